This is an optimization exercise on Yosys and OpenROAD, whose aim is small area, a short achievable clock period and few clock cycles per item, not a production implementation. At most, simulation tests tie the RTL to the original design; equivalence was not proved. Runs are listed by start time; runs that overlapped did not see each other's results, and the first one shown may already differ from the original design. The series may have gaps, and a smaller design here may also do less where the tests do not look. No functional check of the RTL was part of runs 3 to 5, 7, 8, 10, 12, 13, 17, 18 and 20.

<file path="flow/design.v">
`timescale 1ns / 1ps
module Shift_Reg #(parameter MSB = 8) (
  input       clk,
  input  wire din,
  output wire dout
);
reg [MSB-1:0] state;
always @(posedge clk) begin
  state <= {state[MSB-2 : 0], din};
end
assign dout = state[MSB-1];
endmodule
module Zeta (
  input             clka,
  input      [6:0]  addra,
  output reg [15:0] douta
);
always @(posedge clka)
  case (addra)
    7'd0: douta <= 16'd2285;
    7'd1: douta <= 16'd2571;
    7'd2: douta <= 16'd2970;
    7'd3: douta <= 16'd1812;
    7'd4: douta <= 16'd1493;
    7'd5: douta <= 16'd1422;
    7'd6: douta <= 16'd287;
    7'd7: douta <= 16'd202;
    7'd8: douta <= 16'd3158;
    7'd9: douta <= 16'd622;
    7'd10: douta <= 16'd1577;
    7'd11: douta <= 16'd182;
    7'd12: douta <= 16'd962;
    7'd13: douta <= 16'd2127;
    7'd14: douta <= 16'd1855;
    7'd15: douta <= 16'd1468;
    7'd16: douta <= 16'd573;
    7'd17: douta <= 16'd2004;
    7'd18: douta <= 16'd264;
    7'd19: douta <= 16'd383;
    7'd20: douta <= 16'd2500;
    7'd21: douta <= 16'd1458;
    7'd22: douta <= 16'd1727;
    7'd23: douta <= 16'd3199;
    7'd24: douta <= 16'd2648;
    7'd25: douta <= 16'd1017;
    7'd26: douta <= 16'd732;
    7'd27: douta <= 16'd608;
    7'd28: douta <= 16'd1787;
    7'd29: douta <= 16'd411;
    7'd30: douta <= 16'd3124;
    7'd31: douta <= 16'd1758;
    7'd32: douta <= 16'd1223;
    7'd33: douta <= 16'd652;
    7'd34: douta <= 16'd2777;
    7'd35: douta <= 16'd1015;
    7'd36: douta <= 16'd2036;
    7'd37: douta <= 16'd1491;
    7'd38: douta <= 16'd3047;
    7'd39: douta <= 16'd1785;
    7'd40: douta <= 16'd516;
    7'd41: douta <= 16'd3321;
    7'd42: douta <= 16'd3009;
    7'd43: douta <= 16'd2663;
    7'd44: douta <= 16'd1711;
    7'd45: douta <= 16'd2167;
    7'd46: douta <= 16'd126;
    7'd47: douta <= 16'd1469;
    7'd48: douta <= 16'd2476;
    7'd49: douta <= 16'd3239;
    7'd50: douta <= 16'd3058;
    7'd51: douta <= 16'd830;
    7'd52: douta <= 16'd107;
    7'd53: douta <= 16'd1908;
    7'd54: douta <= 16'd3082;
    7'd55: douta <= 16'd2378;
    7'd56: douta <= 16'd2931;
    7'd57: douta <= 16'd961;
    7'd58: douta <= 16'd1821;
    7'd59: douta <= 16'd2604;
    7'd60: douta <= 16'd448;
    7'd61: douta <= 16'd2264;
    7'd62: douta <= 16'd677;
    7'd63: douta <= 16'd2054;
    7'd64: douta <= 16'd2226;
    7'd65: douta <= 16'd430;
    7'd66: douta <= 16'd555;
    7'd67: douta <= 16'd843;
    7'd68: douta <= 16'd2078;
    7'd69: douta <= 16'd871;
    7'd70: douta <= 16'd1550;
    7'd71: douta <= 16'd105;
    7'd72: douta <= 16'd422;
    7'd73: douta <= 16'd587;
    7'd74: douta <= 16'd177;
    7'd75: douta <= 16'd3094;
    7'd76: douta <= 16'd3038;
    7'd77: douta <= 16'd2869;
    7'd78: douta <= 16'd1574;
    7'd79: douta <= 16'd1653;
    7'd80: douta <= 16'd3083;
    7'd81: douta <= 16'd778;
    7'd82: douta <= 16'd1159;
    7'd83: douta <= 16'd3182;
    7'd84: douta <= 16'd2552;
    7'd85: douta <= 16'd1483;
    7'd86: douta <= 16'd2727;
    7'd87: douta <= 16'd1119;
    7'd88: douta <= 16'd1739;
    7'd89: douta <= 16'd644;
    7'd90: douta <= 16'd2457;
    7'd91: douta <= 16'd349;
    7'd92: douta <= 16'd418;
    7'd93: douta <= 16'd329;
    7'd94: douta <= 16'd3173;
    7'd95: douta <= 16'd3254;
    7'd96: douta <= 16'd817;
    7'd97: douta <= 16'd1097;
    7'd98: douta <= 16'd603;
    7'd99: douta <= 16'd610;
    7'd100: douta <= 16'd1322;
    7'd101: douta <= 16'd2044;
    7'd102: douta <= 16'd1864;
    7'd103: douta <= 16'd384;
    7'd104: douta <= 16'd2114;
    7'd105: douta <= 16'd3193;
    7'd106: douta <= 16'd1218;
    7'd107: douta <= 16'd1994;
    7'd108: douta <= 16'd2455;
    7'd109: douta <= 16'd220;
    7'd110: douta <= 16'd2142;
    7'd111: douta <= 16'd1670;
    7'd112: douta <= 16'd2144;
    7'd113: douta <= 16'd1799;
    7'd114: douta <= 16'd2051;
    7'd115: douta <= 16'd794;
    7'd116: douta <= 16'd1819;
    7'd117: douta <= 16'd2475;
    7'd118: douta <= 16'd2459;
    7'd119: douta <= 16'd478;
    7'd120: douta <= 16'd3221;
    7'd121: douta <= 16'd3021;
    7'd122: douta <= 16'd996;
    7'd123: douta <= 16'd991;
    7'd124: douta <= 16'd958;
    7'd125: douta <= 16'd1869;
    7'd126: douta <= 16'd1522;
    7'd127: douta <= 16'd1628;
    default: douta <= 16'd0;
  endcase
endmodule
`timescale 1ns / 1ps
module Montgomery_Reduce #(
  parameter MontgomeryR_QINV = 62209,
  parameter KYBER_Q = 3329)
(
  input                 clk,
  input                 ce,
  input   signed [31:0] iCoeffs_a,
  output  reg    [15:0] oCoeffs,
  output  wire          reduce_done
);
localparam K = 4;
reg signed [31:0] a;
reg signed [31:0] t;
reg signed [15:0] u;
wire signed [31:0] fifo_out;
reg [K-1:0] state;
assign reduce_done = state[K-1];
always @(posedge clk)
  state <= {state[K-2:0], ce};
always @(posedge clk) begin
  a <= iCoeffs_a;
  u <= a * $signed(MontgomeryR_QINV);
  t <= u * $signed(KYBER_Q);
  oCoeffs <= $signed(fifo_out - t) >>> 16;
end
Shift_Reg #(.MSB(K-1)) FIFO[31:0] (
  .clk(clk),
  .din(iCoeffs_a),
  .dout(fifo_out)
);
endmodule
`timescale 1ns / 1ps
module NTT #(
  parameter KYBER_K = 2,
  parameter KYBER_N = 256,
  parameter KYBER_Q = 3329,
  parameter COEFF_SZ = 16
)(
	input clk,		
	input reset_n,
	input enable,
  input [COEFF_SZ-1 : 0] Coef_RData,
  output reg  [7 : 0] Coef_RAd,
  output reg  [0 : 0] Coef_WEN,
  output reg  [7 : 0] Coef_WAd,
  output reg  [COEFF_SZ-1 : 0] Coef_WData,
  output reg Poly_NTT_done
);
localparam LOG2_N = $clog2(KYBER_N);
reg [9:0] index;
reg   [7:0] stage;
reg   [8:0] start;
reg   [7:0] j, k;
reg         update, pass, P0_reduce_enable;
wire        P0_reduce_done;
wire  [7:0] len, j_plus_len;
wire [COEFF_SZ-1:0] zeta_k;
wire [COEFF_SZ-1:0] Montgomery_oCoeffs;
reg        [COEFF_SZ-1:0] A_j;  
reg signed [      32-1:0] a;
reg [2:0] cstate, nstate;
localparam [2:0] IDLE      = 3'd0;
localparam [2:0] COMPUTE_R = 3'd1;
localparam [2:0] REDUCE    = 3'd2;
localparam [2:0] COMPUTE_W = 3'd3;
localparam [2:0] WAIT      = 3'd4;
assign len = 128 >> stage;
assign j_plus_len = len + j;
always @(posedge clk)
  if (!reset_n) cstate <= IDLE;
  else          cstate <= nstate;
always @(cstate, enable, stage, update, P0_reduce_done, pass) begin
  case (cstate)
    IDLE:       if (enable)             nstate = COMPUTE_R;
                else                    nstate = IDLE;
    COMPUTE_R:  if (stage == LOG2_N-1)  nstate = IDLE;
                else if (update)        nstate = WAIT;
                else                    nstate = COMPUTE_R;
    WAIT:                               nstate = REDUCE;
    REDUCE:     if (P0_reduce_done)     nstate = COMPUTE_W;
                else                    nstate = REDUCE;
    COMPUTE_W:                          nstate = COMPUTE_R;
    default:                            nstate = IDLE;
  endcase
end
always @(posedge clk, negedge reset_n) begin
  if (!reset_n) begin
    Coef_WEN  <= 0;
    stage     <= 0;
    start     <= 0;
    j         <= 0;
    k         <= 1;
    index     <= 0;
    update    <= 0;
    pass      <= 0;
    P0_reduce_enable <= 0;
    Poly_NTT_done <= 0;
    Coef_RAd  <= 0;
  end else begin
    case ({cstate,nstate})
      {IDLE,IDLE}: Poly_NTT_done <= 0;
      {IDLE,COMPUTE_R}: begin
        Poly_NTT_done <= 0;
        stage <= 0;
        start <= 0;
        j     <= 0;
        k     <= 1;
        index <= 0;
      end
      {COMPUTE_R,COMPUTE_R}: begin
        Coef_WEN    <= 0;
        if (start < KYBER_N) begin
          if (j < start + len) begin
            update   <= 1;
            Coef_RAd <= j_plus_len;
          end else begin
            k     <= k + 1;
            start <= j + len;
            j     <= j + len;
          end
        end else begin
          stage <= stage + 1;
          start <= 0;
          j     <= 0;
        end
      end
      {COMPUTE_R,WAIT}: begin
        update  <= 0; 
      end
      {WAIT,REDUCE}: begin
        update            <= 0;
        P0_reduce_enable  <= 1;
        a                 <= $signed(Coef_RData) * $signed(zeta_k);
      end
      {REDUCE,REDUCE}: begin
        P0_reduce_enable  <= 0;
        Coef_RAd          <= j;
        A_j               <= Coef_RData;
      end
      {REDUCE,COMPUTE_W}: begin
        Coef_RAd    <= Coef_RAd;  
        Coef_WEN    <= 1;
        Coef_WAd    <= j_plus_len;
        Coef_WData  <= A_j - Montgomery_oCoeffs;
      end
      {COMPUTE_W,COMPUTE_R}: begin
        Coef_WAd    <= j;
        Coef_WData  <= A_j + Montgomery_oCoeffs;
        index       <= index + 1;
        j           <= j + 1;        
      end
      {COMPUTE_R,IDLE}: begin
        Coef_WEN      <= 0;        
        Poly_NTT_done <= 1;
      end
      default: ;
    endcase
  end
end
Zeta M0(
.clka(clk),
.addra(k[6:0]),
.douta(zeta_k)
);    
Montgomery_Reduce P0 (
.clk(clk),
.ce(P0_reduce_enable),
.iCoeffs_a(a),
.oCoeffs(Montgomery_oCoeffs),
.reduce_done(P0_reduce_done)
);
endmodule
</file>
<file path="flow/config.mk">
export PLATFORM = sky130hd
export DESIGN_NAME = NTT
export DESIGN_NICKNAME = NTT
export VERILOG_FILES = /design/flow/design.v
export SDC_FILE = /design/flow/constraint.sdc
export NUM_CORES = 8
export LEC_CHECK = 0
export CAP_MARGIN = 20
export CORE_MARGIN = 2
export CORE_UTILIZATION = 40
export PLACE_DENSITY = 0.6
export SLEW_MARGIN = 20
</file>
<file path="flow/constraint.sdc">
create_clock -name core_clock -period 8.0 [get_ports {clk}]
set_input_delay 1.6000 -clock core_clock [delete_from_list [all_inputs] [get_ports {clk}]]
set_output_delay 1.6000 -clock core_clock [all_outputs]
set_load 0.01 [all_outputs]
</file>
<file path="flow/run.sh">
#!/bin/bash
# synth_recipe.tcl (not shown) runs the flow's synth.tcl, then flattens the netlist and writes it again
# the make line also repeats each setting of config.mk as NAME=value (left out here)
make -C /OpenROAD-flow-scripts/flow DESIGN_CONFIG=/design/flow/config.mk WORK_HOME=/design/flow/orfs CLKGATE_MAP_FILE= SYNTH_SCRIPT=/design/flow/synth_recipe.tcl finish
</file>
==> results of run 1 <==
state kept, by name, indices dropped and copies added, names as in the netlist, 3 cells and up:
name and count:
k 7, M0.douta 12, start 9, a 32, Coef_WAd 8, P0.oCoeffs 16
P0.FIFO.state 88, Coef_RAd 8, cstate 3, P0.state 4, A_j 16, stage 8
j 8, P0.u 8, P0.t 21, Coef_WData 16
metrics by stage:
step	utilization (%)	setup WS (ns)	instance area (µm²)	setup TNS, ns	cells
detailed placement	43.0	-0.119	25400	-0.285	3367
global placement	43.0	-0.00957	25400	-0.0143	3367
finish	44.7	0.459	26400	0	3425
floorplan	-	0.787	24000	0	2596
CTS	44.7	0.518	26400	0	3425
global route	44.7	0.181	26400	0	3425
worst paths after layout:
kind,endpoint,slack [ns],cells past startpoint
max,a[28],0.46,21
min,P0.FIFO[8].state[2],0.32,0
max reg2reg,a[28],1.54,19
min reg2reg,P0.FIFO[8].state[2],0.32,0
max in group asynchronous,k[2],6.42,2
min in group asynchronous,k[3],1.12,2
logic make-up after synthesis:
| logic type | Yosys count | share of synthesized area (%) |
|---|---|---|
| adders and majority gates | 510 | 33.8 |
| buffers and inverters | 551 | 8.75 |
| AOI/OAI and AO/OA | 504 | 13.2 |
| xor gates and xnor gates | 113 | 4.13 |
| DFF | 268 | 26.3 |
| and+or+nand+nor | 630 | 12.5 |
| muxes | 20 | 1.27 |
placed cells by master, fill, tap and decap left out, drive strengths merged, types with 6 or more instances in the layout:
master,Yosys,final
o211ai,12,12
nor2,123,123
mux4,8,8
and3,9,9
xnor2,72,72
nand3,36,36
a21o,41,41
clkdlybuf4s50,0,51
dfrtp,43,43
o21bai,13,13
dfxtp,152,152
mux2i,9,9
nand2,244,244
clkbuf,79,43
fa,231,231
inv,450,455
a21boi,6,6
o31ai,13,13
and2,113,113
clkinv,3,12
a21oi,155,155
o21ai,132,132
nor3,31,31
xor2,41,41
edfxtp,72,72
a211oi,22,22
a31oi,21,21
nand2b,20,20
ha,279,279
or2,8,8
o21a,18,18
or3,7,7
a311oi,11,11
nor2b,15,15
buf,19,45
area by class of cell:
| class | instances | share of cell area, % |
|---|---|---|
| Inverter | 453 | 6.43 |
| Sequential cell | 268 | 23.9 |
| Clock buffer | 43 | 3.37 |
| Timing Repair Buffer | 96 | 3.20 |
| Multi-Input combinational cell | 1777 | 58.9 |
| Clock inverter | 15 | 0.544 |
| Tap cell | 773 | 3.66 |
layer usage:
metal | global-route usage [%] | vias to the layer above
met4 | 5.16 | 0
met2 | 31.9 | 471
met5 | 0 | -
met1 | 26.7 | 8823
li1 | - | 8570
met3 | 1.96 | 95
==> flow_summary_export.csv, run 1 <==
group,metric,value,unit
synthesis,postSynthAreaPerCell,9.24,µm²
sta,finalSetupViolCount,0,
sta,fin_hold_ws,0.316,ns
synthesis,synth.ff_latch_count,268,
synthesis,synthesis.area,24000,µm²
placement,dp.final_hpwl,45.9,mm
detailed_routing,routed-via-count,17959,
clock_tree,cts_buffer_depth,3,
worst_setup_path,r2r-start,"M0.douta[7]",
worst_setup_path,timing.critical_path.slowest_stage_cell,"sky130_fd_sc_hd__clkdlybuf4s50_1",
clock_tree,cts_hold_repair.buffers,0,
synthesis,synth_async_sr_flop_share,16.4,%
detailed_routing,detail_route.wl_per_cell,17.2,µm
sta,grt_setup_unrepaired,"no",
synthesis,warning_count_from_the_yosys_run,4,
global_routing,grt_start_max_net_pins,77,
clock_tree,worstSkewPairLatency,0.60,ns
synthesis,netlist.area_leader.share,19.3,%
cells_and_area,area_of_the_multi_input_gates,15600,µm²
cells_and_area,fillCellCount,5671,
cells_and_area,fin_nets,3156,
die,design.portCount,53,
clock_tree,h-tree-depth,1,
run_status,outcome,"no timing/DRC/antenna violations",
clock_tree,root_buffer,"sky130_fd_sc_hd__clkbuf_16",
worst_setup_path,crit_path_most_repeated_cell,"sky130_fd_sc_hd__fa_1",
clock_tree,ctsResizeCount,0,
detailed_routing,detail_route.wirelength.met1,27.5,mm
die,initial_core_util,40.6,%
worst_setup_path,criticalPathCategory,"in -> reg",
synthesis,synth_edf_count,72,
hold_path,hold_start,"P0.FIFO[8].state[1]",
synthesis,netlist_instances,2596,
placement,buffer_ports.inserted,52,
die,die-area,61900,µm²
global_routing,grt_first_pass_wirelength,97.5,mm
worst_setup_path,critical_path.top_delay_family,"adder cells",
die,floorplan.die.height,249,µm
die,die-width,249,µm
synthesis,synth_cell_types,85,
clock_tree,clkTransAtPathRegs,0.06,ns
worst_setup_path,cp_data_arrival_time,7.88,ns
detailed_routing,met2RoutedLength,27.2,mm
clock_tree,cts.sinks,268,
cells_and_area,antenna_cells_inserted,0,
sta,timing_hold_violations_final,0,
synthesis,ys_top_cells_by_area,"sky130_fd_sc_hd__fa_1, sky130_fd_sc_hd__ha_1, sky130_fd_sc_hd__dfxtp_1, sky130_fd_sc_hd__edfxtp_1, sky130_fd_sc_hd__inv_1",
worst_setup_path,timing.critical_path.from,"Coef_RData[8]",
worst_setup_path,kind_of_launch_point_of_the_worst_setup_path,"input pin",
cells_and_area,drive_gt1_share,5.39,%
detailed_routing,route.antenna.remaining_nets,0,
global_routing,grt_overflow_total,0,
sta,finalWorstPathRequiredPeriod,7.54,ns
global_routing,antenna_violations_before_repair,0,
sta,final.period_utilization,94.3,%
worst_setup_path,critPathRequiredTime,8.34,ns
clock_tree,number_of_clock_buffers_inserted_by_tritoncts,31,
synthesis,yosys.cell_count.top_type,"sky130_fd_sc_hd__inv_1",
worst_setup_path,path_buf_inv,5,
global_routing,first_global_vias,18770,
synthesis,synth_top_area_cell,"sky130_fd_sc_hd__fa_1",
detailed_routing,dr.first_iter.drc_count,1385,
detailed_routing,detailroute.wirelength.met3,2.91,mm
clock_tree,post-cts-setup-buffers,0,
synthesis,synth_top_cells_by_count,"sky130_fd_sc_hd__inv_1, sky130_fd_sc_hd__ha_1, sky130_fd_sc_hd__nand2_1, sky130_fd_sc_hd__fa_1, sky130_fd_sc_hd__a21oi_1",
detailed_routing,remaining_drc_errors,0,
cells_and_area,area_growth_syn_to_layout,10.3,%
worst_setup_path,worst-path-max-fanout,11,
clock_tree,tritoncts,"built",
hold_path,worst_hold_path_type,"reg -> reg",
run,max_cap_viol_count,0,
sta,fin_worst_skew,0.0278,ns
detailed_routing,post_drt_via_cell_ratio,5.24,
die,core_area,59100,µm²
sta,timing_worst_slew_pin_value,1.04,ns
global_routing,globalRouteTotalUtil,19.2,%
cells_and_area,ff_latch_area,6310,µm²
worst_setup_path,cp_cell_sequence,"clkdlybuf4s50_1 > and2_1 > fa_1 > inv_1 > fa_1 > inv_1 > fa_1 > fa_1 > fa_1 > inv_1 > fa_1 > inv_1 > ha_1 > a21o_1 > a211oi_1 > nor2_1 > a2111oi_4 > o2111ai_1 > a31o_2 > a21oi_2 > xnor2_1",
worst_setup_path,end_kind,"flop",
synthesis,synth_ff_type,"sky130_fd_sc_hd__dfxtp_1",
die,rows,89,
detailed_routing,wirelength,59.0,mm
detailed_routing,drt-pass1-iter-count,5,
sta,max_clock_freq,133,MHz
placement,gp_congestion,0.947,
sta,max-slew-margin-rel,29.6,%
synthesis,synth_sequential_area_ratio,26.3,%
worst_setup_path,cpPeakStageDelay,0.75,ns
sta,timing_max_transition_violations_final,0,
detailed_routing,highest_layer,"met4",
Testbench counts, summed over its fixed seeds: cycles 262,400, ntts 32.
Power of run 1 is not shown: default switching activity piles up to over one toggle a cycle in this logic, so the estimate is an artifact.
==> run 2: changes to the inputs <==
==> flow/design.v (replaced) <==
module Zeta (
  input             clka,
  input      [6:0]  addra,
  output reg [11:0] douta
);
always @(posedge clka)
  case (addra)
    7'd0: douta <= 12'd2285;
    7'd1: douta <= 12'd2571;
    7'd2: douta <= 12'd2970;
    7'd3: douta <= 12'd1812;
    7'd4: douta <= 12'd1493;
    7'd5: douta <= 12'd1422;
    7'd6: douta <= 12'd287;
    7'd7: douta <= 12'd202;
    7'd8: douta <= 12'd3158;
    7'd9: douta <= 12'd622;
    7'd10: douta <= 12'd1577;
    7'd11: douta <= 12'd182;
    7'd12: douta <= 12'd962;
    7'd13: douta <= 12'd2127;
    7'd14: douta <= 12'd1855;
    7'd15: douta <= 12'd1468;
    7'd16: douta <= 12'd573;
    7'd17: douta <= 12'd2004;
    7'd18: douta <= 12'd264;
    7'd19: douta <= 12'd383;
    7'd20: douta <= 12'd2500;
    7'd21: douta <= 12'd1458;
    7'd22: douta <= 12'd1727;
    7'd23: douta <= 12'd3199;
    7'd24: douta <= 12'd2648;
    7'd25: douta <= 12'd1017;
    7'd26: douta <= 12'd732;
    7'd27: douta <= 12'd608;
    7'd28: douta <= 12'd1787;
    7'd29: douta <= 12'd411;
    7'd30: douta <= 12'd3124;
    7'd31: douta <= 12'd1758;
    7'd32: douta <= 12'd1223;
    7'd33: douta <= 12'd652;
    7'd34: douta <= 12'd2777;
    7'd35: douta <= 12'd1015;
    7'd36: douta <= 12'd2036;
    7'd37: douta <= 12'd1491;
    7'd38: douta <= 12'd3047;
    7'd39: douta <= 12'd1785;
    7'd40: douta <= 12'd516;
    7'd41: douta <= 12'd3321;
    7'd42: douta <= 12'd3009;
    7'd43: douta <= 12'd2663;
    7'd44: douta <= 12'd1711;
    7'd45: douta <= 12'd2167;
    7'd46: douta <= 12'd126;
    7'd47: douta <= 12'd1469;
    7'd48: douta <= 12'd2476;
    7'd49: douta <= 12'd3239;
    7'd50: douta <= 12'd3058;
    7'd51: douta <= 12'd830;
    7'd52: douta <= 12'd107;
    7'd53: douta <= 12'd1908;
    7'd54: douta <= 12'd3082;
    7'd55: douta <= 12'd2378;
    7'd56: douta <= 12'd2931;
    7'd57: douta <= 12'd961;
    7'd58: douta <= 12'd1821;
    7'd59: douta <= 12'd2604;
    7'd60: douta <= 12'd448;
    7'd61: douta <= 12'd2264;
    7'd62: douta <= 12'd677;
    7'd63: douta <= 12'd2054;
    7'd64: douta <= 12'd2226;
    7'd65: douta <= 12'd430;
    7'd66: douta <= 12'd555;
    7'd67: douta <= 12'd843;
    7'd68: douta <= 12'd2078;
    7'd69: douta <= 12'd871;
    7'd70: douta <= 12'd1550;
    7'd71: douta <= 12'd105;
    7'd72: douta <= 12'd422;
    7'd73: douta <= 12'd587;
    7'd74: douta <= 12'd177;
    7'd75: douta <= 12'd3094;
    7'd76: douta <= 12'd3038;
    7'd77: douta <= 12'd2869;
    7'd78: douta <= 12'd1574;
    7'd79: douta <= 12'd1653;
    7'd80: douta <= 12'd3083;
    7'd81: douta <= 12'd778;
    7'd82: douta <= 12'd1159;
    7'd83: douta <= 12'd3182;
    7'd84: douta <= 12'd2552;
    7'd85: douta <= 12'd1483;
    7'd86: douta <= 12'd2727;
    7'd87: douta <= 12'd1119;
    7'd88: douta <= 12'd1739;
    7'd89: douta <= 12'd644;
    7'd90: douta <= 12'd2457;
    7'd91: douta <= 12'd349;
    7'd92: douta <= 12'd418;
    7'd93: douta <= 12'd329;
    7'd94: douta <= 12'd3173;
    7'd95: douta <= 12'd3254;
    7'd96: douta <= 12'd817;
    7'd97: douta <= 12'd1097;
    7'd98: douta <= 12'd603;
    7'd99: douta <= 12'd610;
    7'd100: douta <= 12'd1322;
    7'd101: douta <= 12'd2044;
    7'd102: douta <= 12'd1864;
    7'd103: douta <= 12'd384;
    7'd104: douta <= 12'd2114;
    7'd105: douta <= 12'd3193;
    7'd106: douta <= 12'd1218;
    7'd107: douta <= 12'd1994;
    7'd108: douta <= 12'd2455;
    7'd109: douta <= 12'd220;
    7'd110: douta <= 12'd2142;
    7'd111: douta <= 12'd1670;
    7'd112: douta <= 12'd2144;
    7'd113: douta <= 12'd1799;
    7'd114: douta <= 12'd2051;
    7'd115: douta <= 12'd794;
    7'd116: douta <= 12'd1819;
    7'd117: douta <= 12'd2475;
    7'd118: douta <= 12'd2459;
    7'd119: douta <= 12'd478;
    7'd120: douta <= 12'd3221;
    7'd121: douta <= 12'd3021;
    7'd122: douta <= 12'd996;
    7'd123: douta <= 12'd991;
    7'd124: douta <= 12'd958;
    7'd125: douta <= 12'd1869;
    7'd126: douta <= 12'd1522;
    7'd127: douta <= 12'd1628;
    default: douta <= 12'd0;
  endcase
endmodule
module Montgomery_Reduce (
  input                    clk,
  input      signed [15:0] v,
  input             [11:0] zeta,
  output reg signed [12:0] r
);
reg signed [27:0] a;
reg signed [15:0] t;
reg signed [11:0] ah1, ah2, tqh;
wire signed [27:0] tq = t * $signed(16'sd3329);
always @(posedge clk) begin
  a   <= v * $signed({1'b0, zeta});
  t   <= a[15:0] * 16'd62209;
  ah1 <= a[27:16];
  tqh <= tq[27:16];
  ah2 <= ah1;
  r   <= ah2 - tqh;
end
endmodule
module NTT #(
  parameter KYBER_K = 2,
  parameter KYBER_N = 256,
  parameter KYBER_Q = 3329,
  parameter COEFF_SZ = 16
)(
  input clk,
  input reset_n,
  input enable,
  input [COEFF_SZ-1 : 0] Coef_RData,
  output reg  [7 : 0] Coef_RAd,
  output reg  [0 : 0] Coef_WEN,
  output reg  [7 : 0] Coef_WAd,
  output reg  [COEFF_SZ-1 : 0] Coef_WData,
  output reg Poly_NTT_done
);
localparam [10:0] LAST_WRITE = 11'd1037;
reg        running;
reg [10:0] c;
wire [10:0] cn = c + 11'd1;      
function [7:0] addr;
  input [7:0] G;
  input [1:0] xsel;
  case (G[7:6])
    2'd0:    addr = {xsel, G[5:0]};
    2'd1:    addr = {G[5], xsel, G[4:0]};
    2'd2:    addr = {G[5:3], xsel, G[2:0]};
    default: addr = {G[5:1], xsel, G[0]};
  endcase
endfunction
function [6:0] zidx1;
  input [7:0] G;
  case (G[7:6])
    2'd0:    zidx1 = 7'd1;
    2'd1:    zidx1 = {6'd1, G[5]};
    2'd2:    zidx1 = {4'd1, G[5:3]};
    default: zidx1 = {2'd1, G[5:1]};
  endcase
endfunction
function [6:0] zidx2;
  input [7:0] G;
  input       d;
  case (G[7:6])
    2'd1:    zidx2 = {5'd1, G[5], d};
    2'd2:    zidx2 = {3'd1, G[5:3], d};
    default: zidx2 = {1'd1, G[5:1], d};
  endcase
endfunction
wire [7:0] gn  = cn[9:2];
wire [7:0] gn1 = gn - 8'd1;
reg  [7:0] raddr_n;
always @(*)
  case (cn[1:0])
    2'd0: raddr_n = addr(gn,  2'd3);
    2'd1: raddr_n = addr(gn1, 2'd2);
    2'd2: raddr_n = addr(gn1, 2'd0);
    default: raddr_n = addr(gn, 2'd1);
  endcase
wire [10:0] cz  = c + 11'd2;
wire [7:0]  gz  = cz[9:2];
wire [7:0]  gz1 = gz - 8'd1;
wire [7:0]  gz2 = gz - 8'd2;
reg  [6:0]  zidx_n, zidx;
always @(*)
  case (cz[1:0])
    2'd2: zidx_n = zidx1(gz);
    2'd3: zidx_n = zidx1(gz1);
    2'd0: zidx_n = zidx2(gz2, 1'b0);
    default: zidx_n = zidx2(gz2, 1'b1);
  endcase
wire [11:0] zeta;
Zeta M0 (.clka(clk), .addra(zidx), .douta(zeta));
wire        dbl   = (cn >= 11'd270);
wire [10:0] w14   = cn - 11'd14;
wire [10:0] w8    = cn - 11'd8;
wire [10:0] w13   = cn - 11'd13;
reg  [7:0]  waddr_n;
reg         wen_n;
always @(*) begin
  if (dbl) begin
    wen_n = (cn <= LAST_WRITE);
    case (w14[1:0])
      2'd0: waddr_n = addr(w14[9:2], 2'd0);
      2'd1: waddr_n = addr(w14[9:2], 2'd2);
      2'd2: waddr_n = addr(w14[9:2], 2'd3);
      default: waddr_n = addr(w14[9:2], 2'd1);
    endcase
  end else begin
    case (cn[1:0])
      2'd0: begin wen_n = (cn >= 11'd8)  && w8[9:8] == 2'd0;  waddr_n = addr(w8[9:2],  2'd1); end
      2'd3: begin wen_n = (cn >= 11'd11) && w8[9:8] == 2'd0;  waddr_n = addr(w8[9:2],  2'd3); end
      2'd1: begin wen_n = (cn >= 11'd13) && w13[9:8] == 2'd0; waddr_n = addr(w13[9:2], 2'd0); end
      default: begin wen_n = (cn >= 11'd14) && w13[9:8] == 2'd0; waddr_n = addr(w13[9:2], 2'd2); end
    endcase
  end
end
wire [1:0] wsel = cn[1:0] + {dbl, 1'b0};
reg  signed [15:0] V, U0, U1, O0, O1, X, Y;
wire signed [12:0] R;
reg  signed [15:0] u;
Montgomery_Reduce P0 (.clk(clk), .v(V), .zeta(zeta), .r(R));
always @(*)
  case (c[1:0])
    2'd2: u = U1;
    2'd3: u = U0;
    2'd0: u = O0;
    default: u = X;
  endcase
always @(posedge clk) begin
  case (c[1:0])
    2'd1, 2'd2: V <= Coef_RData;
    2'd3:       V <= O0;
    default:    V <= X;
  endcase
  if (c[1:0] == 2'd0) U1 <= Coef_RData;
  if (c[1:0] == 2'd3) U0 <= Coef_RData;
  O0 <= u + R;
  O1 <= u - R;
  X  <= O1;
  if (!c[0]) Y <= X;
  zidx <= zidx_n;
  case (wsel)
    2'd0, 2'd1: Coef_WData <= O0;
    2'd2:       Coef_WData <= X;
    default:    Coef_WData <= Y;
  endcase
  Coef_WAd <= waddr_n;
end
always @(posedge clk, negedge reset_n) begin
  if (!reset_n) begin
    running       <= 1'b0;
    c             <= 11'd0;
    Coef_RAd      <= 8'd0;
    Coef_WEN      <= 1'b0;
    Poly_NTT_done <= 1'b0;
  end else begin
    Poly_NTT_done <= running && (c == LAST_WRITE);
    if (running) begin
      c        <= cn;
      Coef_RAd <= raddr_n;
      Coef_WEN <= wen_n;
      if (c == LAST_WRITE) begin
        running  <= 1'b0;
        Coef_WEN <= 1'b0;
      end
    end else if (enable) begin
      running  <= 1'b1;
      c        <= 11'd0;
      Coef_RAd <= addr(8'd0, 2'd3);
      Coef_WEN <= 1'b0;
    end
  end
end
endmodule
==> run 2 against run 1 <==
Still clean on timing, DRC and antenna. Critical path depth is 3 lower. Register-to-register slack better by 0.65 ns. Synthesized cell count is 8.3% higher. Wire length is 7.4% higher. First-iteration DRC count is 12% higher. Worst hold slack better by 0.0033 ns. Clock-buffer cell count is 5 higher. Global-route usage is 0.66 points higher. Core utilization is 0.40 points lower. Sequential share of layout area is 1.6 points lower. Critical path type is now reg -> reg. Largest cell class unchanged.
==> flow_summary_export.csv, run 2 <==
group,metric,value,unit
sta,timing.final.ws_setup,2.19,ns
worst_setup_path,worst-path-max-fanout,16,
sta,finalWorstPathRequiredPeriod,5.81,ns
detailed_routing,routed-via-count,19222,
worst_setup_path,crit_path_most_repeated_cell,"sky130_fd_sc_hd__fa_1",
clock_tree,number_of_clock_buffers_inserted_by_tritoncts,34,
sta,grt_setup_unrepaired,"no",
synthesis,yosys.cell_count.top_type,"sky130_fd_sc_hd__inv_1",
synthesis,synthesis.area,24500,µm²
worst_setup_path,criticalPathCategory,"reg -> reg",
cells_and_area,antenna_cells_inserted,0,
cells_and_area,drive_gt1_share,4.38,%
synthesis,warning_count_from_the_yosys_run,3,
detailed_routing,post_drt_via_cell_ratio,5.35,
cells_and_area,area_growth_syn_to_layout,9.36,%
synthesis,netlist.area_leader.share,17.5,%
worst_setup_path,timing.reg2reg.worst_path_depth,18,
worst_setup_path,cpPeakStageDelay,0.68,ns
sta,finalSetupViolCount,0,
synthesis,synth_edf_count,48,
global_routing,grt_start_max_net_pins,107,
clock_tree,tritoncts,"built",
clock_tree,worstSkewPairLatency,0.55,ns
detailed_routing,remaining_drc_errors,0,
worst_setup_path,critPathRequiredTime,8.47,ns
die,initial_core_util,40.5,%
sta,max-slew-margin-rel,32.3,%
clock_tree,cts_hold_repair.buffers,0,
worst_setup_path,timing.critical_path.slowest_stage_cell,"sky130_fd_sc_hd__dfxtp_1",
detailed_routing,wirelength,63.4,mm
clock_tree,root_buffer,"sky130_fd_sc_hd__clkbuf_16",
worst_setup_path,timing.reg2reg.setup_slack,2.19,ns
worst_setup_path,r2r-start,"M0.douta[6]",
cells_and_area,fillCellCount,5895,
cells_and_area,layout_commonest_cell,"sky130_fd_sc_hd__inv_1",
synthesis,synth.ff_latch_count,269,
worst_setup_path,cp_data_arrival_time,6.28,ns
detailed_routing,route.antenna.remaining_nets,0,
synthesis,synth_top_area_cell,"sky130_fd_sc_hd__fa_1",
worst_setup_path,timing.critical_path.from,"M0.douta[6]",
die,rows,90,
sta,timing_max_transition_violations_final,0,
worst_setup_path,path_buf_inv,3,
placement,gp_congestion,0.909,
run,max_cap_viol_count,0,
cells_and_area,largest_register_ffs,28,
run_status,outcome,"no timing/DRC/antenna violations",
synthesis,ys_top_cells_by_area,"sky130_fd_sc_hd__fa_1, sky130_fd_sc_hd__dfxtp_1, sky130_fd_sc_hd__ha_1, sky130_fd_sc_hd__inv_1, sky130_fd_sc_hd__edfxtp_1",
detailed_routing,dr.first_iter.drc_count,1558,
sta,timing.setup.tns,0,ns
clock_tree,ctsResizeCount,0,
sta,timing_hold_violations_final,0,
worst_setup_path,worstReg2RegEnd,"P0.a[26]",
clock_tree,cts.sinks,269,
cells_and_area,layout.cells.most_common_list,"sky130_fd_sc_hd__inv_1, sky130_fd_sc_hd__ha_1, sky130_fd_sc_hd__nand2_1",
global_routing,globalRouteTotalUtil,19.9,%
detailed_routing,drt-pass1-iter-count,5,
sta,max_clock_freq,172,MHz
global_routing,grt_first_pass_wirelength,102,mm
die,design.portCount,53,
synthesis,synth_cell_types,93,
clock_tree,h-tree-depth,2,
placement,post-place-ws,2.25,ns
synthesis,postSynthAreaPerCell,8.72,µm²
cells_and_area,finalCoreUtilization,44.3,%
worst_setup_path,crit_cells,18,
die,die-width,252,µm
worst_setup_path,cp_cell_sequence,"nand2_1 > fa_1 > fa_1 > inv_1 > fa_1 > fa_1 > inv_1 > fa_1 > inv_1 > ha_1 > a21o_1 > a211oi_1 > nand2_1 > o221ai_1 > o2111ai_1 > a31o_2 > a21oi_1 > xnor2_1",
cells_and_area,fin_nets,3254,
sta,final.period_utilization,72.6,%
worst_setup_path,end_kind,"flop",
synthesis,synth_top_cells_by_count,"sky130_fd_sc_hd__inv_1, sky130_fd_sc_hd__ha_1, sky130_fd_sc_hd__nand2_1, sky130_fd_sc_hd__fa_1, sky130_fd_sc_hd__dfxtp_1",
synthesis,synth_async_sr_flop_share,8.18,%
placement,buffer_ports.inserted,52,
die,floorplan.die.height,252,µm
worst_setup_path,critical_path.top_delay_family,"adder cells",
detailed_routing,detail_route.wl_per_cell,17.7,µm
die,core_area,60500,µm²
cells_and_area,max_flop_register,"P0.a",
die,die-area,63300,µm²
hold_path,worst_hold_path_type,"reg -> reg",
sta,fin_worst_skew,0.0178,ns
clock_tree,post-cts-setup-buffers,0,
synthesis,netlist_instances,2811,
synthesis,synth_ff_type,"sky130_fd_sc_hd__dfxtp_1",
global_routing,grt_overflow_total,0,
cells_and_area,ff_latch_area,5980,µm²
clock_tree,clkTransAtPathRegs,0.06,ns
placement,dp.final_hpwl,48.1,mm
cells_and_area,area_of_the_multi_input_gates,16200,µm²
synthesis,synth_sequential_area_ratio,24.4,%
worst_setup_path,kind_of_launch_point_of_the_worst_setup_path,"flop",
clock_tree,cts_buffer_depth,3,
global_routing,first_global_vias,19313,
global_routing,antenna_violations_before_repair,0,
sta,timing_worst_slew_pin_value,1.02,ns
worst_setup_path,setup.worst_path.end,"P0.a[26]",
[run 2: changes by cell type after synthesis, sizes merged, moves of 21 or more]
cell and delta:
nor2 +54, dfxtp +47, xnor2 +41, ha -40, clkbuf +25, edfxtp -24
mux2i +24, a21o -22, dfrtp -21, inv +21, nand2 -21
[run 2: worst min-delay path by stage]
stage / startpoint / end / slack [ns] / cells past startpoint
finish: P0.ah1[5] / P0.ah2[5] / 0.32 / 0
global route: P0.a[21] / P0.ah1[5] / 0.33 / 0
CTS: P0.ah1[9] / P0.ah2[9] / 0.32 / 0
detailed placement: P0.a[22] / P0.ah1[6] / 0.31 / 0
global placement: O1[3] / X[3] / 0.31 / 0
floorplan: P0.a[16] / P0.ah1[0] / 0.31 / 0
[run 2: through the flow]
stage	area, µm²	instances	hold WS [ns]
after floorplan	24500	2811	0.310
after global placement	25600	3528	0.311
after detailed placement	25600	3528	0.312
after CTS	26800	3590	0.322
after global routing	26800	3590	0.331
final	26800	3590	0.319
[run 2: cells by family after synthesis]
logic type	count (synthesis)	synth area share [%]
AOI/OAI and AO/OA	561	14.7
xor gates and xnor gates	145	5.38
adders and majority gates	453	29.7
buffers and inverters	616	9.58
DFF	269	24.4
muxes	41	1.94
and+or+nand+nor	726	14.4
[run 2: worst reg2reg max path, cell delays in order (launching register included)]
cell,delay [ns]
sky130_fd_sc_hd__dfxtp_1,0.68
sky130_fd_sc_hd__nand2_1,0.18
sky130_fd_sc_hd__fa_1,0.53
sky130_fd_sc_hd__fa_1,0.53
sky130_fd_sc_hd__inv_1,0.06
sky130_fd_sc_hd__fa_1,0.46
sky130_fd_sc_hd__fa_1,0.54
sky130_fd_sc_hd__inv_1,0.05
sky130_fd_sc_hd__fa_1,0.54
sky130_fd_sc_hd__inv_1,0.05
sky130_fd_sc_hd__ha_1,0.39
sky130_fd_sc_hd__a21o_1,0.21
sky130_fd_sc_hd__a211oi_1,0.31
sky130_fd_sc_hd__nand2_1,0.09
sky130_fd_sc_hd__o221ai_1,0.33
sky130_fd_sc_hd__o2111ai_1,0.21
sky130_fd_sc_hd__a31o_2,0.26
sky130_fd_sc_hd__a21oi_1,0.17
sky130_fd_sc_hd__xnor2_1,0.13
[run 2: per-layer routing]
layer / up-vias / wire length [µm] / global-route usage (%)
li1: 9240 / - / -
met1: 9306 / 29100 / 27.2
met2: 577 / 29400 / 32.2
met3: 99 / 3380 / 2.96
met4: 0 / 1570 / 6.45
met5: - / 0 / 0
[run 2: final cells by class]
| type | instances | share of cell area (%) |
|---|---|---|
| repair buffers | 75 | 2.59 |
| flip-flops and latches | 269 | 22.3 |
| inverters | 476 | 6.67 |
| clock buffers | 48 | 3.63 |
| well taps | 782 | 3.65 |
| clock inverters | 14 | 0.728 |
| multi-input cells | 1926 | 60.4 |
Testbench counts for the RTL of run 2, summed over its fixed seeds: cycles 33,248, ntts 32.
Power of run 2 is left out for the same reason.
==> run 3: changes to the inputs <==
--- a/flow/design.v
+++ b/flow/design.v
@@ -142,17 +142,1289 @@
   input             [11:0] zeta,
-  output reg signed [12:0] r
+  output reg        [15:0] rS,
+  output reg        [15:0] rC,
+  output reg               rk
 );
-reg signed [27:0] a;
-reg signed [15:0] t;
-reg signed [11:0] ah1, ah2, tqh;
-wire signed [27:0] tq = t * $signed(16'sd3329);
+wire s1_1;
+wire s1_2;
+wire s1_3;
+wire s1_4;
+wire s1_5;
+wire s1_6;
+wire s1_7;
+wire s1_8;
+wire s1_9;
+wire s1_10;
+wire s1_11;
+wire s1_12;
+wire s1_13;
+wire s1_14;
+wire s1_15;
+wire s1_16;
+wire s1_17;
+wire s1_18;
+wire s1_19;
+wire s1_20;
+wire s1_21;
+wire s1_22;
+wire s1_23;
+wire s1_24;
+wire s1_25;
+wire s1_26;
+wire s1_27;
+wire s1_28;
+wire s1_29;
+wire s1_30;
+wire s1_31;
+wire s1_32;
+wire s1_33;
+wire s1_34;
+wire s1_35;
+wire s1_36;
+wire s1_37;
+wire s1_38;
+wire s1_39;
+wire s1_40;
+wire s1_41;
+wire s1_42;
+wire s1_43;
+wire s1_44;
+wire s1_45;
+wire s1_46;
+wire s1_47;
+wire s1_48;
+wire s1_49;
+wire s1_50;
+wire s1_51;
+wire s1_52;
+wire s1_53;
+wire s1_54;
+wire s1_55;
+wire s1_56;
+wire s1_57;
+wire s1_58;
+wire s1_59;
+wire s1_60;
+wire s1_61;
+wire s1_62;
+wire s1_63;
+wire s1_64;
+wire s1_65;
+wire s1_66;
+wire s1_67;
+wire s1_68;
+wire s1_69;
+wire s1_70;
+wire s1_71;
+wire s1_72;
+wire s1_73;
+wire s1_74;
+wire s1_75;
+wire s1_76;
+wire s1_77;
+wire s1_78;
+wire s1_79;
+wire s1_80;
+wire s1_81;
+wire s1_82;
+wire s1_83;
+wire s1_84;
+wire s1_85;
+wire s1_86;
+wire s1_87;
+wire s1_88;
+wire s1_89;
+wire s1_90;
+wire s1_91;
+wire s1_92;
+wire s1_93;
+wire s1_94;
+wire s1_95;
+wire s1_96;
+wire s1_97;
+wire s1_98;
+wire s1_99;
+wire s1_100;
+wire s1_101;
+wire s1_102;
+wire s1_103;
+wire s1_104;
+wire s1_105;
+wire s1_106;
+wire s1_107;
+wire s1_108;
+wire s1_109;
+wire s1_110;
+wire s1_111;
+wire s1_112;
+wire s1_113;
+wire s1_114;
+wire s1_115;
+wire s1_116;
+wire s1_117;
+wire s1_118;
+wire s1_119;
+wire s1_120;
+wire s1_121;
+wire s1_122;
+wire s1_123;
+wire s1_124;
+wire s1_125;
+wire s1_126;
+wire s1_127;
+wire s1_128;
+wire s1_129;
+wire s1_130;
+wire s1_131;
+wire s1_132;
+wire s1_133;
+wire s1_134;
+wire s1_135;
+wire s1_136;
+wire s1_137;
+wire s1_138;
+wire s1_139;
+wire s1_140;
+wire s1_141;
+wire s1_142;
+wire s1_143;
+wire s1_144;
+wire s1_145;
+wire s1_146;
+wire s1_147;
+wire s1_148;
+wire s1_149;
+wire s1_150;
+wire s1_151;
+wire s1_152;
+wire s1_153;
+wire s1_154;
+wire s1_155;
+wire s1_156;
+wire s1_157;
+wire s1_158;
+wire s1_159;
+wire s1_160;
+wire s1_161;
+wire s1_162;
+wire s1_163;
+wire s1_164;
+wire s1_165;
+wire s1_166;
+wire s1_167;
+wire s1_168;
+wire s1_169;
+wire s1_170;
+wire s1_171;
+wire s1_172;
+wire s1_173;
+wire s1_174;
+wire s1_175;
+wire s1_176;
+wire s1_177;
+wire s1_178;
+wire s1_179;
+wire s1_180;
+wire s1_181;
+wire s1_182;
+wire s1_183;
+wire s1_184;
+wire s1_185;
+wire s1_186;
+wire s1_187;
+wire s1_188;
+wire s1_189;
+wire s1_190;
+wire s1_191;
+wire s1_192;
+wire s1_193;
+wire s1_194;
+wire s1_195;
+wire s1_196;
+wire s1_197;
+wire s1_198;
+wire s1_199;
+wire s1_200;
+wire s1_201;
+wire s1_202;
+wire s1_203;
+wire s1_204;
+wire s1_205;
+wire s1_206;
+wire s1_207;
+wire s1_208;
+wire s1_209;
+wire s1_210;
+wire s1_211;
+wire s1_212;
+wire s1_213;
+wire s1_214;
+wire s1_215;
+wire s1_216;
+wire s1_217;
+wire s1_218;
+wire s1_219;
+wire s1_220;
+wire s1_221;
+wire s1_222;
+wire s1_223;
+wire s1_224;
+wire s1_225;
+wire s1_226;
+wire s1_227;
+wire s1_228;
+wire s1_229;
+wire s1_230;
+wire s1_231;
+wire s1_232;
+wire s1_233;
+wire s1_234;
+wire s1_235;
+wire s1_236;
+wire s1_237;
+wire s1_238;
+wire s1_239;
+wire s1_240;
+wire s1_241;
+wire s1_242;
+wire s1_243;
+wire s1_244;
+wire s1_245;
+wire s1_246;
+wire s1_247;
+wire s1_248;
+wire s1_249;
+wire s1_250;
+wire s1_251;
+wire s1_252;
+wire s1_253;
+wire s1_254;
+wire s1_255;
+wire s1_256;
+wire s1_257;
+wire s1_258;
+wire s1_259;
+wire s1_260;
+wire s1_261;
+wire s1_262;
+wire s1_263;
+wire s1_264;
+wire s1_265;
+wire s1_266;
+wire s1_267;
+wire s1_268;
+wire s1_269;
+wire s1_270;
+wire s1_271;
+wire s1_272;
+wire s1_273;
+wire s1_274;
+wire s1_275;
+wire s1_276;
+wire s1_277;
+wire s1_278;
+wire s1_279;
+wire s1_280;
+wire s1_281;
+wire s1_282;
+wire s1_283;
+wire s1_284;
+wire s1_285;
+wire s1_286;
+wire s1_287;
+wire s1_288;
+wire s1_289;
+wire s1_290;
+wire s1_291;
+wire s1_292;
+wire s1_293;
+wire s1_294;
+wire s1_295;
+wire s1_296;
+wire s1_297;
+wire s1_298;
+wire s1_299;
+wire s1_300;
+wire s1_301;
+wire s1_302;
+wire s1_303;
+wire s1_304;
+wire s1_305;
+wire s1_306;
+wire s1_307;
+wire s1_308;
+wire s1_309;
+wire s1_310;
+wire s1_311;
+wire s1_312;
+wire s1_313;
+wire s1_314;
+wire s1_315;
+wire s1_316;
+wire s1_317;
+wire s1_318;
+wire s1_319;
+wire s1_320;
+wire s1_321;
+wire s1_322;
+wire s1_323;
+wire s1_324;
+wire s1_325;
+wire s1_326;
+wire s1_327;
+wire s1_328;
+wire s1_329;
+wire s1_330;
+wire s1_331;
+wire s1_332;
+wire s1_333;
+wire s1_334;
+wire s1_335;
+wire s1_336;
+wire s1_337;
+wire s1_338;
+wire s1_339;
+wire s1_340;
+wire s1_341;
+wire s1_342;
+wire s1_343;
+wire s1_344;
+wire s1_345;
+wire s1_346;
+wire s1_347;
+wire s1_348;
+wire s1_349;
+wire s1_350;
+wire s1_351;
+wire s1_352;
+wire s1_353;
+wire s1_354;
+wire s1_355;
+wire s1_356;
+wire s1_357;
+wire s1_358;
+wire s1_359;
+wire s1_360;
+wire s1_361;
+wire s1_362;
+wire s1_363;
+wire s1_364;
+wire s1_365;
+wire s1_366;
+wire s1_367;
+wire s1_368;
+wire s1_369;
+wire s1_370;
+wire s1_371;
+wire s1_372;
+wire s1_373;
+wire s1_374;
+wire s1_375;
+wire s1_376;
+wire s1_377;
+wire s1_378;
+wire s1_379;
+wire s1_380;
+wire s1_381;
+wire s1_382;
+wire s1_383;
+wire s1_384;
+wire s1_385;
+wire s1_386;
+wire s1_387;
+wire s1_388;
+wire s1_389;
+wire s1_390;
+wire s1_391;
+wire s1_392;
+wire s1_393;
+wire s1_394;
+wire s1_395;
+wire s1_396;
+wire s1_397;
+wire s1_398;
+wire s1_399;
+wire s1_400;
+wire s1_401;
+wire s1_402;
+wire s1_403;
+wire s1_404;
+wire s1_405;
+wire s1_406;
+wire s1_407;
+wire s1_408;
+wire s1_409;
+wire s1_410;
+wire s1_411;
+wire s1_412;
+wire s1_413;
+wire s1_414;
+wire s1_415;
+wire s1_416;
+wire s1_417;
+wire s1_418;
+wire s1_419;
+wire s1_420;
+wire s1_421;
+wire s1_422;
+wire s1_423;
+wire s1_424;
+wire s1_425;
+wire s1_426;
+wire s1_427;
+wire s1_428;
+wire s1_429;
+wire s1_430;
+wire s1_431;
+wire s1_432;
+wire s1_433;
+wire s1_434;
+wire s1_435;
+wire s1_436;
+wire s1_437;
+wire s1_438;
+wire s1_439;
+wire s1_440;
+wire s1_441;
+wire s1_442;
+wire s1_443;
+wire s1_444;
+wire s1_445;
+wire s1_446;
+assign s1_1 = v[0] & zeta[0];
+assign s1_2 = v[0] & zeta[1];
+assign s1_3 = v[0] & zeta[2];
+assign s1_4 = v[0] & zeta[3];
+assign s1_5 = v[0] & zeta[4];
+assign s1_6 = v[0] & zeta[5];
+assign s1_7 = v[0] & zeta[6];
+assign s1_8 = v[0] & zeta[7];
+assign s1_9 = v[0] & zeta[8];
+assign s1_10 = v[0] & zeta[9];
+assign s1_11 = v[0] & zeta[10];
+assign s1_12 = v[0] & zeta[11];
+assign s1_13 = v[1] & zeta[0];
+assign s1_14 = v[1] & zeta[1];
+assign s1_15 = v[1] & zeta[2];
+assign s1_16 = v[1] & zeta[3];
+assign s1_17 = v[1] & zeta[4];
+assign s1_18 = v[1] & zeta[5];
+assign s1_19 = v[1] & zeta[6];
+assign s1_20 = v[1] & zeta[7];
+assign s1_21 = v[1] & zeta[8];
+assign s1_22 = v[1] & zeta[9];
+assign s1_23 = v[1] & zeta[10];
+assign s1_24 = v[1] & zeta[11];
+assign s1_25 = v[2] & zeta[0];
+assign s1_26 = v[2] & zeta[1];
+assign s1_27 = v[2] & zeta[2];
+assign s1_28 = v[2] & zeta[3];
+assign s1_29 = v[2] & zeta[4];
+assign s1_30 = v[2] & zeta[5];
+assign s1_31 = v[2] & zeta[6];
+assign s1_32 = v[2] & zeta[7];
+assign s1_33 = v[2] & zeta[8];
+assign s1_34 = v[2] & zeta[9];
+assign s1_35 = v[2] & zeta[10];
+assign s1_36 = v[2] & zeta[11];
+assign s1_37 = v[3] & zeta[0];
+assign s1_38 = v[3] & zeta[1];
+assign s1_39 = v[3] & zeta[2];
+assign s1_40 = v[3] & zeta[3];
+assign s1_41 = v[3] & zeta[4];
+assign s1_42 = v[3] & zeta[5];
+assign s1_43 = v[3] & zeta[6];
+assign s1_44 = v[3] & zeta[7];
+assign s1_45 = v[3] & zeta[8];
+assign s1_46 = v[3] & zeta[9];
+assign s1_47 = v[3] & zeta[10];
+assign s1_48 = v[3] & zeta[11];
+assign s1_49 = v[4] & zeta[0];
+assign s1_50 = v[4] & zeta[1];
+assign s1_51 = v[4] & zeta[2];
+assign s1_52 = v[4] & zeta[3];
+assign s1_53 = v[4] & zeta[4];
+assign s1_54 = v[4] & zeta[5];
+assign s1_55 = v[4] & zeta[6];
+assign s1_56 = v[4] & zeta[7];
+assign s1_57 = v[4] & zeta[8];
+assign s1_58 = v[4] & zeta[9];
+assign s1_59 = v[4] & zeta[10];
+assign s1_60 = v[4] & zeta[11];
+assign s1_61 = v[5] & zeta[0];
+assign s1_62 = v[5] & zeta[1];
+assign s1_63 = v[5] & zeta[2];
+assign s1_64 = v[5] & zeta[3];
+assign s1_65 = v[5] & zeta[4];
+assign s1_66 = v[5] & zeta[5];
+assign s1_67 = v[5] & zeta[6];
+assign s1_68 = v[5] & zeta[7];
+assign s1_69 = v[5] & zeta[8];
+assign s1_70 = v[5] & zeta[9];
+assign s1_71 = v[5] & zeta[10];
+assign s1_72 = v[5] & zeta[11];
+assign s1_73 = v[6] & zeta[0];
+assign s1_74 = v[6] & zeta[1];
+assign s1_75 = v[6] & zeta[2];
+assign s1_76 = v[6] & zeta[3];
+assign s1_77 = v[6] & zeta[4];
+assign s1_78 = v[6] & zeta[5];
+assign s1_79 = v[6] & zeta[6];
+assign s1_80 = v[6] & zeta[7];
+assign s1_81 = v[6] & zeta[8];
+assign s1_82 = v[6] & zeta[9];
+assign s1_83 = v[6] & zeta[10];
+assign s1_84 = v[6] & zeta[11];
+assign s1_85 = v[7] & zeta[0];
+assign s1_86 = v[7] & zeta[1];
+assign s1_87 = v[7] & zeta[2];
+assign s1_88 = v[7] & zeta[3];
+assign s1_89 = v[7] & zeta[4];
+assign s1_90 = v[7] & zeta[5];
+assign s1_91 = v[7] & zeta[6];
+assign s1_92 = v[7] & zeta[7];
+assign s1_93 = v[7] & zeta[8];
+assign s1_94 = v[7] & zeta[9];
+assign s1_95 = v[7] & zeta[10];
+assign s1_96 = v[7] & zeta[11];
+assign s1_97 = v[8] & zeta[0];
+assign s1_98 = v[8] & zeta[1];
+assign s1_99 = v[8] & zeta[2];
+assign s1_100 = v[8] & zeta[3];
+assign s1_101 = v[8] & zeta[4];
+assign s1_102 = v[8] & zeta[5];
+assign s1_103 = v[8] & zeta[6];
+assign s1_104 = v[8] & zeta[7];
+assign s1_105 = v[8] & zeta[8];
+assign s1_106 = v[8] & zeta[9];
+assign s1_107 = v[8] & zeta[10];
+assign s1_108 = v[8] & zeta[11];
+assign s1_109 = v[9] & zeta[0];
+assign s1_110 = v[9] & zeta[1];
+assign s1_111 = v[9] & zeta[2];
+assign s1_112 = v[9] & zeta[3];
+assign s1_113 = v[9] & zeta[4];
+assign s1_114 = v[9] & zeta[5];
+assign s1_115 = v[9] & zeta[6];
+assign s1_116 = v[9] & zeta[7];
+assign s1_117 = v[9] & zeta[8];
+assign s1_118 = v[9] & zeta[9];
+assign s1_119 = v[9] & zeta[10];
+assign s1_120 = v[9] & zeta[11];
+assign s1_121 = v[10] & zeta[0];
+assign s1_122 = v[10] & zeta[1];
+assign s1_123 = v[10] & zeta[2];
+assign s1_124 = v[10] & zeta[3];
+assign s1_125 = v[10] & zeta[4];
+assign s1_126 = v[10] & zeta[5];
+assign s1_127 = v[10] & zeta[6];
+assign s1_128 = v[10] & zeta[7];
+assign s1_129 = v[10] & zeta[8];
+assign s1_130 = v[10] & zeta[9];
+assign s1_131 = v[10] & zeta[10];
+assign s1_132 = v[10] & zeta[11];
+assign s1_133 = v[11] & zeta[0];
+assign s1_134 = v[11] & zeta[1];
+assign s1_135 = v[11] & zeta[2];
+assign s1_136 = v[11] & zeta[3];
+assign s1_137 = v[11] & zeta[4];
+assign s1_138 = v[11] & zeta[5];
+assign s1_139 = v[11] & zeta[6];
+assign s1_140 = v[11] & zeta[7];
+assign s1_141 = v[11] & zeta[8];
+assign s1_142 = v[11] & zeta[9];
+assign s1_143 = v[11] & zeta[10];
+assign s1_144 = v[11] & zeta[11];
+assign s1_145 = v[12] & zeta[0];
+assign s1_146 = v[12] & zeta[1];
+assign s1_147 = v[12] & zeta[2];
+assign s1_148 = v[12] & zeta[3];
+assign s1_149 = v[12] & zeta[4];
+assign s1_150 = v[12] & zeta[5];
+assign s1_151 = v[12] & zeta[6];
+assign s1_152 = v[12] & zeta[7];
+assign s1_153 = v[12] & zeta[8];
+assign s1_154 = v[12] & zeta[9];
+assign s1_155 = v[12] & zeta[10];
+assign s1_156 = v[12] & zeta[11];
+assign s1_157 = v[13] & zeta[0];
+assign s1_158 = v[13] & zeta[1];
+assign s1_159 = v[13] & zeta[2];
+assign s1_160 = v[13] & zeta[3];
+assign s1_161 = v[13] & zeta[4];
+assign s1_162 = v[13] & zeta[5];
+assign s1_163 = v[13] & zeta[6];
+assign s1_164 = v[13] & zeta[7];
+assign s1_165 = v[13] & zeta[8];
+assign s1_166 = v[13] & zeta[9];
+assign s1_167 = v[13] & zeta[10];
+assign s1_168 = v[13] & zeta[11];
+assign s1_169 = v[14] & zeta[0];
+assign s1_170 = v[14] & zeta[1];
+assign s1_171 = v[14] & zeta[2];
+assign s1_172 = v[14] & zeta[3];
+assign s1_173 = v[14] & zeta[4];
+assign s1_174 = v[14] & zeta[5];
+assign s1_175 = v[14] & zeta[6];
+assign s1_176 = v[14] & zeta[7];
+assign s1_177 = v[14] & zeta[8];
+assign s1_178 = v[14] & zeta[9];
+assign s1_179 = v[14] & zeta[10];
+assign s1_180 = v[14] & zeta[11];
+assign s1_181 = ~(v[15] & zeta[0]);
+assign s1_182 = ~(v[15] & zeta[1]);
+assign s1_183 = ~(v[15] & zeta[2]);
+assign s1_184 = ~(v[15] & zeta[3]);
+assign s1_185 = ~(v[15] & zeta[4]);
+assign s1_186 = ~(v[15] & zeta[5]);
+assign s1_187 = ~(v[15] & zeta[6]);
+assign s1_188 = ~(v[15] & zeta[7]);
+assign s1_189 = ~(v[15] & zeta[8]);
+assign s1_190 = ~(v[15] & zeta[9]);
+assign s1_191 = ~(v[15] & zeta[10]);
+assign s1_192 = ~(v[15] & zeta[11]);
+HA s1_ha1 (.a(s1_10), .b(s1_21), .s(s1_193), .co(s1_194));
+FA s1_fa1 (.a(s1_11), .b(s1_22), .c(s1_33), .s(s1_195), .co(s1_196));
+HA s1_ha2 (.a(s1_44), .b(s1_55), .s(s1_197), .co(s1_198));
+FA s1_fa2 (.a(s1_12), .b(s1_23), .c(s1_34), .s(s1_199), .co(s1_200));
+FA s1_fa3 (.a(s1_45), .b(s1_56), .c(s1_67), .s(s1_201), .co(s1_202));
+HA s1_ha3 (.a(s1_78), .b(s1_89), .s(s1_203), .co(s1_204));
+FA s1_fa4 (.a(s1_24), .b(s1_35), .c(s1_46), .s(s1_205), .co(s1_206));
+FA s1_fa5 (.a(s1_57), .b(s1_68), .c(s1_79), .s(s1_207), .co(s1_208));
+FA s1_fa6 (.a(s1_90), .b(s1_101), .c(s1_112), .s(s1_209), .co(s1_210));
+FA s1_fa7 (.a(s1_36), .b(s1_47), .c(s1_58), .s(s1_211), .co(s1_212));
+FA s1_fa8 (.a(s1_69), .b(s1_80), .c(s1_91), .s(s1_213), .co(s1_214));
+FA s1_fa9 (.a(s1_102), .b(s1_113), .c(s1_124), .s(s1_215), .co(s1_216));
+FA s1_fa10 (.a(s1_48), .b(s1_59), .c(s1_70), .s(s1_217), .co(s1_218));
+FA s1_fa11 (.a(s1_81), .b(s1_92), .c(s1_103), .s(s1_219), .co(s1_220));
+FA s1_fa12 (.a(s1_114), .b(s1_125), .c(s1_136), .s(s1_221), .co(s1_222));
+assign s1_223 = ~(s1_60 ^ s1_71);
+assign s1_224 = s1_60 | s1_71;
+FA s1_fa13 (.a(s1_82), .b(s1_93), .c(s1_104), .s(s1_225), .co(s1_226));
+FA s1_fa14 (.a(s1_115), .b(s1_126), .c(s1_137), .s(s1_227), .co(s1_228));
+HA s1_ha4 (.a(s1_148), .b(s1_159), .s(s1_229), .co(s1_230));
+FA s1_fa15 (.a(s1_72), .b(s1_83), .c(s1_94), .s(s1_231), .co(s1_232));
+FA s1_fa16 (.a(s1_105), .b(s1_116), .c(s1_127), .s(s1_233), .co(s1_234));
+FA s1_fa17 (.a(s1_138), .b(s1_149), .c(s1_160), .s(s1_235), .co(s1_236));
+FA s1_fa18 (.a(s1_84), .b(s1_95), .c(s1_106), .s(s1_237), .co(s1_238));
+FA s1_fa19 (.a(s1_117), .b(s1_128), .c(s1_139), .s(s1_239), .co(s1_240));
+FA s1_fa20 (.a(s1_96), .b(s1_107), .c(s1_118), .s(s1_241), .co(s1_242));
+HA s1_ha5 (.a(s1_7), .b(s1_18), .s(s1_243), .co(s1_244));
+FA s1_fa21 (.a(s1_8), .b(s1_19), .c(s1_30), .s(s1_245), .co(s1_246));
+HA s1_ha6 (.a(s1_41), .b(s1_52), .s(s1_247), .co(s1_248));
+FA s1_fa22 (.a(s1_9), .b(s1_20), .c(s1_31), .s(s1_249), .co(s1_250));
+FA s1_fa23 (.a(s1_42), .b(s1_53), .c(s1_64), .s(s1_251), .co(s1_252));
+HA s1_ha7 (.a(s1_75), .b(s1_86), .s(s1_253), .co(s1_254));
+FA s1_fa24 (.a(s1_32), .b(s1_43), .c(s1_54), .s(s1_255), .co(s1_256));
+FA s1_fa25 (.a(s1_65), .b(s1_76), .c(s1_87), .s(s1_257), .co(s1_258));
+FA s1_fa26 (.a(s1_98), .b(s1_109), .c(s1_193), .s(s1_259), .co(s1_260));
+FA s1_fa27 (.a(s1_66), .b(s1_77), .c(s1_88), .s(s1_261), .co(s1_262));
+FA s1_fa28 (.a(s1_99), .b(s1_110), .c(s1_121), .s(s1_263), .co(s1_264));
+FA s1_fa29 (.a(s1_197), .b(s1_194), .c(s1_195), .s(s1_265), .co(s1_266));
+FA s1_fa30 (.a(s1_100), .b(s1_111), .c(s1_122), .s(s1_267), .co(s1_268));
+FA s1_fa31 (.a(s1_133), .b(s1_203), .c(s1_198), .s(s1_269), .co(s1_270));
+FA s1_fa32 (.a(s1_199), .b(s1_201), .c(s1_196), .s(s1_271), .co(s1_272));
+FA s1_fa33 (.a(s1_123), .b(s1_134), .c(s1_145), .s(s1_273), .co(s1_274));
+FA s1_fa34 (.a(s1_204), .b(s1_205), .c(s1_207), .s(s1_275), .co(s1_276));
+FA s1_fa35 (.a(s1_209), .b(s1_200), .c(s1_202), .s(s1_277), .co(s1_278));
+FA s1_fa36 (.a(s1_135), .b(s1_146), .c(s1_157), .s(s1_279), .co(s1_280));
+FA s1_fa37 (.a(s1_211), .b(s1_213), .c(s1_215), .s(s1_281), .co(s1_282));
+FA s1_fa38 (.a(s1_206), .b(s1_208), .c(s1_210), .s(s1_283), .co(s1_284));
+FA s1_fa39 (.a(s1_147), .b(s1_158), .c(s1_169), .s(s1_285), .co(s1_286));
+FA s1_fa40 (.a(s1_217), .b(s1_219), .c(s1_221), .s(s1_287), .co(s1_288));
+FA s1_fa41 (.a(s1_212), .b(s1_214), .c(s1_216), .s(s1_289), .co(s1_290));
+FA s1_fa42 (.a(s1_170), .b(s1_181), .c(s1_229), .s(s1_291), .co(s1_292));
+FA s1_fa43 (.a(s1_223), .b(s1_225), .c(s1_227), .s(s1_293), .co(s1_294));
+FA s1_fa44 (.a(s1_218), .b(s1_220), .c(s1_222), .s(s1_295), .co(s1_296));
+FA s1_fa45 (.a(s1_171), .b(s1_182), .c(s1_230), .s(s1_297), .co(s1_298));
+FA s1_fa46 (.a(s1_231), .b(s1_233), .c(s1_235), .s(s1_299), .co(s1_300));
+FA s1_fa47 (.a(s1_224), .b(s1_226), .c(s1_228), .s(s1_301), .co(s1_302));
+FA s1_fa48 (.a(s1_150), .b(s1_161), .c(s1_172), .s(s1_303), .co(s1_304));
+FA s1_fa49 (.a(s1_183), .b(s1_237), .c(s1_239), .s(s1_305), .co(s1_306));
+FA s1_fa50 (.a(s1_232), .b(s1_234), .c(s1_236), .s(s1_307), .co(s1_308));
+FA s1_fa51 (.a(s1_129), .b(s1_140), .c(s1_151), .s(s1_309), .co(s1_310));
+FA s1_fa52 (.a(s1_162), .b(s1_173), .c(s1_184), .s(s1_311), .co(s1_312));
+FA s1_fa53 (.a(s1_241), .b(s1_238), .c(s1_240), .s(s1_313), .co(s1_314));
+FA s1_fa54 (.a(s1_108), .b(s1_119), .c(s1_130), .s(s1_315), .co(s1_316));
+FA s1_fa55 (.a(s1_141), .b(s1_152), .c(s1_163), .s(s1_317), .co(s1_318));
+FA s1_fa56 (.a(s1_174), .b(s1_185), .c(s1_242), .s(s1_319), .co(s1_320));
+FA s1_fa57 (.a(s1_120), .b(s1_131), .c(s1_142), .s(s1_321), .co(s1_322));
+FA s1_fa58 (.a(s1_153), .b(s1_164), .c(s1_175), .s(s1_323), .co(s1_324));
+FA s1_fa59 (.a(s1_132), .b(s1_143), .c(s1_154), .s(s1_325), .co(s1_326));
+HA s1_ha8 (.a(s1_5), .b(s1_16), .s(s1_327), .co(s1_328));
+FA s1_fa60 (.a(s1_6), .b(s1_17), .c(s1_28), .s(s1_329), .co(s1_330));
+HA s1_ha9 (.a(s1_39), .b(s1_50), .s(s1_331), .co(s1_332));
+FA s1_fa61 (.a(s1_29), .b(s1_40), .c(s1_51), .s(s1_333), .co(s1_334));
+FA s1_fa62 (.a(s1_62), .b(s1_73), .c(s1_243), .s(s1_335), .co(s1_336));
+FA s1_fa63 (.a(s1_63), .b(s1_74), .c(s1_85), .s(s1_337), .co(s1_338));
+FA s1_fa64 (.a(s1_247), .b(s1_244), .c(s1_245), .s(s1_339), .co(s1_340));
+FA s1_fa65 (.a(s1_97), .b(s1_253), .c(s1_248), .s(s1_341), .co(s1_342));
+FA s1_fa66 (.a(s1_249), .b(s1_251), .c(s1_246), .s(s1_343), .co(s1_344));
+FA s1_fa67 (.a(s1_254), .b(s1_255), .c(s1_257), .s(s1_345), .co(s1_346));
+FA s1_fa68 (.a(s1_250), .b(s1_252), .c(s1_259), .s(s1_347), .co(s1_348));
+FA s1_fa69 (.a(s1_261), .b(s1_263), .c(s1_256), .s(s1_349), .co(s1_350));
+FA s1_fa70 (.a(s1_258), .b(s1_260), .c(s1_265), .s(s1_351), .co(s1_352));
+FA s1_fa71 (.a(s1_267), .b(s1_262), .c(s1_264), .s(s1_353), .co(s1_354));
+FA s1_fa72 (.a(s1_269), .b(s1_271), .c(s1_266), .s(s1_355), .co(s1_356));
+FA s1_fa73 (.a(s1_273), .b(s1_268), .c(s1_270), .s(s1_357), .co(s1_358));
+FA s1_fa74 (.a(s1_275), .b(s1_277), .c(s1_272), .s(s1_359), .co(s1_360));
+FA s1_fa75 (.a(s1_279), .b(s1_274), .c(s1_281), .s(s1_361), .co(s1_362));
+FA s1_fa76 (.a(s1_283), .b(s1_276), .c(s1_278), .s(s1_363), .co(s1_364));
+FA s1_fa77 (.a(s1_285), .b(s1_280), .c(s1_287), .s(s1_365), .co(s1_366));
+FA s1_fa78 (.a(s1_289), .b(s1_282), .c(s1_284), .s(s1_367), .co(s1_368));
+FA s1_fa79 (.a(s1_286), .b(s1_291), .c(s1_293), .s(s1_369), .co(s1_370));
+FA s1_fa80 (.a(s1_295), .b(s1_288), .c(s1_290), .s(s1_371), .co(s1_372));
+FA s1_fa81 (.a(s1_297), .b(s1_292), .c(s1_299), .s(s1_373), .co(s1_374));
+FA s1_fa82 (.a(s1_301), .b(s1_294), .c(s1_296), .s(s1_375), .co(s1_376));
+FA s1_fa83 (.a(s1_303), .b(s1_298), .c(s1_305), .s(s1_377), .co(s1_378));
+FA s1_fa84 (.a(s1_307), .b(s1_300), .c(s1_302), .s(s1_379), .co(s1_380));
+FA s1_fa85 (.a(s1_309), .b(s1_311), .c(s1_304), .s(s1_381), .co(s1_382));
+FA s1_fa86 (.a(s1_313), .b(s1_306), .c(s1_308), .s(s1_383), .co(s1_384));
+FA s1_fa87 (.a(s1_315), .b(s1_317), .c(s1_310), .s(s1_385), .co(s1_386));
+FA s1_fa88 (.a(s1_312), .b(s1_319), .c(s1_314), .s(s1_387), .co(s1_388));
+FA s1_fa89 (.a(s1_186), .b(s1_321), .c(s1_323), .s(s1_389), .co(s1_390));
+FA s1_fa90 (.a(s1_316), .b(s1_318), .c(s1_320), .s(s1_391), .co(s1_392));
+FA s1_fa91 (.a(s1_165), .b(s1_176), .c(s1_187), .s(s1_393), .co(s1_394));
+FA s1_fa92 (.a(s1_325), .b(s1_322), .c(s1_324), .s(s1_395), .co(s1_396));
+FA s1_fa93 (.a(s1_144), .b(s1_155), .c(s1_166), .s(s1_397), .co(s1_398));
+FA s1_fa94 (.a(s1_177), .b(s1_188), .c(s1_326), .s(s1_399), .co(s1_400));
+FA s1_fa95 (.a(s1_156), .b(s1_167), .c(s1_178), .s(s1_401), .co(s1_402));
+HA s1_ha10 (.a(s1_4), .b(s1_15), .s(s1_403), .co(s1_404));
+FA s1_fa96 (.a(s1_27), .b(s1_38), .c(s1_49), .s(s1_405), .co(s1_406));
+FA s1_fa97 (.a(s1_61), .b(s1_331), .c(s1_328), .s(s1_407), .co(s1_408));
+FA s1_fa98 (.a(s1_332), .b(s1_333), .c(s1_330), .s(s1_409), .co(s1_410));
+FA s1_fa99 (.a(s1_337), .b(s1_334), .c(s1_336), .s(s1_411), .co(s1_412));
+FA s1_fa100 (.a(s1_338), .b(s1_341), .c(s1_343), .s(s1_413), .co(s1_414));
+FA s1_fa101 (.a(s1_342), .b(s1_345), .c(s1_344), .s(s1_415), .co(s1_416));
+FA s1_fa102 (.a(s1_349), .b(s1_346), .c(s1_348), .s(s1_417), .co(s1_418));
+FA s1_fa103 (.a(s1_353), .b(s1_350), .c(s1_355), .s(s1_419), .co(s1_420));
+FA s1_fa104 (.a(s1_354), .b(s1_357), .c(s1_359), .s(s1_421), .co(s1_422));
+FA s1_fa105 (.a(s1_358), .b(s1_361), .c(s1_363), .s(s1_423), .co(s1_424));
+FA s1_fa106 (.a(s1_365), .b(s1_367), .c(s1_362), .s(s1_425), .co(s1_426));
+FA s1_fa107 (.a(s1_369), .b(s1_371), .c(s1_366), .s(s1_427), .co(s1_428));
+FA s1_fa108 (.a(s1_373), .b(s1_375), .c(s1_370), .s(s1_429), .co(s1_430));
+FA s1_fa109 (.a(s1_377), .b(s1_379), .c(s1_374), .s(s1_431), .co(s1_432));
+FA s1_fa110 (.a(s1_381), .b(s1_383), .c(s1_378), .s(s1_433), .co(s1_434));
+FA s1_fa111 (.a(s1_385), .b(s1_382), .c(s1_387), .s(s1_435), .co(s1_436));
+FA s1_fa112 (.a(s1_389), .b(s1_386), .c(s1_391), .s(s1_437), .co(s1_438));
+FA s1_fa113 (.a(s1_393), .b(s1_395), .c(s1_390), .s(s1_439), .co(s1_440));
+FA s1_fa114 (.a(s1_397), .b(s1_394), .c(s1_399), .s(s1_441), .co(s1_442));
+FA s1_fa115 (.a(s1_189), .b(s1_401), .c(s1_398), .s(s1_443), .co(s1_444));
+FA s1_fa116 (.a(s1_168), .b(s1_179), .c(s1_190), .s(s1_445), .co(s1_446));
+reg  [28:0] m0, m1, m2;
+wire s2_1;
+wire s2_2;
+wire s2_3;
+wire s2_4;
+wire s2_5;
+wire s2_6;
+wire s2_7;
+wire s2_8;
+wire s2_9;
+wire s2_10;
+wire s2_11;
+wire s2_12;
+wire s2_13;
+wire s2_14;
+wire s2_15;
+wire s2_16;
+wire s2_17;
+wire s2_18;
+wire s2_19;
+wire s2_20;
+wire s2_21;
+wire s2_22;
+wire s2_23;
+wire s2_24;
+wire s2_25;
+wire s2_26;
+wire s2_27;
+wire s2_28;
+wire s2_29;
+wire s2_30;
+wire s2_31;
+wire s2_32;
+wire s2_33;
+wire s2_34;
+wire s2_35;
+wire s2_36;
+wire s2_37;
+wire s2_38;
+wire s2_39;
+wire s2_40;
+wire s2_41;
+wire s2_42;
+wire s2_43;
+wire s2_44;
+wire s2_45;
+wire s2_46;
+wire s2_47;
+wire s2_48;
+wire s2_49;
+wire s2_50;
+wire s2_51;
+wire s2_52;
+wire s2_53;
+wire s2_54;
+wire s2_55;
+wire s2_56;
+wire s2_57;
+wire s2_58;
+HA s2_ha1 (.a(m0[0]), .b(m1[0]), .s(s2_1), .co(s2_2));
+FA s2_fa1 (.a(m0[1]), .b(m1[1]), .c(m2[1]), .s(s2_3), .co(s2_4));
+FA s2_fa2 (.a(m0[2]), .b(m1[2]), .c(m2[2]), .s(s2_5), .co(s2_6));
+FA s2_fa3 (.a(m0[3]), .b(m1[3]), .c(m2[3]), .s(s2_7), .co(s2_8));
+FA s2_fa4 (.a(m0[4]), .b(m1[4]), .c(m2[4]), .s(s2_9), .co(s2_10));
+FA s2_fa5 (.a(m0[5]), .b(m1[5]), .c(m2[5]), .s(s2_11), .co(s2_12));
+FA s2_fa6 (.a(m0[6]), .b(m1[6]), .c(m2[6]), .s(s2_13), .co(s2_14));
+FA s2_fa7 (.a(m0[7]), .b(m1[7]), .c(m2[7]), .s(s2_15), .co(s2_16));
+FA s2_fa8 (.a(m0[8]), .b(m1[8]), .c(m2[8]), .s(s2_17), .co(s2_18));
+FA s2_fa9 (.a(m0[9]), .b(m1[9]), .c(m2[9]), .s(s2_19), .co(s2_20));
+FA s2_fa10 (.a(m0[10]), .b(m1[10]), .c(m2[10]), .s(s2_21), .co(s2_22));
+FA s2_fa11 (.a(m0[11]), .b(m1[11]), .c(m2[11]), .s(s2_23), .co(s2_24));
+FA s2_fa12 (.a(m0[12]), .b(m1[12]), .c(m2[12]), .s(s2_25), .co(s2_26));
+FA s2_fa13 (.a(m0[13]), .b(m1[13]), .c(m2[13]), .s(s2_27), .co(s2_28));
+FA s2_fa14 (.a(m0[14]), .b(m1[14]), .c(m2[14]), .s(s2_29), .co(s2_30));
+FA s2_fa15 (.a(m0[15]), .b(m1[15]), .c(m2[15]), .s(s2_31), .co(s2_32));
+FA s2_fa16 (.a(m0[16]), .b(m1[16]), .c(m2[16]), .s(s2_33), .co(s2_34));
+FA s2_fa17 (.a(m0[17]), .b(m1[17]), .c(m2[17]), .s(s2_35), .co(s2_36));
+FA s2_fa18 (.a(m0[18]), .b(m1[18]), .c(m2[18]), .s(s2_37), .co(s2_38));
+FA s2_fa19 (.a(m0[19]), .b(m1[19]), .c(m2[19]), .s(s2_39), .co(s2_40));
+FA s2_fa20 (.a(m0[20]), .b(m1[20]), .c(m2[20]), .s(s2_41), .co(s2_42));
+FA s2_fa21 (.a(m0[21]), .b(m1[21]), .c(m2[21]), .s(s2_43), .co(s2_44));
+FA s2_fa22 (.a(m0[22]), .b(m1[22]), .c(m2[22]), .s(s2_45), .co(s2_46));
+FA s2_fa23 (.a(m0[23]), .b(m1[23]), .c(m2[23]), .s(s2_47), .co(s2_48));
+FA s2_fa24 (.a(m0[24]), .b(m1[24]), .c(m2[24]), .s(s2_49), .co(s2_50));
+FA s2_fa25 (.a(m0[25]), .b(m1[25]), .c(m2[25]), .s(s2_51), .co(s2_52));
+FA s2_fa26 (.a(m0[26]), .b(m1[26]), .c(m2[26]), .s(s2_53), .co(s2_54));
+FA s2_fa27 (.a(m0[27]), .b(m1[27]), .c(m2[27]), .s(s2_55), .co(s2_56));
+FA s2_fa28 (.a(m0[28]), .b(m1[28]), .c(m2[28]), .s(s2_57), .co(s2_58));
+wire [28:0] a = {s2_57, s2_55, s2_53, s2_51, s2_49, s2_47, s2_45, s2_43, s2_41, s2_39, s2_37, s2_35, s2_33, s2_31, s2_29, s2_27, s2_25, s2_23, s2_21, s2_19, s2_17, s2_15, s2_13, s2_11, s2_9, s2_7, s2_5, s2_3, m2[0]} + {s2_56, s2_54, s2_52, s2_50, s2_48, s2_46, s2_44, s2_42, s2_40, s2_38, s2_36, s2_34, s2_32, s2_30, s2_28, s2_26, s2_24, s2_22, s2_20, s2_18, s2_16, s2_14, s2_12, s2_10, s2_8, s2_6, s2_4, s2_2, s2_1};
+reg  [28:0] ar;
+wire s3_1;
+wire s3_2;
+wire s3_3;
+wire s3_4;
+wire s3_5;
+wire s3_6;
+wire s3_7;
+wire s3_8;
+wire s3_9;
+wire s3_10;
+wire s3_11;
+wire s3_12;
+wire s3_13;
+wire s3_14;
+wire s3_15;
+wire s3_16;
+wire s3_17;
+wire s3_18;
+wire s3_19;
+wire s3_20;
+wire s3_21;
+wire s3_22;
+wire s3_23;
+wire s3_24;
+wire s3_25;
+wire s3_26;
+wire s3_27;
+wire s3_28;
+wire s3_29;
+wire s3_30;
+assign s3_1 = ~(ar[12]);
+assign s3_2 = ar[12];
+HA s3_ha1 (.a(ar[13]), .b(ar[5]), .s(s3_3), .co(s3_4));
+HA s3_ha2 (.a(ar[14]), .b(ar[6]), .s(s3_5), .co(s3_6));
+HA s3_ha3 (.a(ar[15]), .b(ar[7]), .s(s3_7), .co(s3_8));
+HA s3_ha4 (.a(ar[4]), .b(ar[3]), .s(s3_9), .co(s3_10));
+FA s3_fa1 (.a(ar[4]), .b(~ar[1]), .c(s3_3), .s(s3_11), .co(s3_12));
+FA s3_fa2 (.a(ar[5]), .b(~ar[2]), .c(s3_5), .s(s3_13), .co(s3_14));
+FA s3_fa3 (.a(ar[6]), .b(~ar[3]), .c(s3_7), .s(s3_15), .co(s3_16));
+HA s3_ha5 (.a(ar[9]), .b(ar[1]), .s(s3_17), .co(s3_18));
+FA s3_fa4 (.a(ar[10]), .b(ar[2]), .c(ar[1]), .s(s3_19), .co(s3_20));
+FA s3_fa5 (.a(ar[11]), .b(ar[3]), .c(ar[2]), .s(s3_21), .co(s3_22));
+FA s3_fa6 (.a(~ar[0]), .b(s3_1), .c(s3_9), .s(s3_23), .co(s3_24));
+FA s3_fa7 (.a(s3_2), .b(s3_10), .c(s3_11), .s(s3_25), .co(s3_26));
+FA s3_fa8 (.a(s3_4), .b(s3_13), .c(s3_12), .s(s3_27), .co(s3_28));
+FA s3_fa9 (.a(s3_6), .b(s3_15), .c(s3_14), .s(s3_29), .co(s3_30));
+wire [7:0] th = {s3_29, s3_27, s3_25, s3_23, s3_21, s3_19, ar[0], ar[8]} + {s3_28, s3_26, s3_24, s3_22, s3_20, s3_18, s3_17, ar[0]};
+reg  [15:0] t;
+reg  [28:0] a2;
+wire s4_1;
+wire s4_2;
+wire s4_3;
+wire s4_4;
+wire s4_5;
+wire s4_6;
+wire s4_7;
+wire s4_8;
+wire s4_9;
+wire s4_10;
+wire s4_11;
+wire s4_12;
+wire s4_13;
+wire s4_14;
+wire s4_15;
+wire s4_16;
+wire s4_17;
+wire s4_18;
+wire s4_19;
+wire s4_20;
+wire s4_21;
+wire s4_22;
+wire s4_23;
+wire s4_24;
+wire s4_25;
+wire s4_26;
+wire s4_27;
+wire s4_28;
+wire s4_29;
+wire s4_30;
+wire s4_31;
+wire s4_32;
+wire s4_33;
+wire s4_34;
+wire s4_35;
+wire s4_36;
+wire s4_37;
+wire s4_38;
+wire s4_39;
+wire s4_40;
+wire s4_41;
+wire s4_42;
+wire s4_43;
+wire s4_44;
+wire s4_45;
+wire s4_46;
+wire s4_47;
+wire s4_48;
+wire s4_49;
+wire s4_50;
+wire s4_51;
+wire s4_52;
+wire s4_53;
+wire s4_54;
+wire s4_55;
+wire s4_56;
+wire s4_57;
+wire s4_58;
+wire s4_59;
+wire s4_60;
+wire s4_61;
+wire s4_62;
+wire s4_63;
+wire s4_64;
+wire s4_65;
+wire s4_66;
+wire s4_67;
+wire s4_68;
+wire s4_69;
+wire s4_70;
+wire s4_71;
+wire s4_72;
+wire s4_73;
+wire s4_74;
+wire s4_75;
+wire s4_76;
+wire s4_77;
+wire s4_78;
+wire s4_79;
+wire s4_80;
+wire s4_81;
+wire s4_82;
+wire s4_83;
+wire s4_84;
+wire s4_85;
+wire s4_86;
+wire s4_87;
+wire s4_88;
+wire s4_89;
+wire s4_90;
+wire s4_91;
+wire s4_92;
+wire s4_93;
+wire s4_94;
+wire s4_95;
+wire s4_96;
+wire s4_97;
+wire s4_98;
+wire s4_99;
+wire s4_100;
+wire s4_101;
+wire s4_102;
+wire s4_103;
+wire s4_104;
+wire s4_105;
+wire s4_106;
+wire s4_107;
+wire s4_108;
+wire s4_109;
+wire s4_110;
+wire s4_111;
+wire s4_112;
+wire s4_113;
+wire s4_114;
+wire s4_115;
+wire s4_116;
+wire s4_117;
+wire s4_118;
+wire s4_119;
+wire s4_120;
+wire s4_121;
+wire s4_122;
+wire s4_123;
+wire s4_124;
+wire s4_125;
+wire s4_126;
+wire s4_127;
+wire s4_128;
+wire s4_129;
+wire s4_130;
+wire s4_131;
+wire s4_132;
+wire s4_133;
+wire s4_134;
+wire s4_135;
+wire s4_136;
+wire s4_137;
+wire s4_138;
+wire s4_139;
+wire s4_140;
+wire s4_141;
+wire s4_142;
+wire s4_143;
+wire s4_144;
+wire s4_145;
+wire s4_146;
+wire s4_147;
+wire s4_148;
+wire s4_149;
+wire s4_150;
+wire s4_151;
+wire s4_152;
+wire s4_153;
+wire s4_154;
+assign s4_1 = ~(~t[10]);
+assign s4_2 = ~t[10];
+assign s4_3 = ~(~t[11] ^ ~t[3]);
+assign s4_4 = ~t[11] | ~t[3];
+HA s4_ha1 (.a(~t[1]), .b(~t[0]), .s(s4_5), .co(s4_6));
+FA s4_fa1 (.a(~t[12]), .b(~t[4]), .c(~t[2]), .s(s4_7), .co(s4_8));
+HA s4_ha2 (.a(~t[1]), .b(a2[12]), .s(s4_9), .co(s4_10));
+FA s4_fa2 (.a(~t[13]), .b(~t[5]), .c(~t[3]), .s(s4_11), .co(s4_12));
+HA s4_ha3 (.a(~t[2]), .b(a2[13]), .s(s4_13), .co(s4_14));
+FA s4_fa3 (.a(~t[14]), .b(~t[6]), .c(~t[4]), .s(s4_15), .co(s4_16));
+HA s4_ha4 (.a(~t[3]), .b(a2[14]), .s(s4_17), .co(s4_18));
+assign s4_19 = ~(t[15] ^ ~t[7]);
+assign s4_20 = t[15] | ~t[7];
+FA s4_fa4 (.a(~t[5]), .b(~t[4]), .c(a2[15]), .s(s4_21), .co(s4_22));
+assign s4_23 = ~(~t[8] ^ ~t[6]);
+assign s4_24 = ~t[8] | ~t[6];
+HA s4_ha5 (.a(~t[5]), .b(a2[16]), .s(s4_25), .co(s4_26));
+assign s4_27 = ~(~t[9] ^ ~t[7]);
+assign s4_28 = ~t[9] | ~t[7];
+HA s4_ha6 (.a(~t[6]), .b(a2[17]), .s(s4_29), .co(s4_30));
+assign s4_31 = ~(~t[10] ^ ~t[8]);
+assign s4_32 = ~t[10] | ~t[8];
+HA s4_ha7 (.a(~t[7]), .b(a2[18]), .s(s4_33), .co(s4_34));
+assign s4_35 = ~(~t[11] ^ ~t[9]);
+assign s4_36 = ~t[11] | ~t[9];
+HA s4_ha8 (.a(~t[8]), .b(a2[19]), .s(s4_37), .co(s4_38));
+assign s4_39 = ~(~t[12] ^ ~t[10]);
+assign s4_40 = ~t[12] | ~t[10];
+HA s4_ha9 (.a(~t[9]), .b(a2[20]), .s(s4_41), .co(s4_42));
+assign s4_43 = ~(~t[13] ^ ~t[11]);
+assign s4_44 = ~t[13] | ~t[11];
+HA s4_ha10 (.a(~t[10]), .b(a2[21]), .s(s4_45), .co(s4_46));
+assign s4_47 = ~(~t[14] ^ ~t[12]);
+assign s4_48 = ~t[14] | ~t[12];
+HA s4_ha11 (.a(~t[11]), .b(a2[22]), .s(s4_49), .co(s4_50));
+FA s4_fa5 (.a(t[15]), .b(~t[13]), .c(~t[12]), .s(s4_51), .co(s4_52));
+assign s4_53 = ~(~t[14]);
+assign s4_54 = ~t[14];
+assign s4_55 = ~(~t[8]);
+assign s4_56 = ~t[8];
+HA s4_ha12 (.a(~t[9]), .b(~t[1]), .s(s4_57), .co(s4_58));
+FA s4_fa6 (.a(~t[2]), .b(~t[0]), .c(a2[10]), .s(s4_59), .co(s4_60));
+FA s4_fa7 (.a(a2[11]), .b(s4_5), .c(s4_2), .s(s4_61), .co(s4_62));
+FA s4_fa8 (.a(s4_9), .b(s4_6), .c(s4_7), .s(s4_63), .co(s4_64));
+FA s4_fa9 (.a(s4_13), .b(s4_10), .c(s4_11), .s(s4_65), .co(s4_66));
+FA s4_fa10 (.a(s4_17), .b(s4_14), .c(s4_15), .s(s4_67), .co(s4_68));
+FA s4_fa11 (.a(s4_18), .b(s4_19), .c(s4_21), .s(s4_69), .co(s4_70));
+FA s4_fa12 (.a(s4_25), .b(s4_23), .c(s4_20), .s(s4_71), .co(s4_72));
+FA s4_fa13 (.a(s4_29), .b(s4_26), .c(s4_27), .s(s4_73), .co(s4_74));
+FA s4_fa14 (.a(s4_33), .b(s4_30), .c(s4_31), .s(s4_75), .co(s4_76));
+FA s4_fa15 (.a(s4_37), .b(s4_34), .c(s4_35), .s(s4_77), .co(s4_78));
+FA s4_fa16 (.a(s4_41), .b(s4_38), .c(s4_39), .s(s4_79), .co(s4_80));
+FA s4_fa17 (.a(s4_45), .b(s4_42), .c(s4_43), .s(s4_81), .co(s4_82));
+FA s4_fa18 (.a(s4_49), .b(s4_46), .c(s4_47), .s(s4_83), .co(s4_84));
+FA s4_fa19 (.a(a2[23]), .b(s4_50), .c(s4_51), .s(s4_85), .co(s4_86));
+FA s4_fa20 (.a(~t[13]), .b(a2[24]), .c(s4_53), .s(s4_87), .co(s4_88));
+FA s4_fa21 (.a(t[15]), .b(~t[14]), .c(a2[25]), .s(s4_89), .co(s4_90));
+assign s4_91 = ~(~t[0]);
+assign s4_92 = ~t[0];
+HA s4_ha13 (.a(~t[1]), .b(a2[1]), .s(s4_93), .co(s4_94));
+HA s4_ha14 (.a(~t[2]), .b(a2[2]), .s(s4_95), .co(s4_96));
+HA s4_ha15 (.a(~t[3]), .b(a2[3]), .s(s4_97), .co(s4_98));
+HA s4_ha16 (.a(~t[4]), .b(a2[4]), .s(s4_99), .co(s4_100));
+HA s4_ha17 (.a(~t[5]), .b(a2[5]), .s(s4_101), .co(s4_102));
+HA s4_ha18 (.a(~t[6]), .b(a2[6]), .s(s4_103), .co(s4_104));
+HA s4_ha19 (.a(~t[7]), .b(a2[7]), .s(s4_105), .co(s4_106));
+FA s4_fa22 (.a(~t[0]), .b(a2[8]), .c(s4_55), .s(s4_107), .co(s4_108));
+FA s4_fa23 (.a(a2[9]), .b(s4_57), .c(s4_56), .s(s4_109), .co(s4_110));
+FA s4_fa24 (.a(s4_1), .b(s4_58), .c(s4_59), .s(s4_111), .co(s4_112));
+FA s4_fa25 (.a(s4_3), .b(s4_60), .c(s4_61), .s(s4_113), .co(s4_114));
+FA s4_fa26 (.a(s4_4), .b(s4_62), .c(s4_63), .s(s4_115), .co(s4_116));
+FA s4_fa27 (.a(s4_8), .b(s4_65), .c(s4_64), .s(s4_117), .co(s4_118));
+FA s4_fa28 (.a(s4_12), .b(s4_67), .c(s4_66), .s(s4_119), .co(s4_120));
+FA s4_fa29 (.a(s4_16), .b(s4_69), .c(s4_68), .s(s4_121), .co(s4_122));
+FA s4_fa30 (.a(s4_22), .b(s4_71), .c(s4_70), .s(s4_123), .co(s4_124));
+FA s4_fa31 (.a(s4_24), .b(s4_73), .c(s4_72), .s(s4_125), .co(s4_126));
+FA s4_fa32 (.a(s4_28), .b(s4_75), .c(s4_74), .s(s4_127), .co(s4_128));
+FA s4_fa33 (.a(s4_32), .b(s4_77), .c(s4_76), .s(s4_129), .co(s4_130));
+FA s4_fa34 (.a(s4_36), .b(s4_79), .c(s4_78), .s(s4_131), .co(s4_132));
+FA s4_fa35 (.a(s4_40), .b(s4_81), .c(s4_80), .s(s4_133), .co(s4_134));
+FA s4_fa36 (.a(s4_44), .b(s4_83), .c(s4_82), .s(s4_135), .co(s4_136));
+FA s4_fa37 (.a(s4_48), .b(s4_85), .c(s4_84), .s(s4_137), .co(s4_138));
+FA s4_fa38 (.a(s4_52), .b(s4_87), .c(s4_86), .s(s4_139), .co(s4_140));
+FA s4_fa39 (.a(s4_54), .b(s4_89), .c(s4_88), .s(s4_141), .co(s4_142));
+FA s4_fa40 (.a(t[15]), .b(a2[26]), .c(s4_90), .s(s4_143), .co(s4_144));
+assign s4_145 = ~(a2[27]);
+assign s4_146 = a2[27];
+assign s4_147 = ~(a2[28]);
+assign s4_148 = a2[28];
+assign s4_149 = ~(a2[28]);
+assign s4_150 = a2[28];
+assign s4_151 = ~(a2[28]);
+assign s4_152 = a2[28];
+assign s4_153 = ~(a2[28]);
+assign s4_154 = a2[28];
+wire [31:0] s4_r0 = {s4_153, s4_151, s4_149, s4_147, s4_145, s4_143, s4_141, s4_139, s4_137, s4_135, s4_133, s4_131, s4_129, s4_127, s4_125, s4_123, s4_121, s4_119, s4_117, s4_115, s4_113, s4_111, s4_109, s4_107, s4_105, s4_103, s4_101, s4_99, s4_97, s4_95, s4_93, a2[0]};
+wire [31:0] s4_r1 = {s4_152, s4_150, s4_148, s4_146, s4_144, s4_142, s4_140, s4_138, s4_136, s4_134, s4_132, s4_130, s4_128, s4_126, s4_124, s4_122, s4_120, s4_118, s4_116, s4_114, s4_112, s4_110, s4_108, s4_106, s4_104, s4_102, s4_100, s4_98, s4_96, s4_94, s4_92, s4_91};
 always @(posedge clk) begin
-  a   <= v * $signed({1'b0, zeta});
-  t   <= a[15:0] * 16'd62209;
-  ah1 <= a[27:16];
-  tqh <= tq[27:16];
-  ah2 <= ah1;
-  r   <= ah2 - tqh;
+  m0 <= {1'b1, 1'b1, s1_192, s1_180, s1_402, s1_400, s1_396, s1_392, s1_388, s1_384, s1_380, s1_376, s1_372, s1_368, s1_364, s1_360, s1_356, s1_352, s1_351, s1_347, s1_340, s1_339, s1_335, s1_329, s1_327, s1_26, s1_3, s1_2, s1_1};
+  m1 <= {1'b0, 1'b0, 1'b0, s1_191, s1_445, s1_443, s1_441, s1_439, s1_437, s1_435, s1_433, s1_431, s1_429, s1_427, s1_425, s1_423, s1_421, s1_419, s1_417, s1_415, s1_413, s1_411, s1_409, s1_407, s1_405, s1_37, s1_14, s1_13, 1'b0};
+  m2 <= {1'b0, 1'b0, 1'b0, s1_446, s1_444, s1_442, s1_440, s1_438, s1_436, s1_434, s1_432, s1_430, s1_428, s1_426, s1_424, s1_422, s1_420, s1_418, s1_416, s1_414, s1_412, s1_410, s1_408, s1_406, s1_404, s1_403, s1_25, 1'b0, 1'b0};
+  ar <= a;
+  t  <= {th, ar[7:0]};
+  a2 <= ar;
+  rS <= s4_r0[31:16];
+  rC <= s4_r1[31:16];
+  rk <= |(s4_r0[15:0] | s4_r1[15:0]);
 end
 endmodule
+module Butterfly (
+  input  [15:0] u,
+  input  [15:0] rS,
+  input  [15:0] rC,
+  input         rk,
+  output [15:0] o0,
+  output [15:0] o1
+);
+wire b_1;
+wire b_2;
+wire b_3;
+wire b_4;
+wire b_5;
+wire b_6;
+wire b_7;
+wire b_8;
+wire b_9;
+wire b_10;
+wire b_11;
+wire b_12;
+wire b_13;
+wire b_14;
+wire b_15;
+wire b_16;
+wire b_17;
+wire b_18;
+wire b_19;
+wire b_20;
+wire b_21;
+wire b_22;
+wire b_23;
+wire b_24;
+wire b_25;
+wire b_26;
+wire b_27;
+wire b_28;
+wire b_29;
+wire b_30;
+wire b_31;
+wire b_32;
+wire b_33;
+wire b_34;
+wire b_35;
+wire b_36;
+wire b_37;
+wire b_38;
+wire b_39;
+wire b_40;
+wire b_41;
+wire b_42;
+wire b_43;
+wire b_44;
+wire b_45;
+wire b_46;
+wire b_47;
+wire b_48;
+wire b_49;
+wire b_50;
+wire b_51;
+wire b_52;
+wire b_53;
+wire b_54;
+wire b_55;
+wire b_56;
+wire b_57;
+wire b_58;
+wire b_59;
+wire b_60;
+wire b_61;
+wire b_62;
+wire b_63;
+wire b_64;
+FA b_fa1 (.a(u[0]), .b(rS[0]), .c(rC[0]), .s(b_1), .co(b_2));
+FA b_fa2 (.a(~u[0]), .b(rS[0]), .c(rC[0]), .s(b_3), .co(b_4));
+FA b_fa3 (.a(u[1]), .b(rS[1]), .c(rC[1]), .s(b_5), .co(b_6));
+FA b_fa4 (.a(~u[1]), .b(rS[1]), .c(rC[1]), .s(b_7), .co(b_8));
+FA b_fa5 (.a(u[2]), .b(rS[2]), .c(rC[2]), .s(b_9), .co(b_10));
+FA b_fa6 (.a(~u[2]), .b(rS[2]), .c(rC[2]), .s(b_11), .co(b_12));
+FA b_fa7 (.a(u[3]), .b(rS[3]), .c(rC[3]), .s(b_13), .co(b_14));
+FA b_fa8 (.a(~u[3]), .b(rS[3]), .c(rC[3]), .s(b_15), .co(b_16));
+FA b_fa9 (.a(u[4]), .b(rS[4]), .c(rC[4]), .s(b_17), .co(b_18));
+FA b_fa10 (.a(~u[4]), .b(rS[4]), .c(rC[4]), .s(b_19), .co(b_20));
+FA b_fa11 (.a(u[5]), .b(rS[5]), .c(rC[5]), .s(b_21), .co(b_22));
+FA b_fa12 (.a(~u[5]), .b(rS[5]), .c(rC[5]), .s(b_23), .co(b_24));
+FA b_fa13 (.a(u[6]), .b(rS[6]), .c(rC[6]), .s(b_25), .co(b_26));
+FA b_fa14 (.a(~u[6]), .b(rS[6]), .c(rC[6]), .s(b_27), .co(b_28));
+FA b_fa15 (.a(u[7]), .b(rS[7]), .c(rC[7]), .s(b_29), .co(b_30));
+FA b_fa16 (.a(~u[7]), .b(rS[7]), .c(rC[7]), .s(b_31), .co(b_32));
+FA b_fa17 (.a(u[8]), .b(rS[8]), .c(rC[8]), .s(b_33), .co(b_34));
+FA b_fa18 (.a(~u[8]), .b(rS[8]), .c(rC[8]), .s(b_35), .co(b_36));
+FA b_fa19 (.a(u[9]), .b(rS[9]), .c(rC[9]), .s(b_37), .co(b_38));
+FA b_fa20 (.a(~u[9]), .b(rS[9]), .c(rC[9]), .s(b_39), .co(b_40));
+FA b_fa21 (.a(u[10]), .b(rS[10]), .c(rC[10]), .s(b_41), .co(b_42));
+FA b_fa22 (.a(~u[10]), .b(rS[10]), .c(rC[10]), .s(b_43), .co(b_44));
+FA b_fa23 (.a(u[11]), .b(rS[11]), .c(rC[11]), .s(b_45), .co(b_46));
+FA b_fa24 (.a(~u[11]), .b(rS[11]), .c(rC[11]), .s(b_47), .co(b_48));
+FA b_fa25 (.a(u[12]), .b(rS[12]), .c(rC[12]), .s(b_49), .co(b_50));
+FA b_fa26 (.a(~u[12]), .b(rS[12]), .c(rC[12]), .s(b_51), .co(b_52));
+FA b_fa27 (.a(u[13]), .b(rS[13]), .c(rC[13]), .s(b_53), .co(b_54));
+FA b_fa28 (.a(~u[13]), .b(rS[13]), .c(rC[13]), .s(b_55), .co(b_56));
+FA b_fa29 (.a(u[14]), .b(rS[14]), .c(rC[14]), .s(b_57), .co(b_58));
+FA b_fa30 (.a(~u[14]), .b(rS[14]), .c(rC[14]), .s(b_59), .co(b_60));
+FA b_fa31 (.a(u[15]), .b(rS[15]), .c(rC[15]), .s(b_61), .co(b_62));
+FA b_fa32 (.a(~u[15]), .b(rS[15]), .c(rC[15]), .s(b_63), .co(b_64));
+assign o0 = {b_61, b_57, b_53, b_49, b_45, b_41, b_37, b_33, b_29, b_25, b_21, b_17, b_13, b_9, b_5, b_1} + {{b_58, b_54, b_50, b_46, b_42, b_38, b_34, b_30, b_26, b_22, b_18, b_14, b_10, b_6, b_2}, rk};
+assign o1 = ~({b_63, b_59, b_55, b_51, b_47, b_43, b_39, b_35, b_31, b_27, b_23, b_19, b_15, b_11, b_7, b_3} + {{b_60, b_56, b_52, b_48, b_44, b_40, b_36, b_32, b_28, b_24, b_20, b_16, b_12, b_8, b_4}, rk});
+endmodule
+module FA (input a, input b, input c, output s, output co);
+assign s = a ^ b ^ c;
+assign co = (a & b) | (a & c) | (b & c);
+endmodule
+module HA (input a, input b, output s, output co);
+assign s = a ^ b;
+assign co = a & b;
+endmodule
 module NTT #(
@@ -173,6 +1445,2 @@
 );
-localparam [10:0] LAST_WRITE = 11'd1037;
-reg        running;
-reg [10:0] c;
-wire [10:0] cn = c + 11'd1;      
 function [7:0] addr;
@@ -198,30 +1466,24 @@
   input [7:0] G;
-  input       d;
   case (G[7:6])
-    2'd1:    zidx2 = {5'd1, G[5], d};
-    2'd2:    zidx2 = {3'd1, G[5:3], d};
-    default: zidx2 = {1'd1, G[5:1], d};
+    2'd1:    zidx2 = {5'd1, G[5], 1'b0};
+    2'd2:    zidx2 = {3'd1, G[5:3], 1'b0};
+    default: zidx2 = {1'd1, G[5:1], 1'b0};
   endcase
 endfunction
-wire [7:0] gn  = cn[9:2];
-wire [7:0] gn1 = gn - 8'd1;
-reg  [7:0] raddr_n;
-always @(*)
-  case (cn[1:0])
-    2'd0: raddr_n = addr(gn,  2'd3);
-    2'd1: raddr_n = addr(gn1, 2'd2);
-    2'd2: raddr_n = addr(gn1, 2'd0);
-    default: raddr_n = addr(gn, 2'd1);
-  endcase
-wire [10:0] cz  = c + 11'd2;
-wire [7:0]  gz  = cz[9:2];
-wire [7:0]  gz1 = gz - 8'd1;
-wire [7:0]  gz2 = gz - 8'd2;
-reg  [6:0]  zidx_n, zidx;
+reg       running;
+reg [3:0] sl;             
+reg [8:0] nF, nFm1;       
+reg       wdbl;           
+wire [3:0] ns = {sl[2:0], sl[3]};    
+wire [7:0] rG   = (ns[0] | ns[3]) ? nF[7:0] : nFm1[7:0];
+wire [1:0] rsel = {ns[0] | ns[1], ns[0] | ns[3]};
+wire [7:0] raddr_n = addr(rG, rsel);
+reg  [6:0] zidx;
+reg  [6:0] zidx_n;
 always @(*)
-  case (cz[1:0])
-    2'd2: zidx_n = zidx1(gz);
-    2'd3: zidx_n = zidx1(gz1);
-    2'd0: zidx_n = zidx2(gz2, 1'b0);
-    default: zidx_n = zidx2(gz2, 1'b1);
+  case (1'b1)
+    ns[1]:   zidx_n = zidx1(nF[7:0]);
+    ns[2]:   zidx_n = zidx1(nFm1[7:0]);
+    ns[3]:   zidx_n = zidx2(nFm1[7:0]);
+    default: zidx_n = {zidx[6:1], 1'b1};
   endcase
@@ -229,36 +1491,28 @@
 Zeta M0 (.clka(clk), .addra(zidx), .douta(zeta));
-wire        dbl   = (cn >= 11'd270);
-wire [10:0] w14   = cn - 11'd14;
-wire [10:0] w8    = cn - 11'd8;
-wire [10:0] w13   = cn - 11'd13;
-reg  [7:0]  waddr_n;
-reg         wen_n;
-always @(*) begin
-  if (dbl) begin
-    wen_n = (cn <= LAST_WRITE);
-    case (w14[1:0])
-      2'd0: waddr_n = addr(w14[9:2], 2'd0);
-      2'd1: waddr_n = addr(w14[9:2], 2'd2);
-      2'd2: waddr_n = addr(w14[9:2], 2'd3);
-      default: waddr_n = addr(w14[9:2], 2'd1);
-    endcase
-  end else begin
-    case (cn[1:0])
-      2'd0: begin wen_n = (cn >= 11'd8)  && w8[9:8] == 2'd0;  waddr_n = addr(w8[9:2],  2'd1); end
-      2'd3: begin wen_n = (cn >= 11'd11) && w8[9:8] == 2'd0;  waddr_n = addr(w8[9:2],  2'd3); end
-      2'd1: begin wen_n = (cn >= 11'd13) && w13[9:8] == 2'd0; waddr_n = addr(w13[9:2], 2'd0); end
-      default: begin wen_n = (cn >= 11'd14) && w13[9:8] == 2'd0; waddr_n = addr(w13[9:2], 2'd2); end
-    endcase
-  end
-end
-wire [1:0] wsel = cn[1:0] + {dbl, 1'b0};
-reg  signed [15:0] V, U0, U1, O0, O1, X, Y;
-wire signed [12:0] R;
-reg  signed [15:0] u;
-Montgomery_Reduce P0 (.clk(clk), .v(V), .zeta(zeta), .r(R));
+reg  [8:0] wP, wQ;
+wire       wuseP = wdbl ? (ns[2] | ns[3]) : (ns[0] | ns[3]);
+wire [8:0] wG = wuseP ? wP : wQ;
+reg  [1:0] wsel;
+always @(*)
+  case (1'b1)
+    ns[0]:   wsel = wdbl ? 2'd3 : 2'd1;
+    ns[1]:   wsel = wdbl ? 2'd1 : 2'd0;
+    ns[2]:   wsel = wdbl ? 2'd0 : 2'd2;
+    default: wsel = wdbl ? 2'd2 : 2'd3;
+  endcase
+wire       wvalid = wdbl ? (~wG[8] & (wG[7:6] != 2'd0)) : (wG[8:6] == 3'd0);
+wire [7:0] waddr_n = addr(wG[7:0], wsel);
+wire       wd_o0 = wdbl ? (ns[2] | ns[3]) : (ns[0] | ns[1]);
+wire       wd_x  = wdbl ? ns[0] : ns[2];
+reg  [15:0] V, U0, U1, O0, O1, X, Y;
+wire [15:0] rS, rC, o0, o1;
+wire        rk;
+reg  [15:0] u;
+Montgomery_Reduce P0 (.clk(clk), .v(V), .zeta(zeta), .rS(rS), .rC(rC), .rk(rk));
+Butterfly BF (.u(u), .rS(rS), .rC(rC), .rk(rk), .o0(o0), .o1(o1));
 always @(*)
-  case (c[1:0])
-    2'd2: u = U1;
-    2'd3: u = U0;
-    2'd0: u = O0;
+  case (1'b1)
+    sl[2]:   u = U1;
+    sl[3]:   u = U0;
+    sl[0]:   u = O0;
     default: u = X;
@@ -266,19 +1520,15 @@
 always @(posedge clk) begin
-  case (c[1:0])
-    2'd1, 2'd2: V <= Coef_RData;
-    2'd3:       V <= O0;
-    default:    V <= X;
-  endcase
-  if (c[1:0] == 2'd0) U1 <= Coef_RData;
-  if (c[1:0] == 2'd3) U0 <= Coef_RData;
-  O0 <= u + R;
-  O1 <= u - R;
+  if (sl[1] | sl[2])  V <= Coef_RData;
+  else if (sl[3])     V <= O0;
+  else                V <= X;
+  if (sl[0]) U1 <= Coef_RData;
+  if (sl[3]) U0 <= Coef_RData;
+  O0 <= o0;
+  O1 <= o1;
   X  <= O1;
-  if (!c[0]) Y <= X;
+  if (sl[0] | sl[2]) Y <= X;
   zidx <= zidx_n;
-  case (wsel)
-    2'd0, 2'd1: Coef_WData <= O0;
-    2'd2:       Coef_WData <= X;
-    default:    Coef_WData <= Y;
-  endcase
+  if (wd_o0)     Coef_WData <= O0;
+  else if (wd_x) Coef_WData <= X;
+  else           Coef_WData <= Y;
   Coef_WAd <= waddr_n;
@@ -288,3 +1538,8 @@
     running       <= 1'b0;
-    c             <= 11'd0;
+    sl            <= 4'd1;
+    nF            <= 9'd0;
+    nFm1          <= 9'd0;
+    wP            <= 9'd0;
+    wQ            <= 9'd0;
+    wdbl          <= 1'b0;
     Coef_RAd      <= 8'd0;
@@ -293,8 +1548,17 @@
   end else begin
-    Poly_NTT_done <= running && (c == LAST_WRITE);
+    Poly_NTT_done <= running && ns[2] && nF == 9'd259;
     if (running) begin
-      c        <= cn;
+      sl       <= ns;
       Coef_RAd <= raddr_n;
-      Coef_WEN <= wen_n;
-      if (c == LAST_WRITE) begin
+      Coef_WEN <= wvalid;
+      if (sl[2]) begin
+        nF   <= nF + 9'd1;
+        nFm1 <= nF;
+        if (nF == 9'd66) wdbl <= 1'b1;
+        else begin
+          wP <= wP + 9'd1;
+          wQ <= wP;
+        end
+      end
+      if (ns[2] && nF == 9'd259) begin
         running  <= 1'b0;
@@ -304,3 +1568,8 @@
       running  <= 1'b1;
-      c        <= 11'd0;
+      sl       <= 4'd1;
+      nF       <= 9'd0;
+      nFm1     <= 9'h1ff;
+      wP       <= 9'h1fe;
+      wQ       <= 9'h1fd;
+      wdbl     <= 1'b0;
       Coef_RAd <= addr(8'd0, 2'd3);
--- a/flow/config.mk
+++ b/flow/config.mk
@@ -12 +12,3 @@
 export SLEW_MARGIN = 20
+export SYNTH_HIERARCHICAL = 1
+export SYNTH_MINIMUM_KEEP_SIZE = 0
==> run 3 against run 2 <==
Non-clock buffer count shrank 11. Critical path depth shrank 4. Global-route usage rose by 0.24 points. First-iteration DRC count up 1.2%. Fmax rose by 43%. Worst hold slack better by 0.0055 ns. Via count shrank 13%. Sequential share of layout area up 9.6 points. Final cell count down 16%. Design area is 4.3% lower. Largest cell class unchanged.
==> flow_summary_export.csv, run 3 <==
group,metric,value,unit
run_status,outcome,"no timing/DRC/antenna violations",
global_routing,globalRouteTotalUtil,20.1,%
detailed_routing,post_drt_via_cell_ratio,5.52,
die,design.portCount,53,
synthesis,postSynthAreaPerCell,10.4,µm²
sta,timing_max_transition_violations_final,0,
sta,timing_hold_violations_final,0,
sta,timing_worst_slew_pin_value,0.941,ns
die,initial_core_util,40.3,%
placement,gp_congestion,0.940,
synthesis,synth_edf_count,54,
placement,dp.final_hpwl,44.3,mm
clock_tree,cts_buffer_depth,3,
global_routing,grt_start_max_net_pins,88,
clock_tree,h-tree-depth,2,
worst_setup_path,critPathRequiredTime,8.49,ns
worst_setup_path,cpPeakStageDelay,0.85,ns
cells_and_area,layout_commonest_cell,"sky130_fd_sc_hd__dfxtp_1",
detailed_routing,route.antenna.remaining_nets,0,
clock_tree,number_of_clock_buffers_inserted_by_tritoncts,42,
die,die-area,60000,µm²
detailed_routing,routed-via-count,16662,
sta,finalWorstPathRequiredPeriod,4.07,ns
synthesis,ys_top_cells_by_area,"sky130_fd_sc_hd__dfxtp_1, sky130_fd_sc_hd__fa_1, sky130_fd_sc_hd__edfxtp_1, sky130_fd_sc_hd__ha_1, sky130_fd_sc_hd__dfrtp_1",
synthesis,netlist.area_leader.share,22.8,%
clock_tree,clkTransAtPathRegs,0.06,ns
clock_tree,root_buffer,"sky130_fd_sc_hd__clkbuf_16",
clock_tree,cts.sinks,369,
sta,final.period_utilization,50.8,%
synthesis,warning_count_from_the_yosys_run,9,
cells_and_area,fillCellCount,5457,
die,rows,88,
synthesis,synth_top_area_cell,"sky130_fd_sc_hd__dfxtp_1",
cells_and_area,fin_nets,2573,
cells_and_area,max_flop_register,"P0.ar",
die,floorplan.die.height,245,µm
synthesis,synth_sequential_area_ratio,35.2,%
cells_and_area,layout.cells.most_common_list,"sky130_fd_sc_hd__dfxtp_1, sky130_fd_sc_hd__fa_1, sky130_fd_sc_hd__and2_1",
clock_tree,tritoncts,"built",
worst_setup_path,worst-path-max-fanout,37,
cells_and_area,drive_gt1_share,6.78,%
worst_setup_path,cp_cell_sequence,"buf_4 > mux2i_1 > nor2_1 > a21oi_1 > o21ai_0 > inv_1 > fa_1 > ha_1 > a21oi_1 > a21oi_1 > nor2_1 > o21ai_0 > a31oi_1 > xor2_1",
global_routing,grt_overflow_total,0,
clock_tree,ctsResizeCount,0,
detailed_routing,drt-pass1-iter-count,5,
worst_setup_path,timing.reg2reg.setup_slack,3.93,ns
sta,fin_worst_skew,0.0408,ns
synthesis,yosys.cell_count.top_type,"sky130_fd_sc_hd__dfxtp_1",
synthesis,netlist_instances,2244,
global_routing,first_global_vias,16839,
cells_and_area,reg_top3,"P0.ar: 29 flops, P0.m0: 27 flops, P0.m1: 25 flops",
synthesis,synth_ff_type,"sky130_fd_sc_hd__dfxtp_1",
worst_setup_path,crit_path_most_repeated_cell,"sky130_fd_sc_hd__a21oi_1",
sta,max_clock_freq,246,MHz
die,core_area,57600,µm²
sta,grt_setup_unrepaired,"no",
global_routing,antenna_violations_before_repair,0,
hold_path,worst_hold_path_type,"reg -> reg",
cells_and_area,ff_latch_area,8190,µm²
cells_and_area,antenna_cells_inserted,0,
placement,buffer_ports.inserted,52,
detailed_routing,remaining_drc_errors,0,
global_routing,grt_first_pass_wirelength,95.3,mm
synthesis,synth.ff_latch_count,369,
synthesis,synth_async_sr_flop_share,13.8,%
sta,max-slew-margin-rel,35.9,%
clock_tree,cts_hold_repair.buffers,0,
detailed_routing,dr.first_iter.drc_count,1577,
worst_setup_path,cp_data_arrival_time,4.56,ns
worst_setup_path,kind_of_launch_point_of_the_worst_setup_path,"flop",
cells_and_area,largest_register_ffs,29,
die,die-width,245,µm
synthesis,synthesis.area,23200,µm²
clock_tree,worstSkewPairLatency,0.57,ns
run,max_cap_viol_count,0,
cells_and_area,area_growth_syn_to_layout,10.4,%
sta,finalSetupViolCount,0,
sta,timing.setup.tns,0,ns
detailed_routing,detail_route.wl_per_cell,19.8,µm
detailed_routing,wirelength,59.9,mm
cells_and_area,area_of_the_multi_input_gates,14000,µm²
clock_tree,post-cts-setup-buffers,0,
synthesis,synth_cell_types,117,
worst_setup_path,criticalPathCategory,"reg -> reg",
synthesis,synth_top_cells_by_count,"sky130_fd_sc_hd__dfxtp_1, sky130_fd_sc_hd__fa_1, sky130_fd_sc_hd__and2_1, sky130_fd_sc_hd__nand2_1, sky130_fd_sc_hd__o21ai_0",
worst_setup_path,end_kind,"flop",
worst_setup_path,timing.critical_path.slowest_stage_cell,"sky130_fd_sc_hd__dfstp_2",
[run 3: changes by cell type after synthesis, sizes merged, moves of 26 or more]
cell	delta
ha	-123
and2	+73
xnor2	-71
nor2	-95
inv	-380
dfxtp	+65
clkbuf	-26
mux2i	+35
nand2	-39
a21oi	-39
dfrtp	+28
[run 3: critical path: cells and delay by family (launching register included)]
kind	cells	cell delay [ns]
AND/OR/NAND/NOR	2	0.22
multiplexers	1	0.14
flip-flops	1	0.85
XOR/XNOR	1	0.16
buffers and inverters	2	0.62
adder cells (fa/ha/maj)	2	0.87
AO/OA/AOI/OAI	6	1.12
[run 3: cells by family (layout without fill, tap and decap cells)]
kind of cell / Yosys count / in the layout / share of synthesized area (%)
AO/OA/AOI/OAI: 499 / 499 / 14.3
buffers and inverters: 231 / 233 / 4.44
XOR/XNOR: 71 / 71 / 2.68
adder cells (fa/ha/maj): 332 / 332 / 24.9
flip-flops: 369 / 369 / 35.2
other: 2 / 11 / 0.0323
AND/OR/NAND/NOR: 664 / 664 / 15.0
multiplexers: 76 / 76 / 3.39
[run 3: area by class of cell]
| class | instances | share of cell area, % |
|---|---|---|
| Multi-Input combinational cell | 1653 | 54.8 |
| Sequential cell | 369 | 31.9 |
| Clock buffer | 55 | 4.69 |
| Tap cell | 765 | 3.73 |
| Timing Repair Buffer | 64 | 2.36 |
| Inverter | 92 | 1.35 |
| Clock inverter | 22 | 1.19 |
[run 3: path summary, 6_finish.rpt]
path	from	endpoint	cells after the start
setup / recovery	sl[0]	O1[13]	14
hold / removal	P0.ar[26]	P0.a2[26]	0
setup reg to reg	sl[0]	O1[13]	14
hold reg to reg	P0.ar[26]	P0.a2[26]	0
max in group asynchronous	reset_n	sl[3]	2
min in group asynchronous	reset_n	wQ[1]	2
[run 3: modules after synthesis, one instance, submodules excluded]
module	copies in the design	cells inside	cell area, µm²	flip-flops and latches
HA	25	1	12.5	0
Montgomery_Reduce	1	657	6540	163
Butterfly	1	191	1430	0
NTT	1	732	7920	194
Zeta	1	427	2790	12
FA	212	1	20.0	0
[run 3: stage by stage]
step	cell area, µm²	hold WS [ns]	setup slack (ns)	utilization (%)	std cells
after floorplan	23300	0.310	4.04	-	2253
after global placement	24100	0.310	4.03	41.9	2943
after detailed placement	24100	0.312	3.96	41.9	2943
after CTS	25700	0.326	3.93	44.5	3020
after global routing	25700	0.328	3.59	44.5	3020
final	25700	0.325	3.93	44.5	3020
[run 3: metal layers]
layer,share of wire [%],up-vias,global-route usage [%]
met1,46,8294,27.7
met4,3.3,0,7.35
li1,-,7714,-
met5,0,-,0
met2,46,531,32.6
met3,4.7,123,2.39
Power of run 3 is left out for the same reason.
==> run 4: changes to the inputs <==
--- a/flow/config.mk
+++ b/flow/config.mk
@@ -11,2 +11,3 @@
 export PLACE_DENSITY = 0.6
+export SETUP_SLACK_MARGIN = 5
 export SLEW_MARGIN = 20
==> run 4 against run 3 <==
Fmax up 16%. Wire length up 4.0%. Worst hold slack worse by 0.0093 ns. Flip-flop and latch count unchanged. Critical path depth up 3. Clock-buffer cell count down 1. Design area up 3.3%. Core utilization up 1.5 points. Worst setup slack better by 0.56 ns.
==> flow_summary_export.csv, run 4 <==
group,metric,value,unit
clock_tree,cts.sinks,369,
detailed_routing,post_drt_via_cell_ratio,5.60,
clock_tree,tritoncts,"built",
worst_setup_path,critPathRequiredTime,8.46,ns
detailed_routing,detail_route.wl_per_cell,20.3,µm
synthesis,synth_sequential_area_ratio,35.2,%
die,core_area,57600,µm²
synthesis,postSynthAreaPerCell,10.4,µm²
synthesis,netlist.area_leader.share,22.8,%
die,initial_core_util,40.3,%
worst_setup_path,cp_cell_sequence,"buf_16 > mux2i_1 > nor2_1 > a21oi_2 > o21ai_2 > inv_1 > fa_1 > ha_4 > inv_2 > fa_2 > nor2b_4 > o31ai_4 > a2bb2oi_2 > buf_4 > a41o_1 > a21oi_2 > xor2_1",
die,floorplan.die.height,245,µm
synthesis,synth.ff_latch_count,369,
detailed_routing,route.antenna.remaining_nets,0,
synthesis,ys_top_cells_by_area,"sky130_fd_sc_hd__dfxtp_1, sky130_fd_sc_hd__fa_1, sky130_fd_sc_hd__edfxtp_1, sky130_fd_sc_hd__ha_1, sky130_fd_sc_hd__dfrtp_1",
clock_tree,root_buffer,"sky130_fd_sc_hd__clkbuf_16",
worst_setup_path,kind_of_launch_point_of_the_worst_setup_path,"flop",
detailed_routing,routed-via-count,17123,
cells_and_area,post-route-cell-area,26500,µm²
sta,grt_setup_unrepaired,"yes",
global_routing,global_route.usage.met1,27.5,%
worst_setup_path,criticalPathCategory,"reg -> reg",
detailed_routing,remaining_drc_errors,0,
sta,max-slew-margin-rel,33.9,%
cells_and_area,largest_register_ffs,29,
global_routing,use_met3,2.91,%
synthesis,synth_edf_count,54,
cells_and_area,layout.cells.most_common_list,"sky130_fd_sc_hd__dfxtp_1, sky130_fd_sc_hd__fa_1, sky130_fd_sc_hd__and2_1",
run_status,outcome,"no timing/DRC/antenna violations",
synthesis,synth_async_sr_flop_share,13.8,%
placement,post_dp_cell_area,24300,µm²
clock_tree,h-tree-depth,2,
detailed_routing,wirelength,62.2,mm
cells_and_area,layout_commonest_cell,"sky130_fd_sc_hd__dfxtp_1",
placement,gp_congestion,0.952,
sta,timing_hold_violations_final,0,
sta,final.period_utilization,43.8,%
placement,buffer_ports.inserted,52,
synthesis,synth_top_area_cell,"sky130_fd_sc_hd__dfxtp_1",
worst_setup_path,worst-path-max-fanout,5,
cells_and_area,area_growth_syn_to_layout,14.1,%
cells_and_area,finish.cell_count_without_fillers,3059,
global_routing,grt_most_used_layer,"met2",
sta,timing_max_transition_violations_final,0,
cells_and_area,drive_gt1_share,11.9,%
sta,timing.setup.tns,0,ns
detailed_routing,dr.first_iter.drc_count,1666,
sta,finalWorstPathRequiredPeriod,3.50,ns
detailed_routing,drt-pass1-iter-count,6,
sta,max_clock_freq,286,MHz
synthesis,netlist_instances,2244,
worst_setup_path,cpPeakStageDelay,0.67,ns
clock_tree,cts_hold_repair.buffers,0,
worst_setup_path,cp_data_arrival_time,3.96,ns
clock_tree,cts_buffer_depth,3,
sta,timing_worst_slew_pin_value,0.971,ns
die,design.portCount,53,
placement,post-place-cells,2943,
sta,fin_worst_skew,0.0464,ns
synthesis,synth_cell_types,117,
global_routing,grt_overflow_total,0,
placement,dp.final_hpwl,44.4,mm
clock_tree,number_of_clock_buffers_inserted_by_tritoncts,41,
hold_path,worst_hold_path_type,"reg -> reg",
global_routing,grt_first_pass_wirelength,98.1,mm
synthesis,synthesis.area,23200,µm²
cells_and_area,reg_top3,"P0.ar: 29 flops, P0.m0: 27 flops, P0.m1: 25 flops",
synthesis,synth_top_cells_by_count,"sky130_fd_sc_hd__dfxtp_1, sky130_fd_sc_hd__fa_1, sky130_fd_sc_hd__and2_1, sky130_fd_sc_hd__nand2_1, sky130_fd_sc_hd__o21ai_0",
worst_setup_path,crit_path_most_repeated_cell,"sky130_fd_sc_hd__a21oi_2",
die,rows,88,
worst_setup_path,end_kind,"flop",
global_routing,grt_start_max_net_pins,86,
die,die-area,60000,µm²
cells_and_area,max_flop_register,"P0.ar",
global_routing,first_global_vias,17186,
global_routing,globalRouteTotalUtil,20.7,%
global_routing,use_met2,34.5,%
sta,finalSetupViolCount,0,
global_routing,antenna_violations_before_repair,0,
synthesis,synth_ff_type,"sky130_fd_sc_hd__dfxtp_1",
die,die-width,245,µm
synthesis,warning_count_from_the_yosys_run,9,
worst_setup_path,timing.critical_path.slowest_stage_cell,"sky130_fd_sc_hd__dfstp_4",
synthesis,yosys.cell_count.top_type,"sky130_fd_sc_hd__dfxtp_1",
cells_and_area,antenna_cells_inserted,0,
run,max_cap_viol_count,0,
clock_tree,worstSkewPairLatency,0.57,ns
cells_and_area,fin_nets,2612,
clock_tree,clkTransAtPathRegs,0.06,ns
[run 4: cell counts after synthesis]
No cell type changed its count.
[run 4: cell families after synthesis]
kind of cell,count (synthesis),share of synthesized area [%]
buffers and inverters,231,4.44
adders and majority gates,332,24.9
muxes,76,3.39
DFF,369,35.2
and+or+nand+nor,664,15.0
AOI/OAI and AO/OA,499,14.3
other,2,0.0323
xor gates and xnor gates,71,2.68
[run 4: what timing repair did]
item                                    4_1_cts  5_1_grt
hold endpoints to repair                      0        0
endpoints found under the setup margin       88       47
gates cloned                                  1        0
gates resized for setup                      97       36
buffers inserted                             26       13
pin swaps                                    18       20
[run 4: worst max-delay path: cells and delay by family, from the launching register on]
| kind | cells | cell delay (ns) |
|---|---|---|
| flip-flops | 1 | 0.67 |
| buffers and inverters | 4 | 0.41 |
| multiplexers | 1 | 0.07 |
| AND/OR/NAND/NOR | 2 | 0.28 |
| AO/OA/AOI/OAI | 6 | 0.74 |
| adder cells (fa/ha/maj) | 3 | 1.07 |
| XOR/XNOR | 1 | 0.14 |
[run 4: final timing paths]
kind	from	to	slack (ns)	cells past startpoint
worst max-delay path	sl[0]	O1[12]	4.50	17
worst min-delay path	P0.a2[28]	P0.rC[13]	0.32	0
worst max register to register	sl[0]	O1[12]	4.50	17
worst min register to register	P0.a2[28]	P0.rC[13]	0.32	0
max in group asynchronous	reset_n	sl[3]	6.30	2
min in group asynchronous	reset_n	wQ[6]	1.14	2
[run 4: Yosys stat by module (local to each module, per instance)]
module,cells,times used,flip-flops and latches
Butterfly,191,1,0
FA,1,212,0
HA,1,25,0
Montgomery_Reduce,657,1,163
NTT,732,1,194
Zeta,427,1,12
[run 4: cell type report]
cell class	count	area, µm²
repair buffers	104	1000
fillers	5253	31100
clock inverters	22	327
inverters	92	349
well taps	765	957
multi-input cells	1653	14400
flip-flops and latches	369	8220
clock buffers	54	1210
[run 4: routing by layer]
metal,wire [µm],vias to the layer above
met4,2010,0
li1,-,7812
met1,27100,8651
met2,30100,525
met5,0,-
met3,3070,135
[run 4: stage by stage]
| step | utilization [%] | hold WS, ns | setup WS (ns) |
|---|---|---|---|
| floorplan | - | 0.310 | 4.57 |
| global placement | 42.2 | 0.312 | 3.81 |
| detailed placement | 42.2 | 0.312 | 3.72 |
| CTS | 45.6 | 0.314 | 4.51 |
| global route | 46.0 | 0.310 | 4.35 |
| finish | 46.0 | 0.315 | 4.50 |
Power of run 4 is left out for the same reason.
==> run 5: changes to the inputs <==
--- a/flow/design.v
+++ b/flow/design.v
@@ -1509,12 +1509,5 @@
 wire        rk;
-reg  [15:0] u;
+reg  [15:0] u;            
 Montgomery_Reduce P0 (.clk(clk), .v(V), .zeta(zeta), .rS(rS), .rC(rC), .rk(rk));
 Butterfly BF (.u(u), .rS(rS), .rC(rC), .rk(rk), .o0(o0), .o1(o1));
-always @(*)
-  case (1'b1)
-    sl[2]:   u = U1;
-    sl[3]:   u = U0;
-    sl[0]:   u = O0;
-    default: u = X;
-  endcase
 always @(posedge clk) begin
@@ -1525,2 +1518,6 @@
   if (sl[3]) U0 <= Coef_RData;
+  if (sl[1])      u <= U1;
+  else if (sl[2]) u <= U0;
+  else if (sl[3]) u <= o0;
+  else            u <= O1;
   O0 <= o0;
@@ -1535,2 +1532,26 @@
 end
+always @(posedge clk) begin
+  if (running) begin
+    sl       <= ns;
+    Coef_RAd <= raddr_n;
+    if (sl[2]) begin
+      nF   <= nF + 9'd1;
+      nFm1 <= nF;
+      if (nF == 9'd66) wdbl <= 1'b1;
+      else begin
+        wP <= wP + 9'd1;
+        wQ <= wP;
+      end
+    end
+  end else begin
+    sl       <= 4'd1;
+    nF       <= 9'd0;
+    nFm1     <= 9'h1ff;
+    wP       <= 9'h1fe;
+    wQ       <= 9'h1fd;
+    wdbl     <= 1'b0;
+    Coef_RAd <= addr(8'd0, 2'd3);
+  end
+end
+wire last = ns[2] && nF == 9'd259;    
 always @(posedge clk, negedge reset_n) begin
@@ -1538,9 +1559,2 @@
     running       <= 1'b0;
-    sl            <= 4'd1;
-    nF            <= 9'd0;
-    nFm1          <= 9'd0;
-    wP            <= 9'd0;
-    wQ            <= 9'd0;
-    wdbl          <= 1'b0;
-    Coef_RAd      <= 8'd0;
     Coef_WEN      <= 1'b0;
@@ -1548,31 +1562,8 @@
   end else begin
-    Poly_NTT_done <= running && ns[2] && nF == 9'd259;
+    Poly_NTT_done <= running && last;
+    Coef_WEN      <= running && !last && wvalid;
     if (running) begin
-      sl       <= ns;
-      Coef_RAd <= raddr_n;
-      Coef_WEN <= wvalid;
-      if (sl[2]) begin
-        nF   <= nF + 9'd1;
-        nFm1 <= nF;
-        if (nF == 9'd66) wdbl <= 1'b1;
-        else begin
-          wP <= wP + 9'd1;
-          wQ <= wP;
-        end
-      end
-      if (ns[2] && nF == 9'd259) begin
-        running  <= 1'b0;
-        Coef_WEN <= 1'b0;
-      end
-    end else if (enable) begin
-      running  <= 1'b1;
-      sl       <= 4'd1;
-      nF       <= 9'd0;
-      nFm1     <= 9'h1ff;
-      wP       <= 9'h1fe;
-      wQ       <= 9'h1fd;
-      wdbl     <= 1'b0;
-      Coef_RAd <= addr(8'd0, 2'd3);
-      Coef_WEN <= 1'b0;
-    end
+      if (last) running <= 1'b0;
+    end else if (enable)
+      running <= 1'b1;
   end
==> run 5 against run 4 <==
Core utilization shrank 0.87 points. Worst setup slack gained 0.55 ns. Worst hold slack gained 0.0077 ns. Final cell count shrank 0.82%. Area after synthesis grew 0.11%. Via count shrank 4.1%. Design area shrank 1.9%. Sequential share of layout area grew 0.95 points. Clock-buffer cell count grew 9. Flip-flop and latch count grew 16.
==> flow_summary_export.csv, run 5 <==
group,metric,value,unit
placement,post-place-cells,2944,
detailed_routing,dr.first_iter.drc_count,1307,
global_routing,grt_first_pass_wirelength,92.8,mm
worst_setup_path,worst-path-max-fanout,4,
die,rows,88,
synthesis,synthXorXnorAreaFrac,2.79,%
sta,timing_max_transition_violations_final,0,
hold_path,worst_hold_path_type,"reg -> reg",
sta,grt_setup_unrepaired,"yes",
clock_tree,root_buffer,"sky130_fd_sc_hd__clkbuf_16",
worst_setup_path,end_kind,"flop",
cells_and_area,fin_nets,2588,
synthesis,muxShareOfSynthArea,4.03,%
detailed_routing,remaining_drc_errors,0,
cells_and_area,ff_latch_area,8310,µm²
run,max_cap_viol_count,0,
worst_setup_path,worstReg2RegEnd,"u[13]",
synthesis,synth-adder-area-share,24.8,%
clock_tree,number_of_clock_buffers_inserted_by_tritoncts,43,
sta,timing_hold_violations_final,0,
cells_and_area,reg_top3,"P0.ar: 29 flops, P0.m0: 27 flops, P0.m1: 25 flops",
sta,max-slew-margin-rel,35.6,%
detailed_routing,detail_route.wl_per_cell,19.0,µm
synthesis,synth_sequential_area_ratio,35.5,%
detailed_routing,post_drt_via_cell_ratio,5.41,
detailed_routing,drt-pass1-iter-count,5,
cells_and_area,drive_gt1_share,9.48,%
synthesis,synthSimpleGateAreaFrac,15.1,%
synthesis,synth_ff_type,"sky130_fd_sc_hd__dfxtp_1",
synthesis,synth_compound_area_share,13.5,%
die,floorplan.die.height,245,µm
synthesis,synthesis.area,23300,µm²
hold_path,timing.hold.worst_path_depth,0,
worst_setup_path,r2r-start,"u[2]",
cells_and_area,post-route-cell-area,26000,µm²
worst_setup_path,cpPeakStageDelay,0.52,ns
cells_and_area,layout_commonest_cell,"sky130_fd_sc_hd__dfxtp_1",
clock_tree,clkTransAtPathRegs,0.06,ns
clock_tree,tritoncts,"built",
cells_and_area,finish.cell_count_without_fillers,3034,
synthesis,yosys.cell_count.top_type,"sky130_fd_sc_hd__dfxtp_1",
worst_setup_path,cp_cell_sequence,"fa_1 > ha_4 > nor2_2 > or3_4 > a21boi_4 > a31oi_1 > o21ai_1 > xor2_1 > mux2i_1 > nor2_1 > a21oi_1 > o21ai_1",
synthesis,synth.ff_latch_count,385,
sta,max_clock_freq,339,MHz
synthesis,synth_top_area_cell,"sky130_fd_sc_hd__dfxtp_1",
sta,final.period_utilization,36.8,%
sta,finalSetupViolCount,0,
cells_and_area,area_growth_syn_to_layout,11.8,%
worst_setup_path,criticalPathCategory,"reg -> reg",
synthesis,synth_top_family_by_area,"adder cells",
die,die-width,245,µm
clock_tree,cts.sinks,385,
cells_and_area,largest_register_ffs,29,
placement,post-place-ws,4.64,ns
clock_tree,cts_buffer_depth,3,
synthesis,synth_async_sr_flop_share,0.779,%
placement,buffer_ports.inserted,52,
global_routing,grt_start_max_net_pins,89,
synthesis,netlist_instances,2243,
cells_and_area,fillCellCount,5357,
worst_setup_path,timing.reg2reg.setup_slack,5.05,ns
die,design.portCount,53,
synthesis,synth_top_cells_by_count,"sky130_fd_sc_hd__dfxtp_1, sky130_fd_sc_hd__fa_1, sky130_fd_sc_hd__and2_1, sky130_fd_sc_hd__nand2_1, sky130_fd_sc_hd__ha_1",
synthesis,netlist.area_leader.share,28.2,%
placement,gp_congestion,0.953,
global_routing,first_global_vias,16732,
sta,timing.final.ws_setup,5.05,ns
worst_setup_path,crit_path_most_repeated_cell,"sky130_fd_sc_hd__o21ai_1",
global_routing,globalRouteTotalUtil,19.5,%
synthesis,synth_edf_count,54,
cells_and_area,antenna_cells_inserted,0,
clock_tree,h-tree-depth,2,
global_routing,antenna_violations_before_repair,0,
synthesis,synth_cell_types,95,
synthesis,warning_count_from_the_yosys_run,9,
placement,post_dp_cell_area,24200,µm²
worst_setup_path,kind_of_launch_point_of_the_worst_setup_path,"flop",
hold_path,min_to,"P0.a2[28]",
die,die-area,60100,µm²
sta,fin_worst_skew,0.0353,ns
detailed_routing,routed-via-count,16426,
synthesis,ys_top_cells_by_area,"sky130_fd_sc_hd__dfxtp_1, sky130_fd_sc_hd__fa_1, sky130_fd_sc_hd__edfxtp_1, sky130_fd_sc_hd__ha_1, sky130_fd_sc_hd__and2_1",
detailed_routing,wirelength,57.7,mm
worst_setup_path,timing.reg2reg.worst_path_depth,12,
die,core_area,57600,µm²
placement,dp.final_hpwl,41.9,mm
sta,timing_worst_slew_pin_value,0.965,ns
sta,finalWorstPathRequiredPeriod,2.95,ns
run_status,outcome,"no timing/DRC/antenna violations",
die,initial_core_util,40.4,%
cells_and_area,layout.cells.most_common_list,"sky130_fd_sc_hd__dfxtp_1, sky130_fd_sc_hd__fa_1, sky130_fd_sc_hd__and2_1",
worst_setup_path,timing.critical_path.slowest_stage_cell,"sky130_fd_sc_hd__fa_1",
worst_setup_path,critPathRequiredTime,8.52,ns
detailed_routing,route.antenna.remaining_nets,0,
cells_and_area,area_of_the_multi_input_gates,14200,µm²
cells_and_area,max_flop_register,"P0.ar",
global_routing,grt_overflow_total,0,
hold_path,hold_start,"P0.ar[28]",
worst_setup_path,cp_data_arrival_time,3.46,ns
clock_tree,worstSkewPairLatency,0.58,ns
synthesis,postSynthAreaPerCell,10.4,µm²
sta,timing.setup.tns,0,ns
-- run 5: changes by cell type in the layout (fill, tap and decap cells not counted), moves of 12 or more --
cell                      previous run  this run
sky130_fd_sc_hd__dfrtp_1            48         3
sky130_fd_sc_hd__dfxtp_1           245       293
sky130_fd_sc_hd__nand4_1            22        10
sky130_fd_sc_hd__nor2b_1            16        28
sky130_fd_sc_hd__dfxtp_2            19        34
sky130_fd_sc_hd__nand3_1            59        46
-- run 5: worst max path at each step --
stage / start / endpoint / slack, ns / depth (start not counted)
after CTS: P0.rS[4] / u[14] / 4.97 / 12
after floorplan: P0.rS[0] / u[12] / 5.21 / 13
after global placement: P0.rS[0] / u[14] / 4.75 / 13
final: u[2] / u[13] / 5.05 / 12
after global routing: P0.rC[0] / u[6] / 4.88 / 12
after detailed placement: P0.rS[0] / u[14] / 4.64 / 13
-- run 5: per-layer routing --
metal	track usage, %	up-vias	share of wire (%)
met5	0	-	0
met4	7.50	0	3.4
met3	2.98	125	5.1
met2	31.7	463	47
met1	26.1	8123	45
li1	-	7715	-
-- run 5: final cells by class --
cell class / instances / area share, %
clock buffer: 63 / 4.98
clock inverter: 14 / 0.683
inverter: 86 / 1.26
multi-input combinational: 1640 / 54.8
sequential: 385 / 32.0
tap: 765 / 3.68
timing repair buffer: 81 / 2.69
-- run 5: metrics by stage --
| step | util (%) | hold slack, ns |
|---|---|---|
| after CTS | 44.7 | 0.326 |
| after detailed placement | 42.1 | 0.312 |
| after global placement | 42.1 | 0.313 |
| after floorplan | - | 0.310 |
| after global routing | 45.2 | 0.323 |
| final | 45.2 | 0.323 |
-- run 5: kinds of logic after synthesis --
logic type,count (synthesis)
compound gates,469
other cells,2
fa+ha+maj,332
flops,385
simple gates,670
buf+inv,227
mux,84
xor+xnor,74
-- run 5: timing repair --
| item | in CTS | in global routing |
|---|---|---|
| hold buffers | 0 | 0 |
| buffers inserted | 4 | 9 |
| gates resized for setup | 51 | 58 |
| pin swaps | 8 | 29 |
| setup endpoints to repair | 48 | 36 |
-- run 5: per-module statistics from Yosys, one instance, submodules excluded --
module / flip-flops and latches / area, µm²
Montgomery_Reduce: 163 / 6620
HA: 0 / 12.5
FA: 0 / 20.0
NTT: 210 / 7840
Butterfly: 0 / 1430
Zeta: 12 / 2810
-- run 5: critical path, delay by kind of cell, from the launching register on --
kind                     cells  cell delay, ns
adder cells (fa/ha/maj)      2            0.82
multiplexers                 1            0.12
AND/OR/NAND/NOR              3            0.57
XOR/XNOR                     1            0.27
flip-flops                   1            0.33
AO/OA/AOI/OAI                5            0.78
Power of run 5 is left out for the same reason.
==> run 6: changes to the inputs <==
--- a/flow/design.v
+++ b/flow/design.v
@@ -1492,3 +1492,3 @@
 reg  [8:0] wP, wQ;
-wire       wuseP = wdbl ? (ns[2] | ns[3]) : (ns[0] | ns[3]);
+wire       wuseP = wdbl ? (ns[2] | ns[3]) : (ns[0] | ns[2]);
 wire [8:0] wG = wuseP ? wP : wQ;
@@ -1497,6 +1497,6 @@
   case (1'b1)
-    ns[0]:   wsel = wdbl ? 2'd3 : 2'd1;
-    ns[1]:   wsel = wdbl ? 2'd1 : 2'd0;
-    ns[2]:   wsel = wdbl ? 2'd0 : 2'd2;
-    default: wsel = wdbl ? 2'd2 : 2'd3;
+    ns[0]:   wsel = 2'd1;
+    ns[1]:   wsel = wdbl ? 2'd3 : 2'd0;
+    ns[2]:   wsel = wdbl ? 2'd0 : 2'd3;
+    default: wsel = 2'd2;
   endcase
@@ -1505,4 +1505,3 @@
 wire       wd_o0 = wdbl ? (ns[2] | ns[3]) : (ns[0] | ns[1]);
-wire       wd_x  = wdbl ? ns[0] : ns[2];
-reg  [15:0] V, U0, U1, O0, O1, X, Y;
+reg  [15:0] V, RD, U0, O0, O1, X, Y;
 wire [15:0] rS, rC, o0, o1;
@@ -1516,5 +1515,5 @@
   else                V <= X;
-  if (sl[0]) U1 <= Coef_RData;
+  RD <= Coef_RData;
   if (sl[3]) U0 <= Coef_RData;
-  if (sl[1])      u <= U1;
+  if (sl[1])      u <= RD;
   else if (sl[2]) u <= U0;
@@ -1525,7 +1524,5 @@
   X  <= O1;
-  if (sl[0] | sl[2]) Y <= X;
+  Y  <= X;
   zidx <= zidx_n;
-  if (wd_o0)     Coef_WData <= O0;
-  else if (wd_x) Coef_WData <= X;
-  else           Coef_WData <= Y;
+  Coef_WData <= wd_o0 ? O0 : Y;
   Coef_WAd <= waddr_n;
==> run 6 against run 5 <==
Fmax is 0.18% lower. Core utilization hardly changed. Worst hold slack better by 0.0035 ns. Via count is 2.1% lower. Global-route usage is 0.074 points higher.
==> flow_summary_export.csv, run 6 <==
group,metric,value,unit
run_status,outcome,"no timing/DRC/antenna violations",
clock_tree,number_of_clock_buffers_inserted_by_tritoncts,42,
hold_path,hold_start,"P0.ar[25]",
synthesis,synth_cell_types,103,
sta,max-slew-margin-rel,42.6,%
hold_path,worst_hold_path_type,"reg -> reg",
synthesis,warning_count_from_the_yosys_run,9,
detailed_routing,post_drt_via_cell_ratio,5.35,
clock_tree,tritoncts,"built",
cells_and_area,drive_gt1_share,9.11,%
worst_setup_path,timing.critical_path.slowest_stage_cell,"sky130_fd_sc_hd__fa_1",
cells_and_area,largest_register_ffs,29,
die,initial_core_util,40.6,%
detailed_routing,routed-via-count,16081,
synthesis,yosys.cell_count.top_type,"sky130_fd_sc_hd__dfxtp_1",
die,rows,87,
synthesis,synth_top_cells_by_count,"sky130_fd_sc_hd__dfxtp_1, sky130_fd_sc_hd__fa_1, sky130_fd_sc_hd__and2_1, sky130_fd_sc_hd__nand2_1, sky130_fd_sc_hd__ha_1",
cells_and_area,reg_top3,"P0.ar: 29 flops, P0.m0: 27 flops, P0.m1: 25 flops",
worst_setup_path,end_kind,"flop",
cells_and_area,antenna_cells_inserted,0,
die,core_area,56500,µm²
synthesis,postSynthAreaPerCell,10.3,µm²
die,die-width,243,µm
worst_setup_path,timing.reg2reg.worst_path_depth,12,
detailed_routing,remaining_drc_errors,0,
placement,gp_congestion,0.924,
detailed_routing,route.antenna.remaining_nets,0,
synthesis,synth_edf_count,22,
detailed_routing,dr.first_iter.drc_count,1229,
synthesis,synth_top_area_cell,"sky130_fd_sc_hd__dfxtp_1",
worst_setup_path,worstReg2RegEnd,"u[13]",
worst_setup_path,cpPeakStageDelay,0.52,ns
cells_and_area,fillCellCount,5300,
clock_tree,h-tree-depth,2,
cells_and_area,post-route-cell-area,25500,µm²
sta,finalWorstPathRequiredPeriod,2.95,ns
cells_and_area,area_growth_syn_to_layout,11.2,%
synthesis,synth_async_sr_flop_share,0.779,%
global_routing,globalRouteTotalUtil,19.6,%
sta,timing_worst_slew_pin_value,0.861,ns
sta,fin_worst_skew,0.0315,ns
worst_setup_path,worst-path-max-fanout,4,
worst_setup_path,critPathRequiredTime,8.50,ns
clock_tree,cts.sinks,385,
cells_and_area,max_flop_register,"P0.ar",
sta,timing_max_transition_violations_final,0,
placement,buffer_ports.inserted,52,
worst_setup_path,path_buf_inv,0,
cells_and_area,finalCoreUtilization,45.1,%
synthesis,netlist_instances,2228,
worst_setup_path,timing.reg2reg.setup_slack,5.05,ns
synthesis,synth_ff_type,"sky130_fd_sc_hd__dfxtp_1",
sta,timing.setup.tns,0,ns
worst_setup_path,cp_cell_sequence,"fa_1 > ha_4 > nor2_2 > or3_4 > a21boi_4 > a31oi_1 > o21ai_1 > xor2_1 > mux2i_1 > nor2_1 > a21oi_1 > o21ai_1",
sta,max_clock_freq,339,MHz
clock_tree,root_buffer,"sky130_fd_sc_hd__clkbuf_16",
worst_setup_path,r2r-start,"P0.rS[2]",
die,floorplan.die.height,243,µm
hold_path,timing.hold.worst_path_depth,0,
worst_setup_path,kind_of_launch_point_of_the_worst_setup_path,"flop",
cells_and_area,layout_commonest_cell,"sky130_fd_sc_hd__dfxtp_1",
detailed_routing,drt-pass1-iter-count,8,
cells_and_area,fin_nets,2573,
global_routing,grt_first_pass_wirelength,92.8,mm
worst_setup_path,critical_path.top_delay_family,"adder cells",
worst_setup_path,cp_data_arrival_time,3.45,ns
synthesis,synthXorXnorAreaFrac,2.75,%
sta,finalSetupViolCount,0,
synthesis,synth_compound_area_share,13.4,%
sta,final.period_utilization,36.9,%
synthesis,synthSimpleGateAreaFrac,15.3,%
synthesis,netlist.area_leader.share,31.4,%
synthesis,synth.ff_latch_count,385,
die,design.portCount,53,
placement,post-place-ws,4.67,ns
synthesis,ys_top_cells_by_area,"sky130_fd_sc_hd__dfxtp_1, sky130_fd_sc_hd__fa_1, sky130_fd_sc_hd__ha_1, sky130_fd_sc_hd__and2_1, sky130_fd_sc_hd__edfxtp_1",
detailed_routing,wirelength,57.6,mm
synthesis,synth_sequential_area_ratio,34.6,%
clock_tree,cts_hold_repair.buffers,0,
global_routing,antenna_violations_before_repair,2,
clock_tree,worstSkewPairLatency,0.57,ns
sta,timing.final.ws_setup,5.05,ns
run,max_cap_viol_count,0,
placement,post_dp_cell_area,23900,µm²
clock_tree,cts_buffer_depth,3,
worst_setup_path,crit_path_most_repeated_cell,"sky130_fd_sc_hd__o21ai_1",
clock_tree,clkTransAtPathRegs,0.06,ns
synthesis,muxShareOfSynthArea,4.00,%
synthesis,synth-adder-area-share,25.5,%
global_routing,grt_start_max_net_pins,95,
placement,dp.final_hpwl,42.1,mm
cells_and_area,layout.cells.most_common_list,"sky130_fd_sc_hd__dfxtp_1, sky130_fd_sc_hd__fa_1, sky130_fd_sc_hd__and2_1",
die,die-area,59300,µm²
global_routing,first_global_vias,16484,
sta,timing_hold_violations_final,0,
global_routing,grt_overflow_total,0,
worst_setup_path,criticalPathCategory,"reg -> reg",
detailed_routing,detail_route.wl_per_cell,19.1,µm
sta,grt_setup_unrepaired,"yes",
synthesis,synth_top_family_by_area,"adder cells",
hold_path,min_to,"P0.a2[25]",
synthesis,synthesis.area,22900,µm²
==> run 6: cell count changes after synthesis, moves of 8 or more <==
cell,delta
sky130_fd_sc_hd__dfxtp_1,+32
sky130_fd_sc_hd__edfxtp_1,-32
sky130_fd_sc_hd__nand2_1,-15
sky130_fd_sc_hd__a211oi_1,+14
sky130_fd_sc_hd__clkbuf_1,-14
sky130_fd_sc_hd__mux2_2,+14
sky130_fd_sc_hd__mux2i_1,-11
sky130_fd_sc_hd__nor3_1,+11
sky130_fd_sc_hd__nand3_1,-10
sky130_fd_sc_hd__o21ai_0,-10
sky130_fd_sc_hd__or2_2,-8
==> run 6: logic make-up after synthesis <==
group | Yosys count
and+or+nand+nor | 666
xor gates and xnor gates | 72
muxes | 84
AOI/OAI and AO/OA | 455
DFF | 385
buffers and inverters | 227
adders and majority gates | 337
other | 2
==> run 6: through the flow <==
step | hold WS (ns) | instances
2_1_floorplan | 0.310 | 2237
3_3_place_gp | 0.311 | 2921
3_5_place_dp | 0.312 | 2921
4_1_cts | 0.324 | 3002
5_1_grt | 0.329 | 3007
6_report | 0.327 | 3007
==> run 6: area by class of cell <==
| type | count | area (µm²) | area share [%] |
|---|---|---|---|
| Multi-Input combinational cell | 1625 | 14200 | 55.5 |
| Tap cell | 756 | 946 | 3.71 |
| Clock inverter | 16 | 174 | 0.682 |
| Clock buffer | 62 | 1270 | 4.99 |
| Timing Repair Buffer | 73 | 639 | 2.51 |
| Inverter | 90 | 338 | 1.32 |
| Sequential cell | 385 | 7990 | 31.3 |
==> run 6: metal layers <==
| metal | vias up | share of wire, % | track usage (%) |
|---|---|---|---|
| li1 | 7620 | - | - |
| met1 | 7930 | 46 | 27.0 |
| met2 | 430 | 47 | 32.0 |
| met3 | 101 | 4.4 | 2.37 |
| met4 | 0 | 2.6 | 6.32 |
| met5 | - | 0 | 0 |
==> run 6: worst reg2reg max path: stages, from the launching register on <==
cell and delay [ns]:
sky130_fd_sc_hd__dfxtp_2 0.33, sky130_fd_sc_hd__fa_1 0.52, sky130_fd_sc_hd__ha_4 0.31, sky130_fd_sc_hd__nor2_2 0.05
sky130_fd_sc_hd__or3_4 0.40, sky130_fd_sc_hd__a21boi_4 0.26, sky130_fd_sc_hd__a31oi_1 0.12, sky130_fd_sc_hd__o21ai_1 0.21
sky130_fd_sc_hd__xor2_1 0.24, sky130_fd_sc_hd__mux2i_1 0.11, sky130_fd_sc_hd__nor2_1 0.13, sky130_fd_sc_hd__a21oi_1 0.05
sky130_fd_sc_hd__o21ai_1 0.17
==> run 6: worst max-delay path by stage <==
stage | depth (start not counted) | start | to
6_report | 12 | P0.rS[2] | u[13]
5_1_grt | 12 | P0.rS[12] | u[14]
4_1_cts | 12 | P0.rS[4] | u[13]
3_5_place_dp | 13 | P0.rS[0] | u[14]
3_3_place_gp | 13 | P0.rS[0] | u[14]
2_1_floorplan | 13 | P0.rS[0] | u[12]
==> run 6: modules after synthesis, one instance, submodules excluded <==
| module | cells inside | cell area (µm²) | flops+latches | copies in the design |
|---|---|---|---|---|
| Butterfly | 191 | 1430 | 0 | 1 |
| Zeta | 433 | 2920 | 12 | 1 |
| Montgomery_Reduce | 678 | 6620 | 163 | 1 |
| HA | 1 | 12.5 | 0 | 25 |
| FA | 1 | 20.0 | 0 | 212 |
| NTT | 689 | 7410 | 210 | 1 |
==> run 6: what timing repair did <==
action | CTS | global route
gates resized for setup | 52 | 41
pin swaps | 7 | 16
gates cloned | 0 | 0
setup endpoints to repair | 54 | 33
setup buffers | 3 | 5
Testbench counts for the RTL of run 6, summed over its fixed seeds: cycles 33,248, ntts 32.
Power of run 6 is left out for the same reason.
==> run 7: changes to the inputs <==
--- a/flow/design.v
+++ b/flow/design.v
@@ -592,322 +592,371 @@
 wire s1_446;
-assign s1_1 = v[0] & zeta[0];
-assign s1_2 = v[0] & zeta[1];
-assign s1_3 = v[0] & zeta[2];
-assign s1_4 = v[0] & zeta[3];
-assign s1_5 = v[0] & zeta[4];
-assign s1_6 = v[0] & zeta[5];
-assign s1_7 = v[0] & zeta[6];
-assign s1_8 = v[0] & zeta[7];
-assign s1_9 = v[0] & zeta[8];
-assign s1_10 = v[0] & zeta[9];
-assign s1_11 = v[0] & zeta[10];
-assign s1_12 = v[0] & zeta[11];
-assign s1_13 = v[1] & zeta[0];
-assign s1_14 = v[1] & zeta[1];
-assign s1_15 = v[1] & zeta[2];
-assign s1_16 = v[1] & zeta[3];
-assign s1_17 = v[1] & zeta[4];
-assign s1_18 = v[1] & zeta[5];
-assign s1_19 = v[1] & zeta[6];
-assign s1_20 = v[1] & zeta[7];
-assign s1_21 = v[1] & zeta[8];
-assign s1_22 = v[1] & zeta[9];
-assign s1_23 = v[1] & zeta[10];
-assign s1_24 = v[1] & zeta[11];
-assign s1_25 = v[2] & zeta[0];
-assign s1_26 = v[2] & zeta[1];
-assign s1_27 = v[2] & zeta[2];
-assign s1_28 = v[2] & zeta[3];
-assign s1_29 = v[2] & zeta[4];
-assign s1_30 = v[2] & zeta[5];
-assign s1_31 = v[2] & zeta[6];
-assign s1_32 = v[2] & zeta[7];
-assign s1_33 = v[2] & zeta[8];
-assign s1_34 = v[2] & zeta[9];
-assign s1_35 = v[2] & zeta[10];
-assign s1_36 = v[2] & zeta[11];
-assign s1_37 = v[3] & zeta[0];
-assign s1_38 = v[3] & zeta[1];
-assign s1_39 = v[3] & zeta[2];
-assign s1_40 = v[3] & zeta[3];
-assign s1_41 = v[3] & zeta[4];
-assign s1_42 = v[3] & zeta[5];
-assign s1_43 = v[3] & zeta[6];
-assign s1_44 = v[3] & zeta[7];
-assign s1_45 = v[3] & zeta[8];
-assign s1_46 = v[3] & zeta[9];
-assign s1_47 = v[3] & zeta[10];
-assign s1_48 = v[3] & zeta[11];
-assign s1_49 = v[4] & zeta[0];
-assign s1_50 = v[4] & zeta[1];
-assign s1_51 = v[4] & zeta[2];
-assign s1_52 = v[4] & zeta[3];
-assign s1_53 = v[4] & zeta[4];
-assign s1_54 = v[4] & zeta[5];
-assign s1_55 = v[4] & zeta[6];
-assign s1_56 = v[4] & zeta[7];
-assign s1_57 = v[4] & zeta[8];
-assign s1_58 = v[4] & zeta[9];
-assign s1_59 = v[4] & zeta[10];
-assign s1_60 = v[4] & zeta[11];
-assign s1_61 = v[5] & zeta[0];
-assign s1_62 = v[5] & zeta[1];
-assign s1_63 = v[5] & zeta[2];
-assign s1_64 = v[5] & zeta[3];
-assign s1_65 = v[5] & zeta[4];
-assign s1_66 = v[5] & zeta[5];
-assign s1_67 = v[5] & zeta[6];
-assign s1_68 = v[5] & zeta[7];
-assign s1_69 = v[5] & zeta[8];
-assign s1_70 = v[5] & zeta[9];
-assign s1_71 = v[5] & zeta[10];
-assign s1_72 = v[5] & zeta[11];
-assign s1_73 = v[6] & zeta[0];
-assign s1_74 = v[6] & zeta[1];
-assign s1_75 = v[6] & zeta[2];
-assign s1_76 = v[6] & zeta[3];
-assign s1_77 = v[6] & zeta[4];
-assign s1_78 = v[6] & zeta[5];
-assign s1_79 = v[6] & zeta[6];
-assign s1_80 = v[6] & zeta[7];
-assign s1_81 = v[6] & zeta[8];
-assign s1_82 = v[6] & zeta[9];
-assign s1_83 = v[6] & zeta[10];
-assign s1_84 = v[6] & zeta[11];
-assign s1_85 = v[7] & zeta[0];
-assign s1_86 = v[7] & zeta[1];
-assign s1_87 = v[7] & zeta[2];
-assign s1_88 = v[7] & zeta[3];
-assign s1_89 = v[7] & zeta[4];
-assign s1_90 = v[7] & zeta[5];
-assign s1_91 = v[7] & zeta[6];
-assign s1_92 = v[7] & zeta[7];
-assign s1_93 = v[7] & zeta[8];
-assign s1_94 = v[7] & zeta[9];
-assign s1_95 = v[7] & zeta[10];
-assign s1_96 = v[7] & zeta[11];
-assign s1_97 = v[8] & zeta[0];
-assign s1_98 = v[8] & zeta[1];
-assign s1_99 = v[8] & zeta[2];
-assign s1_100 = v[8] & zeta[3];
-assign s1_101 = v[8] & zeta[4];
-assign s1_102 = v[8] & zeta[5];
-assign s1_103 = v[8] & zeta[6];
-assign s1_104 = v[8] & zeta[7];
-assign s1_105 = v[8] & zeta[8];
-assign s1_106 = v[8] & zeta[9];
-assign s1_107 = v[8] & zeta[10];
-assign s1_108 = v[8] & zeta[11];
-assign s1_109 = v[9] & zeta[0];
-assign s1_110 = v[9] & zeta[1];
-assign s1_111 = v[9] & zeta[2];
-assign s1_112 = v[9] & zeta[3];
-assign s1_113 = v[9] & zeta[4];
-assign s1_114 = v[9] & zeta[5];
-assign s1_115 = v[9] & zeta[6];
-assign s1_116 = v[9] & zeta[7];
-assign s1_117 = v[9] & zeta[8];
-assign s1_118 = v[9] & zeta[9];
-assign s1_119 = v[9] & zeta[10];
-assign s1_120 = v[9] & zeta[11];
-assign s1_121 = v[10] & zeta[0];
-assign s1_122 = v[10] & zeta[1];
-assign s1_123 = v[10] & zeta[2];
-assign s1_124 = v[10] & zeta[3];
-assign s1_125 = v[10] & zeta[4];
-assign s1_126 = v[10] & zeta[5];
-assign s1_127 = v[10] & zeta[6];
-assign s1_128 = v[10] & zeta[7];
-assign s1_129 = v[10] & zeta[8];
-assign s1_130 = v[10] & zeta[9];
-assign s1_131 = v[10] & zeta[10];
-assign s1_132 = v[10] & zeta[11];
-assign s1_133 = v[11] & zeta[0];
-assign s1_134 = v[11] & zeta[1];
-assign s1_135 = v[11] & zeta[2];
-assign s1_136 = v[11] & zeta[3];
-assign s1_137 = v[11] & zeta[4];
-assign s1_138 = v[11] & zeta[5];
-assign s1_139 = v[11] & zeta[6];
-assign s1_140 = v[11] & zeta[7];
-assign s1_141 = v[11] & zeta[8];
-assign s1_142 = v[11] & zeta[9];
-assign s1_143 = v[11] & zeta[10];
-assign s1_144 = v[11] & zeta[11];
-assign s1_145 = v[12] & zeta[0];
-assign s1_146 = v[12] & zeta[1];
-assign s1_147 = v[12] & zeta[2];
-assign s1_148 = v[12] & zeta[3];
-assign s1_149 = v[12] & zeta[4];
-assign s1_150 = v[12] & zeta[5];
-assign s1_151 = v[12] & zeta[6];
-assign s1_152 = v[12] & zeta[7];
-assign s1_153 = v[12] & zeta[8];
-assign s1_154 = v[12] & zeta[9];
-assign s1_155 = v[12] & zeta[10];
-assign s1_156 = v[12] & zeta[11];
-assign s1_157 = v[13] & zeta[0];
-assign s1_158 = v[13] & zeta[1];
-assign s1_159 = v[13] & zeta[2];
-assign s1_160 = v[13] & zeta[3];
-assign s1_161 = v[13] & zeta[4];
-assign s1_162 = v[13] & zeta[5];
-assign s1_163 = v[13] & zeta[6];
-assign s1_164 = v[13] & zeta[7];
-assign s1_165 = v[13] & zeta[8];
-assign s1_166 = v[13] & zeta[9];
-assign s1_167 = v[13] & zeta[10];
-assign s1_168 = v[13] & zeta[11];
-assign s1_169 = v[14] & zeta[0];
-assign s1_170 = v[14] & zeta[1];
-assign s1_171 = v[14] & zeta[2];
-assign s1_172 = v[14] & zeta[3];
-assign s1_173 = v[14] & zeta[4];
-assign s1_174 = v[14] & zeta[5];
-assign s1_175 = v[14] & zeta[6];
-assign s1_176 = v[14] & zeta[7];
-assign s1_177 = v[14] & zeta[8];
-assign s1_178 = v[14] & zeta[9];
-assign s1_179 = v[14] & zeta[10];
-assign s1_180 = v[14] & zeta[11];
-assign s1_181 = ~(v[15] & zeta[0]);
-assign s1_182 = ~(v[15] & zeta[1]);
-assign s1_183 = ~(v[15] & zeta[2]);
-assign s1_184 = ~(v[15] & zeta[3]);
-assign s1_185 = ~(v[15] & zeta[4]);
-assign s1_186 = ~(v[15] & zeta[5]);
-assign s1_187 = ~(v[15] & zeta[6]);
-assign s1_188 = ~(v[15] & zeta[7]);
-assign s1_189 = ~(v[15] & zeta[8]);
-assign s1_190 = ~(v[15] & zeta[9]);
-assign s1_191 = ~(v[15] & zeta[10]);
-assign s1_192 = ~(v[15] & zeta[11]);
-HA s1_ha1 (.a(s1_10), .b(s1_21), .s(s1_193), .co(s1_194));
-FA s1_fa1 (.a(s1_11), .b(s1_22), .c(s1_33), .s(s1_195), .co(s1_196));
-HA s1_ha2 (.a(s1_44), .b(s1_55), .s(s1_197), .co(s1_198));
-FA s1_fa2 (.a(s1_12), .b(s1_23), .c(s1_34), .s(s1_199), .co(s1_200));
-FA s1_fa3 (.a(s1_45), .b(s1_56), .c(s1_67), .s(s1_201), .co(s1_202));
-HA s1_ha3 (.a(s1_78), .b(s1_89), .s(s1_203), .co(s1_204));
-FA s1_fa4 (.a(s1_24), .b(s1_35), .c(s1_46), .s(s1_205), .co(s1_206));
-FA s1_fa5 (.a(s1_57), .b(s1_68), .c(s1_79), .s(s1_207), .co(s1_208));
-FA s1_fa6 (.a(s1_90), .b(s1_101), .c(s1_112), .s(s1_209), .co(s1_210));
-FA s1_fa7 (.a(s1_36), .b(s1_47), .c(s1_58), .s(s1_211), .co(s1_212));
-FA s1_fa8 (.a(s1_69), .b(s1_80), .c(s1_91), .s(s1_213), .co(s1_214));
-FA s1_fa9 (.a(s1_102), .b(s1_113), .c(s1_124), .s(s1_215), .co(s1_216));
-FA s1_fa10 (.a(s1_48), .b(s1_59), .c(s1_70), .s(s1_217), .co(s1_218));
-FA s1_fa11 (.a(s1_81), .b(s1_92), .c(s1_103), .s(s1_219), .co(s1_220));
-FA s1_fa12 (.a(s1_114), .b(s1_125), .c(s1_136), .s(s1_221), .co(s1_222));
-assign s1_223 = ~(s1_60 ^ s1_71);
-assign s1_224 = s1_60 | s1_71;
-FA s1_fa13 (.a(s1_82), .b(s1_93), .c(s1_104), .s(s1_225), .co(s1_226));
-FA s1_fa14 (.a(s1_115), .b(s1_126), .c(s1_137), .s(s1_227), .co(s1_228));
-HA s1_ha4 (.a(s1_148), .b(s1_159), .s(s1_229), .co(s1_230));
-FA s1_fa15 (.a(s1_72), .b(s1_83), .c(s1_94), .s(s1_231), .co(s1_232));
-FA s1_fa16 (.a(s1_105), .b(s1_116), .c(s1_127), .s(s1_233), .co(s1_234));
-FA s1_fa17 (.a(s1_138), .b(s1_149), .c(s1_160), .s(s1_235), .co(s1_236));
-FA s1_fa18 (.a(s1_84), .b(s1_95), .c(s1_106), .s(s1_237), .co(s1_238));
-FA s1_fa19 (.a(s1_117), .b(s1_128), .c(s1_139), .s(s1_239), .co(s1_240));
-FA s1_fa20 (.a(s1_96), .b(s1_107), .c(s1_118), .s(s1_241), .co(s1_242));
-HA s1_ha5 (.a(s1_7), .b(s1_18), .s(s1_243), .co(s1_244));
-FA s1_fa21 (.a(s1_8), .b(s1_19), .c(s1_30), .s(s1_245), .co(s1_246));
-HA s1_ha6 (.a(s1_41), .b(s1_52), .s(s1_247), .co(s1_248));
-FA s1_fa22 (.a(s1_9), .b(s1_20), .c(s1_31), .s(s1_249), .co(s1_250));
-FA s1_fa23 (.a(s1_42), .b(s1_53), .c(s1_64), .s(s1_251), .co(s1_252));
-HA s1_ha7 (.a(s1_75), .b(s1_86), .s(s1_253), .co(s1_254));
-FA s1_fa24 (.a(s1_32), .b(s1_43), .c(s1_54), .s(s1_255), .co(s1_256));
-FA s1_fa25 (.a(s1_65), .b(s1_76), .c(s1_87), .s(s1_257), .co(s1_258));
-FA s1_fa26 (.a(s1_98), .b(s1_109), .c(s1_193), .s(s1_259), .co(s1_260));
-FA s1_fa27 (.a(s1_66), .b(s1_77), .c(s1_88), .s(s1_261), .co(s1_262));
-FA s1_fa28 (.a(s1_99), .b(s1_110), .c(s1_121), .s(s1_263), .co(s1_264));
-FA s1_fa29 (.a(s1_197), .b(s1_194), .c(s1_195), .s(s1_265), .co(s1_266));
-FA s1_fa30 (.a(s1_100), .b(s1_111), .c(s1_122), .s(s1_267), .co(s1_268));
-FA s1_fa31 (.a(s1_133), .b(s1_203), .c(s1_198), .s(s1_269), .co(s1_270));
-FA s1_fa32 (.a(s1_199), .b(s1_201), .c(s1_196), .s(s1_271), .co(s1_272));
-FA s1_fa33 (.a(s1_123), .b(s1_134), .c(s1_145), .s(s1_273), .co(s1_274));
-FA s1_fa34 (.a(s1_204), .b(s1_205), .c(s1_207), .s(s1_275), .co(s1_276));
-FA s1_fa35 (.a(s1_209), .b(s1_200), .c(s1_202), .s(s1_277), .co(s1_278));
-FA s1_fa36 (.a(s1_135), .b(s1_146), .c(s1_157), .s(s1_279), .co(s1_280));
-FA s1_fa37 (.a(s1_211), .b(s1_213), .c(s1_215), .s(s1_281), .co(s1_282));
-FA s1_fa38 (.a(s1_206), .b(s1_208), .c(s1_210), .s(s1_283), .co(s1_284));
-FA s1_fa39 (.a(s1_147), .b(s1_158), .c(s1_169), .s(s1_285), .co(s1_286));
-FA s1_fa40 (.a(s1_217), .b(s1_219), .c(s1_221), .s(s1_287), .co(s1_288));
-FA s1_fa41 (.a(s1_212), .b(s1_214), .c(s1_216), .s(s1_289), .co(s1_290));
-FA s1_fa42 (.a(s1_170), .b(s1_181), .c(s1_229), .s(s1_291), .co(s1_292));
-FA s1_fa43 (.a(s1_223), .b(s1_225), .c(s1_227), .s(s1_293), .co(s1_294));
-FA s1_fa44 (.a(s1_218), .b(s1_220), .c(s1_222), .s(s1_295), .co(s1_296));
-FA s1_fa45 (.a(s1_171), .b(s1_182), .c(s1_230), .s(s1_297), .co(s1_298));
-FA s1_fa46 (.a(s1_231), .b(s1_233), .c(s1_235), .s(s1_299), .co(s1_300));
-FA s1_fa47 (.a(s1_224), .b(s1_226), .c(s1_228), .s(s1_301), .co(s1_302));
-FA s1_fa48 (.a(s1_150), .b(s1_161), .c(s1_172), .s(s1_303), .co(s1_304));
-FA s1_fa49 (.a(s1_183), .b(s1_237), .c(s1_239), .s(s1_305), .co(s1_306));
-FA s1_fa50 (.a(s1_232), .b(s1_234), .c(s1_236), .s(s1_307), .co(s1_308));
-FA s1_fa51 (.a(s1_129), .b(s1_140), .c(s1_151), .s(s1_309), .co(s1_310));
-FA s1_fa52 (.a(s1_162), .b(s1_173), .c(s1_184), .s(s1_311), .co(s1_312));
-FA s1_fa53 (.a(s1_241), .b(s1_238), .c(s1_240), .s(s1_313), .co(s1_314));
-FA s1_fa54 (.a(s1_108), .b(s1_119), .c(s1_130), .s(s1_315), .co(s1_316));
-FA s1_fa55 (.a(s1_141), .b(s1_152), .c(s1_163), .s(s1_317), .co(s1_318));
-FA s1_fa56 (.a(s1_174), .b(s1_185), .c(s1_242), .s(s1_319), .co(s1_320));
-FA s1_fa57 (.a(s1_120), .b(s1_131), .c(s1_142), .s(s1_321), .co(s1_322));
-FA s1_fa58 (.a(s1_153), .b(s1_164), .c(s1_175), .s(s1_323), .co(s1_324));
-FA s1_fa59 (.a(s1_132), .b(s1_143), .c(s1_154), .s(s1_325), .co(s1_326));
-HA s1_ha8 (.a(s1_5), .b(s1_16), .s(s1_327), .co(s1_328));
-FA s1_fa60 (.a(s1_6), .b(s1_17), .c(s1_28), .s(s1_329), .co(s1_330));
-HA s1_ha9 (.a(s1_39), .b(s1_50), .s(s1_331), .co(s1_332));
-FA s1_fa61 (.a(s1_29), .b(s1_40), .c(s1_51), .s(s1_333), .co(s1_334));
-FA s1_fa62 (.a(s1_62), .b(s1_73), .c(s1_243), .s(s1_335), .co(s1_336));
-FA s1_fa63 (.a(s1_63), .b(s1_74), .c(s1_85), .s(s1_337), .co(s1_338));
-FA s1_fa64 (.a(s1_247), .b(s1_244), .c(s1_245), .s(s1_339), .co(s1_340));
-FA s1_fa65 (.a(s1_97), .b(s1_253), .c(s1_248), .s(s1_341), .co(s1_342));
-FA s1_fa66 (.a(s1_249), .b(s1_251), .c(s1_246), .s(s1_343), .co(s1_344));
-FA s1_fa67 (.a(s1_254), .b(s1_255), .c(s1_257), .s(s1_345), .co(s1_346));
-FA s1_fa68 (.a(s1_250), .b(s1_252), .c(s1_259), .s(s1_347), .co(s1_348));
-FA s1_fa69 (.a(s1_261), .b(s1_263), .c(s1_256), .s(s1_349), .co(s1_350));
-FA s1_fa70 (.a(s1_258), .b(s1_260), .c(s1_265), .s(s1_351), .co(s1_352));
-FA s1_fa71 (.a(s1_267), .b(s1_262), .c(s1_264), .s(s1_353), .co(s1_354));
-FA s1_fa72 (.a(s1_269), .b(s1_271), .c(s1_266), .s(s1_355), .co(s1_356));
-FA s1_fa73 (.a(s1_273), .b(s1_268), .c(s1_270), .s(s1_357), .co(s1_358));
-FA s1_fa74 (.a(s1_275), .b(s1_277), .c(s1_272), .s(s1_359), .co(s1_360));
-FA s1_fa75 (.a(s1_279), .b(s1_274), .c(s1_281), .s(s1_361), .co(s1_362));
-FA s1_fa76 (.a(s1_283), .b(s1_276), .c(s1_278), .s(s1_363), .co(s1_364));
-FA s1_fa77 (.a(s1_285), .b(s1_280), .c(s1_287), .s(s1_365), .co(s1_366));
-FA s1_fa78 (.a(s1_289), .b(s1_282), .c(s1_284), .s(s1_367), .co(s1_368));
-FA s1_fa79 (.a(s1_286), .b(s1_291), .c(s1_293), .s(s1_369), .co(s1_370));
-FA s1_fa80 (.a(s1_295), .b(s1_288), .c(s1_290), .s(s1_371), .co(s1_372));
-FA s1_fa81 (.a(s1_297), .b(s1_292), .c(s1_299), .s(s1_373), .co(s1_374));
-FA s1_fa82 (.a(s1_301), .b(s1_294), .c(s1_296), .s(s1_375), .co(s1_376));
-FA s1_fa83 (.a(s1_303), .b(s1_298), .c(s1_305), .s(s1_377), .co(s1_378));
-FA s1_fa84 (.a(s1_307), .b(s1_300), .c(s1_302), .s(s1_379), .co(s1_380));
-FA s1_fa85 (.a(s1_309), .b(s1_311), .c(s1_304), .s(s1_381), .co(s1_382));
-FA s1_fa86 (.a(s1_313), .b(s1_306), .c(s1_308), .s(s1_383), .co(s1_384));
-FA s1_fa87 (.a(s1_315), .b(s1_317), .c(s1_310), .s(s1_385), .co(s1_386));
-FA s1_fa88 (.a(s1_312), .b(s1_319), .c(s1_314), .s(s1_387), .co(s1_388));
-FA s1_fa89 (.a(s1_186), .b(s1_321), .c(s1_323), .s(s1_389), .co(s1_390));
-FA s1_fa90 (.a(s1_316), .b(s1_318), .c(s1_320), .s(s1_391), .co(s1_392));
-FA s1_fa91 (.a(s1_165), .b(s1_176), .c(s1_187), .s(s1_393), .co(s1_394));
-FA s1_fa92 (.a(s1_325), .b(s1_322), .c(s1_324), .s(s1_395), .co(s1_396));
-FA s1_fa93 (.a(s1_144), .b(s1_155), .c(s1_166), .s(s1_397), .co(s1_398));
-FA s1_fa94 (.a(s1_177), .b(s1_188), .c(s1_326), .s(s1_399), .co(s1_400));
-FA s1_fa95 (.a(s1_156), .b(s1_167), .c(s1_178), .s(s1_401), .co(s1_402));
-HA s1_ha10 (.a(s1_4), .b(s1_15), .s(s1_403), .co(s1_404));
-FA s1_fa96 (.a(s1_27), .b(s1_38), .c(s1_49), .s(s1_405), .co(s1_406));
-FA s1_fa97 (.a(s1_61), .b(s1_331), .c(s1_328), .s(s1_407), .co(s1_408));
-FA s1_fa98 (.a(s1_332), .b(s1_333), .c(s1_330), .s(s1_409), .co(s1_410));
-FA s1_fa99 (.a(s1_337), .b(s1_334), .c(s1_336), .s(s1_411), .co(s1_412));
-FA s1_fa100 (.a(s1_338), .b(s1_341), .c(s1_343), .s(s1_413), .co(s1_414));
-FA s1_fa101 (.a(s1_342), .b(s1_345), .c(s1_344), .s(s1_415), .co(s1_416));
-FA s1_fa102 (.a(s1_349), .b(s1_346), .c(s1_348), .s(s1_417), .co(s1_418));
-FA s1_fa103 (.a(s1_353), .b(s1_350), .c(s1_355), .s(s1_419), .co(s1_420));
-FA s1_fa104 (.a(s1_354), .b(s1_357), .c(s1_359), .s(s1_421), .co(s1_422));
-FA s1_fa105 (.a(s1_358), .b(s1_361), .c(s1_363), .s(s1_423), .co(s1_424));
-FA s1_fa106 (.a(s1_365), .b(s1_367), .c(s1_362), .s(s1_425), .co(s1_426));
-FA s1_fa107 (.a(s1_369), .b(s1_371), .c(s1_366), .s(s1_427), .co(s1_428));
-FA s1_fa108 (.a(s1_373), .b(s1_375), .c(s1_370), .s(s1_429), .co(s1_430));
-FA s1_fa109 (.a(s1_377), .b(s1_379), .c(s1_374), .s(s1_431), .co(s1_432));
-FA s1_fa110 (.a(s1_381), .b(s1_383), .c(s1_378), .s(s1_433), .co(s1_434));
-FA s1_fa111 (.a(s1_385), .b(s1_382), .c(s1_387), .s(s1_435), .co(s1_436));
-FA s1_fa112 (.a(s1_389), .b(s1_386), .c(s1_391), .s(s1_437), .co(s1_438));
-FA s1_fa113 (.a(s1_393), .b(s1_395), .c(s1_390), .s(s1_439), .co(s1_440));
-FA s1_fa114 (.a(s1_397), .b(s1_394), .c(s1_399), .s(s1_441), .co(s1_442));
-FA s1_fa115 (.a(s1_189), .b(s1_401), .c(s1_398), .s(s1_443), .co(s1_444));
-FA s1_fa116 (.a(s1_168), .b(s1_179), .c(s1_190), .s(s1_445), .co(s1_446));
+wire s1_447;
+wire s1_448;
+wire s1_449;
+wire s1_450;
+wire s1_451;
+wire s1_452;
+wire s1_453;
+wire s1_454;
+wire s1_455;
+wire s1_456;
+wire s1_457;
+wire s1_458;
+wire s1_459;
+wire s1_460;
+wire s1_461;
+wire s1_462;
+wire s1_463;
+wire s1_464;
+wire s1_465;
+wire s1_466;
+wire s1_467;
+wire s1_468;
+wire s1_469;
+wire s1_470;
+wire s1_471;
+wire s1_472;
+assign s1_1 = ~(v[0] & zeta[0]);
+assign s1_2 = ~(v[0] & zeta[1]);
+assign s1_3 = ~(v[0] & zeta[2]);
+assign s1_4 = ~(v[0] & zeta[3]);
+assign s1_5 = ~(v[0] & zeta[4]);
+assign s1_6 = ~(v[0] & zeta[5]);
+assign s1_7 = ~(v[0] & zeta[6]);
+assign s1_8 = ~(v[0] & zeta[7]);
+assign s1_9 = ~(v[0] & zeta[8]);
+assign s1_10 = ~(v[0] & zeta[9]);
+assign s1_11 = ~(v[0] & zeta[10]);
+assign s1_12 = ~(v[0] & zeta[11]);
+assign s1_13 = ~(v[1] & zeta[0]);
+assign s1_14 = ~(v[1] & zeta[1]);
+assign s1_15 = ~(v[1] & zeta[2]);
+assign s1_16 = ~(v[1] & zeta[3]);
+assign s1_17 = ~(v[1] & zeta[4]);
+assign s1_18 = ~(v[1] & zeta[5]);
+assign s1_19 = ~(v[1] & zeta[6]);
+assign s1_20 = ~(v[1] & zeta[7]);
+assign s1_21 = ~(v[1] & zeta[8]);
+assign s1_22 = ~(v[1] & zeta[9]);
+assign s1_23 = ~(v[1] & zeta[10]);
+assign s1_24 = ~(v[1] & zeta[11]);
+assign s1_25 = ~(v[2] & zeta[0]);
+assign s1_26 = ~(v[2] & zeta[1]);
+assign s1_27 = ~(v[2] & zeta[2]);
+assign s1_28 = ~(v[2] & zeta[3]);
+assign s1_29 = ~(v[2] & zeta[4]);
+assign s1_30 = ~(v[2] & zeta[5]);
+assign s1_31 = ~(v[2] & zeta[6]);
+assign s1_32 = ~(v[2] & zeta[7]);
+assign s1_33 = ~(v[2] & zeta[8]);
+assign s1_34 = ~(v[2] & zeta[9]);
+assign s1_35 = ~(v[2] & zeta[10]);
+assign s1_36 = ~(v[2] & zeta[11]);
+assign s1_37 = ~(v[3] & zeta[0]);
+assign s1_38 = ~(v[3] & zeta[1]);
+assign s1_39 = ~(v[3] & zeta[2]);
+assign s1_40 = ~(v[3] & zeta[3]);
+assign s1_41 = ~(v[3] & zeta[4]);
+assign s1_42 = ~(v[3] & zeta[5]);
+assign s1_43 = ~(v[3] & zeta[6]);
+assign s1_44 = ~(v[3] & zeta[7]);
+assign s1_45 = ~(v[3] & zeta[8]);
+assign s1_46 = ~(v[3] & zeta[9]);
+assign s1_47 = ~(v[3] & zeta[10]);
+assign s1_48 = ~(v[3] & zeta[11]);
+assign s1_49 = ~(v[4] & zeta[0]);
+assign s1_50 = ~(v[4] & zeta[1]);
+assign s1_51 = ~(v[4] & zeta[2]);
+assign s1_52 = ~(v[4] & zeta[3]);
+assign s1_53 = ~(v[4] & zeta[4]);
+assign s1_54 = ~(v[4] & zeta[5]);
+assign s1_55 = ~(v[4] & zeta[6]);
+assign s1_56 = ~(v[4] & zeta[7]);
+assign s1_57 = ~(v[4] & zeta[8]);
+assign s1_58 = ~(v[4] & zeta[9]);
+assign s1_59 = ~(v[4] & zeta[10]);
+assign s1_60 = ~(v[4] & zeta[11]);
+assign s1_61 = ~(v[5] & zeta[0]);
+assign s1_62 = ~(v[5] & zeta[1]);
+assign s1_63 = ~(v[5] & zeta[2]);
+assign s1_64 = ~(v[5] & zeta[3]);
+assign s1_65 = ~(v[5] & zeta[4]);
+assign s1_66 = ~(v[5] & zeta[5]);
+assign s1_67 = ~(v[5] & zeta[6]);
+assign s1_68 = ~(v[5] & zeta[7]);
+assign s1_69 = ~(v[5] & zeta[8]);
+assign s1_70 = ~(v[5] & zeta[9]);
+assign s1_71 = ~(v[5] & zeta[10]);
+assign s1_72 = ~(v[5] & zeta[11]);
+assign s1_73 = ~(v[6] & zeta[0]);
+assign s1_74 = ~(v[6] & zeta[1]);
+assign s1_75 = ~(v[6] & zeta[2]);
+assign s1_76 = ~(v[6] & zeta[3]);
+assign s1_77 = ~(v[6] & zeta[4]);
+assign s1_78 = ~(v[6] & zeta[5]);
+assign s1_79 = ~(v[6] & zeta[6]);
+assign s1_80 = ~(v[6] & zeta[7]);
+assign s1_81 = ~(v[6] & zeta[8]);
+assign s1_82 = ~(v[6] & zeta[9]);
+assign s1_83 = ~(v[6] & zeta[10]);
+assign s1_84 = ~(v[6] & zeta[11]);
+assign s1_85 = ~(v[7] & zeta[0]);
+assign s1_86 = ~(v[7] & zeta[1]);
+assign s1_87 = ~(v[7] & zeta[2]);
+assign s1_88 = ~(v[7] & zeta[3]);
+assign s1_89 = ~(v[7] & zeta[4]);
+assign s1_90 = ~(v[7] & zeta[5]);
+assign s1_91 = ~(v[7] & zeta[6]);
+assign s1_92 = ~(v[7] & zeta[7]);
+assign s1_93 = ~(v[7] & zeta[8]);
+assign s1_94 = ~(v[7] & zeta[9]);
+assign s1_95 = ~(v[7] & zeta[10]);
+assign s1_96 = ~(v[7] & zeta[11]);
+assign s1_97 = ~(v[8] & zeta[0]);
+assign s1_98 = ~(v[8] & zeta[1]);
+assign s1_99 = ~(v[8] & zeta[2]);
+assign s1_100 = ~(v[8] & zeta[3]);
+assign s1_101 = ~(v[8] & zeta[4]);
+assign s1_102 = ~(v[8] & zeta[5]);
+assign s1_103 = ~(v[8] & zeta[6]);
+assign s1_104 = ~(v[8] & zeta[7]);
+assign s1_105 = ~(v[8] & zeta[8]);
+assign s1_106 = ~(v[8] & zeta[9]);
+assign s1_107 = ~(v[8] & zeta[10]);
+assign s1_108 = ~(v[8] & zeta[11]);
+assign s1_109 = ~(v[9] & zeta[0]);
+assign s1_110 = ~(v[9] & zeta[1]);
+assign s1_111 = ~(v[9] & zeta[2]);
+assign s1_112 = ~(v[9] & zeta[3]);
+assign s1_113 = ~(v[9] & zeta[4]);
+assign s1_114 = ~(v[9] & zeta[5]);
+assign s1_115 = ~(v[9] & zeta[6]);
+assign s1_116 = ~(v[9] & zeta[7]);
+assign s1_117 = ~(v[9] & zeta[8]);
+assign s1_118 = ~(v[9] & zeta[9]);
+assign s1_119 = ~(v[9] & zeta[10]);
+assign s1_120 = ~(v[9] & zeta[11]);
+assign s1_121 = ~(v[10] & zeta[0]);
+assign s1_122 = ~(v[10] & zeta[1]);
+assign s1_123 = ~(v[10] & zeta[2]);
+assign s1_124 = ~(v[10] & zeta[3]);
+assign s1_125 = ~(v[10] & zeta[4]);
+assign s1_126 = ~(v[10] & zeta[5]);
+assign s1_127 = ~(v[10] & zeta[6]);
+assign s1_128 = ~(v[10] & zeta[7]);
+assign s1_129 = ~(v[10] & zeta[8]);
+assign s1_130 = ~(v[10] & zeta[9]);
+assign s1_131 = ~(v[10] & zeta[10]);
+assign s1_132 = ~(v[10] & zeta[11]);
+assign s1_133 = ~(v[11] & zeta[0]);
+assign s1_134 = ~(v[11] & zeta[1]);
+assign s1_135 = ~(v[11] & zeta[2]);
+assign s1_136 = ~(v[11] & zeta[3]);
+assign s1_137 = ~(v[11] & zeta[4]);
+assign s1_138 = ~(v[11] & zeta[5]);
+assign s1_139 = ~(v[11] & zeta[6]);
+assign s1_140 = ~(v[11] & zeta[7]);
+assign s1_141 = ~(v[11] & zeta[8]);
+assign s1_142 = ~(v[11] & zeta[9]);
+assign s1_143 = ~(v[11] & zeta[10]);
+assign s1_144 = ~(v[11] & zeta[11]);
+assign s1_145 = ~(v[12] & zeta[0]);
+assign s1_146 = ~(v[12] & zeta[1]);
+assign s1_147 = ~(v[12] & zeta[2]);
+assign s1_148 = ~(v[12] & zeta[3]);
+assign s1_149 = ~(v[12] & zeta[4]);
+assign s1_150 = ~(v[12] & zeta[5]);
+assign s1_151 = ~(v[12] & zeta[6]);
+assign s1_152 = ~(v[12] & zeta[7]);
+assign s1_153 = ~(v[12] & zeta[8]);
+assign s1_154 = ~(v[12] & zeta[9]);
+assign s1_155 = ~(v[12] & zeta[10]);
+assign s1_156 = ~(v[12] & zeta[11]);
+assign s1_157 = ~(v[13] & zeta[0]);
+assign s1_158 = ~(v[13] & zeta[1]);
+assign s1_159 = ~(v[13] & zeta[2]);
+assign s1_160 = ~(v[13] & zeta[3]);
+assign s1_161 = ~(v[13] & zeta[4]);
+assign s1_162 = ~(v[13] & zeta[5]);
+assign s1_163 = ~(v[13] & zeta[6]);
+assign s1_164 = ~(v[13] & zeta[7]);
+assign s1_165 = ~(v[13] & zeta[8]);
+assign s1_166 = ~(v[13] & zeta[9]);
+assign s1_167 = ~(v[13] & zeta[10]);
+assign s1_168 = ~(v[13] & zeta[11]);
+assign s1_169 = ~(v[14] & zeta[0]);
+assign s1_170 = ~(v[14] & zeta[1]);
+assign s1_171 = ~(v[14] & zeta[2]);
+assign s1_172 = ~(v[14] & zeta[3]);
+assign s1_173 = ~(v[14] & zeta[4]);
+assign s1_174 = ~(v[14] & zeta[5]);
+assign s1_175 = ~(v[14] & zeta[6]);
+assign s1_176 = ~(v[14] & zeta[7]);
+assign s1_177 = ~(v[14] & zeta[8]);
+assign s1_178 = ~(v[14] & zeta[9]);
+assign s1_179 = ~(v[14] & zeta[10]);
+assign s1_180 = ~(v[14] & zeta[11]);
+assign s1_181 = v[15] & zeta[0];
+assign s1_182 = v[15] & zeta[1];
+assign s1_183 = v[15] & zeta[2];
+assign s1_184 = v[15] & zeta[3];
+assign s1_185 = v[15] & zeta[4];
+assign s1_186 = v[15] & zeta[5];
+assign s1_187 = v[15] & zeta[6];
+assign s1_188 = v[15] & zeta[7];
+assign s1_189 = v[15] & zeta[8];
+assign s1_190 = v[15] & zeta[9];
+assign s1_191 = v[15] & zeta[10];
+assign s1_192 = v[15] & zeta[11];
+assign s1_193 = ~(s1_9);
+assign s1_194 = s1_9;
+assign s1_195 = ~(s1_10 ^ s1_21);
+assign s1_196 = s1_10 | s1_21;
+HA s1_ha1 (.a(s1_32), .b(s1_43), .s(s1_197), .co(s1_198));
+assign s1_199 = ~(s1_11 ^ s1_22);
+assign s1_200 = s1_11 | s1_22;
+FA s1_fa1 (.a(s1_33), .b(s1_44), .c(s1_55), .s(s1_201), .co(s1_202));
+HA s1_ha2 (.a(s1_66), .b(s1_77), .s(s1_203), .co(s1_204));
+assign s1_205 = ~(s1_12 ^ s1_23);
+assign s1_206 = s1_12 | s1_23;
+FA s1_fa2 (.a(s1_34), .b(s1_45), .c(s1_56), .s(s1_207), .co(s1_208));
+FA s1_fa3 (.a(s1_67), .b(s1_78), .c(s1_89), .s(s1_209), .co(s1_210));
+HA s1_ha3 (.a(s1_100), .b(s1_111), .s(s1_211), .co(s1_212));
+FA s1_fa4 (.a(s1_24), .b(s1_35), .c(s1_46), .s(s1_213), .co(s1_214));
+FA s1_fa5 (.a(s1_57), .b(s1_68), .c(s1_79), .s(s1_215), .co(s1_216));
+FA s1_fa6 (.a(s1_90), .b(s1_101), .c(s1_112), .s(s1_217), .co(s1_218));
+HA s1_ha4 (.a(s1_123), .b(s1_134), .s(s1_219), .co(s1_220));
+FA s1_fa7 (.a(s1_36), .b(s1_47), .c(s1_58), .s(s1_221), .co(s1_222));
+FA s1_fa8 (.a(s1_69), .b(s1_80), .c(s1_91), .s(s1_223), .co(s1_224));
+FA s1_fa9 (.a(s1_102), .b(s1_113), .c(s1_124), .s(s1_225), .co(s1_226));
+HA s1_ha5 (.a(s1_135), .b(s1_146), .s(s1_227), .co(s1_228));
+FA s1_fa10 (.a(s1_48), .b(s1_59), .c(s1_70), .s(s1_229), .co(s1_230));
+FA s1_fa11 (.a(s1_81), .b(s1_92), .c(s1_103), .s(s1_231), .co(s1_232));
+FA s1_fa12 (.a(s1_114), .b(s1_125), .c(s1_136), .s(s1_233), .co(s1_234));
+HA s1_ha6 (.a(s1_147), .b(s1_158), .s(s1_235), .co(s1_236));
+assign s1_237 = ~(s1_60 ^ s1_71);
+assign s1_238 = s1_60 | s1_71;
+FA s1_fa13 (.a(s1_82), .b(s1_93), .c(s1_104), .s(s1_239), .co(s1_240));
+FA s1_fa14 (.a(s1_115), .b(s1_126), .c(s1_137), .s(s1_241), .co(s1_242));
+FA s1_fa15 (.a(s1_148), .b(s1_159), .c(s1_170), .s(s1_243), .co(s1_244));
+FA s1_fa16 (.a(s1_72), .b(s1_83), .c(s1_94), .s(s1_245), .co(s1_246));
+FA s1_fa17 (.a(s1_105), .b(s1_116), .c(s1_127), .s(s1_247), .co(s1_248));
+FA s1_fa18 (.a(s1_138), .b(s1_149), .c(s1_160), .s(s1_249), .co(s1_250));
+FA s1_fa19 (.a(s1_84), .b(s1_95), .c(s1_106), .s(s1_251), .co(s1_252));
+FA s1_fa20 (.a(s1_117), .b(s1_128), .c(s1_139), .s(s1_253), .co(s1_254));
+FA s1_fa21 (.a(s1_96), .b(s1_107), .c(s1_118), .s(s1_255), .co(s1_256));
+assign s1_257 = ~(s1_6);
+assign s1_258 = s1_6;
+assign s1_259 = ~(s1_7 ^ s1_18);
+assign s1_260 = s1_7 | s1_18;
+HA s1_ha7 (.a(s1_29), .b(s1_40), .s(s1_261), .co(s1_262));
+assign s1_263 = ~(s1_8 ^ s1_19);
+assign s1_264 = s1_8 | s1_19;
+FA s1_fa22 (.a(s1_30), .b(s1_41), .c(s1_52), .s(s1_265), .co(s1_266));
+HA s1_ha8 (.a(s1_63), .b(s1_74), .s(s1_267), .co(s1_268));
+FA s1_fa23 (.a(s1_20), .b(s1_31), .c(s1_42), .s(s1_269), .co(s1_270));
+FA s1_fa24 (.a(s1_53), .b(s1_64), .c(s1_75), .s(s1_271), .co(s1_272));
+FA s1_fa25 (.a(s1_86), .b(s1_97), .c(s1_193), .s(s1_273), .co(s1_274));
+FA s1_fa26 (.a(s1_54), .b(s1_65), .c(s1_76), .s(s1_275), .co(s1_276));
+FA s1_fa27 (.a(s1_87), .b(s1_98), .c(s1_109), .s(s1_277), .co(s1_278));
+FA s1_fa28 (.a(s1_197), .b(s1_194), .c(s1_195), .s(s1_279), .co(s1_280));
+FA s1_fa29 (.a(s1_88), .b(s1_99), .c(s1_110), .s(s1_281), .co(s1_282));
+FA s1_fa30 (.a(s1_121), .b(s1_203), .c(s1_198), .s(s1_283), .co(s1_284));
+FA s1_fa31 (.a(s1_199), .b(s1_201), .c(s1_196), .s(s1_285), .co(s1_286));
+FA s1_fa32 (.a(s1_122), .b(s1_133), .c(s1_211), .s(s1_287), .co(s1_288));
+FA s1_fa33 (.a(s1_204), .b(s1_205), .c(s1_207), .s(s1_289), .co(s1_290));
+FA s1_fa34 (.a(s1_209), .b(s1_200), .c(s1_202), .s(s1_291), .co(s1_292));
+FA s1_fa35 (.a(s1_145), .b(s1_219), .c(s1_212), .s(s1_293), .co(s1_294));
+FA s1_fa36 (.a(s1_213), .b(s1_215), .c(s1_217), .s(s1_295), .co(s1_296));
+FA s1_fa37 (.a(s1_206), .b(s1_208), .c(s1_210), .s(s1_297), .co(s1_298));
+FA s1_fa38 (.a(s1_157), .b(s1_227), .c(s1_220), .s(s1_299), .co(s1_300));
+FA s1_fa39 (.a(s1_221), .b(s1_223), .c(s1_225), .s(s1_301), .co(s1_302));
+FA s1_fa40 (.a(s1_214), .b(s1_216), .c(s1_218), .s(s1_303), .co(s1_304));
+FA s1_fa41 (.a(s1_169), .b(s1_235), .c(s1_228), .s(s1_305), .co(s1_306));
+FA s1_fa42 (.a(s1_229), .b(s1_231), .c(s1_233), .s(s1_307), .co(s1_308));
+FA s1_fa43 (.a(s1_222), .b(s1_224), .c(s1_226), .s(s1_309), .co(s1_310));
+FA s1_fa44 (.a(s1_181), .b(s1_236), .c(s1_237), .s(s1_311), .co(s1_312));
+FA s1_fa45 (.a(s1_239), .b(s1_241), .c(s1_243), .s(s1_313), .co(s1_314));
+FA s1_fa46 (.a(s1_230), .b(s1_232), .c(s1_234), .s(s1_315), .co(s1_316));
+FA s1_fa47 (.a(s1_171), .b(s1_182), .c(s1_245), .s(s1_317), .co(s1_318));
+FA s1_fa48 (.a(s1_247), .b(s1_249), .c(s1_238), .s(s1_319), .co(s1_320));
+FA s1_fa49 (.a(s1_240), .b(s1_242), .c(s1_244), .s(s1_321), .co(s1_322));
+FA s1_fa50 (.a(s1_150), .b(s1_161), .c(s1_172), .s(s1_323), .co(s1_324));
+FA s1_fa51 (.a(s1_183), .b(s1_251), .c(s1_253), .s(s1_325), .co(s1_326));
+FA s1_fa52 (.a(s1_246), .b(s1_248), .c(s1_250), .s(s1_327), .co(s1_328));
+FA s1_fa53 (.a(s1_129), .b(s1_140), .c(s1_151), .s(s1_329), .co(s1_330));
+FA s1_fa54 (.a(s1_162), .b(s1_173), .c(s1_184), .s(s1_331), .co(s1_332));
+FA s1_fa55 (.a(s1_255), .b(s1_252), .c(s1_254), .s(s1_333), .co(s1_334));
+FA s1_fa56 (.a(s1_108), .b(s1_119), .c(s1_130), .s(s1_335), .co(s1_336));
+FA s1_fa57 (.a(s1_141), .b(s1_152), .c(s1_163), .s(s1_337), .co(s1_338));
+FA s1_fa58 (.a(s1_174), .b(s1_185), .c(s1_256), .s(s1_339), .co(s1_340));
+FA s1_fa59 (.a(s1_120), .b(s1_131), .c(s1_142), .s(s1_341), .co(s1_342));
+FA s1_fa60 (.a(s1_153), .b(s1_164), .c(s1_175), .s(s1_343), .co(s1_344));
+FA s1_fa61 (.a(s1_132), .b(s1_143), .c(s1_154), .s(s1_345), .co(s1_346));
+assign s1_347 = ~(s1_4);
+assign s1_348 = s1_4;
+assign s1_349 = ~(s1_5 ^ s1_16);
+assign s1_350 = s1_5 | s1_16;
+HA s1_ha9 (.a(s1_27), .b(s1_38), .s(s1_351), .co(s1_352));
+FA s1_fa62 (.a(s1_17), .b(s1_28), .c(s1_39), .s(s1_353), .co(s1_354));
+FA s1_fa63 (.a(s1_50), .b(s1_61), .c(s1_257), .s(s1_355), .co(s1_356));
+FA s1_fa64 (.a(s1_51), .b(s1_62), .c(s1_73), .s(s1_357), .co(s1_358));
+FA s1_fa65 (.a(s1_261), .b(s1_258), .c(s1_259), .s(s1_359), .co(s1_360));
+FA s1_fa66 (.a(s1_85), .b(s1_267), .c(s1_262), .s(s1_361), .co(s1_362));
+FA s1_fa67 (.a(s1_263), .b(s1_265), .c(s1_260), .s(s1_363), .co(s1_364));
+FA s1_fa68 (.a(s1_268), .b(s1_269), .c(s1_271), .s(s1_365), .co(s1_366));
+FA s1_fa69 (.a(s1_264), .b(s1_266), .c(s1_273), .s(s1_367), .co(s1_368));
+FA s1_fa70 (.a(s1_275), .b(s1_277), .c(s1_270), .s(s1_369), .co(s1_370));
+FA s1_fa71 (.a(s1_272), .b(s1_274), .c(s1_279), .s(s1_371), .co(s1_372));
+FA s1_fa72 (.a(s1_281), .b(s1_276), .c(s1_278), .s(s1_373), .co(s1_374));
+FA s1_fa73 (.a(s1_283), .b(s1_285), .c(s1_280), .s(s1_375), .co(s1_376));
+FA s1_fa74 (.a(s1_282), .b(s1_287), .c(s1_284), .s(s1_377), .co(s1_378));
+FA s1_fa75 (.a(s1_289), .b(s1_291), .c(s1_286), .s(s1_379), .co(s1_380));
+FA s1_fa76 (.a(s1_293), .b(s1_288), .c(s1_295), .s(s1_381), .co(s1_382));
+FA s1_fa77 (.a(s1_297), .b(s1_290), .c(s1_292), .s(s1_383), .co(s1_384));
+FA s1_fa78 (.a(s1_299), .b(s1_294), .c(s1_301), .s(s1_385), .co(s1_386));
+FA s1_fa79 (.a(s1_303), .b(s1_296), .c(s1_298), .s(s1_387), .co(s1_388));
+FA s1_fa80 (.a(s1_305), .b(s1_300), .c(s1_307), .s(s1_389), .co(s1_390));
+FA s1_fa81 (.a(s1_309), .b(s1_302), .c(s1_304), .s(s1_391), .co(s1_392));
+FA s1_fa82 (.a(s1_306), .b(s1_311), .c(s1_313), .s(s1_393), .co(s1_394));
+FA s1_fa83 (.a(s1_315), .b(s1_308), .c(s1_310), .s(s1_395), .co(s1_396));
+FA s1_fa84 (.a(s1_317), .b(s1_319), .c(s1_321), .s(s1_397), .co(s1_398));
+FA s1_fa85 (.a(s1_312), .b(s1_314), .c(s1_316), .s(s1_399), .co(s1_400));
+FA s1_fa86 (.a(s1_323), .b(s1_325), .c(s1_327), .s(s1_401), .co(s1_402));
+FA s1_fa87 (.a(s1_318), .b(s1_320), .c(s1_322), .s(s1_403), .co(s1_404));
+FA s1_fa88 (.a(s1_329), .b(s1_331), .c(s1_324), .s(s1_405), .co(s1_406));
+FA s1_fa89 (.a(s1_333), .b(s1_326), .c(s1_328), .s(s1_407), .co(s1_408));
+FA s1_fa90 (.a(s1_335), .b(s1_337), .c(s1_330), .s(s1_409), .co(s1_410));
+FA s1_fa91 (.a(s1_332), .b(s1_339), .c(s1_334), .s(s1_411), .co(s1_412));
+FA s1_fa92 (.a(s1_186), .b(s1_341), .c(s1_343), .s(s1_413), .co(s1_414));
+FA s1_fa93 (.a(s1_336), .b(s1_338), .c(s1_340), .s(s1_415), .co(s1_416));
+FA s1_fa94 (.a(s1_165), .b(s1_176), .c(s1_187), .s(s1_417), .co(s1_418));
+FA s1_fa95 (.a(s1_345), .b(s1_342), .c(s1_344), .s(s1_419), .co(s1_420));
+FA s1_fa96 (.a(s1_144), .b(s1_155), .c(s1_166), .s(s1_421), .co(s1_422));
+FA s1_fa97 (.a(s1_177), .b(s1_188), .c(s1_346), .s(s1_423), .co(s1_424));
+FA s1_fa98 (.a(s1_156), .b(s1_167), .c(s1_178), .s(s1_425), .co(s1_426));
+assign s1_427 = ~(s1_3);
+assign s1_428 = s1_3;
+FA s1_fa99 (.a(s1_15), .b(s1_26), .c(s1_37), .s(s1_429), .co(s1_430));
+FA s1_fa100 (.a(s1_49), .b(s1_351), .c(s1_348), .s(s1_431), .co(s1_432));
+FA s1_fa101 (.a(s1_352), .b(s1_353), .c(s1_350), .s(s1_433), .co(s1_434));
+FA s1_fa102 (.a(s1_357), .b(s1_354), .c(s1_356), .s(s1_435), .co(s1_436));
+FA s1_fa103 (.a(s1_358), .b(s1_361), .c(s1_363), .s(s1_437), .co(s1_438));
+FA s1_fa104 (.a(s1_362), .b(s1_365), .c(s1_364), .s(s1_439), .co(s1_440));
+FA s1_fa105 (.a(s1_369), .b(s1_366), .c(s1_368), .s(s1_441), .co(s1_442));
+FA s1_fa106 (.a(s1_373), .b(s1_370), .c(s1_375), .s(s1_443), .co(s1_444));
+FA s1_fa107 (.a(s1_374), .b(s1_377), .c(s1_379), .s(s1_445), .co(s1_446));
+FA s1_fa108 (.a(s1_378), .b(s1_381), .c(s1_383), .s(s1_447), .co(s1_448));
+FA s1_fa109 (.a(s1_385), .b(s1_387), .c(s1_382), .s(s1_449), .co(s1_450));
+FA s1_fa110 (.a(s1_389), .b(s1_391), .c(s1_386), .s(s1_451), .co(s1_452));
+FA s1_fa111 (.a(s1_393), .b(s1_395), .c(s1_390), .s(s1_453), .co(s1_454));
+FA s1_fa112 (.a(s1_397), .b(s1_399), .c(s1_394), .s(s1_455), .co(s1_456));
+FA s1_fa113 (.a(s1_401), .b(s1_403), .c(s1_398), .s(s1_457), .co(s1_458));
+FA s1_fa114 (.a(s1_405), .b(s1_407), .c(s1_402), .s(s1_459), .co(s1_460));
+FA s1_fa115 (.a(s1_409), .b(s1_406), .c(s1_411), .s(s1_461), .co(s1_462));
+FA s1_fa116 (.a(s1_413), .b(s1_410), .c(s1_415), .s(s1_463), .co(s1_464));
+FA s1_fa117 (.a(s1_417), .b(s1_419), .c(s1_414), .s(s1_465), .co(s1_466));
+FA s1_fa118 (.a(s1_421), .b(s1_418), .c(s1_423), .s(s1_467), .co(s1_468));
+FA s1_fa119 (.a(s1_189), .b(s1_425), .c(s1_422), .s(s1_469), .co(s1_470));
+FA s1_fa120 (.a(s1_168), .b(s1_179), .c(s1_190), .s(s1_471), .co(s1_472));
 reg  [28:0] m0, m1, m2;
@@ -1000,3 +1049,3 @@
 FA s2_fa28 (.a(m0[28]), .b(m1[28]), .c(m2[28]), .s(s2_57), .co(s2_58));
-wire [28:0] a = {s2_57, s2_55, s2_53, s2_51, s2_49, s2_47, s2_45, s2_43, s2_41, s2_39, s2_37, s2_35, s2_33, s2_31, s2_29, s2_27, s2_25, s2_23, s2_21, s2_19, s2_17, s2_15, s2_13, s2_11, s2_9, s2_7, s2_5, s2_3, m2[0]} + {s2_56, s2_54, s2_52, s2_50, s2_48, s2_46, s2_44, s2_42, s2_40, s2_38, s2_36, s2_34, s2_32, s2_30, s2_28, s2_26, s2_24, s2_22, s2_20, s2_18, s2_16, s2_14, s2_12, s2_10, s2_8, s2_6, s2_4, s2_2, s2_1};
+wire [28:0] a = ~({s2_57, s2_55, s2_53, s2_51, s2_49, s2_47, s2_45, s2_43, s2_41, s2_39, s2_37, s2_35, s2_33, s2_31, s2_29, s2_27, s2_25, s2_23, s2_21, s2_19, s2_17, s2_15, s2_13, s2_11, s2_9, s2_7, s2_5, s2_3, m2[0]} + {s2_56, s2_54, s2_52, s2_50, s2_48, s2_46, s2_44, s2_42, s2_40, s2_38, s2_36, s2_34, s2_32, s2_30, s2_28, s2_26, s2_24, s2_22, s2_20, s2_18, s2_16, s2_14, s2_12, s2_10, s2_8, s2_6, s2_4, s2_2, s2_1});
 reg  [28:0] ar;
@@ -1303,5 +1352,5 @@
 always @(posedge clk) begin
-  m0 <= {1'b1, 1'b1, s1_192, s1_180, s1_402, s1_400, s1_396, s1_392, s1_388, s1_384, s1_380, s1_376, s1_372, s1_368, s1_364, s1_360, s1_356, s1_352, s1_351, s1_347, s1_340, s1_339, s1_335, s1_329, s1_327, s1_26, s1_3, s1_2, s1_1};
-  m1 <= {1'b0, 1'b0, 1'b0, s1_191, s1_445, s1_443, s1_441, s1_439, s1_437, s1_435, s1_433, s1_431, s1_429, s1_427, s1_425, s1_423, s1_421, s1_419, s1_417, s1_415, s1_413, s1_411, s1_409, s1_407, s1_405, s1_37, s1_14, s1_13, 1'b0};
-  m2 <= {1'b0, 1'b0, 1'b0, s1_446, s1_444, s1_442, s1_440, s1_438, s1_436, s1_434, s1_432, s1_430, s1_428, s1_426, s1_424, s1_422, s1_420, s1_418, s1_416, s1_414, s1_412, s1_410, s1_408, s1_406, s1_404, s1_403, s1_25, 1'b0, 1'b0};
+  m0 <= {1'b1, 1'b1, s1_192, s1_180, s1_426, s1_424, s1_420, s1_416, s1_412, s1_408, s1_404, s1_400, s1_396, s1_392, s1_388, s1_384, s1_380, s1_376, s1_372, s1_371, s1_367, s1_360, s1_359, s1_355, s1_349, s1_347, s1_14, 1'b1, s1_1};
+  m1 <= {1'b0, 1'b0, 1'b0, s1_191, s1_471, s1_469, s1_467, s1_465, s1_463, s1_461, s1_459, s1_457, s1_455, s1_453, s1_451, s1_449, s1_447, s1_445, s1_443, s1_441, s1_439, s1_437, s1_435, s1_433, s1_431, s1_429, s1_25, s1_2, 1'b0};
+  m2 <= {1'b0, 1'b0, 1'b0, s1_472, s1_470, s1_468, s1_466, s1_464, s1_462, s1_460, s1_458, s1_456, s1_454, s1_452, s1_450, s1_448, s1_446, s1_444, s1_442, s1_440, s1_438, s1_436, s1_434, s1_432, s1_430, s1_428, s1_427, s1_13, 1'b0};
   ar <= a;
--- a/flow/config.mk
+++ b/flow/config.mk
@@ -10,2 +10,5 @@
 export CORE_UTILIZATION = 40
+export CTS_BUF_LIST = sky130_fd_sc_hd__clkbuf_16
+export CTS_CLUSTER_DIAMETER = 80
+export CTS_CLUSTER_SIZE = 24
 export PLACE_DENSITY = 0.6
==> run 7 against run 6 <==
Fmax is 0.18% higher. Highest routed layer is now met5. Register-to-register slack about the same. Worst setup slack gained 0.0053 ns.
==> flow_summary_export.csv, run 7 <==
group,metric,value,unit
run_status,outcome,"no timing/DRC/antenna violations",
clock_tree,tritoncts,"built",
die,core_area,56500,µm²
sta,fin_worst_skew,0.0275,ns
synthesis,synthesis.area,22900,µm²
sta,max-slew-margin-rel,40.7,%
sta,timing_max_transition_violations_final,0,
global_routing,globalRouteTotalUtil,19.2,%
die,design.portCount,53,
cells_and_area,area_growth_syn_to_layout,8.57,%
clock_tree,root_buffer,"sky130_fd_sc_hd__clkbuf_16",
placement,buffer_ports.inserted,52,
clock_tree,cts_hold_repair.buffers,0,
worst_setup_path,criticalPathCategory,"reg -> reg",
synthesis,ys_top_cells_by_area,"sky130_fd_sc_hd__dfxtp_1, sky130_fd_sc_hd__fa_1, sky130_fd_sc_hd__ha_1, sky130_fd_sc_hd__nand2_1, sky130_fd_sc_hd__edfxtp_1",
cells_and_area,fillCellCount,5317,
detailed_routing,post_drt_via_cell_ratio,5.40,
worst_setup_path,path_buf_inv,0,
placement,dp.final_hpwl,41.9,mm
cells_and_area,area_of_the_multi_input_gates,14000,µm²
synthesis,warning_count_from_the_yosys_run,9,
die,floorplan.die.height,243,µm
synthesis,synth_async_sr_flop_share,0.779,%
cells_and_area,largest_register_ffs,29,
sta,grt_setup_unrepaired,"yes",
worst_setup_path,crit_path_most_repeated_cell,"sky130_fd_sc_hd__nor2_1",
cells_and_area,max_flop_register,"P0.ar",
global_routing,grt_overflow_total,0,
global_routing,grt_start_max_net_pins,81,
sta,final.period_utilization,36.8,%
sta,max_clock_freq,339,MHz
die,initial_core_util,40.5,%
cells_and_area,fin_nets,2601,
clock_tree,clkTransAtPathRegs,0.10,ns
worst_setup_path,worst-path-max-fanout,4,
global_routing,antenna_violations_before_repair,4,
synthesis,synth_top_area_cell,"sky130_fd_sc_hd__dfxtp_1",
worst_setup_path,kind_of_launch_point_of_the_worst_setup_path,"flop",
worst_setup_path,cpPeakStageDelay,0.53,ns
synthesis,synth_ff_type,"sky130_fd_sc_hd__dfxtp_1",
synthesis,yosys.cell_count.top_type,"sky130_fd_sc_hd__dfxtp_1",
hold_path,worst_hold_path_type,"reg -> reg",
synthesis,synth_cell_types,102,
synthesis,netlist.area_leader.share,31.5,%
run,max_cap_viol_count,0,
detailed_routing,routed-via-count,16269,
die,die-area,59200,µm²
worst_setup_path,end_kind,"flop",
detailed_routing,route.antenna.remaining_nets,0,
clock_tree,h-tree-depth,1,
worst_setup_path,critical_path.top_delay_family,"adder cells",
sta,finalWorstPathRequiredPeriod,2.95,ns
detailed_routing,drt-pass1-iter-count,6,
clock_tree,cts_buffer_depth,3,
cells_and_area,reg_top3,"P0.ar: 29 flops, P0.m0: 26 flops",
die,die-width,243,µm
sta,timing.setup.tns,0,ns
clock_tree,number_of_clock_buffers_inserted_by_tritoncts,24,
sta,timing_hold_violations_final,0,
global_routing,grt_first_pass_wirelength,91.6,mm
cells_and_area,drive_gt1_share,8.07,%
sta,finalSetupViolCount,0,
detailed_routing,remaining_drc_errors,0,
worst_setup_path,cp_cell_sequence,"fa_1 > ha_4 > nor2_1 > or3_4 > a21boi_4 > nand2_2 > o31ai_2 > xnor2_1 > mux2i_1 > nor2_1 > a21oi_1 > o21ai_0",
worst_setup_path,critPathRequiredTime,8.43,ns
die,rows,87,
cells_and_area,layout.cells.most_common_list,"sky130_fd_sc_hd__dfxtp_1, sky130_fd_sc_hd__nand2_1, sky130_fd_sc_hd__fa_1",
synthesis,netlist_instances,2270,
synthesis,synth_top_cells_by_count,"sky130_fd_sc_hd__dfxtp_1, sky130_fd_sc_hd__nand2_1, sky130_fd_sc_hd__fa_1, sky130_fd_sc_hd__ha_1, sky130_fd_sc_hd__a21oi_1",
cells_and_area,layout_commonest_cell,"sky130_fd_sc_hd__dfxtp_1",
detailed_routing,detail_route.wl_per_cell,18.9,µm
worst_setup_path,timing.critical_path.slowest_stage_cell,"sky130_fd_sc_hd__fa_1",
synthesis,synth_sequential_area_ratio,34.7,%
synthesis,synth.ff_latch_count,385,
clock_tree,cts.sinks,385,
global_routing,first_global_vias,16696,
worst_setup_path,cp_data_arrival_time,3.38,ns
detailed_routing,dr.first_iter.drc_count,1225,
clock_tree,worstSkewPairLatency,0.57,ns
synthesis,postSynthAreaPerCell,10.1,µm²
cells_and_area,ff_latch_area,7990,µm²
placement,gp_congestion,0.933,
detailed_routing,wirelength,57.1,mm
sta,timing_worst_slew_pin_value,0.886,ns
synthesis,synth_edf_count,22,
[run 7: cells by family (layout without fill, tap and decap cells)]
group,Yosys count,count (layout),share of synthesized area (%)
fa+ha+maj,346,346,26.1
other cells,2,12,0.0328
compound gates,471,471,13.8
flops,385,385,34.7
simple gates,654,654,13.6
mux,87,87,4.15
xor+xnor,71,71,2.72
buf+inv,254,229,4.90
[run 7: layout make-up]
type / count / share of cell area [%]
well taps: 756 / 3.80
inverters: 113 / 1.72
diodes: 1 / 0.0101
multi-input cells: 1640 / 56.5
flip-flops and latches: 385 / 32.1
repair buffers: 72 / 2.56
clock inverters: 19 / 0.785
clock buffers: 25 / 2.52
[run 7: path summary, 6_finish.rpt]
path / slack [ns] / from / depth (start not counted) / to
max: 5.05 / u[2] / 12 / u[15]
min: 0.33 / P0.ar[21] / 0 / P0.a2[21]
max reg2reg: 5.05 / u[2] / 12 / u[15]
min reg2reg: 0.33 / P0.ar[21] / 0 / P0.a2[21]
max in group asynchronous: 6.66 / reset_n / 1 / Coef_WEN
min in group asynchronous: 1.21 / reset_n / 1 / running
[run 7: per-stage QoR]
| step | cells | hold WS [ns] | worst slack (ns) | utilization, % | cell area [µm²] |
|---|---|---|---|---|---|
| after CTS | 3006 | 0.332 | 5.00 | 43.7 | 24700 |
| after global routing | 3011 | 0.338 | 4.91 | 44.0 | 24900 |
| after global placement | 2959 | 0.311 | 4.77 | 42.1 | 23800 |
| final | 3011 | 0.332 | 5.05 | 44.0 | 24900 |
| after detailed placement | 2959 | 0.312 | 4.64 | 42.1 | 23800 |
| after floorplan | 2279 | 0.310 | 5.12 | - | 22900 |
[run 7: per-layer routing]
layer / global-route usage (%) / vias up / share of wire, %
met5: 0 / - / 0.047
met4: 5.83 / 4 / 2.8
met3: 2.31 / 112 / 4.5
met2: 32.2 / 443 / 48
met1: 25.9 / 8032 / 45
li1: - / 7678 / -
[run 7: Yosys stat by module, one instance, submodules excluded]
module	area (µm²)	flops+latches	copies in the design
Butterfly	1430	0	1
FA	20.0	0	216
HA	12.5	0	24
Montgomery_Reduce	6520	163	1
NTT	7410	210	1
Zeta	2920	12	1
[run 7: repair_timing]
action | CTS | global route
pin swaps | 5 | 20
buffers inserted | 3 | 4
setup endpoints to repair | 61 | 29
gates resized for setup | 65 | 40
Power of run 7 is left out for the same reason.
==> run 8: changes to the inputs <==
--- a/flow/config.mk
+++ b/flow/config.mk
@@ -11,4 +11,4 @@
 export CTS_BUF_LIST = sky130_fd_sc_hd__clkbuf_16
-export CTS_CLUSTER_DIAMETER = 80
-export CTS_CLUSTER_SIZE = 24
+export CTS_CLUSTER_DIAMETER = 60
+export CTS_CLUSTER_SIZE = 32
 export PLACE_DENSITY = 0.6
==> run 8 against run 7 <==
Still clean. Flip-flop and latch count unchanged. Via count up 0.55%. Critical path depth down 4. Design area up 1.7%. Wire length up 0.65%. Final cell count up 0.56%. Clock-buffer cell count up 11.
==> flow_summary_export.csv, run 8 <==
group,metric,value,unit
run_status,outcome,"no timing/DRC/antenna violations",
global_routing,globalRouteTotalUtil,19.4,%
worst_setup_path,kind_of_launch_point_of_the_worst_setup_path,"flop",
detailed_routing,drt-pass1-iter-count,5,
sta,finalWorstPathRequiredPeriod,2.95,ns
run,max_cap_viol_count,0,
worst_setup_path,worst-path-max-fanout,25,
worst_setup_path,timing.critical_path.slowest_stage_cell,"sky130_fd_sc_hd__o311ai_0",
worst_setup_path,criticalPathCategory,"reg -> reg",
synthesis,netlist.area_leader.share,31.5,%
synthesis,synth_top_cells_by_count,"sky130_fd_sc_hd__dfxtp_1, sky130_fd_sc_hd__nand2_1, sky130_fd_sc_hd__fa_1, sky130_fd_sc_hd__ha_1, sky130_fd_sc_hd__a21oi_1",
die,initial_core_util,40.5,%
detailed_routing,post_drt_via_cell_ratio,5.40,
die,die-width,243,µm
detailed_routing,dr.first_iter.drc_count,1222,
sta,timing_max_transition_violations_final,0,
sta,final.period_utilization,36.9,%
die,design.portCount,53,
placement,gp_congestion,0.933,
global_routing,antenna_violations_before_repair,3,
synthesis,synth.ff_latch_count,385,
sta,max_clock_freq,338,MHz
clock_tree,tritoncts,"built",
cells_and_area,layout.cells.most_common_list,"sky130_fd_sc_hd__dfxtp_1, sky130_fd_sc_hd__nand2_1, sky130_fd_sc_hd__fa_1",
cells_and_area,fillCellCount,5254,
clock_tree,cts.sinks,385,
cells_and_area,fin_nets,2611,
detailed_routing,routed-via-count,16358,
worst_setup_path,path_buf_inv,2,
cells_and_area,layout_commonest_cell,"sky130_fd_sc_hd__dfxtp_1",
worst_setup_path,timing.reg2reg.setup_slack,5.05,ns
global_routing,grt_start_max_net_pins,81,
global_routing,first_global_vias,16812,
synthesis,synthesis.area,22900,µm²
hold_path,worst_hold_path_type,"reg -> reg",
sta,fin_worst_skew,0.0394,ns
synthesis,yosys.cell_count.top_type,"sky130_fd_sc_hd__dfxtp_1",
placement,dp.final_hpwl,41.9,mm
die,floorplan.die.height,243,µm
synthesis,synth_async_sr_flop_share,0.779,%
worst_setup_path,cp_data_arrival_time,3.42,ns
global_routing,grt_first_pass_wirelength,92.0,mm
worst_setup_path,critical_path.top_delay_family,"compound AO/OA/AOI/OAI gates",
die,rows,87,
worst_setup_path,critPathRequiredTime,8.47,ns
die,core_area,56500,µm²
synthesis,synth_ff_type,"sky130_fd_sc_hd__dfxtp_1",
detailed_routing,wirelength,57.4,mm
sta,timing_hold_violations_final,0,
worst_setup_path,cp_cell_sequence,"buf_4 > inv_1 > ha_2 > mux2i_1 > o21ai_0 > a211oi_1 > o311ai_0 > and3_1",
synthesis,postSynthAreaPerCell,10.1,µm²
synthesis,warning_count_from_the_yosys_run,9,
synthesis,synth_cell_types,102,
synthesis,synth_edf_count,22,
sta,max-slew-margin-rel,35.9,%
synthesis,ys_top_cells_by_area,"sky130_fd_sc_hd__dfxtp_1, sky130_fd_sc_hd__fa_1, sky130_fd_sc_hd__ha_1, sky130_fd_sc_hd__nand2_1, sky130_fd_sc_hd__edfxtp_1",
cells_and_area,max_flop_register,"P0.ar",
worst_setup_path,cpPeakStageDelay,0.85,ns
die,die-area,59200,µm²
worst_setup_path,end_kind,"flop",
clock_tree,number_of_clock_buffers_inserted_by_tritoncts,34,
detailed_routing,remaining_drc_errors,0,
global_routing,grt_overflow_total,0,
sta,grt_setup_unrepaired,"yes",
cells_and_area,area_growth_syn_to_layout,10.4,%
synthesis,synth_sequential_area_ratio,34.7,%
detailed_routing,detail_route.wl_per_cell,19.0,µm
detailed_routing,route.antenna.remaining_nets,0,
clock_tree,cts_buffer_depth,3,
clock_tree,worstSkewPairLatency,0.57,ns
cells_and_area,reg_top3,"P0.ar: 29 flops, P0.m0: 26 flops",
sta,finalSetupViolCount,0,
synthesis,synth_top_area_cell,"sky130_fd_sc_hd__dfxtp_1",
sta,timing.setup.tns,0,ns
synthesis,netlist_instances,2270,
cells_and_area,drive_gt1_share,9.16,%
clock_tree,h-tree-depth,2,
clock_tree,clkTransAtPathRegs,0.09,ns
cells_and_area,largest_register_ffs,29,
sta,timing_worst_slew_pin_value,0.950,ns
placement,buffer_ports.inserted,52,
clock_tree,root_buffer,"sky130_fd_sc_hd__clkbuf_16",
-- run 8: cell counts after synthesis --
No cell type changed its count.
-- run 8: path summary, 6_finish.rpt --
kind                                start             to  cells after the start
max in group asynchronous         reset_n  Poly_NTT_done                      1
worst min-delay path            P0.ar[23]      P0.a2[23]                      0
worst max register to register    zidx[1]    M0.douta[9]                      8
worst max-delay path              zidx[1]    M0.douta[9]                      8
min in group asynchronous         reset_n        running                      1
worst min register to register  P0.ar[23]      P0.a2[23]                      0
-- run 8: stage by stage --
| stage | setup WS [ns] | hold WS (ns) | util [%] | instance area, µm² | instances |
|---|---|---|---|---|---|
| floorplan | 5.12 | 0.310 | - | 22900 | 2279 |
| CTS | 5.01 | 0.331 | 44.4 | 25100 | 3023 |
| finish | 5.05 | 0.326 | 44.8 | 25300 | 3028 |
| detailed placement | 4.64 | 0.312 | 42.1 | 23800 | 2959 |
| global placement | 4.77 | 0.311 | 42.1 | 23800 | 2959 |
| global route | 4.92 | 0.335 | 44.8 | 25300 | 3028 |
-- run 8: layer usage --
layer  global-route usage [%]  wire length, µm
met1                     25.9            25700
met3                     2.90             2720
met4                     6.50             1510
met5                        0               13
met2                     32.3            27400
-- run 8: modules after synthesis (local to each module, per instance) --
module             flops+latches  times used
NTT                          210           1
HA                             0          24
Zeta                          12           1
Butterfly                      0           1
FA                             0         216
Montgomery_Reduce            163           1
-- run 8: worst reg2reg max path: stages (launching register included) --
cell	delay, ns
sky130_fd_sc_hd__edfxtp_1	0.32
sky130_fd_sc_hd__buf_4	0.31
sky130_fd_sc_hd__inv_1	0.23
sky130_fd_sc_hd__ha_2	0.59
sky130_fd_sc_hd__mux2i_1	0.11
sky130_fd_sc_hd__o21ai_0	0.17
sky130_fd_sc_hd__a211oi_1	0.06
sky130_fd_sc_hd__o311ai_0	0.85
sky130_fd_sc_hd__and3_1	0.25
-- run 8: what timing repair did --
item	CTS	global route
gates resized for setup	64	44
hold buffers	0	0
endpoints found under the hold margin	0	0
endpoints found under the setup margin	62	28
pin swaps	5	18
setup buffers	3	4
-- run 8: cells by family (layout without fill, tap and decap cells) --
group                    after synthesis  after routing  share of synthesized area (%)
buffers and inverters                254            246                           4.90
flip-flops                           385            385                           34.7
adder cells (fa/ha/maj)              346            346                           26.1
AND/OR/NAND/NOR                      654            654                           13.6
other                                  2             12                         0.0328
AO/OA/AOI/OAI                        471            471                           13.8
XOR/XNOR                              71             71                           2.72
multiplexers                          87             87                           4.15
-- run 8: final cells by class --
class	instances	area (µm²)	share of cell area (%)
Clock inverter	25	338	1.34
Multi-Input combinational cell	1640	14100	55.6
Inverter	113	428	1.69
Sequential cell	385	7990	31.6
Antenna cell	1	2.50	0.00989
Timing Repair Buffer	72	636	2.51
Tap cell	756	946	3.74
Clock buffer	36	901	3.56
Power of run 8 is left out for the same reason.
==> run 9: changes to the inputs <==
--- a/flow/design.v
+++ b/flow/design.v
@@ -1526,4 +1526,4 @@
 wire [3:0] ns = {sl[2:0], sl[3]};    
-wire [7:0] rG   = (ns[0] | ns[3]) ? nF[7:0] : nFm1[7:0];
-wire [1:0] rsel = {ns[0] | ns[1], ns[0] | ns[3]};
+wire [7:0] rG   = (ns[0] | ns[2]) ? nF[7:0] : nFm1[7:0];
+wire [1:0] rsel = {ns[0] | ns[1], ns[0] | ns[2]};
 wire [7:0] raddr_n = addr(rG, rsel);
@@ -1554,3 +1554,3 @@
 wire       wd_o0 = wdbl ? (ns[2] | ns[3]) : (ns[0] | ns[1]);
-reg  [15:0] V, RD, U0, O0, O1, X, Y;
+reg  [15:0] V, RD, RD2, O0, O1, X, Y;
 wire [15:0] rS, rC, o0, o1;
@@ -1564,8 +1564,7 @@
   else                V <= X;
-  RD <= Coef_RData;
-  if (sl[3]) U0 <= Coef_RData;
-  if (sl[1])      u <= RD;
-  else if (sl[2]) u <= U0;
-  else if (sl[3]) u <= o0;
-  else            u <= O1;
+  RD  <= Coef_RData;
+  RD2 <= RD;
+  if (sl[1] | sl[2]) u <= RD2;
+  else if (sl[3])    u <= o0;
+  else               u <= O1;
   O0 <= o0;
--- a/flow/config.mk
+++ b/flow/config.mk
@@ -11,4 +11,4 @@
 export CTS_BUF_LIST = sky130_fd_sc_hd__clkbuf_16
-export CTS_CLUSTER_DIAMETER = 60
-export CTS_CLUSTER_SIZE = 32
+export CTS_CLUSTER_DIAMETER = 80
+export CTS_CLUSTER_SIZE = 24
 export PLACE_DENSITY = 0.6
==> run 9 against run 8 <==
Critical path type unchanged. Global-route usage is 0.62 points lower. Clock skew down 0.0037 ns. Clock-buffer cell count shrank 13. Still clean. Synthesized cell count down 1.9%. Sequential share of layout area grew 0.68 points. Flip-flop and latch count unchanged. Non-clock buffer count down 1. Worst setup slack improved by 0.040 ns. Critical endpoint is now u[12]. Die area fell by 1.9%. Design area is 4.1% lower. Largest cell class unchanged.
==> flow_summary_export.csv, run 9 <==
group,metric,value,unit
sta,max_clock_freq,343,MHz
synthesis,synth_sequential_area_ratio,34.6,%
die,die-area,58100,µm²
cells_and_area,layout_commonest_cell,"sky130_fd_sc_hd__dfxtp_1",
clock_tree,clkTransAtPathRegs,0.09,ns
synthesis,ys_top_cells_by_area,"sky130_fd_sc_hd__dfxtp_1, sky130_fd_sc_hd__fa_1, sky130_fd_sc_hd__ha_1, sky130_fd_sc_hd__nand2_1, sky130_fd_sc_hd__mux2i_1",
cells_and_area,drive_gt1_share,7.60,%
clock_tree,tritoncts,"built",
sta,timing.setup.tns,0,ns
worst_setup_path,timing.critical_path.slowest_stage_cell,"sky130_fd_sc_hd__fa_1",
worst_setup_path,r2r-start,"u[0]",
synthesis,synth.ff_latch_count,385,
cells_and_area,layout.cells.most_common_list,"sky130_fd_sc_hd__dfxtp_1, sky130_fd_sc_hd__nand2_1, sky130_fd_sc_hd__fa_1",
synthesis,synth_async_sr_flop_share,0.779,%
detailed_routing,route.antenna.remaining_nets,0,
worst_setup_path,cp_data_arrival_time,3.41,ns
die,design.portCount,53,
synthesis,synth_top_area_cell,"sky130_fd_sc_hd__dfxtp_1",
cells_and_area,fillCellCount,5335,
cells_and_area,antenna_cells_inserted,0,
die,initial_core_util,40.6,%
placement,buffer_ports.inserted,52,
die,core_area,55300,µm²
cells_and_area,reg_top3,"P0.ar: 29 flops, P0.m0: 26 flops",
die,die-width,241,µm
clock_tree,cts_hold_repair.buffers,0,
synthesis,synth_top_cells_by_count,"sky130_fd_sc_hd__dfxtp_1, sky130_fd_sc_hd__nand2_1, sky130_fd_sc_hd__fa_1, sky130_fd_sc_hd__ha_1, sky130_fd_sc_hd__inv_1",
global_routing,grt_overflow_total,0,
sta,finalSetupViolCount,0,
synthesis,synth-adder-area-share,26.6,%
detailed_routing,dr.first_iter.drc_count,1219,
global_routing,grt_start_max_net_pins,92,
worst_setup_path,cpPeakStageDelay,0.47,ns
clock_tree,worstSkewPairLatency,0.57,ns
clock_tree,h-tree-depth,1,
placement,dp.final_hpwl,40.3,mm
clock_tree,root_buffer,"sky130_fd_sc_hd__clkbuf_16",
hold_path,hold_start,"RD[11]",
cells_and_area,post-route-cell-area,24300,µm²
sta,timing_hold_violations_final,0,
detailed_routing,detail_route.wl_per_cell,18.4,µm
detailed_routing,drt-pass1-iter-count,6,
sta,finalWorstPathRequiredPeriod,2.91,ns
worst_setup_path,critPathRequiredTime,8.50,ns
global_routing,grt_first_pass_wirelength,87.0,mm
synthesis,synth_edf_count,6,
sta,max-slew-margin-rel,35.8,%
detailed_routing,post_drt_via_cell_ratio,5.41,
worst_setup_path,criticalPathCategory,"reg -> reg",
sta,grt_setup_unrepaired,"yes",
clock_tree,cts_buffer_depth,3,
clock_tree,cts.sinks,385,
synthesis,synth_top_family_by_area,"adder cells",
synthesis,warning_count_from_the_yosys_run,9,
cells_and_area,largest_register_ffs,29,
cells_and_area,fin_nets,2565,
cells_and_area,area_growth_syn_to_layout,8.01,%
placement,gp_congestion,0.913,
detailed_routing,routed-via-count,16017,
synthesis,postSynthAreaPerCell,10.1,µm²
synthesis,synthSimpleGateAreaFrac,13.4,%
synthesis,synthesis.area,22500,µm²
sta,timing_worst_slew_pin_value,0.961,ns
global_routing,first_global_vias,16038,
sta,final.period_utilization,36.4,%
synthesis,muxShareOfSynthArea,4.17,%
cells_and_area,max_flop_register,"P0.ar",
die,rows,86,
placement,post_dp_cell_area,23400,µm²
worst_setup_path,cp_cell_sequence,"fa_1 > ha_1 > fa_1 > a21oi_2 > o21ai_1 > a31oi_4 > o21ai_1 > a21oi_1 > xnor2_1 > mux2i_1 > o21ai_0",
global_routing,antenna_violations_before_repair,0,
synthesis,netlist_instances,2228,
worst_setup_path,end_kind,"flop",
synthesis,netlist.area_leader.share,33.5,%
detailed_routing,remaining_drc_errors,0,
run,max_cap_viol_count,0,
clock_tree,number_of_clock_buffers_inserted_by_tritoncts,23,
synthesis,synth_cell_types,111,
detailed_routing,wirelength,54.3,mm
synthesis,yosys.cell_count.top_type,"sky130_fd_sc_hd__dfxtp_1",
hold_path,worst_hold_path_type,"reg -> reg",
die,floorplan.die.height,241,µm
synthesis,synthXorXnorAreaFrac,2.65,%
sta,fin_worst_skew,0.0356,ns
synthesis,synth_compound_area_share,13.6,%
worst_setup_path,worst-path-max-fanout,4,
worst_setup_path,timing.critical_path.from,"u[0]",
global_routing,globalRouteTotalUtil,18.8,%
synthesis,synth_ff_type,"sky130_fd_sc_hd__dfxtp_1",
sta,timing_max_transition_violations_final,0,
worst_setup_path,kind_of_launch_point_of_the_worst_setup_path,"flop",
run_status,outcome,"no timing/DRC/antenna violations",
run 9: cell types whose count changed after synthesis, sizes merged, moves of 5 or more:
cell	before	now
a21oi	117	98
edfxtp	22	6
and4	7	2
nor2b	27	19
and2	53	47
dfxtp	360	376
buf	73	64
nand2	316	330
nor2	84	78
run 9: cells by family (layout without fill, tap and decap cells):
kind of cell,Yosys count,count (layout)
DFF,385,385
adders and majority gates,346,346
xor gates and xnor gates,68,68
AOI/OAI and AO/OA,453,453
buffers and inverters,246,219
other,2,11
muxes,86,86
and+or+nand+nor,642,642
run 9: stage by stage:
stage / utilization [%] / setup WS, ns / instances / hold WS, ns
2_1_floorplan: - / 5.12 / 2237 / 0.310
3_3_place_gp: 42.3 / 4.85 / 2915 / 0.310
3_5_place_dp: 42.3 / 4.85 / 2915 / 0.313
4_1_cts: 43.5 / 4.91 / 2951 / 0.319
5_1_grt: 43.9 / 4.92 / 2958 / 0.337
6_report: 43.9 / 5.09 / 2958 / 0.320
run 9: final cells by class:
| type | instances | area [µm²] | area share [%] |
|---|---|---|---|
| clock inverter | 12 | 133 | 0.547 |
| clock buffer | 23 | 576 | 2.37 |
| timing repair buffer | 71 | 624 | 2.57 |
| sequential | 385 | 7830 | 32.3 |
| inverter | 113 | 424 | 1.75 |
| multi-input combinational | 1606 | 13700 | 56.6 |
| tap | 748 | 936 | 3.86 |
run 9: layer usage:
| layer | vias up | wire [µm] | GRT usage (%) |
|---|---|---|---|
| met4 | 0 | 1280 | 5.26 |
| met1 | 7933 | 24100 | 25.3 |
| met3 | 97 | 2710 | 2.53 |
| li1 | 7520 | - | - |
| met2 | 467 | 26200 | 31.7 |
| met5 | - | 0 | 0 |
run 9: worst paths after layout:
check                      slack, ns       end  cells past startpoint
setup / recovery                5.09     u[12]                     11
hold / removal                  0.32   RD2[11]                      0
setup reg to reg                5.09     u[12]                     11
hold reg to reg                 0.32   RD2[11]                      0
max in group asynchronous       6.60  Coef_WEN                      1
min in group asynchronous       1.24   running                      1
run 9: per-module statistics from Yosys (local to each module, per instance):
module / area (µm²) / times used / cells
HA: 12.5 / 24 / 1
NTT: 7090 / 1 / 652
Montgomery_Reduce: 6410 / 1 / 712
FA: 20.0 / 216 / 1
Zeta: 2920 / 1 / 433
Butterfly: 1430 / 1 / 191
run 9: repair_timing:
item,in CTS,in global routing
setup buffers,1,7
pin swaps,3,15
endpoints found under the setup margin,65,34
gates resized for setup,57,43
run 9: worst max-delay path: cells and delay by family (launching register included):
| kind | cells | cell delay, ns |
|---|---|---|
| AO/OA/AOI/OAI | 6 | 1.08 |
| XOR/XNOR | 1 | 0.17 |
| adder cells (fa/ha/maj) | 3 | 1.15 |
| flip-flops | 1 | 0.34 |
| multiplexers | 1 | 0.10 |
Testbench counts for the RTL of run 9, summed over its fixed seeds: cycles 33,248, ntts 32.
Power of run 9 is left out for the same reason.
==> run 10: changes to the inputs <==
--- a/flow/design.v
+++ b/flow/design.v
@@ -1497,8 +1497,3 @@
   input [1:0] xsel;
-  case (G[7:6])
-    2'd0:    addr = {xsel, G[5:0]};
-    2'd1:    addr = {G[5], xsel, G[4:0]};
-    2'd2:    addr = {G[5:3], xsel, G[2:0]};
-    default: addr = {G[5:1], xsel, G[0]};
-  endcase
+  addr = G[6] ? {G[5:1], xsel, G[0]} : {G[5:3], xsel, G[2:0]};
 endfunction
@@ -1506,8 +1501,3 @@
   input [7:0] G;
-  case (G[7:6])
-    2'd0:    zidx1 = 7'd1;
-    2'd1:    zidx1 = {6'd1, G[5]};
-    2'd2:    zidx1 = {4'd1, G[5:3]};
-    default: zidx1 = {2'd1, G[5:1]};
-  endcase
+  zidx1 = G[6] ? {2'd1, G[5:1]} : {4'd1, G[5:3]};
 endfunction
@@ -1515,12 +1505,55 @@
   input [7:0] G;
-  case (G[7:6])
-    2'd1:    zidx2 = {5'd1, G[5], 1'b0};
-    2'd2:    zidx2 = {3'd1, G[5:3], 1'b0};
-    default: zidx2 = {1'd1, G[5:1], 1'b0};
-  endcase
+  zidx2 = G[6] ? {1'd1, G[5:1], 1'b0} : {3'd1, G[5:3], 1'b0};
 endfunction
-reg       running;
+reg running;    
+reg        p0;           
+reg [11:0] q;            
+reg [5:0]  f0, f0m1, f0m2;    
+reg        ownV, ownU, ownZ;  
+wire [11:0] qn = {q[10:0], q[11]};             
+wire [5:0]  f0n = q[11] ? f0 + 6'd1 : f0;       
+reg [2:0] rk0;
+always @(*)
+  case (1'b1)
+    qn[0]:   rk0 = 3'd7;
+    qn[2]:   rk0 = 3'd3;
+    qn[4]:   rk0 = 3'd6;
+    qn[5]:   rk0 = 3'd5;
+    qn[6]:   rk0 = 3'd2;
+    qn[7]:   rk0 = 3'd1;
+    qn[9]:   rk0 = 3'd4;
+    default: rk0 = 3'd0;
+  endcase
+wire [7:0] raddr0 = {rk0, f0n[4:0]};
+reg [2:0] wk0;
+always @(*)
+  case (1'b1)
+    qn[9]:   wk0 = 3'd4;
+    qn[10]:  wk0 = 3'd2;
+    qn[11]:  wk0 = 3'd6;
+    qn[0]:   wk0 = 3'd3;
+    qn[1]:   wk0 = 3'd7;
+    qn[2]:   wk0 = 3'd5;
+    qn[4]:   wk0 = 3'd0;
+    default: wk0 = 3'd1;
+  endcase
+wire [5:0] wG0     = (qn[9] | qn[10] | qn[11] | qn[0]) ? f0m1 : f0m2;
+wire       wslot0  = ~(qn[3] | qn[6] | qn[7] | qn[8]);
+wire       wvalid0 = p0 & wslot0 & ~wG0[5];
+wire [7:0] waddr0  = {wk0, wG0[4:0]};
+reg [6:0] zidx0;
+always @(*)
+  case (1'b1)
+    q[1]:         zidx0 = 7'd6;
+    q[2]:         zidx0 = 7'd5;
+    q[3]:         zidx0 = 7'd7;
+    q[6] | q[10]: zidx0 = 7'd2;
+    q[7] | q[11]: zidx0 = 7'd3;
+    q[8]:         zidx0 = 7'd4;
+    default:      zidx0 = 7'd1;
+  endcase
+reg       p1;             
 reg [3:0] sl;             
 reg [8:0] nF, nFm1;       
-reg       wdbl;           
+reg [8:0] wP, wQ;         
 wire [3:0] ns = {sl[2:0], sl[3]};    
@@ -1528,29 +1561,25 @@
 wire [1:0] rsel = {ns[0] | ns[1], ns[0] | ns[2]};
-wire [7:0] raddr_n = addr(rG, rsel);
+wire [7:0] raddr1 = addr(rG, rsel);
 reg  [6:0] zidx;
-reg  [6:0] zidx_n;
+reg  [6:0] zidx1_n;
 always @(*)
   case (1'b1)
-    ns[1]:   zidx_n = zidx1(nF[7:0]);
-    ns[2]:   zidx_n = zidx1(nFm1[7:0]);
-    ns[3]:   zidx_n = zidx2(nFm1[7:0]);
-    default: zidx_n = {zidx[6:1], 1'b1};
+    ns[1]:   zidx1_n = zidx1(nF[7:0]);
+    ns[2]:   zidx1_n = zidx1(nFm1[7:0]);
+    ns[3]:   zidx1_n = zidx2(nFm1[7:0]);
+    default: zidx1_n = {zidx[6:1], 1'b1};
   endcase
-wire [11:0] zeta;
-Zeta M0 (.clka(clk), .addra(zidx), .douta(zeta));
-reg  [8:0] wP, wQ;
-wire       wuseP = wdbl ? (ns[2] | ns[3]) : (ns[0] | ns[2]);
-wire [8:0] wG = wuseP ? wP : wQ;
-reg  [1:0] wsel;
+wire [8:0] wG1     = (ns[2] | ns[3]) ? wP : wQ;
+reg  [1:0] wsel1;
 always @(*)
   case (1'b1)
-    ns[0]:   wsel = 2'd1;
-    ns[1]:   wsel = wdbl ? 2'd3 : 2'd0;
-    ns[2]:   wsel = wdbl ? 2'd0 : 2'd3;
-    default: wsel = 2'd2;
-  endcase
-wire       wvalid = wdbl ? (~wG[8] & (wG[7:6] != 2'd0)) : (wG[8:6] == 3'd0);
-wire [7:0] waddr_n = addr(wG[7:0], wsel);
-wire       wd_o0 = wdbl ? (ns[2] | ns[3]) : (ns[0] | ns[1]);
-reg  [15:0] V, RD, RD2, O0, O1, X, Y;
+    ns[0]:   wsel1 = 2'd1;
+    ns[1]:   wsel1 = 2'd3;
+    ns[2]:   wsel1 = 2'd0;
+    default: wsel1 = 2'd2;
+  endcase
+wire       wvalid1 = p1 & ~wG1[8] & wG1[7];
+wire [7:0] waddr1  = addr(wG1[7:0], wsel1);
+wire       last    = p1 && ns[2] && nF == 9'd259;    
+reg  [15:0] V, RD, RD2, O0, O1, X, Y, H1, H2;
 wire [15:0] rS, rC, o0, o1;
@@ -1558,13 +1587,36 @@
 reg  [15:0] u;            
+wire [11:0] zeta;
+Zeta M0 (.clka(clk), .addra(zidx), .douta(zeta));
 Montgomery_Reduce P0 (.clk(clk), .v(V), .zeta(zeta), .rS(rS), .rC(rC), .rk(rk));
 Butterfly BF (.u(u), .rS(rS), .rC(rC), .rk(rk), .o0(o0), .o1(o1));
+wire vR  = ownV ? (q[1] | q[5] | q[6] | q[10]) : (sl[1] | sl[2]);
+wire vO0 = ownV ? (q[2] | q[7] | q[11])        : sl[3];
+wire vX  = ownV ? (q[0] | q[8])                : sl[0];
+wire vY  = ownV & (q[3] | q[4]);
+wire uD  = ownU ? (q[2] | q[5] | q[9] | q[10]) : (sl[1] | sl[2]);
+wire uo  = ownU ? (q[3] | q[11])               : sl[3];
+wire uO1 = ownU ? (q[0] | q[4])                : sl[0];
+wire uO0 = ownU & q[6];
+wire uY  = ownU & (q[7] | q[8]);
+wire wO0 = p0 ? (qn[9] | qn[10] | qn[11] | qn[4]) : (ns[2] | ns[3]);
+wire wY  = p0 ? (qn[0] | qn[1])                   : (ns[0] | ns[1]);
+wire wH1 = p0 & qn[2];
 always @(posedge clk) begin
-  if (sl[1] | sl[2])  V <= Coef_RData;
-  else if (sl[3])     V <= O0;
-  else                V <= X;
+  case (1'b1)
+    vR:      V <= Coef_RData;
+    vO0:     V <= O0;
+    vX:      V <= X;
+    vY:      V <= Y;
+    default: V <= H1;
+  endcase
   RD  <= Coef_RData;
   RD2 <= RD;
-  if (sl[1] | sl[2]) u <= RD2;
-  else if (sl[3])    u <= o0;
-  else               u <= O1;
+  case (1'b1)
+    uo:      u <= o0;
+    uD:      u <= RD2;
+    uO1:     u <= O1;
+    uO0:     u <= O0;
+    uY:      u <= Y;
+    default: u <= H2;
+  endcase
   O0 <= o0;
@@ -1573,5 +1625,13 @@
   Y  <= X;
-  zidx <= zidx_n;
-  Coef_WData <= wd_o0 ? O0 : Y;
-  Coef_WAd <= waddr_n;
+  if (q[1])  H1 <= O0;
+  if (q[10]) H1 <= Y;
+  if (q[5])  H2 <= O0;
+  zidx <= ownZ ? zidx0 : zidx1_n;
+  case (1'b1)
+    wO0:     Coef_WData <= O0;
+    wY:      Coef_WData <= Y;
+    wH1:     Coef_WData <= H1;
+    default: Coef_WData <= X;
+  endcase
+  Coef_WAd <= p0 ? waddr0 : waddr1;
 end
@@ -1579,11 +1639,26 @@
   if (running) begin
-    sl       <= ns;
-    Coef_RAd <= raddr_n;
-    if (sl[2]) begin
-      nF   <= nF + 9'd1;
-      nFm1 <= nF;
-      if (nF == 9'd66) wdbl <= 1'b1;
-      else begin
-        wP <= wP + 9'd1;
-        wQ <= wP;
+    if (p0) begin
+      q  <= qn;
+      f0 <= f0n;
+      if (q[11]) begin
+        f0m1 <= f0;
+        f0m2 <= f0m1;
+      end
+    end
+    if (f0[5] & ~f0[0] & q[8]) begin
+      ownZ     <= 1'b0;
+      p1       <= 1'b1;
+      Coef_RAd <= addr(8'd128, 2'd3);
+    end else
+      Coef_RAd <= p1 ? raddr1 : raddr0;
+    if (f0[5] & ~f0[0] & q[9]) ownV <= 1'b0;
+    if (f0[5] &  f0[0] & q[1]) ownU <= 1'b0;
+    if (f0[5] &  f0[0] & q[4]) p0   <= 1'b0;
+    if (p1) begin
+      sl <= ns;
+      if (sl[2]) begin
+        nF   <= nF + 9'd1;
+        nFm1 <= nF;
+        wP   <= wP + 9'd1;
+        wQ   <= wP;
       end
@@ -1591,12 +1666,19 @@
   end else begin
+    p0       <= 1'b1;
+    q        <= 12'd1;
+    f0       <= 6'd0;
+    f0m1     <= 6'h3f;
+    f0m2     <= 6'h3e;
+    ownV     <= 1'b1;
+    ownU     <= 1'b1;
+    ownZ     <= 1'b1;
+    p1       <= 1'b0;
     sl       <= 4'd1;
-    nF       <= 9'd0;
-    nFm1     <= 9'h1ff;
-    wP       <= 9'h1fe;
-    wQ       <= 9'h1fd;
-    wdbl     <= 1'b0;
-    Coef_RAd <= addr(8'd0, 2'd3);
+    nF       <= 9'd128;
+    nFm1     <= 9'd127;
+    wP       <= 9'd125;
+    wQ       <= 9'd124;
+    Coef_RAd <= 8'd224;      
   end
 end
-wire last = ns[2] && nF == 9'd259;    
 always @(posedge clk, negedge reset_n) begin
@@ -1608,3 +1690,3 @@
     Poly_NTT_done <= running && last;
-    Coef_WEN      <= running && !last && wvalid;
+    Coef_WEN      <= running && !last && (wvalid0 | wvalid1);
     if (running) begin
--- a/flow/config.mk
+++ b/flow/config.mk
@@ -11,4 +11,4 @@
 export CTS_BUF_LIST = sky130_fd_sc_hd__clkbuf_16
-export CTS_CLUSTER_DIAMETER = 80
-export CTS_CLUSTER_SIZE = 24
+export CTS_CLUSTER_DIAMETER = 100
+export CTS_CLUSTER_SIZE = 30
 export PLACE_DENSITY = 0.6
==> run 10 against run 9 <==
Still clean. Sequential share of layout area is 1.4 points higher. Global-route usage rose by 1.8 points. Flip-flop and latch count is 65 higher. Non-clock buffer count up 12. Register-to-register slack got worse by 0.09 ns. Area after synthesis grew 16%. Synthesized cell count increased by 20%. Die area is 16% higher. Clock skew rose by 0.0058 ns. Critical endpoint is now u[11].
==> flow_summary_export.csv, run 10 <==
group,metric,value,unit
clock_tree,number_of_clock_buffers_inserted_by_tritoncts,21,
detailed_routing,highest_layer,"met5",
cells_and_area,max_flop_register,"P0.ar",
sta,max_clock_freq,333,MHz
detailed_routing,dr.first_iter.drc_count,1818,
synthesis,ys_top_cells_by_area,"sky130_fd_sc_hd__dfxtp_1, sky130_fd_sc_hd__fa_1, sky130_fd_sc_hd__nand2_1, sky130_fd_sc_hd__ha_1, sky130_fd_sc_hd__edfxtp_1",
clock_tree,clkTransAtPathRegs,0.11,ns
die,rows,93,
placement,dp.final_hpwl,50.2,mm
placement,buffer_ports.inserted,52,
cells_and_area,largest_register_ffs,29,
clock_tree,cts_hold_repair.buffers,0,
synthesis,synth_top_area_cell,"sky130_fd_sc_hd__dfxtp_1",
placement,gp_congestion,0.915,
sta,finalWorstPathRequiredPeriod,3.01,ns
global_routing,grt_start_max_net_pins,96,
worst_setup_path,cpPeakStageDelay,0.52,ns
detailed_routing,routed-via-count,19414,
detailed_routing,met2RoutedLength,32.5,mm
die,design.portCount,53,
cells_and_area,drive_gt1_share,7.86,%
clock_tree,root_buffer,"sky130_fd_sc_hd__clkbuf_16",
synthesis,postSynthAreaPerCell,9.76,µm²
detailed_routing,drt-pass1-iter-count,8,
sta,finalSetupViolCount,0,
die,floorplan.die.height,260,µm
die,core_area,64500,µm²
synthesis,synth_edf_count,38,
worst_setup_path,cp_cell_sequence,"fa_1 > ha_4 > nand2_2 > or3_4 > a21boi_4 > nand2_2 > o21ai_1 > xor2_1 > buf_4 > nor2_1 > a311oi_2",
clock_tree,h-tree-depth,1,
cells_and_area,layout.cells.most_common_list,"sky130_fd_sc_hd__nand2_1, sky130_fd_sc_hd__dfxtp_1, sky130_fd_sc_hd__fa_1",
sta,fin_worst_skew,0.0414,ns
global_routing,grt_overflow_total,0,
worst_setup_path,cp_data_arrival_time,3.48,ns
global_routing,first_global_vias,19180,
hold_path,worst_hold_path_type,"reg -> reg",
sta,timing_worst_slew_pin_value,1.06,ns
sta,timing_hold_violations_final,0,
cells_and_area,layout_commonest_cell,"sky130_fd_sc_hd__nand2_1",
synthesis,warning_count_from_the_yosys_run,9,
synthesis,netlist.area_leader.share,31.4,%
die,die-width,260,µm
run_status,outcome,"no timing/DRC/antenna violations",
clock_tree,cts_buffer_depth,3,
worst_setup_path,timing.reg2reg.setup_slack,4.99,ns
worst_setup_path,critPathRequiredTime,8.47,ns
cells_and_area,finalCoreUtilization,43.5,%
worst_setup_path,crit_path_most_repeated_cell,"sky130_fd_sc_hd__nand2_2",
run,max_cap_viol_count,0,
worst_setup_path,criticalPathCategory,"reg -> reg",
detailed_routing,detail_route.wl_per_cell,20.2,µm
sta,final.period_utilization,37.6,%
clock_tree,worstSkewPairLatency,0.59,ns
clock_tree,cts.sinks,450,
synthesis,netlist_instances,2677,
synthesis,yosys.cell_count.top_type,"sky130_fd_sc_hd__nand2_1",
sta,timing.final.ws_setup,4.99,ns
worst_setup_path,timing.critical_path.slowest_stage_cell,"sky130_fd_sc_hd__fa_1",
global_routing,antenna_violations_before_repair,1,
sta,grt_setup_unrepaired,"yes",
synthesis,synth.ff_latch_count,450,
sta,timing_max_transition_violations_final,0,
die,initial_core_util,40.5,%
detailed_routing,route.antenna.remaining_nets,0,
worst_setup_path,end_kind,"flop",
worst_setup_path,worst-path-max-fanout,4,
synthesis,synth_cell_types,103,
placement,post-place-ws,4.73,ns
global_routing,grt_first_pass_wirelength,110,mm
detailed_routing,post_drt_via_cell_ratio,5.57,
global_routing,globalRouteTotalUtil,20.6,%
sta,max-slew-margin-rel,29.1,%
sta,timing.setup.tns,0,ns
synthesis,synth_top_cells_by_count,"sky130_fd_sc_hd__nand2_1, sky130_fd_sc_hd__dfxtp_1, sky130_fd_sc_hd__fa_1, sky130_fd_sc_hd__ha_1",
clock_tree,tritoncts,"built",
synthesis,synth_ff_type,"sky130_fd_sc_hd__dfxtp_1",
synthesis,synthesis.area,26100,µm²
cells_and_area,reg_top3,"P0.ar: 29 flops, P0.m0: 26 flops",
worst_setup_path,kind_of_launch_point_of_the_worst_setup_path,"flop",
detailed_routing,remaining_drc_errors,0,
detailed_routing,wirelength,70.4,mm
synthesis,synth_async_sr_flop_share,0.667,%
detailed_routing,detail_route.wirelength.met1,31.5,mm
detailed_routing,detailroute.wirelength.met3,3.93,mm
cells_and_area,fin_nets,2979,
die,die-area,67400,µm²
cells_and_area,area_growth_syn_to_layout,7.38,%
synthesis,synth_sequential_area_ratio,36.0,%
## run 10: cell families after synthesis
group / Yosys count / synth area share [%]
compound gates: 537 / 14.0
xor+xnor: 83 / 2.78
fa+ha+maj: 342 / 22.7
buf+inv: 289 / 4.72
flops: 450 / 36.0
mux: 96 / 4.08
other cells: 2 / 0.0288
simple gates: 878 / 15.7
## run 10: final timing paths
| kind | start | end | cells after the start |
|---|---|---|---|
| setup / recovery | u[4] | u[11] | 11 |
| hold / removal | RD[0] | RD2[0] | 0 |
| setup reg to reg | u[4] | u[11] | 11 |
| hold reg to reg | RD[0] | RD2[0] | 0 |
| max in group asynchronous | reset_n | running | 1 |
| min in group asynchronous | reset_n | Poly_NTT_done | 1 |
## run 10: worst max-delay path, delay by kind of cell (launching register included)
| kind | cells | cell delay, ns |
|---|---|---|
| AND/OR/NAND/NOR | 4 | 0.63 |
| AO/OA/AOI/OAI | 3 | 0.72 |
| adder cells (fa/ha/maj) | 2 | 0.85 |
| buffers and inverters | 1 | 0.16 |
| flip-flops | 1 | 0.34 |
| XOR/XNOR | 1 | 0.18 |
## run 10: per-layer routing
| layer | vias to the layer above | track usage [%] |
|---|---|---|
| met5 | - | 0 |
| met4 | 2 | 7.52 |
| met3 | 157 | 2.00 |
| met2 | 626 | 33.0 |
| met1 | 9574 | 29.0 |
| li1 | 9055 | - |
## run 10: cell type report
class	instances	area, µm²
Clock inverter	15	135
Fill cell	6239	36400
Clock buffer	22	551
Tap cell	855	1070
Antenna cell	1	2.50
Sequential cell	450	9450
Multi-Input combinational cell	1947	15700
Inverter	115	439
Timing Repair Buffer	83	714
## run 10: per-stage QoR
| step | hold slack, ns | area, µm² | cells |
|---|---|---|---|
| detailed placement | 0.312 | 27100 | 3441 |
| finish | 0.310 | 28000 | 3488 |
| floorplan | 0.310 | 26200 | 2686 |
| CTS | 0.318 | 27800 | 3480 |
| global placement | 0.310 | 27100 | 3441 |
| global route | 0.317 | 28000 | 3487 |
## run 10: timing repair
item / CTS / global route
hold endpoints to repair: 0 / 0
pin swaps: 1 / 14
resized for setup: 56 / 43
endpoints found under the setup margin: 55 / 37
setup buffers: 2 / 7
## run 10: Yosys stat by module (local to each module, per instance)
module,area (µm²),times used,flip-flops and latches,cells
Butterfly,1430,1,0,191
FA,20.0,216,0,1
HA,12.5,24,0,1
Montgomery_Reduce,6500,1,163,722
NTT,10600,1,275,1091
Zeta,2920,1,12,433
Power of run 10 is left out for the same reason.
==> run 11: changes to the inputs <==
==> flow/design.v: back to that of run 9 <==
==> run 11 against run 10 <==
Final cell count fell by 16%. Area after synthesis fell by 14%. Fmax is 3.1% higher. Core utilization about the same. Global-route usage is 1.9 points lower. Clock skew decreased by 0.016 ns. Non-clock buffer count decreased by 13. Worst hold slack gained 0.026 ns. Clock-buffer cell count decreased by 3. Highest routed layer is now met4.
==> flow_summary_export.csv, run 11 <==
group,metric,value,unit
run_status,outcome,"no timing/DRC/antenna violations",
sta,finalSetupViolCount,0,
clock_tree,worstSkewPairLatency,0.54,ns
clock_tree,number_of_clock_buffers_inserted_by_tritoncts,18,
die,die-width,241,µm
hold_path,timing.hold.worst_path_depth,0,
synthesis,netlist.area_leader.share,33.5,%
worst_setup_path,cpPeakStageDelay,0.50,ns
detailed_routing,post_drt_via_cell_ratio,5.44,
hold_path,worst_hold_path_type,"reg -> reg",
worst_setup_path,criticalPathCategory,"reg -> reg",
clock_tree,clkTransAtPathRegs,0.11,ns
sta,timing_max_transition_violations_final,0,
sta,timing_worst_slew_pin_value,0.929,ns
cells_and_area,layout_commonest_cell,"sky130_fd_sc_hd__dfxtp_1",
synthesis,synth_edf_count,6,
synthesis,yosys.cell_count.top_type,"sky130_fd_sc_hd__dfxtp_1",
synthesis,synth_top_family_by_area,"adder cells",
sta,finalWorstPathRequiredPeriod,2.92,ns
global_routing,grt_overflow_total,0,
synthesis,synthXorXnorAreaFrac,2.65,%
run,max_cap_viol_count,0,
cells_and_area,antenna_cells_inserted,0,
hold_path,min_to,"RD2[14]",
worst_setup_path,worstReg2RegEnd,"O1[14]",
cells_and_area,drive_gt1_share,7.09,%
worst_setup_path,cp_cell_sequence,"inv_2 > fa_1 > ha_2 > inv_2 > fa_2 > nor2b_4 > o31ai_4 > a2bb2oi_2 > a211oi_2 > o41ai_2 > xnor2_1",
die,design.portCount,53,
worst_setup_path,kind_of_launch_point_of_the_worst_setup_path,"flop",
detailed_routing,detail_route.wl_per_cell,18.4,µm
global_routing,grt_start_max_net_pins,92,
placement,gp_congestion,0.913,
sta,max-slew-margin-rel,38.0,%
cells_and_area,ff_latch_area,7830,µm²
cells_and_area,area_of_the_multi_input_gates,13700,µm²
cells_and_area,layout.cells.most_common_list,"sky130_fd_sc_hd__dfxtp_1, sky130_fd_sc_hd__nand2_1, sky130_fd_sc_hd__fa_1",
worst_setup_path,critPathRequiredTime,8.41,ns
sta,final.period_utilization,36.5,%
clock_tree,h-tree-depth,1,
placement,post-place-cells,2915,
synthesis,postSynthAreaPerCell,10.1,µm²
cells_and_area,max_flop_register,"P0.ar",
synthesis,synth_async_sr_flop_share,0.779,%
global_routing,globalRouteTotalUtil,18.8,%
detailed_routing,routed-via-count,16017,
synthesis,netlist_instances,2228,
synthesis,synth.ff_latch_count,385,
sta,fin_worst_skew,0.0254,ns
worst_setup_path,timing.reg2reg.setup_slack,5.08,ns
worst_setup_path,path_buf_inv,2,
worst_setup_path,end_kind,"flop",
global_routing,first_global_vias,16035,
synthesis,synth_cell_types,111,
die,initial_core_util,40.6,%
placement,buffer_ports.inserted,52,
synthesis,warning_count_from_the_yosys_run,9,
cells_and_area,largest_register_ffs,29,
synthesis,synth-adder-area-share,26.6,%
synthesis,synth_top_cells_by_count,"sky130_fd_sc_hd__dfxtp_1, sky130_fd_sc_hd__nand2_1, sky130_fd_sc_hd__fa_1, sky130_fd_sc_hd__ha_1, sky130_fd_sc_hd__inv_1",
die,core_area,55300,µm²
synthesis,synth_top_area_cell,"sky130_fd_sc_hd__dfxtp_1",
worst_setup_path,crit_path_most_repeated_cell,"sky130_fd_sc_hd__inv_2",
worst_setup_path,r2r-start,"u[0]",
synthesis,muxShareOfSynthArea,4.17,%
global_routing,grt_first_pass_wirelength,86.8,mm
global_routing,antenna_violations_before_repair,0,
worst_setup_path,timing.reg2reg.worst_path_depth,11,
synthesis,synth_sequential_area_ratio,34.6,%
clock_tree,root_buffer,"sky130_fd_sc_hd__clkbuf_16",
placement,dp.final_hpwl,40.3,mm
sta,timing.setup.tns,0,ns
synthesis,ys_top_cells_by_area,"sky130_fd_sc_hd__dfxtp_1, sky130_fd_sc_hd__fa_1, sky130_fd_sc_hd__ha_1, sky130_fd_sc_hd__nand2_1, sky130_fd_sc_hd__mux2i_1",
synthesis,synthSimpleGateAreaFrac,13.4,%
cells_and_area,area_growth_syn_to_layout,7.20,%
die,floorplan.die.height,241,µm
clock_tree,cts.sinks,385,
worst_setup_path,critical_path.top_delay_family,"adder cells",
cells_and_area,fillCellCount,5364,
cells_and_area,fin_nets,2559,
die,rows,86,
sta,grt_setup_unrepaired,"yes",
detailed_routing,remaining_drc_errors,0,
die,die-area,58100,µm²
clock_tree,cts_buffer_depth,3,
worst_setup_path,crit_cells,11,
clock_tree,cts_hold_repair.buffers,0,
sta,max_clock_freq,343,MHz
detailed_routing,route.antenna.remaining_nets,0,
synthesis,synthesis.area,22500,µm²
detailed_routing,dr.first_iter.drc_count,1287,
worst_setup_path,timing.critical_path.slowest_stage_cell,"sky130_fd_sc_hd__fa_1",
detailed_routing,drt-pass1-iter-count,5,
detailed_routing,wirelength,54.3,mm
sta,timing_hold_violations_final,0,
worst_setup_path,cp_data_arrival_time,3.33,ns
clock_tree,tritoncts,"built",
cells_and_area,reg_top3,"P0.ar: 29 flops, P0.m0: 26 flops",
synthesis,synth_compound_area_share,13.6,%
synthesis,synth_ff_type,"sky130_fd_sc_hd__dfxtp_1",
hold_path,hold_start,"RD[14]",
cells_and_area,finish.cell_count_without_fillers,2947,
worst_setup_path,worst-path-max-fanout,3,
run 11: cell count changes after synthesis, sizes merged, moves of 17 or more:
cell / delta
clkbuf: -43
a311o: -17
a311oi: -18
and3: -19
dfxtp: -33
nor3: -19
edfxtp: -32
a21oi: -17
nand2: -102
nor2: -44
run 11: routing by layer:
metal	GRT usage, %	wire length (µm)
met5	0	0
met4	5.03	1290
met3	2.28	2530
met2	31.8	26200
met1	25.3	24300
run 11: area by class of cell:
type	instances	area share, %
Multi-Input combinational cell	1606	57.0
Sequential cell	385	32.5
Tap cell	748	3.89
Timing Repair Buffer	70	2.56
Clock buffer	19	1.97
Inverter	113	1.76
Clock inverter	6	0.332
run 11: kinds of logic (layout without fill, tap and decap cells):
logic type / after synthesis / count (layout)
buffers and inverters: 246 / 208
adders and majority gates: 346 / 346
other: 2 / 11
DFF: 385 / 385
muxes: 86 / 86
and+or+nand+nor: 642 / 642
xor gates and xnor gates: 68 / 68
AOI/OAI and AO/OA: 453 / 453
run 11: per-stage QoR:
step | util (%) | cell area [µm²] | worst slack [ns] | hold WS (ns)
floorplan | - | 22500 | 5.12 | 0.310
global placement | 42.3 | 23400 | 4.85 | 0.310
detailed placement | 42.3 | 23400 | 4.85 | 0.313
CTS | 43.3 | 23900 | 4.99 | 0.339
global route | 43.5 | 24100 | 4.90 | 0.343
finish | 43.5 | 24100 | 5.08 | 0.336
run 11: repair_timing:
action,4_1_cts,5_1_grt
pin swaps,3,14
gates cloned,0,0
buffers inserted,1,6
endpoints found under the setup margin,65,25
gates resized for setup,61,33
run 11: Yosys stat by module (local to each module, per instance):
module | flip-flops and latches | area [µm²] | times used | cells inside
Butterfly | 0 | 1430 | 1 | 191
FA | 0 | 20.0 | 216 | 1
HA | 0 | 12.5 | 24 | 1
Montgomery_Reduce | 163 | 6410 | 1 | 712
NTT | 210 | 7090 | 1 | 652
Zeta | 12 | 2920 | 1 | 433
run 11: how the worst max path moves through the flow:
stage,startpoint,endpoint,slack (ns)
6_report,u[0],O1[14],5.08
5_1_grt,zidx[2],M0.douta[5],4.90
4_1_cts,P0.rS[0],u[14],4.99
3_5_place_dp,P0.rS[0],u[14],4.85
3_3_place_gp,M0.douta[7],P0.m1[16],4.85
2_1_floorplan,M0.douta[11],P0.m1[18],5.12
Testbench counts for the RTL of run 11, summed over its fixed seeds: cycles 33,248, ntts 32.
Power of run 11 is left out for the same reason.
==> run 12: changes to the inputs <==
--- a/flow/design.v
+++ b/flow/design.v
@@ -1049,3 +1049,5 @@
 FA s2_fa28 (.a(m0[28]), .b(m1[28]), .c(m2[28]), .s(s2_57), .co(s2_58));
-wire [28:0] a = ~({s2_57, s2_55, s2_53, s2_51, s2_49, s2_47, s2_45, s2_43, s2_41, s2_39, s2_37, s2_35, s2_33, s2_31, s2_29, s2_27, s2_25, s2_23, s2_21, s2_19, s2_17, s2_15, s2_13, s2_11, s2_9, s2_7, s2_5, s2_3, m2[0]} + {s2_56, s2_54, s2_52, s2_50, s2_48, s2_46, s2_44, s2_42, s2_40, s2_38, s2_36, s2_34, s2_32, s2_30, s2_28, s2_26, s2_24, s2_22, s2_20, s2_18, s2_16, s2_14, s2_12, s2_10, s2_8, s2_6, s2_4, s2_2, s2_1});
+wire [28:0] asum;
+ADD29 s2_add (.a({s2_57, s2_55, s2_53, s2_51, s2_49, s2_47, s2_45, s2_43, s2_41, s2_39, s2_37, s2_35, s2_33, s2_31, s2_29, s2_27, s2_25, s2_23, s2_21, s2_19, s2_17, s2_15, s2_13, s2_11, s2_9, s2_7, s2_5, s2_3, m2[0]}), .b({s2_56, s2_54, s2_52, s2_50, s2_48, s2_46, s2_44, s2_42, s2_40, s2_38, s2_36, s2_34, s2_32, s2_30, s2_28, s2_26, s2_24, s2_22, s2_20, s2_18, s2_16, s2_14, s2_12, s2_10, s2_8, s2_6, s2_4, s2_2, s2_1}), .s(asum));
+wire [28:0] a = ~asum;
 reg  [28:0] ar;
@@ -1097,3 +1099,4 @@
 FA s3_fa9 (.a(s3_6), .b(s3_15), .c(s3_14), .s(s3_29), .co(s3_30));
-wire [7:0] th = {s3_29, s3_27, s3_25, s3_23, s3_21, s3_19, ar[0], ar[8]} + {s3_28, s3_26, s3_24, s3_22, s3_20, s3_18, s3_17, ar[0]};
+wire [7:0] th;
+ADD8 s3_add (.a({s3_29, s3_27, s3_25, s3_23, s3_21, s3_19, ar[0], ar[8]}), .b({s3_28, s3_26, s3_24, s3_22, s3_20, s3_18, s3_17, ar[0]}), .s(th));
 reg  [15:0] t;
@@ -1467,4 +1470,143 @@
 FA b_fa32 (.a(~u[15]), .b(rS[15]), .c(rC[15]), .s(b_63), .co(b_64));
-assign o0 = {b_61, b_57, b_53, b_49, b_45, b_41, b_37, b_33, b_29, b_25, b_21, b_17, b_13, b_9, b_5, b_1} + {{b_58, b_54, b_50, b_46, b_42, b_38, b_34, b_30, b_26, b_22, b_18, b_14, b_10, b_6, b_2}, rk};
-assign o1 = ~({b_63, b_59, b_55, b_51, b_47, b_43, b_39, b_35, b_31, b_27, b_23, b_19, b_15, b_11, b_7, b_3} + {{b_60, b_56, b_52, b_48, b_44, b_40, b_36, b_32, b_28, b_24, b_20, b_16, b_12, b_8, b_4}, rk});
+wire [15:0] o1n;
+ADD16 b_add0 (.a({b_61, b_57, b_53, b_49, b_45, b_41, b_37, b_33, b_29, b_25, b_21, b_17, b_13, b_9, b_5, b_1}), .b({{b_58, b_54, b_50, b_46, b_42, b_38, b_34, b_30, b_26, b_22, b_18, b_14, b_10, b_6, b_2}, rk}), .s(o0));
+ADD16 b_add1 (.a({b_63, b_59, b_55, b_51, b_47, b_43, b_39, b_35, b_31, b_27, b_23, b_19, b_15, b_11, b_7, b_3}), .b({{b_60, b_56, b_52, b_48, b_44, b_40, b_36, b_32, b_28, b_24, b_20, b_16, b_12, b_8, b_4}, rk}), .s(o1n));
+assign o1 = ~o1n;
+endmodule
+module ADD29 (input [28:0] a, input [28:0] b, output [28:0] s);
+wire [28:0] p = a ^ b;
+wire [28:0] g0 = a & b;
+wire G1 = g0[1] | (p[1] & g0[0]);
+wire G2 = g0[3] | (p[3] & g0[2]);
+wire P2 = p[3] & p[2];
+wire G3 = g0[5] | (p[5] & g0[4]);
+wire P3 = p[5] & p[4];
+wire G4 = g0[7] | (p[7] & g0[6]);
+wire P4 = p[7] & p[6];
+wire G5 = g0[9] | (p[9] & g0[8]);
+wire P5 = p[9] & p[8];
+wire G6 = g0[11] | (p[11] & g0[10]);
+wire P6 = p[11] & p[10];
+wire G7 = g0[13] | (p[13] & g0[12]);
+wire P7 = p[13] & p[12];
+wire G8 = g0[15] | (p[15] & g0[14]);
+wire P8 = p[15] & p[14];
+wire G9 = g0[17] | (p[17] & g0[16]);
+wire P9 = p[17] & p[16];
+wire G10 = g0[19] | (p[19] & g0[18]);
+wire P10 = p[19] & p[18];
+wire G11 = g0[21] | (p[21] & g0[20]);
+wire P11 = p[21] & p[20];
+wire G12 = g0[23] | (p[23] & g0[22]);
+wire P12 = p[23] & p[22];
+wire G13 = g0[25] | (p[25] & g0[24]);
+wire P13 = p[25] & p[24];
+wire G14 = g0[27] | (p[27] & g0[26]);
+wire P14 = p[27] & p[26];
+wire G15 = G2 | (P2 & G1);
+wire G16 = G4 | (P4 & G3);
+wire P16 = P4 & P3;
+wire G17 = G6 | (P6 & G5);
+wire P17 = P6 & P5;
+wire G18 = G8 | (P8 & G7);
+wire P18 = P8 & P7;
+wire G19 = G10 | (P10 & G9);
+wire P19 = P10 & P9;
+wire G20 = G12 | (P12 & G11);
+wire P20 = P12 & P11;
+wire G21 = G14 | (P14 & G13);
+wire P21 = P14 & P13;
+wire G22 = G16 | (P16 & G15);
+wire G23 = G18 | (P18 & G17);
+wire P23 = P18 & P17;
+wire G24 = G20 | (P20 & G19);
+wire P24 = P20 & P19;
+wire G25 = G23 | (P23 & G22);
+wire G26 = G24 | (P24 & G25);
+wire G27 = G17 | (P17 & G22);
+wire G28 = G19 | (P19 & G25);
+wire G29 = G21 | (P21 & G26);
+wire G30 = G3 | (P3 & G15);
+wire G31 = G5 | (P5 & G22);
+wire G32 = G7 | (P7 & G27);
+wire G33 = G9 | (P9 & G25);
+wire G34 = G11 | (P11 & G28);
+wire G35 = G13 | (P13 & G26);
+wire G36 = g0[2] | (p[2] & G1);
+wire G37 = g0[4] | (p[4] & G15);
+wire G38 = g0[6] | (p[6] & G30);
+wire G39 = g0[8] | (p[8] & G22);
+wire G40 = g0[10] | (p[10] & G31);
+wire G41 = g0[12] | (p[12] & G27);
+wire G42 = g0[14] | (p[14] & G32);
+wire G43 = g0[16] | (p[16] & G25);
+wire G44 = g0[18] | (p[18] & G33);
+wire G45 = g0[20] | (p[20] & G28);
+wire G46 = g0[22] | (p[22] & G34);
+wire G47 = g0[24] | (p[24] & G26);
+wire G48 = g0[26] | (p[26] & G35);
+wire G49 = g0[28] | (p[28] & G29);
+assign s = p ^ {G29, G48, G35, G47, G26, G46, G34, G45, G28, G44, G33, G43, G25, G42, G32, G41, G27, G40, G31, G39, G22, G38, G30, G37, G15, G36, G1, g0[0], 1'b0};
+endmodule
+module ADD16 (input [15:0] a, input [15:0] b, output [15:0] s);
+wire [15:0] p = a ^ b;
+wire [15:0] g0 = a & b;
+wire G1 = g0[1] | (p[1] & g0[0]);
+wire G2 = g0[3] | (p[3] & g0[2]);
+wire P2 = p[3] & p[2];
+wire G3 = g0[5] | (p[5] & g0[4]);
+wire P3 = p[5] & p[4];
+wire G4 = g0[7] | (p[7] & g0[6]);
+wire P4 = p[7] & p[6];
+wire G5 = g0[9] | (p[9] & g0[8]);
+wire P5 = p[9] & p[8];
+wire G6 = g0[11] | (p[11] & g0[10]);
+wire P6 = p[11] & p[10];
+wire G7 = g0[13] | (p[13] & g0[12]);
+wire P7 = p[13] & p[12];
+wire G8 = g0[15] | (p[15] & g0[14]);
+wire P8 = p[15] & p[14];
+wire G9 = G2 | (P2 & G1);
+wire G10 = G4 | (P4 & G3);
+wire P10 = P4 & P3;
+wire G11 = G6 | (P6 & G5);
+wire P11 = P6 & P5;
+wire G12 = G8 | (P8 & G7);
+wire P12 = P8 & P7;
+wire G13 = G10 | (P10 & G9);
+wire G14 = G12 | (P12 & G11);
+wire P14 = P12 & P11;
+wire G15 = G14 | (P14 & G13);
+wire G16 = G11 | (P11 & G13);
+wire G17 = G3 | (P3 & G9);
+wire G18 = G5 | (P5 & G13);
+wire G19 = G7 | (P7 & G16);
+wire G20 = g0[2] | (p[2] & G1);
+wire G21 = g0[4] | (p[4] & G9);
+wire G22 = g0[6] | (p[6] & G17);
+wire G23 = g0[8] | (p[8] & G13);
+wire G24 = g0[10] | (p[10] & G18);
+wire G25 = g0[12] | (p[12] & G16);
+wire G26 = g0[14] | (p[14] & G19);
+assign s = p ^ {G26, G19, G25, G16, G24, G18, G23, G13, G22, G17, G21, G9, G20, G1, g0[0], 1'b0};
+endmodule
+module ADD8 (input [7:0] a, input [7:0] b, output [7:0] s);
+wire [7:0] p = a ^ b;
+wire [7:0] g0 = a & b;
+wire G1 = g0[1] | (p[1] & g0[0]);
+wire G2 = g0[3] | (p[3] & g0[2]);
+wire P2 = p[3] & p[2];
+wire G3 = g0[5] | (p[5] & g0[4]);
+wire P3 = p[5] & p[4];
+wire G4 = g0[7] | (p[7] & g0[6]);
+wire P4 = p[7] & p[6];
+wire G5 = G2 | (P2 & G1);
+wire G6 = G4 | (P4 & G3);
+wire P6 = P4 & P3;
+wire G7 = G6 | (P6 & G5);
+wire G8 = G3 | (P3 & G5);
+wire G9 = g0[2] | (p[2] & G1);
+wire G10 = g0[4] | (p[4] & G5);
+wire G11 = g0[6] | (p[6] & G8);
+assign s = p ^ {G11, G8, G10, G5, G9, G1, g0[0], 1'b0};
 endmodule
==> run 12 against run 11 <==
Global-route usage decreased by 0.63 points. Area after synthesis decreased by 1.8%. Flip-flop and latch count did not move. Worst hold slack lost 0.00078 ns. Non-clock buffer count is 5 higher. Synthesized cell count is 3.6% lower. Worst setup slack worse by 0.19 ns. Critical path type unchanged.
==> flow_summary_export.csv, run 12 <==
group,metric,value,unit
run_status,outcome,"no timing/DRC/antenna violations",
sta,finalWorstPathRequiredPeriod,3.10,ns
synthesis,synthesis.area,22100,µm²
clock_tree,cts_buffer_depth,3,
clock_tree,tritoncts,"built",
synthesis,synth-adder-area-share,29.2,%
detailed_routing,wirelength,51.1,mm
synthesis,synth_edf_count,6,
clock_tree,root_buffer,"sky130_fd_sc_hd__clkbuf_16",
clock_tree,worstSkewPairLatency,0.54,ns
die,die-width,239,µm
synthesis,synth_top_area_cell,"sky130_fd_sc_hd__dfxtp_1",
clock_tree,h-tree-depth,1,
worst_setup_path,criticalPathCategory,"reg -> reg",
global_routing,grt_first_pass_wirelength,83.0,mm
detailed_routing,remaining_drc_errors,0,
clock_tree,cts_hold_repair.buffers,0,
worst_setup_path,worst-path-max-fanout,3,
cells_and_area,layout_commonest_cell,"sky130_fd_sc_hd__dfxtp_1",
synthesis,synth.ff_latch_count,385,
cells_and_area,drive_gt1_share,8.17,%
worst_setup_path,critical_path.top_delay_family,"adder cells",
global_routing,grt_overflow_total,0,
clock_tree,clkTransAtPathRegs,0.11,ns
synthesis,synth_compound_area_share,10.9,%
sta,timing_max_transition_violations_final,0,
placement,dp.final_hpwl,37.2,mm
cells_and_area,layout.cells.most_common_list,"sky130_fd_sc_hd__dfxtp_1, sky130_fd_sc_hd__nand2_1, sky130_fd_sc_hd__fa_1",
synthesis,synth_top_cells_by_count,"sky130_fd_sc_hd__dfxtp_1, sky130_fd_sc_hd__nand2_1, sky130_fd_sc_hd__fa_1, sky130_fd_sc_hd__inv_1, sky130_fd_sc_hd__ha_1",
die,floorplan.die.height,239,µm
worst_setup_path,timing.critical_path.slowest_stage_cell,"sky130_fd_sc_hd__fa_1",
worst_setup_path,critPathRequiredTime,8.42,ns
detailed_routing,route.antenna.remaining_nets,0,
synthesis,netlist_instances,2147,
cells_and_area,largest_register_ffs,29,
cells_and_area,fin_nets,2510,
synthesis,synth_cell_types,96,
die,initial_core_util,40.3,%
synthesis,synthXorXnorAreaFrac,1.87,%
synthesis,warning_count_from_the_yosys_run,9,
detailed_routing,dr.first_iter.drc_count,1081,
placement,gp_congestion,0.915,
sta,max_clock_freq,322,MHz
clock_tree,number_of_clock_buffers_inserted_by_tritoncts,17,
synthesis,synth_ff_type,"sky130_fd_sc_hd__dfxtp_1",
sta,timing_worst_slew_pin_value,0.872,ns
cells_and_area,fillCellCount,5213,
sta,fin_worst_skew,0.0156,ns
cells_and_area,max_flop_register,"P0.ar",
cells_and_area,antenna_cells_inserted,0,
cells_and_area,reg_top3,"P0.ar: 29 flops, P0.m0: 26 flops",
die,design.portCount,53,
worst_setup_path,cpPeakStageDelay,0.49,ns
hold_path,worst_hold_path_type,"reg -> reg",
die,die-area,57100,µm²
sta,max-slew-margin-rel,41.8,%
synthesis,ys_top_cells_by_area,"sky130_fd_sc_hd__dfxtp_1, sky130_fd_sc_hd__fa_1, sky130_fd_sc_hd__ha_1, sky130_fd_sc_hd__nand2_1, sky130_fd_sc_hd__inv_1",
sta,finalSetupViolCount,0,
detailed_routing,post_drt_via_cell_ratio,5.32,
worst_setup_path,cp_data_arrival_time,3.52,ns
sta,final.period_utilization,38.8,%
sta,grt_setup_unrepaired,"yes",
synthesis,synthSimpleGateAreaFrac,12.6,%
sta,timing.setup.tns,0,ns
synthesis,postSynthAreaPerCell,10.3,µm²
synthesis,yosys.cell_count.top_type,"sky130_fd_sc_hd__dfxtp_1",
global_routing,globalRouteTotalUtil,18.1,%
cells_and_area,area_growth_syn_to_layout,6.99,%
global_routing,first_global_vias,15522,
worst_setup_path,end_kind,"flop",
synthesis,synth_async_sr_flop_share,0.779,%
worst_setup_path,crit_path_most_repeated_cell,"sky130_fd_sc_hd__fa_2",
worst_setup_path,kind_of_launch_point_of_the_worst_setup_path,"flop",
synthesis,synth_top_family_by_area,"adder cells",
detailed_routing,routed-via-count,15074,
die,rows,86,
synthesis,muxShareOfSynthArea,3.59,%
worst_setup_path,cp_cell_sequence,"fa_1 > ha_2 > fa_2 > a211oi_2 > o21a_2 > a211o_1 > buf_4 > nand2_2 > fa_2 > xor2_2 > mux2i_1 > o21ai_0",
sta,timing_hold_violations_final,0,
detailed_routing,detail_route.wl_per_cell,18.0,µm
die,core_area,54800,µm²
clock_tree,cts.sinks,385,
detailed_routing,drt-pass1-iter-count,5,
run,max_cap_viol_count,0,
worst_setup_path,path_buf_inv,1,
global_routing,grt_start_max_net_pins,79,
synthesis,synth_sequential_area_ratio,35.3,%
placement,buffer_ports.inserted,52,
synthesis,netlist.area_leader.share,34.1,%
global_routing,antenna_violations_before_repair,0,
## run 12: cell types whose count changed after synthesis, moves of 13 or more
cell and delta:
sky130_fd_sc_hd__nand2_1 -18, sky130_fd_sc_hd__fa_1 +30, sky130_fd_sc_hd__a21oi_1 -14, sky130_fd_sc_hd__inv_1 +83, sky130_fd_sc_hd__nor3_1 -16, sky130_fd_sc_hd__nor2_1 -19
sky130_fd_sc_hd__a211oi_1 -25, sky130_fd_sc_hd__clkbuf_1 -27, sky130_fd_sc_hd__a21o_1 -16, sky130_fd_sc_hd__o21ai_0 -23, sky130_fd_sc_hd__xor2_1 -13
## run 12: final timing paths
kind	from	to	slack [ns]	cells after the start
min reg2reg	RD[8]	RD2[8]	0.34	0
min in group asynchronous	reset_n	running	1.22	1
max reg2reg	u[0]	u[13]	4.90	12
max	u[0]	u[13]	4.90	12
min	RD[8]	RD2[8]	0.34	0
max in group asynchronous	reset_n	Poly_NTT_done	6.65	1
## run 12: cells by family after synthesis
kind of cell | after synthesis
simple gates | 591
buf+inv | 320
flops | 385
mux | 76
compound gates | 361
xor+xnor | 47
fa+ha+maj | 365
other cells | 2
## run 12: Yosys stat by module (local to each module, per instance)
module / cells inside / flip-flops and latches / copies in the design
ADD16: 65 / 0 / 2
ADD29: 151 / 0 / 1
ADD8: 25 / 0 / 1
Butterfly: 32 / 0 / 1
FA: 1 / 0 / 216
HA: 1 / 0 / 24
Montgomery_Reduce: 490 / 163 / 1
NTT: 652 / 210 / 1
Zeta: 427 / 12 / 1
## run 12: timing repair
item	CTS	global route
buffers inserted	3	6
endpoints found under the setup margin	71	35
resized for setup	77	28
pin swaps	11	23
## run 12: routing by layer
layer | track usage, % | share of wire, %
met1 | 24.3 | 45
met2 | 30.3 | 47
met3 | 2.49 | 5.5
met4 | 5.70 | 3.0
met5 | 0 | 0
## run 12: cell type report
cell class / count / area [µm²] / area share, %
Clock buffer: 17 / 425 / 1.80
Clock inverter: 6 / 53.8 / 0.228
Inverter: 195 / 732 / 3.10
Multi-Input combinational cell: 1452 / 13000 / 55.2
Sequential cell: 385 / 7820 / 33.1
Tap cell: 704 / 881 / 3.73
Timing Repair Buffer: 75 / 658 / 2.79
## run 12: worst reg2reg max path, cell delays in order (launching register included)
cell and delay [ns]:
sky130_fd_sc_hd__dfxtp_2 0.34, sky130_fd_sc_hd__fa_1 0.49, sky130_fd_sc_hd__ha_2 0.22, sky130_fd_sc_hd__fa_2 0.40, sky130_fd_sc_hd__a211oi_2 0.19, sky130_fd_sc_hd__o21a_2 0.18, sky130_fd_sc_hd__a211o_1 0.23, sky130_fd_sc_hd__buf_4 0.15
sky130_fd_sc_hd__nand2_2 0.05, sky130_fd_sc_hd__fa_2 0.37, sky130_fd_sc_hd__xor2_2 0.16, sky130_fd_sc_hd__mux2i_1 0.12, sky130_fd_sc_hd__o21ai_0 0.08
## run 12: stage by stage
step | hold slack, ns | setup WS [ns] | cells | util, % | cell area [µm²]
after floorplan | 0.310 | 5.14 | 2157 | - | 22100
after global placement | 0.310 | 4.72 | 2802 | 41.8 | 22900
after detailed placement | 0.312 | 4.70 | 2802 | 41.8 | 22900
after CTS | 0.338 | 4.92 | 2828 | 42.9 | 23500
after global routing | 0.339 | 4.80 | 2834 | 43.1 | 23600
final | 0.336 | 4.90 | 2834 | 43.1 | 23600
Power of run 12 is left out for the same reason.
==> run 13: changes to the inputs <==
--- a/flow/design.v
+++ b/flow/design.v
@@ -1478,73 +1478,203 @@
 wire [28:0] g0 = a & b;
-wire G1 = g0[1] | (p[1] & g0[0]);
-wire G2 = g0[3] | (p[3] & g0[2]);
-wire P2 = p[3] & p[2];
-wire G3 = g0[5] | (p[5] & g0[4]);
-wire P3 = p[5] & p[4];
-wire G4 = g0[7] | (p[7] & g0[6]);
-wire P4 = p[7] & p[6];
-wire G5 = g0[9] | (p[9] & g0[8]);
-wire P5 = p[9] & p[8];
-wire G6 = g0[11] | (p[11] & g0[10]);
-wire P6 = p[11] & p[10];
-wire G7 = g0[13] | (p[13] & g0[12]);
-wire P7 = p[13] & p[12];
-wire G8 = g0[15] | (p[15] & g0[14]);
-wire P8 = p[15] & p[14];
-wire G9 = g0[17] | (p[17] & g0[16]);
-wire P9 = p[17] & p[16];
+wire G1 = g0[28] | (p[28] & g0[27]);
+wire P1 = p[28] & p[27];
+wire G2 = g0[27] | (p[27] & g0[26]);
+wire P2 = p[27] & p[26];
+wire G3 = g0[26] | (p[26] & g0[25]);
+wire P3 = p[26] & p[25];
+wire G4 = g0[25] | (p[25] & g0[24]);
+wire P4 = p[25] & p[24];
+wire G5 = g0[24] | (p[24] & g0[23]);
+wire P5 = p[24] & p[23];
+wire G6 = g0[23] | (p[23] & g0[22]);
+wire P6 = p[23] & p[22];
+wire G7 = g0[22] | (p[22] & g0[21]);
+wire P7 = p[22] & p[21];
+wire G8 = g0[21] | (p[21] & g0[20]);
+wire P8 = p[21] & p[20];
+wire G9 = g0[20] | (p[20] & g0[19]);
+wire P9 = p[20] & p[19];
 wire G10 = g0[19] | (p[19] & g0[18]);
 wire P10 = p[19] & p[18];
-wire G11 = g0[21] | (p[21] & g0[20]);
-wire P11 = p[21] & p[20];
-wire G12 = g0[23] | (p[23] & g0[22]);
-wire P12 = p[23] & p[22];
-wire G13 = g0[25] | (p[25] & g0[24]);
-wire P13 = p[25] & p[24];
-wire G14 = g0[27] | (p[27] & g0[26]);
-wire P14 = p[27] & p[26];
-wire G15 = G2 | (P2 & G1);
-wire G16 = G4 | (P4 & G3);
-wire P16 = P4 & P3;
-wire G17 = G6 | (P6 & G5);
-wire P17 = P6 & P5;
-wire G18 = G8 | (P8 & G7);
-wire P18 = P8 & P7;
-wire G19 = G10 | (P10 & G9);
-wire P19 = P10 & P9;
-wire G20 = G12 | (P12 & G11);
-wire P20 = P12 & P11;
-wire G21 = G14 | (P14 & G13);
-wire P21 = P14 & P13;
-wire G22 = G16 | (P16 & G15);
-wire G23 = G18 | (P18 & G17);
-wire P23 = P18 & P17;
-wire G24 = G20 | (P20 & G19);
-wire P24 = P20 & P19;
-wire G25 = G23 | (P23 & G22);
-wire G26 = G24 | (P24 & G25);
-wire G27 = G17 | (P17 & G22);
-wire G28 = G19 | (P19 & G25);
-wire G29 = G21 | (P21 & G26);
-wire G30 = G3 | (P3 & G15);
-wire G31 = G5 | (P5 & G22);
-wire G32 = G7 | (P7 & G27);
-wire G33 = G9 | (P9 & G25);
-wire G34 = G11 | (P11 & G28);
-wire G35 = G13 | (P13 & G26);
-wire G36 = g0[2] | (p[2] & G1);
-wire G37 = g0[4] | (p[4] & G15);
-wire G38 = g0[6] | (p[6] & G30);
-wire G39 = g0[8] | (p[8] & G22);
-wire G40 = g0[10] | (p[10] & G31);
-wire G41 = g0[12] | (p[12] & G27);
-wire G42 = g0[14] | (p[14] & G32);
-wire G43 = g0[16] | (p[16] & G25);
-wire G44 = g0[18] | (p[18] & G33);
-wire G45 = g0[20] | (p[20] & G28);
-wire G46 = g0[22] | (p[22] & G34);
-wire G47 = g0[24] | (p[24] & G26);
-wire G48 = g0[26] | (p[26] & G35);
-wire G49 = g0[28] | (p[28] & G29);
-assign s = p ^ {G29, G48, G35, G47, G26, G46, G34, G45, G28, G44, G33, G43, G25, G42, G32, G41, G27, G40, G31, G39, G22, G38, G30, G37, G15, G36, G1, g0[0], 1'b0};
+wire G11 = g0[18] | (p[18] & g0[17]);
+wire P11 = p[18] & p[17];
+wire G12 = g0[17] | (p[17] & g0[16]);
+wire P12 = p[17] & p[16];
+wire G13 = g0[16] | (p[16] & g0[15]);
+wire P13 = p[16] & p[15];
+wire G14 = g0[15] | (p[15] & g0[14]);
+wire P14 = p[15] & p[14];
+wire G15 = g0[14] | (p[14] & g0[13]);
+wire P15 = p[14] & p[13];
+wire G16 = g0[13] | (p[13] & g0[12]);
+wire P16 = p[13] & p[12];
+wire G17 = g0[12] | (p[12] & g0[11]);
+wire P17 = p[12] & p[11];
+wire G18 = g0[11] | (p[11] & g0[10]);
+wire P18 = p[11] & p[10];
+wire G19 = g0[10] | (p[10] & g0[9]);
+wire P19 = p[10] & p[9];
+wire G20 = g0[9] | (p[9] & g0[8]);
+wire P20 = p[9] & p[8];
+wire G21 = g0[8] | (p[8] & g0[7]);
+wire P21 = p[8] & p[7];
+wire G22 = g0[7] | (p[7] & g0[6]);
+wire P22 = p[7] & p[6];
+wire G23 = g0[6] | (p[6] & g0[5]);
+wire P23 = p[6] & p[5];
+wire G24 = g0[5] | (p[5] & g0[4]);
+wire P24 = p[5] & p[4];
+wire G25 = g0[4] | (p[4] & g0[3]);
+wire P25 = p[4] & p[3];
+wire G26 = g0[3] | (p[3] & g0[2]);
+wire P26 = p[3] & p[2];
+wire G27 = g0[2] | (p[2] & g0[1]);
+wire P27 = p[2] & p[1];
+wire G28 = g0[1] | (p[1] & g0[0]);
+wire G29 = G1 | (P1 & G3);
+wire P29 = P1 & P3;
+wire G30 = G2 | (P2 & G4);
+wire P30 = P2 & P4;
+wire G31 = G3 | (P3 & G5);
+wire P31 = P3 & P5;
+wire G32 = G4 | (P4 & G6);
+wire P32 = P4 & P6;
+wire G33 = G5 | (P5 & G7);
+wire P33 = P5 & P7;
+wire G34 = G6 | (P6 & G8);
+wire P34 = P6 & P8;
+wire G35 = G7 | (P7 & G9);
+wire P35 = P7 & P9;
+wire G36 = G8 | (P8 & G10);
+wire P36 = P8 & P10;
+wire G37 = G9 | (P9 & G11);
+wire P37 = P9 & P11;
+wire G38 = G10 | (P10 & G12);
+wire P38 = P10 & P12;
+wire G39 = G11 | (P11 & G13);
+wire P39 = P11 & P13;
+wire G40 = G12 | (P12 & G14);
+wire P40 = P12 & P14;
+wire G41 = G13 | (P13 & G15);
+wire P41 = P13 & P15;
+wire G42 = G14 | (P14 & G16);
+wire P42 = P14 & P16;
+wire G43 = G15 | (P15 & G17);
+wire P43 = P15 & P17;
+wire G44 = G16 | (P16 & G18);
+wire P44 = P16 & P18;
+wire G45 = G17 | (P17 & G19);
+wire P45 = P17 & P19;
+wire G46 = G18 | (P18 & G20);
+wire P46 = P18 & P20;
+wire G47 = G19 | (P19 & G21);
+wire P47 = P19 & P21;
+wire G48 = G20 | (P20 & G22);
+wire P48 = P20 & P22;
+wire G49 = G21 | (P21 & G23);
+wire P49 = P21 & P23;
+wire G50 = G22 | (P22 & G24);
+wire P50 = P22 & P24;
+wire G51 = G23 | (P23 & G25);
+wire P51 = P23 & P25;
+wire G52 = G24 | (P24 & G26);
+wire P52 = P24 & P26;
+wire G53 = G25 | (P25 & G27);
+wire P53 = P25 & P27;
+wire G54 = G26 | (P26 & G28);
+wire G55 = G27 | (P27 & g0[0]);
+wire G56 = G29 | (P29 & G33);
+wire P56 = P29 & P33;
+wire G57 = G30 | (P30 & G34);
+wire P57 = P30 & P34;
+wire G58 = G31 | (P31 & G35);
+wire P58 = P31 & P35;
+wire G59 = G32 | (P32 & G36);
+wire P59 = P32 & P36;
+wire G60 = G33 | (P33 & G37);
+wire P60 = P33 & P37;
+wire G61 = G34 | (P34 & G38);
+wire P61 = P34 & P38;
+wire G62 = G35 | (P35 & G39);
+wire P62 = P35 & P39;
+wire G63 = G36 | (P36 & G40);
+wire P63 = P36 & P40;
+wire G64 = G37 | (P37 & G41);
+wire P64 = P37 & P41;
+wire G65 = G38 | (P38 & G42);
+wire P65 = P38 & P42;
+wire G66 = G39 | (P39 & G43);
+wire P66 = P39 & P43;
+wire G67 = G40 | (P40 & G44);
+wire P67 = P40 & P44;
+wire G68 = G41 | (P41 & G45);
+wire P68 = P41 & P45;
+wire G69 = G42 | (P42 & G46);
+wire P69 = P42 & P46;
+wire G70 = G43 | (P43 & G47);
+wire P70 = P43 & P47;
+wire G71 = G44 | (P44 & G48);
+wire P71 = P44 & P48;
+wire G72 = G45 | (P45 & G49);
+wire P72 = P45 & P49;
+wire G73 = G46 | (P46 & G50);
+wire P73 = P46 & P50;
+wire G74 = G47 | (P47 & G51);
+wire P74 = P47 & P51;
+wire G75 = G48 | (P48 & G52);
+wire P75 = P48 & P52;
+wire G76 = G49 | (P49 & G53);
+wire P76 = P49 & P53;
+wire G77 = G50 | (P50 & G54);
+wire G78 = G51 | (P51 & G55);
+wire G79 = G52 | (P52 & G28);
+wire G80 = G53 | (P53 & g0[0]);
+wire G81 = G56 | (P56 & G64);
+wire P81 = P56 & P64;
+wire G82 = G57 | (P57 & G65);
+wire P82 = P57 & P65;
+wire G83 = G58 | (P58 & G66);
+wire P83 = P58 & P66;
+wire G84 = G59 | (P59 & G67);
+wire P84 = P59 & P67;
+wire G85 = G60 | (P60 & G68);
+wire P85 = P60 & P68;
+wire G86 = G61 | (P61 & G69);
+wire P86 = P61 & P69;
+wire G87 = G62 | (P62 & G70);
+wire P87 = P62 & P70;
+wire G88 = G63 | (P63 & G71);
+wire P88 = P63 & P71;
+wire G89 = G64 | (P64 & G72);
+wire P89 = P64 & P72;
+wire G90 = G65 | (P65 & G73);
+wire P90 = P65 & P73;
+wire G91 = G66 | (P66 & G74);
+wire P91 = P66 & P74;
+wire G92 = G67 | (P67 & G75);
+wire P92 = P67 & P75;
+wire G93 = G68 | (P68 & G76);
+wire P93 = P68 & P76;
+wire G94 = G69 | (P69 & G77);
+wire G95 = G70 | (P70 & G78);
+wire G96 = G71 | (P71 & G79);
+wire G97 = G72 | (P72 & G80);
+wire G98 = G73 | (P73 & G54);
+wire G99 = G74 | (P74 & G55);
+wire G100 = G75 | (P75 & G28);
+wire G101 = G76 | (P76 & g0[0]);
+wire G102 = G81 | (P81 & G97);
+wire G103 = G82 | (P82 & G98);
+wire G104 = G83 | (P83 & G99);
+wire G105 = G84 | (P84 & G100);
+wire G106 = G85 | (P85 & G101);
+wire G107 = G86 | (P86 & G77);
+wire G108 = G87 | (P87 & G78);
+wire G109 = G88 | (P88 & G79);
+wire G110 = G89 | (P89 & G80);
+wire G111 = G90 | (P90 & G54);
+wire G112 = G91 | (P91 & G55);
+wire G113 = G92 | (P92 & G28);
+wire G114 = G93 | (P93 & g0[0]);
+assign s = p ^ {G103, G104, G105, G106, G107, G108, G109, G110, G111, G112, G113, G114, G94, G95, G96, G97, G98, G99, G100, G101, G77, G78, G79, G80, G54, G55, G28, g0[0], 1'b0};
 endmodule
@@ -1553,40 +1683,86 @@
 wire [15:0] g0 = a & b;
-wire G1 = g0[1] | (p[1] & g0[0]);
-wire G2 = g0[3] | (p[3] & g0[2]);
-wire P2 = p[3] & p[2];
-wire G3 = g0[5] | (p[5] & g0[4]);
-wire P3 = p[5] & p[4];
-wire G4 = g0[7] | (p[7] & g0[6]);
-wire P4 = p[7] & p[6];
-wire G5 = g0[9] | (p[9] & g0[8]);
-wire P5 = p[9] & p[8];
-wire G6 = g0[11] | (p[11] & g0[10]);
-wire P6 = p[11] & p[10];
-wire G7 = g0[13] | (p[13] & g0[12]);
-wire P7 = p[13] & p[12];
-wire G8 = g0[15] | (p[15] & g0[14]);
-wire P8 = p[15] & p[14];
-wire G9 = G2 | (P2 & G1);
-wire G10 = G4 | (P4 & G3);
-wire P10 = P4 & P3;
-wire G11 = G6 | (P6 & G5);
-wire P11 = P6 & P5;
-wire G12 = G8 | (P8 & G7);
-wire P12 = P8 & P7;
-wire G13 = G10 | (P10 & G9);
-wire G14 = G12 | (P12 & G11);
-wire P14 = P12 & P11;
-wire G15 = G14 | (P14 & G13);
-wire G16 = G11 | (P11 & G13);
-wire G17 = G3 | (P3 & G9);
-wire G18 = G5 | (P5 & G13);
-wire G19 = G7 | (P7 & G16);
-wire G20 = g0[2] | (p[2] & G1);
-wire G21 = g0[4] | (p[4] & G9);
-wire G22 = g0[6] | (p[6] & G17);
-wire G23 = g0[8] | (p[8] & G13);
-wire G24 = g0[10] | (p[10] & G18);
-wire G25 = g0[12] | (p[12] & G16);
-wire G26 = g0[14] | (p[14] & G19);
-assign s = p ^ {G26, G19, G25, G16, G24, G18, G23, G13, G22, G17, G21, G9, G20, G1, g0[0], 1'b0};
+wire G1 = g0[15] | (p[15] & g0[14]);
+wire P1 = p[15] & p[14];
+wire G2 = g0[14] | (p[14] & g0[13]);
+wire P2 = p[14] & p[13];
+wire G3 = g0[13] | (p[13] & g0[12]);
+wire P3 = p[13] & p[12];
+wire G4 = g0[12] | (p[12] & g0[11]);
+wire P4 = p[12] & p[11];
+wire G5 = g0[11] | (p[11] & g0[10]);
+wire P5 = p[11] & p[10];
+wire G6 = g0[10] | (p[10] & g0[9]);
+wire P6 = p[10] & p[9];
+wire G7 = g0[9] | (p[9] & g0[8]);
+wire P7 = p[9] & p[8];
+wire G8 = g0[8] | (p[8] & g0[7]);
+wire P8 = p[8] & p[7];
+wire G9 = g0[7] | (p[7] & g0[6]);
+wire P9 = p[7] & p[6];
+wire G10 = g0[6] | (p[6] & g0[5]);
+wire P10 = p[6] & p[5];
+wire G11 = g0[5] | (p[5] & g0[4]);
+wire P11 = p[5] & p[4];
+wire G12 = g0[4] | (p[4] & g0[3]);
+wire P12 = p[4] & p[3];
+wire G13 = g0[3] | (p[3] & g0[2]);
+wire P13 = p[3] & p[2];
+wire G14 = g0[2] | (p[2] & g0[1]);
+wire P14 = p[2] & p[1];
+wire G15 = g0[1] | (p[1] & g0[0]);
+wire G16 = G1 | (P1 & G3);
+wire P16 = P1 & P3;
+wire G17 = G2 | (P2 & G4);
+wire P17 = P2 & P4;
+wire G18 = G3 | (P3 & G5);
+wire P18 = P3 & P5;
+wire G19 = G4 | (P4 & G6);
+wire P19 = P4 & P6;
+wire G20 = G5 | (P5 & G7);
+wire P20 = P5 & P7;
+wire G21 = G6 | (P6 & G8);
+wire P21 = P6 & P8;
+wire G22 = G7 | (P7 & G9);
+wire P22 = P7 & P9;
+wire G23 = G8 | (P8 & G10);
+wire P23 = P8 & P10;
+wire G24 = G9 | (P9 & G11);
+wire P24 = P9 & P11;
+wire G25 = G10 | (P10 & G12);
+wire P25 = P10 & P12;
+wire G26 = G11 | (P11 & G13);
+wire P26 = P11 & P13;
+wire G27 = G12 | (P12 & G14);
+wire P27 = P12 & P14;
+wire G28 = G13 | (P13 & G15);
+wire G29 = G14 | (P14 & g0[0]);
+wire G30 = G16 | (P16 & G20);
+wire P30 = P16 & P20;
+wire G31 = G17 | (P17 & G21);
+wire P31 = P17 & P21;
+wire G32 = G18 | (P18 & G22);
+wire P32 = P18 & P22;
+wire G33 = G19 | (P19 & G23);
+wire P33 = P19 & P23;
+wire G34 = G20 | (P20 & G24);
+wire P34 = P20 & P24;
+wire G35 = G21 | (P21 & G25);
+wire P35 = P21 & P25;
+wire G36 = G22 | (P22 & G26);
+wire P36 = P22 & P26;
+wire G37 = G23 | (P23 & G27);
+wire P37 = P23 & P27;
+wire G38 = G24 | (P24 & G28);
+wire G39 = G25 | (P25 & G29);
+wire G40 = G26 | (P26 & G15);
+wire G41 = G27 | (P27 & g0[0]);
+wire G42 = G30 | (P30 & G38);
+wire G43 = G31 | (P31 & G39);
+wire G44 = G32 | (P32 & G40);
+wire G45 = G33 | (P33 & G41);
+wire G46 = G34 | (P34 & G28);
+wire G47 = G35 | (P35 & G29);
+wire G48 = G36 | (P36 & G15);
+wire G49 = G37 | (P37 & g0[0]);
+assign s = p ^ {G43, G44, G45, G46, G47, G48, G49, G38, G39, G40, G41, G28, G29, G15, g0[0], 1'b0};
 endmodule
@@ -1595,18 +1771,30 @@
 wire [7:0] g0 = a & b;
-wire G1 = g0[1] | (p[1] & g0[0]);
-wire G2 = g0[3] | (p[3] & g0[2]);
-wire P2 = p[3] & p[2];
+wire G1 = g0[7] | (p[7] & g0[6]);
+wire P1 = p[7] & p[6];
+wire G2 = g0[6] | (p[6] & g0[5]);
+wire P2 = p[6] & p[5];
 wire G3 = g0[5] | (p[5] & g0[4]);
 wire P3 = p[5] & p[4];
-wire G4 = g0[7] | (p[7] & g0[6]);
-wire P4 = p[7] & p[6];
-wire G5 = G2 | (P2 & G1);
-wire G6 = G4 | (P4 & G3);
-wire P6 = P4 & P3;
-wire G7 = G6 | (P6 & G5);
-wire G8 = G3 | (P3 & G5);
-wire G9 = g0[2] | (p[2] & G1);
-wire G10 = g0[4] | (p[4] & G5);
-wire G11 = g0[6] | (p[6] & G8);
-assign s = p ^ {G11, G8, G10, G5, G9, G1, g0[0], 1'b0};
+wire G4 = g0[4] | (p[4] & g0[3]);
+wire P4 = p[4] & p[3];
+wire G5 = g0[3] | (p[3] & g0[2]);
+wire P5 = p[3] & p[2];
+wire G6 = g0[2] | (p[2] & g0[1]);
+wire P6 = p[2] & p[1];
+wire G7 = g0[1] | (p[1] & g0[0]);
+wire G8 = G1 | (P1 & G3);
+wire P8 = P1 & P3;
+wire G9 = G2 | (P2 & G4);
+wire P9 = P2 & P4;
+wire G10 = G3 | (P3 & G5);
+wire P10 = P3 & P5;
+wire G11 = G4 | (P4 & G6);
+wire P11 = P4 & P6;
+wire G12 = G5 | (P5 & G7);
+wire G13 = G6 | (P6 & g0[0]);
+wire G14 = G8 | (P8 & G12);
+wire G15 = G9 | (P9 & G13);
+wire G16 = G10 | (P10 & G7);
+wire G17 = G11 | (P11 & g0[0]);
+assign s = p ^ {G15, G16, G17, G12, G13, G7, g0[0], 1'b0};
 endmodule
==> run 13 against run 12 <==
Design area grew 2.6%. Wire length grew 9.4%. Register-to-register slack gained 0.14 ns. Critical endpoint is now P0.ar[27]. Highest routed layer unchanged. Largest cell class unchanged. Still clean. Synthesized cell count grew 5.4%. Sequential share of layout area shrank 0.81 points.
==> flow_summary_export.csv, run 13 <==
group,metric,value,unit
synthesis,synth_cell_types,105,
placement,dp.final_hpwl,41.9,mm
hold_path,worst_hold_path_type,"reg -> reg",
run,max_cap_viol_count,0,
synthesis,warning_count_from_the_yosys_run,9,
clock_tree,cts_hold_repair.buffers,0,
detailed_routing,route.antenna.remaining_nets,0,
clock_tree,cts.sinks,385,
clock_tree,root_buffer,"sky130_fd_sc_hd__clkbuf_16",
cells_and_area,largest_register_ffs,29,
die,die-width,242,µm
worst_setup_path,criticalPathCategory,"reg -> reg",
die,rows,87,
synthesis,netlist_instances,2264,
cells_and_area,drive_gt1_share,7.65,%
cells_and_area,finalCoreUtilization,43.1,%
die,initial_core_util,40.4,%
cells_and_area,reg_top3,"P0.ar: 29 flops, P0.m0: 26 flops",
sta,timing_hold_violations_final,0,
synthesis,synth_edf_count,6,
global_routing,first_global_vias,16424,
sta,final.period_utilization,37.0,%
clock_tree,h-tree-depth,1,
sta,max_clock_freq,338,MHz
global_routing,antenna_violations_before_repair,1,
placement,gp_congestion,1.00,
synthesis,yosys.cell_count.top_type,"sky130_fd_sc_hd__dfxtp_1",
synthesis,synth_top_area_cell,"sky130_fd_sc_hd__dfxtp_1",
worst_setup_path,cp_data_arrival_time,3.41,ns
synthesis,synth_ff_type,"sky130_fd_sc_hd__dfxtp_1",
die,core_area,56200,µm²
global_routing,grt_first_pass_wirelength,90.6,mm
detailed_routing,post_drt_via_cell_ratio,5.42,
clock_tree,number_of_clock_buffers_inserted_by_tritoncts,18,
detailed_routing,detail_route.wl_per_cell,18.7,µm
die,die-area,58600,µm²
cells_and_area,layout.cells.most_common_list,"sky130_fd_sc_hd__dfxtp_1, sky130_fd_sc_hd__nand2_1, sky130_fd_sc_hd__fa_1",
global_routing,grt_start_max_net_pins,79,
clock_tree,clkTransAtPathRegs,0.11,ns
detailed_routing,drt-pass1-iter-count,5,
detailed_routing,remaining_drc_errors,0,
synthesis,synthesis.area,22700,µm²
detailed_routing,dr.first_iter.drc_count,1452,
sta,timing_max_transition_violations_final,0,
synthesis,ys_top_cells_by_area,"sky130_fd_sc_hd__dfxtp_1, sky130_fd_sc_hd__fa_1, sky130_fd_sc_hd__ha_1, sky130_fd_sc_hd__nand2_1, sky130_fd_sc_hd__a21oi_1",
clock_tree,tritoncts,"built",
die,design.portCount,53,
clock_tree,worstSkewPairLatency,0.55,ns
global_routing,grt_overflow_total,0,
worst_setup_path,kind_of_launch_point_of_the_worst_setup_path,"flop",
synthesis,postSynthAreaPerCell,10.0,µm²
die,floorplan.die.height,242,µm
sta,timing_worst_slew_pin_value,0.972,ns
sta,finalSetupViolCount,0,
synthesis,netlist.area_leader.share,33.2,%
worst_setup_path,end_kind,"flop",
worst_setup_path,critPathRequiredTime,8.45,ns
cells_and_area,layout_commonest_cell,"sky130_fd_sc_hd__dfxtp_1",
cells_and_area,fin_nets,2591,
run_status,outcome,"no timing/DRC/antenna violations",
sta,max-slew-margin-rel,35.0,%
sta,timing.final.ws_setup,5.04,ns
cells_and_area,fillCellCount,5445,
synthesis,synth_sequential_area_ratio,34.3,%
cells_and_area,area_growth_syn_to_layout,6.80,%
cells_and_area,max_flop_register,"P0.ar",
synthesis,synth_async_sr_flop_share,0.779,%
detailed_routing,routed-via-count,16203,
placement,buffer_ports.inserted,52,
cells_and_area,area_of_the_multi_input_gates,13700,µm²
synthesis,synth.ff_latch_count,385,
sta,finalWorstPathRequiredPeriod,2.96,ns
placement,post-place-ws,4.86,ns
sta,grt_setup_unrepaired,"yes",
synthesis,synth_top_cells_by_count,"sky130_fd_sc_hd__dfxtp_1, sky130_fd_sc_hd__nand2_1, sky130_fd_sc_hd__fa_1, sky130_fd_sc_hd__inv_1, sky130_fd_sc_hd__ha_1",
sta,timing.setup.tns,0,ns
detailed_routing,wirelength,55.9,mm
cells_and_area,ff_latch_area,7830,µm²
sta,fin_worst_skew,0.0280,ns
worst_setup_path,worst-path-max-fanout,6,
clock_tree,cts_buffer_depth,3,
global_routing,globalRouteTotalUtil,19.1,%
run 13: final timing paths:
check	slack, ns	to	depth (start not counted)	from
hold reg to reg	0.33	RD2[11]	0	RD[11]
max in group asynchronous	6.64	Poly_NTT_done	1	reset_n
hold / removal	0.33	RD2[11]	0	RD[11]
min in group asynchronous	1.22	running	1	reset_n
setup reg to reg	5.04	P0.ar[27]	10	P0.m0[12]
setup / recovery	5.04	P0.ar[27]	10	P0.m0[12]
run 13: through the flow:
step	cells	hold WS, ns	instance area (µm²)
after detailed placement	2962	0.312	23500
after global placement	2962	0.310	23500
after CTS	2988	0.324	24100
after global routing	2991	0.331	24200
final	2992	0.330	24200
after floorplan	2274	0.310	22700
run 13: kinds of logic after synthesis:
family                     count (synthesis)  share of synthesized area [%]
adders and majority gates                342                           26.2
xor gates and xnor gates                  74                           2.86
buffers and inverters                    283                           5.84
other                                      2                         0.0331
muxes                                     80                           3.67
DFF                                      385                           34.3
and+or+nand+nor                          642                           13.5
AOI/OAI and AO/OA                        456                           13.6
run 13: metal layers:
metal  wire length, µm  global-route usage, %  share of wire (%)  vias up
li1                  -                      -                  -     7579
met1             25100                   26.3                 45     7943
met2             25700                   30.7                 46      561
met3              3170                   2.63                5.7      120
met4              1900                   6.61                3.4        0
met5                 0                      0                  0        -
run 13: area by class of cell:
cell class	count	area share (%)
clock inverter	6	0.377
multi-input combinational	1606	56.6
clock buffer	19	1.96
timing repair buffer	68	2.49
sequential	385	32.3
inverter	151	2.34
tap	756	3.91
antenna	1	0.0103
run 13: critical path, cell delays in order, from the launching register on:
cell and delay, ns:
sky130_fd_sc_hd__dfxtp_1 0.33, sky130_fd_sc_hd__fa_1 0.55, sky130_fd_sc_hd__ha_2 0.32, sky130_fd_sc_hd__a21oi_1 0.15, sky130_fd_sc_hd__o21ai_0 0.13, sky130_fd_sc_hd__or2_2 0.32, sky130_fd_sc_hd__o32ai_1 0.43, sky130_fd_sc_hd__a21oi_4 0.13
sky130_fd_sc_hd__a41oi_1 0.23, sky130_fd_sc_hd__o311a_1 0.21, sky130_fd_sc_hd__inv_1 0.05
run 13: Yosys stat by module, one instance, submodules excluded:
module / cells / flip-flops and latches / area [µm²] / times used
HA: 1 / 0 / 12.5 / 24
FA: 1 / 0 / 20.0 / 216
Montgomery_Reduce: 490 / 163 / 4820 / 1
ADD16: 85 / 0 / 698 / 2
NTT: 652 / 210 / 7090 / 1
Zeta: 427 / 12 / 2790 / 1
ADD8: 41 / 0 / 317 / 1
Butterfly: 32 / 0 / 120 / 1
ADD29: 212 / 0 / 1530 / 1
run 13: repair_timing:
action | 4_1_cts | 5_1_grt
buffers inserted | 1 | 3
pin swaps | 3 | 8
gates resized for setup | 62 | 25
setup endpoints to repair | 59 | 32
Power of run 13 is left out for the same reason.
==> run 14: changes to the inputs <==
--- a/flow/design.v
+++ b/flow/design.v
@@ -1478,203 +1478,109 @@
 wire [28:0] g0 = a & b;
-wire G1 = g0[28] | (p[28] & g0[27]);
-wire P1 = p[28] & p[27];
-wire G2 = g0[27] | (p[27] & g0[26]);
-wire P2 = p[27] & p[26];
-wire G3 = g0[26] | (p[26] & g0[25]);
-wire P3 = p[26] & p[25];
-wire G4 = g0[25] | (p[25] & g0[24]);
-wire P4 = p[25] & p[24];
-wire G5 = g0[24] | (p[24] & g0[23]);
-wire P5 = p[24] & p[23];
-wire G6 = g0[23] | (p[23] & g0[22]);
-wire P6 = p[23] & p[22];
-wire G7 = g0[22] | (p[22] & g0[21]);
-wire P7 = p[22] & p[21];
-wire G8 = g0[21] | (p[21] & g0[20]);
-wire P8 = p[21] & p[20];
-wire G9 = g0[20] | (p[20] & g0[19]);
-wire P9 = p[20] & p[19];
+wire G1 = g0[1] | (p[1] & g0[0]);
+wire G2 = g0[3] | (p[3] & g0[2]);
+wire P2 = p[3] & p[2];
+wire G3 = g0[5] | (p[5] & g0[4]);
+wire P3 = p[5] & p[4];
+wire G4 = g0[7] | (p[7] & g0[6]);
+wire P4 = p[7] & p[6];
+wire G5 = g0[9] | (p[9] & g0[8]);
+wire P5 = p[9] & p[8];
+wire G6 = g0[11] | (p[11] & g0[10]);
+wire P6 = p[11] & p[10];
+wire G7 = g0[13] | (p[13] & g0[12]);
+wire P7 = p[13] & p[12];
+wire G8 = g0[15] | (p[15] & g0[14]);
+wire P8 = p[15] & p[14];
+wire G9 = g0[17] | (p[17] & g0[16]);
+wire P9 = p[17] & p[16];
 wire G10 = g0[19] | (p[19] & g0[18]);
 wire P10 = p[19] & p[18];
-wire G11 = g0[18] | (p[18] & g0[17]);
-wire P11 = p[18] & p[17];
-wire G12 = g0[17] | (p[17] & g0[16]);
-wire P12 = p[17] & p[16];
-wire G13 = g0[16] | (p[16] & g0[15]);
-wire P13 = p[16] & p[15];
-wire G14 = g0[15] | (p[15] & g0[14]);
-wire P14 = p[15] & p[14];
-wire G15 = g0[14] | (p[14] & g0[13]);
-wire P15 = p[14] & p[13];
-wire G16 = g0[13] | (p[13] & g0[12]);
-wire P16 = p[13] & p[12];
-wire G17 = g0[12] | (p[12] & g0[11]);
-wire P17 = p[12] & p[11];
-wire G18 = g0[11] | (p[11] & g0[10]);
-wire P18 = p[11] & p[10];
-wire G19 = g0[10] | (p[10] & g0[9]);
-wire P19 = p[10] & p[9];
-wire G20 = g0[9] | (p[9] & g0[8]);
-wire P20 = p[9] & p[8];
-wire G21 = g0[8] | (p[8] & g0[7]);
-wire P21 = p[8] & p[7];
-wire G22 = g0[7] | (p[7] & g0[6]);
-wire P22 = p[7] & p[6];
-wire G23 = g0[6] | (p[6] & g0[5]);
-wire P23 = p[6] & p[5];
-wire G24 = g0[5] | (p[5] & g0[4]);
-wire P24 = p[5] & p[4];
-wire G25 = g0[4] | (p[4] & g0[3]);
-wire P25 = p[4] & p[3];
-wire G26 = g0[3] | (p[3] & g0[2]);
-wire P26 = p[3] & p[2];
-wire G27 = g0[2] | (p[2] & g0[1]);
-wire P27 = p[2] & p[1];
-wire G28 = g0[1] | (p[1] & g0[0]);
-wire G29 = G1 | (P1 & G3);
-wire P29 = P1 & P3;
-wire G30 = G2 | (P2 & G4);
-wire P30 = P2 & P4;
-wire G31 = G3 | (P3 & G5);
-wire P31 = P3 & P5;
-wire G32 = G4 | (P4 & G6);
-wire P32 = P4 & P6;
-wire G33 = G5 | (P5 & G7);
-wire P33 = P5 & P7;
-wire G34 = G6 | (P6 & G8);
-wire P34 = P6 & P8;
-wire G35 = G7 | (P7 & G9);
-wire P35 = P7 & P9;
-wire G36 = G8 | (P8 & G10);
-wire P36 = P8 & P10;
-wire G37 = G9 | (P9 & G11);
-wire P37 = P9 & P11;
-wire G38 = G10 | (P10 & G12);
-wire P38 = P10 & P12;
-wire G39 = G11 | (P11 & G13);
-wire P39 = P11 & P13;
-wire G40 = G12 | (P12 & G14);
-wire P40 = P12 & P14;
-wire G41 = G13 | (P13 & G15);
-wire P41 = P13 & P15;
-wire G42 = G14 | (P14 & G16);
-wire P42 = P14 & P16;
-wire G43 = G15 | (P15 & G17);
-wire P43 = P15 & P17;
-wire G44 = G16 | (P16 & G18);
-wire P44 = P16 & P18;
-wire G45 = G17 | (P17 & G19);
-wire P45 = P17 & P19;
-wire G46 = G18 | (P18 & G20);
-wire P46 = P18 & P20;
-wire G47 = G19 | (P19 & G21);
-wire P47 = P19 & P21;
-wire G48 = G20 | (P20 & G22);
-wire P48 = P20 & P22;
-wire G49 = G21 | (P21 & G23);
-wire P49 = P21 & P23;
-wire G50 = G22 | (P22 & G24);
-wire P50 = P22 & P24;
-wire G51 = G23 | (P23 & G25);
-wire P51 = P23 & P25;
-wire G52 = G24 | (P24 & G26);
-wire P52 = P24 & P26;
-wire G53 = G25 | (P25 & G27);
-wire P53 = P25 & P27;
-wire G54 = G26 | (P26 & G28);
-wire G55 = G27 | (P27 & g0[0]);
-wire G56 = G29 | (P29 & G33);
-wire P56 = P29 & P33;
-wire G57 = G30 | (P30 & G34);
-wire P57 = P30 & P34;
-wire G58 = G31 | (P31 & G35);
-wire P58 = P31 & P35;
-wire G59 = G32 | (P32 & G36);
-wire P59 = P32 & P36;
-wire G60 = G33 | (P33 & G37);
-wire P60 = P33 & P37;
-wire G61 = G34 | (P34 & G38);
-wire P61 = P34 & P38;
-wire G62 = G35 | (P35 & G39);
-wire P62 = P35 & P39;
-wire G63 = G36 | (P36 & G40);
-wire P63 = P36 & P40;
-wire G64 = G37 | (P37 & G41);
-wire P64 = P37 & P41;
-wire G65 = G38 | (P38 & G42);
-wire P65 = P38 & P42;
-wire G66 = G39 | (P39 & G43);
-wire P66 = P39 & P43;
-wire G67 = G40 | (P40 & G44);
-wire P67 = P40 & P44;
-wire G68 = G41 | (P41 & G45);
-wire P68 = P41 & P45;
-wire G69 = G42 | (P42 & G46);
-wire P69 = P42 & P46;
-wire G70 = G43 | (P43 & G47);
-wire P70 = P43 & P47;
-wire G71 = G44 | (P44 & G48);
-wire P71 = P44 & P48;
-wire G72 = G45 | (P45 & G49);
-wire P72 = P45 & P49;
-wire G73 = G46 | (P46 & G50);
-wire P73 = P46 & P50;
-wire G74 = G47 | (P47 & G51);
-wire P74 = P47 & P51;
-wire G75 = G48 | (P48 & G52);
-wire P75 = P48 & P52;
-wire G76 = G49 | (P49 & G53);
-wire P76 = P49 & P53;
-wire G77 = G50 | (P50 & G54);
-wire G78 = G51 | (P51 & G55);
-wire G79 = G52 | (P52 & G28);
-wire G80 = G53 | (P53 & g0[0]);
-wire G81 = G56 | (P56 & G64);
-wire P81 = P56 & P64;
-wire G82 = G57 | (P57 & G65);
-wire P82 = P57 & P65;
-wire G83 = G58 | (P58 & G66);
-wire P83 = P58 & P66;
-wire G84 = G59 | (P59 & G67);
-wire P84 = P59 & P67;
-wire G85 = G60 | (P60 & G68);
-wire P85 = P60 & P68;
-wire G86 = G61 | (P61 & G69);
-wire P86 = P61 & P69;
-wire G87 = G62 | (P62 & G70);
-wire P87 = P62 & P70;
-wire G88 = G63 | (P63 & G71);
-wire P88 = P63 & P71;
-wire G89 = G64 | (P64 & G72);
-wire P89 = P64 & P72;
-wire G90 = G65 | (P65 & G73);
-wire P90 = P65 & P73;
-wire G91 = G66 | (P66 & G74);
-wire P91 = P66 & P74;
-wire G92 = G67 | (P67 & G75);
-wire P92 = P67 & P75;
-wire G93 = G68 | (P68 & G76);
-wire P93 = P68 & P76;
-wire G94 = G69 | (P69 & G77);
-wire G95 = G70 | (P70 & G78);
-wire G96 = G71 | (P71 & G79);
-wire G97 = G72 | (P72 & G80);
-wire G98 = G73 | (P73 & G54);
-wire G99 = G74 | (P74 & G55);
-wire G100 = G75 | (P75 & G28);
-wire G101 = G76 | (P76 & g0[0]);
-wire G102 = G81 | (P81 & G97);
-wire G103 = G82 | (P82 & G98);
-wire G104 = G83 | (P83 & G99);
-wire G105 = G84 | (P84 & G100);
-wire G106 = G85 | (P85 & G101);
-wire G107 = G86 | (P86 & G77);
-wire G108 = G87 | (P87 & G78);
-wire G109 = G88 | (P88 & G79);
-wire G110 = G89 | (P89 & G80);
-wire G111 = G90 | (P90 & G54);
-wire G112 = G91 | (P91 & G55);
-wire G113 = G92 | (P92 & G28);
-wire G114 = G93 | (P93 & g0[0]);
-assign s = p ^ {G103, G104, G105, G106, G107, G108, G109, G110, G111, G112, G113, G114, G94, G95, G96, G97, G98, G99, G100, G101, G77, G78, G79, G80, G54, G55, G28, g0[0], 1'b0};
+wire G11 = g0[21] | (p[21] & g0[20]);
+wire P11 = p[21] & p[20];
+wire G12 = g0[23] | (p[23] & g0[22]);
+wire P12 = p[23] & p[22];
+wire G13 = g0[25] | (p[25] & g0[24]);
+wire P13 = p[25] & p[24];
+wire G14 = g0[27] | (p[27] & g0[26]);
+wire P14 = p[27] & p[26];
+wire G15 = g0[2] | (p[2] & G1);
+wire G16 = G2 | (P2 & G1);
+wire G17 = g0[6] | (p[6] & G3);
+wire P17 = p[6] & P3;
+wire G18 = G4 | (P4 & G3);
+wire P18 = P4 & P3;
+wire G19 = g0[10] | (p[10] & G5);
+wire P19 = p[10] & P5;
+wire G20 = G6 | (P6 & G5);
+wire P20 = P6 & P5;
+wire G21 = g0[14] | (p[14] & G7);
+wire P21 = p[14] & P7;
+wire G22 = G8 | (P8 & G7);
+wire P22 = P8 & P7;
+wire G23 = g0[18] | (p[18] & G9);
+wire P23 = p[18] & P9;
+wire G24 = G10 | (P10 & G9);
+wire P24 = P10 & P9;
+wire G25 = g0[22] | (p[22] & G11);
+wire P25 = p[22] & P11;
+wire G26 = G12 | (P12 & G11);
+wire P26 = P12 & P11;
+wire G27 = g0[26] | (p[26] & G13);
+wire P27 = p[26] & P13;
+wire G28 = G14 | (P14 & G13);
+wire P28 = P14 & P13;
+wire G29 = g0[4] | (p[4] & G16);
+wire G30 = G3 | (P3 & G16);
+wire G31 = G17 | (P17 & G16);
+wire G32 = G18 | (P18 & G16);
+wire G33 = g0[12] | (p[12] & G20);
+wire P33 = p[12] & P20;
+wire G34 = G7 | (P7 & G20);
+wire P34 = P7 & P20;
+wire G35 = G21 | (P21 & G20);
+wire P35 = P21 & P20;
+wire G36 = G22 | (P22 & G20);
+wire P36 = P22 & P20;
+wire G37 = g0[20] | (p[20] & G24);
+wire P37 = p[20] & P24;
+wire G38 = G11 | (P11 & G24);
+wire P38 = P11 & P24;
+wire G39 = G25 | (P25 & G24);
+wire P39 = P25 & P24;
+wire G40 = G26 | (P26 & G24);
+wire P40 = P26 & P24;
+wire G41 = g0[28] | (p[28] & G28);
+wire P41 = p[28] & P28;
+wire G42 = g0[8] | (p[8] & G32);
+wire G43 = G5 | (P5 & G32);
+wire G44 = G19 | (P19 & G32);
+wire G45 = G20 | (P20 & G32);
+wire G46 = G33 | (P33 & G32);
+wire G47 = G34 | (P34 & G32);
+wire G48 = G35 | (P35 & G32);
+wire G49 = G36 | (P36 & G32);
+wire G50 = g0[24] | (p[24] & G40);
+wire P50 = p[24] & P40;
+wire G51 = G13 | (P13 & G40);
+wire P51 = P13 & P40;
+wire G52 = G27 | (P27 & G40);
+wire P52 = P27 & P40;
+wire G53 = G28 | (P28 & G40);
+wire P53 = P28 & P40;
+wire G54 = G41 | (P41 & G40);
+wire P54 = P41 & P40;
+wire G55 = g0[16] | (p[16] & G49);
+wire G56 = G9 | (P9 & G49);
+wire G57 = G23 | (P23 & G49);
+wire G58 = G24 | (P24 & G49);
+wire G59 = G37 | (P37 & G49);
+wire G60 = G38 | (P38 & G49);
+wire G61 = G39 | (P39 & G49);
+wire G62 = G40 | (P40 & G49);
+wire G63 = G50 | (P50 & G49);
+wire G64 = G51 | (P51 & G49);
+wire G65 = G52 | (P52 & G49);
+wire G66 = G53 | (P53 & G49);
+wire G67 = G54 | (P54 & G49);
+assign s = p ^ {G66, G65, G64, G63, G62, G61, G60, G59, G58, G57, G56, G55, G49, G48, G47, G46, G45, G44, G43, G42, G32, G31, G30, G29, G16, G15, G1, g0[0], 1'b0};
 endmodule
==> run 14 against run 13 <==
Still clean on timing, DRC and antenna. Worst hold slack lost 0.014 ns. Register-to-register slack gained 0.07 ns. Clock skew grew 0.026 ns. Final cell count shrank 2.4%. Largest cell class unchanged.
==> flow_summary_export.csv, run 14 <==
group,metric,value,unit
hold_path,worst_hold_path_type,"reg -> reg",
die,design.portCount,53,
cells_and_area,fillCellCount,5291,
global_routing,first_global_vias,15765,
cells_and_area,largest_register_ffs,29,
synthesis,synth_edf_count,6,
cells_and_area,fin_nets,2531,
die,core_area,55200,µm²
sta,timing.final.ws_setup,5.11,ns
worst_setup_path,criticalPathCategory,"reg -> reg",
detailed_routing,remaining_drc_errors,0,
synthesis,synth_top_area_cell,"sky130_fd_sc_hd__dfxtp_1",
cells_and_area,antenna_cells_inserted,0,
sta,timing_worst_slew_pin_value,0.923,ns
clock_tree,clkTransAtPathRegs,0.11,ns
placement,buffer_ports.inserted,52,
clock_tree,worstSkewPairLatency,0.56,ns
synthesis,synth.ff_latch_count,385,
synthesis,netlist_instances,2197,
die,rows,86,
clock_tree,cts_buffer_depth,3,
global_routing,grt_overflow_total,0,
clock_tree,number_of_clock_buffers_inserted_by_tritoncts,17,
run,max_cap_viol_count,0,
worst_setup_path,end_kind,"flop",
clock_tree,root_buffer,"sky130_fd_sc_hd__clkbuf_16",
sta,finalSetupViolCount,0,
clock_tree,cts.sinks,385,
clock_tree,h-tree-depth,1,
placement,gp_congestion,0.909,
cells_and_area,reg_top3,"P0.ar: 29 flops, P0.m0: 26 flops",
placement,post-place-ws,4.87,ns
sta,grt_setup_unrepaired,"yes",
synthesis,synthesis.area,22400,µm²
worst_setup_path,worst-path-max-fanout,23,
worst_setup_path,kind_of_launch_point_of_the_worst_setup_path,"flop",
cells_and_area,layout.cells.most_common_list,"sky130_fd_sc_hd__dfxtp_1, sky130_fd_sc_hd__nand2_1, sky130_fd_sc_hd__fa_1",
synthesis,synth_ff_type,"sky130_fd_sc_hd__dfxtp_1",
clock_tree,post-cts-setup-buffers,0,
synthesis,postSynthAreaPerCell,10.2,µm²
synthesis,synth_top_cells_by_count,"sky130_fd_sc_hd__dfxtp_1, sky130_fd_sc_hd__nand2_1, sky130_fd_sc_hd__fa_1, sky130_fd_sc_hd__inv_1, sky130_fd_sc_hd__ha_1",
detailed_routing,drt-pass1-iter-count,5,
cells_and_area,ff_latch_area,7820,µm²
detailed_routing,routed-via-count,15620,
placement,post_dp_cell_area,23200,µm²
die,die-area,57800,µm²
synthesis,warning_count_from_the_yosys_run,9,
worst_setup_path,critPathRequiredTime,8.44,ns
sta,timing_hold_violations_final,0,
cells_and_area,area_growth_syn_to_layout,6.69,%
detailed_routing,wirelength,53.5,mm
cells_and_area,post-route-cell-area,23800,µm²
global_routing,grt_first_pass_wirelength,86.5,mm
synthesis,synth_sequential_area_ratio,34.8,%
sta,finalWorstPathRequiredPeriod,2.89,ns
sta,max-slew-margin-rel,38.4,%
sta,max_clock_freq,345,MHz
global_routing,grt_start_max_net_pins,79,
die,initial_core_util,40.5,%
cells_and_area,max_flop_register,"P0.ar",
global_routing,globalRouteTotalUtil,19.0,%
synthesis,yosys.cell_count.top_type,"sky130_fd_sc_hd__dfxtp_1",
die,floorplan.die.height,240,µm
synthesis,synth_cell_types,105,
synthesis,ys_top_cells_by_area,"sky130_fd_sc_hd__dfxtp_1, sky130_fd_sc_hd__fa_1, sky130_fd_sc_hd__ha_1, sky130_fd_sc_hd__nand2_1, sky130_fd_sc_hd__inv_1",
global_routing,antenna_violations_before_repair,0,
detailed_routing,dr.first_iter.drc_count,1339,
cells_and_area,layout_commonest_cell,"sky130_fd_sc_hd__dfxtp_1",
worst_setup_path,cp_data_arrival_time,3.34,ns
detailed_routing,route.antenna.remaining_nets,0,
detailed_routing,post_drt_via_cell_ratio,5.35,
detailed_routing,detail_route.wl_per_cell,18.3,µm
sta,fin_hold_ws,0.316,ns
sta,fin_worst_skew,0.0542,ns
run_status,outcome,"no timing/DRC/antenna violations",
synthesis,netlist.area_leader.share,33.7,%
clock_tree,tritoncts,"built",
sta,timing_max_transition_violations_final,0,
placement,dp.final_hpwl,39.7,mm
cells_and_area,area_of_the_multi_input_gates,13400,µm²
cells_and_area,drive_gt1_share,7.74,%
sta,final.period_utilization,36.2,%
die,die-width,240,µm
sta,timing.setup.tns,0,ns
synthesis,synth_async_sr_flop_share,0.779,%
run 14: logic make-up (layout without fill, tap and decap cells):
family | after synthesis | count (layout) | synth area share, %
muxes | 79 | 79 | 3.68
and+or+nand+nor | 633 | 633 | 13.7
buffers and inverters | 277 | 241 | 5.76
xor gates and xnor gates | 70 | 70 | 2.74
DFF | 385 | 385 | 34.8
other | 2 | 12 | 0.0336
AOI/OAI and AO/OA | 406 | 406 | 12.4
adders and majority gates | 345 | 345 | 26.8
run 14: worst paths after layout:
check / startpoint / end / slack (ns) / cells after the start
setup / recovery: zidx[1] / M0.douta[10] / 5.11 / 6
hold / removal: O1[10] / X[10] / 0.32 / 0
setup reg to reg: zidx[1] / M0.douta[10] / 5.11 / 6
hold reg to reg: O1[10] / X[10] / 0.32 / 0
max in group asynchronous: reset_n / Coef_WEN / 6.62 / 1
min in group asynchronous: reset_n / Poly_NTT_done / 1.24 / 1
run 14: layout make-up:
type	count	area share (%)
Clock buffer	17	1.78
Clock inverter	6	0.331
Inverter	152	2.39
Multi-Input combinational cell	1545	56.3
Sequential cell	385	32.8
Tap cell	748	3.92
Timing Repair Buffer	66	2.48
run 14: repair_timing:
| action | CTS | global route |
|---|---|---|
| pin swaps | 0 | 6 |
| hold buffers | 0 | 0 |
| resized for setup | 55 | 26 |
| setup endpoints to repair | 54 | 31 |
run 14: per-layer routing:
metal | share of wire, % | routed length [µm] | GRT usage (%) | up-vias
met2 | 47 | 24900 | 31.0 | 503
met3 | 5.9 | 3130 | 2.51 | 99
met5 | 0 | 0 | 0 | -
met1 | 45 | 23900 | 26.3 | 7701
met4 | 2.8 | 1510 | 5.40 | 0
li1 | - | - | - | 7317
run 14: Yosys stat by module (local to each module, per instance), a selection:
module | cells inside | area (µm²) | times used | flip-flops and latches
FA | 1 | 20.0 | 216 | 0
Butterfly | 32 | 120 | 1 | 0
ADD29 | 145 | 1200 | 1 | 0
Montgomery_Reduce | 490 | 4820 | 1 | 163
ADD8 | 41 | 317 | 1 | 0
ADD16 | 85 | 698 | 2 | 0
run 14: through the flow:
stage	util [%]	instances
5_1_grt	43.2	2919
3_3_place_gp	42.1	2896
3_5_place_dp	42.1	2896
6_report	43.2	2919
2_1_floorplan	-	2207
4_1_cts	43.0	2919
run 14: critical path: stages, from the launching register on:
cell and delay, ns:
sky130_fd_sc_hd__edfxtp_1 0.33, sky130_fd_sc_hd__buf_4 0.29, sky130_fd_sc_hd__ha_1 0.54, sky130_fd_sc_hd__nor2b_1 0.74
sky130_fd_sc_hd__o21ai_0 0.22, sky130_fd_sc_hd__a221oi_1 0.44, sky130_fd_sc_hd__o211a_1 0.23
Testbench counts for the RTL of run 14, summed over its fixed seeds: cycles 33,248, ntts 32.
Power of run 14 is left out for the same reason.
==> run 15: changes to the inputs <==
==> flow/design.v: back to that of run 9 <==
==> flow/flow/run.sh (new file) <==
#!/bin/bash
# The standard layout (standard.sh: ORFS synthesis to final layout),
# with timing repair aiming for a setup slack of 5.5 ns at the design's 8 ns
# clock, that is for paths of at most 2.5 ns.
set -euo pipefail
bash standard.sh SETUP_SLACK_MARGIN=5.5 finish > standard.log 2>&1
==> flow/standard.sh (new file) <==
#!/bin/bash
# synth_recipe.tcl (not shown) runs the flow's synth.tcl, then flattens the netlist and writes it again
# the make line also repeats each setting of config.mk as NAME=value (left out here)
make -C /OpenROAD-flow-scripts/flow DESIGN_CONFIG=/design/flow/config.mk WORK_HOME=/design/flow/orfs CLKGATE_MAP_FILE= SYNTH_SCRIPT=/design/flow/synth_recipe.tcl "${@:-finish}"
--- a/flow/config.mk
+++ b/flow/config.mk
@@ -14,3 +14,2 @@
 export PLACE_DENSITY = 0.6
-export SETUP_SLACK_MARGIN = 5
 export SLEW_MARGIN = 20
removed: flow/run.sh
==> run 15 against run 14 <==
Synthesized cell count grew 1.4%. Worst hold slack gained 0.012 ns. Sequential share of layout area shrank 2.7 points. Die area grew 0.51%. Still clean. Fmax grew 4.0%. Clock skew shrank 0.027 ns. Clock-buffer cell count grew 2. Non-clock buffer count grew 134. Worst setup slack gained 0.11 ns. Critical path type unchanged. Critical path depth shrank 1. Area after synthesis grew 0.52%.
==> flow_summary_export.csv, run 15 <==
group,metric,value,unit
run,max_cap_viol_count,0,
die,die-width,241,µm
die,die-area,58100,µm²
global_routing,globalRouteTotalUtil,20.5,%
detailed_routing,wirelength,59.4,mm
worst_setup_path,end_kind,"flop",
placement,buffer_ports.inserted,52,
synthesis,ys_top_cells_by_area,"sky130_fd_sc_hd__dfxtp_1, sky130_fd_sc_hd__fa_1, sky130_fd_sc_hd__ha_1, sky130_fd_sc_hd__nand2_1, sky130_fd_sc_hd__mux2i_1",
die,core_area,55300,µm²
placement,dp.final_hpwl,40.9,mm
sta,timing_worst_slew_pin_value,0.721,ns
sta,timing.setup.tns,0,ns
detailed_routing,dr.first_iter.drc_count,1306,
cells_and_area,area_growth_syn_to_layout,17.4,%
sta,max-slew-margin-rel,51.9,%
synthesis,synth_sequential_area_ratio,34.6,%
detailed_routing,detail_route.wl_per_cell,19.3,µm
hold_path,min_to,"RD2[2]",
detailed_routing,post_drt_via_cell_ratio,5.43,
synthesis,synth_ff_type,"sky130_fd_sc_hd__dfxtp_1",
clock_tree,cts_buffer_depth,3,
die,rows,86,
sta,finalSetupViolCount,0,
detailed_routing,drt-pass1-iter-count,8,
worst_setup_path,worst-path-max-fanout,12,
clock_tree,clkTransAtPathRegs,0.11,ns
worst_setup_path,timing.reg2reg.setup_slack,5.22,ns
synthesis,warning_count_from_the_yosys_run,9,
clock_tree,worstSkewPairLatency,0.55,ns
placement,post-place-cells,2917,
hold_path,hold_start,"RD[2]",
worst_setup_path,criticalPathCategory,"reg -> reg",
clock_tree,root_buffer,"sky130_fd_sc_hd__clkbuf_16",
synthesis,yosys.cell_count.top_type,"sky130_fd_sc_hd__dfxtp_1",
cells_and_area,reg_top3,"P0.ar: 29 flops, P0.m0: 26 flops",
global_routing,use_met3,2.32,%
run_status,outcome,"no timing/DRC/antenna violations",
synthesis,synth.ff_latch_count,385,
detailed_routing,route.antenna.remaining_nets,0,
synthesis,synth_top_cells_by_count,"sky130_fd_sc_hd__dfxtp_1, sky130_fd_sc_hd__nand2_1, sky130_fd_sc_hd__fa_1, sky130_fd_sc_hd__ha_1, sky130_fd_sc_hd__inv_1",
clock_tree,tritoncts,"built",
synthesis,postSynthAreaPerCell,10.1,µm²
cells_and_area,antenna_cells_inserted,0,
worst_setup_path,critPathRequiredTime,8.44,ns
synthesis,synth_cell_types,111,
cells_and_area,largest_register_ffs,29,
global_routing,use_met2,34.2,%
detailed_routing,remaining_drc_errors,0,
sta,max_clock_freq,359,MHz
placement,gp_congestion,0.888,
synthesis,synth_top_area_cell,"sky130_fd_sc_hd__dfxtp_1",
sta,grt_setup_unrepaired,"yes",
cells_and_area,drive_gt1_share,21.7,%
detailed_routing,routed-via-count,16719,
synthesis,synth_edf_count,6,
sta,fin_worst_skew,0.0272,ns
sta,timing_max_transition_violations_final,0,
synthesis,netlist.area_leader.share,33.5,%
die,design.portCount,53,
global_routing,global_route.usage.met1,27.5,%
cells_and_area,finish.cell_count_without_fillers,3081,
cells_and_area,finalCoreUtilization,47.7,%
sta,finalWorstPathRequiredPeriod,2.78,ns
synthesis,synthesis.area,22500,µm²
cells_and_area,layout.cells.most_common_list,"sky130_fd_sc_hd__dfxtp_1, sky130_fd_sc_hd__nand2_1, sky130_fd_sc_hd__fa_1",
global_routing,grt_most_used_layer,"met2",
global_routing,grt_first_pass_wirelength,94.1,mm
worst_setup_path,cp_data_arrival_time,3.22,ns
global_routing,first_global_vias,17170,
cells_and_area,max_flop_register,"P0.ar",
worst_setup_path,r2r-start,"V[13]",
synthesis,netlist_instances,2228,
worst_setup_path,worstReg2RegEnd,"P0.m1[15]",
worst_setup_path,timing.reg2reg.worst_path_depth,5,
hold_path,worst_hold_path_type,"reg -> reg",
die,initial_core_util,40.6,%
worst_setup_path,kind_of_launch_point_of_the_worst_setup_path,"flop",
clock_tree,h-tree-depth,1,
sta,final.period_utilization,34.8,%
die,floorplan.die.height,241,µm
global_routing,grt_start_max_net_pins,101,
synthesis,synth_async_sr_flop_share,0.779,%
hold_path,timing.hold.worst_path_depth,0,
sta,fin_hold_ws,0.329,ns
global_routing,grt_overflow_total,0,
clock_tree,cts.sinks,385,
clock_tree,number_of_clock_buffers_inserted_by_tritoncts,19,
global_routing,antenna_violations_before_repair,0,
sta,timing_hold_violations_final,0,
cells_and_area,fin_nets,2690,
[run 15: worst max-delay path, cell delays in order (launching register included)]
cell and delay, ns:
sky130_fd_sc_hd__dfxtp_2 0.54, sky130_fd_sc_hd__nand2_1 0.12, sky130_fd_sc_hd__fa_1 0.49, sky130_fd_sc_hd__fa_1 0.53, sky130_fd_sc_hd__fa_1 0.56, sky130_fd_sc_hd__fa_1 0.42
[run 15: cell type report]
cell class	count	area (µm²)
sequential	385	7940
clock inverter	10	134
timing repair buffer	200	1810
tap	748	936
multi-input combinational	1606	14700
fill	5173	28900
inverter	113	437
clock buffer	19	475
[run 15: worst max path at each step]
stage,start,endpoint,slack [ns],cells past startpoint
floorplan,M0.douta[9],P0.m1[16],5.38,6
global placement,zidx[0],M0.douta[5],4.77,7
detailed placement,zidx[0],M0.douta[4],4.73,7
CTS,P0.rC[0],O1[14],5.19,10
global route,u[2],u[11],5.10,10
finish,V[13],P0.m1[15],5.22,5
[run 15: through the flow]
step / area, µm² / setup WS, ns
after detailed placement: 23500 / 4.73
final: 26400 / 5.22
after CTS: 25600 / 5.19
after global routing: 26400 / 5.10
after global placement: 23500 / 4.77
after floorplan: 22800 / 5.38
[run 15: modules after synthesis, one instance, submodules excluded]
module | flops+latches | cell area, µm²
FA | 0 | 20.0
Zeta | 12 | 2920
Butterfly | 0 | 1430
HA | 0 | 12.5
NTT | 210 | 7090
Montgomery_Reduce | 163 | 6410
[run 15: metal layers]
metal / part of all wire (%) / vias up
li1: - / 7769
met1: 44 / 8343
met2: 48 / 480
met3: 5.0 / 127
met4: 3.4 / 0
met5: 0 / -
[run 15: repair_timing]
action,CTS,global route
setup buffers,98,36
pin swaps,81,77
setup endpoints to repair,111,108
cloned,0,1
gates resized for setup,369,118
hold buffers,0,0
hold endpoints to repair,0,0
[run 15: kinds of logic (layout without fill, tap and decap cells)]
logic type,Yosys count,in the layout,share of synthesized area [%]
flip-flops,385,385,34.6
other,2,11,0.0334
XOR/XNOR,68,68,2.65
AO/OA/AOI/OAI,453,453,13.6
adder cells (fa/ha/maj),346,346,26.6
buffers and inverters,246,342,4.89
AND/OR/NAND/NOR,642,642,13.4
multiplexers,86,86,4.17
Testbench counts for the RTL of run 15, summed over its fixed seeds: cycles 33,248, ntts 32.
Power of run 15 is left out for the same reason.
==> run 16: changes to the inputs <==
==> flow/design.v: back to that of run 14 <==
==> flow/run.sh (new file) <==
#!/bin/bash
# synth_recipe.tcl (not shown) runs the flow's synth.tcl, then flattens the netlist and writes it again
# the make line also repeats each setting of config.mk as NAME=value (left out here)
make -C /OpenROAD-flow-scripts/flow DESIGN_CONFIG=/design/flow/config.mk WORK_HOME=/design/flow/orfs CLKGATE_MAP_FILE= SYNTH_SCRIPT=/design/flow/synth_recipe.tcl finish
--- a/flow/config.mk
+++ b/flow/config.mk
@@ -7,2 +7,3 @@
 export LEC_CHECK = 0
+export ABC_AREA = 1
 export CAP_MARGIN = 20
@@ -14,2 +15,3 @@
 export PLACE_DENSITY = 0.6
+export SETUP_SLACK_MARGIN = 5
 export SLEW_MARGIN = 20
removed: flow/flow/run.sh
removed: flow/standard.sh
==> run 16 against run 15 <==
Synthesized cell count rose by 23%. Fmax fell by 4.1%. Area after synthesis rose by 2.7%. Wire length fell by 2.1%. Highest routed layer unchanged. Non-clock buffer count fell by 138.
==> flow_summary_export.csv, run 16 <==
group,metric,value,unit
global_routing,grt_first_pass_wirelength,93.7,mm
synthesis,synth.ff_latch_count,385,
worst_setup_path,r2r-start,"V[14]",
sta,timing_max_transition_violations_final,0,
global_routing,grt_overflow_total,0,
detailed_routing,post_drt_via_cell_ratio,4.98,
die,initial_core_util,40.2,%
synthesis,synthXorXnorAreaFrac,1.37,%
synthesis,netlist_instances,2739,
synthesis,synth_ff_type,"sky130_fd_sc_hd__dfxtp_1",
cells_and_area,max_flop_register,"P0.ar",
sta,finalSetupViolCount,0,
cells_and_area,layout_commonest_cell,"sky130_fd_sc_hd__nand2_1",
die,rows,88,
synthesis,netlist.area_leader.share,32.6,%
cells_and_area,fin_nets,3085,
sta,timing_worst_slew_pin_value,0.912,ns
clock_tree,cts_buffer_depth,3,
clock_tree,root_buffer,"sky130_fd_sc_hd__clkbuf_16",
clock_tree,tritoncts,"built",
cells_and_area,reg_top3,"P0.ar: 29 flops, P0.m0: 26 flops",
sta,max_clock_freq,344,MHz
synthesis,synth_top_cells_by_count,"sky130_fd_sc_hd__nand2_1, sky130_fd_sc_hd__dfxtp_1, sky130_fd_sc_hd__inv_1, sky130_fd_sc_hd__fa_1, sky130_fd_sc_hd__nand3_1",
global_routing,globalRouteTotalUtil,19.7,%
sta,final.period_utilization,36.3,%
worst_setup_path,cp_cell_sequence,"nand2_1 > fa_1 > fa_1 > fa_1 > fa_1",
synthesis,synth_top_family_by_area,"adder cells",
worst_setup_path,setup.worst_path.end,"P0.m1[15]",
placement,dp.final_hpwl,44.4,mm
worst_setup_path,cp_data_arrival_time,3.39,ns
clock_tree,clkTransAtPathRegs,0.11,ns
detailed_routing,drt-pass1-iter-count,8,
sta,timing.setup.tns,0,ns
worst_setup_path,worst-path-max-fanout,12,
cells_and_area,layout.cells.most_common_list,"sky130_fd_sc_hd__nand2_1, sky130_fd_sc_hd__dfxtp_1, sky130_fd_sc_hd__inv_1",
cells_and_area,drive_gt1_share,5.83,%
detailed_routing,routed-via-count,17381,
detailed_routing,wirelength,58.2,mm
worst_setup_path,timing.reg2reg.worst_path_depth,5,
global_routing,first_global_vias,17308,
worst_setup_path,timing.reg2reg.setup_slack,5.10,ns
cells_and_area,fillCellCount,5686,
cells_and_area,largest_register_ffs,29,
sta,fin_worst_skew,0.0270,ns
placement,buffer_ports.inserted,52,
worst_setup_path,timing.critical_path.from,"V[14]",
worst_setup_path,cpPeakStageDelay,0.70,ns
synthesis,synth_cell_types,55,
hold_path,worst_hold_path_type,"reg -> reg",
clock_tree,cts.sinks,385,
global_routing,grt_start_max_net_pins,54,
run,max_cap_viol_count,0,
cells_and_area,antenna_cells_inserted,0,
worst_setup_path,critPathRequiredTime,8.49,ns
synthesis,warning_count_from_the_yosys_run,9,
synthesis,synth_async_sr_flop_share,0.779,%
worst_setup_path,end_kind,"flop",
clock_tree,number_of_clock_buffers_inserted_by_tritoncts,17,
worst_setup_path,criticalPathCategory,"reg -> reg",
detailed_routing,route.antenna.remaining_nets,0,
synthesis,synth_edf_count,6,
synthesis,ys_top_cells_by_area,"sky130_fd_sc_hd__dfxtp_1, sky130_fd_sc_hd__fa_1, sky130_fd_sc_hd__nand2_1, sky130_fd_sc_hd__ha_1, sky130_fd_sc_hd__inv_1",
die,floorplan.die.height,244,µm
worst_setup_path,timing.critical_path.slowest_stage_cell,"sky130_fd_sc_hd__dfxtp_1",
die,design.portCount,53,
synthesis,muxShareOfSynthArea,0.944,%
clock_tree,cts_hold_repair.buffers,0,
die,die-width,244,µm
clock_tree,h-tree-depth,1,
synthesis,yosys.cell_count.top_type,"sky130_fd_sc_hd__nand2_1",
synthesis,synth_sequential_area_ratio,33.7,%
sta,grt_setup_unrepaired,"no",
detailed_routing,dr.first_iter.drc_count,1576,
cells_and_area,area_growth_syn_to_layout,5.59,%
sta,finalWorstPathRequiredPeriod,2.90,ns
clock_tree,post-cts-setup-buffers,0,
die,die-area,59600,µm²
detailed_routing,detail_route.wl_per_cell,16.7,µm
sta,max-slew-margin-rel,39.2,%
synthesis,synthSimpleGateAreaFrac,23.1,%
sta,timing_hold_violations_final,0,
synthesis,synth-adder-area-share,26.0,%
synthesis,synthesis.area,23100,µm²
worst_setup_path,crit_path_most_repeated_cell,"sky130_fd_sc_hd__fa_1",
clock_tree,worstSkewPairLatency,0.54,ns
die,core_area,57400,µm²
detailed_routing,remaining_drc_errors,0,
synthesis,synth_top_area_cell,"sky130_fd_sc_hd__dfxtp_1",
synthesis,postSynthAreaPerCell,8.42,µm²
worst_setup_path,kind_of_launch_point_of_the_worst_setup_path,"flop",
global_routing,antenna_violations_before_repair,0,
run_status,outcome,"no timing/DRC/antenna violations",
placement,gp_congestion,0.967,
worst_setup_path,worstReg2RegEnd,"P0.m1[15]",
synthesis,synth_compound_area_share,5.73,%
run 16: cell families after synthesis:
logic type | after synthesis
other | 2
DFF | 385
xor gates and xnor gates | 34
muxes | 16
AOI/OAI and AO/OA | 243
adders and majority gates | 345
buffers and inverters | 460
and+or+nand+nor | 1254
run 16: routing by layer:
metal / wire length (µm) / share of wire, % / GRT usage (%) / vias up
met3: 3090 / 5.3 / 2.12 / 92
met1: 26000 / 45 / 27.1 / 8357
met4: 1700 / 2.9 / 5.60 / 0
met5: 0 / 0 / 0 / -
met2: 27400 / 47 / 32.9 / 545
li1: - / - / - / 8387
run 16: worst min path at each step:
stage          slack (ns)  depth (start not counted)  startpoint         to
2_1_floorplan        0.31                          0   P0.ar[16]  P0.a2[16]
6_report             0.34                          0       RD[7]     RD2[7]
3_3_place_gp         0.31                          0      RD[10]    RD2[10]
5_1_grt              0.35                          0      RD[12]    RD2[12]
3_5_place_dp         0.31                          0   P0.ar[25]  P0.a2[25]
4_1_cts              0.34                          0   P0.ar[25]  P0.a2[25]
run 16: worst max-delay path, delay by kind of cell (launching register included):
family,cells,cell delay (ns)
adders and majority gates,4,2.01
DFF,1,0.70
and+or+nand+nor,1,0.15
run 16: stage by stage:
| stage | area, µm² | util [%] | std cells | hold WS, ns | setup WS [ns] |
|---|---|---|---|---|---|
| after CTS | 24300 | 42.4 | 3491 | 0.339 | 4.97 |
| after floorplan | 23100 | - | 2749 | 0.310 | 5.30 |
| after detailed placement | 23900 | 41.6 | 3467 | 0.312 | 4.79 |
| final | 24400 | 42.5 | 3491 | 0.337 | 5.10 |
| after global routing | 24400 | 42.5 | 3491 | 0.346 | 5.01 |
| after global placement | 23900 | 41.6 | 3467 | 0.310 | 4.88 |
run 16: what timing repair did:
action,in CTS,in global routing
resized for setup,50,9
endpoints found under the hold margin,0,0
cloned,0,0
endpoints found under the setup margin,52,14
run 16: cell type report:
class	instances	area [µm²]	area share, %
Inverter	351	1320	5.43
Clock inverter	7	53.8	0.221
Multi-Input combinational cell	1904	13200	54.3
Sequential cell	385	7820	32.1
Timing Repair Buffer	62	553	2.27
Clock buffer	17	425	1.75
Tap cell	765	957	3.93
run 16: per-module statistics from Yosys, one instance, submodules excluded:
module	cell area, µm²	cells	flip-flops and latches
NTT	6970	748	210
Montgomery_Reduce	5020	527	163
ADD29	1480	251	0
Zeta	2620	527	12
ADD16	932	176	0
ADD8	379	62	0
Butterfly	120	32	0
HA	12.5	1	0
FA	20.0	1	0
Testbench counts for the RTL of run 16, summed over its fixed seeds: cycles 33,248, ntts 32.
Power of run 16 is left out for the same reason.
==> run 17: changes to the inputs <==
--- a/flow/design.v
+++ b/flow/design.v
@@ -1759,6 +1759,7 @@
 reg [3:0] sl;             
-reg [8:0] nF, nFm1;       
+reg [8:0] nF;             
+wire [7:0] nFm1 = nF[7:0] - 8'd1;
 reg       wdbl;           
 wire [3:0] ns = {sl[2:0], sl[3]};    
-wire [7:0] rG   = (ns[0] | ns[2]) ? nF[7:0] : nFm1[7:0];
+wire [7:0] rG   = (ns[0] | ns[2]) ? nF[7:0] : nFm1;
 wire [1:0] rsel = {ns[0] | ns[1], ns[0] | ns[2]};
@@ -1770,4 +1771,4 @@
     ns[1]:   zidx_n = zidx1(nF[7:0]);
-    ns[2]:   zidx_n = zidx1(nFm1[7:0]);
-    ns[3]:   zidx_n = zidx2(nFm1[7:0]);
+    ns[2]:   zidx_n = zidx1(nFm1);
+    ns[3]:   zidx_n = zidx2(nFm1);
     default: zidx_n = {zidx[6:1], 1'b1};
@@ -1776,5 +1777,6 @@
 Zeta M0 (.clka(clk), .addra(zidx), .douta(zeta));
-reg  [8:0] wP, wQ;
+reg  [8:0] wP;
 wire       wuseP = wdbl ? (ns[2] | ns[3]) : (ns[0] | ns[2]);
-wire [8:0] wG = wuseP ? wP : wQ;
+wire [8:0] wPm1 = wP - 9'd1;
+wire [8:0] wG = wuseP ? wP : wPm1;
 reg  [1:0] wsel;
@@ -1819,8 +1821,4 @@
       nF   <= nF + 9'd1;
-      nFm1 <= nF;
       if (nF == 9'd66) wdbl <= 1'b1;
-      else begin
-        wP <= wP + 9'd1;
-        wQ <= wP;
-      end
+      else wP <= wP + 9'd1;
     end
@@ -1829,5 +1827,3 @@
     nF       <= 9'd0;
-    nFm1     <= 9'h1ff;
     wP       <= 9'h1fe;
-    wQ       <= 9'h1fd;
     wdbl     <= 1'b0;
--- a/flow/config.mk
+++ b/flow/config.mk
@@ -7,6 +7,5 @@
 export LEC_CHECK = 0
-export ABC_AREA = 1
 export CAP_MARGIN = 20
 export CORE_MARGIN = 2
-export CORE_UTILIZATION = 40
+export CORE_UTILIZATION = 55
 export CTS_BUF_LIST = sky130_fd_sc_hd__clkbuf_16
@@ -14,3 +13,3 @@
 export CTS_CLUSTER_SIZE = 30
-export PLACE_DENSITY = 0.6
+export PLACE_DENSITY = 0.7
 export SETUP_SLACK_MARGIN = 5
==> run 17 against run 16 <==
Still clean on timing, DRC and antenna. Critical path depth increased by 5. Die area decreased by 30%. Core utilization increased by 16 points. Flip-flop and latch count decreased by 17. Sequential share of layout area about the same. Wire length decreased by 10%. Critical endpoint is now P0.ar[27]. Largest cell class unchanged.
==> flow_summary_export.csv, run 17 <==
group,metric,value,unit
synthesis,synth_cell_types,115,
run_status,outcome,"no timing/DRC/antenna violations",
global_routing,first_global_vias,15852,
die,die-width,204,µm
detailed_routing,drt-pass1-iter-count,5,
synthesis,synth_sequential_area_ratio,33.9,%
sta,finalSetupViolCount,0,
worst_setup_path,worst-path-max-fanout,4,
synthesis,synthXorXnorAreaFrac,3.66,%
sta,timing_hold_violations_final,0,
detailed_routing,detail_route.wl_per_cell,19.6,µm
placement,buffer_ports.inserted,52,
synthesis,yosys.cell_count.top_type,"sky130_fd_sc_hd__dfxtp_1",
synthesis,synth_compound_area_share,12.1,%
clock_tree,number_of_clock_buffers_inserted_by_tritoncts,17,
cells_and_area,antenna_cells_inserted,0,
cells_and_area,fillCellCount,3344,
synthesis,synth_top_family_by_area,"adder cells",
synthesis,synth_top_area_cell,"sky130_fd_sc_hd__dfxtp_1",
synthesis,synth_edf_count,6,
worst_setup_path,criticalPathCategory,"reg -> reg",
worst_setup_path,end_kind,"flop",
clock_tree,cts_buffer_depth,3,
synthesis,synth_ff_type,"sky130_fd_sc_hd__dfxtp_1",
hold_path,worst_hold_path_type,"reg -> reg",
worst_setup_path,timing.reg2reg.worst_path_depth,10,
cells_and_area,drive_gt1_share,7.46,%
detailed_routing,routed-via-count,15613,
global_routing,grt_overflow_total,0,
placement,gp_congestion,0.934,
sta,timing_worst_slew_pin_value,1.02,ns
cells_and_area,layout_commonest_cell,"sky130_fd_sc_hd__dfxtp_1",
synthesis,synth-adder-area-share,27.4,%
worst_setup_path,cp_data_arrival_time,3.43,ns
cells_and_area,area_growth_syn_to_layout,6.04,%
synthesis,synth_top_cells_by_count,"sky130_fd_sc_hd__dfxtp_1, sky130_fd_sc_hd__nand2_1, sky130_fd_sc_hd__fa_1, sky130_fd_sc_hd__inv_1, sky130_fd_sc_hd__ha_1",
worst_setup_path,critPathRequiredTime,8.42,ns
sta,grt_setup_unrepaired,"yes",
clock_tree,clkTransAtPathRegs,0.11,ns
synthesis,synthSimpleGateAreaFrac,14.1,%
synthesis,netlist.area_leader.share,32.7,%
sta,fin_worst_skew,0.0690,ns
cells_and_area,finalCoreUtilization,58.9,%
sta,timing.setup.tns,0,ns
sta,max-slew-margin-rel,31.7,%
cells_and_area,area_of_the_multi_input_gates,13400,µm²
die,initial_core_util,55.5,%
sta,timing_max_transition_violations_final,0,
global_routing,grt_first_pass_wirelength,84.2,mm
die,rows,73,
sta,finalWorstPathRequiredPeriod,3.01,ns
clock_tree,cts.sinks,368,
die,design.portCount,53,
synthesis,synthesis.area,22000,µm²
synthesis,muxShareOfSynthArea,2.96,%
synthesis,synth.ff_latch_count,368,
run,max_cap_viol_count,0,
clock_tree,h-tree-depth,1,
hold_path,timing.hold.worst_path_depth,0,
clock_tree,root_buffer,"sky130_fd_sc_hd__clkbuf_16",
placement,dp.final_hpwl,39.1,mm
clock_tree,worstSkewPairLatency,0.55,ns
detailed_routing,wirelength,52.3,mm
clock_tree,cts_hold_repair.buffers,0,
clock_tree,tritoncts,"built",
global_routing,globalRouteTotalUtil,25.6,%
synthesis,warning_count_from_the_yosys_run,9,
cells_and_area,largest_register_ffs,29,
detailed_routing,post_drt_via_cell_ratio,5.85,
global_routing,antenna_violations_before_repair,3,
sta,final.period_utilization,37.6,%
synthesis,ys_top_cells_by_area,"sky130_fd_sc_hd__dfxtp_1, sky130_fd_sc_hd__fa_1, sky130_fd_sc_hd__ha_1, sky130_fd_sc_hd__nand2_1, sky130_fd_sc_hd__inv_1",
worst_setup_path,kind_of_launch_point_of_the_worst_setup_path,"flop",
synthesis,netlist_instances,2167,
die,die-area,41500,µm²
detailed_routing,dr.first_iter.drc_count,1201,
cells_and_area,layout.cells.most_common_list,"sky130_fd_sc_hd__dfxtp_1, sky130_fd_sc_hd__nand2_1, sky130_fd_sc_hd__fa_1",
synthesis,postSynthAreaPerCell,10.1,µm²
cells_and_area,reg_top3,"P0.ar: 29 flops, P0.m0: 26 flops",
die,core_area,39500,µm²
detailed_routing,route.antenna.remaining_nets,0,
synthesis,synth_async_sr_flop_share,0.815,%
cells_and_area,max_flop_register,"P0.ar",
detailed_routing,remaining_drc_errors,0,
global_routing,grt_start_max_net_pins,79,
cells_and_area,ff_latch_area,7480,µm²
sta,max_clock_freq,333,MHz
die,floorplan.die.height,204,µm
cells_and_area,fin_nets,2505,
==> run 17: final timing paths <==
kind | from | endpoint | slack [ns]
setup reg to reg | P0.m2[3] | P0.ar[27] | 4.99
max in group asynchronous | reset_n | running | 6.61
hold reg to reg | RD[8] | RD2[8] | 0.32
hold / removal | RD[8] | RD2[8] | 0.32
min in group asynchronous | reset_n | Poly_NTT_done | 1.25
setup / recovery | P0.m2[3] | P0.ar[27] | 4.99
==> run 17: repair_timing <==
item	in CTS	in global routing
pin swaps	3	20
endpoints found under the setup margin	42	45
cloned	0	0
buffers inserted	1	6
resized for setup	37	50
==> run 17: Yosys stat by module, one instance, submodules excluded <==
module | times used | cells inside | flip-flops and latches | area, µm²
ADD16 | 2 | 86 | 0 | 674
Zeta | 1 | 427 | 12 | 2790
HA | 24 | 1 | 0 | 12.5
Montgomery_Reduce | 1 | 490 | 163 | 4820
NTT | 1 | 628 | 193 | 6820
ADD29 | 1 | 137 | 0 | 1120
Butterfly | 1 | 32 | 0 | 120
FA | 216 | 1 | 0 | 20.0
ADD8 | 1 | 41 | 0 | 317
==> run 17: cell families (layout without fill, tap and decap cells) <==
group                    after synthesis  count (layout)
adder cells (fa/ha/maj)              347             347
other                                  2              12
AND/OR/NAND/NOR                      630             630
flip-flops                           368             368
AO/OA/AOI/OAI                        396             396
buffers and inverters                272             239
XOR/XNOR                              90              90
multiplexers                          62              62
==> run 17: layer usage <==
metal  global-route usage (%)  vias up  wire (µm)
met5                        0        -         27
met1                     34.2     7647      21800
met3                     4.62      129       3820
li1                         -     7216          -
met2                     41.9      617      24700
met4                     8.76        4       1890
==> run 17: final cells by class <==
cell class              instances  share of cell area, %
repair buffers                 70                   2.86
clock buffers                  17                   1.83
flip-flops and latches        368                   32.1
inverters                     145                   2.34
multi-input cells            1537                   57.7
clock inverters                 7                  0.322
well taps                     525                   2.82
==> run 17: through the flow <==
stage / cell area [µm²] / hold WS [ns] / cells / setup slack, ns
5_1_grt: 23300 / 0.335 / 2669 / 4.92
4_1_cts: 23000 / 0.308 / 2663 / 4.89
3_3_place_gp: 22500 / 0.311 / 2638 / 4.91
3_5_place_dp: 22500 / 0.312 / 2638 / 4.90
2_1_floorplan: 22000 / 0.310 / 2177 / 5.28
6_report: 23300 / 0.317 / 2669 / 4.99
==> run 17: worst max-delay path, cell delays in order, from the launching register on <==
cell	delay, ns
sky130_fd_sc_hd__dfxtp_2	0.34
sky130_fd_sc_hd__fa_1	0.57
sky130_fd_sc_hd__ha_4	0.21
sky130_fd_sc_hd__o211ai_1	0.23
sky130_fd_sc_hd__o211ai_1	0.27
sky130_fd_sc_hd__nand4_1	0.19
sky130_fd_sc_hd__o211ai_1	0.22
sky130_fd_sc_hd__o41a_1	0.50
sky130_fd_sc_hd__buf_4	0.15
sky130_fd_sc_hd__xor2_1	0.14
sky130_fd_sc_hd__inv_1	0.06
Power of run 17 is left out for the same reason.
==> run 18: changes to the inputs <==
--- a/flow/design.v
+++ b/flow/design.v
@@ -1478,109 +1478,203 @@
 wire [28:0] g0 = a & b;
-wire G1 = g0[1] | (p[1] & g0[0]);
-wire G2 = g0[3] | (p[3] & g0[2]);
-wire P2 = p[3] & p[2];
-wire G3 = g0[5] | (p[5] & g0[4]);
-wire P3 = p[5] & p[4];
-wire G4 = g0[7] | (p[7] & g0[6]);
-wire P4 = p[7] & p[6];
-wire G5 = g0[9] | (p[9] & g0[8]);
-wire P5 = p[9] & p[8];
-wire G6 = g0[11] | (p[11] & g0[10]);
-wire P6 = p[11] & p[10];
-wire G7 = g0[13] | (p[13] & g0[12]);
-wire P7 = p[13] & p[12];
-wire G8 = g0[15] | (p[15] & g0[14]);
-wire P8 = p[15] & p[14];
-wire G9 = g0[17] | (p[17] & g0[16]);
-wire P9 = p[17] & p[16];
+wire G1 = g0[28] | (p[28] & g0[27]);
+wire P1 = p[28] & p[27];
+wire G2 = g0[27] | (p[27] & g0[26]);
+wire P2 = p[27] & p[26];
+wire G3 = g0[26] | (p[26] & g0[25]);
+wire P3 = p[26] & p[25];
+wire G4 = g0[25] | (p[25] & g0[24]);
+wire P4 = p[25] & p[24];
+wire G5 = g0[24] | (p[24] & g0[23]);
+wire P5 = p[24] & p[23];
+wire G6 = g0[23] | (p[23] & g0[22]);
+wire P6 = p[23] & p[22];
+wire G7 = g0[22] | (p[22] & g0[21]);
+wire P7 = p[22] & p[21];
+wire G8 = g0[21] | (p[21] & g0[20]);
+wire P8 = p[21] & p[20];
+wire G9 = g0[20] | (p[20] & g0[19]);
+wire P9 = p[20] & p[19];
 wire G10 = g0[19] | (p[19] & g0[18]);
 wire P10 = p[19] & p[18];
-wire G11 = g0[21] | (p[21] & g0[20]);
-wire P11 = p[21] & p[20];
-wire G12 = g0[23] | (p[23] & g0[22]);
-wire P12 = p[23] & p[22];
-wire G13 = g0[25] | (p[25] & g0[24]);
-wire P13 = p[25] & p[24];
-wire G14 = g0[27] | (p[27] & g0[26]);
-wire P14 = p[27] & p[26];
-wire G15 = g0[2] | (p[2] & G1);
-wire G16 = G2 | (P2 & G1);
-wire G17 = g0[6] | (p[6] & G3);
-wire P17 = p[6] & P3;
-wire G18 = G4 | (P4 & G3);
-wire P18 = P4 & P3;
-wire G19 = g0[10] | (p[10] & G5);
-wire P19 = p[10] & P5;
-wire G20 = G6 | (P6 & G5);
-wire P20 = P6 & P5;
-wire G21 = g0[14] | (p[14] & G7);
-wire P21 = p[14] & P7;
-wire G22 = G8 | (P8 & G7);
-wire P22 = P8 & P7;
-wire G23 = g0[18] | (p[18] & G9);
-wire P23 = p[18] & P9;
-wire G24 = G10 | (P10 & G9);
-wire P24 = P10 & P9;
-wire G25 = g0[22] | (p[22] & G11);
-wire P25 = p[22] & P11;
-wire G26 = G12 | (P12 & G11);
-wire P26 = P12 & P11;
-wire G27 = g0[26] | (p[26] & G13);
-wire P27 = p[26] & P13;
-wire G28 = G14 | (P14 & G13);
-wire P28 = P14 & P13;
-wire G29 = g0[4] | (p[4] & G16);
-wire G30 = G3 | (P3 & G16);
-wire G31 = G17 | (P17 & G16);
-wire G32 = G18 | (P18 & G16);
-wire G33 = g0[12] | (p[12] & G20);
-wire P33 = p[12] & P20;
-wire G34 = G7 | (P7 & G20);
-wire P34 = P7 & P20;
-wire G35 = G21 | (P21 & G20);
-wire P35 = P21 & P20;
-wire G36 = G22 | (P22 & G20);
-wire P36 = P22 & P20;
-wire G37 = g0[20] | (p[20] & G24);
-wire P37 = p[20] & P24;
-wire G38 = G11 | (P11 & G24);
-wire P38 = P11 & P24;
-wire G39 = G25 | (P25 & G24);
-wire P39 = P25 & P24;
-wire G40 = G26 | (P26 & G24);
-wire P40 = P26 & P24;
-wire G41 = g0[28] | (p[28] & G28);
-wire P41 = p[28] & P28;
-wire G42 = g0[8] | (p[8] & G32);
-wire G43 = G5 | (P5 & G32);
-wire G44 = G19 | (P19 & G32);
-wire G45 = G20 | (P20 & G32);
-wire G46 = G33 | (P33 & G32);
-wire G47 = G34 | (P34 & G32);
-wire G48 = G35 | (P35 & G32);
-wire G49 = G36 | (P36 & G32);
-wire G50 = g0[24] | (p[24] & G40);
-wire P50 = p[24] & P40;
-wire G51 = G13 | (P13 & G40);
-wire P51 = P13 & P40;
-wire G52 = G27 | (P27 & G40);
-wire P52 = P27 & P40;
-wire G53 = G28 | (P28 & G40);
-wire P53 = P28 & P40;
-wire G54 = G41 | (P41 & G40);
-wire P54 = P41 & P40;
-wire G55 = g0[16] | (p[16] & G49);
-wire G56 = G9 | (P9 & G49);
-wire G57 = G23 | (P23 & G49);
-wire G58 = G24 | (P24 & G49);
-wire G59 = G37 | (P37 & G49);
-wire G60 = G38 | (P38 & G49);
-wire G61 = G39 | (P39 & G49);
-wire G62 = G40 | (P40 & G49);
-wire G63 = G50 | (P50 & G49);
-wire G64 = G51 | (P51 & G49);
-wire G65 = G52 | (P52 & G49);
-wire G66 = G53 | (P53 & G49);
-wire G67 = G54 | (P54 & G49);
-assign s = p ^ {G66, G65, G64, G63, G62, G61, G60, G59, G58, G57, G56, G55, G49, G48, G47, G46, G45, G44, G43, G42, G32, G31, G30, G29, G16, G15, G1, g0[0], 1'b0};
+wire G11 = g0[18] | (p[18] & g0[17]);
+wire P11 = p[18] & p[17];
+wire G12 = g0[17] | (p[17] & g0[16]);
+wire P12 = p[17] & p[16];
+wire G13 = g0[16] | (p[16] & g0[15]);
+wire P13 = p[16] & p[15];
+wire G14 = g0[15] | (p[15] & g0[14]);
+wire P14 = p[15] & p[14];
+wire G15 = g0[14] | (p[14] & g0[13]);
+wire P15 = p[14] & p[13];
+wire G16 = g0[13] | (p[13] & g0[12]);
+wire P16 = p[13] & p[12];
+wire G17 = g0[12] | (p[12] & g0[11]);
+wire P17 = p[12] & p[11];
+wire G18 = g0[11] | (p[11] & g0[10]);
+wire P18 = p[11] & p[10];
+wire G19 = g0[10] | (p[10] & g0[9]);
+wire P19 = p[10] & p[9];
+wire G20 = g0[9] | (p[9] & g0[8]);
+wire P20 = p[9] & p[8];
+wire G21 = g0[8] | (p[8] & g0[7]);
+wire P21 = p[8] & p[7];
+wire G22 = g0[7] | (p[7] & g0[6]);
+wire P22 = p[7] & p[6];
+wire G23 = g0[6] | (p[6] & g0[5]);
+wire P23 = p[6] & p[5];
+wire G24 = g0[5] | (p[5] & g0[4]);
+wire P24 = p[5] & p[4];
+wire G25 = g0[4] | (p[4] & g0[3]);
+wire P25 = p[4] & p[3];
+wire G26 = g0[3] | (p[3] & g0[2]);
+wire P26 = p[3] & p[2];
+wire G27 = g0[2] | (p[2] & g0[1]);
+wire P27 = p[2] & p[1];
+wire G28 = g0[1] | (p[1] & g0[0]);
+wire G29 = G1 | (P1 & G3);
+wire P29 = P1 & P3;
+wire G30 = G2 | (P2 & G4);
+wire P30 = P2 & P4;
+wire G31 = G3 | (P3 & G5);
+wire P31 = P3 & P5;
+wire G32 = G4 | (P4 & G6);
+wire P32 = P4 & P6;
+wire G33 = G5 | (P5 & G7);
+wire P33 = P5 & P7;
+wire G34 = G6 | (P6 & G8);
+wire P34 = P6 & P8;
+wire G35 = G7 | (P7 & G9);
+wire P35 = P7 & P9;
+wire G36 = G8 | (P8 & G10);
+wire P36 = P8 & P10;
+wire G37 = G9 | (P9 & G11);
+wire P37 = P9 & P11;
+wire G38 = G10 | (P10 & G12);
+wire P38 = P10 & P12;
+wire G39 = G11 | (P11 & G13);
+wire P39 = P11 & P13;
+wire G40 = G12 | (P12 & G14);
+wire P40 = P12 & P14;
+wire G41 = G13 | (P13 & G15);
+wire P41 = P13 & P15;
+wire G42 = G14 | (P14 & G16);
+wire P42 = P14 & P16;
+wire G43 = G15 | (P15 & G17);
+wire P43 = P15 & P17;
+wire G44 = G16 | (P16 & G18);
+wire P44 = P16 & P18;
+wire G45 = G17 | (P17 & G19);
+wire P45 = P17 & P19;
+wire G46 = G18 | (P18 & G20);
+wire P46 = P18 & P20;
+wire G47 = G19 | (P19 & G21);
+wire P47 = P19 & P21;
+wire G48 = G20 | (P20 & G22);
+wire P48 = P20 & P22;
+wire G49 = G21 | (P21 & G23);
+wire P49 = P21 & P23;
+wire G50 = G22 | (P22 & G24);
+wire P50 = P22 & P24;
+wire G51 = G23 | (P23 & G25);
+wire P51 = P23 & P25;
+wire G52 = G24 | (P24 & G26);
+wire P52 = P24 & P26;
+wire G53 = G25 | (P25 & G27);
+wire P53 = P25 & P27;
+wire G54 = G26 | (P26 & G28);
+wire G55 = G27 | (P27 & g0[0]);
+wire G56 = G29 | (P29 & G33);
+wire P56 = P29 & P33;
+wire G57 = G30 | (P30 & G34);
+wire P57 = P30 & P34;
+wire G58 = G31 | (P31 & G35);
+wire P58 = P31 & P35;
+wire G59 = G32 | (P32 & G36);
+wire P59 = P32 & P36;
+wire G60 = G33 | (P33 & G37);
+wire P60 = P33 & P37;
+wire G61 = G34 | (P34 & G38);
+wire P61 = P34 & P38;
+wire G62 = G35 | (P35 & G39);
+wire P62 = P35 & P39;
+wire G63 = G36 | (P36 & G40);
+wire P63 = P36 & P40;
+wire G64 = G37 | (P37 & G41);
+wire P64 = P37 & P41;
+wire G65 = G38 | (P38 & G42);
+wire P65 = P38 & P42;
+wire G66 = G39 | (P39 & G43);
+wire P66 = P39 & P43;
+wire G67 = G40 | (P40 & G44);
+wire P67 = P40 & P44;
+wire G68 = G41 | (P41 & G45);
+wire P68 = P41 & P45;
+wire G69 = G42 | (P42 & G46);
+wire P69 = P42 & P46;
+wire G70 = G43 | (P43 & G47);
+wire P70 = P43 & P47;
+wire G71 = G44 | (P44 & G48);
+wire P71 = P44 & P48;
+wire G72 = G45 | (P45 & G49);
+wire P72 = P45 & P49;
+wire G73 = G46 | (P46 & G50);
+wire P73 = P46 & P50;
+wire G74 = G47 | (P47 & G51);
+wire P74 = P47 & P51;
+wire G75 = G48 | (P48 & G52);
+wire P75 = P48 & P52;
+wire G76 = G49 | (P49 & G53);
+wire P76 = P49 & P53;
+wire G77 = G50 | (P50 & G54);
+wire G78 = G51 | (P51 & G55);
+wire G79 = G52 | (P52 & G28);
+wire G80 = G53 | (P53 & g0[0]);
+wire G81 = G56 | (P56 & G64);
+wire P81 = P56 & P64;
+wire G82 = G57 | (P57 & G65);
+wire P82 = P57 & P65;
+wire G83 = G58 | (P58 & G66);
+wire P83 = P58 & P66;
+wire G84 = G59 | (P59 & G67);
+wire P84 = P59 & P67;
+wire G85 = G60 | (P60 & G68);
+wire P85 = P60 & P68;
+wire G86 = G61 | (P61 & G69);
+wire P86 = P61 & P69;
+wire G87 = G62 | (P62 & G70);
+wire P87 = P62 & P70;
+wire G88 = G63 | (P63 & G71);
+wire P88 = P63 & P71;
+wire G89 = G64 | (P64 & G72);
+wire P89 = P64 & P72;
+wire G90 = G65 | (P65 & G73);
+wire P90 = P65 & P73;
+wire G91 = G66 | (P66 & G74);
+wire P91 = P66 & P74;
+wire G92 = G67 | (P67 & G75);
+wire P92 = P67 & P75;
+wire G93 = G68 | (P68 & G76);
+wire P93 = P68 & P76;
+wire G94 = G69 | (P69 & G77);
+wire G95 = G70 | (P70 & G78);
+wire G96 = G71 | (P71 & G79);
+wire G97 = G72 | (P72 & G80);
+wire G98 = G73 | (P73 & G54);
+wire G99 = G74 | (P74 & G55);
+wire G100 = G75 | (P75 & G28);
+wire G101 = G76 | (P76 & g0[0]);
+wire G102 = G81 | (P81 & G97);
+wire G103 = G82 | (P82 & G98);
+wire G104 = G83 | (P83 & G99);
+wire G105 = G84 | (P84 & G100);
+wire G106 = G85 | (P85 & G101);
+wire G107 = G86 | (P86 & G77);
+wire G108 = G87 | (P87 & G78);
+wire G109 = G88 | (P88 & G79);
+wire G110 = G89 | (P89 & G80);
+wire G111 = G90 | (P90 & G54);
+wire G112 = G91 | (P91 & G55);
+wire G113 = G92 | (P92 & G28);
+wire G114 = G93 | (P93 & g0[0]);
+assign s = p ^ {G103, G104, G105, G106, G107, G108, G109, G110, G111, G112, G113, G114, G94, G95, G96, G97, G98, G99, G100, G101, G77, G78, G79, G80, G54, G55, G28, g0[0], 1'b0};
 endmodule
==> run 18 against run 17 <==
Critical endpoint is now M0.douta[8]. Sequential share of layout area shrank 0.45 points. Register-to-register slack better by 0.08 ns. Critical path depth down 4.
==> flow_summary_export.csv, run 18 <==
group,metric,value,unit
run_status,outcome,"no timing/DRC/antenna violations",
worst_setup_path,timing.reg2reg.worst_path_depth,6,
die,die-area,42400,µm²
clock_tree,tritoncts,"built",
placement,buffer_ports.inserted,52,
global_routing,globalRouteTotalUtil,26.0,%
cells_and_area,area_growth_syn_to_layout,5.39,%
synthesis,synth_top_cells_by_count,"sky130_fd_sc_hd__dfxtp_1, sky130_fd_sc_hd__nand2_1, sky130_fd_sc_hd__fa_1, sky130_fd_sc_hd__inv_1, sky130_fd_sc_hd__ha_1",
die,core_area,40000,µm²
cells_and_area,area_of_the_multi_input_gates,13800,µm²
detailed_routing,drt-pass1-iter-count,5,
cells_and_area,drive_gt1_share,7.35,%
synthesis,synth_top_area_cell,"sky130_fd_sc_hd__dfxtp_1",
sta,grt_setup_unrepaired,"no",
synthesis,synth_ff_type,"sky130_fd_sc_hd__dfxtp_1",
cells_and_area,layout.cells.most_common_list,"sky130_fd_sc_hd__dfxtp_1, sky130_fd_sc_hd__nand2_1, sky130_fd_sc_hd__fa_1",
cells_and_area,largest_register_ffs,29,
global_routing,antenna_violations_before_repair,1,
die,initial_core_util,56.0,%
cells_and_area,max_flop_register,"P0.ar",
worst_setup_path,cp_data_arrival_time,3.42,ns
sta,timing_worst_slew_pin_value,0.964,ns
global_routing,grt_overflow_total,0,
sta,finalWorstPathRequiredPeriod,2.93,ns
worst_setup_path,worstReg2RegEnd,"M0.douta[8]",
sta,timing.setup.tns,0,ns
die,design.portCount,53,
hold_path,hold_start,"RD[6]",
detailed_routing,dr.first_iter.drc_count,1419,
sta,timing_hold_violations_final,0,
detailed_routing,remaining_drc_errors,0,
worst_setup_path,timing.critical_path.from,"zidx[2]",
worst_setup_path,end_kind,"flop",
synthesis,warning_count_from_the_yosys_run,9,
cells_and_area,finalCoreUtilization,59.0,%
synthesis,netlist_instances,2240,
synthesis,synth_edf_count,6,
sta,max_clock_freq,342,MHz
sta,fin_worst_skew,0.0349,ns
clock_tree,number_of_clock_buffers_inserted_by_tritoncts,16,
placement,dp.final_hpwl,41.0,mm
die,rows,73,
cells_and_area,ff_latch_area,7480,µm²
global_routing,first_global_vias,16217,
sta,fin_hold_ws,0.321,ns
sta,finalSetupViolCount,0,
cells_and_area,reg_top3,"P0.ar: 29 flops, P0.m0: 26 flops",
placement,gp_congestion,0.965,
detailed_routing,detail_route.wl_per_cell,19.9,µm
placement,post_dp_cell_area,22900,µm²
clock_tree,worstSkewPairLatency,0.54,ns
cells_and_area,layout_commonest_cell,"sky130_fd_sc_hd__dfxtp_1",
clock_tree,clkTransAtPathRegs,0.12,ns
cells_and_area,fillCellCount,3369,
worst_setup_path,cp_cell_sequence,"buf_4 > nand2b_1 > a31oi_1 > a221o_1 > a31oi_1 > or3_1",
clock_tree,cts_buffer_depth,3,
synthesis,synth_sequential_area_ratio,33.2,%
worst_setup_path,setup.worst_path.end,"M0.douta[8]",
worst_setup_path,timing.reg2reg.setup_slack,5.07,ns
clock_tree,cts.sinks,368,
worst_setup_path,timing.critical_path.slowest_stage_cell,"sky130_fd_sc_hd__edfxtp_1",
worst_setup_path,criticalPathCategory,"reg -> reg",
die,die-width,206,µm
worst_setup_path,critPathRequiredTime,8.49,ns
synthesis,yosys.cell_count.top_type,"sky130_fd_sc_hd__dfxtp_1",
global_routing,grt_start_max_net_pins,87,
run,max_cap_viol_count,0,
worst_setup_path,worst-path-max-fanout,62,
synthesis,synthesis.area,22400,µm²
die,floorplan.die.height,206,µm
cells_and_area,fin_nets,2563,
clock_tree,cts_hold_repair.buffers,0,
sta,final.period_utilization,36.6,%
global_routing,grt_first_pass_wirelength,86.9,mm
synthesis,synth_async_sr_flop_share,0.815,%
detailed_routing,wirelength,54.2,mm
clock_tree,root_buffer,"sky130_fd_sc_hd__clkbuf_16",
worst_setup_path,crit_path_most_repeated_cell,"sky130_fd_sc_hd__a31oi_1",
worst_setup_path,r2r-start,"zidx[2]",
cells_and_area,post-route-cell-area,23600,µm²
clock_tree,h-tree-depth,1,
sta,timing_max_transition_violations_final,0,
worst_setup_path,kind_of_launch_point_of_the_worst_setup_path,"flop",
worst_setup_path,cpPeakStageDelay,0.75,ns
cells_and_area,antenna_cells_inserted,0,
detailed_routing,post_drt_via_cell_ratio,5.87,
synthesis,synth_cell_types,118,
sta,max-slew-margin-rel,35.5,%
detailed_routing,route.antenna.remaining_nets,0,
synthesis,postSynthAreaPerCell,10.0,µm²
hold_path,worst_hold_path_type,"reg -> reg",
synthesis,synth.ff_latch_count,368,
detailed_routing,routed-via-count,16020,
synthesis,ys_top_cells_by_area,"sky130_fd_sc_hd__dfxtp_1, sky130_fd_sc_hd__fa_1, sky130_fd_sc_hd__ha_1, sky130_fd_sc_hd__nand2_1, sky130_fd_sc_hd__inv_1",
synthesis,netlist.area_leader.share,32.1,%
## run 18: changes by cell type after synthesis, moves of 6 or more
| cell | before | now |
|---|---|---|
| sky130_fd_sc_hd__inv_1 | 143 | 153 |
| sky130_fd_sc_hd__a21oi_1 | 87 | 111 |
| sky130_fd_sc_hd__nand2_1 | 282 | 288 |
| sky130_fd_sc_hd__nand3_1 | 50 | 43 |
| sky130_fd_sc_hd__xnor2_1 | 49 | 57 |
| sky130_fd_sc_hd__o21ai_0 | 89 | 104 |
| sky130_fd_sc_hd__o21bai_1 | 3 | 9 |
## run 18: worst min-delay path by stage
| stage | to | slack [ns] | cells after the start |
|---|---|---|---|
| finish | RD2[6] | 0.32 | 0 |
| global route | P0.a2[17] | 0.34 | 0 |
| CTS | RD2[6] | 0.32 | 0 |
| detailed placement | RD2[10] | 0.31 | 0 |
| global placement | RD2[13] | 0.31 | 0 |
| floorplan | P0.a2[16] | 0.31 | 0 |
## run 18: area by class of cell
class | instances | area share [%]
clock buffers | 18 | 1.91
flip-flops and latches | 368 | 31.7
inverters | 155 | 2.46
multi-input cells | 1593 | 58.3
well taps | 525 | 2.78
clock inverters | 4 | 0.106
repair buffers | 66 | 2.80
## run 18: worst max-delay path: cells and delay by family (launching register included)
kind,cells,cell delay [ns]
AO/OA/AOI/OAI,3,0.78
buffers and inverters,1,0.62
AND/OR/NAND/NOR,2,0.72
flip-flops,1,0.75
## run 18: modules after synthesis, one instance, submodules excluded
module             flops+latches  cells  copies in the design
Zeta                          12    427                     1
ADD29                          0    212                     1
NTT                          193    628                     1
Butterfly                      0     32                     1
ADD8                           0     41                     1
HA                             0      1                    24
ADD16                          0     85                     2
FA                             0      1                   216
Montgomery_Reduce            163    490                     1
## run 18: cell families (layout without fill, tap and decap cells)
logic type | count (synthesis) | in the layout | share of synthesized area, %
other cells | 2 | 12 | 0.0335
compound gates | 443 | 443 | 13.4
fa+ha+maj | 344 | 344 | 26.6
flops | 368 | 368 | 33.2
simple gates | 632 | 632 | 13.8
mux | 65 | 65 | 3.03
xor+xnor | 97 | 97 | 3.86
buf+inv | 289 | 243 | 6.09
## run 18: routing by layer
| layer | track usage [%] | share of wire [%] | vias to the layer above |
|---|---|---|---|
| met5 | 0 | 0 | - |
| met4 | 10.3 | 4.4 | 0 |
| met3 | 3.26 | 5.4 | 141 |
| met2 | 42.0 | 46 | 573 |
| met1 | 35.7 | 44 | 7859 |
| li1 | - | - | 7447 |
## run 18: stage by stage
step                setup slack (ns)  cells
floorplan                       5.28   2250
global placement                4.94   2704
detailed placement              4.81   2704
CTS                             4.90   2728
global route                    5.00   2729
finish                          5.07   2729
## run 18: timing repair
action / in CTS / in global routing
setup buffers: 2 / 1
endpoints found under the setup margin: 33 / 59
gates resized for setup: 29 / 60
pin swaps: 2 / 6
Power of run 18 is left out for the same reason.
==> run 19: changes to the inputs <==
==> flow/design.v: back to that of run 14 <==
==> run 19 against run 18 <==
Clock skew increased by 0.019 ns. Design area shrank 0.31%. Core utilization about the same. Global-route usage is 0.23 points lower. Critical path depth rose by 1. Flip-flop and latch count up 17. Non-clock buffer count up 1. Highest routed layer is now met5. Die area decreased by 0.25%. Final cell count shrank 1.2%. Clock-buffer cell count shrank 1. Critical path type unchanged. First-iteration DRC count fell by 11%. Worst setup slack got worse by 0.023 ns.
==> flow_summary_export.csv, run 19 <==
group,metric,value,unit
synthesis,synth_compound_area_share,12.4,%
synthesis,synth_top_area_cell,"sky130_fd_sc_hd__dfxtp_1",
die,die-area,42300,µm²
cells_and_area,max_flop_register,"P0.ar",
clock_tree,tritoncts,"built",
placement,post-place-ws,4.89,ns
clock_tree,number_of_clock_buffers_inserted_by_tritoncts,17,
synthesis,synth_ff_type,"sky130_fd_sc_hd__dfxtp_1",
hold_path,timing.hold.worst_path_depth,0,
synthesis,netlist.area_leader.share,33.7,%
clock_tree,cts_hold_repair.buffers,0,
detailed_routing,remaining_drc_errors,0,
sta,finalWorstPathRequiredPeriod,2.95,ns
placement,gp_congestion,0.958,
clock_tree,worstSkewPairLatency,0.55,ns
synthesis,synthXorXnorAreaFrac,2.74,%
sta,timing.final.ws_setup,5.05,ns
placement,buffer_ports.inserted,52,
global_routing,globalRouteTotalUtil,25.8,%
sta,timing_worst_slew_pin_value,0.949,ns
detailed_routing,drt-pass1-iter-count,5,
cells_and_area,layout.cells.most_common_list,"sky130_fd_sc_hd__dfxtp_1, sky130_fd_sc_hd__nand2_1, sky130_fd_sc_hd__fa_1",
synthesis,synthSimpleGateAreaFrac,13.7,%
worst_setup_path,end_kind,"flop",
synthesis,ys_top_cells_by_area,"sky130_fd_sc_hd__dfxtp_1, sky130_fd_sc_hd__fa_1, sky130_fd_sc_hd__ha_1, sky130_fd_sc_hd__nand2_1, sky130_fd_sc_hd__inv_1",
hold_path,worst_hold_path_type,"reg -> reg",
global_routing,grt_start_max_net_pins,79,
synthesis,muxShareOfSynthArea,3.68,%
synthesis,synth_sequential_area_ratio,34.8,%
global_routing,grt_first_pass_wirelength,85.7,mm
die,die-width,206,µm
worst_setup_path,cp_data_arrival_time,3.43,ns
worst_setup_path,criticalPathCategory,"reg -> reg",
global_routing,first_global_vias,15880,
synthesis,yosys.cell_count.top_type,"sky130_fd_sc_hd__dfxtp_1",
sta,timing_max_transition_violations_final,0,
synthesis,synth_async_sr_flop_share,0.779,%
die,floorplan.die.height,206,µm
clock_tree,h-tree-depth,1,
synthesis,synth_cell_types,105,
run_status,outcome,"no timing/DRC/antenna violations",
synthesis,netlist_instances,2197,
cells_and_area,area_growth_syn_to_layout,5.33,%
cells_and_area,reg_top3,"P0.ar: 29 flops, P0.m0: 26 flops",
worst_setup_path,critPathRequiredTime,8.48,ns
die,core_area,39900,µm²
cells_and_area,fin_nets,2532,
cells_and_area,layout_commonest_cell,"sky130_fd_sc_hd__dfxtp_1",
die,design.portCount,53,
global_routing,antenna_violations_before_repair,2,
detailed_routing,routed-via-count,15582,
worst_setup_path,timing.reg2reg.worst_path_depth,7,
detailed_routing,post_drt_via_cell_ratio,5.78,
synthesis,synth.ff_latch_count,385,
global_routing,grt_overflow_total,0,
cells_and_area,antenna_cells_inserted,0,
clock_tree,clkTransAtPathRegs,0.12,ns
synthesis,synth_edf_count,6,
sta,final.period_utilization,36.9,%
sta,max_clock_freq,339,MHz
detailed_routing,detail_route.wl_per_cell,19.5,µm
cells_and_area,drive_gt1_share,7.60,%
sta,fin_worst_skew,0.0535,ns
detailed_routing,wirelength,52.7,mm
sta,timing_hold_violations_final,0,
placement,dp.final_hpwl,38.9,mm
run,max_cap_viol_count,0,
detailed_routing,dr.first_iter.drc_count,1268,
detailed_routing,route.antenna.remaining_nets,0,
die,rows,73,
worst_setup_path,timing.reg2reg.setup_slack,5.05,ns
synthesis,postSynthAreaPerCell,10.2,µm²
synthesis,synth_top_family_by_area,"adder cells",
sta,finalSetupViolCount,0,
clock_tree,cts.sinks,385,
synthesis,synth_top_cells_by_count,"sky130_fd_sc_hd__dfxtp_1, sky130_fd_sc_hd__nand2_1, sky130_fd_sc_hd__fa_1, sky130_fd_sc_hd__inv_1, sky130_fd_sc_hd__ha_1",
cells_and_area,largest_register_ffs,29,
die,initial_core_util,56.0,%
synthesis,synthesis.area,22400,µm²
sta,grt_setup_unrepaired,"yes",
synthesis,synth-adder-area-share,26.8,%
synthesis,warning_count_from_the_yosys_run,9,
clock_tree,cts_buffer_depth,3,
sta,max-slew-margin-rel,36.6,%
sta,timing.setup.tns,0,ns
worst_setup_path,kind_of_launch_point_of_the_worst_setup_path,"flop",
clock_tree,root_buffer,"sky130_fd_sc_hd__clkbuf_16",
worst_setup_path,worst-path-max-fanout,23,
==> run 19: cell types whose count changed after synthesis, sizes merged, moves of 6 or more <==
cell    previous run  this run
nand4             28        22
xor2              39        31
nand2            288       314
mux2i             45        54
a221oi             5        11
dfxtp            359       376
o21ai            114       108
a21o              23        16
nor2              77        64
a21oi            116        98
xnor2             58        39
==> run 19: final timing paths <==
path                            from     endpoint
min                        P0.ar[21]    P0.a2[21]
min reg2reg                P0.ar[21]    P0.a2[21]
min in group asynchronous    reset_n     Coef_WEN
max in group asynchronous    reset_n      running
max reg2reg                  zidx[1]  M0.douta[5]
max                          zidx[1]  M0.douta[5]
==> run 19: layout make-up <==
class | count | area, µm²
Fill cell | 3373 | 16400
Multi-Input combinational cell | 1545 | 13400
Sequential cell | 385 | 7820
Tap cell | 525 | 657
Timing Repair Buffer | 67 | 594
Inverter | 152 | 571
Clock buffer | 17 | 425
Clock inverter | 6 | 58.8
==> run 19: logic make-up after synthesis <==
| family | Yosys count |
|---|---|
| AO/OA/AOI/OAI | 406 |
| XOR/XNOR | 70 |
| AND/OR/NAND/NOR | 633 |
| other | 2 |
| multiplexers | 79 |
| buffers and inverters | 277 |
| adder cells (fa/ha/maj) | 345 |
| flip-flops | 385 |
==> run 19: layer usage <==
metal | vias to the layer above | track usage, % | share of wire (%)
met4 | 2 | 9.61 | 3.6
met2 | 489 | 41.9 | 47
li1 | 7325 | - | -
met3 | 109 | 3.36 | 5.8
met1 | 7657 | 35.2 | 43
met5 | - | 0 | 0.027
==> run 19: modules after synthesis, one instance, submodules excluded <==
module,flip-flops and latches,times used,cells inside,cell area (µm²)
Zeta,12,1,427,2790
ADD29,0,1,145,1200
Butterfly,0,1,32,120
NTT,210,1,652,7090
ADD8,0,1,41,317
HA,0,24,1,12.5
FA,0,216,1,20.0
ADD16,0,2,85,698
Montgomery_Reduce,163,1,490,4820
==> run 19: what timing repair did <==
item / CTS / global route
setup endpoints to repair: 53 / 32
pin swaps: 0 / 9
resized for setup: 51 / 26
setup buffers: 0 / 2
==> run 19: per-stage QoR <==
stage	utilization, %	cells	hold WS [ns]	area [µm²]
2_1_floorplan	-	2207	0.310	22400
3_3_place_gp	57.5	2672	0.312	23000
3_5_place_dp	57.5	2672	0.312	23000
4_1_cts	58.7	2695	0.331	23400
5_1_grt	59.0	2697	0.338	23500
6_report	59.0	2697	0.328	23500
==> run 19: worst max-delay path, stage by stage, from the launching register on <==
cell and delay [ns]:
sky130_fd_sc_hd__edfxtp_1 0.34, sky130_fd_sc_hd__buf_4 0.27, sky130_fd_sc_hd__ha_1 0.60, sky130_fd_sc_hd__nor2b_1 0.78
sky130_fd_sc_hd__a221oi_1 0.22, sky130_fd_sc_hd__a31oi_1 0.32, sky130_fd_sc_hd__a211o_1 0.15, sky130_fd_sc_hd__o2111a_1 0.18
Testbench counts for the RTL of run 19, summed over its fixed seeds: cycles 33,248, ntts 32.
Power of run 19 is left out for the same reason.
==> run 20: changes to the inputs <==
--- a/flow/design.v
+++ b/flow/design.v
@@ -1760,2 +1760,3 @@
 reg [8:0] nF, nFm1;       
+reg [7:0] nFm2;           
 reg       wdbl;           
@@ -1772,3 +1773,3 @@
     ns[3]:   zidx_n = zidx2(nFm1[7:0]);
-    default: zidx_n = {zidx[6:1], 1'b1};
+    default: zidx_n = zidx2(nFm2) | 7'd1;
   endcase
@@ -1820,2 +1821,3 @@
       nFm1 <= nF;
+      nFm2 <= nFm1[7:0];
       if (nF == 9'd66) wdbl <= 1'b1;
@@ -1830,2 +1832,3 @@
     nFm1     <= 9'h1ff;
+    nFm2     <= 8'hfe;
     wP       <= 9'h1fe;
==> run 20 against run 19 <==
Critical path type unchanged. Non-clock buffer count up 4. Flip-flop and latch count up 7. Fmax down 0.47%. Core utilization down 0.054 points. Worst hold slack better by 0.0075 ns. Wire length down 0.81%. Die area up 1.3%.
==> flow_summary_export.csv, run 20 <==
group,metric,value,unit
run_status,outcome,"no timing/DRC/antenna violations",
synthesis,synth_ff_type,"sky130_fd_sc_hd__dfxtp_1",
synthesis,synth_top_area_cell,"sky130_fd_sc_hd__dfxtp_1",
worst_setup_path,cp_data_arrival_time,3.38,ns
clock_tree,cts.sinks,392,
hold_path,worst_hold_path_type,"reg -> reg",
synthesis,netlist.area_leader.share,34.4,%
synthesis,postSynthAreaPerCell,10.2,µm²
run,max_cap_viol_count,0,
sta,timing_hold_violations_final,0,
sta,max_clock_freq,337,MHz
synthesis,synthesis.area,22700,µm²
die,rows,74,
worst_setup_path,worstReg2RegEnd,"M0.douta[5]",
cells_and_area,drive_gt1_share,8.49,%
sta,timing_worst_slew_pin_value,1.00,ns
cells_and_area,reg_top3,"P0.ar: 29 flops, P0.m0: 26 flops",
synthesis,synth_edf_count,0,
cells_and_area,area_growth_syn_to_layout,5.98,%
clock_tree,h-tree-depth,1,
global_routing,grt_overflow_total,0,
clock_tree,worstSkewPairLatency,0.53,ns
synthesis,ys_top_cells_by_area,"sky130_fd_sc_hd__dfxtp_1, sky130_fd_sc_hd__fa_1, sky130_fd_sc_hd__ha_1, sky130_fd_sc_hd__nand2_1, sky130_fd_sc_hd__mux2i_1",
worst_setup_path,worst-path-max-fanout,21,
detailed_routing,remaining_drc_errors,0,
die,die-area,42800,µm²
synthesis,netlist_instances,2220,
cells_and_area,finalCoreUtilization,58.9,%
synthesis,warning_count_from_the_yosys_run,9,
worst_setup_path,end_kind,"flop",
synthesis,synth_cell_types,96,
sta,timing_max_transition_violations_final,0,
worst_setup_path,r2r-start,"zidx[1]",
global_routing,grt_start_max_net_pins,82,
worst_setup_path,timing.reg2reg.setup_slack,5.04,ns
die,initial_core_util,55.6,%
worst_setup_path,timing.reg2reg.worst_path_depth,8,
detailed_routing,wirelength,52.3,mm
sta,max-slew-margin-rel,33.1,%
clock_tree,root_buffer,"sky130_fd_sc_hd__clkbuf_16",
cells_and_area,max_flop_register,"P0.ar",
detailed_routing,routed-via-count,15889,
clock_tree,number_of_clock_buffers_inserted_by_tritoncts,17,
global_routing,first_global_vias,16103,
hold_path,hold_start,"P0.ar[26]",
cells_and_area,layout_commonest_cell,"sky130_fd_sc_hd__dfxtp_1",
cells_and_area,antenna_cells_inserted,0,
sta,fin_worst_skew,0.0137,ns
sta,timing.setup.tns,0,ns
hold_path,timing.hold.worst_path_depth,0,
detailed_routing,post_drt_via_cell_ratio,5.84,
placement,buffer_ports.inserted,52,
synthesis,yosys.cell_count.top_type,"sky130_fd_sc_hd__dfxtp_1",
detailed_routing,route.antenna.remaining_nets,0,
detailed_routing,detail_route.wl_per_cell,19.2,µm
die,core_area,40700,µm²
synthesis,synth.ff_latch_count,392,
clock_tree,cts_buffer_depth,3,
cells_and_area,fin_nets,2554,
detailed_routing,drt-pass1-iter-count,5,
clock_tree,tritoncts,"built",
global_routing,antenna_violations_before_repair,0,
die,floorplan.die.height,207,µm
die,design.portCount,53,
placement,gp_congestion,0.963,
die,die-width,207,µm
clock_tree,clkTransAtPathRegs,0.11,ns
sta,grt_setup_unrepaired,"yes",
global_routing,globalRouteTotalUtil,25.1,%
worst_setup_path,criticalPathCategory,"reg -> reg",
cells_and_area,layout.cells.most_common_list,"sky130_fd_sc_hd__dfxtp_1, sky130_fd_sc_hd__nand2_1, sky130_fd_sc_hd__fa_1",
synthesis,synth_top_cells_by_count,"sky130_fd_sc_hd__dfxtp_1, sky130_fd_sc_hd__nand2_1, sky130_fd_sc_hd__fa_1, sky130_fd_sc_hd__inv_1, sky130_fd_sc_hd__ha_1",
cells_and_area,fillCellCount,3464,
synthesis,synth_async_sr_flop_share,0.765,%
sta,finalSetupViolCount,0,
synthesis,synth_sequential_area_ratio,34.7,%
sta,finalWorstPathRequiredPeriod,2.96,ns
placement,dp.final_hpwl,38.3,mm
worst_setup_path,kind_of_launch_point_of_the_worst_setup_path,"flop",
detailed_routing,dr.first_iter.drc_count,1134,
worst_setup_path,critPathRequiredTime,8.41,ns
cells_and_area,largest_register_ffs,29,
sta,final.period_utilization,37.0,%
global_routing,grt_first_pass_wirelength,84.8,mm
hold_path,min_to,"P0.a2[26]",
==> run 20: layout make-up <==
type	instances	area (µm²)	area share [%]
Clock buffer	17	425	1.77
Clock inverter	5	40.0	0.167
Tap cell	532	666	2.77
Sequential cell	392	7910	32.9
Inverter	160	601	2.50
Multi-Input combinational cell	1546	13700	57.2
Timing Repair Buffer	71	632	2.63
==> run 20: worst max path at each step <==
stage                         startpoint              to  slack [ns]  cells after the start
final                            zidx[1]     M0.douta[5]        5.04                      8
after global placement       M0.douta[8]       P0.m1[16]        4.97                      5
after CTS                 Coef_WData[10]  Coef_WData[10]        5.00                      1
after global routing           P0.m1[11]       P0.ar[27]        4.91                     11
after floorplan             M0.douta[11]       P0.m1[18]        5.28                      6
after detailed placement            V[2]       P0.m1[13]        4.89                      5
==> run 20: logic make-up (layout without fill, tap and decap cells) <==
| group | count (synthesis) | count (layout) | synth area share [%] |
|---|---|---|---|
| AOI/OAI and AO/OA | 403 | 403 | 12.1 |
| xor gates and xnor gates | 68 | 68 | 2.63 |
| adders and majority gates | 347 | 347 | 26.6 |
| buffers and inverters | 292 | 253 | 5.73 |
| DFF | 392 | 392 | 34.7 |
| muxes | 106 | 106 | 5.46 |
| other | 2 | 12 | 0.0332 |
| and+or+nand+nor | 610 | 610 | 12.7 |
==> run 20: metrics by stage <==
stage	worst slack, ns	instances	area (µm²)	hold slack (ns)
floorplan	5.28	2230	22700	0.310
global placement	4.97	2695	23300	0.311
detailed placement	4.89	2695	23300	0.312
CTS	5.00	2719	23800	0.337
global route	4.91	2723	24000	0.343
finish	5.04	2723	24000	0.336
==> run 20: modules after synthesis (local to each module, per instance), excerpt <==
module / area (µm²) / flops+latches
ADD29: 1120 / 0
ADD8: 317 / 0
Butterfly: 120 / 0
HA: 12.5 / 0
Montgomery_Reduce: 4820 / 163
NTT: 7420 / 217
Zeta: 2830 / 12
==> run 20: metal layers <==
metal | up-vias | global-route usage [%] | share of wire (%)
met5 | - | 0 | 0
met4 | 0 | 7.90 | 3.1
met3 | 99 | 3.69 | 6.4
met2 | 593 | 41.2 | 48
met1 | 7820 | 34.3 | 43
li1 | 7377 | - | -
==> run 20: repair_timing <==
item                                    4_1_cts  5_1_grt
buffers inserted                              2        4
pin swaps                                     2       23
gates resized for setup                      51       43
endpoints found under the setup margin       47       33
hold buffers                                  0        0
==> run 20: worst max-delay path, stage by stage, from the launching register on <==
cell and delay [ns]:
sky130_fd_sc_hd__dfxtp_1 0.31, sky130_fd_sc_hd__buf_4 0.20, sky130_fd_sc_hd__inv_1 0.31, sky130_fd_sc_hd__ha_1 0.64, sky130_fd_sc_hd__nor3b_1 0.19, sky130_fd_sc_hd__nor2_1 0.32
sky130_fd_sc_hd__a32oi_1 0.10, sky130_fd_sc_hd__mux4_2 0.46, sky130_fd_sc_hd__o2bb2ai_1 0.29
Power of run 20 is left out for the same reason.
==> run 21: changes to the inputs <==
--- a/flow/design.v
+++ b/flow/design.v
@@ -1760,3 +1760,2 @@
 reg [8:0] nF, nFm1;       
-reg [7:0] nFm2;           
 reg       wdbl;           
@@ -1773,3 +1772,3 @@
     ns[3]:   zidx_n = zidx2(nFm1[7:0]);
-    default: zidx_n = zidx2(nFm2) | 7'd1;
+    default: zidx_n = {zidx[6:1], 1'b1};
   endcase
@@ -1821,3 +1820,2 @@
       nFm1 <= nF;
-      nFm2 <= nFm1[7:0];
       if (nF == 9'd66) wdbl <= 1'b1;
@@ -1832,3 +1830,2 @@
     nFm1     <= 9'h1ff;
-    nFm2     <= 8'hfe;
     wP       <= 9'h1fe;
--- a/flow/config.mk
+++ b/flow/config.mk
@@ -9,3 +9,3 @@
 export CORE_MARGIN = 2
-export CORE_UTILIZATION = 55
+export CORE_UTILIZATION = 65
 export CTS_BUF_LIST = sky130_fd_sc_hd__clkbuf_16
@@ -13,3 +13,3 @@
 export CTS_CLUSTER_SIZE = 30
-export PLACE_DENSITY = 0.7
+export PLACE_DENSITY = 0.78
 export SETUP_SLACK_MARGIN = 5
==> run 21 against run 20 <==
Fmax up 0.34%. Die area down 16%. Wire length down 1.6%. Via count down 0.42%. Register-to-register slack about the same. Critical path type unchanged. Core utilization up 10 points. Flip-flop and latch count down 7. Clock-buffer cell count down 1. Critical path depth down 3. Sequential share of layout area up 0.49 points.
==> flow_summary_export.csv, run 21 <==
group,metric,value,unit
hold_path,timing.hold.worst_path_depth,0,
sta,finalSetupViolCount,0,
clock_tree,number_of_clock_buffers_inserted_by_tritoncts,16,
global_routing,grt_overflow_total,0,
synthesis,synth_top_cells_by_count,"sky130_fd_sc_hd__dfxtp_1, sky130_fd_sc_hd__nand2_1, sky130_fd_sc_hd__fa_1, sky130_fd_sc_hd__inv_1, sky130_fd_sc_hd__ha_1",
detailed_routing,wirelength,51.5,mm
synthesis,synth_sequential_area_ratio,34.8,%
sta,max_clock_freq,339,MHz
clock_tree,cts.sinks,385,
clock_tree,h-tree-depth,1,
sta,finalWorstPathRequiredPeriod,2.95,ns
detailed_routing,route.antenna.remaining_nets,0,
detailed_routing,detail_route.wl_per_cell,19.7,µm
die,rows,67,
die,die-area,35900,µm²
cells_and_area,antenna_cells_inserted,0,
run,max_cap_viol_count,0,
detailed_routing,dr.first_iter.drc_count,1497,
die,design.portCount,53,
detailed_routing,remaining_drc_errors,0,
hold_path,min_to,"P0.a2[19]",
worst_setup_path,timing.reg2reg.setup_slack,5.05,ns
synthesis,yosys.cell_count.top_type,"sky130_fd_sc_hd__dfxtp_1",
synthesis,netlist_instances,2197,
synthesis,synth_ff_type,"sky130_fd_sc_hd__dfxtp_1",
hold_path,worst_hold_path_type,"reg -> reg",
die,floorplan.die.height,189,µm
clock_tree,clkTransAtPathRegs,0.12,ns
synthesis,netlist.area_leader.share,33.7,%
sta,timing_worst_slew_pin_value,0.959,ns
synthesis,synth_top_area_cell,"sky130_fd_sc_hd__dfxtp_1",
cells_and_area,drive_gt1_share,7.33,%
worst_setup_path,critPathRequiredTime,8.47,ns
synthesis,synth_async_sr_flop_share,0.779,%
cells_and_area,layout_commonest_cell,"sky130_fd_sc_hd__dfxtp_1",
sta,max-slew-margin-rel,35.8,%
die,core_area,33700,µm²
synthesis,warning_count_from_the_yosys_run,9,
clock_tree,cts_buffer_depth,3,
cells_and_area,area_of_the_multi_input_gates,13400,µm²
sta,fin_worst_skew,0.0192,ns
worst_setup_path,kind_of_launch_point_of_the_worst_setup_path,"flop",
worst_setup_path,path_buf_inv,0,
clock_tree,root_buffer,"sky130_fd_sc_hd__clkbuf_16",
synthesis,ys_top_cells_by_area,"sky130_fd_sc_hd__dfxtp_1, sky130_fd_sc_hd__fa_1, sky130_fd_sc_hd__ha_1, sky130_fd_sc_hd__nand2_1, sky130_fd_sc_hd__inv_1",
global_routing,grt_first_pass_wirelength,84.1,mm
global_routing,globalRouteTotalUtil,29.3,%
worst_setup_path,timing.reg2reg.worst_path_depth,5,
worst_setup_path,worst-path-max-fanout,12,
placement,dp.final_hpwl,38.3,mm
synthesis,postSynthAreaPerCell,10.2,µm²
placement,gp_congestion,1.03,
synthesis,synth.ff_latch_count,385,
worst_setup_path,crit_path_most_repeated_cell,"sky130_fd_sc_hd__fa_1",
cells_and_area,fillCellCount,2537,
worst_setup_path,cp_data_arrival_time,3.43,ns
sta,timing_max_transition_violations_final,0,
clock_tree,tritoncts,"built",
global_routing,grt_start_max_net_pins,79,
cells_and_area,fin_nets,2531,
die,die-width,189,µm
sta,timing.setup.tns,0,ns
synthesis,synth_edf_count,6,
sta,timing_hold_violations_final,0,
sta,final.period_utilization,36.9,%
worst_setup_path,cp_cell_sequence,"nand2_1 > fa_1 > fa_1 > fa_1 > fa_1",
hold_path,hold_start,"P0.ar[19]",
cells_and_area,layout.cells.most_common_list,"sky130_fd_sc_hd__dfxtp_1, sky130_fd_sc_hd__nand2_1, sky130_fd_sc_hd__fa_1",
synthesis,synthesis.area,22400,µm²
clock_tree,worstSkewPairLatency,0.53,ns
global_routing,antenna_violations_before_repair,0,
die,initial_core_util,66.3,%
global_routing,first_global_vias,16024,
synthesis,synth_cell_types,105,
worst_setup_path,cpPeakStageDelay,0.64,ns
detailed_routing,drt-pass1-iter-count,7,
worst_setup_path,worstReg2RegEnd,"P0.m1[14]",
cells_and_area,ff_latch_area,7820,µm²
worst_setup_path,end_kind,"flop",
worst_setup_path,r2r-start,"V[3]",
cells_and_area,area_growth_syn_to_layout,4.67,%
worst_setup_path,criticalPathCategory,"reg -> reg",
detailed_routing,post_drt_via_cell_ratio,6.04,
run_status,outcome,"no timing/DRC/antenna violations",
clock_tree,cts_hold_repair.buffers,0,
placement,buffer_ports.inserted,52,
cells_and_area,largest_register_ffs,29,
cells_and_area,reg_top3,"P0.ar: 29 flops, P0.m0: 26 flops",
worst_setup_path,timing.critical_path.slowest_stage_cell,"sky130_fd_sc_hd__dfxtp_1",
detailed_routing,routed-via-count,15823,
cells_and_area,max_flop_register,"P0.ar",
worst_setup_path,critical_path.top_delay_family,"adder cells",
sta,grt_setup_unrepaired,"yes",
==> run 21: changes by cell type in the layout (fill, tap and decap cells not counted), moves of 7 or more <==
| cell | previous run | this run |
|---|---|---|
| sky130_fd_sc_hd__mux2i_1 | 67 | 54 |
| sky130_fd_sc_hd__nand4_1 | 6 | 19 |
| sky130_fd_sc_hd__nor3_1 | 38 | 26 |
| sky130_fd_sc_hd__mux4_2 | 11 | 0 |
| sky130_fd_sc_hd__a21oi_1 | 77 | 87 |
| sky130_fd_sc_hd__nand3_1 | 38 | 48 |
| sky130_fd_sc_hd__or3_1 | 5 | 13 |
| sky130_fd_sc_hd__a211o_1 | 9 | 2 |
| sky130_fd_sc_hd__a31oi_1 | 12 | 19 |
| sky130_fd_sc_hd__dfxtp_1 | 355 | 348 |
==> run 21: layout make-up <==
type                       instances  share of cell area [%]
clock buffer                      16                    1.71
sequential                       385                    33.4
tap                              448                    2.40
inverter                         152                    2.44
timing repair buffer              67                    2.68
multi-input combinational       1545                    57.1
clock inverter                     5                   0.246
==> run 21: Yosys stat by module (local to each module, per instance), excerpt <==
module | cells inside | cell area (µm²) | times used
ADD16 | 85 | 698 | 2
ADD29 | 145 | 1200 | 1
ADD8 | 41 | 317 | 1
Butterfly | 32 | 120 | 1
HA | 1 | 12.5 | 24
Montgomery_Reduce | 490 | 4820 | 1
NTT | 652 | 7090 | 1
Zeta | 427 | 2790 | 1
==> run 21: worst max path at each step <==
stage | startpoint | endpoint | cells past startpoint
after CTS | u[0] | u[14] | 9
after global placement | P0.rS[0] | u[14] | 9
after global routing | u[0] | u[12] | 10
final | V[3] | P0.m1[14] | 5
after floorplan | M0.douta[11] | P0.m1[18] | 6
after detailed placement | M0.douta[8] | P0.m1[14] | 5
==> run 21: stage by stage <==
step | utilization, % | instance area (µm²) | cells | worst slack (ns) | hold WS (ns)
floorplan | - | 22400 | 2207 | 5.28 | 0.310
detailed placement | 67.8 | 22900 | 2595 | 4.84 | 0.312
finish | 69.4 | 23400 | 2618 | 5.05 | 0.337
CTS | 69.2 | 23300 | 2616 | 4.95 | 0.338
global placement | 67.8 | 22800 | 2594 | 4.96 | 0.311
global route | 69.4 | 23400 | 2618 | 4.92 | 0.346
==> run 21: logic make-up after synthesis <==
family                     synth area share [%]
muxes                                      3.68
DFF                                        34.8
AOI/OAI and AO/OA                          12.4
buffers and inverters                      5.76
adders and majority gates                  26.8
other                                    0.0336
and+or+nand+nor                            13.7
xor gates and xnor gates                   2.74
==> run 21: what timing repair did <==
action	in CTS	in global routing
setup buffers	0	2
pin swaps	0	7
gates cloned	0	0
setup endpoints to repair	42	37
gates resized for setup	40	30
==> run 21: worst register-to-register path, delay by kind of cell (launching register included) <==
kind	cells	cell delay, ns
simple gates	1	0.17
flops	1	0.64
fa+ha+maj	4	2.10
==> run 21: metal layers <==
layer	vias to the layer above	wire [µm]	global-route usage, %
li1	7328	-	-
met1	7647	21700	40.1
met2	689	24300	47.8
met3	159	3330	3.84
met4	0	2100	11.0
met5	-	0	0
Testbench counts for the RTL of run 21, summed over its fixed seeds: cycles 33,248, ntts 32.
Power of run 21 is left out for the same reason.

## static timing again, ports no longer ideal
No port has a modelled driver above. Below, the same layouts with a new extraction and two added sets of constraints.
Step 1: set_driving_cell puts a clkbuf_16 on clk and a buf_2 on each other input, an assumption about the parent block.
Step 2 adds t to the input delays and takes it off the output delays; t is the mean of the earliest and latest rising clock arrival at the registers after step 1. Input paths then give back, and output paths get back, about the clock's delay inside the block.
Slacks: ideal ports / drivers / drivers and shift; pairs: ideal ports / drivers.
| run | t, ns | setup WS [ns] | worst register clock-pin slew, ns |
|---|---|---|---|
| run 1 | 0.641 | 0.459 / 0.492 / -0.149 | 0.07 / 0.07 |
| run 2 | 0.591 | 2.192 / 2.192 / 2.192 | 0.06 / 0.06 |
| run 3 | 0.599 | 3.934 / 3.934 / 3.934 | 0.06 / 0.06 |
| run 4 | 0.597 | 4.499 / 4.499 / 4.499 | 0.07 / 0.07 |
| run 5 | 0.613 | 5.053 / 5.053 / 5.053 | 0.06 / 0.06 |
| run 6 | 0.607 | 5.048 / 5.048 / 5.048 | 0.06 / 0.06 |
| run 7 | 0.609 | 5.053 / 5.053 / 5.053 | 0.10 / 0.10 |
| run 8 | 0.600 | 5.046 / 5.046 / 5.046 | 0.09 / 0.09 |
| run 9 | 0.601 | 5.085 / 5.085 / 5.085 | 0.10 / 0.10 |
| run 10 | 0.627 | 4.993 / 4.993 / 4.993 | 0.12 / 0.12 |
| run 11 | 0.579 | 5.083 / 5.083 / 5.083 | 0.11 / 0.11 |
| run 12 | 0.590 | 4.896 / 4.896 / 4.896 | 0.11 / 0.11 |
| run 13 | 0.584 | 5.039 / 5.039 / 5.039 | 0.11 / 0.11 |
| run 14 | 0.593 | 5.106 / 5.106 / 5.106 | 0.12 / 0.12 |
| run 15 | 0.594 | 5.217 / 5.217 / 5.217 | 0.12 / 0.12 |
| run 16 | 0.587 | 5.096 / 5.096 / 5.096 | 0.12 / 0.12 |
| run 17 | 0.567 | 4.993 / 4.993 / 4.993 | 0.12 / 0.12 |
| run 18 | 0.582 | 5.074 / 5.074 / 5.074 | 0.12 / 0.12 |
| run 19 | 0.573 | 5.051 / 5.051 / 5.051 | 0.12 / 0.12 |
| run 20 | 0.579 | 5.037 / 5.037 / 5.037 | 0.11 / 0.11 |
| run 21 | 0.571 | 5.047 / 5.047 / 5.047 | 0.12 / 0.12 |
Met with ideal ports but missed after step 2: setup timing in run 1. For run 1, which loses most, drivers alone change the setup slack by +0.033 ns; drivers and shift together by -0.608 ns.
